Background: an optimization exercise with open tools, aiming at small area and a short achievable clock period. Do not read the settings as production practice. RTL that was checked went through simulation tests only; none was proved equivalent to the original. Runs are listed by start time; runs that overlapped did not see each other's results, and the first one shown may already differ from the original design. The series may have gaps, and a smaller design here may also do less where the tests do not look. For runs 3 to 6, 9, 10, 13, 16 and 28 to 31, only the layout was checked, not whether the RTL still works. Power figures rest on the tool's default switching activity, not on a simulated workload.

--- flow/run.sh ---
#!/bin/bash
# synth_recipe.tcl (not shown) runs the flow's synth.tcl, then flattens the netlist and writes it again
# the make line also repeats each setting of config.mk as NAME=value (left out here)
make -C /OpenROAD-flow-scripts/flow DESIGN_CONFIG=/design/flow/config.mk WORK_HOME=/design/flow/orfs CLKGATE_MAP_FILE= SYNTH_SCRIPT=/design/flow/synth_recipe.tcl finish
--- flow/config.mk ---
export PLATFORM = sky130hd
export DESIGN_NAME = fp16_multiplier
export DESIGN_NICKNAME = fp16_multiplier
export VERILOG_FILES = /design/flow/design.v
export SDC_FILE = /design/flow/constraint.sdc
export NUM_CORES = 4
export LEC_CHECK = 0
export CAP_MARGIN = 20
export CORE_MARGIN = 2
export CORE_UTILIZATION = 40
export SLEW_MARGIN = 20
--- flow/constraint.sdc ---
create_clock -name core_clock -period 5.0 [get_ports {clk}]
set_input_delay 1.0000 -clock core_clock [delete_from_list [all_inputs] [get_ports {clk}]]
set_output_delay 1.0000 -clock core_clock [all_outputs]
set_load 0.01 [all_outputs]
--- flow/design.v ---
`timescale 1ns / 1ps
module fp16_multiplier(
  input wire clk,
  input wire [15:0] a,
  input wire [15:0] b,
  output wire [15:0] out
);
  function automatic [21:0] umul22b_11b_x_11b (input reg [10:0] lhs, input reg [10:0] rhs);
    begin
      umul22b_11b_x_11b = lhs * rhs;
    end
  endfunction
  reg [15:0] p0_a;
  reg [15:0] p0_b;
  always @ (posedge clk) begin
    p0_a <= a;
    p0_b <= b;
  end
  wire [4:0] p1_exp_a_comb;
  wire [4:0] p1_exp_b_comb;
  wire p1_eq_869_comb;
  wire p1_eq_870_comb;
  wire [9:0] p1_frac_a_raw_comb;
  wire [9:0] p1_frac_b_raw_comb;
  wire p1_leading_a_comb;
  wire p1_leading_b_comb;
  wire p1_eq_894_comb;
  wire p1_eq_895_comb;
  wire p1_eq_896_comb;
  wire p1_eq_897_comb;
  wire p1_is_zero_a_comb;
  wire p1_is_zero_b_comb;
  wire p1_is_inf_a_chk_comb;
  wire p1_is_inf_b_chk_comb;
  wire [21:0] p1_frac_mult_comb;
  wire p1_is_zero_result_comb;
  wire p1_sign_a_comb;
  wire p1_sign_b_comb;
  wire p1_is_nan_comb;
  wire p1_is_nan__1_comb;
  wire p1_leading_bit_comb;
  wire p1_bit_slice_879_comb;
  wire p1_bit_slice_880_comb;
  wire [7:0] p1_bit_slice_881_comb;
  wire [10:0] p1_bit_slice_882_comb;
  wire [10:0] p1_bit_slice_883_comb;
  wire p1_bit_slice_884_comb;
  wire [5:0] p1_add_889_comb;
  wire p1_not_903_comb;
  wire p1_sign_result_comb;
  wire p1_is_nan_result_comb;
  assign p1_exp_a_comb = p0_a[14:10];
  assign p1_exp_b_comb = p0_b[14:10];
  assign p1_eq_869_comb = p1_exp_a_comb == 5'h00;
  assign p1_eq_870_comb = p1_exp_b_comb == 5'h00;
  assign p1_frac_a_raw_comb = p0_a[9:0];
  assign p1_frac_b_raw_comb = p0_b[9:0];
  assign p1_leading_a_comb = ~p1_eq_869_comb;
  assign p1_leading_b_comb = ~p1_eq_870_comb;
  assign p1_eq_894_comb = p1_frac_a_raw_comb == 10'h000;
  assign p1_eq_895_comb = p1_frac_b_raw_comb == 10'h000;
  assign p1_eq_896_comb = p1_exp_a_comb == 5'h1f;
  assign p1_eq_897_comb = p1_exp_b_comb == 5'h1f;
  assign p1_is_zero_a_comb = p1_eq_869_comb & p1_eq_894_comb;
  assign p1_is_zero_b_comb = p1_eq_870_comb & p1_eq_895_comb;
  assign p1_is_inf_a_chk_comb = p1_eq_896_comb & p1_eq_894_comb;
  assign p1_is_inf_b_chk_comb = p1_eq_897_comb & p1_eq_895_comb;
  assign p1_frac_mult_comb = umul22b_11b_x_11b({p1_leading_a_comb, p1_frac_a_raw_comb}, {p1_leading_b_comb, p1_frac_b_raw_comb});
  assign p1_is_zero_result_comb = p1_is_zero_a_comb | p1_is_zero_b_comb;
  assign p1_sign_a_comb = p0_a[15];
  assign p1_sign_b_comb = p0_b[15];
  assign p1_is_nan_comb = ~(~p1_eq_896_comb | p1_eq_894_comb);
  assign p1_is_nan__1_comb = ~(~p1_eq_897_comb | p1_eq_895_comb);
  assign p1_leading_bit_comb = p1_frac_mult_comb[21];
  assign p1_bit_slice_879_comb = p1_frac_mult_comb[8];
  assign p1_bit_slice_880_comb = p1_frac_mult_comb[9];
  assign p1_bit_slice_881_comb = p1_frac_mult_comb[7:0];
  assign p1_bit_slice_882_comb = p1_frac_mult_comb[20:10];
  assign p1_bit_slice_883_comb = p1_frac_mult_comb[21:11];
  assign p1_bit_slice_884_comb = p1_frac_mult_comb[10];
  assign p1_add_889_comb = {1'h0, p1_exp_a_comb} + {1'h0, p1_exp_b_comb};
  assign p1_not_903_comb = ~p1_is_zero_result_comb;
  assign p1_sign_result_comb = p1_sign_a_comb ^ p1_sign_b_comb;
  assign p1_is_nan_result_comb = p1_is_nan_comb | p1_is_nan__1_comb | p1_is_inf_a_chk_comb & p1_eq_870_comb & p1_eq_895_comb | p1_eq_869_comb & p1_eq_894_comb & p1_is_inf_b_chk_comb;
  reg p1_leading_bit;
  reg p1_bit_slice_879;
  reg p1_bit_slice_880;
  reg [7:0] p1_bit_slice_881;
  reg [10:0] p1_bit_slice_882;
  reg [10:0] p1_bit_slice_883;
  reg p1_bit_slice_884;
  reg [5:0] p1_add_889;
  reg p1_is_inf_a_chk;
  reg p1_is_inf_b_chk;
  reg p1_not_903;
  reg p1_sign_result;
  reg p1_is_nan_result;
  always @ (posedge clk) begin
    p1_leading_bit <= p1_leading_bit_comb;
    p1_bit_slice_879 <= p1_bit_slice_879_comb;
    p1_bit_slice_880 <= p1_bit_slice_880_comb;
    p1_bit_slice_881 <= p1_bit_slice_881_comb;
    p1_bit_slice_882 <= p1_bit_slice_882_comb;
    p1_bit_slice_883 <= p1_bit_slice_883_comb;
    p1_bit_slice_884 <= p1_bit_slice_884_comb;
    p1_add_889 <= p1_add_889_comb;
    p1_is_inf_a_chk <= p1_is_inf_a_chk_comb;
    p1_is_inf_b_chk <= p1_is_inf_b_chk_comb;
    p1_not_903 <= p1_not_903_comb;
    p1_sign_result <= p1_sign_result_comb;
    p1_is_nan_result <= p1_is_nan_result_comb;
  end
  wire p2_round_bit_comb;
  wire p2_sticky_bit_comb;
  wire [10:0] p2_frac_adjusted_comb;
  wire p2_guard_bit_comb;
  wire p2_round_condition_comb;
  wire [11:0] p2_frac_adjusted_12_comb;
  wire [11:0] p2_one_12__1_comb;
  wire [11:0] p2_frac_no_of_12_comb;
  assign p2_round_bit_comb = p1_leading_bit ? p1_bit_slice_880 : p1_bit_slice_879;
  assign p2_sticky_bit_comb = p1_bit_slice_881 != 8'h00;
  assign p2_frac_adjusted_comb = p1_leading_bit ? p1_bit_slice_883 : p1_bit_slice_882;
  assign p2_guard_bit_comb = p1_leading_bit ? p1_bit_slice_884 : p1_bit_slice_880;
  assign p2_round_condition_comb = p2_guard_bit_comb & (p2_round_bit_comb | p2_sticky_bit_comb) | p2_guard_bit_comb & ~p2_round_bit_comb & ~p2_sticky_bit_comb & p2_frac_adjusted_comb[0];
  assign p2_frac_adjusted_12_comb = {1'h0, p2_frac_adjusted_comb};
  assign p2_one_12__1_comb = {11'h000, p2_round_condition_comb};
  assign p2_frac_no_of_12_comb = p2_frac_adjusted_12_comb + p2_one_12__1_comb;
  reg p2_leading_bit;
  reg [11:0] p2_frac_no_of_12;
  reg [5:0] p2_add_889;
  reg p2_is_inf_a_chk;
  reg p2_is_inf_b_chk;
  reg p2_not_903;
  reg p2_sign_result;
  reg p2_is_nan_result;
  always @ (posedge clk) begin
    p2_leading_bit <= p1_leading_bit;
    p2_frac_no_of_12 <= p2_frac_no_of_12_comb;
    p2_add_889 <= p1_add_889;
    p2_is_inf_a_chk <= p1_is_inf_a_chk;
    p2_is_inf_b_chk <= p1_is_inf_b_chk;
    p2_not_903 <= p1_not_903;
    p2_sign_result <= p1_sign_result;
    p2_is_nan_result <= p1_is_nan_result;
  end
  wire p3_cond_of_comb;
  wire [6:0] p3_concat_981_comb;
  wire [1:0] p3_add_986_comb;
  wire [6:0] p3_add_988_comb;
  wire [5:0] p3_add_989_comb;
  wire [10:0] p3_frac_no_of_11_comb;
  wire [10:0] p3_frac_of_shifted_11_comb;
  wire [6:0] p3_add_995_comb;
  wire [7:0] p3_add_996_comb;
  wire [10:0] p3_frac_final_11_comb;
  assign p3_cond_of_comb = p2_frac_no_of_12[11];
  assign p3_concat_981_comb = {1'h0, p2_add_889};
  assign p3_add_986_comb = {1'h0, p2_leading_bit} + {1'h0, p3_cond_of_comb};
  assign p3_add_988_comb = p3_concat_981_comb + {6'h00, p2_leading_bit};
  assign p3_add_989_comb = {5'h00, p3_cond_of_comb} + 6'h31;
  assign p3_frac_no_of_11_comb = p2_frac_no_of_12[10:0];
  assign p3_frac_of_shifted_11_comb = p2_frac_no_of_12[11:1];
  assign p3_add_995_comb = p3_concat_981_comb + {5'h00, p3_add_986_comb};
  assign p3_add_996_comb = {1'h0, p3_add_988_comb} + {{2{p3_add_989_comb[5]}}, p3_add_989_comb};
  assign p3_frac_final_11_comb = p3_cond_of_comb ? p3_frac_of_shifted_11_comb : p3_frac_no_of_11_comb;
  reg [6:0] p3_add_995;
  reg [7:0] p3_add_996;
  reg [10:0] p3_frac_final_11;
  reg p3_is_inf_a_chk;
  reg p3_is_inf_b_chk;
  reg p3_not_903;
  reg p3_sign_result;
  reg p3_is_nan_result;
  always @ (posedge clk) begin
    p3_add_995 <= p3_add_995_comb;
    p3_add_996 <= p3_add_996_comb;
    p3_frac_final_11 <= p3_frac_final_11_comb;
    p3_is_inf_a_chk <= p2_is_inf_a_chk;
    p3_is_inf_b_chk <= p2_is_inf_b_chk;
    p3_not_903 <= p2_not_903;
    p3_sign_result <= p2_sign_result;
    p3_is_nan_result <= p2_is_nan_result;
  end
  wire [4:0] p4_exp_out_5_comb;
  wire [31:0] p4_frac_final_32_comb;
  wire [8:0] p4_shift_9_comb;
  wire [31:0] p4_frac_subnormal_32_comb;
  wire p4_sign_comb;
  wire [9:0] p4_frac_out_10_comb;
  wire [9:0] p4_frac_subnormal_comb;
  wire p4_is_subnormal_comb;
  wire p4_is_inf_result_comb;
  wire [14:0] p4_sel_1039_comb;
  assign p4_exp_out_5_comb = p3_add_996[4:0];
  assign p4_frac_final_32_comb = {21'h00_0000, p3_frac_final_11};
  assign p4_shift_9_comb = 9'h010 - {2'h0, p3_add_995};
  assign p4_frac_subnormal_32_comb = p4_shift_9_comb >= 9'h020 ? 32'h0000_0000 : p4_frac_final_32_comb >> p4_shift_9_comb;
  assign p4_sign_comb = p3_add_996[7];
  assign p4_frac_out_10_comb = p3_frac_final_11[9:0];
  assign p4_frac_subnormal_comb = p4_frac_subnormal_32_comb[9:0];
  assign p4_is_subnormal_comb = p4_sign_comb | ~((|p3_add_996[7:1]) | p3_add_996[0]);
  assign p4_is_inf_result_comb = p3_is_inf_a_chk | p3_is_inf_b_chk | ~(p4_sign_comb | ~((|p3_add_996[7:5]) | (&p4_exp_out_5_comb)));
  assign p4_sel_1039_comb = p4_is_subnormal_comb ? {5'h00, p4_frac_subnormal_comb} : {p4_exp_out_5_comb, p4_frac_out_10_comb};
  reg p4_is_inf_result;
  reg [14:0] p4_sel_1039;
  reg p4_not_903;
  reg p4_sign_result;
  reg p4_is_nan_result;
  always @ (posedge clk) begin
    p4_is_inf_result <= p4_is_inf_result_comb;
    p4_sel_1039 <= p4_sel_1039_comb;
    p4_not_903 <= p3_not_903;
    p4_sign_result <= p3_sign_result;
    p4_is_nan_result <= p3_is_nan_result;
  end
  wire [15:0] p5_result_comb;
  assign p5_result_comb = p4_is_nan_result ? 16'h7e00 : {p4_sign_result, (p4_is_inf_result ? 15'h7c00 : p4_sel_1039) & {15{p4_not_903}}};
  reg [15:0] p5_result;
  always @ (posedge clk) begin
    p5_result <= p5_result_comb;
  end
  assign out = p5_result;
endmodule
==> impl_metrics.yaml, run 1 <==
run_status:
  status: "no timing/DRC/antenna violations"
synthesis:
  proportion_of_synthesized_chip_area_in_sequential_cells_pct: 33.7
  yosys.area.top_type: "dfxtp_1"
  postSynthCellCount: 933
  synth_async_sr_flop_share_pct: 0
  post-synth-top-count-cell: "dfxtp_1"
  synth_warnings: 1
  postSynthRegisterBits: 155
  synth_edf_count: 0
  synthFlopType: "dfxtp_1"
  ys_top_cells_by_count: "dfxtp_1, inv_1, fa_1"
  syn_avg_cell_area_um2: 9.86
  netlist_top_cells_area: "dfxtp_1, fa_1, ha_1"
  count_of_cell_types_in_the_netlist: 61
  synth_top_area_share_pct: 33.7
  syn_area_um2: 9200
drt:
  post_drt_via_cell_ratio: 4.78
  drt_first_pass_iters: 4
  drt_iter0_drc: 230
  via_total_after_detailed_routing: 6292
  wirelength_um: 17200
  drcViolationCount: 0
  detail-route-antenna-nets: 0
  post_dr_wirelength_cell_um: 13.1
clock_tree:
  ctsHoldBuffers: 0
  cts.path.max_buffers: 2
  cts-buffers-inserted: 17
  insertion_delay_ns: 0.41
  clk_transition_reported_paths_ns: 0.06
  htree_levels: 4
  tritoncts: "done"
  root_cell_of_the_clock_tree: "clkbuf_16"
  cts_sinks: 155
die:
  vertical_die_dimension_um: 156
  io_pins: 49
  floorplan.die_area_um2: 24200
  floorplan.rows: 55
  fp.coreArea_um2: 22600
  initial_utilization_pct: 40.7
  die_width_um: 156
timing:
  final-max-slew-violation-count: 0
  rsz0062_at_grt: "yes"
  finalCritPeriodShare_pct: 98.3
  timing.slew.headroom_pct: 42.1
  final_hold_viol_count: 0
  layout_min_cycle_time_ns: 4.92
  worstMarginPinSlew_ns: 0.864
  final_setup_vio_count: 0
  finalSetupTns_ns: 0
  setup_slack_ns: 0.0843
  skew_ns: 0.0112
  fmax_mhz: 203
global_routing:
  grt_max_degree: 24
  grt_pass1_vias: 6432
  initial_antenna_violation_count: 0
  track_usage_pct: 15.0
  grt-ovfl-total: 0
  grt_pass1_wl_um: 29600
placed_design:
  hpwl_detailed_um: 13500
  dpl_cell_area_um2: 10300
  placement.io_buffers: 48
  place.detailed.instances: 1279
  place_worst_setup_slack_ns: -0.207
  routabilityCongestion: 0.889
cells_and_area:
  filler_cell_count_in_the_final_layout: 2114
  num-nets-final: 1205
  antennaDiodeCount: 0
  flow.area_growth_from_synthesis_pct: 20.5
  final_cells: 1315
  drive_above_1_share_pct: 14.8
  design_area_um2: 11100
min_path:
  hold-path-cell-count: 0
  min_path_type: "reg2reg"
worst_setup_path:
  critical_path_arrival_ns: 5.20
  critical_path_type: "reg2reg"
  critPathRequiredTime_ns: 5.29
  setup.worst_path.start_class: "flop"
  crit_path_end_kind: "flop"
  critical_path.max_fanout: 5
  timing.reg2reg.worst_path_depth: 17
power_and_ir_drop:
  post-layout-total-power_uw: 7470
  power_leakage_uw: 0.00498
  power_density_nw_per_um2: 674
  peakVddDrop_v: 0.000347
run:
  maxCapViolations: 0
state kept, by name, indices dropped and copies added (netlist names), 6 cells and up:
register / flops
p0_a: 16
p0_b: 16
p5_result: 16
p4_sel_1039: 15
p2_frac_no_of_12: 12
p3_frac_final_11: 11
p1_bit_slice_883: 10
p1_bit_slice_881: 8
p3_add_996: 8
p3_add_995: 7
p1_add_889: 6
p2_add_889: 6
layout make-up:
class | count | area (µm²) | area share, %
Clock buffer | 18 | 429 | 3.87
Tap cell | 285 | 357 | 3.22
Timing Repair Buffer | 102 | 890 | 8.03
Sequential cell | 155 | 3110 | 28.0
Multi-Input combinational cell | 614 | 5690 | 51.3
Inverter | 128 | 480 | 4.34
Clock inverter | 13 | 134 | 1.21
metrics by stage:
step	utilization, %	hold slack [ns]
after floorplan	-	0.310
after global placement	45.5	0.311
after detailed placement	45.5	0.312
after CTS	48.4	0.327
after global routing	49.1	0.329
final	49.1	0.323
worst max-delay path, stage by stage (launching register included):
cell and delay (ns):
dfxtp_2 0.33, nor3_2 0.18, nand2_2 0.16, nand2_2 0.11, fa_1 0.43, fa_1 0.50, inv_2 0.04, fa_1 0.49
fa_1 0.50, inv_2 0.04, fa_1 0.54, inv_2 0.05, ha_4 0.21, a2111o_1 0.44, o211ai_1 0.23, a22oi_2 0.14
a2111oi_4 0.31, a211oi_2 0.07
cells in the final DEF (no fill, tap or decap), types with 7 or more instances in the layout:
cell type,count
dfxtp_1,152
inv_1,120
fa_1,82
nand2_1,79
and2_1,77
ha_1,61
buf_4,53
clkdlybuf4s50_1,48
nor2_1,39
xnor2_1,27
o21ai_0,24
mux2i_1,21
nand3_1,20
a21oi_1,17
clkbuf_16,17
nor2b_1,15
mux2_2,14
xor2_1,12
nand2b_1,11
ha_4,9
inv_2,8
o21a_1,7
a21o_1,7
nor4_1,7
power breakdown:
part           leakage (µW)  internal (µW)  total (µW)  switching, µW
logic               0.00341           2220        4310           2080
registers           0.00130           1650        1940            288
clock network      0.000272            697        1220            527
repair_timing:
action                     CTS  global route
gates resized for setup     15            29
setup buffers                3             3
pin swaps                   14            40
setup endpoints to repair    6             8
routing by layer:
metal / routed length (µm) / global-route usage (%) / vias up / share of wire, %
met1: 7650 / 18.8 / 3043 / 45
li1: - / - / 3143 / -
met5: 0 / 0 / - / 0
met4: 97 / 3.06 / 0 / 0.56
met2: 8860 / 27.1 / 96 / 52
met3: 559 / 2.97 / 10 / 3.3
cells by family after synthesis:
kind of cell | Yosys count | synth area share (%)
buffers and inverters | 164 | 6.86
AND/OR/NAND/NOR | 283 | 15.9
XOR/XNOR | 40 | 3.89
adder cells (fa/ha/maj) | 154 | 27.8
multiplexers | 38 | 4.74
flip-flops | 155 | 33.7
AO/OA/AOI/OAI | 99 | 7.05
worst paths after layout:
check / slack [ns] / start / to
worst max-delay path: 0.08 / p0_b[14] / p1_bit_slice_883[8]
worst min-delay path: 0.32 / p1_sign_result / p2_sign_result
worst max register to register: 0.08 / p0_b[14] / p1_bit_slice_883[8]
worst min register to register: 0.32 / p1_sign_result / p2_sign_result
==> run 2, diff against run 1 <==
==> flow/design.v (replaced) <==
`timescale 1ns / 1ps
module fp16_multiplier(
  input wire clk,
  input wire [15:0] a,
  input wire [15:0] b,
  output wire [15:0] out
);
  reg r0_s;
  reg [14:0] r0_a, r0_b;
  always @(posedge clk) begin
    r0_s <= a[15] ^ b[15];
    r0_a <= a[14:0];
    r0_b <= b[14:0];
  end
  wire [4:0] ea = r0_a[14:10], eb = r0_b[14:10];
  wire [9:0] fa = r0_a[9:0], fb = r0_b[9:0];
  wire ea0 = ea == 5'd0, eb0 = eb == 5'd0, ea31 = &ea, eb31 = &eb;
  wire fa0 = fa == 10'd0, fb0 = fb == 10'd0;
  wire za = ea0 & fa0, zb = eb0 & fb0;
  wire ia = ea31 & fa0, ib = eb31 & fb0;
  wire s1_nan = (ea31 & ~fa0) | (eb31 & ~fb0) | (ia & zb) | (za & ib);
  wire [5:0] esum = {1'b0, ea} + {1'b0, eb};
  wire [5:0] s1_esum = (za | zb) ? 6'd0 : (ia | ib) ? 6'd63 : esum;
  wire [10:0] ma = {~ea0, fa}, mb = {~eb0, fb};
  wire [8:0] tza, tzb;   
  assign tza[0] = 1'b1; assign tzb[0] = 1'b1;
  genvar gk;
  generate for (gk = 1; gk <= 8; gk = gk + 1) begin : g_tz
    assign tza[gk] = tza[gk-1] & ~ma[gk-1];
    assign tzb[gk] = tzb[gk-1] & ~mb[gk-1];
  end endgenerate
  wire s1_sticky = ~|(tza & {tzb[0], tzb[1], tzb[2], tzb[3], tzb[4], tzb[5], tzb[6], tzb[7], tzb[8]});
  wire pp0_0 = ma[0] & mb[0];
  wire pp0_1 = ma[0] & mb[1];
  wire pp0_2 = ma[0] & mb[2];
  wire pp0_3 = ma[0] & mb[3];
  wire pp0_4 = ma[0] & mb[4];
  wire pp0_5 = ma[0] & mb[5];
  wire pp0_6 = ma[0] & mb[6];
  wire pp0_7 = ma[0] & mb[7];
  wire pp0_8 = ma[0] & mb[8];
  wire pp0_9 = ma[0] & mb[9];
  wire pp0_10 = ma[0] & mb[10];
  wire pp1_0 = ma[1] & mb[0];
  wire pp1_1 = ma[1] & mb[1];
  wire pp1_2 = ma[1] & mb[2];
  wire pp1_3 = ma[1] & mb[3];
  wire pp1_4 = ma[1] & mb[4];
  wire pp1_5 = ma[1] & mb[5];
  wire pp1_6 = ma[1] & mb[6];
  wire pp1_7 = ma[1] & mb[7];
  wire pp1_8 = ma[1] & mb[8];
  wire pp1_9 = ma[1] & mb[9];
  wire pp1_10 = ma[1] & mb[10];
  wire pp2_0 = ma[2] & mb[0];
  wire pp2_1 = ma[2] & mb[1];
  wire pp2_2 = ma[2] & mb[2];
  wire pp2_3 = ma[2] & mb[3];
  wire pp2_4 = ma[2] & mb[4];
  wire pp2_5 = ma[2] & mb[5];
  wire pp2_6 = ma[2] & mb[6];
  wire pp2_7 = ma[2] & mb[7];
  wire pp2_8 = ma[2] & mb[8];
  wire pp2_9 = ma[2] & mb[9];
  wire pp2_10 = ma[2] & mb[10];
  wire pp3_0 = ma[3] & mb[0];
  wire pp3_1 = ma[3] & mb[1];
  wire pp3_2 = ma[3] & mb[2];
  wire pp3_3 = ma[3] & mb[3];
  wire pp3_4 = ma[3] & mb[4];
  wire pp3_5 = ma[3] & mb[5];
  wire pp3_6 = ma[3] & mb[6];
  wire pp3_7 = ma[3] & mb[7];
  wire pp3_8 = ma[3] & mb[8];
  wire pp3_9 = ma[3] & mb[9];
  wire pp3_10 = ma[3] & mb[10];
  wire pp4_0 = ma[4] & mb[0];
  wire pp4_1 = ma[4] & mb[1];
  wire pp4_2 = ma[4] & mb[2];
  wire pp4_3 = ma[4] & mb[3];
  wire pp4_4 = ma[4] & mb[4];
  wire pp4_5 = ma[4] & mb[5];
  wire pp4_6 = ma[4] & mb[6];
  wire pp4_7 = ma[4] & mb[7];
  wire pp4_8 = ma[4] & mb[8];
  wire pp4_9 = ma[4] & mb[9];
  wire pp4_10 = ma[4] & mb[10];
  wire pp5_0 = ma[5] & mb[0];
  wire pp5_1 = ma[5] & mb[1];
  wire pp5_2 = ma[5] & mb[2];
  wire pp5_3 = ma[5] & mb[3];
  wire pp5_4 = ma[5] & mb[4];
  wire pp5_5 = ma[5] & mb[5];
  wire pp5_6 = ma[5] & mb[6];
  wire pp5_7 = ma[5] & mb[7];
  wire pp5_8 = ma[5] & mb[8];
  wire pp5_9 = ma[5] & mb[9];
  wire pp5_10 = ma[5] & mb[10];
  wire pp6_0 = ma[6] & mb[0];
  wire pp6_1 = ma[6] & mb[1];
  wire pp6_2 = ma[6] & mb[2];
  wire pp6_3 = ma[6] & mb[3];
  wire pp6_4 = ma[6] & mb[4];
  wire pp6_5 = ma[6] & mb[5];
  wire pp6_6 = ma[6] & mb[6];
  wire pp6_7 = ma[6] & mb[7];
  wire pp6_8 = ma[6] & mb[8];
  wire pp6_9 = ma[6] & mb[9];
  wire pp6_10 = ma[6] & mb[10];
  wire pp7_0 = ma[7] & mb[0];
  wire pp7_1 = ma[7] & mb[1];
  wire pp7_2 = ma[7] & mb[2];
  wire pp7_3 = ma[7] & mb[3];
  wire pp7_4 = ma[7] & mb[4];
  wire pp7_5 = ma[7] & mb[5];
  wire pp7_6 = ma[7] & mb[6];
  wire pp7_7 = ma[7] & mb[7];
  wire pp7_8 = ma[7] & mb[8];
  wire pp7_9 = ma[7] & mb[9];
  wire pp7_10 = ma[7] & mb[10];
  wire pp8_0 = ma[8] & mb[0];
  wire pp8_1 = ma[8] & mb[1];
  wire pp8_2 = ma[8] & mb[2];
  wire pp8_3 = ma[8] & mb[3];
  wire pp8_4 = ma[8] & mb[4];
  wire pp8_5 = ma[8] & mb[5];
  wire pp8_6 = ma[8] & mb[6];
  wire pp8_7 = ma[8] & mb[7];
  wire pp8_8 = ma[8] & mb[8];
  wire pp8_9 = ma[8] & mb[9];
  wire pp8_10 = ma[8] & mb[10];
  wire pp9_0 = ma[9] & mb[0];
  wire pp9_1 = ma[9] & mb[1];
  wire pp9_2 = ma[9] & mb[2];
  wire pp9_3 = ma[9] & mb[3];
  wire pp9_4 = ma[9] & mb[4];
  wire pp9_5 = ma[9] & mb[5];
  wire pp9_6 = ma[9] & mb[6];
  wire pp9_7 = ma[9] & mb[7];
  wire pp9_8 = ma[9] & mb[8];
  wire pp9_9 = ma[9] & mb[9];
  wire pp9_10 = ma[9] & mb[10];
  wire pp10_0 = ma[10] & mb[0];
  wire pp10_1 = ma[10] & mb[1];
  wire pp10_2 = ma[10] & mb[2];
  wire pp10_3 = ma[10] & mb[3];
  wire pp10_4 = ma[10] & mb[4];
  wire pp10_5 = ma[10] & mb[5];
  wire pp10_6 = ma[10] & mb[6];
  wire pp10_7 = ma[10] & mb[7];
  wire pp10_8 = ma[10] & mb[8];
  wire pp10_9 = ma[10] & mb[9];
  wire pp10_10 = ma[10] & mb[10];
  wire fs0 = pp0_9 ^ pp1_8;
  wire fc0 = pp0_9 & pp1_8;
  wire fs1 = pp0_10 ^ pp1_9 ^ pp2_8;
  wire fc1 = (pp0_10 & pp1_9) | (pp2_8 & (pp0_10 ^ pp1_9));
  wire fs2 = pp3_7 ^ pp4_6;
  wire fc2 = pp3_7 & pp4_6;
  wire fs3 = pp1_10 ^ pp2_9 ^ pp3_8;
  wire fc3 = (pp1_10 & pp2_9) | (pp3_8 & (pp1_10 ^ pp2_9));
  wire fs4 = pp4_7 ^ pp5_6;
  wire fc4 = pp4_7 & pp5_6;
  wire fs5 = pp2_10 ^ pp3_9 ^ pp4_8;
  wire fc5 = (pp2_10 & pp3_9) | (pp4_8 & (pp2_10 ^ pp3_9));
  wire fs6 = pp0_6 ^ pp1_5;
  wire fc6 = pp0_6 & pp1_5;
  wire fs7 = pp0_7 ^ pp1_6 ^ pp2_5;
  wire fc7 = (pp0_7 & pp1_6) | (pp2_5 & (pp0_7 ^ pp1_6));
  wire fs8 = pp3_4 ^ pp4_3;
  wire fc8 = pp3_4 & pp4_3;
  wire fs9 = pp0_8 ^ pp1_7 ^ pp2_6;
  wire fc9 = (pp0_8 & pp1_7) | (pp2_6 & (pp0_8 ^ pp1_7));
  wire fs10 = pp3_5 ^ pp4_4 ^ pp5_3;
  wire fc10 = (pp3_5 & pp4_4) | (pp5_3 & (pp3_5 ^ pp4_4));
  wire fs11 = pp6_2 ^ pp7_1;
  wire fc11 = pp6_2 & pp7_1;
  wire fs12 = pp2_7 ^ pp3_6 ^ pp4_5;
  wire fc12 = (pp2_7 & pp3_6) | (pp4_5 & (pp2_7 ^ pp3_6));
  wire fs13 = pp5_4 ^ pp6_3 ^ pp7_2;
  wire fc13 = (pp5_4 & pp6_3) | (pp7_2 & (pp5_4 ^ pp6_3));
  wire fs14 = pp8_1 ^ pp9_0 ^ fs0;
  wire fc14 = (pp8_1 & pp9_0) | (fs0 & (pp8_1 ^ pp9_0));
  wire fs15 = pp5_5 ^ pp6_4 ^ pp7_3;
  wire fc15 = (pp5_5 & pp6_4) | (pp7_3 & (pp5_5 ^ pp6_4));
  wire fs16 = pp8_2 ^ pp9_1 ^ pp10_0;
  wire fc16 = (pp8_2 & pp9_1) | (pp10_0 & (pp8_2 ^ pp9_1));
  wire fs17 = fc0 ^ fs2 ^ fs1;
  wire fc17 = (fc0 & fs2) | (fs1 & (fc0 ^ fs2));
  wire fs18 = pp6_5 ^ pp7_4 ^ pp8_3;
  wire fc18 = (pp6_5 & pp7_4) | (pp8_3 & (pp6_5 ^ pp7_4));
  wire fs19 = pp9_2 ^ pp10_1 ^ fc2;
  wire fc19 = (pp9_2 & pp10_1) | (fc2 & (pp9_2 ^ pp10_1));
  wire fs20 = fs4 ^ fc1 ^ fs3;
  wire fc20 = (fs4 & fc1) | (fs3 & (fs4 ^ fc1));
  wire fs21 = pp5_7 ^ pp6_6 ^ pp7_5;
  wire fc21 = (pp5_7 & pp6_6) | (pp7_5 & (pp5_7 ^ pp6_6));
  wire fs22 = pp8_4 ^ pp9_3 ^ pp10_2;
  wire fc22 = (pp8_4 & pp9_3) | (pp10_2 & (pp8_4 ^ pp9_3));
  wire fs23 = fc4 ^ fc3 ^ fs5;
  wire fc23 = (fc4 & fc3) | (fs5 & (fc4 ^ fc3));
  wire fs24 = pp3_10 ^ pp4_9 ^ pp5_8;
  wire fc24 = (pp3_10 & pp4_9) | (pp5_8 & (pp3_10 ^ pp4_9));
  wire fs25 = pp6_7 ^ pp7_6 ^ pp8_5;
  wire fc25 = (pp6_7 & pp7_6) | (pp8_5 & (pp6_7 ^ pp7_6));
  wire fs26 = pp9_4 ^ pp10_3 ^ fc5;
  wire fc26 = (pp9_4 & pp10_3) | (fc5 & (pp9_4 ^ pp10_3));
  wire fs27 = pp4_10 ^ pp5_9 ^ pp6_8;
  wire fc27 = (pp4_10 & pp5_9) | (pp6_8 & (pp4_10 ^ pp5_9));
  wire fs28 = pp7_7 ^ pp8_6 ^ pp9_5;
  wire fc28 = (pp7_7 & pp8_6) | (pp9_5 & (pp7_7 ^ pp8_6));
  wire fs29 = pp5_10 ^ pp6_9 ^ pp7_8;
  wire fc29 = (pp5_10 & pp6_9) | (pp7_8 & (pp5_10 ^ pp6_9));
  wire fs30 = pp0_4 ^ pp1_3;
  wire fc30 = pp0_4 & pp1_3;
  wire fs31 = pp0_5 ^ pp1_4 ^ pp2_3;
  wire fc31 = (pp0_5 & pp1_4) | (pp2_3 & (pp0_5 ^ pp1_4));
  wire fs32 = pp3_2 ^ pp4_1;
  wire fc32 = pp3_2 & pp4_1;
  wire fs33 = pp2_4 ^ pp3_3 ^ pp4_2;
  wire fc33 = (pp2_4 & pp3_3) | (pp4_2 & (pp2_4 ^ pp3_3));
  wire fs34 = pp5_1 ^ pp6_0 ^ fs6;
  wire fc34 = (pp5_1 & pp6_0) | (fs6 & (pp5_1 ^ pp6_0));
  wire fs35 = pp5_2 ^ pp6_1 ^ pp7_0;
  wire fc35 = (pp5_2 & pp6_1) | (pp7_0 & (pp5_2 ^ pp6_1));
  wire fs36 = fc6 ^ fs8 ^ fs7;
  wire fc36 = (fc6 & fs8) | (fs7 & (fc6 ^ fs8));
  wire fs37 = pp8_0 ^ fc8 ^ fs11;
  wire fc37 = (pp8_0 & fc8) | (fs11 & (pp8_0 ^ fc8));
  wire fs38 = fc7 ^ fs9 ^ fs10;
  wire fc38 = (fc7 & fs9) | (fs10 & (fc7 ^ fs9));
  wire fs39 = fc11 ^ fc9 ^ fc10;
  wire fc39 = (fc11 & fc9) | (fc10 & (fc11 ^ fc9));
  wire fs40 = fs12 ^ fs13 ^ fs14;
  wire fc40 = (fs12 & fs13) | (fs14 & (fs12 ^ fs13));
  wire fs41 = fc12 ^ fc13 ^ fs15;
  wire fc41 = (fc12 & fc13) | (fs15 & (fc12 ^ fc13));
  wire fs42 = fs16 ^ fc14 ^ fs17;
  wire fc42 = (fs16 & fc14) | (fs17 & (fs16 ^ fc14));
  wire fs43 = fc15 ^ fc16 ^ fs18;
  wire fc43 = (fc15 & fc16) | (fs18 & (fc15 ^ fc16));
  wire fs44 = fs19 ^ fc17 ^ fs20;
  wire fc44 = (fs19 & fc17) | (fs20 & (fs19 ^ fc17));
  wire fs45 = fc18 ^ fs21 ^ fs22;
  wire fc45 = (fc18 & fs21) | (fs22 & (fc18 ^ fs21));
  wire fs46 = fc19 ^ fc20 ^ fs23;
  wire fc46 = (fc19 & fc20) | (fs23 & (fc19 ^ fc20));
  wire fs47 = fc21 ^ fc22 ^ fs24;
  wire fc47 = (fc21 & fc22) | (fs24 & (fc21 ^ fc22));
  wire fs48 = fs25 ^ fs26 ^ fc23;
  wire fc48 = (fs25 & fs26) | (fc23 & (fs25 ^ fs26));
  wire fs49 = pp10_4 ^ fc24 ^ fc25;
  wire fc49 = (pp10_4 & fc24) | (fc25 & (pp10_4 ^ fc24));
  wire fs50 = fs27 ^ fs28 ^ fc26;
  wire fc50 = (fs27 & fs28) | (fc26 & (fs27 ^ fs28));
  wire fs51 = pp8_7 ^ pp9_6 ^ pp10_5;
  wire fc51 = (pp8_7 & pp9_6) | (pp10_5 & (pp8_7 ^ pp9_6));
  wire fs52 = fc27 ^ fc28 ^ fs29;
  wire fc52 = (fc27 & fc28) | (fs29 & (fc27 ^ fc28));
  wire fs53 = pp6_10 ^ pp7_9 ^ pp8_8;
  wire fc53 = (pp6_10 & pp7_9) | (pp8_8 & (pp6_10 ^ pp7_9));
  wire fs54 = pp9_7 ^ pp10_6 ^ fc29;
  wire fc54 = (pp9_7 & pp10_6) | (fc29 & (pp9_7 ^ pp10_6));
  wire fs55 = pp7_10 ^ pp8_9 ^ pp9_8;
  wire fc55 = (pp7_10 & pp8_9) | (pp9_8 & (pp7_10 ^ pp8_9));
  wire fs56 = pp0_3 ^ pp1_2;
  wire fc56 = pp0_3 & pp1_2;
  wire fs57 = pp2_2 ^ pp3_1 ^ pp4_0;
  wire fc57 = (pp2_2 & pp3_1) | (pp4_0 & (pp2_2 ^ pp3_1));
  wire fs58 = pp5_0 ^ fc30 ^ fs32;
  wire fc58 = (pp5_0 & fc30) | (fs32 & (pp5_0 ^ fc30));
  wire fs59 = fc32 ^ fc31 ^ fs33;
  wire fc59 = (fc32 & fc31) | (fs33 & (fc32 ^ fc31));
  wire fs60 = fc33 ^ fs35 ^ fc34;
  wire fc60 = (fc33 & fs35) | (fc34 & (fc33 ^ fs35));
  wire fs61 = fc35 ^ fs37 ^ fc36;
  wire fc61 = (fc35 & fs37) | (fc36 & (fc35 ^ fs37));
  wire fs62 = fc37 ^ fs39 ^ fc38;
  wire fc62 = (fc37 & fs39) | (fc38 & (fc37 ^ fs39));
  wire fs63 = fc39 ^ fs41 ^ fc40;
  wire fc63 = (fc39 & fs41) | (fc40 & (fc39 ^ fs41));
  wire fs64 = fc41 ^ fs43 ^ fc42;
  wire fc64 = (fc41 & fs43) | (fc42 & (fc41 ^ fs43));
  wire fs65 = fc43 ^ fs45 ^ fc44;
  wire fc65 = (fc43 & fs45) | (fc44 & (fc43 ^ fs45));
  wire fs66 = fc45 ^ fs47 ^ fs48;
  wire fc66 = (fc45 & fs47) | (fs48 & (fc45 ^ fs47));
  wire fs67 = fs49 ^ fc47 ^ fs50;
  wire fc67 = (fs49 & fc47) | (fs50 & (fs49 ^ fc47));
  wire fs68 = fs51 ^ fc49 ^ fs52;
  wire fc68 = (fs51 & fc49) | (fs52 & (fs51 ^ fc49));
  wire fs69 = fc51 ^ fs53 ^ fs54;
  wire fc69 = (fc51 & fs53) | (fs54 & (fc51 ^ fs53));
  wire fs70 = pp10_7 ^ fc53 ^ fs55;
  wire fc70 = (pp10_7 & fc53) | (fs55 & (pp10_7 ^ fc53));
  wire fs71 = pp8_10 ^ pp9_9 ^ pp10_8;
  wire fc71 = (pp8_10 & pp9_9) | (pp10_8 & (pp8_10 ^ pp9_9));
  wire fs72 = pp0_2 ^ pp1_1;
  wire fc72 = pp0_2 & pp1_1;
  wire fs73 = pp2_1 ^ pp3_0 ^ fs56;
  wire fc73 = (pp2_1 & pp3_0) | (fs56 & (pp2_1 ^ pp3_0));
  wire fs74 = fc56 ^ fs30 ^ fs57;
  wire fc74 = (fc56 & fs30) | (fs57 & (fc56 ^ fs30));
  wire fs75 = fc57 ^ fs31 ^ fs58;
  wire fc75 = (fc57 & fs31) | (fs58 & (fc57 ^ fs31));
  wire fs76 = fc58 ^ fs34 ^ fs59;
  wire fc76 = (fc58 & fs34) | (fs59 & (fc58 ^ fs34));
  wire fs77 = fc59 ^ fs36 ^ fs60;
  wire fc77 = (fc59 & fs36) | (fs60 & (fc59 ^ fs36));
  wire fs78 = fs38 ^ fc60 ^ fs61;
  wire fc78 = (fs38 & fc60) | (fs61 & (fs38 ^ fc60));
  wire fs79 = fs40 ^ fc61 ^ fs62;
  wire fc79 = (fs40 & fc61) | (fs62 & (fs40 ^ fc61));
  wire fs80 = fc62 ^ fs42 ^ fs63;
  wire fc80 = (fc62 & fs42) | (fs63 & (fc62 ^ fs42));
  wire fs81 = fs44 ^ fc63 ^ fs64;
  wire fc81 = (fs44 & fc63) | (fs64 & (fs44 ^ fc63));
  wire fs82 = fs46 ^ fc64 ^ fs65;
  wire fc82 = (fs46 & fc64) | (fs65 & (fs46 ^ fc64));
  wire fs83 = fc46 ^ fc65 ^ fs66;
  wire fc83 = (fc46 & fc65) | (fs66 & (fc46 ^ fc65));
  wire fs84 = fc48 ^ fc66 ^ fs67;
  wire fc84 = (fc48 & fc66) | (fs67 & (fc48 ^ fc66));
  wire fs85 = fc50 ^ fs68 ^ fc67;
  wire fc85 = (fc50 & fs68) | (fc67 & (fc50 ^ fs68));
  wire fs86 = fc52 ^ fs69 ^ fc68;
  wire fc86 = (fc52 & fs69) | (fc68 & (fc52 ^ fs69));
  wire fs87 = fc54 ^ fs70 ^ fc69;
  wire fc87 = (fc54 & fs70) | (fc69 & (fc54 ^ fs70));
  wire fs88 = fc55 ^ fs71 ^ fc70;
  wire fc88 = (fc55 & fs71) | (fc70 & (fc55 ^ fs71));
  wire fs89 = pp9_10 ^ pp10_9 ^ fc71;
  wire fc89 = (pp9_10 & pp10_9) | (fc71 & (pp9_10 ^ pp10_9));
  wire [7:0] lx = {fs77, fs76, fs75, fs74, fs73, pp2_0, pp0_1, pp0_0};
  wire [7:0] ly = {fc76, fc75, fc74, fc73, fc72, fs72, pp1_0, 1'b0};
  wire [8:0] lsum = {1'b0, lx} + {1'b0, ly};
  wire s1_cin = lsum[8];
  wire [21:8] s1_hx = {1'b0, pp10_10, fs89, fs88, fs87, fs86, fs85, fs84, fs83, fs82, fs81, fs80, fs79, fs78};
  wire [21:8] s1_hy = {1'b0, fc89, fc88, fc87, fc86, fc85, fc84, fc83, fc82, fc81, fc80, fc79, fc78, fc77};
  reg [21:8] r1_hx, r1_hy;
  reg r1_cin, r1_sticky, r1_nan, r1_s;
  reg [5:0] r1_esum;
  always @(posedge clk) begin
    r1_hx <= s1_hx; r1_hy <= s1_hy; r1_cin <= s1_cin; r1_sticky <= s1_sticky;
    r1_nan <= s1_nan; r1_s <= r0_s; r1_esum <= s1_esum;
  end
  wire [21:8] p = r1_hx + r1_hy + {13'd0, r1_cin};
  wire lead = p[21];
  wire [10:0] kept = lead ? p[21:11] : p[20:10];
  wire guard = lead ? p[10] : p[9];
  wire rnd = lead ? p[9] : p[8];
  wire s2_ru = guard & (rnd | r1_sticky | kept[0]);
  reg [10:0] r2_kept;
  reg r2_ru, r2_lead, r2_nan, r2_s;
  reg [5:0] r2_esum;
  always @(posedge clk) begin
    r2_kept <= kept; r2_ru <= s2_ru; r2_lead <= lead;
    r2_nan <= r1_nan; r2_s <= r1_s; r2_esum <= r1_esum;
  end
  wire [11:0] sum = {1'b0, r2_kept} + {11'd0, r2_ru};
  wire of = sum[11];
  wire [10:0] s3_frac = {sum[10] | of, sum[9:0]};
  wire [6:0] s3_e = {1'b0, r2_esum} + {6'd0, r2_lead} + {6'd0, of};
  reg [10:0] r3_frac;
  reg [6:0] r3_e;
  reg r3_nan, r3_s;
  always @(posedge clk) begin
    r3_frac <= s3_frac; r3_e <= s3_e; r3_nan <= r2_nan; r3_s <= r2_s;
  end
  wire sub = r3_e[6:4] == 3'd0;
  wire ovf = r3_e >= 7'd46;
  wire [4:0] ex = (r3_e[4:0] + 5'd1) ^ 5'b10000;
  wire [9:0] subf = r3_frac[10:1] >> (~r3_e[3:0]);
  wire [14:0] low = ovf ? 15'h7c00 : sub ? {5'd0, subf} : {ex, r3_frac[9:0]};
  wire [15:0] s4_out = r3_nan ? 16'h7e00 : {r3_s, low};
  reg [15:0] r4_out, r5_out;
  always @(posedge clk) begin
    r4_out <= s4_out;
    r5_out <= r4_out;
  end
  assign out = r5_out;
endmodule
==> run 2 against run 1 <==
Compared with the run above: utilization down 1.2 points; worst hold slack worse by 0.0028 ns; clock power about the same; register-to-register slack gained 1.2 ns; clock-buffer cell count fell by 1; sequential cell count down 15; fmax is 34% higher; synthesized area down 16%; cell area is 19% lower; critical path depth down 5; critical endpoint is now r1_hx[5].
==> impl_metrics.yaml, run 2 <==
clock_tree:
  insertion_delay_ns: 0.42
  tritoncts: "done"
  cts-buffers-inserted: 17
  htree_levels: 4
  clk_transition_reported_paths_ns: 0.07
  cts-resized-gates: 0
  ctsHoldBuffers: 0
  cts.path.max_buffers: 2
  cts_sinks: 140
  root_cell_of_the_clock_tree: "clkbuf_16"
  post_cts_setup_buffers: 0
synthesis:
  proportion_of_synthesized_chip_area_in_sequential_cells_pct: 36.2
  synth_top_area_share_pct: 36.2
  postSynthRegisterBits: 140
  synthFlopType: "dfxtp_1"
  ys_top_cells_by_count: "dfxtp_1, inv_1, nand2_1"
  post-synth-top-count-cell: "dfxtp_1"
  netlist_top_cells_area: "dfxtp_1, fa_1, ha_1"
  synth_edf_count: 0
  yosys.area.top_type: "dfxtp_1"
  count_of_cell_types_in_the_netlist: 58
  synth_warnings: 1
  postSynthCellCount: 778
  syn_area_um2: 7740
  synth_async_sr_flop_share_pct: 0
  syn_avg_cell_area_um2: 9.94
cells_and_area:
  num-nets-final: 967
  layout.cells.most_common_list: "dfxtp_1, inv_1, nand2_1, fa_1, and2_1"
  design_area_um2: 9010
  antennaDiodeCount: 0
  biggestRegsByFlops: "r4_out: 16 flops, r5_out: 16 flops"
  seqCellArea_um2: 2800
  flow.area_growth_from_synthesis_pct: 16.5
  filler_cell_count_in_the_final_layout: 1762
  mostFrequentLayoutCell: "dfxtp_1"
  drive_above_1_share_pct: 6.55
  multiInputGateArea_um2: 4390
global_routing:
  grt_max_degree: 21
  grt_pass1_vias: 5128
  grt_pass1_wl_um: 24200
  grt-ovfl-total: 0
  initial_antenna_violation_count: 0
  track_usage_pct: 15.0
worst_setup_path:
  crit_slowest_cell: "fa_1"
  regToRegStartpoint: "r0_b[10]"
  critical_path_arrival_ns: 3.97
  critPathRequiredTime_ns: 5.29
  critical_path.max_fanout: 13
  cp_slowest_stage_delay_ns: 0.42
  critical_path_type: "reg2reg"
  number_of_buffers_and_inverters_on_the_critical_path: 4
  crit_path_end_kind: "flop"
  crit_path_frequent_cell: "fa_1"
  r2r-end: "r1_hx[5]"
  cp_cell_sequence: "nor3_1 -> nand2_1 -> and2_1 -> fa_1 -> inv_1 -> fa_1 -> inv_1 -> fa_1 -> inv_1 -> fa_1 -> inv_1 -> fa_1"
  timing.reg2reg.worst_path_depth: 12
  setup.worst_path.start_class: "flop"
  reg2reg_setup_slack_ns: 1.32
  timing.critical_path.max_delay_family: "adder cells"
drt:
  post_dr_wirelength_cell_um: 13.0
  drcViolationCount: 0
  wirelength_um: 14100
  drt_iter0_drc: 207
  via_total_after_detailed_routing: 5037
  post_drt_via_cell_ratio: 4.64
  detail-route-antenna-nets: 0
  drt_first_pass_iters: 4
run:
  maxCapViolations: 0
power_and_ir_drop:
  power_density_nw_per_um2: 529
  power_leakage_uw: 0.00402
  clock_power_share_pct: 26.2
  net-switching-power_uw: 1660
  peakVddDrop_v: 0.000279
  comb_power_share_pct: 37.4
  seqPwrFrac_pct: 36.4
  switching_share_pct: 34.9
  power.internal_uw: 3100
die:
  initial_utilization_pct: 41.1
  floorplan.die_area_um2: 20500
  io_pins: 49
  fp.coreArea_um2: 18800
  floorplan.rows: 50
  die_width_um: 143
  vertical_die_dimension_um: 143
timing:
  finalCritPeriodShare_pct: 73.5
  final_setup_vio_count: 0
  worstMarginPinSlew_ns: 0.821
  final-max-slew-violation-count: 0
  final_hold_viol_count: 0
  fmax_mhz: 272
  timing.slew.headroom_pct: 44.8
  layout_min_cycle_time_ns: 3.68
  rsz0062_at_grt: "no"
  finalSetupTns_ns: 0
  skew_ns: 0.0139
min_path:
  min_path_type: "reg2reg"
  hold-path-cell-count: 0
  hp-start: "r4_out[0]"
  worst_hold_path.endpoint: "r5_out[0]"
placed_design:
  placement.io_buffers: 48
  dpl_cell_area_um2: 8410
  routabilityCongestion: 0.823
  hpwl_detailed_um: 10500
run_status:
  status: "no timing/DRC/antenna violations"
run 2: final cells by class:
type                    count  area share [%]
clock inverters            15            1.94
inverters                 111            4.62
flip-flops and latches    140            31.1
repair buffers             48            5.33
multi-input cells         494            48.7
well taps                 260            3.61
clock buffers              17            4.72
run 2: cells by family (layout without fill, tap and decap cells):
| logic type | Yosys count | after routing | synth area share, % |
|---|---|---|---|
| flops | 140 | 140 | 36.2 |
| simple gates | 237 | 237 | 14.9 |
| compound gates | 86 | 86 | 7.73 |
| mux | 21 | 21 | 3.06 |
| buf+inv | 144 | 191 | 7.05 |
| fa+ha+maj | 122 | 122 | 27.9 |
| xor+xnor | 28 | 28 | 3.17 |
run 2: metrics by stage:
| stage | setup WS (ns) | instances | power (µW) | util (%) | hold WS [ns] |
|---|---|---|---|---|---|
| detailed placement | 1.36 | 1053 | 3540 | 44.7 | 0.312 |
| CTS | 1.29 | 1085 | 4820 | 47.9 | 0.323 |
| finish | 1.32 | 1085 | 4770 | 47.9 | 0.321 |
| floorplan | 1.60 | 778 | 3070 | - | 0.310 |
| global route | 1.07 | 1085 | 5170 | 47.9 | 0.330 |
| global placement | 1.38 | 1053 | 3520 | 44.7 | 0.310 |
run 2: worst max-delay path by stage:
stage | endpoint | slack (ns) | cells after the start | startpoint
final | r1_hx[5] | 1.32 | 12 | r0_b[10]
after detailed placement | r1_hx[5] | 1.36 | 12 | r0_b[11]
after CTS | r1_hx[5] | 1.29 | 12 | r0_b[10]
after global routing | r1_hx[5] | 1.07 | 12 | r0_b[11]
after floorplan | r1_hx[5] | 1.60 | 13 | r0_b[10]
after global placement | r1_hx[5] | 1.38 | 12 | r0_b[11]
run 2: power groups by stage:
stage	sequential [µW]	clock (µW)	combinational, µW
after floorplan	1680	0	1390
after global placement	1760	0	1760
after detailed placement	1760	0	1780
after CTS	1740	1280	1800
after global routing	1780	1330	2050
final	1740	1250	1780
run 2: routing by layer:
| metal | GRT usage, % | routed length, µm | vias to the layer above |
|---|---|---|---|
| li1 | - | - | 2518 |
| met1 | 19.7 | 6720 | 2396 |
| met2 | 24.8 | 6630 | 102 |
| met3 | 3.12 | 487 | 21 |
| met4 | 5.32 | 221 | 0 |
| met5 | 0 | 0 | - |
run 2: worst reg2reg max path: stages (launching register included):
cell and delay [ns]:
dfxtp_1 0.32, nor3_1 0.20, nand2_1 0.35, and2_1 0.33
fa_1 0.42, inv_1 0.08, fa_1 0.42, inv_1 0.09
fa_1 0.41, inv_1 0.08, fa_1 0.40, inv_1 0.08
fa_1 0.39
==> run 3, diff against run 2 <==
--- a/flow/design.v
+++ b/flow/design.v
@@ -5,23 +5,25 @@
   input wire [15:0] b,
   output wire [15:0] out
 );
-  reg r0_s;
-  reg [14:0] r0_a, r0_b;
-  always @(posedge clk) begin
-    r0_s <= a[15] ^ b[15];
-    r0_a <= a[14:0];
-    r0_b <= b[14:0];
-  end
-  wire [4:0] ea = r0_a[14:10], eb = r0_b[14:10];
-  wire [9:0] fa = r0_a[9:0], fb = r0_b[9:0];
+  wire [4:0] ea = a[14:10], eb = b[14:10];
+  wire [9:0] fa = a[9:0], fb = b[9:0];
   wire ea0 = ea == 5'd0, eb0 = eb == 5'd0, ea31 = &ea, eb31 = &eb;
   wire fa0 = fa == 10'd0, fb0 = fb == 10'd0;
   wire za = ea0 & fa0, zb = eb0 & fb0;
   wire ia = ea31 & fa0, ib = eb31 & fb0;
-  wire s1_nan = (ea31 & ~fa0) | (eb31 & ~fb0) | (ia & zb) | (za & ib);
+  wire s0_nan = (ea31 & ~fa0) | (eb31 & ~fb0) | (ia & zb) | (za & ib);
   wire [5:0] esum = {1'b0, ea} + {1'b0, eb};
-  wire [5:0] s1_esum = (za | zb) ? 6'd0 : (ia | ib) ? 6'd63 : esum;
-  wire [10:0] ma = {~ea0, fa}, mb = {~eb0, fb};
+  wire [5:0] s0_esum = (za | zb) ? 6'd0 : (ia | ib) ? 6'd63 : esum;
+  reg r0_s, r0_nan;
+  reg [5:0] r0_esum;
+  reg [10:0] ma, mb;
+  always @(posedge clk) begin
+    r0_s <= a[15] ^ b[15];
+    r0_nan <= s0_nan;
+    r0_esum <= s0_esum;
+    ma <= {~ea0, fa};
+    mb <= {~eb0, fb};
+  end
   wire [8:0] tza, tzb;   
   assign tza[0] = 1'b1; assign tzb[0] = 1'b1;
   genvar gk;
@@ -342,36 +344,37 @@
   reg [5:0] r1_esum;
   always @(posedge clk) begin
     r1_hx <= s1_hx; r1_hy <= s1_hy; r1_cin <= s1_cin; r1_sticky <= s1_sticky;
-    r1_nan <= s1_nan; r1_s <= r0_s; r1_esum <= s1_esum;
+    r1_nan <= r0_nan; r1_s <= r0_s; r1_esum <= r0_esum;
   end
-  wire [21:8] p = r1_hx + r1_hy + {13'd0, r1_cin};
-  wire lead = p[21];
-  wire [10:0] kept = lead ? p[21:11] : p[20:10];
-  wire guard = lead ? p[10] : p[9];
-  wire rnd = lead ? p[9] : p[8];
-  wire s2_ru = guard & (rnd | r1_sticky | kept[0]);
-  reg [10:0] r2_kept;
-  reg r2_ru, r2_lead, r2_nan, r2_s;
+  wire [22:8] psum = {1'b0, r1_hx, 1'b1} + {1'b0, r1_hy, r1_cin};
+  wire [21:8] s2_p = psum[22:9];
+  reg [21:8] r2_p;
+  reg r2_sticky, r2_nan, r2_s;
   reg [5:0] r2_esum;
   always @(posedge clk) begin
-    r2_kept <= kept; r2_ru <= s2_ru; r2_lead <= lead;
+    r2_p <= s2_p; r2_sticky <= r1_sticky;
     r2_nan <= r1_nan; r2_s <= r1_s; r2_esum <= r1_esum;
   end
-  wire [11:0] sum = {1'b0, r2_kept} + {11'd0, r2_ru};
-  wire of = sum[11];
-  wire [10:0] s3_frac = {sum[10] | of, sum[9:0]};
-  wire [6:0] s3_e = {1'b0, r2_esum} + {6'd0, r2_lead} + {6'd0, of};
-  reg [10:0] r3_frac;
+  wire lead = r2_p[21];
+  wire [10:0] kept = lead ? r2_p[21:11] : r2_p[20:10];
+  wire guard = lead ? r2_p[10] : r2_p[9];
+  wire rnd = lead ? r2_p[9] : r2_p[8];
+  wire ru = guard & (rnd | r2_sticky | kept[0]);
+  wire [11:0] s3_sum = {1'b0, kept} + {11'd0, ru};
+  wire [6:0] s3_e = {1'b0, r2_esum} + {6'd0, lead};
+  reg [11:0] r3_sum;
   reg [6:0] r3_e;
   reg r3_nan, r3_s;
   always @(posedge clk) begin
-    r3_frac <= s3_frac; r3_e <= s3_e; r3_nan <= r2_nan; r3_s <= r2_s;
+    r3_sum <= s3_sum; r3_e <= s3_e; r3_nan <= r2_nan; r3_s <= r2_s;
   end
-  wire sub = r3_e[6:4] == 3'd0;
-  wire ovf = r3_e >= 7'd46;
-  wire [4:0] ex = (r3_e[4:0] + 5'd1) ^ 5'b10000;
-  wire [9:0] subf = r3_frac[10:1] >> (~r3_e[3:0]);
-  wire [14:0] low = ovf ? 15'h7c00 : sub ? {5'd0, subf} : {ex, r3_frac[9:0]};
+  wire of = r3_sum[11];
+  wire [7:0] e = {1'b0, r3_e} + {7'd0, of};
+  wire sub = e[7:4] == 4'd0;
+  wire ovf = e >= 8'd46;
+  wire [4:0] ex = (e[4:0] + 5'd1) ^ 5'b10000;
+  wire [9:0] subf = r3_sum[11:1] >> (~r3_e[3:0]);
+  wire [14:0] low = ovf ? 15'h7c00 : sub ? {5'd0, subf} : {ex, r3_sum[9:0]};
   wire [15:0] s4_out = r3_nan ? 16'h7e00 : {r3_s, low};
   reg [15:0] r4_out, r5_out;
   always @(posedge clk) begin
==> flow/flow/run.sh (new file) <==
#!/bin/bash
# The standard layout, except that synthesis leaves full and half adders to ABC
# (ADDER_MAP_FILE empty: no extract_fa, no fa/ha cells); everything else is standard.sh.
set -euo pipefail
ADDER_MAP_FILE= bash standard.sh synth > synth.log 2>&1
bash standard.sh > layout.log 2>&1
==> flow/standard.sh (new file) <==
#!/bin/bash
# synth_recipe.tcl (not shown) runs the flow's synth.tcl, then flattens the netlist and writes it again
# the make line also repeats each setting of config.mk as NAME=value (left out here)
make -C /OpenROAD-flow-scripts/flow DESIGN_CONFIG=/design/flow/config.mk WORK_HOME=/design/flow/orfs CLKGATE_MAP_FILE= SYNTH_SCRIPT=/design/flow/synth_recipe.tcl "${@:-finish}"
--- a/flow/config.mk
+++ b/flow/config.mk
@@ -8,4 +8,5 @@
 export CAP_MARGIN = 20
 export CORE_MARGIN = 2
 export CORE_UTILIZATION = 40
+export SETUP_SLACK_MARGIN = 2.5
 export SLEW_MARGIN = 20
removed: flow/run.sh
==> run 3 against run 2 <==
Compared with the run above: clock power about the same; worst hold slack gained 0.0042 ns; sequential share of layout area is 0.99 points lower; register-to-register slack better by 1.2 ns; clock-buffer cell count is the same; first-iteration DRC count grew 27%; utilization shrank 0.32 points; synthesized cell count up 25%; global-route usage is 0.73 points higher.
==> impl_metrics.yaml, run 3 <==
min_path:
  worst_hold_path.endpoint: "r5_out[4]"
  hold-path-cell-count: 0
  hp-start: "r4_out[4]"
  min_path_type: "reg2reg"
worst_setup_path:
  critical_path_arrival_ns: 2.73
  reg2reg_setup_slack_ns: 2.57
  regToRegStartpoint: "mb[6]"
  critical_path.max_fanout: 18
  crit_path_end_kind: "flop"
  critPathRequiredTime_ns: 5.30
  r2r-end: "r1_hy[2]"
  critical_path_type: "reg2reg"
  timing.reg2reg.worst_path_depth: 6
  setup.worst_path.start_class: "flop"
  critical_path.startpoint: "mb[6]"
placed_design:
  routabilityCongestion: 0.867
  place.detailed.instances: 1240
  placement.io_buffers: 48
  hpwl_detailed_um: 11900
power_and_ir_drop:
  switching_share_pct: 36.2
  clock_power_share_pct: 25.6
  power.internal_uw: 3190
  power_density_nw_per_um2: 518
  net-switching-power_uw: 1810
  seqPwrFrac_pct: 37.3
  peakVddDrop_v: 0.000296
  comb_power_share_pct: 37.1
  power_leakage_uw: 0.00369
drt:
  drcViolationCount: 0
  post_drt_via_cell_ratio: 4.98
  wirelength_um: 17100
  drt_iter0_drc: 263
  detail-route-antenna-nets: 0
  drt_first_pass_iters: 5
  post_dr_wirelength_cell_um: 13.3
  via_total_after_detailed_routing: 6392
global_routing:
  grt-ovfl-total: 0
  grt_pass1_wl_um: 28200
  grt_max_degree: 31
  grt_pass1_vias: 5964
  track_usage_pct: 15.8
  initial_antenna_violation_count: 0
timing:
  fmax_mhz: 411
  finalSetupTns_ns: 0
  skew_ns: 0.0170
  final_hold_viol_count: 0
  layout_min_cycle_time_ns: 2.43
  final_setup_vio_count: 0
  rsz0062_at_grt: "yes"
  finalCritPeriodShare_pct: 48.7
  final-max-slew-violation-count: 0
  timing.slew.headroom_pct: 52.5
  worstMarginPinSlew_ns: 0.711
clock_tree:
  clk_transition_reported_paths_ns: 0.07
  insertion_delay_ns: 0.43
  htree_levels: 4
  ctsHoldBuffers: 0
  root_cell_of_the_clock_tree: "clkbuf_16"
  tritoncts: "done"
  cts_sinks: 142
  cts-buffers-inserted: 17
  cts.path.max_buffers: 2
synthesis:
  synth_edf_count: 0
  postSynthRegisterBits: 142
  post-synth-top-count-cell: "nand2_1"
  synth_async_sr_flop_share_pct: 0
  count_of_cell_types_in_the_netlist: 66
  synth_warnings: 1
  proportion_of_synthesized_chip_area_in_sequential_cells_pct: 34.3
  syn_avg_cell_area_um2: 8.53
  synthFlopType: "dfxtp_1"
  postSynthCellCount: 972
  yosys.area.top_type: "dfxtp_1"
  synth_top_area_share_pct: 34.3
  ys_top_cells_by_count: "nand2_1, dfxtp_1, xnor2_1"
  netlist_top_cells_area: "dfxtp_1, xnor2_1, nand2_1"
  syn_area_um2: 8290
cells_and_area:
  antennaDiodeCount: 0
  drive_above_1_share_pct: 10.7
  mostFrequentLayoutCell: "nand2_1"
  final_cells: 1284
  num-nets-final: 1034
  flow.area_growth_from_synthesis_pct: 16.5
  biggestRegsByFlops: "r4_out: 16 flops, r5_out: 16 flops, r2_p: 14 flops"
  final_core_utilization_pct: 47.5
  layout.cells.most_common_list: "nand2_1, xnor2_1, dfxtp_1, nor2_1, xor2_1"
die:
  floorplan.die_area_um2: 21900
  vertical_die_dimension_um: 148
  fp.coreArea_um2: 20300
  die_width_um: 148
  floorplan.rows: 52
  io_pins: 49
  initial_utilization_pct: 40.8
run:
  maxCapViolations: 0
run_status:
  status: "no timing/DRC/antenna violations"
[run 3: power groups by stage]
stage	Sequential (µW)	Clock, µW	Combinational (µW)
global placement	1890	0	1830
global route	1930	1360	2070
floorplan	1760	0	1560
finish	1870	1280	1850
detailed placement	1900	0	1840
CTS	1870	1320	1850
[run 3: worst max-delay path by stage]
stage / depth (start not counted) / endpoint / slack (ns)
2_1_floorplan: 7 / r0_esum[5] / 2.56
3_3_place_gp: 8 / r0_esum[5] / 2.02
3_5_place_dp: 8 / r0_esum[5] / 1.98
4_1_cts: 8 / r1_cin / 2.49
5_1_grt: 8 / r1_cin / 2.42
6_report: 6 / r1_hy[2] / 2.57
[run 3: logic make-up (layout without fill, tap and decap cells)]
kind of cell	after synthesis	in the layout	share of synthesized area (%)
AO/OA/AOI/OAI	164	164	12.9
buffers and inverters	63	105	3.73
flip-flops	142	142	34.3
XOR/XNOR	199	199	22.1
multiplexers	21	21	2.58
AND/OR/NAND/NOR	325	325	17.3
adder cells (fa/ha/maj)	58	58	7.13
[run 3: stage by stage]
step / hold WS [ns] / power (µW) / area, µm² / setup WS, ns
2_1_floorplan: 0.310 / 3320 / 8290 / 2.56
3_3_place_gp: 0.310 / 3710 / 8850 / 2.02
3_5_place_dp: 0.312 / 3740 / 8850 / 1.98
4_1_cts: 0.328 / 5040 / 9520 / 2.49
5_1_grt: 0.328 / 5360 / 9650 / 2.42
6_report: 0.325 / 5000 / 9650 / 2.57
[run 3: layout make-up]
| cell class | instances | area [µm²] |
|---|---|---|
| multi-input combinational | 767 | 5170 |
| clock inverter | 15 | 191 |
| inverter | 12 | 45.0 |
| fill | 1988 | 10600 |
| tap | 270 | 338 |
| timing repair buffer | 61 | 581 |
| clock buffer | 17 | 425 |
| sequential | 142 | 2910 |
[run 3: worst max-delay path: stages (launching register included)]
cell,delay [ns]
dfxtp_2,0.56
nand2_1,0.21
maj3_1,0.44
maj3_1,0.40
xor2_1,0.18
xnor2_1,0.16
maj3_1,0.34
[run 3: per-layer routing]
metal	track usage, %	up-vias	share of wire [%]
li1	-	3366	-
met1	19.9	2878	46
met2	27.0	121	48
met3	2.81	27	3.1
met4	5.81	0	2.1
met5	0	-	0
[run 3: repair_timing]
action,in CTS,in global routing
setup buffers,0,12
gates resized for setup,37,12
pin swaps,1,1
setup endpoints to repair,16,21
==> run 4, diff against run 3 <==
==> flow/run.sh (new file) <==
#!/bin/bash
# synth_recipe.tcl (not shown) runs the flow's synth.tcl, then flattens the netlist and writes it again
# the make line also repeats each setting of config.mk as NAME=value (left out here)
make -C /OpenROAD-flow-scripts/flow DESIGN_CONFIG=/design/flow/config.mk WORK_HOME=/design/flow/orfs CLKGATE_MAP_FILE= SYNTH_SCRIPT=/design/flow/synth_recipe.tcl finish
removed: flow/flow/run.sh
removed: flow/standard.sh
==> run 4 against run 3 <==
Compared with the run above: still clean on timing, DRC and antenna; clock-buffer cell count is the same; worst hold slack lost 0.0075 ns; routed wire length shrank 5.8%; sequential cell count is the same; cell area grew 3.3%; setup slack lost 0.53 ns; fmax shrank 18%.
==> impl_metrics.yaml, run 4 <==
run_status:
  status: "no timing/DRC/antenna violations"
die:
  vertical_die_dimension_um: 147
  floorplan.rows: 52
  fp.coreArea_um2: 20200
  initial_utilization_pct: 40.5
  io_pins: 49
  die_width_um: 147
  floorplan.die_area_um2: 21600
global_routing:
  grt_pass1_vias: 5895
  grt_pass1_wl_um: 27700
  track_usage_pct: 16.0
  grt-ovfl-total: 0
  initial_antenna_violation_count: 0
  grt_max_degree: 24
drt:
  post_drt_via_cell_ratio: 4.87
  wirelength_um: 16100
  detail-route-antenna-nets: 0
  drcViolationCount: 0
  drt_iter0_drc: 244
  drt_first_pass_iters: 7
  via_total_after_detailed_routing: 5700
  post_dr_wirelength_cell_um: 13.8
power_and_ir_drop:
  switching_share_pct: 35.8
  clock_power_share_pct: 24.9
  power_leakage_uw: 0.00434
  comb_power_share_pct: 39.5
  power_density_nw_per_um2: 508
  peakVddDrop_v: 0.000284
  seqPwrFrac_pct: 35.6
  power.internal_uw: 3250
  net-switching-power_uw: 1820
synthesis:
  postSynthCellCount: 829
  synth_top_area_share_pct: 34.8
  synthFlopType: "dfxtp_1"
  synth-compound-area-share_pct: 8.55
  synth_simple_gate_area_share_pct: 15.6
  synth_async_sr_flop_share_pct: 0
  count_of_cell_types_in_the_netlist: 59
  synth_edf_count: 0
  synth_top_family_by_area: "adder cells"
  proportion_of_synthesized_chip_area_in_sequential_cells_pct: 34.8
  netlist_top_cells_area: "dfxtp_1, fa_1, ha_1"
  multiplexer_share_of_the_synthesized_area_pct: 4.75
  synthXorXnorAreaFrac_pct: 3.22
  ys_top_cells_by_count: "dfxtp_1, nand2_1, inv_1"
  synthAdderAreaFrac_pct: 26.5
  postSynthRegisterBits: 142
  yosys.area.top_type: "dfxtp_1"
  syn_area_um2: 8170
  synth_warnings: 1
  post-synth-top-count-cell: "dfxtp_1"
  syn_avg_cell_area_um2: 9.86
cells_and_area:
  biggestRegsByFlops: "r4_out: 16 flops, r5_out: 16 flops, r2_p: 14 flops"
  drive_above_1_share_pct: 20.0
  layout.cells.most_common_list: "dfxtp_1, nand2_1, inv_1, fa_1, clkdlybuf4s50_1"
  filler_cell_count_in_the_final_layout: 1892
  mostFrequentLayoutCell: "dfxtp_1"
  antennaDiodeCount: 0
  flow.area_growth_from_synthesis_pct: 22.0
  num-nets-final: 1045
  final_core_utilization_pct: 49.4
worst_setup_path:
  cp_slowest_stage_delay_ns: 0.48
  crit_slowest_cell: "fa_1"
  crit_path_end_kind: "flop"
  critPathRequiredTime_ns: 5.30
  critical_path_arrival_ns: 3.26
  cp_cell_sequence: "nand2_4 -> fa_2 -> fa_1 -> inv_1 -> fa_1 -> inv_1 -> fa_1 -> inv_1 -> fa_1"
  setup.worst_path.start_class: "flop"
  critical_path_type: "reg2reg"
  critical_path.max_fanout: 5
  crit_path_frequent_cell: "fa_1"
timing:
  finalCritPeriodShare_pct: 59.3
  final-max-slew-violation-count: 0
  skew_ns: 0.00816
  worstMarginPinSlew_ns: 0.512
  layout_min_cycle_time_ns: 2.96
  finalSetupTns_ns: 0
  timing.slew.headroom_pct: 65.5
  final_hold_viol_count: 0
  rsz0062_at_grt: "yes"
  fmax_mhz: 337
  holdWs_ns: 0.317
  final_setup_vio_count: 0
clock_tree:
  cts.path.max_buffers: 2
  cts-buffers-inserted: 17
  insertion_delay_ns: 0.42
  htree_levels: 4
  tritoncts: "done"
  cts_sinks: 142
  ctsHoldBuffers: 0
  clk_transition_reported_paths_ns: 0.07
  root_cell_of_the_clock_tree: "clkbuf_16"
placed_design:
  placement.io_buffers: 48
  hpwl_detailed_um: 11600
  routabilityCongestion: 0.861
run:
  maxCapViolations: 0
min_path:
  min_path_type: "reg2reg"
-- run 4: cell types whose count changed after synthesis, sizes merged, moves of 39 or more --
cell and delta:
ha +42, fa +82, and2 +39, xor2 -43
nand2 -64, xnor2 -121, maj3 -58, inv +83
-- run 4: stage by stage --
step / power (µW) / std cells / instance area [µm²] / setup slack (ns)
floorplan: 3260 / 829 / 8420 / 2.02
global placement: 3720 / 1108 / 8890 / 1.84
detailed placement: 3750 / 1108 / 8890 / 1.82
CTS: 5070 / 1157 / 9760 / 2.03
global route: 5490 / 1171 / 9970 / 1.96
finish: 5070 / 1171 / 9970 / 2.04
-- run 4: cells by family after synthesis --
logic type      after synthesis
simple gates                260
flops                       142
buf+inv                     135
fa+ha+maj                   124
compound gates              106
mux                          32
xor+xnor                     30
-- run 4: path summary, 6_finish.rpt --
path	start	endpoint	slack (ns)	cells after the start
worst max-delay path	mb[8]	r1_hx[5]	2.04	9
worst min-delay path	r4_out[3]	r5_out[3]	0.32	0
worst max register to register	mb[8]	r1_hx[5]	2.04	9
worst min register to register	r4_out[3]	r5_out[3]	0.32	0
-- run 4: metal layers --
metal  up-vias  routed length (µm)  GRT usage [%]
li1       2820                   -              -
met2       115                8190           27.8
met5         -                   0              0
met4         0                 206           5.24
met3        19                 648           4.44
met1      2746                7060           19.4
-- run 4: cell type report --
type / count / area (µm²) / area share, %
Sequential cell: 142 / 2920 / 29.3
Tap cell: 270 / 338 / 3.39
Multi-Input combinational cell: 553 / 4990 / 50.1
Clock buffer: 17 / 425 / 4.27
Clock inverter: 15 / 175 / 1.76
Inverter: 95 / 357 / 3.58
Timing Repair Buffer: 79 / 754 / 7.57
-- run 4: repair_timing --
item                                   CTS  global route
setup endpoints to repair               41            41
endpoints found under the hold margin    0             0
cloned                                   1             0
setup buffers                           16            14
gates resized for setup                 58            40
pin swaps                               16            16
-- run 4: power by group through the flow --
stage / combinational, µW / clock, µW / sequential, µW
2_1_floorplan: 1530 / 0 / 1730
3_3_place_gp: 1870 / 0 / 1850
3_5_place_dp: 1910 / 0 / 1850
4_1_cts: 1960 / 1300 / 1810
5_1_grt: 2290 / 1350 / 1850
6_report: 2000 / 1260 / 1800
-- run 4: critical path, delay by kind of cell, from the launching register on --
family	cells	cell delay [ns]
buf+inv	3	0.15
simple gates	1	0.06
flops	1	0.41
fa+ha+maj	5	2.22
==> run 5, diff against run 4 <==
==> flow/flow/run.sh (new file) <==
#!/bin/bash
# The standard layout (standard.sh), with two changes:
# - synthesis leaves full and half adders to ABC (ADDER_MAP_FILE empty: no extract_fa,
#   no fa/ha cells);
# - the port buffers are buf_2 cells instead of the delay buffers buffer_ports picks.
set -euo pipefail
ADDER_MAP_FILE= bash standard.sh synth > synth.log 2>&1
BUFFER_PORTS_ARGS="-buffer_cell sky130_fd_sc_hd__buf_2" bash standard.sh > layout.log 2>&1
==> flow/standard.sh (new file) <==
#!/bin/bash
# synth_recipe.tcl (not shown) runs the flow's synth.tcl, then flattens the netlist and writes it again
# the make line also repeats each setting of config.mk as NAME=value (left out here)
make -C /OpenROAD-flow-scripts/flow DESIGN_CONFIG=/design/flow/config.mk WORK_HOME=/design/flow/orfs CLKGATE_MAP_FILE= SYNTH_SCRIPT=/design/flow/synth_recipe.tcl "${@:-finish}"
--- a/flow/config.mk
+++ b/flow/config.mk
@@ -8,5 +8,5 @@
 export CAP_MARGIN = 20
 export CORE_MARGIN = 2
 export CORE_UTILIZATION = 40
-export SETUP_SLACK_MARGIN = 2.5
+export SETUP_SLACK_MARGIN = 3.0
 export SLEW_MARGIN = 20
removed: flow/run.sh
==> run 5 against run 4 <==
Compared with the run above: register-to-register slack better by 0.58 ns; clock-buffer cell count is the same; utilization increased by 8.1 points; via count increased by 30%; die area increased by 1.4%; worst hold slack gained 0.0036 ns; setup slack improved by 0.58 ns; routed wire length increased by 38%; synthesized area is 1.4% higher.
==> impl_metrics.yaml, run 5 <==
run_status:
  status: "no timing/DRC/antenna violations"
die:
  io_pins: 49
  floorplan.die_area_um2: 21900
  fp.coreArea_um2: 20300
  vertical_die_dimension_um: 148
  initial_utilization_pct: 40.8
  die_width_um: 148
  floorplan.rows: 52
worst_setup_path:
  critical_path.max_fanout: 6
  cp_cell_sequence: "nor2_2 -> o21ai_1 -> maj3_2 -> maj3_1 -> a211o_4 -> maj3_2 -> maj3_2"
  setup.worst_path.start_class: "flop"
  timing.critical_path.max_delay_family: "adder cells"
  cp_slowest_stage_delay_ns: 0.39
  critPathRequiredTime_ns: 5.31
  reg2reg_setup_slack_ns: 2.61
  crit_slowest_cell: "maj3_1"
  crit_path_end_kind: "flop"
  crit_path_frequent_cell: "maj3_2"
  number_of_buffers_and_inverters_on_the_critical_path: 0
  critical_path_type: "reg2reg"
  critical_path_arrival_ns: 2.70
clock_tree:
  clk_transition_reported_paths_ns: 0.07
  htree_levels: 4
  cts.path.max_buffers: 2
  cts-buffers-inserted: 17
  cts_sinks: 142
  ctsHoldBuffers: 0
  root_cell_of_the_clock_tree: "clkbuf_16"
  tritoncts: "done"
  insertion_delay_ns: 0.45
cells_and_area:
  flow.area_growth_from_synthesis_pct: 40.8
  final_core_utilization_pct: 57.5
  drive_above_1_share_pct: 39.8
  biggestRegsByFlops: "r4_out: 16 flops, r5_out: 16 flops, r2_p: 14 flops"
  antennaDiodeCount: 0
  mostFrequentLayoutCell: "nand2_1"
  layout.cells.most_common_list: "nand2_1, dfxtp_1, buf_4, xnor2_1, nor2_1"
  num-nets-final: 1167
drt:
  post_drt_via_cell_ratio: 5.22
  post_dr_wirelength_cell_um: 15.7
  wirelength_um: 22200
  via_total_after_detailed_routing: 7397
  drt_iter0_drc: 371
  drt_first_pass_iters: 5
  detail-route-antenna-nets: 0
  drcViolationCount: 0
timing:
  rsz0062_at_grt: "yes"
  layout_min_cycle_time_ns: 2.39
  worstMarginPinSlew_ns: 0.450
  final-max-slew-violation-count: 0
  finalCritPeriodShare_pct: 47.7
  skew_ns: 0.0250
  final_hold_viol_count: 0
  final_setup_vio_count: 0
  fmax_mhz: 419
  timing.slew.headroom_pct: 69.8
  finalSetupTns_ns: 0
  setup_slack_ns: 2.61
power_and_ir_drop:
  power_density_nw_per_um2: 476
  net-switching-power_uw: 2010
  seqPwrFrac_pct: 33.4
  switching_share_pct: 36.2
  comb_power_share_pct: 43.1
  power_leakage_uw: 0.00486
  clock_power_share_pct: 23.5
  power.internal_uw: 3540
  peakVddDrop_v: 0.000309
synthesis:
  netlist_top_cells_area: "dfxtp_1, xnor2_1, nand2_1"
  synth_async_sr_flop_share_pct: 0
  count_of_cell_types_in_the_netlist: 66
  synth_edf_count: 0
  proportion_of_synthesized_chip_area_in_sequential_cells_pct: 34.3
  postSynthRegisterBits: 142
  synth_warnings: 1
  yosys.area.top_type: "dfxtp_1"
  postSynthCellCount: 972
  post-synth-top-count-cell: "nand2_1"
  ys_top_cells_by_count: "nand2_1, dfxtp_1, xnor2_1"
  synthFlopType: "dfxtp_1"
  syn_avg_cell_area_um2: 8.53
  syn_area_um2: 8290
  synth_top_area_share_pct: 34.3
global_routing:
  grt_max_degree: 31
  initial_antenna_violation_count: 0
  grt-ovfl-total: 0
  track_usage_pct: 18.1
  grt_pass1_wl_um: 31800
  grt_pass1_vias: 6721
run:
  maxCapViolations: 0
placed_design:
  placement.io_buffers: 48
  routabilityCongestion: 0.801
  place_worst_setup_slack_ns: 2.01
  hpwl_detailed_um: 11600
min_path:
  min_path_type: "reg2reg"
[run 5: final cells by class]
type / count / area (µm²)
Timing Repair Buffer: 194 / 1680
Clock buffer: 17 / 425
Clock inverter: 15 / 186
Inverter: 12 / 45.0
Sequential cell: 142 / 2940
Fill cell: 1717 / 8630
Multi-Input combinational cell: 767 / 6050
Tap cell: 270 / 338
[run 5: path summary, 6_finish.rpt]
path	startpoint	end	cells after the start
setup / recovery	r1_hx[8]	r2_p[21]	7
hold reg to reg	r1_esum[3]	r2_esum[3]	0
hold / removal	r1_esum[3]	r2_esum[3]	0
setup reg to reg	r1_hx[8]	r2_p[21]	7
[run 5: cells by family (layout without fill, tap and decap cells)]
group	Yosys count	in the layout	share of synthesized area [%]
flip-flops	142	142	34.3
AND/OR/NAND/NOR	325	325	17.3
adder cells (fa/ha/maj)	58	58	7.13
buffers and inverters	63	238	3.73
multiplexers	21	21	2.58
AO/OA/AOI/OAI	164	164	12.9
XOR/XNOR	199	199	22.1
[run 5: what timing repair did]
| action | CTS | global route |
|---|---|---|
| setup buffers | 101 | 43 |
| gates cloned | 0 | 1 |
| pin swaps | 73 | 82 |
| gates resized for setup | 145 | 135 |
| endpoints found under the setup margin | 46 | 47 |
[run 5: metal layers]
layer	GRT usage, %	vias up	part of all wire (%)
met4	9.05	0	4.0
li1	-	3624	-
met2	30.7	247	50
met5	0	-	0
met3	3.83	72	5.1
met1	21.8	3454	40
[run 5: power groups by stage]
stage | Clock, µW | Combinational [µW] | Sequential, µW
final | 1300 | 2390 | 1850
after CTS | 1320 | 2110 | 1840
after global placement | 0 | 1780 | 1880
after floorplan | 0 | 1590 | 1760
after detailed placement | 0 | 1790 | 1900
after global routing | 1380 | 2620 | 1900
[run 5: per-stage QoR]
step / total power (µW) / area, µm² / hold WS (ns) / instances
finish: 5550 / 11700 / 0.321 / 1417
detailed placement: 3690 / 8710 / 0.312 / 1240
CTS: 5270 / 10700 / 0.319 / 1373
floorplan: 3350 / 8460 / 0.310 / 972
global route: 5900 / 11700 / 0.331 / 1417
global placement: 3660 / 8710 / 0.310 / 1240
==> run 6, diff against run 5 <==
--- a/flow/config.mk
+++ b/flow/config.mk
@@ -8,5 +8,5 @@
 export CAP_MARGIN = 20
 export CORE_MARGIN = 2
 export CORE_UTILIZATION = 40
-export SETUP_SLACK_MARGIN = 3.0
+export SETUP_SLACK_MARGIN = 2.5
 export SLEW_MARGIN = 20
==> run 6 against run 5 <==
Compared with the run above: cell area decreased by 19%; clock skew is 0.010 ns lower; register-to-register slack got worse by 0.04 ns; clock power about the same; clock-buffer cell count unchanged; sequential power about the same; total power decreased by 11%; non-clock buffer count shrank 127; critical endpoint unchanged; largest cell class unchanged; highest routed layer unchanged.
==> impl_metrics.yaml, run 6 <==
run_status:
  status: "no timing/DRC/antenna violations"
timing:
  final_setup_vio_count: 0
  final-max-slew-violation-count: 0
  skew_ns: 0.0150
  rsz0062_at_grt: "yes"
  timing.slew.headroom_pct: 50.9
  finalSetupTns_ns: 0
  worstMarginPinSlew_ns: 0.736
  final_hold_viol_count: 0
  fmax_mhz: 412
  finalCritPeriodShare_pct: 48.6
  layout_min_cycle_time_ns: 2.43
global_routing:
  initial_antenna_violation_count: 0
  grt-ovfl-total: 0
  grt_pass1_vias: 5713
  grt_pass1_wl_um: 27000
  grt_max_degree: 31
  track_usage_pct: 15.1
cells_and_area:
  filler_cell_count_in_the_final_layout: 1977
  drive_above_1_share_pct: 15.5
  multiInputGateArea_um2: 5140
  num-nets-final: 1040
  antennaDiodeCount: 0
  biggestRegsByFlops: "r4_out: 16 flops, r5_out: 16 flops, r2_p: 14 flops"
  layout.cells.most_common_list: "nand2_1, xnor2_1, dfxtp_1, nor2_1, xor2_1"
  flow.area_growth_from_synthesis_pct: 14.0
  design_area_um2: 9450
  seqCellArea_um2: 2910
  mostFrequentLayoutCell: "nand2_1"
synthesis:
  syn_area_um2: 8290
  synthFlopType: "dfxtp_1"
  post-synth-top-count-cell: "nand2_1"
  yosys.area.top_type: "dfxtp_1"
  ys_top_cells_by_count: "nand2_1, dfxtp_1, xnor2_1"
  synth_edf_count: 0
  synth_top_area_share_pct: 34.3
  proportion_of_synthesized_chip_area_in_sequential_cells_pct: 34.3
  postSynthRegisterBits: 142
  netlist_top_cells_area: "dfxtp_1, xnor2_1, nand2_1"
  synth_async_sr_flop_share_pct: 0
  count_of_cell_types_in_the_netlist: 66
  synth_warnings: 1
  syn_avg_cell_area_um2: 8.53
  postSynthCellCount: 972
die:
  vertical_die_dimension_um: 148
  floorplan.die_area_um2: 21900
  initial_utilization_pct: 40.8
  io_pins: 49
  die_width_um: 148
  floorplan.rows: 52
  fp.coreArea_um2: 20300
clock_tree:
  htree_levels: 4
  cts.path.max_buffers: 2
  cts-buffers-inserted: 17
  ctsHoldBuffers: 0
  cts_sinks: 142
  clk_transition_reported_paths_ns: 0.07
  insertion_delay_ns: 0.43
  root_cell_of_the_clock_tree: "clkbuf_16"
  tritoncts: "done"
worst_setup_path:
  cp_slowest_stage_delay_ns: 0.35
  r2r-end: "r2_p[21]"
  setup.worst_path.start_class: "flop"
  critPathRequiredTime_ns: 5.31
  regToRegStartpoint: "r1_cin"
  critical_path.max_fanout: 3
  crit_path_frequent_cell: "maj3_2"
  cp_cell_sequence: "maj3_2 -> a211o_2 -> a31oi_4 -> a21oi_2 -> a211o_2 -> maj3_2 -> maj3_2"
  critical_path_type: "reg2reg"
  crit_slowest_cell: "dfxtp_1"
  crit_path_end_kind: "flop"
  timing.reg2reg.worst_path_depth: 7
  critical_path_arrival_ns: 2.74
  reg2reg_setup_slack_ns: 2.57
drt:
  via_total_after_detailed_routing: 6429
  wirelength_um: 16300
  post_dr_wirelength_cell_um: 12.7
  drcViolationCount: 0
  post_drt_via_cell_ratio: 4.98
  drt_iter0_drc: 311
  detail-route-antenna-nets: 0
  drt_first_pass_iters: 5
min_path:
  worst_hold_path.endpoint: "r1_s"
  min_path_type: "reg2reg"
  hp-start: "r0_s"
  hold-path-cell-count: 0
power_and_ir_drop:
  net-switching-power_uw: 1790
  clock_power_share_pct: 25.8
  post-layout-total-power_uw: 4910
  comb_power_share_pct: 36.4
  peakVddDrop_v: 0.000284
  seqPwrFrac_pct: 37.8
  power_density_nw_per_um2: 520
  switching_share_pct: 36.3
  power_leakage_uw: 0.00371
  power.internal_uw: 3130
placed_design:
  routabilityCongestion: 0.838
  placement.io_buffers: 48
  hpwl_detailed_um: 11500
  dpl_cell_area_um2: 8610
run:
  maxCapViolations: 0
-- run 6: cell counts after synthesis --
No cell type changed its count.
-- run 6: layout make-up --
| cell class | count | share of cell area (%) |
|---|---|---|
| multi-input combinational | 767 | 54.4 |
| sequential | 142 | 30.8 |
| clock buffer | 17 | 4.50 |
| timing repair buffer | 67 | 4.18 |
| tap | 270 | 3.57 |
| clock inverter | 15 | 2.05 |
| inverter | 12 | 0.477 |
-- run 6: cell families (layout without fill, tap and decap cells) --
group,count (synthesis),count (layout),synth area share (%)
flip-flops,142,142,34.3
multiplexers,21,21,2.58
XOR/XNOR,199,199,22.1
AO/OA/AOI/OAI,164,164,12.9
AND/OR/NAND/NOR,325,325,17.3
buffers and inverters,63,111,3.73
adder cells (fa/ha/maj),58,58,7.13
-- run 6: repair_timing --
action                     in CTS  in global routing
setup endpoints to repair      16                 15
setup buffers                   0                 18
gates resized for setup        28                 15
pin swaps                       0                  1
-- run 6: power by group through the flow --
| stage | Clock (µW) | Combinational (µW) | Sequential, µW |
|---|---|---|---|
| after global routing | 1350 | 2010 | 1910 |
| after detailed placement | 0 | 1770 | 1900 |
| after floorplan | 0 | 1560 | 1760 |
| after global placement | 0 | 1750 | 1890 |
| final | 1270 | 1790 | 1860 |
| after CTS | 1310 | 1770 | 1870 |
-- run 6: worst max-delay path: cells and delay by family, from the launching register on --
family                     cells  cell delay (ns)
DFF                            1             0.35
adders and majority gates      3             1.01
AOI/OAI and AO/OA              4             0.95
-- run 6: routing by layer --
layer  vias to the layer above  global-route usage (%)  routed length, µm
met5                         -                       0                  0
met4                         0                    4.33                130
met3                        10                    2.99                708
met2                       125                    26.0               7890
met1                      2918                    19.3               7610
li1                       3376                       -                  -
-- run 6: stage by stage --
step	cells	setup slack (ns)	hold WS (ns)	util (%)
detailed placement	1240	2.02	0.312	42.4
CTS	1272	2.49	0.319	45.7
global route	1290	2.42	0.325	46.6
floorplan	972	2.56	0.310	-
finish	1290	2.57	0.317	46.6
global placement	1240	2.08	0.310	42.4
-- run 6: worst max path at each step --
stage | start | endpoint | slack (ns) | cells past startpoint
final | r1_cin | r2_p[21] | 2.57 | 7
after floorplan | a[11] | r0_esum[5] | 2.56 | 7
after CTS | ma[0] | r1_cin | 2.49 | 8
after detailed placement | ma[0] | r1_cin | 2.02 | 8
after global placement | ma[0] | r1_cin | 2.08 | 8
after global routing | mb[2] | r1_cin | 2.42 | 8
==> run 7, diff against run 6 <==
==> flow/design.v (replaced) <==
`timescale 1ns / 1ps
module fp16_multiplier(
  input wire clk,
  input wire [15:0] a,
  input wire [15:0] b,
  output wire [15:0] out
);
  wire [4:0] ea = a[14:10], eb = b[14:10];
  wire [9:0] fa = a[9:0], fb = b[9:0];
  wire ea0 = ea == 5'd0, eb0 = eb == 5'd0, ea31 = &ea, eb31 = &eb;
  wire fa0 = fa == 10'd0, fb0 = fb == 10'd0;
  wire za = ea0 & fa0, zb = eb0 & fb0;
  wire ia = ea31 & fa0, ib = eb31 & fb0;
  wire s0_nan = (ea31 & ~fa0) | (eb31 & ~fb0) | (ia & zb) | (za & ib);
  wire [5:0] esum = {1'b0, ea} + {1'b0, eb};
  wire [5:0] s0_esum = (za | zb) ? 6'd0 : (ia | ib) ? 6'd63 : esum;
  wire [8:0] tza, tzb;   
  assign tza[0] = 1'b1; assign tzb[0] = 1'b1;
  genvar gk;
  generate for (gk = 1; gk <= 8; gk = gk + 1) begin : g_tz
    assign tza[gk] = tza[gk-1] & ~fa[gk-1];
    assign tzb[gk] = tzb[gk-1] & ~fb[gk-1];
  end endgenerate
  wire s0_sticky = ~|(tza & {tzb[0], tzb[1], tzb[2], tzb[3], tzb[4], tzb[5], tzb[6], tzb[7], tzb[8]});
  wire [12:0] mbx = {1'b0, ~eb0, fb, 1'b0};   
  wire [5:0] s0_bo, s0_bt, s0_bn;
  generate for (gk = 0; gk < 6; gk = gk + 1) begin : g_booth
    wire y2 = mbx[2*gk+2], y1 = mbx[2*gk+1], y0 = mbx[2*gk];
    assign s0_bo[gk] = y1 ^ y0;
    assign s0_bt[gk] = (y2 & ~y1 & ~y0) | (~y2 & y1 & y0);
    assign s0_bn[gk] = y2 & ~(y1 & y0);
  end endgenerate
  reg r0_s, r0_nan, r0_sticky;
  reg [5:0] r0_esum;
  reg [10:0] ma;
  reg [5:0] bo, bt;
  reg [4:0] bn;
  always @(posedge clk) begin
    r0_s <= a[15] ^ b[15];
    r0_nan <= s0_nan;
    r0_esum <= s0_esum;
    r0_sticky <= s0_sticky;
    ma <= {~ea0, fa};
    bo <= s0_bo;
    bt <= s0_bt;
    bn <= s0_bn[4:0];
  end
  wire t0_0 = ((bo[0] & ma[0])) ^ bn[0];
  wire t0_1 = ((bo[0] & ma[1]) | (bt[0] & ma[0])) ^ bn[0];
  wire t0_2 = ((bo[0] & ma[2]) | (bt[0] & ma[1])) ^ bn[0];
  wire t0_3 = ((bo[0] & ma[3]) | (bt[0] & ma[2])) ^ bn[0];
  wire t0_4 = ((bo[0] & ma[4]) | (bt[0] & ma[3])) ^ bn[0];
  wire t0_5 = ((bo[0] & ma[5]) | (bt[0] & ma[4])) ^ bn[0];
  wire t0_6 = ((bo[0] & ma[6]) | (bt[0] & ma[5])) ^ bn[0];
  wire t0_7 = ((bo[0] & ma[7]) | (bt[0] & ma[6])) ^ bn[0];
  wire t0_8 = ((bo[0] & ma[8]) | (bt[0] & ma[7])) ^ bn[0];
  wire t0_9 = ((bo[0] & ma[9]) | (bt[0] & ma[8])) ^ bn[0];
  wire t0_10 = ((bo[0] & ma[10]) | (bt[0] & ma[9])) ^ bn[0];
  wire t0_11 = ((bt[0] & ma[10])) ^ bn[0];
  wire t1_0 = ((bo[1] & ma[0])) ^ bn[1];
  wire t1_1 = ((bo[1] & ma[1]) | (bt[1] & ma[0])) ^ bn[1];
  wire t1_2 = ((bo[1] & ma[2]) | (bt[1] & ma[1])) ^ bn[1];
  wire t1_3 = ((bo[1] & ma[3]) | (bt[1] & ma[2])) ^ bn[1];
  wire t1_4 = ((bo[1] & ma[4]) | (bt[1] & ma[3])) ^ bn[1];
  wire t1_5 = ((bo[1] & ma[5]) | (bt[1] & ma[4])) ^ bn[1];
  wire t1_6 = ((bo[1] & ma[6]) | (bt[1] & ma[5])) ^ bn[1];
  wire t1_7 = ((bo[1] & ma[7]) | (bt[1] & ma[6])) ^ bn[1];
  wire t1_8 = ((bo[1] & ma[8]) | (bt[1] & ma[7])) ^ bn[1];
  wire t1_9 = ((bo[1] & ma[9]) | (bt[1] & ma[8])) ^ bn[1];
  wire t1_10 = ((bo[1] & ma[10]) | (bt[1] & ma[9])) ^ bn[1];
  wire t1_11 = ((bt[1] & ma[10])) ^ bn[1];
  wire t2_0 = ((bo[2] & ma[0])) ^ bn[2];
  wire t2_1 = ((bo[2] & ma[1]) | (bt[2] & ma[0])) ^ bn[2];
  wire t2_2 = ((bo[2] & ma[2]) | (bt[2] & ma[1])) ^ bn[2];
  wire t2_3 = ((bo[2] & ma[3]) | (bt[2] & ma[2])) ^ bn[2];
  wire t2_4 = ((bo[2] & ma[4]) | (bt[2] & ma[3])) ^ bn[2];
  wire t2_5 = ((bo[2] & ma[5]) | (bt[2] & ma[4])) ^ bn[2];
  wire t2_6 = ((bo[2] & ma[6]) | (bt[2] & ma[5])) ^ bn[2];
  wire t2_7 = ((bo[2] & ma[7]) | (bt[2] & ma[6])) ^ bn[2];
  wire t2_8 = ((bo[2] & ma[8]) | (bt[2] & ma[7])) ^ bn[2];
  wire t2_9 = ((bo[2] & ma[9]) | (bt[2] & ma[8])) ^ bn[2];
  wire t2_10 = ((bo[2] & ma[10]) | (bt[2] & ma[9])) ^ bn[2];
  wire t2_11 = ((bt[2] & ma[10])) ^ bn[2];
  wire t3_0 = ((bo[3] & ma[0])) ^ bn[3];
  wire t3_1 = ((bo[3] & ma[1]) | (bt[3] & ma[0])) ^ bn[3];
  wire t3_2 = ((bo[3] & ma[2]) | (bt[3] & ma[1])) ^ bn[3];
  wire t3_3 = ((bo[3] & ma[3]) | (bt[3] & ma[2])) ^ bn[3];
  wire t3_4 = ((bo[3] & ma[4]) | (bt[3] & ma[3])) ^ bn[3];
  wire t3_5 = ((bo[3] & ma[5]) | (bt[3] & ma[4])) ^ bn[3];
  wire t3_6 = ((bo[3] & ma[6]) | (bt[3] & ma[5])) ^ bn[3];
  wire t3_7 = ((bo[3] & ma[7]) | (bt[3] & ma[6])) ^ bn[3];
  wire t3_8 = ((bo[3] & ma[8]) | (bt[3] & ma[7])) ^ bn[3];
  wire t3_9 = ((bo[3] & ma[9]) | (bt[3] & ma[8])) ^ bn[3];
  wire t3_10 = ((bo[3] & ma[10]) | (bt[3] & ma[9])) ^ bn[3];
  wire t3_11 = ((bt[3] & ma[10])) ^ bn[3];
  wire t4_0 = ((bo[4] & ma[0])) ^ bn[4];
  wire t4_1 = ((bo[4] & ma[1]) | (bt[4] & ma[0])) ^ bn[4];
  wire t4_2 = ((bo[4] & ma[2]) | (bt[4] & ma[1])) ^ bn[4];
  wire t4_3 = ((bo[4] & ma[3]) | (bt[4] & ma[2])) ^ bn[4];
  wire t4_4 = ((bo[4] & ma[4]) | (bt[4] & ma[3])) ^ bn[4];
  wire t4_5 = ((bo[4] & ma[5]) | (bt[4] & ma[4])) ^ bn[4];
  wire t4_6 = ((bo[4] & ma[6]) | (bt[4] & ma[5])) ^ bn[4];
  wire t4_7 = ((bo[4] & ma[7]) | (bt[4] & ma[6])) ^ bn[4];
  wire t4_8 = ((bo[4] & ma[8]) | (bt[4] & ma[7])) ^ bn[4];
  wire t4_9 = ((bo[4] & ma[9]) | (bt[4] & ma[8])) ^ bn[4];
  wire t4_10 = ((bo[4] & ma[10]) | (bt[4] & ma[9])) ^ bn[4];
  wire t4_11 = ((bt[4] & ma[10])) ^ bn[4];
  wire t5_0 = (bo[5] & ma[0]);
  wire t5_1 = (bo[5] & ma[1]) | (bt[5] & ma[0]);
  wire t5_2 = (bo[5] & ma[2]) | (bt[5] & ma[1]);
  wire t5_3 = (bo[5] & ma[3]) | (bt[5] & ma[2]);
  wire t5_4 = (bo[5] & ma[4]) | (bt[5] & ma[3]);
  wire t5_5 = (bo[5] & ma[5]) | (bt[5] & ma[4]);
  wire t5_6 = (bo[5] & ma[6]) | (bt[5] & ma[5]);
  wire t5_7 = (bo[5] & ma[7]) | (bt[5] & ma[6]);
  wire t5_8 = (bo[5] & ma[8]) | (bt[5] & ma[7]);
  wire t5_9 = (bo[5] & ma[9]) | (bt[5] & ma[8]);
  wire t5_10 = (bo[5] & ma[10]) | (bt[5] & ma[9]);
  wire t5_11 = (bt[5] & ma[10]);
  wire fs0 = t0_6 ^ t1_4;
  wire fc0 = t0_6 & t1_4;
  wire fs1 = t0_7 ^ t1_5;
  wire fc1 = t0_7 & t1_5;
  wire fs2 = t0_8 ^ t1_6 ^ t2_4;
  wire fc2 = (t0_8 & t1_6) | (t2_4 & (t0_8 ^ t1_6));
  wire fs3 = t3_2 ^ t4_0;
  wire fc3 = t3_2 & t4_0;
  wire fs4 = t0_9 ^ t1_7 ^ t2_5;
  wire fc4 = (t0_9 & t1_7) | (t2_5 & (t0_9 ^ t1_7));
  wire fs5 = t3_3 ^ t4_1;
  wire fc5 = t3_3 & t4_1;
  wire fs6 = t0_10 ^ t1_8 ^ t2_6;
  wire fc6 = (t0_10 & t1_8) | (t2_6 & (t0_10 ^ t1_8));
  wire fs7 = t3_4 ^ t4_2 ^ t5_0;
  wire fc7 = (t3_4 & t4_2) | (t5_0 & (t3_4 ^ t4_2));
  wire fs8 = t0_11 ^ t1_9 ^ t2_7;
  wire fc8 = (t0_11 & t1_9) | (t2_7 & (t0_11 ^ t1_9));
  wire fs9 = t3_5 ^ t4_3 ^ t5_1;
  wire fc9 = (t3_5 & t4_3) | (t5_1 & (t3_5 ^ t4_3));
  wire fs10 = t1_10 ^ t2_8 ^ t3_6;
  wire fc10 = (t1_10 & t2_8) | (t3_6 & (t1_10 ^ t2_8));
  wire fs11 = t4_4 ^ t5_2 ^ bn[0];
  wire fc11 = (t4_4 & t5_2) | (bn[0] & (t4_4 ^ t5_2));
  wire fs12 = t1_11 ^ t2_9 ^ t3_7;
  wire fc12 = (t1_11 & t2_9) | (t3_7 & (t1_11 ^ t2_9));
  wire fs13 = t4_5 ^ t5_3 ^ bn[0];
  wire fc13 = (t4_5 & t5_3) | (bn[0] & (t4_5 ^ t5_3));
  wire fs14 = t2_10 ^ t3_8 ^ t4_6;
  wire fc14 = (t2_10 & t3_8) | (t4_6 & (t2_10 ^ t3_8));
  wire fs15 = t5_4 ^ ~bn[1] ^ ~bn[0];
  wire fc15 = (t5_4 & ~bn[1]) | (~bn[0] & (t5_4 ^ ~bn[1]));
  wire fs16 = t2_11 ^ t3_9 ^ t4_7;
  wire fc16 = (t2_11 & t3_9) | (t4_7 & (t2_11 ^ t3_9));
  wire fs17 = t5_5 ^ 1'b1;
  wire fc17 = t5_5 & 1'b1;
  wire fs18 = t3_10 ^ t4_8 ^ t5_6;
  wire fc18 = (t3_10 & t4_8) | (t5_6 & (t3_10 ^ t4_8));
  wire fs19 = t3_11 ^ t4_9;
  wire fc19 = t3_11 & t4_9;
  wire fs20 = t0_4 ^ t1_2;
  wire fc20 = t0_4 & t1_2;
  wire fs21 = t0_5 ^ t1_3;
  wire fc21 = t0_5 & t1_3;
  wire fs22 = t2_2 ^ t3_0 ^ bn[3];
  wire fc22 = (t2_2 & t3_0) | (bn[3] & (t2_2 ^ t3_0));
  wire fs23 = t2_3 ^ t3_1 ^ fs1;
  wire fc23 = (t2_3 & t3_1) | (fs1 & (t2_3 ^ t3_1));
  wire fs24 = bn[4] ^ fs3 ^ fc1;
  wire fc24 = (bn[4] & fs3) | (fc1 & (bn[4] ^ fs3));
  wire fs25 = fs5 ^ fc3 ^ fs4;
  wire fc25 = (fs5 & fc3) | (fs4 & (fs5 ^ fc3));
  wire fs26 = fc5 ^ fs6 ^ fs7;
  wire fc26 = (fc5 & fs6) | (fs7 & (fc5 ^ fs6));
  wire fs27 = fs8 ^ fs9 ^ fc6;
  wire fc27 = (fs8 & fs9) | (fc6 & (fs8 ^ fs9));
  wire fs28 = fs10 ^ fs11 ^ fc8;
  wire fc28 = (fs10 & fs11) | (fc8 & (fs10 ^ fs11));
  wire fs29 = fs12 ^ fs13 ^ fc10;
  wire fc29 = (fs12 & fs13) | (fc10 & (fs12 ^ fs13));
  wire fs30 = fs14 ^ fs15 ^ fc12;
  wire fc30 = (fs14 & fs15) | (fc12 & (fs14 ^ fs15));
  wire fs31 = fs17 ^ fs16 ^ fc14;
  wire fc31 = (fs17 & fs16) | (fc14 & (fs17 ^ fs16));
  wire fs32 = ~bn[2] ^ fc17 ^ fs18;
  wire fc32 = (~bn[2] & fc17) | (fs18 & (~bn[2] ^ fc17));
  wire fs33 = t5_7 ^ 1'b1 ^ fs19;
  wire fc33 = (t5_7 & 1'b1) | (fs19 & (t5_7 ^ 1'b1));
  wire fs34 = t4_10 ^ t5_8 ^ ~bn[3];
  wire fc34 = (t4_10 & t5_8) | (~bn[3] & (t4_10 ^ t5_8));
  wire fs35 = t4_11 ^ t5_9;
  wire fc35 = t4_11 & t5_9;
  wire fs36 = t0_2 ^ t1_0;
  wire fc36 = t0_2 & t1_0;
  wire fs37 = t0_3 ^ t1_1;
  wire fc37 = t0_3 & t1_1;
  wire fs38 = t2_0 ^ bn[2] ^ fs20;
  wire fc38 = (t2_0 & bn[2]) | (fs20 & (t2_0 ^ bn[2]));
  wire fs39 = t2_1 ^ fs21 ^ fc20;
  wire fc39 = (t2_1 & fs21) | (fc20 & (t2_1 ^ fs21));
  wire fs40 = fs0 ^ fc21 ^ fs22;
  wire fc40 = (fs0 & fc21) | (fs22 & (fs0 ^ fc21));
  wire fs41 = fc0 ^ fc22 ^ fs23;
  wire fc41 = (fc0 & fc22) | (fs23 & (fc0 ^ fc22));
  wire fs42 = fs2 ^ fs24 ^ fc23;
  wire fc42 = (fs2 & fs24) | (fc23 & (fs2 ^ fs24));
  wire fs43 = fc2 ^ fc24 ^ fs25;
  wire fc43 = (fc2 & fc24) | (fs25 & (fc2 ^ fc24));
  wire fs44 = fc4 ^ fs26 ^ fc25;
  wire fc44 = (fc4 & fs26) | (fc25 & (fc4 ^ fs26));
  wire fs45 = fc7 ^ fs27 ^ fc26;
  wire fc45 = (fc7 & fs27) | (fc26 & (fc7 ^ fs27));
  wire fs46 = fc9 ^ fs28 ^ fc27;
  wire fc46 = (fc9 & fs28) | (fc27 & (fc9 ^ fs28));
  wire fs47 = fc11 ^ fs29 ^ fc28;
  wire fc47 = (fc11 & fs29) | (fc28 & (fc11 ^ fs29));
  wire fs48 = fc13 ^ fs30 ^ fc29;
  wire fc48 = (fc13 & fs30) | (fc29 & (fc13 ^ fs30));
  wire fs49 = fc15 ^ fs31 ^ fc30;
  wire fc49 = (fc15 & fs31) | (fc30 & (fc15 ^ fs31));
  wire fs50 = fc16 ^ fs32 ^ fc31;
  wire fc50 = (fc16 & fs32) | (fc31 & (fc16 ^ fs32));
  wire fs51 = fc18 ^ fs33 ^ fc32;
  wire fc51 = (fc18 & fs33) | (fc32 & (fc18 ^ fs33));
  wire fs52 = fc19 ^ fs34 ^ fc33;
  wire fc52 = (fc19 & fs34) | (fc33 & (fc19 ^ fs34));
  wire fs53 = 1'b1 ^ fs35 ^ fc34;
  wire fc53 = (1'b1 & fs35) | (fc34 & (1'b1 ^ fs35));
  wire fs54 = t5_10 ^ ~bn[4] ^ fc35;
  wire fc54 = (t5_10 & ~bn[4]) | (fc35 & (t5_10 ^ ~bn[4]));
  wire fs55 = t5_11 ^ 1'b1;
  wire fc55 = t5_11 & 1'b1;
  wire [7:0] lx = {fs41, fs40, fs39, fs38, fs37, bn[1], t0_1, t0_0};
  wire [7:0] ly = {fc40, fc39, fc38, fc37, fc36, fs36, 1'b0, bn[0]};
  wire [8:0] lsum = {1'b0, lx} + {1'b0, ly};
  wire s1_cin = lsum[8];
  wire [21:8] s1_hx = {fs55, fs54, fs53, fs52, fs51, fs50, fs49, fs48, fs47, fs46, fs45, fs44, fs43, fs42};
  wire [21:8] s1_hy = {fc54, fc53, fc52, fc51, fc50, fc49, fc48, fc47, fc46, fc45, fc44, fc43, fc42, fc41};
  reg [21:8] r1_hx, r1_hy;
  reg r1_cin, r1_sticky, r1_nan, r1_s;
  reg [5:0] r1_esum;
  always @(posedge clk) begin
    r1_hx <= s1_hx; r1_hy <= s1_hy; r1_cin <= s1_cin; r1_sticky <= r0_sticky;
    r1_nan <= r0_nan; r1_s <= r0_s; r1_esum <= r0_esum;
  end
  wire [14:0] psum = {r1_hx, 1'b1} + {r1_hy, r1_cin};
  wire [21:8] s2_p = psum[14:1];
  reg [21:8] r2_p;
  reg r2_sticky, r2_nan, r2_s;
  reg [5:0] r2_esum;
  always @(posedge clk) begin
    r2_p <= s2_p; r2_sticky <= r1_sticky;
    r2_nan <= r1_nan; r2_s <= r1_s; r2_esum <= r1_esum;
  end
  wire lead = r2_p[21];
  wire [10:0] kept = lead ? r2_p[21:11] : r2_p[20:10];
  wire guard = lead ? r2_p[10] : r2_p[9];
  wire rnd = lead ? r2_p[9] : r2_p[8];
  wire ru = guard & (rnd | r2_sticky | kept[0]);
  wire [11:0] s3_sum = {1'b0, kept} + {11'd0, ru};
  wire [6:0] s3_e = {1'b0, r2_esum} + {6'd0, lead};
  reg [11:0] r3_sum;
  reg [6:0] r3_e;
  reg r3_nan, r3_s;
  always @(posedge clk) begin
    r3_sum <= s3_sum; r3_e <= s3_e; r3_nan <= r2_nan; r3_s <= r2_s;
  end
  wire of = r3_sum[11];
  wire [7:0] e = {1'b0, r3_e} + {7'd0, of};
  wire sub = e[7:4] == 4'd0;
  wire ovf = e >= 8'd46;
  wire [4:0] ex = (e[4:0] + 5'd1) ^ 5'b10000;
  wire [9:0] subf = r3_sum[11:1] >> (~r3_e[3:0]);
  wire [14:0] low = ovf ? 15'h7c00 : sub ? {5'd0, subf} : {ex, r3_sum[9:0]};
  wire [15:0] s4_out = r3_nan ? 16'h7e00 : {r3_s, low};
  reg [15:0] r4_out, r5_out;
  always @(posedge clk) begin
    r4_out <= s4_out;
    r5_out <= r4_out;
  end
  assign out = r5_out;
endmodule
--- a/flow/config.mk
+++ b/flow/config.mk
@@ -8,5 +8,5 @@
 export CAP_MARGIN = 20
 export CORE_MARGIN = 2
 export CORE_UTILIZATION = 40
-export SETUP_SLACK_MARGIN = 2.5
+export SETUP_SLACK_MARGIN = 2.8
 export SLEW_MARGIN = 20
==> run 7 against run 6 <==
Compared with the run above: via count down 7.9%; critical path depth up 2; worst hold slack better by 0.0051 ns; setup slack better by 0.17 ns; fmax up 7.4%; routed wire length down 3.8%; sequential power up 9%; clock-buffer cell count up 1; first-iteration DRC count up 15%; die area down 3.7%; clock skew down 0.0049 ns; clock power up 3%; critical path type unchanged; critical endpoint is now r1_cin; highest routed layer unchanged.
==> impl_metrics.yaml, run 7 <==
drt:
  drt_first_pass_iters: 5
  wirelength_um: 15700
  post_drt_via_cell_ratio: 5.01
  detail-route-antenna-nets: 0
  via_total_after_detailed_routing: 5922
  drt_iter0_drc: 359
  post_dr_wirelength_cell_um: 13.3
  drcViolationCount: 0
worst_setup_path:
  crit_path_end_kind: "flop"
  critical_path_type: "reg2reg"
  critPathRequiredTime_ns: 5.30
  critical_path_arrival_ns: 2.56
  reg2reg_setup_slack_ns: 2.74
  setup.worst_path.start_class: "flop"
  critical_path.max_fanout: 4
synthesis:
  yosys.area.top_type: "dfxtp_1"
  post-synth-top-count-cell: "xnor2_1"
  syn_avg_cell_area_um2: 9.28
  synth_edf_count: 0
  synth_warnings: 1
  syn_area_um2: 7970
  synthFlopType: "dfxtp_1"
  ys_top_cells_by_count: "xnor2_1, dfxtp_1, nand2_1"
  count_of_cell_types_in_the_netlist: 66
  postSynthRegisterBits: 151
  postSynthCellCount: 859
  proportion_of_synthesized_chip_area_in_sequential_cells_pct: 37.9
  netlist_top_cells_area: "dfxtp_1, xnor2_1, a22oi_1"
  synth_async_sr_flop_share_pct: 0
  synth_top_area_share_pct: 37.9
clock_tree:
  insertion_delay_ns: 0.42
  cts_sinks: 151
  root_cell_of_the_clock_tree: "clkbuf_16"
  clk_transition_reported_paths_ns: 0.07
  tritoncts: "done"
  htree_levels: 4
  ctsHoldBuffers: 0
  cts.path.max_buffers: 2
  cts-buffers-inserted: 17
power_and_ir_drop:
  post-layout-total-power_uw: 5670
  power_density_nw_per_um2: 604
  peakVddDrop_v: 0.000307
  power_leakage_uw: 0.00357
die:
  vertical_die_dimension_um: 145
  floorplan.die_area_um2: 21100
  die_width_um: 145
  fp.coreArea_um2: 19500
  initial_utilization_pct: 40.8
  floorplan.rows: 51
  io_pins: 49
cells_and_area:
  antennaDiodeCount: 0
  flow.area_growth_from_synthesis_pct: 17.8
  final_core_utilization_pct: 48.1
  drive_above_1_share_pct: 22.6
  design_area_um2: 9390
  biggestRegsByFlops: "r4_out: 16 flops, r5_out: 16 flops"
  num-nets-final: 937
  layout.cells.most_common_list: "xnor2_1, dfxtp_1, nand2_1, nor2_1, a22oi_1"
  mostFrequentLayoutCell: "xnor2_1"
timing:
  fmax_mhz: 442
  final_hold_viol_count: 0
  setup_slack_ns: 2.74
  timing.slew.headroom_pct: 55.7
  skew_ns: 0.0101
  finalCritPeriodShare_pct: 45.2
  rsz0062_at_grt: "yes"
  final-max-slew-violation-count: 0
  finalSetupTns_ns: 0
  final_setup_vio_count: 0
  layout_min_cycle_time_ns: 2.26
  worstMarginPinSlew_ns: 0.664
placed_design:
  hpwl_detailed_um: 11100
  place_worst_setup_slack_ns: 2.36
  dpl_cell_area_um2: 8270
  routabilityCongestion: 0.825
  placement.io_buffers: 48
global_routing:
  grt-ovfl-total: 0
  initial_antenna_violation_count: 0
  grt_pass1_wl_um: 26200
  grt_pass1_vias: 5487
  grt_max_degree: 22
  track_usage_pct: 15.1
run_status:
  status: "no timing/DRC/antenna violations"
run:
  maxCapViolations: 0
min_path:
  min_path_type: "reg2reg"
==> run 7: changes by cell type in the layout (fill, tap and decap cells not counted), moves of 7 or more <==
| cell | delta |
|---|---|
| nand2_1 | -93 |
| xor2_1 | -20 |
| a22oi_1 | +43 |
| o21ai_0 | -7 |
| nand4_1 | -8 |
| a22oi_2 | +8 |
| a211oi_1 | -9 |
| maj3_1 | -25 |
| xnor2_1 | +9 |
| nor2_1 | -14 |
| xnor2_2 | +9 |
| buf_4 | +8 |
==> run 7: cell families after synthesis <==
kind of cell / synth area share [%]
AOI/OAI and AO/OA: 16.7
xor gates and xnor gates: 22.8
adders and majority gates: 3.93
buffers and inverters: 4.29
DFF: 37.9
muxes: 2.73
and+or+nand+nor: 11.7
==> run 7: layout make-up <==
type / count / area (µm²)
Fill cell: 1893 / 10100
Multi-Input combinational cell: 651 / 4860
Sequential cell: 151 / 3110
Timing Repair Buffer: 74 / 435
Clock buffer: 18 / 429
Tap cell: 265 / 332
Clock inverter: 14 / 184
Inverter: 9 / 33.8
==> run 7: what timing repair did <==
| action | CTS | global route |
|---|---|---|
| buffers inserted | 20 | 5 |
| gates resized for setup | 45 | 49 |
| endpoints found under the setup margin | 21 | 20 |
| pin swaps | 16 | 14 |
==> run 7: worst paths after layout <==
check	startpoint	end	cells after the start
worst max-delay path	ma[3]	r1_cin	9
worst min-delay path	r4_out[1]	r5_out[1]	0
worst max register to register	ma[3]	r1_cin	9
worst min register to register	r4_out[1]	r5_out[1]	0
==> run 7: where the power goes <==
part / internal [µW] / total (µW) / switching (µW)
combinational: 1240 / 2330 / 1090
sequential: 1640 / 2030 / 389
clock: 761 / 1310 / 547
total: 3640 / 5670 / 2030
==> run 7: critical path, stage by stage (launching register included) <==
cell	delay [ns]
dfxtp_4	0.36
buf_4	0.15
a22oi_2	0.18
xnor2_2	0.17
and2_1	0.20
xor3_1	0.47
a31oi_4	0.19
o21a_1	0.17
o22a_1	0.16
o221ai_2	0.09
==> run 7: layer usage <==
layer,track usage (%),routed length (µm)
met2,25.5,7510
met1,19.1,7300
met3,3.27,747
met5,0,0
met4,5.39,167
==> run 7: through the flow <==
stage | hold slack (ns) | instances
after floorplan | 0.310 | 859
after global placement | 0.311 | 1125
after detailed placement | 0.312 | 1125
after CTS | 0.323 | 1177
after global routing | 0.330 | 1182
final | 0.322 | 1182
==> run 8, diff against run 7 <==
--- a/flow/config.mk
+++ b/flow/config.mk
@@ -8,5 +8,5 @@
 export CAP_MARGIN = 20
 export CORE_MARGIN = 2
 export CORE_UTILIZATION = 40
-export SETUP_SLACK_MARGIN = 2.8
+export SETUP_SLACK_MARGIN = 2.5
 export SLEW_MARGIN = 20
==> run 8 against run 7 <==
Compared with the run above: critical path depth fell by 4; sequential power barely moved; sequential share of layout area rose by 1.2 points; non-clock buffer count fell by 22; register-to-register slack got worse by 0.14 ns; setup slack got worse by 0.14 ns; clock-buffer cell count did not move; clock skew rose by 0.0029 ns; cell area fell by 4.9%; via count fell by 3.3%; largest power group unchanged; largest cell class unchanged; sequential cell count did not move; fmax fell by 5.8%.
==> impl_metrics.yaml, run 8 <==
run_status:
  status: "no timing/DRC/antenna violations"
clock_tree:
  cts.path.max_buffers: 2
  clk_transition_reported_paths_ns: 0.07
  cts_sinks: 151
  tritoncts: "done"
  htree_levels: 4
  root_cell_of_the_clock_tree: "clkbuf_16"
  insertion_delay_ns: 0.43
  cts-buffers-inserted: 17
min_path:
  min_path_type: "reg2reg"
global_routing:
  track_usage_pct: 14.7
  grt_pass1_vias: 5517
  grt_max_degree: 23
  initial_antenna_violation_count: 0
  grt-ovfl-total: 0
  grt_pass1_wl_um: 25700
die:
  io_pins: 49
  floorplan.die_area_um2: 21100
  die_width_um: 145
  floorplan.rows: 51
  initial_utilization_pct: 40.8
  fp.coreArea_um2: 19500
  vertical_die_dimension_um: 145
cells_and_area:
  filler_cell_count_in_the_final_layout: 1925
  layout.cells.most_common_list: "xnor2_1, dfxtp_1, nand2_1, nor2_1, a22oi_1"
  multiInputGateArea_um2: 4630
  seqCellArea_um2: 3070
  final_cells: 1160
  flow.area_growth_from_synthesis_pct: 12.0
  biggestRegsByFlops: "r4_out: 16 flops, r5_out: 16 flops"
  drive_above_1_share_pct: 15.5
  antennaDiodeCount: 0
  mostFrequentLayoutCell: "xnor2_1"
  num-nets-final: 915
timing:
  worstMarginPinSlew_ns: 0.665
  timing.slew.headroom_pct: 55.4
  finalSetupTns_ns: 0
  final_hold_viol_count: 0
  skew_ns: 0.0129
  final_setup_vio_count: 0
  fmax_mhz: 417
  rsz0062_at_grt: "yes"
  final-max-slew-violation-count: 0
  layout_min_cycle_time_ns: 2.40
  finalCritPeriodShare_pct: 48.0
power_and_ir_drop:
  power.internal_uw: 3420
  power_leakage_uw: 0.00335
  clock_power_share_pct: 23.2
  switching_share_pct: 36.2
  peakVddDrop_v: 0.000306
  power_density_nw_per_um2: 599
  comb_power_share_pct: 39.1
  seqPwrFrac_pct: 37.6
  net-switching-power_uw: 1930
worst_setup_path:
  critPathRequiredTime_ns: 5.30
  crit_slowest_cell: "dfxtp_1"
  number_of_buffers_and_inverters_on_the_critical_path: 0
  crit_path_frequent_cell: "maj3_1"
  critical_path_arrival_ns: 2.70
  crit_path_end_kind: "flop"
  critical_path.max_fanout: 11
  critical_path_type: "reg2reg"
  cp_cell_sequence: "a22oi_1 -> xnor2_1 -> xnor3_1 -> maj3_1 -> maj3_1"
  timing.critical_path.max_delay_family: "adder cells"
  cp_slowest_stage_delay_ns: 0.60
  setup.worst_path.start_class: "flop"
synthesis:
  yosys.area.top_type: "dfxtp_1"
  ys_top_cells_by_count: "xnor2_1, dfxtp_1, nand2_1"
  synthFlopType: "dfxtp_1"
  syn_area_um2: 7970
  post-synth-top-count-cell: "xnor2_1"
  postSynthCellCount: 859
  synth_edf_count: 0
  synth_async_sr_flop_share_pct: 0
  postSynthRegisterBits: 151
  count_of_cell_types_in_the_netlist: 66
  proportion_of_synthesized_chip_area_in_sequential_cells_pct: 37.9
  netlist_top_cells_area: "dfxtp_1, xnor2_1, a22oi_1"
  synth_warnings: 1
  syn_avg_cell_area_um2: 9.28
  synth_top_area_share_pct: 37.9
drt:
  detail-route-antenna-nets: 0
  via_total_after_detailed_routing: 5724
  drt_first_pass_iters: 5
  post_dr_wirelength_cell_um: 12.9
  post_drt_via_cell_ratio: 4.93
  drt_iter0_drc: 207
  wirelength_um: 15000
  drcViolationCount: 0
placed_design:
  place.detailed.instances: 1125
  placement.io_buffers: 48
  routabilityCongestion: 0.807
  hpwl_detailed_um: 10900
run:
  maxCapViolations: 0
==> run 8: cell type report <==
type	count	area share [%]
Sequential cell	151	34.4
Timing Repair Buffer	52	3.03
Multi-Input combinational cell	651	51.9
Tap cell	265	3.72
Clock inverter	14	1.67
Inverter	9	0.379
Clock buffer	18	4.92
==> run 8: worst paths after layout <==
kind / end / cells past startpoint / start / slack [ns]
max: r1_hy[15] / 5 / bo[4] / 2.60
min: r1_esum[4] / 0 / r0_esum[4] / 0.32
max reg2reg: r1_hy[15] / 5 / bo[4] / 2.60
min reg2reg: r1_esum[4] / 0 / r0_esum[4] / 0.32
==> run 8: layer usage <==
layer / GRT usage [%] / share of wire [%]
met5: 0 / 0
met3: 3.52 / 3.8
met4: 5.59 / 1.9
met1: 18.6 / 48
met2: 24.4 / 47
==> run 8: logic make-up after synthesis <==
group | count (synthesis) | share of synthesized area, %
simple gates | 204 | 11.7
buf+inv | 57 | 4.29
xor+xnor | 198 | 22.8
mux | 21 | 2.73
fa+ha+maj | 31 | 3.93
compound gates | 197 | 16.7
flops | 151 | 37.9
==> run 8: stage by stage <==
stage	power [µW]	hold WS (ns)	instance area, µm²	setup slack [ns]	util [%]
6_report	5350	0.317	8920	2.60	45.7
3_3_place_gp	4120	0.310	8240	2.33	42.2
2_1_floorplan	3770	0.310	7970	2.51	-
5_1_grt	5780	0.330	8920	2.49	45.7
3_5_place_dp	4140	0.312	8240	2.28	42.2
4_1_cts	5400	0.323	8840	2.43	45.3
==> run 8: what timing repair did <==
| item | CTS | global route |
|---|---|---|
| endpoints found under the hold margin | 0 | 0 |
| pin swaps | 0 | 2 |
| setup endpoints to repair | 6 | 9 |
| setup buffers | 0 | 3 |
| resized for setup | 5 | 29 |
| hold buffers | 0 | 0 |
==> run 8: power by group through the flow <==
stage | Clock, µW | Combinational [µW] | Sequential [µW]
floorplan | 0 | 1870 | 1900
global placement | 0 | 2080 | 2030
detailed placement | 0 | 2100 | 2040
CTS | 1280 | 2110 | 2010
global route | 1330 | 2370 | 2080
finish | 1240 | 2090 | 2010
==> run 9, diff against run 8 <==
--- a/flow/design.v
+++ b/flow/design.v
@@ -229,21 +229,21 @@
   wire fc54 = (t5_10 & ~bn[4]) | (fc35 & (t5_10 ^ ~bn[4]));
   wire fs55 = t5_11 ^ 1'b1;
   wire fc55 = t5_11 & 1'b1;
-  wire [7:0] lx = {fs41, fs40, fs39, fs38, fs37, bn[1], t0_1, t0_0};
-  wire [7:0] ly = {fc40, fc39, fc38, fc37, fc36, fs36, 1'b0, bn[0]};
-  wire [8:0] lsum = {1'b0, lx} + {1'b0, ly};
-  wire s1_cin = lsum[8];
-  wire [21:8] s1_hx = {fs55, fs54, fs53, fs52, fs51, fs50, fs49, fs48, fs47, fs46, fs45, fs44, fs43, fs42};
-  wire [21:8] s1_hy = {fc54, fc53, fc52, fc51, fc50, fc49, fc48, fc47, fc46, fc45, fc44, fc43, fc42, fc41};
-  reg [21:8] r1_hx, r1_hy;
+  wire [5:0] lx = {fs39, fs38, fs37, bn[1], t0_1, t0_0};
+  wire [5:0] ly = {fc38, fc37, fc36, fs36, 1'b0, bn[0]};
+  wire [6:0] lsum = {1'b0, lx} + {1'b0, ly};
+  wire s1_cin = lsum[6];
+  wire [21:6] s1_hx = {fs55, fs54, fs53, fs52, fs51, fs50, fs49, fs48, fs47, fs46, fs45, fs44, fs43, fs42, fs41, fs40};
+  wire [21:6] s1_hy = {fc54, fc53, fc52, fc51, fc50, fc49, fc48, fc47, fc46, fc45, fc44, fc43, fc42, fc41, fc40, fc39};
+  reg [21:6] r1_hx, r1_hy;
   reg r1_cin, r1_sticky, r1_nan, r1_s;
   reg [5:0] r1_esum;
   always @(posedge clk) begin
     r1_hx <= s1_hx; r1_hy <= s1_hy; r1_cin <= s1_cin; r1_sticky <= r0_sticky;
     r1_nan <= r0_nan; r1_s <= r0_s; r1_esum <= r0_esum;
   end
-  wire [14:0] psum = {r1_hx, 1'b1} + {r1_hy, r1_cin};
-  wire [21:8] s2_p = psum[14:1];
+  wire [16:0] psum = {r1_hx, 1'b1} + {r1_hy, r1_cin};
+  wire [21:8] s2_p = psum[16:3];
   reg [21:8] r2_p;
   reg r2_sticky, r2_nan, r2_s;
   reg [5:0] r2_esum;
--- a/flow/config.mk
+++ b/flow/config.mk
@@ -8,5 +8,5 @@
 export CAP_MARGIN = 20
 export CORE_MARGIN = 2
 export CORE_UTILIZATION = 40
-export SETUP_SLACK_MARGIN = 2.5
+export SETUP_SLACK_MARGIN = 2.8
 export SLEW_MARGIN = 20
==> run 9 against run 8 <==
Compared with the run above: die area is 0.40% higher; highest routed layer unchanged; cell area is 7.3% higher; register-to-register slack better by 0.07 ns; non-clock buffer count is 29 higher; critical path depth is 2 higher; sequential power is 2% higher; synthesized cell count is 0.47% higher.
==> impl_metrics.yaml, run 9 <==
drt:
  via_total_after_detailed_routing: 6014
  drt_iter0_drc: 300
  detail-route-antenna-nets: 0
  wirelength_um: 16300
  post_drt_via_cell_ratio: 5.05
  post_dr_wirelength_cell_um: 13.7
  drt_first_pass_iters: 5
  drcViolationCount: 0
global_routing:
  track_usage_pct: 15.8
  groute.layer.met3.usage_pct: 3.64
  grt_pass1_wl_um: 27500
  grt-ovfl-total: 0
  grt_max_degree: 26
  use_met1_pct: 20.3
  initial_antenna_violation_count: 0
  gr-usage-met2_pct: 25.9
  grt_pass1_vias: 5571
  grt.busiest_layer: "met2"
cells_and_area:
  multiInputGateArea_um2: 4840
  num-nets-final: 945
  drive_above_1_share_pct: 21.3
  filler_cell_count_in_the_final_layout: 1834
  antennaDiodeCount: 0
  final_core_utilization_pct: 49.0
  mostFrequentLayoutCell: "xnor2_1"
  seqCellArea_um2: 3200
  flow.area_growth_from_synthesis_pct: 19.7
  final_cells: 1190
  layout.cells.most_common_list: "xnor2_1, dfxtp_1, nor2_1, nand2_1, a22oi_1"
die:
  fp.coreArea_um2: 19500
  io_pins: 49
  vertical_die_dimension_um: 145
  floorplan.die_area_um2: 21200
  floorplan.rows: 51
  die_width_um: 145
  initial_utilization_pct: 41.0
run:
  maxCapViolations: 0
timing:
  finalCritPeriodShare_pct: 46.7
  final_hold_viol_count: 0
  final-max-slew-violation-count: 0
  fmax_mhz: 429
  rsz0062_at_grt: "yes"
  timing.slew.headroom_pct: 56.6
  final_setup_vio_count: 0
  layout_min_cycle_time_ns: 2.33
  skew_ns: 0.00930
  worstMarginPinSlew_ns: 0.651
  finalSetupTns_ns: 0
power_and_ir_drop:
  power_leakage_uw: 0.00371
  post-layout-total-power_uw: 5750
  peakVddDrop_v: 0.000303
  power_density_nw_per_um2: 600
clock_tree:
  cts.path.max_buffers: 2
  root_cell_of_the_clock_tree: "clkbuf_16"
  htree_levels: 4
  clk_transition_reported_paths_ns: 0.07
  ctsHoldBuffers: 0
  insertion_delay_ns: 0.43
  cts-buffers-inserted: 17
  tritoncts: "done"
  cts_sinks: 155
synthesis:
  synth_edf_count: 0
  synthAdderAreaFrac_pct: 4.71
  multiplexer_share_of_the_synthesized_area_pct: 3.16
  synth-compound-area-share_pct: 16.6
  synth_top_area_share_pct: 38.8
  count_of_cell_types_in_the_netlist: 59
  syn_avg_cell_area_um2: 9.27
  synthXorXnorAreaFrac_pct: 22.8
  synth_async_sr_flop_share_pct: 0
  synth_warnings: 1
  post-synth-top-count-cell: "dfxtp_1"
  synth_top_family_by_area: "XOR/XNOR gates"
  proportion_of_synthesized_chip_area_in_sequential_cells_pct: 38.8
  postSynthCellCount: 863
  netlist_top_cells_area: "dfxtp_1, xnor2_1, a22oi_1"
  yosys.area.top_type: "dfxtp_1"
  ys_top_cells_by_count: "dfxtp_1, xnor2_1, nor2_1"
  synth_simple_gate_area_share_pct: 10.9
  syn_area_um2: 8000
  postSynthRegisterBits: 155
  synthFlopType: "dfxtp_1"
placed_design:
  placement.io_buffers: 48
  hpwl_detailed_um: 11400
  routabilityCongestion: 0.811
  place.detailed.instances: 1126
worst_setup_path:
  critical_path_arrival_ns: 2.64
  crit_path_end_kind: "flop"
  critPathRequiredTime_ns: 5.30
  setup.worst_path.start_class: "flop"
  critical_path_type: "reg2reg"
  critical_path.max_fanout: 2
  timing.reg2reg.worst_path_depth: 7
run_status:
  status: "no timing/DRC/antenna violations"
min_path:
  hold-path-cell-count: 0
  min_path_type: "reg2reg"
## run 9: cell types whose count changed after synthesis, sizes merged, moves of 6 or more
cell,before,now
buf,26,9
clkbuf,22,42
maj3,31,37
nand2,71,59
nor2,58,64
nor3,15,9
xor2,40,33
## run 9: metrics by stage
stage | instance area [µm²] | setup WS, ns | hold WS [ns]
2_1_floorplan | 8040 | 2.26 | 0.310
3_3_place_gp | 8400 | 2.23 | 0.310
3_5_place_dp | 8400 | 2.20 | 0.312
4_1_cts | 9250 | 2.67 | 0.326
5_1_grt | 9580 | 2.61 | 0.328
6_report | 9580 | 2.67 | 0.326
## run 9: final cells by class
type	instances	share of cell area, %
Multi-Input combinational cell	646	50.5
Sequential cell	155	33.4
Timing Repair Buffer	81	5.55
Clock buffer	18	4.48
Tap cell	265	3.46
Clock inverter	14	2.13
Inverter	11	0.470
## run 9: what timing repair did
| action | in CTS | in global routing |
|---|---|---|
| hold endpoints to repair | 0 | 0 |
| gates resized for setup | 68 | 31 |
| buffers inserted | 6 | 26 |
| endpoints found under the setup margin | 39 | 29 |
| pin swaps | 13 | 15 |
## run 9: worst max-delay path: stages, from the launching register on
cell	delay, ns
dfxtp_1	0.30
maj3_2	0.33
a21o_1	0.20
maj3_2	0.32
maj3_2	0.31
maj3_2	0.32
maj3_2	0.30
xnor2_1	0.12
## run 9: worst paths after layout
kind             start         to  slack [ns]
max             r1_cin   r2_p[12]        2.67
min          r4_out[2]  r5_out[2]        0.33
max reg2reg     r1_cin   r2_p[12]        2.67
min reg2reg  r4_out[2]  r5_out[2]        0.33
## run 9: cell families (layout without fill, tap and decap cells)
group | count (synthesis) | count (layout)
AO/OA/AOI/OAI | 200 | 200
XOR/XNOR | 195 | 195
AND/OR/NAND/NOR | 190 | 190
flip-flops | 155 | 155
buffers and inverters | 62 | 124
adder cells (fa/ha/maj) | 37 | 37
multiplexers | 24 | 24
## run 9: per-layer routing
layer,vias to the layer above,share of wire [%]
met4,0,2.1
met1,2728,47
met2,144,47
met5,-,0
met3,30,4.3
li1,3112,-
## run 9: report_power, final
| part | leakage (µW) | internal (µW) | switching [µW] |
|---|---|---|---|
| Combinational | 0.00209 | 1250 | 1080 |
| Clock | 0.000301 | 807 | 553 |
| Sequential | 0.00131 | 1680 | 378 |
| Total | 0.00371 | 3740 | 2010 |
==> run 10, diff against run 9 <==
--- a/flow/design.v
+++ b/flow/design.v
@@ -229,21 +229,21 @@
   wire fc54 = (t5_10 & ~bn[4]) | (fc35 & (t5_10 ^ ~bn[4]));
   wire fs55 = t5_11 ^ 1'b1;
   wire fc55 = t5_11 & 1'b1;
-  wire [5:0] lx = {fs39, fs38, fs37, bn[1], t0_1, t0_0};
-  wire [5:0] ly = {fc38, fc37, fc36, fs36, 1'b0, bn[0]};
-  wire [6:0] lsum = {1'b0, lx} + {1'b0, ly};
-  wire s1_cin = lsum[6];
-  wire [21:6] s1_hx = {fs55, fs54, fs53, fs52, fs51, fs50, fs49, fs48, fs47, fs46, fs45, fs44, fs43, fs42, fs41, fs40};
-  wire [21:6] s1_hy = {fc54, fc53, fc52, fc51, fc50, fc49, fc48, fc47, fc46, fc45, fc44, fc43, fc42, fc41, fc40, fc39};
-  reg [21:6] r1_hx, r1_hy;
+  wire [3:0] lx = {fs37, bn[1], t0_1, t0_0};
+  wire [3:0] ly = {fc36, fs36, 1'b0, bn[0]};
+  wire [4:0] lsum = {1'b0, lx} + {1'b0, ly};
+  wire s1_cin = lsum[4];
+  wire [21:4] s1_hx = {fs55, fs54, fs53, fs52, fs51, fs50, fs49, fs48, fs47, fs46, fs45, fs44, fs43, fs42, fs41, fs40, fs39, fs38};
+  wire [21:4] s1_hy = {fc54, fc53, fc52, fc51, fc50, fc49, fc48, fc47, fc46, fc45, fc44, fc43, fc42, fc41, fc40, fc39, fc38, fc37};
+  reg [21:4] r1_hx, r1_hy;
   reg r1_cin, r1_sticky, r1_nan, r1_s;
   reg [5:0] r1_esum;
   always @(posedge clk) begin
     r1_hx <= s1_hx; r1_hy <= s1_hy; r1_cin <= s1_cin; r1_sticky <= r0_sticky;
     r1_nan <= r0_nan; r1_s <= r0_s; r1_esum <= r0_esum;
   end
-  wire [16:0] psum = {r1_hx, 1'b1} + {r1_hy, r1_cin};
-  wire [21:8] s2_p = psum[16:3];
+  wire [18:0] psum = {r1_hx, 1'b1} + {r1_hy, r1_cin};
+  wire [21:8] s2_p = psum[18:5];
   reg [21:8] r2_p;
   reg r2_sticky, r2_nan, r2_s;
   reg [5:0] r2_esum;
==> run 10 against run 9 <==
Compared with the run above: fmax increased by 3.0%; clock-buffer cell count decreased by 1; synthesized area increased by 1.7%; total power about the same; non-clock buffer count decreased by 5; still clean on timing, DRC and antenna; synthesized cell count decreased by 0.93%; via count decreased by 0.93%; first-iteration DRC count decreased by 16%; global-route usage decreased by 0.77 points.
==> impl_metrics.yaml, run 10 <==
worst_setup_path:
  critical_path.max_fanout: 6
  critical_path_arrival_ns: 2.58
  crit_path_end_kind: "flop"
  setup.worst_path.start_class: "input pin"
  critical_path_type: "in2reg"
  critPathRequiredTime_ns: 5.32
timing:
  final_setup_vio_count: 0
  layout_min_cycle_time_ns: 2.27
  skew_ns: 0.00953
  worstMarginPinSlew_ns: 0.565
  finalCritPeriodShare_pct: 45.3
  finalSetupTns_ns: 0
  timing.slew.headroom_pct: 62.3
  final-max-slew-violation-count: 0
  final_hold_viol_count: 0
  rsz0062_at_grt: "yes"
  fmax_mhz: 441
synthesis:
  synthFlopType: "dfxtp_1"
  syn_area_um2: 8140
  ys_top_cells_by_count: "dfxtp_1, xnor2_1, a22oi_1"
  synth_async_sr_flop_share_pct: 0
  count_of_cell_types_in_the_netlist: 68
  postSynthCellCount: 855
  postSynthRegisterBits: 159
  synth_top_area_share_pct: 39.1
  proportion_of_synthesized_chip_area_in_sequential_cells_pct: 39.1
  yosys.area.top_type: "dfxtp_1"
  syn_avg_cell_area_um2: 9.52
  post-synth-top-count-cell: "dfxtp_1"
  synth_edf_count: 0
  netlist_top_cells_area: "dfxtp_1, xnor2_1, a22oi_1"
  synth_warnings: 1
die:
  fp.coreArea_um2: 20100
  floorplan.rows: 52
  floorplan.die_area_um2: 21500
  io_pins: 49
  initial_utilization_pct: 40.5
  vertical_die_dimension_um: 147
  die_width_um: 147
placed_design:
  placement.io_buffers: 48
  hpwl_detailed_um: 11400
  dpl_cell_area_um2: 8520
  routabilityCongestion: 0.804
power_and_ir_drop:
  comb_power_share_pct: 40.2
  power_leakage_uw: 0.00368
  clock_power_share_pct: 22.3
  peakVddDrop_v: 0.000325
  power.internal_uw: 3680
  switching_share_pct: 36.0
  post-layout-total-power_uw: 5750
  power_density_nw_per_um2: 597
  net-switching-power_uw: 2070
  seqPwrFrac_pct: 37.5
drt:
  drcViolationCount: 0
  wirelength_um: 15800
  drt_first_pass_iters: 4
  post_dr_wirelength_cell_um: 13.4
  drt_iter0_drc: 253
  via_total_after_detailed_routing: 5958
  post_drt_via_cell_ratio: 5.04
  detail-route-antenna-nets: 0
global_routing:
  track_usage_pct: 15.0
  grt_pass1_vias: 5549
  grt-ovfl-total: 0
  grt_pass1_wl_um: 26400
  initial_antenna_violation_count: 0
  grt_max_degree: 24
clock_tree:
  insertion_delay_ns: 0.43
  clk_transition_reported_paths_ns: 0.07
  tritoncts: "done"
  htree_levels: 4
  root_cell_of_the_clock_tree: "clkbuf_16"
  cts_sinks: 159
  cts.path.max_buffers: 2
  cts-buffers-inserted: 17
run:
  maxCapViolations: 0
cells_and_area:
  design_area_um2: 9630
  num-nets-final: 932
  drive_above_1_share_pct: 22.0
  final_core_utilization_pct: 47.9
  filler_cell_count_in_the_final_layout: 1904
  multiInputGateArea_um2: 4880
  layout.cells.most_common_list: "xnor2_1, dfxtp_1, nand2_1, a22oi_1, nor2_1"
  antennaDiodeCount: 0
  biggestRegsByFlops: "r1_hx: 18 flops, r1_hy: 18 flops"
  mostFrequentLayoutCell: "xnor2_1"
  flow.area_growth_from_synthesis_pct: 18.3
  seqCellArea_um2: 3280
min_path:
  min_path_type: "reg2reg"
run_status:
  status: "no timing/DRC/antenna violations"
[run 10: final cells by class]
type | count | share of cell area (%)
multi-input combinational | 638 | 50.6
sequential | 159 | 34.1
timing repair buffer | 76 | 5.08
clock buffer | 17 | 4.42
tap | 270 | 3.51
clock inverter | 15 | 2.01
inverter | 7 | 0.273
[run 10: through the flow]
step	setup WS (ns)	std cells	hold slack, ns
after detailed placement	2.20	1123	0.312
final	2.73	1182	0.324
after global placement	2.22	1123	0.310
after global routing	2.71	1182	0.327
after CTS	2.63	1163	0.325
after floorplan	2.28	855	0.310
[run 10: kinds of logic (layout without fill, tap and decap cells)]
kind of cell	after synthesis	after routing	synth area share, %
adder cells (fa/ha/maj)	37	37	4.63
buffers and inverters	58	115	3.00
AND/OR/NAND/NOR	177	177	10.2
AO/OA/AOI/OAI	194	194	16.6
multiplexers	26	26	3.44
flip-flops	159	159	39.1
XOR/XNOR	204	204	23.1
[run 10: critical path, stage by stage]
cell and delay (ns):
buf_8 0.10, or4_4 0.53, or4b_4 0.57, nor3_4 0.14, or2_4 0.20, a21oi_2 0.04
[run 10: repair_timing]
action | in CTS | in global routing
setup buffers | 8 | 19
hold endpoints to repair | 0 | 0
setup endpoints to repair | 37 | 37
pin swaps | 15 | 27
gates resized for setup | 49 | 51
gates cloned | 0 | 0
hold buffers | 0 | 0
[run 10: layer usage]
metal / GRT usage [%] / vias to the layer above / wire length (µm)
met2: 26.2 / 107 / 7890
met1: 17.8 / 2752 / 7010
met3: 3.84 / 21 / 603
li1: - / 3078 / -
met4: 5.53 / 0 / 284
met5: 0 / - / 0
[run 10: worst paths after layout]
| path | from | endpoint | slack (ns) | cells after the start |
|---|---|---|---|---|
| hold / removal | r1_esum[3] | r2_esum[3] | 0.32 | 0 |
| setup reg to reg | bo[4] | r1_hy[11] | 2.78 | 6 |
| hold reg to reg | r1_esum[3] | r2_esum[3] | 0.32 | 0 |
| setup / recovery | b[7] | r0_esum[2] | 2.73 | 6 |
[run 10: power groups by stage]
stage | combinational [µW] | sequential [µW] | clock (µW)
floorplan | 1870 | 2010 | 0
global placement | 2110 | 2160 | 0
detailed placement | 2130 | 2170 | 0
CTS | 2220 | 2150 | 1310
global route | 2580 | 2230 | 1380
finish | 2310 | 2160 | 1280
==> run 11, diff against run 10 <==
--- a/flow/design.v
+++ b/flow/design.v
@@ -229,21 +229,21 @@
   wire fc54 = (t5_10 & ~bn[4]) | (fc35 & (t5_10 ^ ~bn[4]));
   wire fs55 = t5_11 ^ 1'b1;
   wire fc55 = t5_11 & 1'b1;
-  wire [3:0] lx = {fs37, bn[1], t0_1, t0_0};
-  wire [3:0] ly = {fc36, fs36, 1'b0, bn[0]};
-  wire [4:0] lsum = {1'b0, lx} + {1'b0, ly};
-  wire s1_cin = lsum[4];
-  wire [21:4] s1_hx = {fs55, fs54, fs53, fs52, fs51, fs50, fs49, fs48, fs47, fs46, fs45, fs44, fs43, fs42, fs41, fs40, fs39, fs38};
-  wire [21:4] s1_hy = {fc54, fc53, fc52, fc51, fc50, fc49, fc48, fc47, fc46, fc45, fc44, fc43, fc42, fc41, fc40, fc39, fc38, fc37};
-  reg [21:4] r1_hx, r1_hy;
+  wire [7:0] lx = {fs41, fs40, fs39, fs38, fs37, bn[1], t0_1, t0_0};
+  wire [7:0] ly = {fc40, fc39, fc38, fc37, fc36, fs36, 1'b0, bn[0]};
+  wire [8:0] lsum = {1'b0, lx} + {1'b0, ly};
+  wire s1_cin = lsum[8];
+  wire [21:8] s1_hx = {fs55, fs54, fs53, fs52, fs51, fs50, fs49, fs48, fs47, fs46, fs45, fs44, fs43, fs42};
+  wire [21:8] s1_hy = {fc54, fc53, fc52, fc51, fc50, fc49, fc48, fc47, fc46, fc45, fc44, fc43, fc42, fc41};
+  reg [21:8] r1_hx, r1_hy;
   reg r1_cin, r1_sticky, r1_nan, r1_s;
   reg [5:0] r1_esum;
   always @(posedge clk) begin
     r1_hx <= s1_hx; r1_hy <= s1_hy; r1_cin <= s1_cin; r1_sticky <= r0_sticky;
     r1_nan <= r0_nan; r1_s <= r0_s; r1_esum <= r0_esum;
   end
-  wire [18:0] psum = {r1_hx, 1'b1} + {r1_hy, r1_cin};
-  wire [21:8] s2_p = psum[18:5];
+  wire [14:0] psum = {r1_hx, 1'b1} + {r1_hy, r1_cin};
+  wire [21:8] s2_p = psum[14:1];
   reg [21:8] r2_p;
   reg r2_sticky, r2_nan, r2_s;
   reg [5:0] r2_esum;
==> flow/flow/run.sh (replaced) <==
#!/bin/bash
# The standard layout (standard.sh), with these changes:
# - synthesis leaves full and half adders to ABC (ADDER_MAP_FILE empty: no extract_fa,
#   no fa/ha cells);
# - the port buffers are buf_1 cells instead of the delay buffers buffer_ports picks;
# - clock tree synthesis inserts no dummy loads.
set -euo pipefail
ADDER_MAP_FILE= bash standard.sh synth > synth.log 2>&1
export BUFFER_PORTS_ARGS="-buffer_cell sky130_fd_sc_hd__buf_1"
export CTS_ARGS="-sink_clustering_enable -repair_clock_nets -dont_use_dummy_load -buf_list sky130_fd_sc_hd__clkbuf_8 -sink_clustering_size 20"
bash standard.sh > layout.log 2>&1
--- a/flow/config.mk
+++ b/flow/config.mk
@@ -8,5 +8,7 @@
 export CAP_MARGIN = 20
 export CORE_MARGIN = 2
 export CORE_UTILIZATION = 40
+export CTS_BUF_LIST = sky130_fd_sc_hd__clkbuf_8
+export CTS_CLUSTER_SIZE = 20
 export SETUP_SLACK_MARGIN = 2.8
 export SLEW_MARGIN = 20
==> run 11 against run 10 <==
Compared with the run above: cell area shrank 6.8%; worst hold slack worse by 0.016 ns; sequential share of layout area is 0.61 points higher; critical endpoint is now r1_cin.
==> impl_metrics.yaml, run 11 <==
clock_tree:
  cts_sinks: 151
  tritoncts: "done"
  htree_levels: 4
  root_cell_of_the_clock_tree: "clkbuf_8"
  cts-buffers-inserted: 17
  clk_transition_reported_paths_ns: 0.08
  ctsHoldBuffers: 0
  insertion_delay_ns: 0.45
  cts.path.max_buffers: 2
global_routing:
  grt_pass1_wl_um: 26600
  grt-ovfl-total: 0
  grt_pass1_vias: 5470
  initial_antenna_violation_count: 0
  track_usage_pct: 15.4
  grt_max_degree: 22
power_and_ir_drop:
  comb_power_share_pct: 46.2
  clock_power_share_pct: 13.4
  power_density_nw_per_um2: 557
  switching_share_pct: 37.1
  power_leakage_uw: 0.00327
  power.internal_uw: 3140
  seqPwrFrac_pct: 40.4
  post-layout-total-power_uw: 5000
  peakVddDrop_v: 0.000229
  net-switching-power_uw: 1860
cells_and_area:
  final_core_utilization_pct: 46.0
  flow.area_growth_from_synthesis_pct: 12.6
  antennaDiodeCount: 0
  num-nets-final: 935
  design_area_um2: 8980
  biggestRegsByFlops: "r4_out: 16 flops, r5_out: 16 flops"
  mostFrequentLayoutCell: "xnor2_1"
  drive_above_1_share_pct: 16.4
  layout.cells.most_common_list: "xnor2_1, dfxtp_1, nand2_1, nor2_1, a22oi_1"
  filler_cell_count_in_the_final_layout: 1911
timing:
  layout_min_cycle_time_ns: 2.32
  final_hold_viol_count: 0
  finalCritPeriodShare_pct: 46.4
  finalSetupTns_ns: 0
  skew_ns: 0.0241
  fmax_mhz: 431
  final-max-slew-violation-count: 0
  final_setup_vio_count: 0
  holdWs_ns: 0.308
  rsz0062_at_grt: "yes"
  timing.slew.headroom_pct: 54.1
  worstMarginPinSlew_ns: 0.687
placed_design:
  placement.io_buffers: 48
  dpl_cell_area_um2: 8210
  routabilityCongestion: 0.823
  hpwl_detailed_um: 11300
min_path:
  hold-path-cell-count: 0
  min_path_type: "reg2reg"
  worst_hold_path.endpoint: "r5_out[1]"
  hp-start: "r4_out[1]"
worst_setup_path:
  critical_path_arrival_ns: 2.66
  critical_path.max_fanout: 4
  reg2reg_setup_slack_ns: 2.68
  regToRegStartpoint: "ma[3]"
  timing.reg2reg.worst_path_depth: 8
  critPathRequiredTime_ns: 5.34
  critical_path_type: "reg2reg"
  setup.worst_path.start_class: "flop"
  r2r-end: "r1_cin"
  crit_path_end_kind: "flop"
die:
  floorplan.die_area_um2: 21100
  floorplan.rows: 51
  io_pins: 49
  vertical_die_dimension_um: 145
  initial_utilization_pct: 40.8
  fp.coreArea_um2: 19500
  die_width_um: 145
drt:
  drcViolationCount: 0
  via_total_after_detailed_routing: 5918
  post_drt_via_cell_ratio: 5.08
  drt_first_pass_iters: 6
  drt_iter0_drc: 352
  wirelength_um: 15800
  detail-route-antenna-nets: 0
  post_dr_wirelength_cell_um: 13.6
synthesis:
  netlist_top_cells_area: "dfxtp_1, xnor2_1, a22oi_1"
  synth_warnings: 1
  synthFlopType: "dfxtp_1"
  synth-compound-area-share_pct: 16.7
  syn_avg_cell_area_um2: 9.28
  proportion_of_synthesized_chip_area_in_sequential_cells_pct: 37.9
  synth_async_sr_flop_share_pct: 0
  synthXorXnorAreaFrac_pct: 22.8
  synth_edf_count: 0
  postSynthCellCount: 859
  synth_top_family_by_area: "XOR/XNOR gates"
  multiplexer_share_of_the_synthesized_area_pct: 2.73
  syn_area_um2: 7970
  synth_top_area_share_pct: 37.9
  synthAdderAreaFrac_pct: 3.93
  synth_simple_gate_area_share_pct: 11.7
  yosys.area.top_type: "dfxtp_1"
  post-synth-top-count-cell: "xnor2_1"
  ys_top_cells_by_count: "xnor2_1, dfxtp_1, nand2_1"
  count_of_cell_types_in_the_netlist: 66
  postSynthRegisterBits: 151
run:
  maxCapViolations: 0
run_status:
  status: "no timing/DRC/antenna violations"
==> run 11: cell types whose count changed in the layout (fill, tap and decap cells not counted), moves of 10 or more <==
| cell | delta |
|---|---|
| a21oi_1 | +12 |
| a22oi_2 | +10 |
| buf_1 | +48 |
| buf_2 | -45 |
| clkbuf_16 | -17 |
| clkbuf_8 | +17 |
| dfxtp_2 | -15 |
| nand2_1 | +14 |
| xnor2_2 | +10 |
| xor2_1 | -10 |
==> run 11: kinds of logic (layout without fill, tap and decap cells) <==
| logic type | count (synthesis) | count (layout) |
|---|---|---|
| AND/OR/NAND/NOR | 204 | 204 |
| flip-flops | 151 | 151 |
| AO/OA/AOI/OAI | 197 | 197 |
| buffers and inverters | 57 | 98 |
| XOR/XNOR | 198 | 198 |
| adder cells (fa/ha/maj) | 31 | 31 |
| multiplexers | 21 | 21 |
==> run 11: cell type report <==
type                    instances  area [µm²]  share of cell area (%)
well taps                     265         332                    3.69
repair buffers                 72         364                    4.06
flip-flops and latches        151        3110                    34.7
inverters                       9        33.8                   0.376
multi-input cells             651        4900                    54.6
clock buffers                  17         234                    2.61
==> run 11: worst max path at each step <==
stage / startpoint / end / slack (ns) / depth (start not counted)
global placement: bn[0] / r1_cin / 2.43 / 8
CTS: ma[3] / r1_cin / 2.71 / 8
floorplan: b[11] / r0_esum[5] / 2.73 / 7
global route: bo[0] / r1_cin / 2.53 / 8
detailed placement: bn[0] / r1_cin / 2.37 / 8
finish: ma[3] / r1_cin / 2.68 / 8
==> run 11: worst max-delay path, cell delays in order (launching register included) <==
cell	delay [ns]
dfxtp_4	0.37
or4_4	0.53
a21oi_2	0.16
o2111ai_2	0.15
a2bb2oi_2	0.23
a31oi_2	0.13
o31a_1	0.26
o22a_1	0.22
o221ai_2	0.17
==> run 11: routing by layer <==
layer	vias up	global-route usage (%)	wire (µm)
li1	3046	-	-
met4	0	6.47	285
met1	2711	19.5	7420
met3	22	3.30	674
met2	139	25.6	7460
met5	-	0	0
==> run 11: power by group through the flow <==
stage | sequential [µW] | clock (µW) | combinational (µW)
global placement | 2050 | 0 | 2070
global route | 2090 | 746 | 2580
detailed placement | 2060 | 0 | 2110
CTS | 2030 | 698 | 2230
finish | 2020 | 668 | 2310
floorplan | 1900 | 0 | 1870
==> run 11: metrics by stage <==
| stage | instances | setup WS, ns |
|---|---|---|
| global placement | 1125 | 2.43 |
| CTS | 1158 | 2.71 |
| finish | 1165 | 2.68 |
| floorplan | 859 | 2.73 |
| global route | 1165 | 2.53 |
| detailed placement | 1125 | 2.37 |
==> run 11: repair_timing <==
action	in CTS	in global routing
gates resized for setup	46	57
setup buffers	16	7
endpoints found under the hold margin	0	0
setup endpoints to repair	21	23
pin swaps	17	21
==> run 12, diff against run 11 <==
--- a/flow/config.mk
+++ b/flow/config.mk
@@ -7,7 +7,7 @@
 export LEC_CHECK = 0
 export CAP_MARGIN = 20
 export CORE_MARGIN = 2
-export CORE_UTILIZATION = 40
+export CORE_UTILIZATION = 70
 export CTS_BUF_LIST = sky130_fd_sc_hd__clkbuf_8
 export CTS_CLUSTER_SIZE = 20
 export SETUP_SLACK_MARGIN = 2.8
==> run 12 against run 11 <==
Compared with the run above: non-clock buffer count increased by 11; clock-buffer cell count unchanged; via count increased by 8.3%; synthesized cell count unchanged.
==> impl_metrics.yaml, run 12 <==
timing:
  worstMarginPinSlew_ns: 0.672
  finalCritPeriodShare_pct: 46.7
  final_setup_vio_count: 0
  finalSetupTns_ns: 0
  timing.slew.headroom_pct: 55.2
  layout_min_cycle_time_ns: 2.33
  rsz0062_at_grt: "yes"
  skew_ns: 0.0417
  fmax_mhz: 429
  final_hold_viol_count: 0
  final-max-slew-violation-count: 0
min_path:
  hold-path-cell-count: 0
  min_path_type: "reg2reg"
placed_design:
  placement.io_buffers: 48
  place.detailed.instances: 1000
  hpwl_detailed_um: 12400
  routabilityCongestion: 0.904
synthesis:
  synth_top_area_share_pct: 37.9
  post-synth-top-count-cell: "xnor2_1"
  proportion_of_synthesized_chip_area_in_sequential_cells_pct: 37.9
  synth_warnings: 1
  syn_avg_cell_area_um2: 9.28
  synth_async_sr_flop_share_pct: 0
  yosys.area.top_type: "dfxtp_1"
  synthFlopType: "dfxtp_1"
  ys_top_cells_by_count: "xnor2_1, dfxtp_1, nand2_1"
  postSynthRegisterBits: 151
  syn_area_um2: 7970
  count_of_cell_types_in_the_netlist: 66
  synth_edf_count: 0
  netlist_top_cells_area: "dfxtp_1, xnor2_1, a22oi_1"
  postSynthCellCount: 859
cells_and_area:
  drive_above_1_share_pct: 18.4
  layout.cells.most_common_list: "xnor2_1, dfxtp_1, nand2_1, nor2_1, a22oi_1"
  antennaDiodeCount: 0
  final_cells: 1051
  flow.area_growth_from_synthesis_pct: 12.0
  filler_cell_count_in_the_final_layout: 674
  mostFrequentLayoutCell: "xnor2_1"
  biggestRegsByFlops: "r4_out: 16 flops, r5_out: 16 flops"
  num-nets-final: 946
power_and_ir_drop:
  power_density_nw_per_um2: 602
  seqPwrFrac_pct: 38.6
  peakVddDrop_v: 0.000519
  power.internal_uw: 3270
  net-switching-power_uw: 2100
  power_leakage_uw: 0.00333
  clock_power_share_pct: 12.5
  comb_power_share_pct: 48.9
  switching_share_pct: 39.1
drt:
  drt_first_pass_iters: 7
  via_total_after_detailed_routing: 6411
  drt_iter0_drc: 641
  wirelength_um: 18800
  post_drt_via_cell_ratio: 6.10
  detail-route-antenna-nets: 0
  post_dr_wirelength_cell_um: 17.9
  drcViolationCount: 0
global_routing:
  grt_pass1_wl_um: 29400
  grt-ovfl-total: 0
  initial_antenna_violation_count: 0
  groute.layer.met3.usage_pct: 7.16
  grt_max_degree: 23
  use_met1_pct: 38.4
  track_usage_pct: 29.4
  grt_pass1_vias: 6088
  gr-usage-met2_pct: 49.0
  grt.busiest_layer: "met2"
die:
  floorplan.rows: 38
  vertical_die_dimension_um: 111
  initial_utilization_pct: 72.6
  floorplan.die_area_um2: 12300
  fp.coreArea_um2: 11000
  die_width_um: 111
  io_pins: 49
clock_tree:
  clk_transition_reported_paths_ns: 0.10
  cts-buffers-inserted: 17
  insertion_delay_ns: 0.46
  root_cell_of_the_clock_tree: "clkbuf_8"
  ctsHoldBuffers: 0
  cts_sinks: 151
  tritoncts: "done"
  cts.path.max_buffers: 2
  htree_levels: 4
worst_setup_path:
  setup.worst_path.start_class: "flop"
  critPathRequiredTime_ns: 5.29
  crit_path_end_kind: "flop"
  critical_path_arrival_ns: 2.63
  critical_path_type: "reg2reg"
  timing.reg2reg.worst_path_depth: 10
  critical_path.max_fanout: 3
run:
  maxCapViolations: 0
run_status:
  status: "no timing/DRC/antenna violations"
## run 12: final timing paths
check                                 from    endpoint  slack [ns]
worst min-delay path            r4_out[14]  r5_out[14]        0.30
worst max register to register      r1_cin    r2_p[13]        2.67
worst max-delay path                r1_cin    r2_p[13]        2.67
worst min register to register  r4_out[14]  r5_out[14]        0.30
## run 12: layout make-up
| type | instances | area, µm² | area share (%) |
|---|---|---|---|
| Clock buffer | 17 | 234 | 2.62 |
| Tap cell | 140 | 175 | 1.96 |
| Multi-Input combinational cell | 651 | 4890 | 54.8 |
| Inverter | 9 | 37.5 | 0.420 |
| Timing Repair Buffer | 83 | 460 | 5.16 |
| Sequential cell | 151 | 3130 | 35.0 |
## run 12: cell families after synthesis
logic type | Yosys count | share of synthesized area (%)
AND/OR/NAND/NOR | 204 | 11.7
XOR/XNOR | 198 | 22.8
AO/OA/AOI/OAI | 197 | 16.7
flip-flops | 151 | 37.9
buffers and inverters | 57 | 4.29
adder cells (fa/ha/maj) | 31 | 3.93
multiplexers | 21 | 2.73
## run 12: timing repair
action	4_1_cts	5_1_grt
gates resized for setup	52	61
setup endpoints to repair	22	25
buffers inserted	17	17
cloned	0	0
pin swaps	17	21
## run 12: routing by layer
| metal | wire length [µm] | share of wire [%] | vias to the layer above |
|---|---|---|---|
| li1 | - | - | 3074 |
| met1 | 7990 | 42 | 3021 |
| met2 | 9090 | 48 | 278 |
| met3 | 1360 | 7.2 | 38 |
| met4 | 400 | 2.1 | 0 |
| met5 | 0 | 0 | - |
## run 12: worst max-delay path: stages, from the launching register on
cell and delay [ns]:
dfxtp_4 0.35, maj3_2 0.32, a21oi_2 0.18, maj3_2 0.31, buf_12 0.13, o21ai_4 0.06
maj3_2 0.35, buf_4 0.14, buf_4 0.12, buf_4 0.12, xnor2_1 0.13
## run 12: per-stage QoR
step | utilization [%] | power (µW) | setup WS [ns] | hold WS, ns | cell area (µm²)
floorplan | - | 3770 | 2.73 | 0.310 | 8000
global placement | 73.3 | 4090 | 2.45 | 0.310 | 8050
detailed placement | 73.3 | 4200 | 2.37 | 0.312 | 8050
CTS | 77.7 | 5050 | 2.75 | 0.302 | 8540
global route | 81.3 | 5710 | 2.61 | 0.305 | 8930
finish | 81.3 | 5380 | 2.67 | 0.298 | 8930
## run 12: power by group through the flow
stage,clock [µW],sequential (µW),combinational [µW]
2_1_floorplan,0,1900,1870
3_3_place_gp,0,2030,2060
3_5_place_dp,0,2060,2140
4_1_cts,676,2040,2330
5_1_grt,734,2120,2850
6_report,670,2080,2630
==> run 13, diff against run 12 <==
--- a/flow/design.v
+++ b/flow/design.v
@@ -229,21 +229,21 @@
   wire fc54 = (t5_10 & ~bn[4]) | (fc35 & (t5_10 ^ ~bn[4]));
   wire fs55 = t5_11 ^ 1'b1;
   wire fc55 = t5_11 & 1'b1;
-  wire [7:0] lx = {fs41, fs40, fs39, fs38, fs37, bn[1], t0_1, t0_0};
-  wire [7:0] ly = {fc40, fc39, fc38, fc37, fc36, fs36, 1'b0, bn[0]};
-  wire [8:0] lsum = {1'b0, lx} + {1'b0, ly};
-  wire s1_cin = lsum[8];
-  wire [21:8] s1_hx = {fs55, fs54, fs53, fs52, fs51, fs50, fs49, fs48, fs47, fs46, fs45, fs44, fs43, fs42};
-  wire [21:8] s1_hy = {fc54, fc53, fc52, fc51, fc50, fc49, fc48, fc47, fc46, fc45, fc44, fc43, fc42, fc41};
-  reg [21:8] r1_hx, r1_hy;
+  wire [3:0] lx = {fs37, bn[1], t0_1, t0_0};
+  wire [3:0] ly = {fc36, fs36, 1'b0, bn[0]};
+  wire [4:0] lsum = {1'b0, lx} + {1'b0, ly};
+  wire s1_cin = lsum[4];
+  wire [21:4] s1_hx = {fs55, fs54, fs53, fs52, fs51, fs50, fs49, fs48, fs47, fs46, fs45, fs44, fs43, fs42, fs41, fs40, fs39, fs38};
+  wire [21:4] s1_hy = {fc54, fc53, fc52, fc51, fc50, fc49, fc48, fc47, fc46, fc45, fc44, fc43, fc42, fc41, fc40, fc39, fc38, fc37};
+  reg [21:4] r1_hx, r1_hy;
   reg r1_cin, r1_sticky, r1_nan, r1_s;
   reg [5:0] r1_esum;
   always @(posedge clk) begin
     r1_hx <= s1_hx; r1_hy <= s1_hy; r1_cin <= s1_cin; r1_sticky <= r0_sticky;
     r1_nan <= r0_nan; r1_s <= r0_s; r1_esum <= r0_esum;
   end
-  wire [14:0] psum = {r1_hx, 1'b1} + {r1_hy, r1_cin};
-  wire [21:8] s2_p = psum[14:1];
+  wire [18:0] psum = {r1_hx, 1'b1} + {r1_hy, r1_cin};
+  wire [21:8] s2_p = psum[18:5];
   reg [21:8] r2_p;
   reg r2_sticky, r2_nan, r2_s;
   reg [5:0] r2_esum;
--- a/flow/config.mk
+++ b/flow/config.mk
@@ -7,7 +7,7 @@
 export LEC_CHECK = 0
 export CAP_MARGIN = 20
 export CORE_MARGIN = 2
-export CORE_UTILIZATION = 70
+export CORE_UTILIZATION = 60
 export CTS_BUF_LIST = sky130_fd_sc_hd__clkbuf_8
 export CTS_CLUSTER_SIZE = 20
 export SETUP_SLACK_MARGIN = 2.8
==> run 13 against run 12 <==
Compared with the run above: fmax increased by 2.9%; clock power about the same; setup slack improved by 0.066 ns; sequential power increased by 6%; still clean; die area increased by 18%; worst hold slack improved by 0.030 ns; highest routed layer unchanged; cell area increased by 2.2%; first-iteration DRC count decreased by 18%; utilization decreased by 12 points; via count decreased by 4.5%; sequential cell count increased by 8; total power decreased by 1.9%.
==> impl_metrics.yaml, run 13 <==
run_status:
  status: "no timing/DRC/antenna violations"
timing:
  finalCritPeriodShare_pct: 45.3
  timing.slew.headroom_pct: 57.9
  finalSetupTns_ns: 0
  worstMarginPinSlew_ns: 0.632
  fmax_mhz: 441
  rsz0062_at_grt: "yes"
  skew_ns: 0.0265
  final-max-slew-violation-count: 0
  final_setup_vio_count: 0
  setup_slack_ns: 2.73
  holdWs_ns: 0.328
  final_hold_viol_count: 0
  layout_min_cycle_time_ns: 2.27
cells_and_area:
  antennaDiodeCount: 0
  final_cells: 1067
  layout.cells.most_common_list: "xnor2_1, dfxtp_1, nand2_1, a22oi_1, nor2_1"
  design_area_um2: 9120
  mostFrequentLayoutCell: "xnor2_1"
  num-nets-final: 926
  flow.area_growth_from_synthesis_pct: 12.1
  drive_above_1_share_pct: 16.7
  biggestRegsByFlops: "r1_hx: 18 flops, r1_hy: 18 flops"
run:
  maxCapViolations: 0
drt:
  via_total_after_detailed_routing: 6125
  drt_iter0_drc: 525
  post_drt_via_cell_ratio: 5.74
  wirelength_um: 16900
  drt_first_pass_iters: 7
  detail-route-antenna-nets: 0
  drcViolationCount: 0
  post_dr_wirelength_cell_um: 15.8
synthesis:
  postSynthRegisterBits: 159
  postSynthCellCount: 855
  yosys.area.top_type: "dfxtp_1"
  proportion_of_synthesized_chip_area_in_sequential_cells_pct: 39.1
  netlist_top_cells_area: "dfxtp_1, xnor2_1, a22oi_1"
  syn_area_um2: 8140
  synth_async_sr_flop_share_pct: 0
  post-synth-top-count-cell: "dfxtp_1"
  syn_avg_cell_area_um2: 9.52
  synth_warnings: 1
  synth_edf_count: 0
  ys_top_cells_by_count: "dfxtp_1, xnor2_1, a22oi_1"
  synth_top_area_share_pct: 39.1
  synthFlopType: "dfxtp_1"
  count_of_cell_types_in_the_netlist: 68
min_path:
  min_path_type: "reg2reg"
  hp-start: "r4_out[10]"
global_routing:
  track_usage_pct: 23.9
  grt_pass1_vias: 5827
  grt-ovfl-total: 0
  grt_max_degree: 24
  initial_antenna_violation_count: 1
  grt_pass1_wl_um: 27800
worst_setup_path:
  crit_path_frequent_cell: "buf_4"
  worst_setup_path_endpoint: "r2_p[21]"
  crit_slowest_cell: "dfxtp_4"
  cp_cell_sequence: "a21oi_2 -> o32ai_4 -> buf_4 -> a221oi_2 -> buf_4 -> o211ai_1 -> a31o_2 -> maj3_2 -> xnor2_2"
  setup.worst_path.start_class: "flop"
  cp_slowest_stage_delay_ns: 0.37
  critical_path.max_fanout: 4
  regToRegStartpoint: "r1_hx[5]"
  critical_path_arrival_ns: 2.60
  critical_path_type: "reg2reg"
  crit_path_end_kind: "flop"
  reg2reg_setup_slack_ns: 2.73
  critical_path.startpoint: "r1_hx[5]"
  r2r-end: "r2_p[21]"
  timing.reg2reg.worst_path_depth: 9
  critPathRequiredTime_ns: 5.34
die:
  floorplan.rows: 42
  initial_utilization_pct: 61.5
  fp.coreArea_um2: 13200
  floorplan.die_area_um2: 14500
  vertical_die_dimension_um: 120
  die_width_um: 120
  io_pins: 49
power_and_ir_drop:
  clock_power_share_pct: 12.7
  net-switching-power_uw: 1950
  seqPwrFrac_pct: 41.7
  power_leakage_uw: 0.00338
  power.internal_uw: 3320
  comb_power_share_pct: 45.6
  peakVddDrop_v: 0.000239
  power_density_nw_per_um2: 578
  switching_share_pct: 37.0
placed_design:
  routabilityCongestion: 0.886
  place_worst_setup_slack_ns: 2.17
  dpl_cell_area_um2: 8350
  placement.io_buffers: 48
  place.detailed.instances: 1029
  hpwl_detailed_um: 12100
clock_tree:
  cts-buffers-inserted: 17
  ctsHoldBuffers: 0
  cts.path.max_buffers: 2
  htree_levels: 4
  root_cell_of_the_clock_tree: "clkbuf_8"
  insertion_delay_ns: 0.44
  clk_transition_reported_paths_ns: 0.08
  tritoncts: "done"
  cts_sinks: 159
[run 13: changes by cell type in the layout (fill, tap and decap cells not counted), sizes merged, moves of 4 or more]
cell	change
buf	-15
nand2	-15
a21oi	-8
dfxtp	+8
xor2	+8
maj3	+6
nor3	-6
o21ai	-5
mux2i	+4
nor2	-4
[run 13: worst max-delay path, delay by kind of cell, from the launching register on]
family                     cells  cell delay, ns
DFF                            1            0.37
AOI/OAI and AO/OA              5            1.03
adders and majority gates      1            0.32
xor gates and xnor gates       1            0.13
buffers and inverters          2            0.32
[run 13: through the flow]
step / total power (µW) / utilization [%]
after global placement: 4250 / 63.0
after global routing: 5660 / 68.9
after CTS: 5100 / 66.3
after floorplan: 3880 / -
after detailed placement: 4320 / 63.0
final: 5270 / 68.9
[run 13: per-layer routing]
layer	wire length, µm	vias to the layer above	global-route usage [%]
met4	195	0	9.08
met3	1000	19	4.81
li1	-	3054	-
met1	7810	2874	31.8
met2	7850	178	38.3
met5	0	-	0
[run 13: worst min path at each step]
| stage | endpoint | slack, ns | cells after the start |
|---|---|---|---|
| finish | r5_out[10] | 0.33 | 0 |
| global route | r5_out[6] | 0.33 | 0 |
| CTS | r5_out[6] | 0.33 | 0 |
| detailed placement | r1_esum[3] | 0.31 | 0 |
| global placement | r5_out[14] | 0.31 | 0 |
| floorplan | r1_esum[0] | 0.31 | 0 |
[run 13: power by group through the flow]
stage / Clock, µW / Sequential (µW) / Combinational (µW)
floorplan: 0 / 2010 / 1870
CTS: 698 / 2160 / 2240
finish: 669 / 2200 / 2400
global route: 748 / 2260 / 2650
detailed placement: 0 / 2170 / 2150
global placement: 0 / 2160 / 2100
[run 13: cell families (layout without fill, tap and decap cells)]
family	Yosys count	in the layout	share of synthesized area [%]
adders and majority gates	37	37	4.63
muxes	26	26	3.44
DFF	159	159	39.1
and+or+nand+nor	177	177	10.2
buffers and inverters	58	94	3.00
xor gates and xnor gates	204	204	23.1
AOI/OAI and AO/OA	194	194	16.6
[run 13: area by class of cell]
cell class	count	area [µm²]
multi-input cells	638	4960
fillers	1057	4120
flip-flops and latches	159	3290
repair buffers	70	382
clock buffers	17	234
well taps	176	220
inverters	7	30.0
[run 13: repair_timing]
item | 4_1_cts | 5_1_grt
buffers inserted | 9 | 12
setup endpoints to repair | 46 | 39
hold endpoints to repair | 0 | 0
resized for setup | 52 | 74
pin swaps | 16 | 30
==> run 14, diff against run 13 <==
--- a/flow/design.v
+++ b/flow/design.v
@@ -229,21 +229,21 @@
   wire fc54 = (t5_10 & ~bn[4]) | (fc35 & (t5_10 ^ ~bn[4]));
   wire fs55 = t5_11 ^ 1'b1;
   wire fc55 = t5_11 & 1'b1;
-  wire [3:0] lx = {fs37, bn[1], t0_1, t0_0};
-  wire [3:0] ly = {fc36, fs36, 1'b0, bn[0]};
-  wire [4:0] lsum = {1'b0, lx} + {1'b0, ly};
-  wire s1_cin = lsum[4];
-  wire [21:4] s1_hx = {fs55, fs54, fs53, fs52, fs51, fs50, fs49, fs48, fs47, fs46, fs45, fs44, fs43, fs42, fs41, fs40, fs39, fs38};
-  wire [21:4] s1_hy = {fc54, fc53, fc52, fc51, fc50, fc49, fc48, fc47, fc46, fc45, fc44, fc43, fc42, fc41, fc40, fc39, fc38, fc37};
-  reg [21:4] r1_hx, r1_hy;
+  wire [7:0] lx = {fs41, fs40, fs39, fs38, fs37, bn[1], t0_1, t0_0};
+  wire [7:0] ly = {fc40, fc39, fc38, fc37, fc36, fs36, 1'b0, bn[0]};
+  wire [8:0] lsum = {1'b0, lx} + {1'b0, ly};
+  wire s1_cin = lsum[8];
+  wire [21:8] s1_hx = {fs55, fs54, fs53, fs52, fs51, fs50, fs49, fs48, fs47, fs46, fs45, fs44, fs43, fs42};
+  wire [21:8] s1_hy = {fc54, fc53, fc52, fc51, fc50, fc49, fc48, fc47, fc46, fc45, fc44, fc43, fc42, fc41};
+  reg [21:8] r1_hx, r1_hy;
   reg r1_cin, r1_sticky, r1_nan, r1_s;
   reg [5:0] r1_esum;
   always @(posedge clk) begin
     r1_hx <= s1_hx; r1_hy <= s1_hy; r1_cin <= s1_cin; r1_sticky <= r0_sticky;
     r1_nan <= r0_nan; r1_s <= r0_s; r1_esum <= r0_esum;
   end
-  wire [18:0] psum = {r1_hx, 1'b1} + {r1_hy, r1_cin};
-  wire [21:8] s2_p = psum[18:5];
+  wire [14:0] psum = {r1_hx, 1'b1} + {r1_hy, r1_cin};
+  wire [21:8] s2_p = psum[14:1];
   reg [21:8] r2_p;
   reg r2_sticky, r2_nan, r2_s;
   reg [5:0] r2_esum;
==> run 14 against run 13 <==
Compared with the run above: still clean; sequential cell count down 8; total power down 4.5%; clock-buffer cell count unchanged; combinational power down 3%; via count about the same; clock power down 2%; sequential share of layout area down 0.46 points; setup slack worse by 0.032 ns; critical path type unchanged; largest cell class unchanged; largest power group unchanged.
==> impl_metrics.yaml, run 14 <==
run_status:
  status: "no timing/DRC/antenna violations"
clock_tree:
  cts_sinks: 151
  htree_levels: 4
  cts-buffers-inserted: 17
  root_cell_of_the_clock_tree: "clkbuf_8"
  insertion_delay_ns: 0.46
  clk_transition_reported_paths_ns: 0.06
  tritoncts: "done"
  cts.path.max_buffers: 2
die:
  fp.coreArea_um2: 13100
  floorplan.die_area_um2: 14200
  floorplan.rows: 42
  die_width_um: 119
  initial_utilization_pct: 60.9
  vertical_die_dimension_um: 119
  io_pins: 49
synthesis:
  syn_area_um2: 7970
  yosys.area.top_type: "dfxtp_1"
  postSynthCellCount: 859
  netlist_top_cells_area: "dfxtp_1, xnor2_1, a22oi_1"
  proportion_of_synthesized_chip_area_in_sequential_cells_pct: 37.9
  postSynthRegisterBits: 151
  synth_warnings: 1
  count_of_cell_types_in_the_netlist: 66
  synth_top_area_share_pct: 37.9
  synth_async_sr_flop_share_pct: 0
  synth_simple_gate_area_share_pct: 11.7
  synth-compound-area-share_pct: 16.7
  syn_avg_cell_area_um2: 9.28
  synth_top_family_by_area: "XOR/XNOR gates"
  synth_edf_count: 0
  synthXorXnorAreaFrac_pct: 22.8
  post-synth-top-count-cell: "xnor2_1"
  multiplexer_share_of_the_synthesized_area_pct: 2.73
  synthFlopType: "dfxtp_1"
  ys_top_cells_by_count: "xnor2_1, dfxtp_1, nand2_1"
  synthAdderAreaFrac_pct: 3.93
power_and_ir_drop:
  power.internal_uw: 3130
  net-switching-power_uw: 1910
  comb_power_share_pct: 46.2
  peakVddDrop_v: 0.000210
  power_density_nw_per_um2: 575
  power_leakage_uw: 0.00321
  switching_share_pct: 37.9
  clock_power_share_pct: 13.0
  seqPwrFrac_pct: 40.8
drt:
  drt_iter0_drc: 423
  drt_first_pass_iters: 5
  drcViolationCount: 0
  post_drt_via_cell_ratio: 5.72
  post_dr_wirelength_cell_um: 15.7
  detail-route-antenna-nets: 0
  wirelength_um: 16800
  via_total_after_detailed_routing: 6123
timing:
  final-max-slew-violation-count: 0
  skew_ns: 0.0332
  final_hold_viol_count: 0
  worstMarginPinSlew_ns: 0.666
  finalCritPeriodShare_pct: 46.0
  rsz0062_at_grt: "yes"
  holdWs_ns: 0.326
  setup_slack_ns: 2.70
  final_setup_vio_count: 0
  timing.slew.headroom_pct: 55.5
  layout_min_cycle_time_ns: 2.30
  finalSetupTns_ns: 0
  fmax_mhz: 435
min_path:
  min_path_type: "reg2reg"
worst_setup_path:
  critical_path.max_fanout: 9
  critPathRequiredTime_ns: 5.35
  setup.worst_path.start_class: "flop"
  critical_path_type: "reg2reg"
  crit_slowest_cell: "or4_1"
  cp_slowest_stage_delay_ns: 0.54
  crit_path_end_kind: "flop"
  cp_cell_sequence: "or4_1 -> a21oi_2 -> o2111ai_2 -> a2bb2oi_2 -> a31oi_2 -> o31a_1 -> o22a_1 -> o221ai_2"
  critical_path_arrival_ns: 2.65
global_routing:
  grt-ovfl-total: 0
  grt_max_degree: 22
  track_usage_pct: 23.8
  initial_antenna_violation_count: 0
  grt_pass1_wl_um: 27000
  grt_pass1_vias: 5469
run:
  maxCapViolations: 0
cells_and_area:
  mostFrequentLayoutCell: "xnor2_1"
  drive_above_1_share_pct: 15.2
  flow.area_growth_from_synthesis_pct: 9.83
  biggestRegsByFlops: "r4_out: 16 flops, r5_out: 16 flops"
  num-nets-final: 929
  design_area_um2: 8750
  layout.cells.most_common_list: "xnor2_1, dfxtp_1, nand2_1, nor2_1, a22oi_1"
  antennaDiodeCount: 0
  filler_cell_count_in_the_final_layout: 1106
placed_design:
  place_worst_setup_slack_ns: 2.31
  routabilityCongestion: 0.867
  dpl_cell_area_um2: 8100
  hpwl_detailed_um: 12300
  placement.io_buffers: 48
## run 14: power groups by stage
stage / clock network, µW / logic (µW) / registers [µW]
4_1_cts: 673 / 2200 / 2050
2_1_floorplan: 0 / 1870 / 1900
3_3_place_gp: 0 / 2090 / 2050
6_report: 654 / 2330 / 2050
5_1_grt: 719 / 2580 / 2110
3_5_place_dp: 0 / 2140 / 2070
## run 14: cells by family after synthesis
group,after synthesis
adders and majority gates,31
xor gates and xnor gates,198
AOI/OAI and AO/OA,197
muxes,21
DFF,151
and+or+nand+nor,204
buffers and inverters,57
## run 14: layer usage
metal  global-route usage [%]  routed length (µm)  share of wire (%)
met1                     32.8                7910                 47
met2                     38.1                7780                 46
met3                     4.45                 828                4.9
met4                     7.29                 248                1.5
met5                        0                   0                  0
## run 14: critical path: cells and delay by family (launching register included)
kind            cells  cell delay [ns]
compound gates      7             1.31
simple gates        1             0.54
flops               1             0.38
## run 14: final cells by class
class | instances | area [µm²] | share of cell area (%)
multi-input cells | 651 | 4830 | 55.2
flip-flops and latches | 151 | 3120 | 35.6
well taps | 176 | 220 | 2.52
clock buffers | 17 | 234 | 2.67
inverters | 9 | 33.8 | 0.386
repair buffers | 66 | 315 | 3.60
## run 14: stage by stage
step                      utilization (%)  std cells  total power, µW
after global placement               61.9       1036             4140
final                                66.9       1070             5040
after floorplan                         -        859             3770
after global routing                 66.9       1070             5410
after CTS                            64.7       1059             4920
after detailed placement             61.9       1036             4210
## run 14: path summary, 6_finish.rpt
check	cells after the start	from	endpoint	slack, ns
setup / recovery	8	ma[2]	r1_cin	2.70
hold / removal	0	r1_sticky	r2_sticky	0.33
setup reg to reg	8	ma[2]	r1_cin	2.70
hold reg to reg	0	r1_sticky	r2_sticky	0.33
## run 14: timing repair
action / CTS / global route
cloned: 0 / 0
endpoints found under the setup margin: 24 / 24
pin swaps: 7 / 21
hold buffers: 0 / 0
hold endpoints to repair: 0 / 0
resized for setup: 45 / 47
buffers inserted: 6 / 11
==> run 15, diff against run 14 <==
==> flow/design.v (replaced) <==
`timescale 1ns / 1ps
module fp16_multiplier(
  input wire clk,
  input wire [15:0] a,
  input wire [15:0] b,
  output wire [15:0] out
);
  wire s0_s, s0_nan, s0_sticky;
  wire [5:0] s0_esum;
  wire [10:0] s0_ma;
  wire [12:0] s0_m3;
  wire [3:0] s0_d1, s0_d2, s0_d3, s0_d4;
  wire [2:0] s0_dn;
  fp16m_stage0 u_s0(.a(a), .b(b), .s(s0_s), .nan(s0_nan), .sticky(s0_sticky), .esum(s0_esum),
    .ma(s0_ma), .m3(s0_m3), .d1(s0_d1), .d2(s0_d2), .d3(s0_d3), .d4(s0_d4), .dn(s0_dn));
  reg r0_s, r0_nan, r0_sticky;
  reg [5:0] r0_esum;
  reg [10:0] ma;
  reg [12:0] m3;
  reg [3:0] d1, d2, d3, d4;
  reg [2:0] dn;
  always @(posedge clk) begin
    r0_s <= s0_s; r0_nan <= s0_nan; r0_esum <= s0_esum; r0_sticky <= s0_sticky;
    ma <= s0_ma; m3 <= s0_m3; d1 <= s0_d1; d2 <= s0_d2; d3 <= s0_d3; d4 <= s0_d4; dn <= s0_dn;
  end
  wire [21:8] s1_hx, s1_hy;
  wire [8:8] s1_pl;   
  fp16m_stage1 u_s1(.ma(ma), .m3(m3), .d1(d1), .d2(d2), .d3(d3), .d4(d4), .dn(dn),
    .hx(s1_hx), .hy(s1_hy), .pl(s1_pl));
  reg [21:8] r1_hx, r1_hy;
  reg [8:8] r1_pl;
  reg r1_sticky, r1_nan, r1_s;
  reg [5:0] r1_esum;
  always @(posedge clk) begin
    r1_hx <= s1_hx; r1_hy <= s1_hy; r1_pl <= s1_pl;
    r1_sticky <= r0_sticky; r1_nan <= r0_nan; r1_s <= r0_s; r1_esum <= r0_esum;
  end
  wire [21:8] s2_p;
  fp16m_stage2 u_s2(.hx(r1_hx), .hy(r1_hy), .pl(r1_pl), .p(s2_p));
  reg [21:8] r2_p;
  reg r2_sticky, r2_nan, r2_s;
  reg [5:0] r2_esum;
  always @(posedge clk) begin
    r2_p <= s2_p;
    r2_sticky <= r1_sticky; r2_nan <= r1_nan; r2_s <= r1_s; r2_esum <= r1_esum;
  end
  wire lead = r2_p[21];
  wire [10:0] kept = lead ? r2_p[21:11] : r2_p[20:10];
  wire guard = lead ? r2_p[10] : r2_p[9];
  wire rnd = lead ? r2_p[9] : r2_p[8];
  wire ru = guard & (rnd | r2_sticky | kept[0]);
  reg [11:0] r3_sum;   
  reg [6:0] r3_e;
  reg r3_nan, r3_s;
  always @(posedge clk) begin
    r3_sum <= {1'b0, kept} + {11'd0, ru};
    r3_e <= {1'b0, r2_esum} + {6'd0, lead};
    r3_nan <= r2_nan; r3_s <= r2_s;
  end
  wire of = r3_sum[11];
  wire [7:0] e = {1'b0, r3_e} + {7'd0, of};
  wire sub = e[7:4] == 4'd0;
  wire ovf = e >= 8'd46;
  wire [4:0] ex = (e[4:0] + 5'd1) ^ 5'b10000;
  wire [9:0] subf = r3_sum[11:1] >> (~r3_e[3:0]);
  wire [14:0] low = ovf ? 15'h7c00 : sub ? {5'd0, subf} : {ex, r3_sum[9:0]};
  reg [15:0] r4_out, r5_out;
  always @(posedge clk) begin
    r4_out <= r3_nan ? 16'h7e00 : {r3_s, low};
    r5_out <= r4_out;
  end
  assign out = r5_out;
endmodule
module fp16m_stage1(
  input wire [10:0] ma,
  input wire [12:0] m3,
  input wire [3:0] d1, d2, d3, d4,
  input wire [2:0] dn,
  output wire [21:8] hx, hy,
  output wire [8:8] pl
);
  wire t0_0 = ((d1[0] & ma[0]) | (d3[0] & m3[0])) ^ dn[0];
  wire t0_1 = ((d1[0] & ma[1]) | (d2[0] & ma[0]) | (d3[0] & m3[1])) ^ dn[0];
  wire t0_2 = ((d1[0] & ma[2]) | (d2[0] & ma[1]) | (d3[0] & m3[2]) | (d4[0] & ma[0])) ^ dn[0];
  wire t0_3 = ((d1[0] & ma[3]) | (d2[0] & ma[2]) | (d3[0] & m3[3]) | (d4[0] & ma[1])) ^ dn[0];
  wire t0_4 = ((d1[0] & ma[4]) | (d2[0] & ma[3]) | (d3[0] & m3[4]) | (d4[0] & ma[2])) ^ dn[0];
  wire t0_5 = ((d1[0] & ma[5]) | (d2[0] & ma[4]) | (d3[0] & m3[5]) | (d4[0] & ma[3])) ^ dn[0];
  wire t0_6 = ((d1[0] & ma[6]) | (d2[0] & ma[5]) | (d3[0] & m3[6]) | (d4[0] & ma[4])) ^ dn[0];
  wire t0_7 = ((d1[0] & ma[7]) | (d2[0] & ma[6]) | (d3[0] & m3[7]) | (d4[0] & ma[5])) ^ dn[0];
  wire t0_8 = ((d1[0] & ma[8]) | (d2[0] & ma[7]) | (d3[0] & m3[8]) | (d4[0] & ma[6])) ^ dn[0];
  wire t0_9 = ((d1[0] & ma[9]) | (d2[0] & ma[8]) | (d3[0] & m3[9]) | (d4[0] & ma[7])) ^ dn[0];
  wire t0_10 = ((d1[0] & ma[10]) | (d2[0] & ma[9]) | (d3[0] & m3[10]) | (d4[0] & ma[8])) ^ dn[0];
  wire t0_11 = ((d2[0] & ma[10]) | (d3[0] & m3[11]) | (d4[0] & ma[9])) ^ dn[0];
  wire t0_12 = ((d3[0] & m3[12]) | (d4[0] & ma[10])) ^ dn[0];
  wire t1_0 = ((d1[1] & ma[0]) | (d3[1] & m3[0])) ^ dn[1];
  wire t1_1 = ((d1[1] & ma[1]) | (d2[1] & ma[0]) | (d3[1] & m3[1])) ^ dn[1];
  wire t1_2 = ((d1[1] & ma[2]) | (d2[1] & ma[1]) | (d3[1] & m3[2]) | (d4[1] & ma[0])) ^ dn[1];
  wire t1_3 = ((d1[1] & ma[3]) | (d2[1] & ma[2]) | (d3[1] & m3[3]) | (d4[1] & ma[1])) ^ dn[1];
  wire t1_4 = ((d1[1] & ma[4]) | (d2[1] & ma[3]) | (d3[1] & m3[4]) | (d4[1] & ma[2])) ^ dn[1];
  wire t1_5 = ((d1[1] & ma[5]) | (d2[1] & ma[4]) | (d3[1] & m3[5]) | (d4[1] & ma[3])) ^ dn[1];
  wire t1_6 = ((d1[1] & ma[6]) | (d2[1] & ma[5]) | (d3[1] & m3[6]) | (d4[1] & ma[4])) ^ dn[1];
  wire t1_7 = ((d1[1] & ma[7]) | (d2[1] & ma[6]) | (d3[1] & m3[7]) | (d4[1] & ma[5])) ^ dn[1];
  wire t1_8 = ((d1[1] & ma[8]) | (d2[1] & ma[7]) | (d3[1] & m3[8]) | (d4[1] & ma[6])) ^ dn[1];
  wire t1_9 = ((d1[1] & ma[9]) | (d2[1] & ma[8]) | (d3[1] & m3[9]) | (d4[1] & ma[7])) ^ dn[1];
  wire t1_10 = ((d1[1] & ma[10]) | (d2[1] & ma[9]) | (d3[1] & m3[10]) | (d4[1] & ma[8])) ^ dn[1];
  wire t1_11 = ((d2[1] & ma[10]) | (d3[1] & m3[11]) | (d4[1] & ma[9])) ^ dn[1];
  wire t1_12 = ((d3[1] & m3[12]) | (d4[1] & ma[10])) ^ dn[1];
  wire t2_0 = ((d1[2] & ma[0]) | (d3[2] & m3[0])) ^ dn[2];
  wire t2_1 = ((d1[2] & ma[1]) | (d2[2] & ma[0]) | (d3[2] & m3[1])) ^ dn[2];
  wire t2_2 = ((d1[2] & ma[2]) | (d2[2] & ma[1]) | (d3[2] & m3[2]) | (d4[2] & ma[0])) ^ dn[2];
  wire t2_3 = ((d1[2] & ma[3]) | (d2[2] & ma[2]) | (d3[2] & m3[3]) | (d4[2] & ma[1])) ^ dn[2];
  wire t2_4 = ((d1[2] & ma[4]) | (d2[2] & ma[3]) | (d3[2] & m3[4]) | (d4[2] & ma[2])) ^ dn[2];
  wire t2_5 = ((d1[2] & ma[5]) | (d2[2] & ma[4]) | (d3[2] & m3[5]) | (d4[2] & ma[3])) ^ dn[2];
  wire t2_6 = ((d1[2] & ma[6]) | (d2[2] & ma[5]) | (d3[2] & m3[6]) | (d4[2] & ma[4])) ^ dn[2];
  wire t2_7 = ((d1[2] & ma[7]) | (d2[2] & ma[6]) | (d3[2] & m3[7]) | (d4[2] & ma[5])) ^ dn[2];
  wire t2_8 = ((d1[2] & ma[8]) | (d2[2] & ma[7]) | (d3[2] & m3[8]) | (d4[2] & ma[6])) ^ dn[2];
  wire t2_9 = ((d1[2] & ma[9]) | (d2[2] & ma[8]) | (d3[2] & m3[9]) | (d4[2] & ma[7])) ^ dn[2];
  wire t2_10 = ((d1[2] & ma[10]) | (d2[2] & ma[9]) | (d3[2] & m3[10]) | (d4[2] & ma[8])) ^ dn[2];
  wire t2_11 = ((d2[2] & ma[10]) | (d3[2] & m3[11]) | (d4[2] & ma[9])) ^ dn[2];
  wire t2_12 = ((d3[2] & m3[12]) | (d4[2] & ma[10])) ^ dn[2];
  wire t3_0 = (d1[3] & ma[0]) | (d3[3] & m3[0]);
  wire t3_1 = (d1[3] & ma[1]) | (d2[3] & ma[0]) | (d3[3] & m3[1]);
  wire t3_2 = (d1[3] & ma[2]) | (d2[3] & ma[1]) | (d3[3] & m3[2]) | (d4[3] & ma[0]);
  wire t3_3 = (d1[3] & ma[3]) | (d2[3] & ma[2]) | (d3[3] & m3[3]) | (d4[3] & ma[1]);
  wire t3_4 = (d1[3] & ma[4]) | (d2[3] & ma[3]) | (d3[3] & m3[4]) | (d4[3] & ma[2]);
  wire t3_5 = (d1[3] & ma[5]) | (d2[3] & ma[4]) | (d3[3] & m3[5]) | (d4[3] & ma[3]);
  wire t3_6 = (d1[3] & ma[6]) | (d2[3] & ma[5]) | (d3[3] & m3[6]) | (d4[3] & ma[4]);
  wire t3_7 = (d1[3] & ma[7]) | (d2[3] & ma[6]) | (d3[3] & m3[7]) | (d4[3] & ma[5]);
  wire t3_8 = (d1[3] & ma[8]) | (d2[3] & ma[7]) | (d3[3] & m3[8]) | (d4[3] & ma[6]);
  wire t3_9 = (d1[3] & ma[9]) | (d2[3] & ma[8]) | (d3[3] & m3[9]) | (d4[3] & ma[7]);
  wire t3_10 = (d1[3] & ma[10]) | (d2[3] & ma[9]) | (d3[3] & m3[10]) | (d4[3] & ma[8]);
  wire t3_11 = (d2[3] & ma[10]) | (d3[3] & m3[11]) | (d4[3] & ma[9]);
  wire t3_12 = (d3[3] & m3[12]) | (d4[3] & ma[10]);
  wire fs0 = t0_6 ^ t1_3;
  wire fc0 = t0_6 & t1_3;
  wire fs1 = t0_7 ^ t1_4;
  wire fc1 = t0_7 & t1_4;
  wire fs2 = t0_8 ^ t1_5;
  wire fc2 = t0_8 & t1_5;
  wire fs3 = t0_9 ^ t1_6 ^ t2_3;
  wire fc3 = (t0_9 & t1_6) | (t2_3 & (t0_9 ^ t1_6));
  wire fs4 = t0_10 ^ t1_7 ^ t2_4;
  wire fc4 = (t0_10 & t1_7) | (t2_4 & (t0_10 ^ t1_7));
  wire fs5 = t0_11 ^ t1_8 ^ t2_5;
  wire fc5 = (t0_11 & t1_8) | (t2_5 & (t0_11 ^ t1_8));
  wire fs6 = t0_12 ^ t1_9 ^ t2_6;
  wire fc6 = (t0_12 & t1_9) | (t2_6 & (t0_12 ^ t1_9));
  wire fs7 = t1_10 ^ t2_7 ^ t3_4;
  wire fc7 = (t1_10 & t2_7) | (t3_4 & (t1_10 ^ t2_7));
  wire fs8 = t1_11 ^ t2_8 ^ t3_5;
  wire fc8 = (t1_11 & t2_8) | (t3_5 & (t1_11 ^ t2_8));
  wire fs9 = t1_12 ^ t2_9 ^ t3_6;
  wire fc9 = (t1_12 & t2_9) | (t3_6 & (t1_12 ^ t2_9));
  wire fs10 = t2_10 ^ t3_7 ^ ~dn[1];
  wire fc10 = (t2_10 & t3_7) | (~dn[1] & (t2_10 ^ t3_7));
  wire fs11 = t2_11 ^ t3_8;
  wire fc11 = t2_11 & t3_8;
  wire fs12 = t2_12 ^ t3_9;
  wire fc12 = t2_12 & t3_9;
  wire fs13 = t0_3 ^ t1_0;
  wire fc13 = t0_3 & t1_0;
  wire fs14 = t0_4 ^ t1_1;
  wire fc14 = t0_4 & t1_1;
  wire fs15 = t0_5 ^ t1_2;
  wire fc15 = t0_5 & t1_2;
  wire fs16 = t2_0 ^ dn[2] ^ fs0;
  wire fc16 = (t2_0 & dn[2]) | (fs0 & (t2_0 ^ dn[2]));
  wire fs17 = t2_1 ^ fs1 ^ fc0;
  wire fc17 = (t2_1 & fs1) | (fc0 & (t2_1 ^ fs1));
  wire fs18 = t2_2 ^ fs2 ^ fc1;
  wire fc18 = (t2_2 & fs2) | (fc1 & (t2_2 ^ fs2));
  wire fs19 = t3_0 ^ fc2 ^ fs3;
  wire fc19 = (t3_0 & fc2) | (fs3 & (t3_0 ^ fc2));
  wire fs20 = t3_1 ^ fs4 ^ fc3;
  wire fc20 = (t3_1 & fs4) | (fc3 & (t3_1 ^ fs4));
  wire fs21 = t3_2 ^ fs5 ^ fc4;
  wire fc21 = (t3_2 & fs5) | (fc4 & (t3_2 ^ fs5));
  wire fs22 = t3_3 ^ fs6 ^ fc5;
  wire fc22 = (t3_3 & fs6) | (fc5 & (t3_3 ^ fs6));
  wire fs23 = dn[0] ^ fs7 ^ fc6;
  wire fc23 = (dn[0] & fs7) | (fc6 & (dn[0] ^ fs7));
  wire fs24 = dn[0] ^ fs8 ^ fc7;
  wire fc24 = (dn[0] & fs8) | (fc7 & (dn[0] ^ fs8));
  wire fs25 = dn[0] ^ fs9 ^ fc8;
  wire fc25 = (dn[0] & fs9) | (fc8 & (dn[0] ^ fs9));
  wire fs26 = ~dn[0] ^ fs10 ^ fc9;
  wire fc26 = (~dn[0] & fs10) | (fc9 & (~dn[0] ^ fs10));
  wire fs27 = 1'b1 ^ fs11 ^ fc10;
  wire fc27 = (1'b1 & fs11) | (fc10 & (1'b1 ^ fs11));
  wire fs28 = 1'b1 ^ fs12 ^ fc11;
  wire fc28 = (1'b1 & fs12) | (fc11 & (1'b1 ^ fs12));
  wire fs29 = t3_10 ^ ~dn[2] ^ fc12;
  wire fc29 = (t3_10 & ~dn[2]) | (fc12 & (t3_10 ^ ~dn[2]));
  wire fs30 = t3_11 ^ 1'b1;
  wire fc30 = t3_11 & 1'b1;
  wire fs31 = t3_12 ^ 1'b1;
  wire fc31 = t3_12 & 1'b1;
  wire [7:0] lx = {fs17, fs16, fs15, fs14, dn[1], t0_2, t0_1, t0_0};
  wire [7:0] ly = {fc16, fc15, fc14, fc13, fs13, 1'b0, 1'b0, dn[0]};
  wire [8:0] lsum = {1'b0, lx} + {1'b0, ly};
  assign pl = lsum[8:8];
  assign hx = {fs31, fs30, fs29, fs28, fs27, fs26, fs25, fs24, fs23, fs22, fs21, fs20, fs19, fs18};
  assign hy = {fc30, fc29, fc28, fc27, fc26, fc25, fc24, fc23, fc22, fc21, fc20, fc19, fc18, fc17};
endmodule
module fp16m_stage2(
  input wire [21:8] hx, hy,
  input wire [8:8] pl,
  output wire [21:8] p
);
  wire [14:0] psum = {hx, 1'b1} + {hy, pl[8]};
  assign p = psum[14:1];
endmodule
module fp16m_stage0(
  input wire [15:0] a, b,
  output wire s, nan, sticky,
  output wire [5:0] esum,
  output wire [10:0] ma,
  output wire [12:0] m3,
  output wire [3:0] d1, d2, d3, d4,
  output wire [2:0] dn
);
  wire [4:0] ea = a[14:10], eb = b[14:10];
  wire [9:0] fa = a[9:0], fb = b[9:0];
  wire ea0 = ea == 5'd0, eb0 = eb == 5'd0, ea31 = &ea, eb31 = &eb;
  wire fa0 = fa == 10'd0, fb0 = fb == 10'd0;
  wire za = ea0 & fa0, zb = eb0 & fb0;
  wire ia = ea31 & fa0, ib = eb31 & fb0;
  assign s = a[15] ^ b[15];
  assign nan = (ea31 & ~fa0) | (eb31 & ~fb0) | (ia & zb) | (za & ib);
  wire [5:0] sum = {1'b0, ea} + {1'b0, eb};
  assign esum = (za | zb) ? 6'd0 : (ia | ib) ? 6'd63 : sum;
  wire [8:0] tza, tzb;   
  assign tza[0] = 1'b1; assign tzb[0] = 1'b1;
  genvar gk;
  generate for (gk = 1; gk <= 8; gk = gk + 1) begin : g_tz
    assign tza[gk] = tza[gk-1] & ~fa[gk-1];
    assign tzb[gk] = tzb[gk-1] & ~fb[gk-1];
  end endgenerate
  assign sticky = ~|(tza & {tzb[0], tzb[1], tzb[2], tzb[3], tzb[4], tzb[5], tzb[6], tzb[7], tzb[8]});
  assign ma = {~ea0, fa};
  assign m3 = {2'b00, ma} + {1'b0, ma, 1'b0};
  wire [12:0] mbx = {1'b0, 1'b0, ~eb0, fb, 1'b0};   
  wire [3:0] dnx;
  generate for (gk = 0; gk < 4; gk = gk + 1) begin : g_booth
    wire y3 = mbx[3*gk+3], y2 = mbx[3*gk+2], y1 = mbx[3*gk+1], y0 = mbx[3*gk];
    wire [2:0] v = {1'b0, y2, 1'b0} + {2'b00, y1} + {2'b00, y0};   
    wire [2:0] m = y3 ? 3'd4 - v : v;
    assign d1[gk] = m == 3'd1;
    assign d2[gk] = m == 3'd2;
    assign d3[gk] = m == 3'd3;
    assign d4[gk] = m == 3'd4;
    assign dnx[gk] = y3 & (m != 3'd0);
  end endgenerate
  assign dn = dnx[2:0];   
endmodule
==> run 15 against run 14 <==
Compared with the run above: still clean; synthesized cell count decreased by 2.9%; worst hold slack lost 0.019 ns; fmax increased by 3.5%; sequential power increased by 7%; final cell count down 2.7%; synthesized area fell by 0.25%; combinational power fell by 18%; critical endpoint is now r1_pl; highest routed layer unchanged.
==> impl_metrics.yaml, run 15 <==
synthesis:
  synthAdderAreaFrac_pct: 3.53
  synth_async_sr_flop_share_pct: 0
  multiplexer_share_of_the_synthesized_area_pct: 2.94
  synthXorXnorAreaFrac_pct: 16.7
  synth_warnings: 1
  count_of_cell_types_in_the_netlist: 70
  ys_top_cells_by_count: "dfxtp_1, xnor2_1, nand2_1, nor2_1, a21oi_1"
  syn_avg_cell_area_um2: 9.53
  postSynthCellCount: 834
  post-synth-top-count-cell: "dfxtp_1"
  synth-compound-area-share_pct: 19.5
  postSynthRegisterBits: 165
  netlist_top_cells_area: "dfxtp_1, xnor2_1, maj3_1"
  syn_area_um2: 7950
  synthFlopType: "dfxtp_1"
  synth_edf_count: 0
  synth_top_area_share_pct: 41.6
  yosys.area.top_type: "dfxtp_1"
  synth_top_family_by_area: "compound AO/OA/AOI/OAI gates"
  proportion_of_synthesized_chip_area_in_sequential_cells_pct: 41.6
  synth_simple_gate_area_share_pct: 11.0
drt:
  drt_iter0_drc: 674
  post_dr_wirelength_cell_um: 15.8
  drcViolationCount: 0
  detail-route-antenna-nets: 0
  wirelength_um: 16500
  drt_first_pass_iters: 8
  post_drt_via_cell_ratio: 5.78
  via_total_after_detailed_routing: 6022
worst_setup_path:
  critical_path_arrival_ns: 2.54
  crit_path_end_kind: "flop"
  critical_path.max_fanout: 11
  critPathRequiredTime_ns: 5.32
  setup.worst_path.start_class: "flop"
  critical_path_type: "reg2reg"
clock_tree:
  ctsHoldBuffers: 0
  htree_levels: 4
  cts.path.max_buffers: 2
  clk_transition_reported_paths_ns: 0.10
  cts-buffers-inserted: 17
  tritoncts: "done"
  root_cell_of_the_clock_tree: "clkbuf_8"
  cts_sinks: 165
  insertion_delay_ns: 0.46
placed_design:
  hpwl_detailed_um: 12100
  place.detailed.instances: 1002
  routabilityCongestion: 0.916
  placement.io_buffers: 48
power_and_ir_drop:
  power_leakage_uw: 0.00328
  peakVddDrop_v: 0.000217
  net-switching-power_uw: 1730
  post-layout-total-power_uw: 4780
  clock_power_share_pct: 14.3
  switching_share_pct: 36.1
  seqPwrFrac_pct: 45.9
  power.internal_uw: 3050
  power_density_nw_per_um2: 547
  comb_power_share_pct: 39.9
die:
  vertical_die_dimension_um: 119
  io_pins: 49
  fp.coreArea_um2: 13100
  initial_utilization_pct: 60.7
  floorplan.rows: 42
  floorplan.die_area_um2: 14200
  die_width_um: 119
timing:
  layout_min_cycle_time_ns: 2.22
  finalCritPeriodShare_pct: 44.4
  final_hold_viol_count: 0
  holdWs_ns: 0.306
  final-max-slew-violation-count: 0
  rsz0062_at_grt: "yes"
  final_setup_vio_count: 0
  timing.slew.headroom_pct: 45.8
  finalSetupTns_ns: 0
  skew_ns: 0.0449
  worstMarginPinSlew_ns: 0.811
  fmax_mhz: 450
cells_and_area:
  biggestRegsByFlops: "r4_out: 16 flops, r5_out: 16 flops"
  layout.cells.most_common_list: "dfxtp_1, xnor2_1, nor2_1, nand2_1, buf_1"
  drive_above_1_share_pct: 14.8
  flow.area_growth_from_synthesis_pct: 9.93
  final_cells: 1041
  antennaDiodeCount: 0
  filler_cell_count_in_the_final_layout: 1058
  num-nets-final: 900
  mostFrequentLayoutCell: "dfxtp_1"
min_path:
  min_path_type: "reg2reg"
global_routing:
  grt_pass1_wl_um: 26000
  initial_antenna_violation_count: 0
  grt_pass1_vias: 5438
  grt_max_degree: 27
  grt-ovfl-total: 0
  track_usage_pct: 22.7
run:
  maxCapViolations: 0
run_status:
  status: "no timing/DRC/antenna violations"
[run 15: changes by cell type after synthesis, sizes merged, moves of 17 or more]
cell and delta:
a22oi -28, a22o +21, xnor2 -29, nand2 -17
a221oi +23
[run 15: power groups by stage]
stage	Clock (µW)	Combinational (µW)	Sequential, µW
final	682	1910	2190
after global routing	749	2110	2250
after CTS	701	1820	2160
after detailed placement	0	1760	2180
after global placement	0	1720	2160
after floorplan	0	1560	2010
[run 15: cell type report]
cell class	count	area, µm²	area share [%]
timing repair buffer	71	398	4.55
tap	176	220	2.52
multi-input combinational	594	4450	50.9
sequential	165	3370	38.6
clock buffer	17	234	2.68
inverter	18	67.6	0.773
[run 15: path summary, 6_finish.rpt]
| check | start | endpoint | slack, ns | cells after the start |
|---|---|---|---|---|
| setup / recovery | d1[1] | r1_pl | 2.78 | 8 |
| hold / removal | r1_esum[3] | r2_esum[3] | 0.31 | 0 |
| setup reg to reg | d1[1] | r1_pl | 2.78 | 8 |
| hold reg to reg | r1_esum[3] | r2_esum[3] | 0.31 | 0 |
[run 15: kinds of logic (layout without fill, tap and decap cells)]
kind of cell             count (synthesis)  after routing
flip-flops                             165            165
adder cells (fa/ha/maj)                 28             28
AO/OA/AOI/OAI                          210            210
AND/OR/NAND/NOR                        184            184
buffers and inverters                   75            106
multiplexers                            23             23
XOR/XNOR                               149            149
[run 15: per-stage QoR]
| step | setup slack, ns | utilization, % | area [µm²] |
|---|---|---|---|
| CTS | 2.75 | 64.1 | 8390 |
| floorplan | 2.42 | - | 8000 |
| global placement | 2.15 | 61.6 | 8060 |
| detailed placement | 2.07 | 61.6 | 8060 |
| global route | 2.69 | 66.8 | 8740 |
| finish | 2.78 | 66.8 | 8740 |
[run 15: timing repair]
item	4_1_cts	5_1_grt
setup buffers	3	19
pin swaps	3	21
setup endpoints to repair	9	27
hold endpoints to repair	0	0
gates resized for setup	27	73
[run 15: routing by layer]
| layer | part of all wire [%] | wire, µm | global-route usage, % |
|---|---|---|---|
| met5 | 0 | 0 | 0 |
| met4 | 1.8 | 291 | 7.89 |
| met3 | 5.5 | 914 | 4.84 |
| met2 | 47 | 7690 | 36.8 |
| met1 | 46 | 7590 | 30.1 |
[run 15: critical path, stage by stage (launching register included)]
cell	delay, ns
dfxtp_2	0.40
a22o_1	0.26
a221oi_2	0.28
xnor2_1	0.24
xnor2_2	0.17
xnor3_1	0.36
o21ai_0	0.10
o221ai_1	0.14
o211a_1	0.15
==> run 16, diff against run 15 <==
--- a/flow/design.v
+++ b/flow/design.v
@@ -23,12 +23,12 @@
     r0_s <= s0_s; r0_nan <= s0_nan; r0_esum <= s0_esum; r0_sticky <= s0_sticky;
     ma <= s0_ma; m3 <= s0_m3; d1 <= s0_d1; d2 <= s0_d2; d3 <= s0_d3; d4 <= s0_d4; dn <= s0_dn;
   end
-  wire [21:8] s1_hx, s1_hy;
-  wire [8:8] s1_pl;   
+  wire [21:10] s1_hx, s1_hy;
+  wire [10:8] s1_pl;   
   fp16m_stage1 u_s1(.ma(ma), .m3(m3), .d1(d1), .d2(d2), .d3(d3), .d4(d4), .dn(dn),
     .hx(s1_hx), .hy(s1_hy), .pl(s1_pl));
-  reg [21:8] r1_hx, r1_hy;
-  reg [8:8] r1_pl;
+  reg [21:10] r1_hx, r1_hy;
+  reg [10:8] r1_pl;
   reg r1_sticky, r1_nan, r1_s;
   reg [5:0] r1_esum;
   always @(posedge clk) begin
@@ -76,8 +76,8 @@
   input wire [12:0] m3,
   input wire [3:0] d1, d2, d3, d4,
   input wire [2:0] dn,
-  output wire [21:8] hx, hy,
-  output wire [8:8] pl
+  output wire [21:10] hx, hy,
+  output wire [10:8] pl
 );
   wire t0_0 = ((d1[0] & ma[0]) | (d3[0] & m3[0])) ^ dn[0];
   wire t0_1 = ((d1[0] & ma[1]) | (d2[0] & ma[0]) | (d3[0] & m3[1])) ^ dn[0];
@@ -195,20 +195,20 @@
   wire fc30 = t3_11 & 1'b1;
   wire fs31 = t3_12 ^ 1'b1;
   wire fc31 = t3_12 & 1'b1;
-  wire [7:0] lx = {fs17, fs16, fs15, fs14, dn[1], t0_2, t0_1, t0_0};
-  wire [7:0] ly = {fc16, fc15, fc14, fc13, fs13, 1'b0, 1'b0, dn[0]};
-  wire [8:0] lsum = {1'b0, lx} + {1'b0, ly};
-  assign pl = lsum[8:8];
-  assign hx = {fs31, fs30, fs29, fs28, fs27, fs26, fs25, fs24, fs23, fs22, fs21, fs20, fs19, fs18};
-  assign hy = {fc30, fc29, fc28, fc27, fc26, fc25, fc24, fc23, fc22, fc21, fc20, fc19, fc18, fc17};
+  wire [9:0] lx = {fs19, fs18, fs17, fs16, fs15, fs14, dn[1], t0_2, t0_1, t0_0};
+  wire [9:0] ly = {fc18, fc17, fc16, fc15, fc14, fc13, fs13, 1'b0, 1'b0, dn[0]};
+  wire [10:0] lsum = {1'b0, lx} + {1'b0, ly};
+  assign pl = lsum[10:8];
+  assign hx = {fs31, fs30, fs29, fs28, fs27, fs26, fs25, fs24, fs23, fs22, fs21, fs20};
+  assign hy = {fc30, fc29, fc28, fc27, fc26, fc25, fc24, fc23, fc22, fc21, fc20, fc19};
 endmodule
 module fp16m_stage2(
-  input wire [21:8] hx, hy,
-  input wire [8:8] pl,
+  input wire [21:10] hx, hy,
+  input wire [10:8] pl,
   output wire [21:8] p
 );
-  wire [14:0] psum = {hx, 1'b1} + {hy, pl[8]};
-  assign p = psum[14:1];
+  wire [12:0] psum = {hx, 1'b1} + {hy, pl[10]};
+  assign p = {psum[12:1], pl[9:8]};
 endmodule
 module fp16m_stage0(
   input wire [15:0] a, b,
--- a/flow/config.mk
+++ b/flow/config.mk
@@ -10,5 +10,6 @@
 export CORE_UTILIZATION = 60
 export CTS_BUF_LIST = sky130_fd_sc_hd__clkbuf_8
 export CTS_CLUSTER_SIZE = 20
-export SETUP_SLACK_MARGIN = 2.8
+export SETUP_SLACK_MARGIN = 3.0
 export SLEW_MARGIN = 20
+export SYNTH_HIERARCHICAL = 1
==> run 16 against run 15 <==
Compared with the run above: still clean on timing, DRC and antenna; first-iteration DRC count increased by 7.7%; fmax decreased by 18%; routed wire length increased by 15%; sequential share of layout area decreased by 3.3 points; synthesized cell count increased by 8.2%; sequential power about the same; utilization increased by 1.4 points; die area increased by 8.5%; clock skew decreased by 0.015 ns; highest routed layer unchanged.
==> impl_metrics.yaml, run 16 <==
worst_setup_path:
  regToRegStartpoint: "d1[2]"
  crit_slowest_cell: "xor3_1"
  r2r-end: "r1_pl[10]"
  timing.critical_path.max_delay_family: "compound AO/OA/AOI/OAI gates"
  critical_path.max_fanout: 11
  number_of_buffers_and_inverters_on_the_critical_path: 0
  timing.reg2reg.worst_path_depth: 8
  reg2reg_setup_slack_ns: 2.30
  critical_path_arrival_ns: 3.02
  critical_path_type: "reg2reg"
  setup.worst_path.start_class: "flop"
  cp_cell_sequence: "a222oi_1 -> xnor2_1 -> xor3_1 -> a21oi_2 -> a21oi_1 -> a22o_1 -> o31a_1 -> maj3_2"
  crit_path_end_kind: "flop"
  cp_slowest_stage_delay_ns: 0.50
  critPathRequiredTime_ns: 5.32
global_routing:
  grt.busiest_layer: "met2"
  gr-usage-met2_pct: 40.0
  groute.layer.met3.usage_pct: 6.59
  grt-ovfl-total: 0
  grt_max_degree: 29
  initial_antenna_violation_count: 0
  use_met1_pct: 35.1
  grt_pass1_wl_um: 30700
  grt_pass1_vias: 6015
  track_usage_pct: 25.7
synthesis:
  syn_area_um2: 8650
  synthFlopType: "dfxtp_1"
  yosys.area.top_type: "dfxtp_1"
  ys_top_cells_by_count: "dfxtp_1, xnor2_1, nand2_1"
  synth_warnings: 7
  synth_top_area_share_pct: 38.0
  netlist_top_cells_area: "dfxtp_1, xnor2_1, buf_4"
  count_of_cell_types_in_the_netlist: 78
  syn_avg_cell_area_um2: 9.59
  proportion_of_synthesized_chip_area_in_sequential_cells_pct: 38.0
  postSynthCellCount: 902
  synth_async_sr_flop_share_pct: 0
  postSynthRegisterBits: 164
  post-synth-top-count-cell: "dfxtp_1"
  synth_edf_count: 0
die:
  vertical_die_dimension_um: 124
  die_width_um: 124
  initial_utilization_pct: 61.8
  floorplan.die_area_um2: 15400
  io_pins: 49
  floorplan.rows: 43
  fp.coreArea_um2: 14000
drt:
  post_drt_via_cell_ratio: 5.97
  drcViolationCount: 0
  wirelength_um: 19000
  via_total_after_detailed_routing: 6567
  detail-route-antenna-nets: 0
  post_dr_wirelength_cell_um: 17.3
  drt_first_pass_iters: 6
  drt_iter0_drc: 726
timing:
  final-max-slew-violation-count: 0
  layout_min_cycle_time_ns: 2.70
  timing.slew.headroom_pct: 59.3
  rsz0062_at_grt: "yes"
  final_setup_vio_count: 0
  final_hold_viol_count: 0
  worstMarginPinSlew_ns: 0.610
  fmax_mhz: 371
  finalSetupTns_ns: 0
  skew_ns: 0.0297
  finalCritPeriodShare_pct: 54.0
cells_and_area:
  num-nets-final: 955
  mostFrequentLayoutCell: "dfxtp_1"
  layout.cells.most_common_list: "dfxtp_1, xnor2_1, nand2_1, buf_4"
  filler_cell_count_in_the_final_layout: 1142
  biggestRegsByFlops: "r4_out: 16 flops, r5_out: 16 flops, r2_p: 14 flops"
  flow.area_growth_from_synthesis_pct: 10.3
  design_area_um2: 9540
  drive_above_1_share_pct: 21.7
  antennaDiodeCount: 0
clock_tree:
  insertion_delay_ns: 0.47
  clk_transition_reported_paths_ns: 0.10
  cts_sinks: 164
  htree_levels: 4
  cts.path.max_buffers: 2
  ctsHoldBuffers: 0
  tritoncts: "done"
  root_cell_of_the_clock_tree: "clkbuf_8"
  cts-buffers-inserted: 17
placed_design:
  placement.io_buffers: 48
  hpwl_detailed_um: 13500
  dpl_cell_area_um2: 8640
  routabilityCongestion: 0.862
min_path:
  hp-start: "r0_esum[3]"
  worst_hold_path.endpoint: "r1_esum[3]"
  min_path_type: "reg2reg"
  hold-path-cell-count: 0
power_and_ir_drop:
  power_leakage_uw: 0.00362
  peakVddDrop_v: 0.000223
  power_density_nw_per_um2: 531
run_status:
  status: "no timing/DRC/antenna violations"
run:
  maxCapViolations: 0
[run 16: cell types whose count changed after synthesis, sizes merged, moves of 8 or more]
| cell | change |
|---|---|
| buf | +36 |
| nor2 | -16 |
| a31oi | +8 |
| nand2b | -8 |
| a21oi | +10 |
[run 16: logic make-up (layout without fill, tap and decap cells)]
| logic type | Yosys count | count (layout) | share of synthesized area (%) |
|---|---|---|---|
| adder cells (fa/ha/maj) | 25 | 25 | 2.92 |
| multiplexers | 36 | 36 | 4.85 |
| AND/OR/NAND/NOR | 186 | 186 | 11.5 |
| AO/OA/AOI/OAI | 227 | 227 | 19.6 |
| flip-flops | 164 | 164 | 38.0 |
| XOR/XNOR | 151 | 151 | 16.0 |
| buffers and inverters | 113 | 131 | 7.23 |
[run 16: layer usage]
layer / share of wire [%] / up-vias
met2: 46 / 220
li1: - / 3232
met4: 1.6 / 0
met3: 7.0 / 31
met1: 46 / 3084
met5: 0 / -
[run 16: Yosys stat by module, one instance, submodules excluded]
module | flip-flops and latches | cells inside
fp16_multiplier | 164 | 345
fp16m_stage1 | 0 | 314
fp16m_stage0 | 0 | 163
fp16m_stage2 | 0 | 80
[run 16: worst reg2reg max path, stage by stage (launching register included)]
cell and delay (ns):
dfxtp_4 0.41, a222oi_1 0.45, xnor2_1 0.22, xor3_1 0.50, a21oi_2 0.14, a21oi_1 0.06
a22o_1 0.24, o31a_1 0.26, maj3_2 0.31
[run 16: worst max-delay path by stage]
stage	start	to	slack [ns]	cells after the start
after global placement	dn[0]	r1_pl[10]	2.03	8
after floorplan	d3[0]	r1_pl[10]	2.40	10
after CTS	ma[1]	r1_pl[10]	2.35	9
after detailed placement	dn[0]	r1_pl[10]	1.97	8
final	d1[2]	r1_pl[10]	2.30	8
after global routing	ma[0]	r1_pl[10]	2.21	8
[run 16: timing repair]
| item | 4_1_cts | 5_1_grt |
|---|---|---|
| resized for setup | 65 | 45 |
| pin swaps | 24 | 16 |
| setup buffers | 33 | 12 |
| endpoints found under the setup margin | 33 | 31 |
[run 16: through the flow]
stage          utilization, %  setup slack, ns  instances  power, µW  hold WS [ns]
2_1_floorplan               -             2.40        902       3980         0.310
3_3_place_gp             61.7             2.03       1038       4180         0.310
3_5_place_dp             61.7             1.97       1038       4240         0.312
4_1_cts                  66.5             2.35       1088       5020         0.307
5_1_grt                  68.2             2.21       1100       5440         0.306
6_report                 68.2             2.30       1100       5070         0.307
[run 16: layout make-up]
type	instances	area (µm²)	area share, %
repair buffers	94	577	6.05
well taps	180	225	2.36
clock buffers	17	234	2.45
inverters	20	75.1	0.787
flip-flops and latches	164	3370	35.3
multi-input cells	625	5060	53.1
[run 16: where the power goes]
part           internal (µW)  total (µW)  switching, µW
registers               1730        2210            478
clock network            299         688            389
logic                   1120        2170           1050
total                   3150        5070           1910
==> run 17, diff against run 16 <==
--- a/flow/design.v
+++ b/flow/design.v
@@ -23,12 +23,12 @@
     r0_s <= s0_s; r0_nan <= s0_nan; r0_esum <= s0_esum; r0_sticky <= s0_sticky;
     ma <= s0_ma; m3 <= s0_m3; d1 <= s0_d1; d2 <= s0_d2; d3 <= s0_d3; d4 <= s0_d4; dn <= s0_dn;
   end
-  wire [21:10] s1_hx, s1_hy;
-  wire [10:8] s1_pl;   
+  wire [21:8] s1_hx, s1_hy;
+  wire [8:8] s1_pl;   
   fp16m_stage1 u_s1(.ma(ma), .m3(m3), .d1(d1), .d2(d2), .d3(d3), .d4(d4), .dn(dn),
     .hx(s1_hx), .hy(s1_hy), .pl(s1_pl));
-  reg [21:10] r1_hx, r1_hy;
-  reg [10:8] r1_pl;
+  reg [21:8] r1_hx, r1_hy;
+  reg [8:8] r1_pl;
   reg r1_sticky, r1_nan, r1_s;
   reg [5:0] r1_esum;
   always @(posedge clk) begin
@@ -76,8 +76,8 @@
   input wire [12:0] m3,
   input wire [3:0] d1, d2, d3, d4,
   input wire [2:0] dn,
-  output wire [21:10] hx, hy,
-  output wire [10:8] pl
+  output wire [21:8] hx, hy,
+  output wire [8:8] pl
 );
   wire t0_0 = ((d1[0] & ma[0]) | (d3[0] & m3[0])) ^ dn[0];
   wire t0_1 = ((d1[0] & ma[1]) | (d2[0] & ma[0]) | (d3[0] & m3[1])) ^ dn[0];
@@ -195,20 +195,20 @@
   wire fc30 = t3_11 & 1'b1;
   wire fs31 = t3_12 ^ 1'b1;
   wire fc31 = t3_12 & 1'b1;
-  wire [9:0] lx = {fs19, fs18, fs17, fs16, fs15, fs14, dn[1], t0_2, t0_1, t0_0};
-  wire [9:0] ly = {fc18, fc17, fc16, fc15, fc14, fc13, fs13, 1'b0, 1'b0, dn[0]};
-  wire [10:0] lsum = {1'b0, lx} + {1'b0, ly};
-  assign pl = lsum[10:8];
-  assign hx = {fs31, fs30, fs29, fs28, fs27, fs26, fs25, fs24, fs23, fs22, fs21, fs20};
-  assign hy = {fc30, fc29, fc28, fc27, fc26, fc25, fc24, fc23, fc22, fc21, fc20, fc19};
+  wire [7:0] lx = {fs17, fs16, fs15, fs14, dn[1], t0_2, t0_1, t0_0};
+  wire [7:0] ly = {fc16, fc15, fc14, fc13, fs13, 1'b0, 1'b0, dn[0]};
+  wire [8:0] lsum = {1'b0, lx} + {1'b0, ly};
+  assign pl = lsum[8:8];
+  assign hx = {fs31, fs30, fs29, fs28, fs27, fs26, fs25, fs24, fs23, fs22, fs21, fs20, fs19, fs18};
+  assign hy = {fc30, fc29, fc28, fc27, fc26, fc25, fc24, fc23, fc22, fc21, fc20, fc19, fc18, fc17};
 endmodule
 module fp16m_stage2(
-  input wire [21:10] hx, hy,
-  input wire [10:8] pl,
+  input wire [21:8] hx, hy,
+  input wire [8:8] pl,
   output wire [21:8] p
 );
-  wire [12:0] psum = {hx, 1'b1} + {hy, pl[10]};
-  assign p = {psum[12:1], pl[9:8]};
+  wire [14:0] psum = {hx, 1'b1} + {hy, pl[8]};
+  assign p = psum[14:1];
 endmodule
 module fp16m_stage0(
   input wire [15:0] a, b,
--- a/flow/config.mk
+++ b/flow/config.mk
@@ -10,6 +10,6 @@
 export CORE_UTILIZATION = 60
 export CTS_BUF_LIST = sky130_fd_sc_hd__clkbuf_8
 export CTS_CLUSTER_SIZE = 20
-export SETUP_SLACK_MARGIN = 3.0
+export SETUP_SLACK_MARGIN = 3.2
 export SLEW_MARGIN = 20
 export SYNTH_HIERARCHICAL = 1
==> run 17 against run 16 <==
Compared with the run above: largest cell class unchanged; synthesized area grew 2.2%; sequential share of layout area fell by 0.92 points; total power increased by 7.5%; highest routed layer unchanged; critical path type unchanged; global-route usage shrank 1.4 points; via count up 2.4%.
==> impl_metrics.yaml, run 17 <==
worst_setup_path:
  cp_cell_sequence: "maj3_2 -> o21a_1 -> maj3_2 -> a211o_4 -> a221oi_4 -> xnor2_1"
  critPathRequiredTime_ns: 5.36
  crit_path_frequent_cell: "maj3_2"
  setup.worst_path.start_class: "flop"
  crit_path_end_kind: "flop"
  critical_path_type: "reg2reg"
  cp_slowest_stage_delay_ns: 0.37
  crit_slowest_cell: "a211o_4"
  critical_path.max_fanout: 2
  critical_path_arrival_ns: 2.36
run:
  maxCapViolations: 0
cells_and_area:
  final_core_utilization_pct: 68.7
  biggestRegsByFlops: "r4_out: 16 flops, r5_out: 16 flops"
  num-nets-final: 969
  drive_above_1_share_pct: 28.9
  antennaDiodeCount: 0
  layout.cells.most_common_list: "dfxtp_1, xnor2_1, nand2_1, buf_4, nor2_1"
  flow.area_growth_from_synthesis_pct: 12.5
  filler_cell_count_in_the_final_layout: 1147
  mostFrequentLayoutCell: "dfxtp_1"
clock_tree:
  cts.path.max_buffers: 2
  clk_transition_reported_paths_ns: 0.08
  cts_sinks: 166
  insertion_delay_ns: 0.46
  root_cell_of_the_clock_tree: "clkbuf_8"
  tritoncts: "done"
  htree_levels: 4
  cts-buffers-inserted: 17
synthesis:
  synth_warnings: 7
  postSynthRegisterBits: 166
  yosys.area.top_type: "dfxtp_1"
  syn_avg_cell_area_um2: 9.69
  synthFlopType: "dfxtp_1"
  syn_area_um2: 8840
  proportion_of_synthesized_chip_area_in_sequential_cells_pct: 37.6
  ys_top_cells_by_count: "dfxtp_1, xnor2_1, nand2_1"
  post-synth-top-count-cell: "dfxtp_1"
  synth_top_area_share_pct: 37.6
  postSynthCellCount: 912
  synth_async_sr_flop_share_pct: 0
  count_of_cell_types_in_the_netlist: 76
  synth_edf_count: 0
  netlist_top_cells_area: "dfxtp_1, xnor2_1, buf_4"
die:
  die_width_um: 125
  vertical_die_dimension_um: 125
  floorplan.die_area_um2: 15700
  fp.coreArea_um2: 14500
  floorplan.rows: 44
  initial_utilization_pct: 61.0
  io_pins: 49
drt:
  highest_layer_used_for_signal_routing: "met4"
  detail-route-antenna-nets: 0
  wirelength_um: 19300
  wl_met2_um: 9120
  met3_length_um: 804
  post_dr_wirelength_cell_um: 17.3
  post_drt_via_cell_ratio: 6.01
  drt_first_pass_iters: 5
  drcViolationCount: 0
  drt_iter0_drc: 531
  via_total_after_detailed_routing: 6722
  wl_met1_um: 8960
run_status:
  status: "no timing/DRC/antenna violations"
timing:
  final_hold_viol_count: 0
  layout_min_cycle_time_ns: 2.01
  timing.slew.headroom_pct: 64.3
  holdWs_ns: 0.322
  skew_ns: 0.0239
  setup_slack_ns: 2.99
  final-max-slew-violation-count: 0
  worstMarginPinSlew_ns: 0.535
  fmax_mhz: 498
  rsz0062_at_grt: "yes"
  finalSetupTns_ns: 0
  finalCritPeriodShare_pct: 40.2
  final_setup_vio_count: 0
global_routing:
  track_usage_pct: 24.3
  grt_max_degree: 29
  grt-ovfl-total: 0
  grt_pass1_vias: 6291
  grt_pass1_wl_um: 31200
  initial_antenna_violation_count: 0
power_and_ir_drop:
  peakVddDrop_v: 0.000223
  power_leakage_uw: 0.00379
  post-layout-total-power_uw: 5450
  power_density_nw_per_um2: 548
placed_design:
  place_worst_setup_slack_ns: 2.43
  hpwl_detailed_um: 13300
  placement.io_buffers: 48
  routabilityCongestion: 0.880
min_path:
  min_path_type: "reg2reg"
## run 17: changes by cell type in the layout (fill, tap and decap cells not counted), moves of 6 or more
cell | before | now
buf_1 | 37 | 13
buf_2 | 6 | 19
buf_4 | 43 | 50
xnor2_2 | 5 | 14
maj3_2 | 10 | 20
maj3_1 | 15 | 5
xor2_1 | 28 | 22
buf_6 | 4 | 11
## run 17: metrics by stage
stage	instance area, µm²	cells
final	9940	1118
after global routing	9940	1118
after CTS	9490	1093
after detailed placement	8680	1045
after global placement	8680	1045
after floorplan	8970	912
## run 17: modules after synthesis, one instance, submodules excluded
module	copies in the design	cells	area, µm²	flops+latches
fp16_multiplier	1	347	4660	166
fp16m_stage0	1	163	1030	0
fp16m_stage1	1	295	2400	0
fp16m_stage2	1	107	743	0
## run 17: critical path: cells and delay by family (launching register included)
| family | cells | cell delay [ns] |
|---|---|---|
| adders and majority gates | 2 | 0.66 |
| AOI/OAI and AO/OA | 3 | 0.80 |
| DFF | 1 | 0.34 |
| xor gates and xnor gates | 1 | 0.14 |
## run 17: timing repair
action,4_1_cts,5_1_grt
gates resized for setup,119,66
setup endpoints to repair,66,62
hold buffers,0,0
pin swaps,39,35
buffers inserted,31,25
## run 17: worst paths after layout
| path | startpoint | endpoint | slack, ns | cells past startpoint |
|---|---|---|---|---|
| worst min-delay path | r4_out[13] | r5_out[13] | 0.32 | 0 |
| worst max register to register | r1_pl | r2_p[21] | 2.99 | 6 |
| worst max-delay path | r1_pl | r2_p[21] | 2.99 | 6 |
| worst min register to register | r4_out[13] | r5_out[13] | 0.32 | 0 |
## run 17: cell families after synthesis
family | synth area share (%)
xor gates and xnor gates | 15.2
DFF | 37.6
muxes | 4.74
buffers and inverters | 7.79
AOI/OAI and AO/OA | 20.0
and+or+nand+nor | 11.5
adders and majority gates | 3.09
## run 17: area by class of cell
cell class	instances	area, µm²	area share, %
Clock buffer	17	234	2.35
Inverter	16	60.1	0.604
Multi-Input combinational cell	630	5200	52.3
Sequential cell	166	3420	34.4
Tap cell	184	230	2.32
Timing Repair Buffer	105	798	8.03
## run 17: per-layer routing
metal | track usage [%] | vias up
li1 | - | 3276
met1 | 32.7 | 3205
met2 | 38.7 | 201
met3 | 4.92 | 40
met4 | 9.48 | 0
met5 | 0 | -
## run 17: power by group
part / internal (µW) / switching [µW]
Sequential: 1760 / 495
Clock: 300 / 391
Combinational: 1310 / 1190
Total: 3370 / 2070
==> run 18, diff against run 17 <==
--- a/flow/config.mk
+++ b/flow/config.mk
@@ -10,6 +10,6 @@
 export CORE_UTILIZATION = 60
 export CTS_BUF_LIST = sky130_fd_sc_hd__clkbuf_8
 export CTS_CLUSTER_SIZE = 20
-export SETUP_SLACK_MARGIN = 3.2
+export SETUP_SLACK_MARGIN = 3.0
 export SLEW_MARGIN = 20
 export SYNTH_HIERARCHICAL = 1
==> run 18 against run 17 <==
Compared with the run above: total power is 6.4% lower; final cell count is 3.6% lower; utilization is 4.9 points lower; combinational power is 14% lower; sequential share of layout area is 2.2 points higher; highest routed layer unchanged.
==> impl_metrics.yaml, run 18 <==
cells_and_area:
  num-nets-final: 929
  layout.cells.most_common_list: "dfxtp_1, xnor2_1, nand2_1, nor2_1, buf_1"
  antennaDiodeCount: 0
  biggestRegsByFlops: "r4_out: 16 flops, r5_out: 16 flops"
  drive_above_1_share_pct: 18.8
  mostFrequentLayoutCell: "dfxtp_1"
  design_area_um2: 9230
  flow.area_growth_from_synthesis_pct: 4.43
run_status:
  status: "no timing/DRC/antenna violations"
drt:
  via_total_after_detailed_routing: 6426
  wirelength_um: 18100
  drcViolationCount: 0
  detail-route-antenna-nets: 0
  post_drt_via_cell_ratio: 5.96
  drt_first_pass_iters: 5
  post_dr_wirelength_cell_um: 16.8
  drt_iter0_drc: 715
synthesis:
  syn_area_um2: 8840
  synth_edf_count: 0
  netlist_top_cells_area: "dfxtp_1, xnor2_1, buf_4"
  ys_top_cells_by_count: "dfxtp_1, xnor2_1, nand2_1"
  count_of_cell_types_in_the_netlist: 76
  proportion_of_synthesized_chip_area_in_sequential_cells_pct: 37.6
  synth_top_area_share_pct: 37.6
  yosys.area.top_type: "dfxtp_1"
  syn_avg_cell_area_um2: 9.69
  synth_async_sr_flop_share_pct: 0
  postSynthRegisterBits: 166
  post-synth-top-count-cell: "dfxtp_1"
  synth_warnings: 7
  synthFlopType: "dfxtp_1"
  postSynthCellCount: 912
power_and_ir_drop:
  power_density_nw_per_um2: 552
  peakVddDrop_v: 0.000201
  power_leakage_uw: 0.00338
placed_design:
  placement.io_buffers: 48
  dpl_cell_area_um2: 8640
  hpwl_detailed_um: 13100
  routabilityCongestion: 0.854
worst_setup_path:
  critical_path_type: "reg2reg"
  reg2reg_setup_slack_ns: 2.92
  setup.worst_path.start_class: "flop"
  critPathRequiredTime_ns: 5.35
  critical_path_arrival_ns: 2.43
  critical_path.max_fanout: 8
  crit_path_end_kind: "flop"
global_routing:
  grt-ovfl-total: 0
  grt_max_degree: 29
  grt_pass1_wl_um: 29600
  initial_antenna_violation_count: 0
  grt_pass1_vias: 6006
  track_usage_pct: 22.9
clock_tree:
  ctsHoldBuffers: 0
  clk_transition_reported_paths_ns: 0.09
  cts_sinks: 166
  tritoncts: "done"
  cts.path.max_buffers: 2
  htree_levels: 4
  insertion_delay_ns: 0.44
  cts-buffers-inserted: 17
  root_cell_of_the_clock_tree: "clkbuf_8"
die:
  vertical_die_dimension_um: 125
  initial_utilization_pct: 61.0
  floorplan.rows: 44
  io_pins: 49
  die_width_um: 125
  fp.coreArea_um2: 14500
  floorplan.die_area_um2: 15700
timing:
  skew_ns: 0.0353
  layout_min_cycle_time_ns: 2.08
  finalSetupTns_ns: 0
  timing.slew.headroom_pct: 63.9
  final-max-slew-violation-count: 0
  final_hold_viol_count: 0
  worstMarginPinSlew_ns: 0.536
  rsz0062_at_grt: "yes"
  fmax_mhz: 481
  final_setup_vio_count: 0
  finalCritPeriodShare_pct: 41.6
min_path:
  min_path_type: "reg2reg"
run:
  maxCapViolations: 0
[run 18: cell counts after synthesis]
No cell type changed its count.
[run 18: per-layer routing]
layer,global-route usage (%),routed length (µm)
met4,7.12,249
met3,5.05,1090
met5,0,0
met2,36.5,8420
met1,31.1,8350
[run 18: metrics by stage]
stage	total power, µW	util (%)	worst slack [ns]	hold slack, ns	instances
6_report	5090	63.7	2.92	0.310	1078
5_1_grt	5470	63.7	2.84	0.314	1078
4_1_cts	5090	62.0	2.88	0.315	1066
3_5_place_dp	4340	59.7	2.40	0.312	1045
3_3_place_gp	4290	59.7	2.48	0.310	1045
2_1_floorplan	4090	-	2.67	0.310	912
[run 18: cell type report]
class                      instances  area, µm²
fill                            1214       5250
multi-input combinational        630       4970
sequential                       166       3380
timing repair buffer              65        355
clock buffer                      17        234
tap                              184        230
inverter                          16       60.1
[run 18: worst paths after layout]
kind	cells past startpoint	from	end
min reg2reg	0	r4_out[2]	r5_out[2]
min	0	r4_out[2]	r5_out[2]
max reg2reg	7	d3[1]	r1_pl
max	7	d3[1]	r1_pl
[run 18: modules after synthesis, one instance, submodules excluded]
module	flops+latches	cell area, µm²	copies in the design
fp16m_stage1	0	2400	1
fp16_multiplier	166	4660	1
fp16m_stage2	0	743	1
fp16m_stage0	0	1030	1
[run 18: power breakdown]
part | switching (µW) | internal, µW
Combinational | 1050 | 1100
Sequential | 492 | 1760
Clock | 391 | 300
[run 18: cells by family after synthesis]
| kind of cell | Yosys count | share of synthesized area [%] |
|---|---|---|
| compound gates | 230 | 20.0 |
| simple gates | 187 | 11.5 |
| flops | 166 | 37.6 |
| xor+xnor | 152 | 15.2 |
| buf+inv | 116 | 7.79 |
| mux | 36 | 4.74 |
| fa+ha+maj | 25 | 3.09 |
[run 18: repair_timing]
| action | in CTS | in global routing |
|---|---|---|
| gates resized for setup | 26 | 65 |
| pin swaps | 8 | 13 |
| endpoints found under the setup margin | 23 | 33 |
| cloned | 0 | 0 |
| buffers inserted | 4 | 12 |
[run 18: critical path, cell delays in order (launching register included)]
cell and delay [ns]:
dfxtp_4 0.39, a22o_1 0.25, or3_1 0.38, and4b_4 0.24, xor2_2 0.16, xnor2_2 0.22, nand4_1 0.14, a211oi_2 0.21
==> run 19, diff against run 18 <==
--- a/flow/flow/run.sh
+++ b/flow/flow/run.sh
@@ -7,5 +7,5 @@
 set -euo pipefail
 ADDER_MAP_FILE= bash standard.sh synth > synth.log 2>&1
 export BUFFER_PORTS_ARGS="-buffer_cell sky130_fd_sc_hd__buf_1"
-export CTS_ARGS="-sink_clustering_enable -repair_clock_nets -dont_use_dummy_load -buf_list sky130_fd_sc_hd__clkbuf_8 -sink_clustering_size 20"
+export CTS_ARGS="-sink_clustering_enable -repair_clock_nets -dont_use_dummy_load -buf_list sky130_fd_sc_hd__clkbuf_8 -sink_clustering_size 50 -sink_clustering_max_diameter 150"
 bash standard.sh > layout.log 2>&1
--- a/flow/config.mk
+++ b/flow/config.mk
@@ -9,7 +9,8 @@
 export CORE_MARGIN = 2
 export CORE_UTILIZATION = 60
 export CTS_BUF_LIST = sky130_fd_sc_hd__clkbuf_8
-export CTS_CLUSTER_SIZE = 20
+export CTS_CLUSTER_DIAMETER = 150
+export CTS_CLUSTER_SIZE = 50
 export SETUP_SLACK_MARGIN = 3.0
 export SLEW_MARGIN = 20
 export SYNTH_HIERARCHICAL = 1
==> run 19 against run 18 <==
Compared with the run above: still clean on timing, DRC and antenna; first-iteration DRC count is the same; setup slack did not move; synthesized cell count unchanged; total power is the same; via count did not move; sequential cell count stayed put.
==> impl_metrics.yaml, run 19 <==
placed_design:
  hpwl_detailed_um: 13100
  placement.io_buffers: 48
  routabilityCongestion: 0.854
  dpl_cell_area_um2: 8640
min_path:
  worst_hold_path.endpoint: "r5_out[2]"
  min_path_type: "reg2reg"
  hold-path-cell-count: 0
  hp-start: "r4_out[2]"
synthesis:
  ys_top_cells_by_count: "dfxtp_1, xnor2_1, nand2_1"
  synthFlopType: "dfxtp_1"
  netlist_top_cells_area: "dfxtp_1, xnor2_1, buf_4"
  postSynthCellCount: 912
  synth_edf_count: 0
  yosys.area.top_type: "dfxtp_1"
  count_of_cell_types_in_the_netlist: 76
  postSynthRegisterBits: 166
  synth_async_sr_flop_share_pct: 0
  synth_warnings: 7
  proportion_of_synthesized_chip_area_in_sequential_cells_pct: 37.6
  synth_top_area_share_pct: 37.6
  post-synth-top-count-cell: "dfxtp_1"
  syn_area_um2: 8840
  syn_avg_cell_area_um2: 9.69
clock_tree:
  cts-buffers-inserted: 17
  clk_transition_reported_paths_ns: 0.09
  ctsHoldBuffers: 0
  insertion_delay_ns: 0.44
  cts_sinks: 166
  cts.path.max_buffers: 2
  root_cell_of_the_clock_tree: "clkbuf_8"
  tritoncts: "done"
  htree_levels: 4
timing:
  worstMarginPinSlew_ns: 0.536
  finalSetupTns_ns: 0
  rsz0062_at_grt: "yes"
  layout_min_cycle_time_ns: 2.08
  final-max-slew-violation-count: 0
  finalCritPeriodShare_pct: 41.6
  final_hold_viol_count: 0
  final_setup_vio_count: 0
  skew_ns: 0.0353
  timing.slew.headroom_pct: 63.9
  fmax_mhz: 481
power_and_ir_drop:
  peakVddDrop_v: 0.000201
  post-layout-total-power_uw: 5090
  power_leakage_uw: 0.00338
  power_density_nw_per_um2: 552
global_routing:
  grt_pass1_wl_um: 29600
  grt_pass1_vias: 6006
  grt-ovfl-total: 0
  grt_max_degree: 29
  initial_antenna_violation_count: 0
  track_usage_pct: 22.9
cells_and_area:
  filler_cell_count_in_the_final_layout: 1214
  antennaDiodeCount: 0
  seqCellArea_um2: 3380
  mostFrequentLayoutCell: "dfxtp_1"
  drive_above_1_share_pct: 18.8
  design_area_um2: 9230
  num-nets-final: 929
  layout.cells.most_common_list: "dfxtp_1, xnor2_1, nand2_1, nor2_1, buf_1"
  biggestRegsByFlops: "r4_out: 16 flops, r5_out: 16 flops"
  flow.area_growth_from_synthesis_pct: 4.43
  multiInputGateArea_um2: 4970
worst_setup_path:
  setup.worst_path.start_class: "flop"
  regToRegStartpoint: "d3[1]"
  cp_cell_sequence: "a22o_1 -> or3_1 -> and4b_4 -> xor2_2 -> xnor2_2 -> nand4_1 -> a211oi_2"
  critPathRequiredTime_ns: 5.35
  critical_path_arrival_ns: 2.43
  timing.reg2reg.worst_path_depth: 7
  cp_slowest_stage_delay_ns: 0.39
  r2r-end: "r1_pl"
  crit_slowest_cell: "dfxtp_4"
  reg2reg_setup_slack_ns: 2.92
  crit_path_end_kind: "flop"
  timing.critical_path.max_delay_family: "simple AND/OR/NAND/NOR gates"
  critical_path.max_fanout: 8
  number_of_buffers_and_inverters_on_the_critical_path: 0
  critical_path_type: "reg2reg"
drt:
  drt_first_pass_iters: 5
  post_dr_wirelength_cell_um: 16.8
  drcViolationCount: 0
  via_total_after_detailed_routing: 6426
  drt_iter0_drc: 715
  post_drt_via_cell_ratio: 5.96
  wirelength_um: 18100
  detail-route-antenna-nets: 0
die:
  floorplan.die_area_um2: 15700
  io_pins: 49
  die_width_um: 125
  fp.coreArea_um2: 14500
  initial_utilization_pct: 61.0
  vertical_die_dimension_um: 125
  floorplan.rows: 44
run:
  maxCapViolations: 0
run_status:
  status: "no timing/DRC/antenna violations"
## run 19: routing by layer
metal  part of all wire, %  vias up  GRT usage [%]  wire length (µm)
li1                      -     3191              -                 -
met1                    46     2970           31.1              8350
met2                    47      236           36.5              8420
met3                   6.0       29           5.05              1090
met4                   1.4        0           7.12               249
met5                     0        -              0                 0
## run 19: where the power goes
part | switching [µW] | internal [µW]
Combinational | 1050 | 1100
Sequential | 492 | 1760
Clock | 391 | 300
Total | 1930 | 3160
## run 19: timing repair
action	4_1_cts	5_1_grt
endpoints found under the setup margin	23	33
pin swaps	8	13
resized for setup	26	65
buffers inserted	4	12
cloned	0	0
## run 19: area by class of cell
| type | count | area share, % |
|---|---|---|
| well taps | 184 | 2.49 |
| flip-flops and latches | 166 | 36.6 |
| inverters | 16 | 0.651 |
| clock buffers | 17 | 2.54 |
| multi-input cells | 630 | 53.9 |
| repair buffers | 65 | 3.85 |
## run 19: worst max-delay path by stage
stage,from,end,slack (ns),cells past startpoint
floorplan,a[4],r0_nan,2.67,5
global placement,a[5],r0_nan,2.48,6
detailed placement,a[5],r0_nan,2.40,6
CTS,ma[2],r1_pl,2.88,7
global route,d3[1],r1_pl,2.84,7
finish,d3[1],r1_pl,2.92,7
## run 19: per-module statistics from Yosys (local to each module, per instance)
| module | cells | cell area, µm² | copies in the design | flops+latches |
|---|---|---|---|---|
| fp16m_stage1 | 295 | 2400 | 1 | 0 |
| fp16m_stage2 | 107 | 743 | 1 | 0 |
| fp16_multiplier | 347 | 4660 | 1 | 166 |
| fp16m_stage0 | 163 | 1030 | 1 | 0 |
## run 19: through the flow
step	hold slack [ns]	setup slack (ns)	util (%)	instances
CTS	0.315	2.88	62.0	1066
global placement	0.310	2.48	59.7	1045
global route	0.314	2.84	63.7	1078
floorplan	0.310	2.67	-	912
detailed placement	0.312	2.40	59.7	1045
finish	0.310	2.92	63.7	1078
## run 19: kinds of logic (layout without fill, tap and decap cells)
group / Yosys count / in the layout / share of synthesized area (%)
flip-flops: 166 / 166 / 37.6
AND/OR/NAND/NOR: 187 / 187 / 11.5
adder cells (fa/ha/maj): 25 / 25 / 3.09
multiplexers: 36 / 36 / 4.74
XOR/XNOR: 152 / 152 / 15.2
buffers and inverters: 116 / 98 / 7.79
AO/OA/AOI/OAI: 230 / 230 / 20.0
==> run 20, diff against run 19 <==
--- a/flow/flow/run.sh
+++ b/flow/flow/run.sh
@@ -7,5 +7,5 @@
 set -euo pipefail
 ADDER_MAP_FILE= bash standard.sh synth > synth.log 2>&1
 export BUFFER_PORTS_ARGS="-buffer_cell sky130_fd_sc_hd__buf_1"
-export CTS_ARGS="-sink_clustering_enable -repair_clock_nets -dont_use_dummy_load -buf_list sky130_fd_sc_hd__clkbuf_8 -sink_clustering_size 50 -sink_clustering_max_diameter 150"
+export CTS_ARGS="-sink_clustering_enable -repair_clock_nets -dont_use_dummy_load -buf_list sky130_fd_sc_hd__clkbuf_8 -sink_clustering_size 20"
 bash standard.sh > layout.log 2>&1
--- a/flow/config.mk
+++ b/flow/config.mk
@@ -9,8 +9,7 @@
 export CORE_MARGIN = 2
 export CORE_UTILIZATION = 60
 export CTS_BUF_LIST = sky130_fd_sc_hd__clkbuf_8
-export CTS_CLUSTER_DIAMETER = 150
-export CTS_CLUSTER_SIZE = 50
-export SETUP_SLACK_MARGIN = 3.0
+export CTS_CLUSTER_SIZE = 20
+export SETUP_SLACK_MARGIN = 2.9
 export SLEW_MARGIN = 20
 export SYNTH_HIERARCHICAL = 1
==> run 20 against run 19 <==
Compared with the run above: final cell count decreased by 1.1%; synthesized area unchanged; die area unchanged; worst hold slack got worse by 0.0036 ns; clock-buffer cell count unchanged.
==> impl_metrics.yaml, run 20 <==
run_status:
  status: "no timing/DRC/antenna violations"
cells_and_area:
  layout.cells.most_common_list: "dfxtp_1, xnor2_1, nand2_1, buf_1"
  mostFrequentLayoutCell: "dfxtp_1"
  final_cells: 1066
  flow.area_growth_from_synthesis_pct: 1.95
  num-nets-final: 917
  drive_above_1_share_pct: 14.7
  final_core_utilization_pct: 62.2
  biggestRegsByFlops: "r4_out: 16 flops, r5_out: 16 flops"
  antennaDiodeCount: 0
timing:
  skew_ns: 0.0329
  layout_min_cycle_time_ns: 2.07
  rsz0062_at_grt: "yes"
  finalCritPeriodShare_pct: 41.3
  setup_slack_ns: 2.93
  final_setup_vio_count: 0
  finalSetupTns_ns: 0
  worstMarginPinSlew_ns: 0.842
  fmax_mhz: 484
  final_hold_viol_count: 0
  final-max-slew-violation-count: 0
  timing.slew.headroom_pct: 43.8
global_routing:
  initial_antenna_violation_count: 0
  grt_max_degree: 29
  grt_pass1_wl_um: 30300
  grt-ovfl-total: 0
  track_usage_pct: 23.5
  grt_pass1_vias: 6172
synthesis:
  synth_top_area_share_pct: 37.6
  yosys.area.top_type: "dfxtp_1"
  synth_async_sr_flop_share_pct: 0
  multiplexer_share_of_the_synthesized_area_pct: 4.74
  postSynthRegisterBits: 166
  ys_top_cells_by_count: "dfxtp_1, xnor2_1, nand2_1"
  post-synth-top-count-cell: "dfxtp_1"
  syn_avg_cell_area_um2: 9.69
  synth-compound-area-share_pct: 20.0
  netlist_top_cells_area: "dfxtp_1, xnor2_1, buf_4"
  synth_simple_gate_area_share_pct: 11.5
  synthAdderAreaFrac_pct: 3.09
  count_of_cell_types_in_the_netlist: 76
  synth_warnings: 7
  syn_area_um2: 8840
  synth_top_family_by_area: "compound AO/OA/AOI/OAI gates"
  synthXorXnorAreaFrac_pct: 15.2
  proportion_of_synthesized_chip_area_in_sequential_cells_pct: 37.6
  postSynthCellCount: 912
  synthFlopType: "dfxtp_1"
  synth_edf_count: 0
die:
  floorplan.die_area_um2: 15700
  die_width_um: 125
  floorplan.rows: 44
  initial_utilization_pct: 61.0
  fp.coreArea_um2: 14500
  io_pins: 49
  vertical_die_dimension_um: 125
worst_setup_path:
  cp_slowest_stage_delay_ns: 0.43
  critPathRequiredTime_ns: 5.35
  timing.reg2reg.worst_path_depth: 7
  cp_cell_sequence: "a22o_1 -> or3_1 -> and4b_4 -> xor2_2 -> xnor2_2 -> nand4_1 -> a211oi_2"
  crit_path_end_kind: "flop"
  critical_path_type: "reg2reg"
  r2r-end: "r1_pl"
  crit_slowest_cell: "dfxtp_2"
  critical_path_arrival_ns: 2.42
  setup.worst_path.start_class: "flop"
  timing.critical_path.max_delay_family: "simple AND/OR/NAND/NOR gates"
  critical_path.max_fanout: 11
  regToRegStartpoint: "d2[1]"
  number_of_buffers_and_inverters_on_the_critical_path: 0
  reg2reg_setup_slack_ns: 2.93
drt:
  drt_iter0_drc: 596
  drt_first_pass_iters: 7
  wirelength_um: 18500
  post_drt_via_cell_ratio: 6.04
  via_total_after_detailed_routing: 6438
  drcViolationCount: 0
  post_dr_wirelength_cell_um: 17.3
  detail-route-antenna-nets: 0
power_and_ir_drop:
  peakVddDrop_v: 0.000216
  switching_share_pct: 38.3
  power_density_nw_per_um2: 563
  comb_power_share_pct: 42.1
  clock_power_share_pct: 13.5
  power_leakage_uw: 0.00327
  power.internal_uw: 3130
  net-switching-power_uw: 1940
  seqPwrFrac_pct: 44.4
clock_tree:
  cts-buffers-inserted: 17
  ctsHoldBuffers: 0
  insertion_delay_ns: 0.45
  htree_levels: 4
  cts_sinks: 166
  root_cell_of_the_clock_tree: "clkbuf_8"
  tritoncts: "done"
  cts.path.max_buffers: 2
  clk_transition_reported_paths_ns: 0.09
min_path:
  min_path_type: "reg2reg"
  hold-path-cell-count: 0
  hp-start: "r4_out[4]"
  worst_hold_path.endpoint: "r5_out[4]"
placed_design:
  place_worst_setup_slack_ns: 2.44
  placement.io_buffers: 48
  hpwl_detailed_um: 13300
  place.detailed.instances: 1045
  routabilityCongestion: 0.871
run:
  maxCapViolations: 0
run 20: logic make-up (layout without fill, tap and decap cells):
kind of cell             Yosys count  count (layout)
adder cells (fa/ha/maj)           25              25
AND/OR/NAND/NOR                  187             187
flip-flops                       166             166
XOR/XNOR                         152             152
multiplexers                      36              36
AO/OA/AOI/OAI                    230             230
buffers and inverters            116              86
run 20: per-layer routing:
metal / vias to the layer above / GRT usage, % / routed length [µm]
met4: 0 / 10.2 / 433
met1: 2996 / 31.5 / 8570
met2: 236 / 37.0 / 8390
met5: - / 0 / 0
met3: 41 / 4.66 / 1070
li1: 3165 / - / -
run 20: worst max path at each step:
stage,from,depth (start not counted),slack [ns],end
after detailed placement,a[5],6,2.44,r0_esum[4]
after floorplan,a[4],5,2.67,r0_nan
after global placement,a[5],6,2.47,r0_nan
final,d2[1],7,2.93,r1_pl
after CTS,d1[1],7,2.86,r1_pl
after global routing,d4[1],7,2.80,r1_pl
run 20: worst reg2reg max path, delay by kind of cell, from the launching register on:
kind                      cells  cell delay [ns]
and+or+nand+nor               3             0.74
AOI/OAI and AO/OA             2             0.44
xor gates and xnor gates      2             0.38
DFF                           1             0.43
run 20: what timing repair did:
item                       4_1_cts  5_1_grt
buffers inserted                 1        3
setup endpoints to repair        6       23
pin swaps                        2        7
gates resized for setup          8       37
run 20: area by class of cell:
type / count / area [µm²]
Sequential cell: 166 / 3360
Inverter: 16 / 60.1
Tap cell: 184 / 230
Timing Repair Buffer: 53 / 224
Multi-Input combinational cell: 630 / 4900
Fill cell: 1222 / 5470
Clock buffer: 17 / 234
run 20: power groups by stage:
stage               combinational (µW)  sequential, µW  clock (µW)
floorplan                         2060            2030           0
global placement                  2040            2250           0
detailed placement                2070            2260           0
CTS                               2110            2240         703
global route                      2360            2310         758
finish                            2140            2250         683
run 20: per-module statistics from Yosys, one instance, submodules excluded:
| module | times used | area [µm²] | flip-flops and latches | cells |
|---|---|---|---|---|
| fp16m_stage0 | 1 | 1030 | 0 | 163 |
| fp16m_stage2 | 1 | 743 | 0 | 107 |
| fp16m_stage1 | 1 | 2400 | 0 | 295 |
| fp16_multiplier | 1 | 4660 | 166 | 347 |
run 20: metrics by stage:
step | instance area (µm²) | total power (µW) | hold slack (ns)
after CTS | 8910 | 5060 | 0.314
final | 9010 | 5070 | 0.306
after global placement | 8640 | 4290 | 0.310
after floorplan | 8860 | 4090 | 0.310
after detailed placement | 8640 | 4340 | 0.312
after global routing | 9010 | 5430 | 0.325
==> run 21, diff against run 20 <==
--- a/flow/config.mk
+++ b/flow/config.mk
@@ -7,9 +7,9 @@
 export LEC_CHECK = 0
 export CAP_MARGIN = 20
 export CORE_MARGIN = 2
-export CORE_UTILIZATION = 60
+export CORE_UTILIZATION = 50
 export CTS_BUF_LIST = sky130_fd_sc_hd__clkbuf_8
 export CTS_CLUSTER_SIZE = 20
-export SETUP_SLACK_MARGIN = 2.9
+export SETUP_SLACK_MARGIN = 3.0
 export SLEW_MARGIN = 20
 export SYNTH_HIERARCHICAL = 1
==> run 21 against run 20 <==
Compared with the run above: sequential cell count did not move; worst hold slack improved by 0.021 ns; global-route usage fell by 3.5 points; sequential share of layout area fell by 0.80 points; synthesized area did not move; combinational power barely moved; register-to-register slack improved by 0.07 ns; setup slack improved by 0.055 ns; sequential power barely moved; via count fell by 1.9%; clock-buffer cell count did not move; fmax rose by 2.7%; critical endpoint is now r0_nan; largest cell class unchanged; highest routed layer unchanged.
==> impl_metrics.yaml, run 21 <==
run_status:
  status: "no timing/DRC/antenna violations"
power_and_ir_drop:
  power_leakage_uw: 0.00334
  peakVddDrop_v: 0.000226
  post-layout-total-power_uw: 5100
  power_density_nw_per_um2: 553
clock_tree:
  clk_transition_reported_paths_ns: 0.08
  cts.path.max_buffers: 2
  cts_sinks: 166
  cts-buffers-inserted: 17
  htree_levels: 4
  insertion_delay_ns: 0.47
  tritoncts: "done"
  root_cell_of_the_clock_tree: "clkbuf_8"
synthesis:
  postSynthRegisterBits: 166
  synth_edf_count: 0
  count_of_cell_types_in_the_netlist: 76
  postSynthCellCount: 912
  yosys.area.top_type: "dfxtp_1"
  synth_async_sr_flop_share_pct: 0
  synthFlopType: "dfxtp_1"
  synth_warnings: 7
  syn_area_um2: 8840
  ys_top_cells_by_count: "dfxtp_1, xnor2_1, nand2_1"
  post-synth-top-count-cell: "dfxtp_1"
  synth_top_area_share_pct: 37.6
  proportion_of_synthesized_chip_area_in_sequential_cells_pct: 37.6
  netlist_top_cells_area: "dfxtp_1, xnor2_1, buf_4"
  syn_avg_cell_area_um2: 9.69
placed_design:
  routabilityCongestion: 0.884
  hpwl_detailed_um: 13600
  placement.io_buffers: 48
global_routing:
  grt_pass1_wl_um: 29900
  initial_antenna_violation_count: 0
  grt_pass1_vias: 5954
  grt-ovfl-total: 0
  track_usage_pct: 20.0
  grt_max_degree: 26
cells_and_area:
  mostFrequentLayoutCell: "dfxtp_1"
  drive_above_1_share_pct: 18.6
  biggestRegsByFlops: "r4_out: 16 flops, r5_out: 16 flops"
  layout.cells.most_common_list: "dfxtp_1, xnor2_1, nand2_1, nor2_1, buf_1"
  flow.area_growth_from_synthesis_pct: 4.23
  antennaDiodeCount: 0
  num-nets-final: 921
  filler_cell_count_in_the_final_layout: 1601
worst_setup_path:
  regToRegStartpoint: "d3[1]"
  critical_path_arrival_ns: 2.36
  crit_slowest_cell: "or4_4"
  critical_path.max_fanout: 10
  critical_path_type: "in2reg"
  critical_path.startpoint: "a[2]"
  critPathRequiredTime_ns: 5.35
  number_of_buffers_and_inverters_on_the_critical_path: 1
  cp_slowest_stage_delay_ns: 0.59
  crit_path_end_kind: "flop"
  timing.critical_path.max_delay_family: "simple AND/OR/NAND/NOR gates"
  setup.worst_path.start_class: "input pin"
  timing.reg2reg.worst_path_depth: 7
  r2r-end: "r1_pl"
  reg2reg_setup_slack_ns: 3.00
  cp_cell_sequence: "buf_2 -> or4_4 -> nor3_4 -> nand2_1 -> a31o_2"
timing:
  finalCritPeriodShare_pct: 40.2
  skew_ns: 0.0398
  timing.slew.headroom_pct: 49.3
  rsz0062_at_grt: "yes"
  final-max-slew-violation-count: 0
  worstMarginPinSlew_ns: 0.759
  final_hold_viol_count: 0
  finalSetupTns_ns: 0
  fmax_mhz: 497
  final_setup_vio_count: 0
  layout_min_cycle_time_ns: 2.01
die:
  vertical_die_dimension_um: 137
  initial_utilization_pct: 51.1
  floorplan.rows: 48
  io_pins: 49
  fp.coreArea_um2: 17300
  die_width_um: 137
  floorplan.die_area_um2: 18800
min_path:
  min_path_type: "reg2reg"
  hp-start: "r4_out[2]"
  worst_hold_path.endpoint: "r5_out[2]"
  hold-path-cell-count: 0
drt:
  post_dr_wirelength_cell_um: 16.5
  post_drt_via_cell_ratio: 5.69
  drt_first_pass_iters: 5
  wirelength_um: 18400
  via_total_after_detailed_routing: 6317
  detail-route-antenna-nets: 0
  drcViolationCount: 0
  drt_iter0_drc: 490
run:
  maxCapViolations: 0
run 21: cell counts after synthesis:
Identical to the previous run, type by type.
run 21: worst register-to-register path: stages (launching register included):
cell	delay (ns)
dfxtp_2	0.41
a22o_1	0.28
or3_1	0.36
and4b_4	0.23
xor2_2	0.15
xnor2_2	0.19
nand4_1	0.13
a211oi_2	0.19
run 21: through the flow:
step                setup WS [ns]  hold slack [ns]  util [%]  std cells  area [µm²]
detailed placement           2.41            0.312      50.3       1086        8700
floorplan                    2.67            0.310         -        912        8870
finish                       2.99            0.327      53.3       1111        9210
CTS                          2.90            0.331      52.0       1106        8990
global placement             2.48            0.310      50.3       1086        8700
global route                 2.91            0.332      53.3       1111        9210
run 21: what timing repair did:
| item | in CTS | in global routing |
|---|---|---|
| hold buffers | 0 | 0 |
| gates resized for setup | 19 | 64 |
| endpoints found under the setup margin | 22 | 33 |
| setup buffers | 3 | 5 |
| pin swaps | 6 | 13 |
run 21: worst max path at each step:
stage,end,depth (start not counted)
final,r0_nan,5
after global routing,r1_pl,7
after CTS,r1_pl,7
after detailed placement,r0_esum[4],6
after global placement,r0_esum[5],6
after floorplan,r0_nan,5
run 21: area by class of cell:
cell class | count | area, µm² | share of cell area (%)
well taps | 225 | 282 | 3.06
multi-input cells | 630 | 4990 | 54.2
repair buffers | 57 | 277 | 3.00
clock buffers | 17 | 234 | 2.54
flip-flops and latches | 166 | 3370 | 36.5
inverters | 16 | 60.1 | 0.652
run 21: per-module statistics from Yosys (local to each module, per instance):
module,cells,times used
fp16_multiplier,347,1
fp16m_stage0,163,1
fp16m_stage1,295,1
fp16m_stage2,107,1
run 21: per-layer routing:
metal  GRT usage, %  wire (µm)  up-vias  part of all wire [%]
met4           6.30        212        0                   1.2
met5              0          0        -                     0
met2           31.9       8620      164                    47
met3           4.48        768       21                   4.2
li1               -          -     3174                     -
met1           26.8       8750     2958                    48
run 21: logic make-up after synthesis:
group	after synthesis	share of synthesized area, %
fa+ha+maj	25	3.09
xor+xnor	152	15.2
buf+inv	116	7.79
compound gates	230	20.0
flops	166	37.6
mux	36	4.74
simple gates	187	11.5
run 21: power by group:
part           switching [µW]  internal (µW)  leakage (µW)
Clock                     388            300      0.000122
Combinational            1060           1100       0.00182
Sequential                498           1760       0.00140
==> run 22, diff against run 21 <==
--- a/flow/config.mk
+++ b/flow/config.mk
@@ -10,6 +10,6 @@
 export CORE_UTILIZATION = 50
 export CTS_BUF_LIST = sky130_fd_sc_hd__clkbuf_8
 export CTS_CLUSTER_SIZE = 20
-export SETUP_SLACK_MARGIN = 3.0
+export SETUP_SLACK_MARGIN = 2.9
 export SLEW_MARGIN = 20
 export SYNTH_HIERARCHICAL = 1
==> run 22 against run 21 <==
Compared with the run above: still clean; clock-buffer cell count is the same; final cell count is the same; total power shrank 1.0%; worst hold slack lost 0.0038 ns; utilization shrank 0.56 points; fmax shrank 2.4%; clock power shrank 2%; global-route usage shrank 0.12 points; first-iteration DRC count shrank 11%; sequential cell count is the same; largest cell class unchanged; highest routed layer unchanged.
==> impl_metrics.yaml, run 22 <==
run_status:
  status: "no timing/DRC/antenna violations"
timing:
  final-max-slew-violation-count: 0
  final_hold_viol_count: 0
  final_setup_vio_count: 0
  layout_min_cycle_time_ns: 2.06
  timing.slew.headroom_pct: 48.8
  skew_ns: 0.0267
  fmax_mhz: 485
  finalSetupTns_ns: 0
  worstMarginPinSlew_ns: 0.767
  finalCritPeriodShare_pct: 41.2
  rsz0062_at_grt: "yes"
synthesis:
  syn_area_um2: 8840
  synth_top_area_share_pct: 37.6
  synth_async_sr_flop_share_pct: 0
  ys_top_cells_by_count: "dfxtp_1, xnor2_1, nand2_1"
  synth_edf_count: 0
  count_of_cell_types_in_the_netlist: 76
  postSynthRegisterBits: 166
  yosys.area.top_type: "dfxtp_1"
  syn_avg_cell_area_um2: 9.69
  proportion_of_synthesized_chip_area_in_sequential_cells_pct: 37.6
  synth_warnings: 7
  post-synth-top-count-cell: "dfxtp_1"
  synthFlopType: "dfxtp_1"
  postSynthCellCount: 912
  netlist_top_cells_area: "dfxtp_1, xnor2_1, buf_4"
global_routing:
  track_usage_pct: 19.8
  grt_max_degree: 26
  initial_antenna_violation_count: 0
  grt-ovfl-total: 0
  grt_pass1_vias: 6008
  grt_pass1_wl_um: 29700
cells_and_area:
  seqCellArea_um2: 3370
  multiInputGateArea_um2: 4910
  layout.cells.most_common_list: "dfxtp_1, xnor2_1, nand2_1, buf_1, nor2_1"
  num-nets-final: 921
  flow.area_growth_from_synthesis_pct: 3.14
  drive_above_1_share_pct: 15.6
  design_area_um2: 9110
  antennaDiodeCount: 0
  mostFrequentLayoutCell: "dfxtp_1"
  filler_cell_count_in_the_final_layout: 1599
  biggestRegsByFlops: "r4_out: 16 flops, r5_out: 16 flops"
  final_cells: 1111
clock_tree:
  cts-buffers-inserted: 17
  insertion_delay_ns: 0.45
  clk_transition_reported_paths_ns: 0.10
  cts_sinks: 166
  cts.path.max_buffers: 2
  root_cell_of_the_clock_tree: "clkbuf_8"
  ctsHoldBuffers: 0
  tritoncts: "done"
  htree_levels: 4
worst_setup_path:
  crit_path_end_kind: "flop"
  critical_path_type: "reg2reg"
  critical_path_arrival_ns: 2.40
  cp_slowest_stage_delay_ns: 0.41
  critPathRequiredTime_ns: 5.33
  crit_slowest_cell: "dfxtp_2"
  critical_path.max_fanout: 12
  number_of_buffers_and_inverters_on_the_critical_path: 0
  regToRegStartpoint: "ma[5]"
  timing.critical_path.max_delay_family: "compound AO/OA/AOI/OAI gates"
  r2r-end: "r1_pl"
  reg2reg_setup_slack_ns: 2.94
  cp.depth: 7
  critical_path.startpoint: "ma[5]"
  setup.worst_path.start_class: "flop"
  cp_cell_sequence: "a22o_1 -> a221oi_1 -> xnor2_1 -> nand2_1 -> o31ai_1 -> a21oi_1 -> a211oi_2"
  timing.reg2reg.worst_path_depth: 7
  worst_setup_path_endpoint: "r1_pl"
power_and_ir_drop:
  clock_power_share_pct: 13.3
  net-switching-power_uw: 1910
  comb_power_share_pct: 42.0
  seqPwrFrac_pct: 44.6
  power_leakage_uw: 0.00330
  power.internal_uw: 3140
  peakVddDrop_v: 0.000241
  switching_share_pct: 37.8
  power_density_nw_per_um2: 554
placed_design:
  hpwl_detailed_um: 13500
  placement.io_buffers: 48
  dpl_cell_area_um2: 8690
  routabilityCongestion: 0.883
  place.detailed.instances: 1086
min_path:
  min_path_type: "reg2reg"
  hp-start: "r0_nan"
drt:
  drcViolationCount: 0
  drt_iter0_drc: 436
  wirelength_um: 18100
  post_dr_wirelength_cell_um: 16.3
  drt_first_pass_iters: 6
  detail-route-antenna-nets: 0
  via_total_after_detailed_routing: 6356
  post_drt_via_cell_ratio: 5.72
die:
  initial_utilization_pct: 51.1
  floorplan.rows: 48
  floorplan.die_area_um2: 18800
  vertical_die_dimension_um: 137
  die_width_um: 137
  fp.coreArea_um2: 17300
  io_pins: 49
run:
  maxCapViolations: 0
-- run 22: cell counts after synthesis --
Identical to the previous run, type by type.
-- run 22: how the worst min path moves through the flow --
stage	to	slack, ns	cells after the start
2_1_floorplan	r1_esum[0]	0.31	0
3_3_place_gp	r5_out[2]	0.31	0
3_5_place_dp	r2_esum[0]	0.31	0
4_1_cts	r5_out[4]	0.33	0
5_1_grt	r1_nan	0.33	0
6_report	r1_nan	0.32	0
-- run 22: cell families (layout without fill, tap and decap cells) --
logic type	after synthesis	in the layout	synth area share, %
and+or+nand+nor	187	187	11.5
adders and majority gates	25	25	3.09
xor gates and xnor gates	152	152	15.2
DFF	166	166	37.6
buffers and inverters	116	90	7.79
muxes	36	36	4.74
AOI/OAI and AO/OA	230	230	20.0
-- run 22: cell type report --
type | instances | area share [%]
multi-input cells | 630 | 53.9
repair buffers | 57 | 2.80
clock buffers | 17 | 2.57
inverters | 16 | 0.659
well taps | 225 | 3.09
flip-flops and latches | 166 | 37.0
-- run 22: stage by stage --
step,util (%),worst slack [ns],power [µW],hold WS (ns)
global placement,50.2,2.46,4290,0.310
CTS,51.7,2.81,5030,0.331
global route,52.7,2.83,5430,0.333
finish,52.7,2.94,5050,0.323
detailed placement,50.2,2.41,4340,0.312
floorplan,-,2.67,4090,0.310
-- run 22: modules after synthesis (local to each module, per instance) --
| module | flops+latches | copies in the design | cell area, µm² |
|---|---|---|---|
| fp16_multiplier | 166 | 1 | 4660 |
| fp16m_stage2 | 0 | 1 | 743 |
| fp16m_stage0 | 0 | 1 | 1030 |
| fp16m_stage1 | 0 | 1 | 2400 |
-- run 22: per-layer routing --
metal / global-route usage [%] / routed length, µm / vias to the layer above
li1: - / - / 3178
met1: 25.8 / 8370 / 2957
met2: 32.4 / 8430 / 188
met3: 3.56 / 861 / 33
met4: 8.25 / 408 / 0
met5: 0 / 0 / -
-- run 22: power by group through the flow --
stage | logic [µW] | clock network [µW] | registers [µW]
after floorplan | 2060 | 0 | 2030
after global placement | 2040 | 0 | 2250
after detailed placement | 2070 | 0 | 2270
after CTS | 2080 | 707 | 2250
after global routing | 2350 | 760 | 2320
final | 2120 | 674 | 2250
-- run 22: what timing repair did --
item | 4_1_cts | 5_1_grt
setup buffers | 0 | 8
gates resized for setup | 7 | 45
pin swaps | 2 | 12
endpoints found under the hold margin | 0 | 0
setup endpoints to repair | 10 | 16
cloned | 0 | 0
==> run 23, diff against run 22 <==
--- a/flow/config.mk
+++ b/flow/config.mk
@@ -7,9 +7,9 @@
 export LEC_CHECK = 0
 export CAP_MARGIN = 20
 export CORE_MARGIN = 2
-export CORE_UTILIZATION = 50
+export CORE_UTILIZATION = 45
 export CTS_BUF_LIST = sky130_fd_sc_hd__clkbuf_8
 export CTS_CLUSTER_SIZE = 20
-export SETUP_SLACK_MARGIN = 2.9
+export SETUP_SLACK_MARGIN = 3.0
 export SLEW_MARGIN = 20
 export SYNTH_HIERARCHICAL = 1
==> run 23 against run 22 <==
Compared with the run above: routed wire length down 4.4%; setup slack better by 0.0074 ns; largest cell class unchanged; critical path depth unchanged; critical endpoint unchanged; global-route usage down 2.8 points; worst hold slack worse by 0.017 ns; critical path type unchanged; synthesized cell count unchanged.
==> impl_metrics.yaml, run 23 <==
cells_and_area:
  layout.cells.most_common_list: "dfxtp_1, xnor2_1, nand2_1, nor2_1, buf_1"
  final_core_utilization_pct: 48.4
  flow.area_growth_from_synthesis_pct: 5.99
  drive_above_1_share_pct: 19.5
  filler_cell_count_in_the_final_layout: 1893
  antennaDiodeCount: 0
  num-nets-final: 934
  mostFrequentLayoutCell: "dfxtp_1"
  biggestRegsByFlops: "r4_out: 16 flops, r5_out: 16 flops"
timing:
  worstMarginPinSlew_ns: 0.569
  finalCritPeriodShare_pct: 41.1
  timing.slew.headroom_pct: 62.0
  final-max-slew-violation-count: 0
  final_setup_vio_count: 0
  layout_min_cycle_time_ns: 2.05
  rsz0062_at_grt: "yes"
  skew_ns: 0.0299
  finalSetupTns_ns: 0
  final_hold_viol_count: 0
  fmax_mhz: 487
power_and_ir_drop:
  clock_power_share_pct: 13.6
  post-layout-total-power_uw: 5040
  power.internal_uw: 3160
  power_density_nw_per_um2: 539
  switching_share_pct: 37.3
  power_leakage_uw: 0.00340
  net-switching-power_uw: 1880
  seqPwrFrac_pct: 44.3
  comb_power_share_pct: 42.0
  peakVddDrop_v: 0.000215
die:
  floorplan.die_area_um2: 20800
  initial_utilization_pct: 45.7
  fp.coreArea_um2: 19300
  die_width_um: 144
  floorplan.rows: 51
  io_pins: 49
  vertical_die_dimension_um: 144
clock_tree:
  root_cell_of_the_clock_tree: "clkbuf_8"
  cts-buffers-inserted: 17
  insertion_delay_ns: 0.45
  cts_sinks: 166
  ctsHoldBuffers: 0
  clk_transition_reported_paths_ns: 0.08
  htree_levels: 4
  cts.path.max_buffers: 2
  tritoncts: "done"
global_routing:
  grt_pass1_wl_um: 28600
  grt.busiest_layer: "met2"
  track_usage_pct: 17.0
  grt-ovfl-total: 0
  grt_max_degree: 26
  groute.layer.met3.usage_pct: 3.25
  gr-usage-met2_pct: 28.0
  grt_pass1_vias: 5721
  use_met1_pct: 22.6
  initial_antenna_violation_count: 0
drt:
  post_drt_via_cell_ratio: 5.42
  drt_first_pass_iters: 6
  via_total_after_detailed_routing: 6314
  wirelength_um: 17300
  post_dr_wirelength_cell_um: 14.8
  detail-route-antenna-nets: 0
  drcViolationCount: 0
  drt_iter0_drc: 425
worst_setup_path:
  critical_path_type: "reg2reg"
  critPathRequiredTime_ns: 5.34
  crit_path_end_kind: "flop"
  critical_path_arrival_ns: 2.40
  critical_path.max_fanout: 10
  timing.reg2reg.worst_path_depth: 7
  setup.worst_path.start_class: "flop"
synthesis:
  post-synth-top-count-cell: "dfxtp_1"
  synthFlopType: "dfxtp_1"
  syn_avg_cell_area_um2: 9.69
  netlist_top_cells_area: "dfxtp_1, xnor2_1, buf_4"
  proportion_of_synthesized_chip_area_in_sequential_cells_pct: 37.6
  synth_top_area_share_pct: 37.6
  postSynthRegisterBits: 166
  syn_area_um2: 8840
  ys_top_cells_by_count: "dfxtp_1, xnor2_1, nand2_1"
  synth_async_sr_flop_share_pct: 0
  yosys.area.top_type: "dfxtp_1"
  synth_warnings: 7
  count_of_cell_types_in_the_netlist: 76
  postSynthCellCount: 912
  synth_edf_count: 0
placed_design:
  placement.io_buffers: 48
  routabilityCongestion: 0.867
  hpwl_detailed_um: 12700
min_path:
  hold-path-cell-count: 0
  min_path_type: "reg2reg"
run:
  maxCapViolations: 0
run_status:
  status: "no timing/DRC/antenna violations"
[run 23: logic make-up after synthesis]
group	after synthesis	synth area share, %
AOI/OAI and AO/OA	230	20.0
adders and majority gates	25	3.09
DFF	166	37.6
muxes	36	4.74
xor gates and xnor gates	152	15.2
buffers and inverters	116	7.79
and+or+nand+nor	187	11.5
[run 23: worst paths after layout]
path         startpoint         end  slack (ns)
max               d1[1]       r1_pl        2.95
min          r1_esum[0]  r2_esum[0]        0.31
max reg2reg       d1[1]       r1_pl        2.95
min reg2reg  r1_esum[0]  r2_esum[0]        0.31
[run 23: power by group through the flow]
stage / sequential, µW / combinational (µW) / clock, µW
after global routing: 2300 / 2370 / 766
after detailed placement: 2260 / 2040 / 0
after CTS: 2230 / 2080 / 718
after global placement: 2250 / 2020 / 0
final: 2240 / 2120 / 688
after floorplan: 2030 / 2060 / 0
[run 23: through the flow]
| step | area [µm²] | hold WS, ns | setup WS, ns | instances |
|---|---|---|---|---|
| after floorplan | 8870 | 0.310 | 2.67 | 912 |
| after global placement | 8750 | 0.310 | 2.45 | 1127 |
| after detailed placement | 8750 | 0.312 | 2.41 | 1127 |
| after CTS | 9070 | 0.308 | 2.86 | 1147 |
| after global routing | 9370 | 0.313 | 2.82 | 1164 |
| final | 9370 | 0.307 | 2.95 | 1164 |
[run 23: timing repair]
item	4_1_cts	5_1_grt
gates resized for setup	20	62
pin swaps	7	12
endpoints found under the setup margin	17	34
buffers inserted	3	17
[run 23: cell type report]
| cell class | count | area (µm²) | share of cell area [%] |
|---|---|---|---|
| Multi-Input combinational cell | 630 | 4990 | 53.2 |
| Clock buffer | 17 | 234 | 2.50 |
| Inverter | 16 | 63.8 | 0.681 |
| Timing Repair Buffer | 70 | 375 | 4.01 |
| Tap cell | 265 | 332 | 3.54 |
| Sequential cell | 166 | 3380 | 36.0 |
[run 23: per-module statistics from Yosys (local to each module, per instance)]
| module | cell area (µm²) | cells |
|---|---|---|
| fp16m_stage2 | 743 | 107 |
| fp16m_stage1 | 2400 | 295 |
| fp16m_stage0 | 1030 | 163 |
| fp16_multiplier | 4660 | 347 |
[run 23: layer usage]
metal,vias up,share of wire [%]
li1,3202,-
met1,2951,47
met2,134,48
met3,27,3.4
met4,0,1.7
met5,-,0
[run 23: critical path, cell delays in order (launching register included)]
cell and delay (ns):
dfxtp_4 0.38, a22o_1 0.24, or3_4 0.33, and4b_4 0.23, xor2_2 0.15, xnor2_2 0.22, nand4_1 0.13, a211oi_2 0.27
==> run 24, diff against run 23 <==
--- a/flow/design.v
+++ b/flow/design.v
@@ -5,44 +5,44 @@
   input wire [15:0] b,
   output wire [15:0] out
 );
-  wire s0_s, s0_nan, s0_sticky;
+  wire s0_s, s0_sticky;
   wire [5:0] s0_esum;
   wire [10:0] s0_ma;
-  wire [12:0] s0_m3;
+  wire [12:1] s0_m3;
   wire [3:0] s0_d1, s0_d2, s0_d3, s0_d4;
   wire [2:0] s0_dn;
-  fp16m_stage0 u_s0(.a(a), .b(b), .s(s0_s), .nan(s0_nan), .sticky(s0_sticky), .esum(s0_esum),
+  fp16m_stage0 u_s0(.a(a), .b(b), .s(s0_s), .sticky(s0_sticky), .esum(s0_esum),
     .ma(s0_ma), .m3(s0_m3), .d1(s0_d1), .d2(s0_d2), .d3(s0_d3), .d4(s0_d4), .dn(s0_dn));
-  reg r0_s, r0_nan, r0_sticky;
+  reg r0_s, r0_sticky;
   reg [5:0] r0_esum;
   reg [10:0] ma;
-  reg [12:0] m3;
+  reg [12:1] m3;   
   reg [3:0] d1, d2, d3, d4;
   reg [2:0] dn;
   always @(posedge clk) begin
-    r0_s <= s0_s; r0_nan <= s0_nan; r0_esum <= s0_esum; r0_sticky <= s0_sticky;
+    r0_s <= s0_s; r0_esum <= s0_esum; r0_sticky <= s0_sticky;
     ma <= s0_ma; m3 <= s0_m3; d1 <= s0_d1; d2 <= s0_d2; d3 <= s0_d3; d4 <= s0_d4; dn <= s0_dn;
   end
   wire [21:8] s1_hx, s1_hy;
   wire [8:8] s1_pl;   
-  fp16m_stage1 u_s1(.ma(ma), .m3(m3), .d1(d1), .d2(d2), .d3(d3), .d4(d4), .dn(dn),
+  fp16m_stage1 u_s1(.ma(ma), .m3({m3, ma[0]}), .d1(d1), .d2(d2), .d3(d3), .d4(d4), .dn(dn),
     .hx(s1_hx), .hy(s1_hy), .pl(s1_pl));
   reg [21:8] r1_hx, r1_hy;
   reg [8:8] r1_pl;
-  reg r1_sticky, r1_nan, r1_s;
+  reg r1_sticky, r1_s;
   reg [5:0] r1_esum;
   always @(posedge clk) begin
     r1_hx <= s1_hx; r1_hy <= s1_hy; r1_pl <= s1_pl;
-    r1_sticky <= r0_sticky; r1_nan <= r0_nan; r1_s <= r0_s; r1_esum <= r0_esum;
+    r1_sticky <= r0_sticky; r1_s <= r0_s; r1_esum <= r0_esum;
   end
   wire [21:8] s2_p;
   fp16m_stage2 u_s2(.hx(r1_hx), .hy(r1_hy), .pl(r1_pl), .p(s2_p));
   reg [21:8] r2_p;
-  reg r2_sticky, r2_nan, r2_s;
+  reg r2_sticky, r2_s;
   reg [5:0] r2_esum;
   always @(posedge clk) begin
     r2_p <= s2_p;
-    r2_sticky <= r1_sticky; r2_nan <= r1_nan; r2_s <= r1_s; r2_esum <= r1_esum;
+    r2_sticky <= r1_sticky; r2_s <= r1_s; r2_esum <= r1_esum;
   end
   wire lead = r2_p[21];
   wire [10:0] kept = lead ? r2_p[21:11] : r2_p[20:10];
@@ -50,17 +50,17 @@
   wire rnd = lead ? r2_p[9] : r2_p[8];
   wire ru = guard & (rnd | r2_sticky | kept[0]);
   reg [11:0] r3_sum;   
-  reg [6:0] r3_e;
+  reg [5:0] r3_e;
   reg r3_nan, r3_s;
   always @(posedge clk) begin
     r3_sum <= {1'b0, kept} + {11'd0, ru};
-    r3_e <= {1'b0, r2_esum} + {6'd0, lead};
-    r3_nan <= r2_nan; r3_s <= r2_s;
+    r3_e <= r2_esum + {5'd0, lead};   
+    r3_nan <= &r2_esum; r3_s <= r2_s;
   end
   wire of = r3_sum[11];
-  wire [7:0] e = {1'b0, r3_e} + {7'd0, of};
-  wire sub = e[7:4] == 4'd0;
-  wire ovf = e >= 8'd46;
+  wire [6:0] e = {1'b0, r3_e} + {6'd0, of};
+  wire sub = e[6:4] == 3'd0;
+  wire ovf = e >= 7'd46;
   wire [4:0] ex = (e[4:0] + 5'd1) ^ 5'b10000;
   wire [9:0] subf = r3_sum[11:1] >> (~r3_e[3:0]);
   wire [14:0] low = ovf ? 15'h7c00 : sub ? {5'd0, subf} : {ex, r3_sum[9:0]};
@@ -212,10 +212,10 @@
 endmodule
 module fp16m_stage0(
   input wire [15:0] a, b,
-  output wire s, nan, sticky,
+  output wire s, sticky,
   output wire [5:0] esum,
   output wire [10:0] ma,
-  output wire [12:0] m3,
+  output wire [12:1] m3,
   output wire [3:0] d1, d2, d3, d4,
   output wire [2:0] dn
 );
@@ -226,9 +226,9 @@
   wire za = ea0 & fa0, zb = eb0 & fb0;
   wire ia = ea31 & fa0, ib = eb31 & fb0;
   assign s = a[15] ^ b[15];
-  assign nan = (ea31 & ~fa0) | (eb31 & ~fb0) | (ia & zb) | (za & ib);
+  wire nan = (ea31 & ~fa0) | (eb31 & ~fb0) | (ia & zb) | (za & ib);
   wire [5:0] sum = {1'b0, ea} + {1'b0, eb};
-  assign esum = (za | zb) ? 6'd0 : (ia | ib) ? 6'd63 : sum;
+  assign esum = nan ? 6'd63 : (za | zb) ? 6'd0 : (ia | ib) ? 6'd46 : sum;
   wire [8:0] tza, tzb;   
   assign tza[0] = 1'b1; assign tzb[0] = 1'b1;
   genvar gk;
@@ -238,7 +238,8 @@
   end endgenerate
   assign sticky = ~|(tza & {tzb[0], tzb[1], tzb[2], tzb[3], tzb[4], tzb[5], tzb[6], tzb[7], tzb[8]});
   assign ma = {~ea0, fa};
-  assign m3 = {2'b00, ma} + {1'b0, ma, 1'b0};
+  wire [12:0] m3x = {2'b00, ma} + {1'b0, ma, 1'b0};
+  assign m3 = m3x[12:1];
   wire [12:0] mbx = {1'b0, 1'b0, ~eb0, fb, 1'b0};   
   wire [3:0] dnx;
   generate for (gk = 0; gk < 4; gk = gk + 1) begin : g_booth
--- a/flow/config.mk
+++ b/flow/config.mk
@@ -7,9 +7,9 @@
 export LEC_CHECK = 0
 export CAP_MARGIN = 20
 export CORE_MARGIN = 2
-export CORE_UTILIZATION = 45
+export CORE_UTILIZATION = 60
 export CTS_BUF_LIST = sky130_fd_sc_hd__clkbuf_8
 export CTS_CLUSTER_SIZE = 20
-export SETUP_SLACK_MARGIN = 3.0
+export SETUP_SLACK_MARGIN = 2.9
 export SLEW_MARGIN = 20
 export SYNTH_HIERARCHICAL = 1
==> run 24 against run 23 <==
Compared with the run above: fmax fell by 0.48%; cell area fell by 6.2%; sequential cell count is 5 lower; synthesized cell count is 0.44% higher.
==> impl_metrics.yaml, run 24 <==
run_status:
  status: "no timing/DRC/antenna violations"
clock_tree:
  tritoncts: "done"
  cts.path.max_buffers: 2
  cts_sinks: 161
  insertion_delay_ns: 0.46
  htree_levels: 4
  clk_transition_reported_paths_ns: 0.10
  cts-buffers-inserted: 17
  ctsHoldBuffers: 0
  root_cell_of_the_clock_tree: "clkbuf_8"
drt:
  detail-route-antenna-nets: 0
  post_dr_wirelength_cell_um: 16.5
  drt_first_pass_iters: 5
  via_total_after_detailed_routing: 6300
  wirelength_um: 17600
  post_drt_via_cell_ratio: 5.90
  drt_iter0_drc: 510
  drcViolationCount: 0
worst_setup_path:
  critical_path_arrival_ns: 2.38
  critPathRequiredTime_ns: 5.31
  setup.worst_path.start_class: "flop"
  crit_path_end_kind: "flop"
  critical_path_type: "reg2reg"
  cp_slowest_stage_delay_ns: 0.64
  cp_cell_sequence: "a222oi_1 -> xnor2_1 -> maj3_2 -> maj3_1"
  critical_path.max_fanout: 10
  crit_slowest_cell: "a222oi_1"
cells_and_area:
  num-nets-final: 923
  biggestRegsByFlops: "r4_out: 16 flops, r5_out: 16 flops"
  multiInputGateArea_um2: 4820
  antennaDiodeCount: 0
  drive_above_1_share_pct: 13.9
  design_area_um2: 8790
  layout.cells.most_common_list: "dfxtp_1, xnor2_1, nand2_1, nor2_1, buf_1"
  flow.area_growth_from_synthesis_pct: 1.36
  final_core_utilization_pct: 62.8
  seqCellArea_um2: 3250
  filler_cell_count_in_the_final_layout: 1220
  mostFrequentLayoutCell: "dfxtp_1"
die:
  floorplan.die_area_um2: 15400
  fp.coreArea_um2: 14000
  initial_utilization_pct: 62.0
  vertical_die_dimension_um: 124
  floorplan.rows: 43
  io_pins: 49
  die_width_um: 124
run:
  maxCapViolations: 0
synthesis:
  post-synth-top-count-cell: "dfxtp_1"
  proportion_of_synthesized_chip_area_in_sequential_cells_pct: 37.2
  synthFlopType: "dfxtp_1"
  postSynthRegisterBits: 161
  syn_avg_cell_area_um2: 9.46
  ys_top_cells_by_count: "dfxtp_1, xnor2_1, nand2_1"
  synth_async_sr_flop_share_pct: 0
  postSynthCellCount: 916
  syn_area_um2: 8670
  yosys.area.top_type: "dfxtp_1"
  synth_edf_count: 0
  synth_warnings: 7
  netlist_top_cells_area: "dfxtp_1, xnor2_1, buf_4"
  synth_top_area_share_pct: 37.2
  count_of_cell_types_in_the_netlist: 81
placed_design:
  dpl_cell_area_um2: 8470
  hpwl_detailed_um: 13500
  routabilityCongestion: 0.892
  placement.io_buffers: 48
  place_worst_setup_slack_ns: 2.55
timing:
  rsz0062_at_grt: "yes"
  fmax_mhz: 485
  skew_ns: 0.0301
  worstMarginPinSlew_ns: 0.778
  finalSetupTns_ns: 0
  finalCritPeriodShare_pct: 41.3
  layout_min_cycle_time_ns: 2.06
  timing.slew.headroom_pct: 48.1
  final_hold_viol_count: 0
  final_setup_vio_count: 0
  setup_slack_ns: 2.94
  final-max-slew-violation-count: 0
power_and_ir_drop:
  power_leakage_uw: 0.00319
  power_density_nw_per_um2: 558
  peakVddDrop_v: 0.000215
global_routing:
  groute.layer.met3.usage_pct: 4.62
  grt_pass1_vias: 5869
  grt_max_degree: 21
  initial_antenna_violation_count: 1
  use_met1_pct: 30.1
  grt-ovfl-total: 0
  gr-usage-met2_pct: 40.0
  track_usage_pct: 23.8
  grt.busiest_layer: "met2"
  grt_pass1_wl_um: 28600
min_path:
  min_path_type: "reg2reg"
==> run 24: cell families after synthesis <==
family,count (synthesis),share of synthesized area (%)
buf+inv,110,7.66
xor+xnor,158,16.1
flops,161,37.2
fa+ha+maj,23,2.92
compound gates,231,20.9
simple gates,208,12.2
mux,25,3.00
==> run 24: layout make-up <==
cell class | instances | area share [%]
clock buffers | 17 | 2.66
inverters | 15 | 0.655
multi-input cells | 645 | 54.9
flip-flops and latches | 161 | 37.0
well taps | 180 | 2.56
repair buffers | 50 | 2.24
==> run 24: what timing repair did <==
action / CTS / global route
gates resized for setup: 4 / 28
buffers inserted: 0 / 2
setup endpoints to repair: 10 / 16
pin swaps: 1 / 5
==> run 24: final timing paths <==
kind | startpoint | to | slack [ns] | depth (start not counted)
min | r1_esum[0] | r2_esum[0] | 0.31 | 0
max reg2reg | d2[0] | r1_hy[13] | 2.94 | 4
max | d2[0] | r1_hy[13] | 2.94 | 4
min reg2reg | r1_esum[0] | r2_esum[0] | 0.31 | 0
==> run 24: Yosys stat by module (local to each module, per instance) <==
module | flip-flops and latches | cell area, µm² | cells | copies in the design
fp16m_stage1 | 0 | 2400 | 295 | 1
fp16m_stage0 | 0 | 1140 | 176 | 1
fp16m_stage2 | 0 | 743 | 107 | 1
fp16_multiplier | 161 | 4390 | 338 | 1
==> run 24: per-stage QoR <==
| step | cells | hold WS [ns] | total power (µW) |
|---|---|---|---|
| 3_3_place_gp | 1049 | 0.310 | 4150 |
| 6_report | 1068 | 0.313 | 4910 |
| 5_1_grt | 1068 | 0.318 | 5270 |
| 2_1_floorplan | 916 | 0.310 | 3960 |
| 3_5_place_dp | 1049 | 0.312 | 4210 |
| 4_1_cts | 1066 | 0.316 | 4900 |
==> run 24: layer usage <==
layer | part of all wire (%) | vias up | routed length [µm]
li1 | - | 3160 | -
met1 | 46 | 2915 | 8100
met2 | 47 | 194 | 8360
met3 | 5.0 | 31 | 876
met4 | 1.7 | 0 | 308
met5 | 0 | - | 0
==> run 24: critical path, delay by kind of cell, from the launching register on <==
| kind | cells | cell delay, ns |
|---|---|---|
| fa+ha+maj | 2 | 0.70 |
| xor+xnor | 1 | 0.20 |
| compound gates | 1 | 0.64 |
| flops | 1 | 0.42 |
==> run 24: where the power goes <==
group / leakage [µW] / total [µW] / switching (µW) / internal, µW
Combinational: 0.00172 / 2020 / 1000 / 1020
Sequential: 0.00135 / 2220 / 499 / 1720
Clock: 0.000122 / 669 / 370 / 299
Total: 0.00319 / 4910 / 1870 / 3040
==> run 25, diff against run 24 <==
--- a/flow/config.mk
+++ b/flow/config.mk
@@ -7,9 +7,9 @@
 export LEC_CHECK = 0
 export CAP_MARGIN = 20
 export CORE_MARGIN = 2
-export CORE_UTILIZATION = 60
+export CORE_UTILIZATION = 50
 export CTS_BUF_LIST = sky130_fd_sc_hd__clkbuf_8
 export CTS_CLUSTER_SIZE = 20
-export SETUP_SLACK_MARGIN = 2.9
+export SETUP_SLACK_MARGIN = 3.0
 export SLEW_MARGIN = 20
 export SYNTH_HIERARCHICAL = 1
==> run 25 against run 24 <==
Compared with the run above: worst hold slack gained 0.0040 ns; largest cell class unchanged; still clean on timing, DRC and antenna; clock power about the same; largest power group unchanged; sequential cell count did not move; final cell count up 4.5%; critical endpoint is now r2_p[21]; sequential power about the same.
==> impl_metrics.yaml, run 25 <==
power_and_ir_drop:
  power_density_nw_per_um2: 556
  peakVddDrop_v: 0.000254
  power_leakage_uw: 0.00324
timing:
  finalSetupTns_ns: 0
  finalCritPeriodShare_pct: 40.7
  layout_min_cycle_time_ns: 2.04
  final_hold_viol_count: 0
  fmax_mhz: 491
  skew_ns: 0.0265
  final-max-slew-violation-count: 0
  timing.slew.headroom_pct: 63.5
  worstMarginPinSlew_ns: 0.547
  setup_slack_ns: 2.96
  rsz0062_at_grt: "yes"
  final_setup_vio_count: 0
die:
  initial_utilization_pct: 50.6
  fp.coreArea_um2: 17100
  vertical_die_dimension_um: 136
  floorplan.rows: 48
  floorplan.die_area_um2: 18400
  die_width_um: 136
  io_pins: 49
synthesis:
  post-synth-top-count-cell: "dfxtp_1"
  synth_top_area_share_pct: 37.2
  count_of_cell_types_in_the_netlist: 81
  netlist_top_cells_area: "dfxtp_1, xnor2_1, buf_4"
  synth_async_sr_flop_share_pct: 0
  yosys.area.top_type: "dfxtp_1"
  postSynthCellCount: 916
  postSynthRegisterBits: 161
  synth_warnings: 7
  syn_area_um2: 8670
  proportion_of_synthesized_chip_area_in_sequential_cells_pct: 37.2
  ys_top_cells_by_count: "dfxtp_1, xnor2_1, nand2_1"
  synth_edf_count: 0
  synthFlopType: "dfxtp_1"
  syn_avg_cell_area_um2: 9.46
run_status:
  status: "no timing/DRC/antenna violations"
cells_and_area:
  seqCellArea_um2: 3260
  filler_cell_count_in_the_final_layout: 1580
  biggestRegsByFlops: "r4_out: 16 flops, r5_out: 16 flops"
  drive_above_1_share_pct: 16.2
  design_area_um2: 8930
  final_cells: 1116
  antennaDiodeCount: 0
  layout.cells.most_common_list: "dfxtp_1, xnor2_1, nand2_1, nor2_1, buf_1"
  num-nets-final: 926
  multiInputGateArea_um2: 4870
  flow.area_growth_from_synthesis_pct: 3.02
  mostFrequentLayoutCell: "dfxtp_1"
  final_core_utilization_pct: 52.2
worst_setup_path:
  critical_path.startpoint: "r1_pl"
  timing.reg2reg.worst_path_depth: 6
  critical_path.max_fanout: 3
  critPathRequiredTime_ns: 5.34
  crit_slowest_cell: "a211o_4"
  reg2reg_setup_slack_ns: 2.96
  setup.worst_path.start_class: "flop"
  r2r-end: "r2_p[21]"
  crit_path_frequent_cell: "maj3_2"
  cp_cell_sequence: "maj3_2 -> o21a_1 -> maj3_2 -> a211o_4 -> a221oi_2 -> xnor2_1"
  cp_slowest_stage_delay_ns: 0.35
  critical_path_arrival_ns: 2.37
  critical_path_type: "reg2reg"
  regToRegStartpoint: "r1_pl"
  crit_path_end_kind: "flop"
drt:
  post_drt_via_cell_ratio: 5.66
  detail-route-antenna-nets: 0
  wl_met1_um: 8460
  met3_length_um: 840
  post_dr_wirelength_cell_um: 16.2
  wl_met2_um: 8540
  drt_iter0_drc: 670
  drt_first_pass_iters: 8
  wirelength_um: 18100
  via_total_after_detailed_routing: 6313
  highest_layer_used_for_signal_routing: "met4"
  drcViolationCount: 0
clock_tree:
  cts_sinks: 161
  cts-buffers-inserted: 17
  cts.path.max_buffers: 2
  insertion_delay_ns: 0.44
  root_cell_of_the_clock_tree: "clkbuf_8"
  ctsHoldBuffers: 0
  tritoncts: "done"
  htree_levels: 4
  clk_transition_reported_paths_ns: 0.08
global_routing:
  initial_antenna_violation_count: 0
  grt_max_degree: 19
  grt-ovfl-total: 0
  grt_pass1_wl_um: 30100
  track_usage_pct: 20.4
  grt_pass1_vias: 6003
placed_design:
  place.detailed.instances: 1095
  place_worst_setup_slack_ns: 2.52
  routabilityCongestion: 0.926
  dpl_cell_area_um2: 8530
  hpwl_detailed_um: 13800
  placement.io_buffers: 48
min_path:
  hold-path-cell-count: 0
  min_path_type: "reg2reg"
  worst_hold_path.endpoint: "r5_out[8]"
  hp-start: "r4_out[8]"
run:
  maxCapViolations: 0
## run 25: timing repair
item | CTS | global route
endpoints found under the setup margin | 8 | 27
buffers inserted | 3 | 1
gates resized for setup | 9 | 42
pin swaps | 5 | 4
## run 25: worst max path at each step
| stage | end | slack (ns) | depth (start not counted) |
|---|---|---|---|
| 4_1_cts | r1_pl | 2.87 | 7 |
| 3_3_place_gp | r0_esum[0] | 2.56 | 6 |
| 2_1_floorplan | m3[11] | 2.93 | 6 |
| 3_5_place_dp | r0_esum[0] | 2.52 | 6 |
| 5_1_grt | r1_pl | 2.84 | 7 |
| 6_report | r2_p[21] | 2.96 | 6 |
## run 25: metal layers
layer  vias to the layer above  track usage [%]
met3                        28             4.34
met1                      2921             27.0
met5                         -                0
li1                       3167                -
met2                       197             33.4
met4                         0             6.13
## run 25: layout make-up
cell class	instances	share of cell area [%]
clock buffer	17	2.62
inverter	15	0.645
multi-input combinational	645	54.5
sequential	161	36.5
tap	225	3.15
timing repair buffer	53	2.49
## run 25: critical path, delay by kind of cell (launching register included)
kind	cells	cell delay, ns
XOR/XNOR	1	0.17
adder cells (fa/ha/maj)	2	0.67
flip-flops	1	0.32
AO/OA/AOI/OAI	3	0.79
## run 25: cell families after synthesis
family,count (synthesis),share of synthesized area (%)
AO/OA/AOI/OAI,231,20.9
XOR/XNOR,158,16.1
adder cells (fa/ha/maj),23,2.92
buffers and inverters,110,7.66
flip-flops,161,37.2
multiplexers,25,3.00
AND/OR/NAND/NOR,208,12.2
## run 25: where the power goes
| group | internal (µW) | switching, µW |
|---|---|---|
| sequential | 1720 | 477 |
| clock | 300 | 370 |
| combinational | 1050 | 1040 |
## run 25: metrics by stage
step	power, µW	hold slack (ns)
global placement	4170	0.310
global route	5340	0.332
detailed placement	4220	0.312
CTS	4930	0.323
finish	4960	0.317
floorplan	3960	0.310
## run 25: Yosys stat by module, one instance, submodules excluded
module           times used  cells  flops+latches
fp16m_stage1              1    295              0
fp16m_stage2              1    107              0
fp16m_stage0              1    176              0
fp16_multiplier           1    338            161
==> run 26, diff against run 25 <==
--- a/flow/config.mk
+++ b/flow/config.mk
@@ -7,7 +7,7 @@
 export LEC_CHECK = 0
 export CAP_MARGIN = 20
 export CORE_MARGIN = 2
-export CORE_UTILIZATION = 50
+export CORE_UTILIZATION = 55
 export CTS_BUF_LIST = sky130_fd_sc_hd__clkbuf_8
 export CTS_CLUSTER_SIZE = 20
 export SETUP_SLACK_MARGIN = 3.0
==> run 26 against run 25 <==
Compared with the run above: still clean; combinational power about the same; final cell count shrank 0.72%; clock power barely moved; worst hold slack lost 0.014 ns; cell area about the same; utilization is 6.1 points higher; routed wire length fell by 1.1%; total power shrank 0.13%; register-to-register slack is essentially flat; die area down 8.8%; critical path type unchanged.
==> impl_metrics.yaml, run 26 <==
run_status:
  status: "no timing/DRC/antenna violations"
cells_and_area:
  multiInputGateArea_um2: 4840
  drive_above_1_share_pct: 15.6
  biggestRegsByFlops: "r4_out: 16 flops, r5_out: 16 flops"
  flow.area_growth_from_synthesis_pct: 3.03
  layout.cells.most_common_list: "dfxtp_1, xnor2_1, nand2_1, nor2_1, buf_1"
  seqCellArea_um2: 3270
  antennaDiodeCount: 0
  filler_cell_count_in_the_final_layout: 1399
  num-nets-final: 932
  mostFrequentLayoutCell: "dfxtp_1"
synthesis:
  syn_avg_cell_area_um2: 9.46
  synth_warnings: 7
  synthFlopType: "dfxtp_1"
  synth_edf_count: 0
  post-synth-top-count-cell: "dfxtp_1"
  synthXorXnorAreaFrac_pct: 16.1
  yosys.area.top_type: "dfxtp_1"
  postSynthRegisterBits: 161
  synth_simple_gate_area_share_pct: 12.2
  multiplexer_share_of_the_synthesized_area_pct: 3.00
  netlist_top_cells_area: "dfxtp_1, xnor2_1, buf_4"
  count_of_cell_types_in_the_netlist: 81
  synth-compound-area-share_pct: 20.9
  synth_top_area_share_pct: 37.2
  postSynthCellCount: 916
  synthAdderAreaFrac_pct: 2.92
  synth_async_sr_flop_share_pct: 0
  syn_area_um2: 8670
  synth_top_family_by_area: "compound AO/OA/AOI/OAI gates"
  ys_top_cells_by_count: "dfxtp_1, xnor2_1, nand2_1"
  proportion_of_synthesized_chip_area_in_sequential_cells_pct: 37.2
timing:
  finalSetupTns_ns: 0
  timing.slew.headroom_pct: 45.8
  finalCritPeriodShare_pct: 40.8
  layout_min_cycle_time_ns: 2.04
  rsz0062_at_grt: "yes"
  final_setup_vio_count: 0
  worstMarginPinSlew_ns: 0.812
  fmax_mhz: 491
  final_hold_viol_count: 0
  skew_ns: 0.0389
  final-max-slew-violation-count: 0
  setup_slack_ns: 2.96
drt:
  drt_first_pass_iters: 5
  detail-route-antenna-nets: 0
  via_total_after_detailed_routing: 6351
  drcViolationCount: 0
  drt_iter0_drc: 504
  wirelength_um: 17900
  post_drt_via_cell_ratio: 5.73
  post_dr_wirelength_cell_um: 16.2
clock_tree:
  ctsHoldBuffers: 0
  cts.path.max_buffers: 2
  cts_sinks: 161
  tritoncts: "done"
  root_cell_of_the_clock_tree: "clkbuf_8"
  insertion_delay_ns: 0.46
  cts-buffers-inserted: 17
  htree_levels: 4
  clk_transition_reported_paths_ns: 0.11
die:
  vertical_die_dimension_um: 130
  fp.coreArea_um2: 15300
  floorplan.rows: 45
  floorplan.die_area_um2: 16800
  io_pins: 49
  die_width_um: 130
  initial_utilization_pct: 56.6
worst_setup_path:
  critical_path_arrival_ns: 2.35
  critPathRequiredTime_ns: 5.31
  critical_path.startpoint: "r1_pl"
  critical_path_type: "reg2reg"
  critical_path.max_fanout: 3
  setup.worst_path.start_class: "flop"
  regToRegStartpoint: "r1_pl"
  crit_path_end_kind: "flop"
  timing.reg2reg.worst_path_depth: 6
global_routing:
  initial_antenna_violation_count: 0
  grt_pass1_vias: 5873
  grt-ovfl-total: 0
  grt_pass1_wl_um: 28900
  track_usage_pct: 21.9
  grt_max_degree: 21
min_path:
  hp-start: "r0_esum[1]"
  hold-path-cell-count: 0
  min_path_type: "reg2reg"
placed_design:
  routabilityCongestion: 0.864
  placement.io_buffers: 48
  hpwl_detailed_um: 13600
  place_worst_setup_slack_ns: 2.57
power_and_ir_drop:
  peakVddDrop_v: 0.000210
  power_density_nw_per_um2: 555
  power_leakage_uw: 0.00325
run:
  maxCapViolations: 0
[run 26: cell counts after synthesis]
No cell type changed its count.
[run 26: routing by layer]
layer | share of wire [%] | wire length [µm] | vias to the layer above | track usage [%]
met5 | 0 | 0 | - | 0
met4 | 2.1 | 367 | 0 | 8.35
met3 | 5.0 | 903 | 25 | 3.92
met2 | 47 | 8380 | 203 | 36.4
met1 | 46 | 8250 | 2948 | 28.4
li1 | - | - | 3175 | -
[run 26: kinds of logic after synthesis]
logic type,Yosys count
compound gates,231
xor+xnor,158
fa+ha+maj,23
buf+inv,110
flops,161
mux,25
simple gates,208
[run 26: what timing repair did]
item	in CTS	in global routing
gates resized for setup	26	18
pin swaps	8	2
gates cloned	0	0
endpoints found under the setup margin	14	19
setup buffers	4	6
[run 26: modules after synthesis, one instance, submodules excluded]
module,times used,area [µm²]
fp16_multiplier,1,4390
fp16m_stage0,1,1140
fp16m_stage1,1,2400
fp16m_stage2,1,743
[run 26: worst max-delay path, cell delays in order, from the launching register on]
cell and delay (ns):
dfxtp_2 0.34, maj3_2 0.32, o21a_1 0.20, maj3_2 0.34
a211o_4 0.37, a221oi_4 0.24, xnor2_1 0.10
[run 26: per-stage QoR]
stage               cells  instance area [µm²]  total power [µW]  util (%)  hold slack, ns
floorplan             916                 8670              3960         -           0.310
global placement     1081                 8510              4170      55.6           0.310
detailed placement   1081                 8510              4210      55.6           0.312
CTS                  1102                 8840              4940      57.7           0.306
global route         1108                 8930              5320      58.3           0.311
finish               1108                 8930              4960      58.3           0.304
[run 26: final timing paths]
check | end | slack, ns
worst max-delay path | r2_p[21] | 2.96
worst min-delay path | r1_esum[1] | 0.30
worst max register to register | r2_p[21] | 2.96
worst min register to register | r1_esum[1] | 0.30
[run 26: final cells by class]
type                    instances  share of cell area (%)
clock buffers                  17                    2.62
repair buffers                 59                    2.97
inverters                      15                   0.644
well taps                     211                    2.96
multi-input cells             645                    54.2
flip-flops and latches        161                    36.6
[run 26: power by group]
part           switching [µW]  internal, µW
Combinational            1040          1060
Clock                     373           299
Sequential                465          1720
==> run 27, diff against run 26 <==
--- a/flow/config.mk
+++ b/flow/config.mk
@@ -7,9 +7,10 @@
 export LEC_CHECK = 0
 export CAP_MARGIN = 20
 export CORE_MARGIN = 2
-export CORE_UTILIZATION = 55
+export CORE_UTILIZATION = 50
 export CTS_BUF_LIST = sky130_fd_sc_hd__clkbuf_8
 export CTS_CLUSTER_SIZE = 20
 export SETUP_SLACK_MARGIN = 3.0
 export SLEW_MARGIN = 20
 export SYNTH_HIERARCHICAL = 1
+export SYNTH_MINIMUM_KEEP_SIZE = 500
==> run 27 against run 26 <==
Compared with the run above: still clean; global-route usage decreased by 2.4 points; total power down 1.7%; non-clock buffer count increased by 15; final cell count hardly changed; routed wire length shrank 1.3%; cell area rose by 1.6%; worst hold slack improved by 0.012 ns; via count fell by 1.9%; first-iteration DRC count rose by 33%; die area grew 8.4%; clock-buffer cell count unchanged; critical endpoint is now r1_pl.
==> impl_metrics.yaml, run 27 <==
die:
  vertical_die_dimension_um: 135
  floorplan.rows: 47
  io_pins: 49
  die_width_um: 135
  initial_utilization_pct: 51.5
  fp.coreArea_um2: 16600
  floorplan.die_area_um2: 18200
clock_tree:
  cts-buffers-inserted: 17
  cts.path.max_buffers: 2
  cts_sinks: 161
  root_cell_of_the_clock_tree: "clkbuf_8"
  insertion_delay_ns: 0.44
  htree_levels: 4
  clk_transition_reported_paths_ns: 0.10
  tritoncts: "done"
drt:
  via_total_after_detailed_routing: 6229
  post_drt_via_cell_ratio: 5.63
  wirelength_um: 17700
  post_dr_wirelength_cell_um: 16.0
  drt_iter0_drc: 669
  detail-route-antenna-nets: 0
  drcViolationCount: 0
  drt_first_pass_iters: 9
cells_and_area:
  layout.cells.most_common_list: "dfxtp_1, xnor2_1, nand2_1, nor2_1, buf_1"
  drive_above_1_share_pct: 20.3
  final_core_utilization_pct: 54.5
  flow.area_growth_from_synthesis_pct: 5.90
  antennaDiodeCount: 0
  mostFrequentLayoutCell: "dfxtp_1"
  biggestRegsByFlops: "r4_out: 16 flops, r5_out: 16 flops"
  num-nets-final: 922
worst_setup_path:
  critical_path_arrival_ns: 2.36
  critical_path_type: "reg2reg"
  regToRegStartpoint: "d1[1]"
  cp_slowest_stage_delay_ns: 0.37
  crit_path_end_kind: "flop"
  timing.critical_path.max_delay_family: "simple AND/OR/NAND/NOR gates"
  r2r-end: "r1_pl"
  critPathRequiredTime_ns: 5.33
  critical_path.max_fanout: 6
  cp_cell_sequence: "a22o_1 -> or3_4 -> and4b_4 -> xor2_2 -> xnor2_2 -> nand4_1 -> a211oi_2"
  reg2reg_setup_slack_ns: 2.97
  crit_slowest_cell: "dfxtp_4"
  timing.reg2reg.worst_path_depth: 7
  number_of_buffers_and_inverters_on_the_critical_path: 0
  setup.worst_path.start_class: "flop"
synthesis:
  syn_avg_cell_area_um2: 9.59
  synth_top_area_share_pct: 37.6
  synth_warnings: 7
  ys_top_cells_by_count: "dfxtp_1, xnor2_1, nand2_1"
  count_of_cell_types_in_the_netlist: 75
  netlist_top_cells_area: "dfxtp_1, xnor2_1, buf_4"
  post-synth-top-count-cell: "dfxtp_1"
  proportion_of_synthesized_chip_area_in_sequential_cells_pct: 37.6
  postSynthCellCount: 893
  syn_area_um2: 8570
  postSynthRegisterBits: 161
  synthFlopType: "dfxtp_1"
  yosys.area.top_type: "dfxtp_1"
  synth_async_sr_flop_share_pct: 0
  synth_edf_count: 0
min_path:
  hold-path-cell-count: 0
  worst_hold_path.endpoint: "r2_esum[2]"
  min_path_type: "reg2reg"
  hp-start: "r1_esum[2]"
timing:
  final-max-slew-violation-count: 0
  final_hold_viol_count: 0
  rsz0062_at_grt: "yes"
  skew_ns: 0.0386
  finalSetupTns_ns: 0
  layout_min_cycle_time_ns: 2.03
  fmax_mhz: 493
  final_setup_vio_count: 0
  worstMarginPinSlew_ns: 0.665
  finalCritPeriodShare_pct: 40.6
  holdWs_ns: 0.315
  timing.slew.headroom_pct: 55.6
power_and_ir_drop:
  power_leakage_uw: 0.00330
  peakVddDrop_v: 0.000269
  power_density_nw_per_um2: 537
run:
  maxCapViolations: 0
global_routing:
  grt_max_degree: 30
  initial_antenna_violation_count: 0
  grt-ovfl-total: 0
  grt_pass1_wl_um: 28500
  grt_pass1_vias: 5772
  track_usage_pct: 19.5
placed_design:
  hpwl_detailed_um: 12900
  placement.io_buffers: 48
  routabilityCongestion: 0.901
run_status:
  status: "no timing/DRC/antenna violations"
==> run 27: changes by cell type after synthesis, moves of 5 or more <==
| cell | previous run | this run |
|---|---|---|
| a21oi_1 | 34 | 39 |
| a31oi_1 | 8 | 2 |
| mux2i_1 | 19 | 12 |
| nand2_1 | 69 | 59 |
| nand3_1 | 24 | 18 |
| nor2_1 | 49 | 54 |
| o21ai_0 | 35 | 30 |
| o22ai_1 | 7 | 1 |
==> run 27: worst max-delay path by stage <==
stage          startpoint         end  slack [ns]  cells after the start
2_1_floorplan        a[1]      m3[11]        2.93                      6
3_3_place_gp         a[2]  r0_esum[4]        2.60                      6
3_5_place_dp         a[1]      m3[10]        2.55                      6
4_1_cts             d3[1]       r1_pl        2.81                      7
5_1_grt             ma[6]       r1_pl        2.82                      7
6_report            d1[1]       r1_pl        2.97                      7
==> run 27: logic make-up after synthesis <==
group	Yosys count	synth area share (%)
AND/OR/NAND/NOR	195	11.6
adder cells (fa/ha/maj)	28	3.55
buffers and inverters	113	7.67
flip-flops	161	37.6
XOR/XNOR	158	16.3
AO/OA/AOI/OAI	213	19.6
multiplexers	25	3.64
==> run 27: report_power, final <==
part	internal, µW	switching (µW)	leakage (µW)
logic	1070	981	0.00182
clock network	299	366	0.000122
registers	1720	433	0.00136
==> run 27: worst reg2reg max path, cell delays in order, from the launching register on <==
cell	delay, ns
dfxtp_4	0.37
a22o_1	0.24
or3_4	0.37
and4b_4	0.23
xor2_2	0.15
xnor2_2	0.21
nand4_1	0.14
a211oi_2	0.23
==> run 27: layer usage <==
layer  share of wire [%]  routed length (µm)  vias to the layer above  GRT usage (%)
li1                    -                   -                     3097              -
met4                 1.7                 303                        0           7.43
met1                  46                8150                     2875           26.0
met3                 5.2                 921                       35           4.20
met2                  47                8300                      222           30.8
met5                   0                   0                        -              0
==> run 27: through the flow <==
stage	std cells	setup WS [ns]	power [µW]	instance area, µm²
floorplan	893	2.93	3900	8570
global placement	1065	2.60	4070	8430
detailed placement	1065	2.55	4110	8430
CTS	1082	2.81	4800	8680
global route	1107	2.82	5240	9070
finish	1107	2.97	4870	9070
==> run 27: repair_timing <==
item / 4_1_cts / 5_1_grt
resized for setup: 4 / 68
buffers inserted: 0 / 25
pin swaps: 0 / 20
endpoints found under the setup margin: 14 / 44
hold buffers: 0 / 0
==> run 27: per-module statistics from Yosys (local to each module, per instance) <==
module,times used,cell area (µm²),cells inside,flip-flops and latches
fp16_multiplier,1,5030,422,161
fp16m_stage0,1,1140,176,0
fp16m_stage1,1,2400,295,0
==> run 27: area by class of cell <==
cell class / count / area, µm²
Fill cell: 1499 / 7570
Sequential cell: 161 / 3280
Clock buffer: 17 / 234
Tap cell: 220 / 275
Multi-Input combinational cell: 619 / 4820
Timing Repair Buffer: 74 / 399
Inverter: 16 / 61.3
==> run 28, diff against run 27 <==
--- a/flow/design.v
+++ b/flow/design.v
@@ -23,20 +23,22 @@
     r0_s <= s0_s; r0_esum <= s0_esum; r0_sticky <= s0_sticky;
     ma <= s0_ma; m3 <= s0_m3; d1 <= s0_d1; d2 <= s0_d2; d3 <= s0_d3; d4 <= s0_d4; dn <= s0_dn;
   end
-  wire [21:8] s1_hx, s1_hy;
+  wire [21:8] s1_hp;
+  wire [20:8] s1_hg;
   wire [8:8] s1_pl;   
   fp16m_stage1 u_s1(.ma(ma), .m3({m3, ma[0]}), .d1(d1), .d2(d2), .d3(d3), .d4(d4), .dn(dn),
-    .hx(s1_hx), .hy(s1_hy), .pl(s1_pl));
-  reg [21:8] r1_hx, r1_hy;
+    .hp(s1_hp), .hg(s1_hg), .pl(s1_pl));
+  reg [21:8] r1_hp;
+  reg [20:8] r1_hg;
   reg [8:8] r1_pl;
   reg r1_sticky, r1_s;
   reg [5:0] r1_esum;
   always @(posedge clk) begin
-    r1_hx <= s1_hx; r1_hy <= s1_hy; r1_pl <= s1_pl;
+    r1_hp <= s1_hp; r1_hg <= s1_hg; r1_pl <= s1_pl;
     r1_sticky <= r0_sticky; r1_s <= r0_s; r1_esum <= r0_esum;
   end
   wire [21:8] s2_p;
-  fp16m_stage2 u_s2(.hx(r1_hx), .hy(r1_hy), .pl(r1_pl), .p(s2_p));
+  fp16m_stage2 u_s2(.hp(r1_hp), .hg(r1_hg), .pl(r1_pl), .p(s2_p));
   reg [21:8] r2_p;
   reg r2_sticky, r2_s;
   reg [5:0] r2_esum;
@@ -76,7 +78,8 @@
   input wire [12:0] m3,
   input wire [3:0] d1, d2, d3, d4,
   input wire [2:0] dn,
-  output wire [21:8] hx, hy,
+  output wire [21:8] hp,
+  output wire [20:8] hg,
   output wire [8:8] pl
 );
   wire t0_0 = ((d1[0] & ma[0]) | (d3[0] & m3[0])) ^ dn[0];
@@ -199,16 +202,88 @@
   wire [7:0] ly = {fc16, fc15, fc14, fc13, fs13, 1'b0, 1'b0, dn[0]};
   wire [8:0] lsum = {1'b0, lx} + {1'b0, ly};
   assign pl = lsum[8:8];
-  assign hx = {fs31, fs30, fs29, fs28, fs27, fs26, fs25, fs24, fs23, fs22, fs21, fs20, fs19, fs18};
-  assign hy = {fc30, fc29, fc28, fc27, fc26, fc25, fc24, fc23, fc22, fc21, fc20, fc19, fc18, fc17};
+  wire [21:8] hx = {fs31, fs30, fs29, fs28, fs27, fs26, fs25, fs24, fs23, fs22, fs21, fs20, fs19, fs18};
+  wire [21:8] hy = {fc30, fc29, fc28, fc27, fc26, fc25, fc24, fc23, fc22, fc21, fc20, fc19, fc18, fc17};
+  assign hp = hx ^ hy;
+  assign hg = hx[20:8] & hy[20:8];
 endmodule
 module fp16m_stage2(
-  input wire [21:8] hx, hy,
+  input wire [21:8] hp,
+  input wire [20:8] hg,
   input wire [8:8] pl,
   output wire [21:8] p
 );
-  wire [14:0] psum = {hx, 1'b1} + {hy, pl[8]};
-  assign p = psum[14:1];
+  wire g0_8 = hg[8] | (hp[8] & pl[8]);
+  wire g0_9 = hg[9] | (hp[9] & hg[8]);
+  wire p0_9 = hp[9] & hp[8];
+  wire g0_10 = hg[10] | (hp[10] & hg[9]);
+  wire p0_10 = hp[10] & hp[9];
+  wire g0_11 = hg[11] | (hp[11] & hg[10]);
+  wire p0_11 = hp[11] & hp[10];
+  wire g0_12 = hg[12] | (hp[12] & hg[11]);
+  wire p0_12 = hp[12] & hp[11];
+  wire g0_13 = hg[13] | (hp[13] & hg[12]);
+  wire p0_13 = hp[13] & hp[12];
+  wire g0_14 = hg[14] | (hp[14] & hg[13]);
+  wire p0_14 = hp[14] & hp[13];
+  wire g0_15 = hg[15] | (hp[15] & hg[14]);
+  wire p0_15 = hp[15] & hp[14];
+  wire g0_16 = hg[16] | (hp[16] & hg[15]);
+  wire p0_16 = hp[16] & hp[15];
+  wire g0_17 = hg[17] | (hp[17] & hg[16]);
+  wire p0_17 = hp[17] & hp[16];
+  wire g0_18 = hg[18] | (hp[18] & hg[17]);
+  wire p0_18 = hp[18] & hp[17];
+  wire g0_19 = hg[19] | (hp[19] & hg[18]);
+  wire p0_19 = hp[19] & hp[18];
+  wire g0_20 = hg[20] | (hp[20] & hg[19]);
+  wire p0_20 = hp[20] & hp[19];
+  wire g1_9 = g0_9 | (p0_9 & pl[8]);
+  wire g1_10 = g0_10 | (p0_10 & g0_8);
+  wire g1_11 = g0_11 | (p0_11 & g0_9);
+  wire p1_11 = p0_11 & p0_9;
+  wire g1_12 = g0_12 | (p0_12 & g0_10);
+  wire p1_12 = p0_12 & p0_10;
+  wire g1_13 = g0_13 | (p0_13 & g0_11);
+  wire p1_13 = p0_13 & p0_11;
+  wire g1_14 = g0_14 | (p0_14 & g0_12);
+  wire p1_14 = p0_14 & p0_12;
+  wire g1_15 = g0_15 | (p0_15 & g0_13);
+  wire p1_15 = p0_15 & p0_13;
+  wire g1_16 = g0_16 | (p0_16 & g0_14);
+  wire p1_16 = p0_16 & p0_14;
+  wire g1_17 = g0_17 | (p0_17 & g0_15);
+  wire p1_17 = p0_17 & p0_15;
+  wire g1_18 = g0_18 | (p0_18 & g0_16);
+  wire p1_18 = p0_18 & p0_16;
+  wire g1_19 = g0_19 | (p0_19 & g0_17);
+  wire p1_19 = p0_19 & p0_17;
+  wire g1_20 = g0_20 | (p0_20 & g0_18);
+  wire p1_20 = p0_20 & p0_18;
+  wire g2_11 = g1_11 | (p1_11 & pl[8]);
+  wire g2_12 = g1_12 | (p1_12 & g0_8);
+  wire g2_13 = g1_13 | (p1_13 & g1_9);
+  wire g2_14 = g1_14 | (p1_14 & g1_10);
+  wire g2_15 = g1_15 | (p1_15 & g1_11);
+  wire p2_15 = p1_15 & p1_11;
+  wire g2_16 = g1_16 | (p1_16 & g1_12);
+  wire p2_16 = p1_16 & p1_12;
+  wire g2_17 = g1_17 | (p1_17 & g1_13);
+  wire p2_17 = p1_17 & p1_13;
+  wire g2_18 = g1_18 | (p1_18 & g1_14);
+  wire p2_18 = p1_18 & p1_14;
+  wire g2_19 = g1_19 | (p1_19 & g1_15);
+  wire p2_19 = p1_19 & p1_15;
+  wire g2_20 = g1_20 | (p1_20 & g1_16);
+  wire p2_20 = p1_20 & p1_16;
+  wire g3_15 = g2_15 | (p2_15 & pl[8]);
+  wire g3_16 = g2_16 | (p2_16 & g0_8);
+  wire g3_17 = g2_17 | (p2_17 & g1_9);
+  wire g3_18 = g2_18 | (p2_18 & g1_10);
+  wire g3_19 = g2_19 | (p2_19 & g2_11);
+  wire g3_20 = g2_20 | (p2_20 & g2_12);
+  wire [21:8] hs = {hp[21] ^ g3_20, hp[20] ^ g3_19, hp[19] ^ g3_18, hp[18] ^ g3_17, hp[17] ^ g3_16, hp[16] ^ g3_15, hp[15] ^ g2_14, hp[14] ^ g2_13, hp[13] ^ g2_12, hp[12] ^ g2_11, hp[11] ^ g1_10, hp[10] ^ g1_9, hp[9] ^ g0_8, hp[8] ^ pl[8]};
+  assign p = hs;
 endmodule
 module fp16m_stage0(
   input wire [15:0] a, b,
--- a/flow/config.mk
+++ b/flow/config.mk
@@ -7,10 +7,9 @@
 export LEC_CHECK = 0
 export CAP_MARGIN = 20
 export CORE_MARGIN = 2
-export CORE_UTILIZATION = 50
+export CORE_UTILIZATION = 60
 export CTS_BUF_LIST = sky130_fd_sc_hd__clkbuf_8
 export CTS_CLUSTER_SIZE = 20
-export SETUP_SLACK_MARGIN = 3.0
+export SETUP_SLACK_MARGIN = 2.9
 export SLEW_MARGIN = 20
 export SYNTH_HIERARCHICAL = 1
-export SYNTH_MINIMUM_KEEP_SIZE = 500
==> run 28 against run 27 <==
Compared with the run above: still clean; sequential share of layout area decreased by 1.4 points; sequential cell count decreased by 1; combinational power about the same; cell area increased by 4.0%; final cell count about the same; register-to-register slack got worse by 0.31 ns.
==> impl_metrics.yaml, run 28 <==
run_status:
  status: "no timing/DRC/antenna violations"
synthesis:
  proportion_of_synthesized_chip_area_in_sequential_cells_pct: 38.2
  postSynthRegisterBits: 160
  yosys.area.top_type: "dfxtp_1"
  synth_warnings: 7
  netlist_top_cells_area: "dfxtp_1, xnor2_1, xor2_1"
  postSynthCellCount: 884
  synth_edf_count: 0
  synth_async_sr_flop_share_pct: 0
  synth_top_area_share_pct: 38.2
  ys_top_cells_by_count: "dfxtp_1, xnor2_1, nand2_1"
  post-synth-top-count-cell: "dfxtp_1"
  count_of_cell_types_in_the_netlist: 85
  synthFlopType: "dfxtp_1"
  syn_avg_cell_area_um2: 9.49
  syn_area_um2: 8390
timing:
  layout_min_cycle_time_ns: 2.34
  final_setup_vio_count: 0
  timing.slew.headroom_pct: 39.5
  skew_ns: 0.0254
  worstMarginPinSlew_ns: 0.908
  final-max-slew-violation-count: 0
  rsz0062_at_grt: "yes"
  final_hold_viol_count: 0
  holdWs_ns: 0.310
  fmax_mhz: 427
  finalSetupTns_ns: 0
  finalCritPeriodShare_pct: 46.8
clock_tree:
  htree_levels: 4
  cts_sinks: 160
  root_cell_of_the_clock_tree: "clkbuf_8"
  insertion_delay_ns: 0.45
  cts.path.max_buffers: 2
  cts-buffers-inserted: 17
  tritoncts: "done"
  clk_transition_reported_paths_ns: 0.08
placed_design:
  hpwl_detailed_um: 12900
  routabilityCongestion: 0.988
  placement.io_buffers: 48
cells_and_area:
  mostFrequentLayoutCell: "dfxtp_1"
  biggestRegsByFlops: "r4_out: 16 flops, r5_out: 16 flops"
  layout.cells.most_common_list: "dfxtp_1, xnor2_1, nand2_1, nor2_1, buf_1"
  flow.area_growth_from_synthesis_pct: 12.5
  antennaDiodeCount: 0
  seqCellArea_um2: 3280
  num-nets-final: 963
  drive_above_1_share_pct: 21.9
  filler_cell_count_in_the_final_layout: 1121
  multiInputGateArea_um2: 5090
drt:
  via_total_after_detailed_routing: 6678
  detail-route-antenna-nets: 0
  drcViolationCount: 0
  post_dr_wirelength_cell_um: 16.9
  wirelength_um: 18700
  drt_iter0_drc: 794
  post_drt_via_cell_ratio: 6.03
  drt_first_pass_iters: 8
die:
  fp.coreArea_um2: 13800
  io_pins: 49
  floorplan.rows: 43
  vertical_die_dimension_um: 122
  die_width_um: 122
  floorplan.die_area_um2: 14900
  initial_utilization_pct: 60.9
global_routing:
  grt_pass1_wl_um: 28700
  grt_max_degree: 19
  grt-ovfl-total: 0
  grt_pass1_vias: 5955
  initial_antenna_violation_count: 0
  track_usage_pct: 24.4
power_and_ir_drop:
  peakVddDrop_v: 0.000220
  power_leakage_uw: 0.00359
  power_density_nw_per_um2: 514
worst_setup_path:
  critical_path_type: "reg2reg"
  critical_path.max_fanout: 6
  setup.worst_path.start_class: "flop"
  critical_path_arrival_ns: 2.65
  crit_path_end_kind: "flop"
  critPathRequiredTime_ns: 5.31
run:
  maxCapViolations: 0
min_path:
  min_path_type: "reg2reg"
run 28: report_power, final:
part	switching, µW	internal (µW)	leakage [µW]	total (µW)
Combinational	1000	1050	0.00211	2050
Clock	380	299	0.000122	680
Sequential	415	1700	0.00135	2120
Total	1800	3050	0.00359	4840
run 28: worst paths after layout:
check	start	end	slack (ns)	cells past startpoint
worst max-delay path	d2[1]	r1_hp[14]	2.66	9
worst min-delay path	r4_out[11]	r5_out[11]	0.31	0
worst max register to register	d2[1]	r1_hp[14]	2.66	9
worst min register to register	r4_out[11]	r5_out[11]	0.31	0
run 28: routing by layer:
metal	global-route usage (%)	vias up	part of all wire, %
met3	6.32	44	7.1
met4	9.20	0	2.3
li1	-	3219	-
met5	0	-	0
met2	40.1	292	48
met1	30.9	3123	43
run 28: critical path: stages, from the launching register on:
cell and delay, ns:
dfxtp_4 0.35, buf_12 0.13, buf_2 0.16, a22o_1 0.23, a221oi_2 0.27, xnor2_1 0.25
maj3_2 0.30, inv_2 0.04, maj3_2 0.32, xor2_1 0.16
run 28: Yosys stat by module (local to each module, per instance):
module	cell area, µm²	flops+latches
fp16m_stage0	1140	0
fp16_multiplier	4370	160
fp16m_stage1	2490	0
fp16m_stage2	385	0
run 28: cell families after synthesis:
group / synth area share, %
compound gates: 21.3
simple gates: 13.4
flops: 38.2
xor+xnor: 16.4
buf+inv: 5.31
mux: 3.10
fa+ha+maj: 2.34
run 28: through the flow:
stage / util (%) / cells / total power, µW / area [µm²] / setup slack, ns
finish: 68.5 / 1108 / 4840 / 9430 / 2.66
global route: 68.5 / 1108 / 5190 / 9430 / 2.61
CTS: 65.4 / 1087 / 4730 / 9000 / 2.74
detailed placement: 61.3 / 1052 / 3940 / 8450 / 2.41
global placement: 61.3 / 1052 / 3890 / 8450 / 2.52
floorplan: - / 884 / 3580 / 8400 / 2.84
run 28: final cells by class:
class	count	area share, %
inverter	21	0.849
sequential	160	34.7
timing repair buffer	88	5.58
tap	180	2.39
multi-input combinational	642	54.0
clock buffer	17	2.48
run 28: timing repair:
action | 4_1_cts | 5_1_grt
endpoints found under the hold margin | 0 | 0
hold buffers | 0 | 0
buffers inserted | 17 | 21
gates resized for setup | 59 | 50
pin swaps | 30 | 35
gates cloned | 1 | 0
setup endpoints to repair | 23 | 23
==> run 29, diff against run 28 <==
--- a/flow/config.mk
+++ b/flow/config.mk
@@ -7,9 +7,9 @@
 export LEC_CHECK = 0
 export CAP_MARGIN = 20
 export CORE_MARGIN = 2
-export CORE_UTILIZATION = 60
+export CORE_UTILIZATION = 50
 export CTS_BUF_LIST = sky130_fd_sc_hd__clkbuf_8
 export CTS_CLUSTER_SIZE = 20
-export SETUP_SLACK_MARGIN = 2.9
+export SETUP_SLACK_MARGIN = 3.0
 export SLEW_MARGIN = 20
 export SYNTH_HIERARCHICAL = 1
==> run 29 against run 28 <==
Compared with the run above: global-route usage is 3.3 points lower; fmax rose by 4.8%; synthesized area stayed put; non-clock buffer count up 7; via count down 2.1%; critical endpoint is now r1_pl.
==> impl_metrics.yaml, run 29 <==
power_and_ir_drop:
  peakVddDrop_v: 0.000220
  power_leakage_uw: 0.00363
  post-layout-total-power_uw: 4860
  power_density_nw_per_um2: 509
timing:
  final_setup_vio_count: 0
  skew_ns: 0.0260
  layout_min_cycle_time_ns: 2.24
  final-max-slew-violation-count: 0
  finalCritPeriodShare_pct: 44.7
  final_hold_viol_count: 0
  timing.slew.headroom_pct: 38.4
  finalSetupTns_ns: 0
  fmax_mhz: 447
  rsz0062_at_grt: "yes"
  worstMarginPinSlew_ns: 0.924
worst_setup_path:
  critPathRequiredTime_ns: 5.31
  critical_path_type: "reg2reg"
  worst_setup_path_endpoint: "r1_pl"
  critical_path_arrival_ns: 2.55
  timing.reg2reg.worst_path_depth: 7
  regToRegStartpoint: "d2[0]"
  critical_path.max_fanout: 12
  critical_path.startpoint: "d2[0]"
  setup.worst_path.start_class: "flop"
  r2r-end: "r1_pl"
  crit_path_end_kind: "flop"
  reg2reg_setup_slack_ns: 2.76
clock_tree:
  cts.path.max_buffers: 2
  tritoncts: "done"
  insertion_delay_ns: 0.45
  cts-buffers-inserted: 17
  htree_levels: 4
  clk_transition_reported_paths_ns: 0.08
  root_cell_of_the_clock_tree: "clkbuf_8"
  cts_sinks: 160
run:
  maxCapViolations: 0
synthesis:
  synthFlopType: "dfxtp_1"
  proportion_of_synthesized_chip_area_in_sequential_cells_pct: 38.2
  netlist_top_cells_area: "dfxtp_1, xnor2_1, xor2_1"
  synth_top_area_share_pct: 38.2
  syn_area_um2: 8390
  synth_edf_count: 0
  yosys.area.top_type: "dfxtp_1"
  ys_top_cells_by_count: "dfxtp_1, xnor2_1, nand2_1"
  synth_warnings: 7
  count_of_cell_types_in_the_netlist: 85
  syn_avg_cell_area_um2: 9.49
  postSynthRegisterBits: 160
  post-synth-top-count-cell: "dfxtp_1"
  synth_async_sr_flop_share_pct: 0
  postSynthCellCount: 884
die:
  fp.coreArea_um2: 16500
  die_width_um: 134
  initial_utilization_pct: 50.9
  vertical_die_dimension_um: 134
  floorplan.die_area_um2: 17800
  io_pins: 49
  floorplan.rows: 47
cells_and_area:
  filler_cell_count_in_the_final_layout: 1451
  mostFrequentLayoutCell: "dfxtp_1"
  num-nets-final: 970
  antennaDiodeCount: 0
  drive_above_1_share_pct: 23.3
  biggestRegsByFlops: "r4_out: 16 flops, r5_out: 16 flops"
  flow.area_growth_from_synthesis_pct: 13.8
  layout.cells.most_common_list: "dfxtp_1, xnor2_1, nand2_1, nor2_1, buf_1"
global_routing:
  grt-ovfl-total: 0
  grt_pass1_wl_um: 30000
  track_usage_pct: 21.1
  initial_antenna_violation_count: 0
  grt_pass1_vias: 6098
  grt_max_degree: 19
run_status:
  status: "no timing/DRC/antenna violations"
drt:
  wirelength_um: 18800
  drt_iter0_drc: 500
  via_total_after_detailed_routing: 6539
  post_dr_wirelength_cell_um: 16.2
  post_drt_via_cell_ratio: 5.66
  detail-route-antenna-nets: 0
  drcViolationCount: 0
  drt_first_pass_iters: 6
placed_design:
  routabilityCongestion: 0.905
  hpwl_detailed_um: 13600
  placement.io_buffers: 48
min_path:
  hp-start: "r4_out[0]"
  min_path_type: "reg2reg"
==> run 29: final cells by class <==
cell class,instances,area [µm²],area share (%)
sequential,160,3290,34.5
tap,220,275,2.88
timing repair buffer,95,554,5.81
clock buffer,17,234,2.45
multi-input combinational,642,5110,53.6
inverter,21,80.1,0.839
==> run 29: how the worst min path moves through the flow <==
stage                  to  slack (ns)  cells past startpoint
2_1_floorplan  r1_esum[0]        0.31                      0
3_5_place_dp   r2_esum[1]        0.31                      0
6_report        r5_out[0]        0.31                      0
4_1_cts         r5_out[0]        0.32                      0
3_3_place_gp         r3_s        0.31                      0
5_1_grt         r5_out[0]        0.33                      0
==> run 29: stage by stage <==
| step | utilization [%] | setup WS [ns] | cell area [µm²] | hold slack, ns | instances |
|---|---|---|---|---|---|
| finish | 58.0 | 2.76 | 9550 | 0.314 | 1155 |
| global route | 58.0 | 2.71 | 9550 | 0.331 | 1155 |
| CTS | 56.6 | 2.79 | 9310 | 0.315 | 1146 |
| detailed placement | 51.9 | 2.38 | 8540 | 0.312 | 1092 |
| global placement | 51.9 | 2.45 | 8540 | 0.310 | 1092 |
| floorplan | - | 2.84 | 8470 | 0.310 | 884 |
==> run 29: worst max-delay path, cell delays in order, from the launching register on <==
cell	delay, ns
dfxtp_2	0.42
a22oi_2	0.31
and3_4	0.27
nor2_1	0.08
o41ai_2	0.33
a32oi_1	0.10
maj3_2	0.31
a221o_1	0.30
==> run 29: modules after synthesis (local to each module, per instance) <==
module,area [µm²],copies in the design,cells inside
fp16m_stage1,2490,1,314
fp16m_stage2,385,1,57
fp16m_stage0,1140,1,176
fp16_multiplier,4370,1,337
==> run 29: kinds of logic (layout without fill, tap and decap cells) <==
family	count (synthesis)	count (layout)	share of synthesized area [%]
flip-flops	160	160	38.2
buffers and inverters	82	133	5.31
adder cells (fa/ha/maj)	19	19	2.34
AND/OR/NAND/NOR	222	222	13.4
AO/OA/AOI/OAI	225	225	21.3
XOR/XNOR	151	151	16.4
multiplexers	25	25	3.10
==> run 29: routing by layer <==
| metal | global-route usage, % | up-vias | share of wire (%) |
|---|---|---|---|
| li1 | - | 3244 | - |
| met1 | 28.2 | 3060 | 46 |
| met2 | 34.3 | 195 | 47 |
| met3 | 4.68 | 40 | 5.4 |
| met4 | 6.68 | 0 | 2.0 |
| met5 | 0 | - | 0 |
==> run 29: what timing repair did <==
item,in CTS,in global routing
pin swaps,43,32
setup endpoints to repair,23,32
hold buffers,0,0
gates resized for setup,73,35
setup buffers,37,9
==> run 29: report_power, final <==
part | leakage, µW | switching [µW] | internal, µW
combinational | 0.00216 | 1000 | 1060
sequential | 0.00135 | 421 | 1700
clock | 0.000122 | 378 | 300
total | 0.00363 | 1800 | 3060
==> run 30, diff against run 29 <==
--- a/flow/design.v
+++ b/flow/design.v
@@ -200,13 +200,19 @@
   wire fc31 = t3_12 & 1'b1;
   wire [7:0] lx = {fs17, fs16, fs15, fs14, dn[1], t0_2, t0_1, t0_0};
   wire [7:0] ly = {fc16, fc15, fc14, fc13, fs13, 1'b0, 1'b0, dn[0]};
-  wire [8:0] lsum = {1'b0, lx} + {1'b0, ly};
-  assign pl = lsum[8:8];
+  fp16m_lowadd u_low(.lx(lx), .ly(ly), .pl(pl));
   wire [21:8] hx = {fs31, fs30, fs29, fs28, fs27, fs26, fs25, fs24, fs23, fs22, fs21, fs20, fs19, fs18};
   wire [21:8] hy = {fc30, fc29, fc28, fc27, fc26, fc25, fc24, fc23, fc22, fc21, fc20, fc19, fc18, fc17};
   assign hp = hx ^ hy;
   assign hg = hx[20:8] & hy[20:8];
 endmodule
+module fp16m_lowadd(
+  input wire [7:0] lx, ly,
+  output wire [8:8] pl
+);
+  wire [8:0] lsum = {1'b0, lx} + {1'b0, ly};
+  assign pl = lsum[8:8];
+endmodule
 module fp16m_stage2(
   input wire [21:8] hp,
   input wire [20:8] hg,
--- a/flow/config.mk
+++ b/flow/config.mk
@@ -7,9 +7,9 @@
 export LEC_CHECK = 0
 export CAP_MARGIN = 20
 export CORE_MARGIN = 2
-export CORE_UTILIZATION = 50
+export CORE_UTILIZATION = 60
 export CTS_BUF_LIST = sky130_fd_sc_hd__clkbuf_8
 export CTS_CLUSTER_SIZE = 20
-export SETUP_SLACK_MARGIN = 3.0
+export SETUP_SLACK_MARGIN = 2.9
 export SLEW_MARGIN = 20
 export SYNTH_HIERARCHICAL = 1
==> run 30 against run 29 <==
Compared with the run above: still clean on timing, DRC and antenna; combinational power decreased by 8%; global-route usage increased by 2.9 points; clock-buffer cell count unchanged; synthesized cell count increased by 1.2%; synthesized area decreased by 0.88%; clock skew decreased by 0.00099 ns; cell area decreased by 3.6%; via count decreased by 0.75%; total power decreased by 3.4%; final cell count decreased by 4.0%; routed wire length decreased by 3.4%; non-clock buffer count decreased by 17; critical path type unchanged; highest routed layer unchanged.
==> impl_metrics.yaml, run 30 <==
run_status:
  status: "no timing/DRC/antenna violations"
clock_tree:
  tritoncts: "done"
  insertion_delay_ns: 0.44
  clk_transition_reported_paths_ns: 0.09
  cts-buffers-inserted: 17
  root_cell_of_the_clock_tree: "clkbuf_8"
  cts.path.max_buffers: 2
  htree_levels: 4
  cts_sinks: 160
  ctsHoldBuffers: 0
power_and_ir_drop:
  post-layout-total-power_uw: 4690
  power_leakage_uw: 0.00348
  power_density_nw_per_um2: 510
  peakVddDrop_v: 0.000212
die:
  fp.coreArea_um2: 13700
  floorplan.die_area_um2: 14800
  initial_utilization_pct: 60.6
  vertical_die_dimension_um: 122
  die_width_um: 122
  io_pins: 49
  floorplan.rows: 43
worst_setup_path:
  cp_slowest_stage_delay_ns: 0.41
  critical_path.max_fanout: 13
  crit_path_end_kind: "flop"
  critical_path_type: "reg2reg"
  cp_cell_sequence: "a22o_1 -> a221oi_2 -> xnor2_1 -> maj3_1 -> maj3_2 -> xor2_1"
  number_of_buffers_and_inverters_on_the_critical_path: 0
  timing.critical_path.max_delay_family: "adder cells"
  crit_slowest_cell: "dfxtp_4"
  critical_path_arrival_ns: 2.38
  critPathRequiredTime_ns: 5.32
  setup.worst_path.start_class: "flop"
timing:
  worstMarginPinSlew_ns: 0.624
  final-max-slew-violation-count: 0
  finalSetupTns_ns: 0
  fmax_mhz: 485
  timing.slew.headroom_pct: 58.4
  skew_ns: 0.0250
  final_setup_vio_count: 0
  final_hold_viol_count: 0
  rsz0062_at_grt: "yes"
  layout_min_cycle_time_ns: 2.06
  setup_slack_ns: 2.94
  finalCritPeriodShare_pct: 41.3
cells_and_area:
  antennaDiodeCount: 0
  final_core_utilization_pct: 67.1
  flow.area_growth_from_synthesis_pct: 10.7
  num-nets-final: 964
  layout.cells.most_common_list: "dfxtp_1, xnor2_1, nand2_1, nor2_1, xor2_1"
  filler_cell_count_in_the_final_layout: 1113
  biggestRegsByFlops: "r4_out: 16 flops, r5_out: 16 flops"
  mostFrequentLayoutCell: "dfxtp_1"
  drive_above_1_share_pct: 18.0
  design_area_um2: 9200
global_routing:
  grt_pass1_wl_um: 28200
  grt-ovfl-total: 0
  grt_pass1_vias: 5776
  grt_max_degree: 27
  track_usage_pct: 24.0
  initial_antenna_violation_count: 0
synthesis:
  synth_async_sr_flop_share_pct: 0
  proportion_of_synthesized_chip_area_in_sequential_cells_pct: 38.5
  synth_warnings: 7
  postSynthCellCount: 895
  count_of_cell_types_in_the_netlist: 75
  synth_edf_count: 0
  synthFlopType: "dfxtp_1"
  ys_top_cells_by_count: "dfxtp_1, xnor2_1, nand2_1"
  post-synth-top-count-cell: "dfxtp_1"
  syn_area_um2: 8310
  synth_top_area_share_pct: 38.5
  yosys.area.top_type: "dfxtp_1"
  syn_avg_cell_area_um2: 9.29
  postSynthRegisterBits: 160
  netlist_top_cells_area: "dfxtp_1, xnor2_1, xor2_1"
drt:
  drt_first_pass_iters: 7
  via_total_after_detailed_routing: 6490
  post_dr_wirelength_cell_um: 16.3
  detail-route-antenna-nets: 0
  drt_iter0_drc: 971
  wirelength_um: 18100
  drcViolationCount: 0
  post_drt_via_cell_ratio: 5.85
placed_design:
  placement.io_buffers: 48
  hpwl_detailed_um: 13000
  place_worst_setup_slack_ns: 2.54
  dpl_cell_area_um2: 8400
  routabilityCongestion: 0.953
min_path:
  min_path_type: "reg2reg"
run:
  maxCapViolations: 0
## run 30: per-stage QoR
step                hold slack [ns]  std cells
detailed placement            0.312       1064
finish                        0.319       1109
CTS                           0.323       1083
floorplan                     0.310        897
global route                  0.325       1109
global placement              0.310       1064
## run 30: per-layer routing
metal | wire length (µm) | up-vias | global-route usage [%] | part of all wire (%)
met2 | 8470 | 254 | 38.7 | 47
li1 | - | 3208 | - | -
met4 | 519 | 0 | 10.4 | 2.9
met5 | 0 | - | 0 | 0
met3 | 1110 | 59 | 4.82 | 6.1
met1 | 8020 | 2969 | 31.5 | 44
## run 30: final cells by class
cell class                      count  area [µm²]  share of cell area [%]
Tap cell                          180         225                    2.45
Sequential cell                   160        3290                    35.7
Multi-Input combinational cell    659        4980                    54.1
Clock buffer                       17         234                    2.54
Inverter                           15        57.6                   0.626
Timing Repair Buffer               78         419                    4.56
## run 30: per-module statistics from Yosys, one instance, submodules excluded
module | copies in the design | flip-flops and latches | cells inside | cell area, µm²
fp16_multiplier | 1 | 160 | 337 | 4370
fp16m_lowadd | 1 | 0 | 15 | 92.6
fp16m_stage2 | 1 | 0 | 57 | 385
fp16m_stage1 | 1 | 0 | 310 | 2330
fp16m_stage0 | 1 | 0 | 176 | 1140
## run 30: cell families after synthesis
| kind of cell | synth area share [%] |
|---|---|
| flip-flops | 38.5 |
| AND/OR/NAND/NOR | 13.5 |
| AO/OA/AOI/OAI | 20.1 |
| other | 0.0451 |
| buffers and inverters | 4.77 |
| XOR/XNOR | 18.0 |
| multiplexers | 3.27 |
| adder cells (fa/ha/maj) | 1.87 |
## run 30: path summary, 6_finish.rpt
check	startpoint	to	slack (ns)	cells after the start
worst max-delay path	d3[1]	r1_hp[14]	2.94	6
worst min-delay path	r0_esum[2]	r1_esum[2]	0.32	0
worst max register to register	d3[1]	r1_hp[14]	2.94	6
worst min register to register	r0_esum[2]	r1_esum[2]	0.32	0
## run 30: power breakdown
| part | total, µW | leakage, µW | internal (µW) | switching (µW) |
|---|---|---|---|---|
| clock network | 670 | 0.000122 | 299 | 370 |
| logic | 1890 | 0.00200 | 935 | 954 |
| registers | 2130 | 0.00135 | 1710 | 425 |
| total | 4690 | 0.00348 | 2940 | 1750 |
## run 30: what timing repair did
item | 4_1_cts | 5_1_grt
setup endpoints to repair | 22 | 18
resized for setup | 23 | 75
buffers inserted | 2 | 26
pin swaps | 4 | 34
==> run 31, diff against run 30 <==
--- a/flow/config.mk
+++ b/flow/config.mk
@@ -7,9 +7,9 @@
 export LEC_CHECK = 0
 export CAP_MARGIN = 20
 export CORE_MARGIN = 2
-export CORE_UTILIZATION = 60
+export CORE_UTILIZATION = 50
 export CTS_BUF_LIST = sky130_fd_sc_hd__clkbuf_8
 export CTS_CLUSTER_SIZE = 20
-export SETUP_SLACK_MARGIN = 2.9
+export SETUP_SLACK_MARGIN = 3.0
 export SLEW_MARGIN = 20
 export SYNTH_HIERARCHICAL = 1
==> run 31 against run 30 <==
Compared with the run above: critical endpoint is now r1_pl; combinational power is 2% higher; first-iteration DRC count is 26% lower; global-route usage is 3.3 points lower; final cell count is 3.8% higher; synthesized area stayed put; setup slack worse by 0.042 ns; critical path depth is 3 higher; clock skew is 0.018 ns higher; largest power group unchanged; total power is 0.67% higher.
==> impl_metrics.yaml, run 31 <==
drt:
  post_drt_via_cell_ratio: 5.55
  drt_first_pass_iters: 6
  wl_met2_um: 8320
  highest_layer_used_for_signal_routing: "met4"
  wl_met1_um: 8330
  post_dr_wirelength_cell_um: 15.6
  drt_iter0_drc: 714
  via_total_after_detailed_routing: 6383
  wirelength_um: 17900
  met3_length_um: 889
  drcViolationCount: 0
  detail-route-antenna-nets: 0
cells_and_area:
  mostFrequentLayoutCell: "dfxtp_1"
  antennaDiodeCount: 0
  drive_above_1_share_pct: 18.2
  multiInputGateArea_um2: 4910
  seqCellArea_um2: 3280
  filler_cell_count_in_the_final_layout: 1511
  design_area_um2: 9210
  flow.area_growth_from_synthesis_pct: 10.8
  num-nets-final: 966
  biggestRegsByFlops: "r4_out: 16 flops, r5_out: 16 flops"
  layout.cells.most_common_list: "dfxtp_1, xnor2_1, nand2_1, nor2_1, xor2_1"
clock_tree:
  root_cell_of_the_clock_tree: "clkbuf_8"
  cts-buffers-inserted: 17
  cts_sinks: 160
  clk_transition_reported_paths_ns: 0.07
  htree_levels: 4
  cts.path.max_buffers: 2
  tritoncts: "done"
  insertion_delay_ns: 0.47
die:
  die_width_um: 133
  floorplan.die_area_um2: 17700
  fp.coreArea_um2: 16400
  io_pins: 49
  vertical_die_dimension_um: 133
  floorplan.rows: 47
  initial_utilization_pct: 50.7
power_and_ir_drop:
  peakVddDrop_v: 0.000214
  power_density_nw_per_um2: 513
  power_leakage_uw: 0.00351
  post-layout-total-power_uw: 4720
synthesis:
  multiplexer_share_of_the_synthesized_area_pct: 3.27
  synthAdderAreaFrac_pct: 1.87
  synth_top_family_by_area: "compound AO/OA/AOI/OAI gates"
  synth_top_area_share_pct: 38.5
  post-synth-top-count-cell: "dfxtp_1"
  synth_async_sr_flop_share_pct: 0
  syn_avg_cell_area_um2: 9.29
  synth_simple_gate_area_share_pct: 13.5
  synth-compound-area-share_pct: 20.1
  synthFlopType: "dfxtp_1"
  syn_area_um2: 8310
  synth_edf_count: 0
  postSynthCellCount: 895
  yosys.area.top_type: "dfxtp_1"
  count_of_cell_types_in_the_netlist: 75
  netlist_top_cells_area: "dfxtp_1, xnor2_1, xor2_1"
  proportion_of_synthesized_chip_area_in_sequential_cells_pct: 38.5
  synth_warnings: 7
  ys_top_cells_by_count: "dfxtp_1, xnor2_1, nand2_1"
  synthXorXnorAreaFrac_pct: 18.0
  postSynthRegisterBits: 160
worst_setup_path:
  critical_path_arrival_ns: 2.46
  cp_cell_sequence: "a22oi_1 -> nand2_1 -> xor2_1 -> xnor2_1 -> xnor2_1 -> xnor2_1 -> buf_4 -> a211o_1 -> o22ai_1"
  crit_path_end_kind: "flop"
  critPathRequiredTime_ns: 5.36
  critical_path_type: "reg2reg"
  setup.worst_path.start_class: "flop"
  number_of_buffers_and_inverters_on_the_critical_path: 1
  cp_slowest_stage_delay_ns: 0.41
  timing.critical_path.max_delay_family: "XOR/XNOR gates"
  crit_slowest_cell: "dfxtp_2"
  critical_path.max_fanout: 12
  crit_path_frequent_cell: "xnor2_1"
global_routing:
  grt_pass1_wl_um: 29500
  grt_max_degree: 27
  track_usage_pct: 20.8
  initial_antenna_violation_count: 0
  grt_pass1_vias: 5963
  grt-ovfl-total: 0
timing:
  finalCritPeriodShare_pct: 42.1
  final_setup_vio_count: 0
  worstMarginPinSlew_ns: 0.614
  final_hold_viol_count: 0
  final-max-slew-violation-count: 0
  fmax_mhz: 475
  rsz0062_at_grt: "yes"
  finalSetupTns_ns: 0
  holdWs_ns: 0.320
  layout_min_cycle_time_ns: 2.10
  skew_ns: 0.0426
  timing.slew.headroom_pct: 59.1
run_status:
  status: "no timing/DRC/antenna violations"
min_path:
  min_path_type: "reg2reg"
run:
  maxCapViolations: 0
placed_design:
  placement.io_buffers: 48
  routabilityCongestion: 0.923
  hpwl_detailed_um: 13100
  dpl_cell_area_um2: 8450
## run 31: cell types whose count changed in the layout (fill, tap and decap cells not counted), moves of 4 or more
cell | previous run | this run
nand2_2 | 6 | 1
a221oi_4 | 5 | 1
nand2_1 | 73 | 78
a22oi_2 | 9 | 0
a22oi_1 | 38 | 47
## run 31: through the flow
step	utilization, %	worst slack (ns)	std cells
after floorplan	-	2.93	897
after global placement	51.5	2.59	1104
after detailed placement	51.5	2.51	1104
after CTS	55.1	2.98	1146
after global routing	56.1	2.78	1151
final	56.1	2.90	1151
## run 31: final cells by class
| class | count | area share [%] |
|---|---|---|
| clock buffer | 17 | 2.54 |
| inverter | 15 | 0.625 |
| tap | 220 | 2.99 |
| multi-input combinational | 659 | 53.4 |
| sequential | 160 | 35.7 |
| timing repair buffer | 80 | 4.80 |
## run 31: where the power goes
part / switching [µW] / leakage [µW] / total, µW / internal, µW
logic: 958 / 0.00203 / 1930 / 969
registers: 412 / 0.00135 / 2120 / 1710
clock network: 376 / 0.000122 / 675 / 299
## run 31: cell families after synthesis
group	Yosys count
simple gates	226
other cells	1
compound gates	220
buf+inv	78
flops	160
xor+xnor	169
fa+ha+maj	15
mux	26
## run 31: per-module statistics from Yosys (local to each module, per instance)
module,times used,area [µm²],cells inside
fp16_multiplier,1,4370,337
fp16m_stage1,1,2330,310
fp16m_stage0,1,1140,176
fp16m_stage2,1,385,57
fp16m_lowadd,1,92.6,15
## run 31: final timing paths
kind             start         to  slack, ns  cells after the start
min reg2reg  r4_out[2]  r5_out[2]       0.32                      0
max reg2reg      ma[5]      r1_pl       2.90                      9
max              ma[5]      r1_pl       2.90                      9
min          r4_out[2]  r5_out[2]       0.32                      0
## run 31: layer usage
metal	up-vias	GRT usage [%]
li1	3211	-
met1	2929	26.9
met2	209	34.2
met3	34	4.37
met4	0	7.59
met5	-	0
## run 31: what timing repair did
item / in CTS / in global routing
setup buffers: 25 / 5
endpoints found under the setup margin: 22 / 35
pin swaps: 20 / 32
hold buffers: 0 / 0
resized for setup: 61 / 37
==> run 32, diff against run 31 <==
==> flow/design.v: back to that of run 24 <==
--- a/flow/config.mk
+++ b/flow/config.mk
@@ -10,6 +10,6 @@
 export CORE_UTILIZATION = 50
 export CTS_BUF_LIST = sky130_fd_sc_hd__clkbuf_8
 export CTS_CLUSTER_SIZE = 20
-export SETUP_SLACK_MARGIN = 3.0
+export SETUP_SLACK_MARGIN = 3.1
 export SLEW_MARGIN = 20
 export SYNTH_HIERARCHICAL = 1
==> run 32 against run 31 <==
Compared with the run above: cell area up 1.6%; clock-buffer cell count is the same; sequential power is 4% higher; sequential share of layout area decreased by 0.34 points; die area grew 4.1%; synthesized cell count increased by 2.3%; synthesized area increased by 4.3%; total power is 8.0% higher; final cell count decreased by 1.1%; critical endpoint is now r2_p[21]; largest cell class unchanged; largest power group is now combinational cells.
==> impl_metrics.yaml, run 32 <==
synthesis:
  proportion_of_synthesized_chip_area_in_sequential_cells_pct: 37.2
  synth_async_sr_flop_share_pct: 0
  synth_edf_count: 0
  post-synth-top-count-cell: "dfxtp_1"
  synth_top_area_share_pct: 37.2
  synthFlopType: "dfxtp_1"
  syn_area_um2: 8670
  yosys.area.top_type: "dfxtp_1"
  count_of_cell_types_in_the_netlist: 81
  postSynthCellCount: 916
  syn_avg_cell_area_um2: 9.46
  synth_warnings: 7
  ys_top_cells_by_count: "dfxtp_1, xnor2_1, nand2_1"
  netlist_top_cells_area: "dfxtp_1, xnor2_1, buf_4"
  postSynthRegisterBits: 161
clock_tree:
  insertion_delay_ns: 0.44
  clk_transition_reported_paths_ns: 0.08
  ctsHoldBuffers: 0
  tritoncts: "done"
  cts.path.max_buffers: 2
  htree_levels: 4
  cts_sinks: 161
  cts-buffers-inserted: 17
  root_cell_of_the_clock_tree: "clkbuf_8"
drt:
  post_drt_via_cell_ratio: 5.61
  drt_iter0_drc: 790
  wirelength_um: 18400
  drcViolationCount: 0
  drt_first_pass_iters: 5
  post_dr_wirelength_cell_um: 16.1
  detail-route-antenna-nets: 0
  via_total_after_detailed_routing: 6387
timing:
  final_hold_viol_count: 0
  worstMarginPinSlew_ns: 0.521
  final_setup_vio_count: 0
  skew_ns: 0.0311
  rsz0062_at_grt: "yes"
  layout_min_cycle_time_ns: 2.03
  finalSetupTns_ns: 0
  final-max-slew-violation-count: 0
  timing.slew.headroom_pct: 65.0
  fmax_mhz: 492
  finalCritPeriodShare_pct: 40.7
worst_setup_path:
  setup.worst_path.start_class: "flop"
  critical_path_arrival_ns: 2.36
  critPathRequiredTime_ns: 5.33
  critical_path_type: "reg2reg"
  critical_path.startpoint: "r1_pl"
  worst_setup_path_endpoint: "r2_p[21]"
  critical_path.max_fanout: 3
  crit_path_end_kind: "flop"
  timing.reg2reg.worst_path_depth: 6
  r2r-end: "r2_p[21]"
  regToRegStartpoint: "r1_pl"
  reg2reg_setup_slack_ns: 2.97
cells_and_area:
  mostFrequentLayoutCell: "dfxtp_1"
  flow.area_growth_from_synthesis_pct: 7.92
  antennaDiodeCount: 0
  biggestRegsByFlops: "r4_out: 16 flops, r5_out: 16 flops"
  final_cells: 1138
  seqCellArea_um2: 3310
  filler_cell_count_in_the_final_layout: 1537
  design_area_um2: 9360
  num-nets-final: 948
  drive_above_1_share_pct: 22.9
  multiInputGateArea_um2: 5010
  layout.cells.most_common_list: "dfxtp_1, xnor2_1, nand2_1, nor2_1, a21oi_1"
placed_design:
  placement.io_buffers: 48
  place.detailed.instances: 1095
  dpl_cell_area_um2: 8540
  hpwl_detailed_um: 13700
  routabilityCongestion: 0.908
die:
  initial_utilization_pct: 50.6
  die_width_um: 136
  io_pins: 49
  vertical_die_dimension_um: 136
  fp.coreArea_um2: 17100
  floorplan.die_area_um2: 18400
  floorplan.rows: 48
power_and_ir_drop:
  net-switching-power_uw: 1920
  peakVddDrop_v: 0.000264
  power_leakage_uw: 0.00349
  clock_power_share_pct: 13.1
  post-layout-total-power_uw: 5100
  comb_power_share_pct: 43.7
  switching_share_pct: 37.7
  seqPwrFrac_pct: 43.2
  power_density_nw_per_um2: 545
  power.internal_uw: 3180
min_path:
  hp-start: "r4_out[8]"
  hold-path-cell-count: 0
  min_path_type: "reg2reg"
run_status:
  status: "no timing/DRC/antenna violations"
global_routing:
  grt_max_degree: 20
  grt_pass1_vias: 5948
  grt-ovfl-total: 0
  initial_antenna_violation_count: 0
  grt_pass1_wl_um: 29800
  track_usage_pct: 20.2
run:
  maxCapViolations: 0
[run 32: cell types whose count changed after synthesis, moves of 9 or more]
cell,previous run,this run
buf_4,13,44
xor2_1,55,28
a22oi_1,47,29
xnor2_1,112,128
maj3_2,4,18
a221oi_2,6,17
nand2_1,79,69
a22o_1,21,30
[run 32: per-stage QoR]
| step | worst slack (ns) | hold WS, ns | util (%) |
|---|---|---|---|
| finish | 2.97 | 0.319 | 54.7 |
| global route | 2.88 | 0.332 | 54.7 |
| CTS | 2.95 | 0.325 | 52.1 |
| detailed placement | 2.47 | 0.312 | 49.9 |
| global placement | 2.56 | 0.310 | 49.9 |
| floorplan | 2.93 | 0.310 | - |
[run 32: layer usage]
| metal | global-route usage [%] | vias up | part of all wire, % |
|---|---|---|---|
| met5 | 0 | - | 0 |
| met4 | 6.66 | 0 | 1.3 |
| met3 | 4.12 | 30 | 4.2 |
| met2 | 33.3 | 181 | 48 |
| met1 | 26.5 | 2974 | 46 |
| li1 | - | 3202 | - |
[run 32: modules after synthesis, one instance, submodules excluded]
module,cell area (µm²),flops+latches,cells
fp16m_stage1,2400,0,295
fp16_multiplier,4390,161,338
fp16m_stage2,743,0,107
fp16m_stage0,1140,0,176
[run 32: logic make-up (layout without fill, tap and decap cells)]
group / Yosys count / after routing / synth area share, %
xor gates and xnor gates: 158 / 158 / 16.1
buffers and inverters: 110 / 107 / 7.66
AOI/OAI and AO/OA: 231 / 231 / 20.9
DFF: 161 / 161 / 37.2
and+or+nand+nor: 208 / 208 / 12.2
muxes: 25 / 25 / 3.00
adders and majority gates: 23 / 23 / 2.92
[run 32: how the worst min path moves through the flow]
stage / slack (ns) / end
2_1_floorplan: 0.31 / r1_esum[0]
3_3_place_gp: 0.31 / r5_out[8]
3_5_place_dp: 0.31 / r2_esum[1]
4_1_cts: 0.32 / r5_out[8]
5_1_grt: 0.33 / r5_out[0]
6_report: 0.32 / r5_out[8]
[run 32: timing repair]
item,4_1_cts,5_1_grt
buffers inserted,7,19
pin swaps,5,22
hold endpoints to repair,0,0
setup endpoints to repair,48,55
gates cloned,0,0
resized for setup,52,81
[run 32: cell type report]
type                       count  area share, %
clock buffer                  17           2.50
timing repair buffer          75           4.94
sequential                   161           35.3
multi-input combinational    645           53.6
inverter                      15          0.615
tap                          225           3.01
[run 32: power by group through the flow]
stage | Combinational [µW] | Clock [µW] | Sequential [µW]
3_3_place_gp | 1980 | 0 | 2190
6_report | 2230 | 667 | 2200
3_5_place_dp | 2010 | 0 | 2210
2_1_floorplan | 1980 | 0 | 1990
5_1_grt | 2460 | 753 | 2270
4_1_cts | 2090 | 704 | 2190
[run 32: critical path: stages, from the launching register on]
cell and delay, ns:
dfxtp_2 0.32, maj3_2 0.33, o21a_1 0.20, maj3_2 0.34, a211o_4 0.35, a221oi_4 0.23, xnor2_1 0.16
==> run 33, diff against run 32 <==
--- a/flow/config.mk
+++ b/flow/config.mk
@@ -10,6 +10,7 @@
 export CORE_UTILIZATION = 50
 export CTS_BUF_LIST = sky130_fd_sc_hd__clkbuf_8
 export CTS_CLUSTER_SIZE = 20
-export SETUP_SLACK_MARGIN = 3.1
+export GPL_ROUTABILITY_DRIVEN = 0
+export SETUP_SLACK_MARGIN = 3.0
 export SLEW_MARGIN = 20
 export SYNTH_HIERARCHICAL = 1
==> run 33 against run 32 <==
Compared with the run above: clock-buffer cell count did not move; sequential cell count did not move; fmax rose by 2.3%; worst hold slack improved by 0.0024 ns; non-clock buffer count fell by 11; synthesized cell count did not move; setup slack improved by 0.045 ns; critical path type unchanged; largest cell class unchanged; utilization fell by 1.3 points; sequential share of layout area rose by 0.64 points.
==> impl_metrics.yaml, run 33 <==
run_status:
  status: "no timing/DRC/antenna violations"
min_path:
  min_path_type: "reg2reg"
  worst_hold_path.endpoint: "r5_out[8]"
  hold-path-cell-count: 0
  hp-start: "r4_out[8]"
global_routing:
  grt_pass1_vias: 5881
  track_usage_pct: 19.1
  initial_antenna_violation_count: 0
  grt-ovfl-total: 0
  grt_max_degree: 21
  grt_pass1_wl_um: 28400
synthesis:
  synth_warnings: 7
  synth_async_sr_flop_share_pct: 0
  postSynthRegisterBits: 161
  post-synth-top-count-cell: "dfxtp_1"
  netlist_top_cells_area: "dfxtp_1, xnor2_1, buf_4"
  syn_area_um2: 8670
  count_of_cell_types_in_the_netlist: 81
  yosys.area.top_type: "dfxtp_1"
  synth_top_area_share_pct: 37.2
  synth_edf_count: 0
  syn_avg_cell_area_um2: 9.46
  ys_top_cells_by_count: "dfxtp_1, xnor2_1, nand2_1"
  synthFlopType: "dfxtp_1"
  proportion_of_synthesized_chip_area_in_sequential_cells_pct: 37.2
  postSynthCellCount: 916
die:
  initial_utilization_pct: 50.6
  die_width_um: 136
  floorplan.rows: 48
  io_pins: 49
  floorplan.die_area_um2: 18400
  fp.coreArea_um2: 17100
  vertical_die_dimension_um: 136
power_and_ir_drop:
  power_leakage_uw: 0.00332
  net-switching-power_uw: 1880
  power.internal_uw: 3080
  clock_power_share_pct: 13.6
  post-layout-total-power_uw: 4950
  power_density_nw_per_um2: 542
  peakVddDrop_v: 0.000243
  seqPwrFrac_pct: 44.6
  switching_share_pct: 37.9
  comb_power_share_pct: 41.8
clock_tree:
  cts-buffers-inserted: 17
  root_cell_of_the_clock_tree: "clkbuf_8"
  clk_transition_reported_paths_ns: 0.08
  tritoncts: "done"
  ctsHoldBuffers: 0
  cts.path.max_buffers: 2
  cts_sinks: 161
  insertion_delay_ns: 0.44
  htree_levels: 4
worst_setup_path:
  setup.worst_path.start_class: "flop"
  reg2reg_setup_slack_ns: 3.01
  cp_slowest_stage_delay_ns: 0.36
  r2r-end: "r2_p[21]"
  critical_path_arrival_ns: 2.34
  critical_path_type: "reg2reg"
  crit_slowest_cell: "a211o_4"
  cp_cell_sequence: "maj3_2 -> o21a_1 -> maj3_2 -> a211o_4 -> a221oi_4 -> xnor2_1"
  timing.reg2reg.worst_path_depth: 6
  regToRegStartpoint: "r1_pl"
  crit_path_end_kind: "flop"
  crit_path_frequent_cell: "maj3_2"
  critPathRequiredTime_ns: 5.35
  critical_path.max_fanout: 3
cells_and_area:
  mostFrequentLayoutCell: "dfxtp_1"
  antennaDiodeCount: 0
  biggestRegsByFlops: "r4_out: 16 flops, r5_out: 16 flops"
  num-nets-final: 937
  layout.cells.most_common_list: "dfxtp_1, xnor2_1, nand2_1, nor2_1, buf_1"
  flow.area_growth_from_synthesis_pct: 5.33
  drive_above_1_share_pct: 17.5
drt:
  wl_met1_um: 8200
  wirelength_um: 17500
  drt_iter0_drc: 746
  post_drt_via_cell_ratio: 5.60
  met3_length_um: 839
  drcViolationCount: 0
  post_dr_wirelength_cell_um: 15.5
  detail-route-antenna-nets: 0
  drt_first_pass_iters: 6
  wl_met2_um: 8030
  highest_layer_used_for_signal_routing: "met4"
  via_total_after_detailed_routing: 6309
run:
  maxCapViolations: 0
timing:
  final_setup_vio_count: 0
  finalCritPeriodShare_pct: 39.8
  holdWs_ns: 0.322
  final-max-slew-violation-count: 0
  timing.slew.headroom_pct: 60.6
  layout_min_cycle_time_ns: 1.99
  final_hold_viol_count: 0
  finalSetupTns_ns: 0
  worstMarginPinSlew_ns: 0.590
  rsz0062_at_grt: "yes"
  skew_ns: 0.0287
  fmax_mhz: 503
placed_design:
  placement.io_buffers: 48
  hpwl_detailed_um: 13100
==> run 33: per-layer routing <==
metal  GRT usage, %  vias to the layer above
li1               -                     3192
met1           25.0                     2858
met2           31.1                      220
met3           3.85                       39
met4           7.41                        0
met5              0                        -
==> run 33: worst max-delay path: cells and delay by family, from the launching register on <==
family,cells,cell delay [ns]
adder cells (fa/ha/maj),2,0.66
flip-flops,1,0.32
XOR/XNOR,1,0.14
AO/OA/AOI/OAI,3,0.80
==> run 33: final cells by class <==
class	instances	area [µm²]
repair buffers	64	332
flip-flops and latches	161	3280
multi-input cells	645	4940
well taps	225	282
fillers	1605	7990
clock buffers	17	234
inverters	15	57.6
==> run 33: repair_timing <==
action,in CTS,in global routing
setup endpoints to repair,15,35
hold endpoints to repair,0,0
pin swaps,4,23
setup buffers,3,13
gates cloned,0,0
resized for setup,6,70
==> run 33: Yosys stat by module, one instance, submodules excluded <==
module / cells inside / flops+latches / area [µm²] / copies in the design
fp16m_stage2: 107 / 0 / 743 / 1
fp16m_stage0: 176 / 0 / 1140 / 1
fp16_multiplier: 338 / 161 / 4390 / 1
fp16m_stage1: 295 / 0 / 2400 / 1
==> run 33: worst max-delay path by stage <==
stage	endpoint	cells after the start	startpoint	slack [ns]
2_1_floorplan	m3[11]	6	a[1]	2.93
5_1_grt	r1_pl	7	d3[0]	2.87
3_5_place_dp	r0_esum[4]	6	a[2]	2.54
3_3_place_gp	r0_esum[4]	6	a[2]	2.62
6_report	r2_p[21]	6	r1_pl	3.01
4_1_cts	r1_pl	7	ma[5]	2.85
==> run 33: power groups by stage <==
stage / Sequential [µW] / Combinational [µW] / Clock, µW
6_report: 2210 / 2070 / 672
5_1_grt: 2270 / 2310 / 750
3_3_place_gp: 2200 / 1940 / 0
3_5_place_dp: 2220 / 1970 / 0
4_1_cts: 2200 / 2010 / 698
2_1_floorplan: 1990 / 1980 / 0
==> run 33: cell families (layout without fill, tap and decap cells) <==
| logic type | after synthesis | in the layout | synth area share [%] |
|---|---|---|---|
| buffers and inverters | 110 | 96 | 7.66 |
| DFF | 161 | 161 | 37.2 |
| and+or+nand+nor | 208 | 208 | 12.2 |
| adders and majority gates | 23 | 23 | 2.92 |
| AOI/OAI and AO/OA | 231 | 231 | 20.9 |
| muxes | 25 | 25 | 3.00 |
| xor gates and xnor gates | 158 | 158 | 16.1 |
==> run 33: metrics by stage <==
| step | instances | worst slack [ns] | util [%] | area, µm² |
|---|---|---|---|---|
| 2_1_floorplan | 916 | 2.93 | - | 8670 |
| 3_3_place_gp | 1094 | 2.62 | 49.8 | 8520 |
| 3_5_place_dp | 1094 | 2.54 | 49.8 | 8520 |
| 4_1_cts | 1114 | 2.85 | 51.4 | 8800 |
| 5_1_grt | 1127 | 2.87 | 53.3 | 9130 |
| 6_report | 1127 | 3.01 | 53.3 | 9130 |
==> run 34, diff against run 33 <==
--- a/flow/flow/run.sh
+++ b/flow/flow/run.sh
@@ -7,5 +7,5 @@
 set -euo pipefail
 ADDER_MAP_FILE= bash standard.sh synth > synth.log 2>&1
 export BUFFER_PORTS_ARGS="-buffer_cell sky130_fd_sc_hd__buf_1"
-export CTS_ARGS="-sink_clustering_enable -repair_clock_nets -dont_use_dummy_load -buf_list sky130_fd_sc_hd__clkbuf_8 -sink_clustering_size 20"
+export CTS_ARGS="-sink_clustering_enable -repair_clock_nets -dont_use_dummy_load -buf_list {sky130_fd_sc_hd__clkbuf_4 sky130_fd_sc_hd__clkbuf_8} -sink_clustering_size 20"
 bash standard.sh > layout.log 2>&1
--- a/flow/config.mk
+++ b/flow/config.mk
@@ -8,9 +8,8 @@
 export CAP_MARGIN = 20
 export CORE_MARGIN = 2
 export CORE_UTILIZATION = 50
-export CTS_BUF_LIST = sky130_fd_sc_hd__clkbuf_8
+export CTS_BUF_LIST = sky130_fd_sc_hd__clkbuf_4 sky130_fd_sc_hd__clkbuf_8
 export CTS_CLUSTER_SIZE = 20
-export GPL_ROUTABILITY_DRIVEN = 0
 export SETUP_SLACK_MARGIN = 3.0
 export SLEW_MARGIN = 20
 export SYNTH_HIERARCHICAL = 1
==> run 34 against run 33 <==
Compared with the run above: critical endpoint unchanged; die area unchanged; largest cell class unchanged; worst hold slack got worse by 0.0045 ns; utilization is 1.2 points lower; clock skew decreased by 0.0022 ns; synthesized area stayed put; synthesized cell count stayed put; via count barely moved; highest routed layer unchanged; global-route usage is 1.3 points higher; critical path type unchanged.
==> impl_metrics.yaml, run 34 <==
run_status:
  status: "no timing/DRC/antenna violations"
synthesis:
  synth_top_area_share_pct: 37.2
  synthFlopType: "dfxtp_1"
  netlist_top_cells_area: "dfxtp_1, xnor2_1, buf_4"
  synth_edf_count: 0
  syn_area_um2: 8670
  synth_warnings: 7
  post-synth-top-count-cell: "dfxtp_1"
  count_of_cell_types_in_the_netlist: 81
  syn_avg_cell_area_um2: 9.46
  proportion_of_synthesized_chip_area_in_sequential_cells_pct: 37.2
  postSynthRegisterBits: 161
  postSynthCellCount: 916
  synth_async_sr_flop_share_pct: 0
  yosys.area.top_type: "dfxtp_1"
  ys_top_cells_by_count: "dfxtp_1, xnor2_1, nand2_1"
drt:
  detail-route-antenna-nets: 0
  drt_iter0_drc: 670
  post_drt_via_cell_ratio: 5.66
  via_total_after_detailed_routing: 6313
  post_dr_wirelength_cell_um: 16.2
  wirelength_um: 18100
  drcViolationCount: 0
  drt_first_pass_iters: 8
placed_design:
  dpl_cell_area_um2: 8530
  placement.io_buffers: 48
  hpwl_detailed_um: 13800
  routabilityCongestion: 0.926
cells_and_area:
  flow.area_growth_from_synthesis_pct: 3.02
  drive_above_1_share_pct: 16.2
  seqCellArea_um2: 3260
  num-nets-final: 926
  mostFrequentLayoutCell: "dfxtp_1"
  biggestRegsByFlops: "r4_out: 16 flops, r5_out: 16 flops"
  multiInputGateArea_um2: 4870
  antennaDiodeCount: 0
  filler_cell_count_in_the_final_layout: 1580
  design_area_um2: 8930
  layout.cells.most_common_list: "dfxtp_1, xnor2_1, nand2_1, nor2_1, buf_1"
  final_core_utilization_pct: 52.2
timing:
  final_setup_vio_count: 0
  final_hold_viol_count: 0
  layout_min_cycle_time_ns: 2.04
  rsz0062_at_grt: "yes"
  skew_ns: 0.0265
  finalCritPeriodShare_pct: 40.7
  timing.slew.headroom_pct: 63.5
  finalSetupTns_ns: 0
  fmax_mhz: 491
  final-max-slew-violation-count: 0
  worstMarginPinSlew_ns: 0.547
power_and_ir_drop:
  power_density_nw_per_um2: 556
  switching_share_pct: 38.1
  clock_power_share_pct: 13.5
  comb_power_share_pct: 42.2
  seqPwrFrac_pct: 44.3
  post-layout-total-power_uw: 4960
  power_leakage_uw: 0.00324
  peakVddDrop_v: 0.000254
  net-switching-power_uw: 1890
  power.internal_uw: 3070
die:
  vertical_die_dimension_um: 136
  floorplan.rows: 48
  initial_utilization_pct: 50.6
  floorplan.die_area_um2: 18400
  fp.coreArea_um2: 17100
  die_width_um: 136
  io_pins: 49
clock_tree:
  clk_transition_reported_paths_ns: 0.08
  tritoncts: "done"
  insertion_delay_ns: 0.44
  cts-buffers-inserted: 17
  cts_sinks: 161
  ctsHoldBuffers: 0
  cts.path.max_buffers: 2
  root_cell_of_the_clock_tree: "clkbuf_8"
  htree_levels: 4
worst_setup_path:
  crit_path_frequent_cell: "maj3_2"
  number_of_buffers_and_inverters_on_the_critical_path: 0
  crit_slowest_cell: "a211o_4"
  cp_slowest_stage_delay_ns: 0.35
  critPathRequiredTime_ns: 5.34
  critical_path_type: "reg2reg"
  crit_path_end_kind: "flop"
  cp_cell_sequence: "maj3_2 -> o21a_1 -> maj3_2 -> a211o_4 -> a221oi_2 -> xnor2_1"
  critical_path.max_fanout: 3
  critical_path_arrival_ns: 2.37
  timing.critical_path.max_delay_family: "compound AO/OA/AOI/OAI gates"
  setup.worst_path.start_class: "flop"
global_routing:
  grt_pass1_vias: 6003
  grt_pass1_wl_um: 30100
  grt-ovfl-total: 0
  track_usage_pct: 20.4
  initial_antenna_violation_count: 0
  grt_max_degree: 19
run:
  maxCapViolations: 0
min_path:
  min_path_type: "reg2reg"
-- run 34: cell counts after synthesis --
Identical to the previous run, type by type.
-- run 34: logic make-up after synthesis --
logic type	synth area share (%)
and+or+nand+nor	12.2
muxes	3.00
DFF	37.2
buffers and inverters	7.66
adders and majority gates	2.92
AOI/OAI and AO/OA	20.9
xor gates and xnor gates	16.1
-- run 34: modules after synthesis (local to each module, per instance) --
module           cells  area [µm²]
fp16m_stage1       295        2400
fp16m_stage2       107         743
fp16_multiplier    338        4390
fp16m_stage0       176        1140
-- run 34: power groups by stage --
stage	Clock, µW	Combinational [µW]	Sequential, µW
after floorplan	0	1980	1990
after CTS	699	2050	2180
final	669	2090	2200
after global placement	0	1980	2190
after global routing	751	2330	2260
after detailed placement	0	2010	2200
-- run 34: final cells by class --
class,instances,area share [%]
repair buffers,53,2.49
multi-input cells,645,54.5
flip-flops and latches,161,36.5
clock buffers,17,2.62
inverters,15,0.645
well taps,225,3.15
-- run 34: timing repair --
item                                    CTS  global route
resized for setup                         9            42
buffers inserted                          3             1
endpoints found under the setup margin    8            27
pin swaps                                 5             4
-- run 34: layer usage --
metal | wire length, µm | track usage (%) | vias up
li1 | - | - | 3167
met1 | 8460 | 27.0 | 2921
met2 | 8540 | 33.4 | 197
met3 | 840 | 4.34 | 28
met4 | 261 | 6.13 | 0
met5 | 0 | 0 | -
-- run 34: metrics by stage --
step / setup WS, ns / std cells / hold slack [ns]
3_3_place_gp: 2.56 / 1095 / 0.310
2_1_floorplan: 2.93 / 916 / 0.310
5_1_grt: 2.84 / 1116 / 0.332
6_report: 2.96 / 1116 / 0.317
3_5_place_dp: 2.52 / 1095 / 0.312
4_1_cts: 2.87 / 1115 / 0.323
-- run 34: final timing paths --
path,startpoint,to,slack [ns],cells past startpoint
worst max-delay path,r1_pl,r2_p[21],2.96,6
worst min-delay path,r4_out[8],r5_out[8],0.32,0
worst max register to register,r1_pl,r2_p[21],2.96,6
worst min register to register,r4_out[8],r5_out[8],0.32,0
==> run 35, diff against run 34 <==
--- a/flow/flow/run.sh
+++ b/flow/flow/run.sh
@@ -7,5 +7,5 @@
 set -euo pipefail
 ADDER_MAP_FILE= bash standard.sh synth > synth.log 2>&1
 export BUFFER_PORTS_ARGS="-buffer_cell sky130_fd_sc_hd__buf_1"
-export CTS_ARGS="-sink_clustering_enable -repair_clock_nets -dont_use_dummy_load -buf_list {sky130_fd_sc_hd__clkbuf_4 sky130_fd_sc_hd__clkbuf_8} -sink_clustering_size 20"
+export CTS_ARGS="-sink_clustering_enable -repair_clock_nets -dont_use_dummy_load -buf_list sky130_fd_sc_hd__clkbuf_8 -sink_clustering_size 20"
 bash standard.sh > layout.log 2>&1
==> flow/config.mk (replaced) <==
export PLATFORM = sky130hd
export DESIGN_NAME = fp16_multiplier
export DESIGN_NICKNAME = fp16_multiplier
export VERILOG_FILES = /design/flow/design.v
export SDC_FILE = /design/flow/constraint.sdc
export NUM_CORES = 4
export LEC_CHECK = 0
export ABC_AREA = 1
export CAP_MARGIN = 20
export CORE_MARGIN = 2
export CORE_UTILIZATION = 50
export CTS_BUF_LIST = sky130_fd_sc_hd__clkbuf_8
export CTS_CLUSTER_SIZE = 20
export SETUP_SLACK_MARGIN = 3.0
export SLEW_MARGIN = 20
==> run 35 against run 34 <==
Compared with the run above: global-route usage rose by 2.9 points; register-to-register slack improved by 0.16 ns; synthesized cell count rose by 39%; clock skew rose by 0.0018 ns; critical path depth rose by 3; worst hold slack got worse by 0.0096 ns; via count rose by 24%; die area fell by 1.6%; non-clock buffer count rose by 13; combinational power fell by 4%; sequential power fell by 11%; largest cell class unchanged; largest power group is now combinational cells.
==> impl_metrics.yaml, run 35 <==
synthesis:
  synth_edf_count: 0
  postSynthCellCount: 1274
  synth_top_area_share_pct: 37.8
  synth_warnings: 1
  count_of_cell_types_in_the_netlist: 47
  netlist_top_cells_area: "dfxtp_1, nand2_1, inv_1"
  post-synth-top-count-cell: "nand2_1"
  syn_avg_cell_area_um2: 6.69
  synth_async_sr_flop_share_pct: 0
  syn_area_um2: 8530
  postSynthRegisterBits: 161
  synthFlopType: "dfxtp_1"
  ys_top_cells_by_count: "nand2_1, inv_1, dfxtp_1"
  proportion_of_synthesized_chip_area_in_sequential_cells_pct: 37.8
  yosys.area.top_type: "dfxtp_1"
timing:
  fmax_mhz: 510
  finalCritPeriodShare_pct: 39.2
  skew_ns: 0.0283
  final_hold_viol_count: 0
  layout_min_cycle_time_ns: 1.96
  worstMarginPinSlew_ns: 0.421
  timing.slew.headroom_pct: 71.1
  final-max-slew-violation-count: 0
  final_setup_vio_count: 0
  finalSetupTns_ns: 0
  rsz0062_at_grt: "yes"
drt:
  post_dr_wirelength_cell_um: 13.4
  detail-route-antenna-nets: 0
  wirelength_um: 20800
  post_drt_via_cell_ratio: 5.04
  via_total_after_detailed_routing: 7839
  drt_first_pass_iters: 6
  drcViolationCount: 0
  drt_iter0_drc: 448
cells_and_area:
  mostFrequentLayoutCell: "nand2_1"
  layout.cells.most_common_list: "nand2_1, inv_1, dfxtp_1, nor2_1, nand3_1"
  num-nets-final: 1370
  biggestRegsByFlops: "r4_out: 16 flops, r5_out: 16 flops"
  drive_above_1_share_pct: 10.9
  flow.area_growth_from_synthesis_pct: 11.5
  final_core_utilization_pct: 57.1
  filler_cell_count_in_the_final_layout: 1666
  antennaDiodeCount: 0
die:
  floorplan.rows: 47
  die_width_um: 135
  floorplan.die_area_um2: 18100
  io_pins: 49
  initial_utilization_pct: 51.2
  fp.coreArea_um2: 16600
  vertical_die_dimension_um: 135
clock_tree:
  cts_sinks: 161
  clk_transition_reported_paths_ns: 0.09
  root_cell_of_the_clock_tree: "clkbuf_8"
  cts-buffers-inserted: 17
  tritoncts: "done"
  insertion_delay_ns: 0.44
  cts.path.max_buffers: 2
  htree_levels: 4
placed_design:
  routabilityCongestion: 0.948
  placement.io_buffers: 48
  hpwl_detailed_um: 15900
worst_setup_path:
  number_of_buffers_and_inverters_on_the_critical_path: 2
  setup.worst_path.start_class: "input pin"
  timing.critical_path.max_delay_family: "simple AND/OR/NAND/NOR gates"
  timing.reg2reg.worst_path_depth: 6
  cp.depth: 9
  cp_slowest_stage_delay_ns: 0.28
  critical_path_type: "in2reg"
  crit_slowest_cell: "nor4_1"
  crit_path_end_kind: "flop"
  critPathRequiredTime_ns: 5.35
  critical_path.max_fanout: 7
  cp_cell_sequence: "buf_2 -> nor2_1 -> nor2_2 -> inv_1 -> or2_4 -> nor4_1 -> nand3_1 -> nand2_1 -> xnor2_1"
  critical_path_arrival_ns: 2.32
power_and_ir_drop:
  power_density_nw_per_um2: 488
  post-layout-total-power_uw: 4640
  peakVddDrop_v: 0.000257
  power_leakage_uw: 0.00479
global_routing:
  grt_max_degree: 18
  groute.layer.met3.usage_pct: 4.50
  track_usage_pct: 23.3
  grt.busiest_layer: "met2"
  grt_pass1_wl_um: 33600
  use_met1_pct: 32.3
  grt_pass1_vias: 6965
  initial_antenna_violation_count: 0
  grt-ovfl-total: 0
  gr-usage-met2_pct: 37.4
min_path:
  min_path_type: "reg2reg"
  hold-path-cell-count: 0
run_status:
  status: "no timing/DRC/antenna violations"
run:
  maxCapViolations: 0
## run 35: cell count changes after synthesis, moves of 25 or more
cell	delta
o22ai_1	+49
nand3_1	+45
buf_4	-43
xor2_1	+37
o21ai_0	+28
a22o_1	-27
xnor2_1	-118
a22oi_1	-25
nor2_1	+91
nand2_1	+308
inv_1	+157
## run 35: area by class of cell
class	instances	area, µm²	area share [%]
Multi-Input combinational cell	904	4660	49.0
Timing Repair inverter	1	5.00	0.0526
Clock buffer	17	234	2.46
Inverter	186	751	7.89
Sequential cell	161	3260	34.3
Tap cell	220	275	2.89
Timing Repair Buffer	66	329	3.46
## run 35: what timing repair did
item / in CTS / in global routing
gates cloned: 0 / 1
endpoints found under the setup margin: 51 / 49
pin swaps: 1 / 12
resized for setup: 16 / 72
buffers inserted: 4 / 14
hold buffers: 0 / 0
## run 35: worst paths after layout
kind | start | endpoint | slack [ns]
setup / recovery | a[4] | m3[10] | 3.04
hold / removal | r4_out[1] | r5_out[1] | 0.31
setup reg to reg | ma[5] | r1_hx[8] | 3.12
hold reg to reg | r4_out[1] | r5_out[1] | 0.31
## run 35: power breakdown
group / internal (µW) / switching [µW]
clock network: 300 / 388
registers: 1710 / 249
logic: 722 / 1270
total: 2730 / 1910
## run 35: logic make-up (layout without fill, tap and decap cells)
family | count (synthesis) | count (layout) | synth area share (%)
AO/OA/AOI/OAI | 196 | 196 | 13.6
XOR/XNOR | 76 | 76 | 7.97
multiplexers | 7 | 7 | 0.822
buffers and inverters | 209 | 270 | 9.60
flip-flops | 161 | 161 | 37.8
AND/OR/NAND/NOR | 625 | 625 | 30.2
## run 35: through the flow
step	setup WS [ns]	area [µm²]	instances	hold WS, ns
after floorplan	2.83	8590	1274	0.310
after global placement	2.50	8930	1519	0.310
after detailed placement	2.34	8930	1519	0.312
after CTS	3.00	9240	1540	0.306
after global routing	2.94	9510	1555	0.303
final	3.04	9510	1555	0.308
## run 35: worst register-to-register path, stage by stage (launching register included)
cell	delay [ns]
dfxtp_1	0.46
inv_1	0.21
o22ai_1	0.20
nor2_1	0.08
xor2_1	0.17
xnor2_1	0.32
xnor3_1	0.31
## run 35: per-layer routing
| metal | part of all wire, % | wire length [µm] |
|---|---|---|
| met1 | 49 | 10200 |
| met2 | 45 | 9260 |
| met3 | 5.2 | 1090 |
| met4 | 1.3 | 263 |
| met5 | 0 | 0 |
==> run 36, diff against run 35 <==
--- a/flow/config.mk
+++ b/flow/config.mk
@@ -11,5 +11,5 @@
 export CORE_UTILIZATION = 50
 export CTS_BUF_LIST = sky130_fd_sc_hd__clkbuf_8
 export CTS_CLUSTER_SIZE = 20
-export SETUP_SLACK_MARGIN = 3.0
+export SETUP_SLACK_MARGIN = 3.1
 export SLEW_MARGIN = 20
==> run 36 against run 35 <==
Compared with the run above: critical path depth decreased by 8; first-iteration DRC count decreased by 1.3%; synthesized cell count unchanged; die area unchanged; still clean on timing, DRC and antenna; cell area increased by 4.7%; routed wire length increased by 0.90%; critical endpoint is now out[14]; non-clock buffer count increased by 19; clock-buffer cell count unchanged; utilization increased by 2.7 points; combinational power increased by 6%.
==> impl_metrics.yaml, run 36 <==
timing:
  rsz0062_at_grt: "yes"
  setup_slack_ns: 3.11
  final_hold_viol_count: 0
  fmax_mhz: 529
  final_setup_vio_count: 0
  worstMarginPinSlew_ns: 0.427
  finalSetupTns_ns: 0
  timing.slew.headroom_pct: 70.7
  finalCritPeriodShare_pct: 37.8
  holdWs_ns: 0.305
  layout_min_cycle_time_ns: 1.89
  skew_ns: 0.0309
  final-max-slew-violation-count: 0
worst_setup_path:
  r2r-end: "r1_hx[14]"
  timing.reg2reg.worst_path_depth: 11
  reg2reg_setup_slack_ns: 3.15
  worst_setup_path_endpoint: "out[14]"
  crit_path_end_kind: "output port"
  regToRegStartpoint: "ma[9]"
  cp_slowest_stage_delay_ns: 0.33
  critPathRequiredTime_ns: 4.00
  cp_cell_sequence: "buf_6"
  number_of_buffers_and_inverters_on_the_critical_path: 1
  critical_path_type: "reg2out"
  crit_slowest_cell: "dfxtp_2"
  timing.critical_path.max_delay_family: "flip-flops"
  cp.depth: 1
  critical_path.startpoint: "r5_out[14]"
  critical_path.max_fanout: 1
  setup.worst_path.start_class: "flop"
  critical_path_arrival_ns: 0.89
synthesis:
  syn_area_um2: 8530
  synth_top_area_share_pct: 37.8
  postSynthCellCount: 1274
  count_of_cell_types_in_the_netlist: 47
  syn_avg_cell_area_um2: 6.69
  synth_edf_count: 0
  synth_async_sr_flop_share_pct: 0
  yosys.area.top_type: "dfxtp_1"
  ys_top_cells_by_count: "nand2_1, inv_1, dfxtp_1"
  proportion_of_synthesized_chip_area_in_sequential_cells_pct: 37.8
  synthFlopType: "dfxtp_1"
  postSynthRegisterBits: 161
  synth-compound-area-share_pct: 13.6
  post-synth-top-count-cell: "nand2_1"
  synth_top_family_by_area: "simple AND/OR/NAND/NOR gates"
  synthXorXnorAreaFrac_pct: 7.97
  netlist_top_cells_area: "dfxtp_1, nand2_1, inv_1"
  synth_simple_gate_area_share_pct: 30.2
  multiplexer_share_of_the_synthesized_area_pct: 0.822
  synthAdderAreaFrac_pct: 0
  synth_warnings: 1
clock_tree:
  cts.path.max_buffers: 2
  insertion_delay_ns: 0.46
  cts-buffers-inserted: 17
  cts_sinks: 161
  clk_transition_reported_paths_ns: 0.09
  tritoncts: "done"
  root_cell_of_the_clock_tree: "clkbuf_8"
  htree_levels: 4
  ctsHoldBuffers: 0
die:
  io_pins: 49
  floorplan.die_area_um2: 18100
  floorplan.rows: 47
  die_width_um: 135
  initial_utilization_pct: 51.2
  fp.coreArea_um2: 16600
  vertical_die_dimension_um: 135
global_routing:
  grt_max_degree: 19
  grt_pass1_vias: 6985
  initial_antenna_violation_count: 0
  grt-ovfl-total: 0
  grt_pass1_wl_um: 33600
  track_usage_pct: 23.3
cells_and_area:
  flow.area_growth_from_synthesis_pct: 16.8
  biggestRegsByFlops: "r4_out: 16 flops, r5_out: 16 flops"
  layout.cells.most_common_list: "nand2_1, inv_1, dfxtp_1, nor2_1, xor2_1"
  antennaDiodeCount: 0
  mostFrequentLayoutCell: "nand2_1"
  filler_cell_count_in_the_final_layout: 1594
  design_area_um2: 9960
  num-nets-final: 1389
  drive_above_1_share_pct: 16.5
  final_core_utilization_pct: 59.8
run_status:
  status: "no timing/DRC/antenna violations"
drt:
  detail-route-antenna-nets: 0
  drt_iter0_drc: 442
  wirelength_um: 21000
  drt_first_pass_iters: 5
  post_drt_via_cell_ratio: 5.03
  post_dr_wirelength_cell_um: 13.3
  via_total_after_detailed_routing: 7913
  drcViolationCount: 0
min_path:
  min_path_type: "reg2reg"
power_and_ir_drop:
  power_leakage_uw: 0.00501
  power_density_nw_per_um2: 480
  peakVddDrop_v: 0.000271
placed_design:
  routabilityCongestion: 0.941
  place_worst_setup_slack_ns: 2.41
  dpl_cell_area_um2: 8960
  hpwl_detailed_um: 15700
  placement.io_buffers: 48
run:
  maxCapViolations: 0
==> run 36: worst min-delay path by stage <==
| stage | startpoint | endpoint | cells past startpoint |
|---|---|---|---|
| after global routing | r4_out[8] | r5_out[8] | 0 |
| after floorplan | r0_esum[0] | r1_esum[0] | 0 |
| after CTS | r4_out[8] | r5_out[8] | 0 |
| after global placement | r1_s | r2_s | 0 |
| after detailed placement | r1_esum[2] | r2_esum[2] | 0 |
| final | r4_out[8] | r5_out[8] | 0 |
==> run 36: power breakdown <==
group	leakage, µW	switching, µW	total [µW]	internal (µW)
clock	0.000122	385	684	300
combinational	0.00353	1320	2130	809
sequential	0.00136	248	1960	1710
==> run 36: final cells by class <==
| class | count | area, µm² | area share, % |
|---|---|---|---|
| Sequential cell | 161 | 3280 | 32.9 |
| Tap cell | 220 | 275 | 2.76 |
| Timing Repair inverter | 1 | 5.00 | 0.0503 |
| Multi-Input combinational cell | 904 | 4820 | 48.5 |
| Timing Repair Buffer | 85 | 589 | 5.92 |
| Clock buffer | 17 | 234 | 2.35 |
| Inverter | 186 | 752 | 7.55 |
==> run 36: stage by stage <==
stage	std cells	total power, µW
after floorplan	1274	3440
after global routing	1574	5200
after global placement	1519	3880
final	1574	4780
after detailed placement	1519	3900
after CTS	1548	4630
==> run 36: layer usage <==
layer	up-vias	global-route usage, %	wire, µm
met4	0	6.55	377
met1	3439	31.7	9970
met3	33	5.26	1180
met5	-	0	0
met2	235	37.2	9430
li1	4206	-	-
==> run 36: cell families (layout without fill, tap and decap cells) <==
kind of cell,Yosys count,count (layout)
compound gates,196,196
xor+xnor,76,76
buf+inv,209,289
flops,161,161
mux,7,7
simple gates,625,625
==> run 36: what timing repair did <==
item                                    4_1_cts  5_1_grt
gates resized for setup                      59      118
pin swaps                                     9       22
endpoints found under the setup margin       68       76
gates cloned                                  0        1
setup buffers                                12       25
==> run 37, diff against run 36 <==
--- a/flow/config.mk
+++ b/flow/config.mk
@@ -5,11 +5,12 @@
 export SDC_FILE = /design/flow/constraint.sdc
 export NUM_CORES = 4
 export LEC_CHECK = 0
-export ABC_AREA = 1
 export CAP_MARGIN = 20
 export CORE_MARGIN = 2
 export CORE_UTILIZATION = 50
 export CTS_BUF_LIST = sky130_fd_sc_hd__clkbuf_8
 export CTS_CLUSTER_SIZE = 20
-export SETUP_SLACK_MARGIN = 3.1
+export SETUP_SLACK_MARGIN = 3.0
 export SLEW_MARGIN = 20
+export SYNTH_HIERARCHICAL = 1
+export TNS_END_PERCENT = 25
==> run 37 against run 36 <==
Compared with the run above: clock power down 1%; sequential cell count is the same; fmax shrank 7.3%; clock-buffer cell count unchanged; setup slack got worse by 0.15 ns; still clean; utilization down 8.0 points; sequential share of layout area rose by 3.7 points; combinational power shrank 4%; largest power group is now sequential cells; non-clock buffer count fell by 33; critical endpoint is now r1_pl; clock skew decreased by 0.0054 ns; global-route usage decreased by 3.7 points.
==> impl_metrics.yaml, run 37 <==
cells_and_area:
  flow.area_growth_from_synthesis_pct: 2.32
  layout.cells.most_common_list: "dfxtp_1, xnor2_1, nand2_1, nor2_1, buf_1"
  filler_cell_count_in_the_final_layout: 1585
  design_area_um2: 8870
  biggestRegsByFlops: "r4_out: 16 flops, r5_out: 16 flops"
  drive_above_1_share_pct: 14.3
  num-nets-final: 925
  antennaDiodeCount: 0
  mostFrequentLayoutCell: "dfxtp_1"
global_routing:
  grt_max_degree: 19
  track_usage_pct: 19.6
  grt-ovfl-total: 0
  grt_pass1_vias: 5763
  initial_antenna_violation_count: 0
  grt_pass1_wl_um: 28800
drt:
  drt_first_pass_iters: 8
  post_drt_via_cell_ratio: 5.64
  post_dr_wirelength_cell_um: 16.0
  via_total_after_detailed_routing: 6288
  detail-route-antenna-nets: 0
  wirelength_um: 17800
  drt_iter0_drc: 681
  drcViolationCount: 0
die:
  floorplan.die_area_um2: 18400
  fp.coreArea_um2: 17100
  io_pins: 49
  die_width_um: 136
  vertical_die_dimension_um: 136
  floorplan.rows: 48
  initial_utilization_pct: 50.6
placed_design:
  dpl_cell_area_um2: 8530
  placement.io_buffers: 48
  routabilityCongestion: 0.898
  hpwl_detailed_um: 13600
synthesis:
  netlist_top_cells_area: "dfxtp_1, xnor2_1, buf_4"
  synth_top_area_share_pct: 37.2
  ys_top_cells_by_count: "dfxtp_1, xnor2_1, nand2_1"
  syn_avg_cell_area_um2: 9.46
  synthFlopType: "dfxtp_1"
  post-synth-top-count-cell: "dfxtp_1"
  postSynthCellCount: 916
  syn_area_um2: 8670
  synth_async_sr_flop_share_pct: 0
  yosys.area.top_type: "dfxtp_1"
  proportion_of_synthesized_chip_area_in_sequential_cells_pct: 37.2
  synth_edf_count: 0
  postSynthRegisterBits: 161
  synth_warnings: 7
  count_of_cell_types_in_the_netlist: 81
power_and_ir_drop:
  seqPwrFrac_pct: 44.6
  switching_share_pct: 38.0
  clock_power_share_pct: 13.7
  power_leakage_uw: 0.00321
  peakVddDrop_v: 0.000258
  power.internal_uw: 3040
  power_density_nw_per_um2: 554
  comb_power_share_pct: 41.7
  net-switching-power_uw: 1870
worst_setup_path:
  regToRegStartpoint: "d2[2]"
  critical_path.max_fanout: 11
  worst_setup_path_endpoint: "r1_pl"
  crit_path_end_kind: "flop"
  critPathRequiredTime_ns: 5.34
  critical_path.startpoint: "d2[2]"
  critical_path_arrival_ns: 2.38
  r2r-end: "r1_pl"
  reg2reg_setup_slack_ns: 2.96
  timing.reg2reg.worst_path_depth: 6
  critical_path_type: "reg2reg"
  setup.worst_path.start_class: "flop"
clock_tree:
  htree_levels: 4
  cts_sinks: 161
  ctsHoldBuffers: 0
  tritoncts: "done"
  clk_transition_reported_paths_ns: 0.08
  insertion_delay_ns: 0.44
  cts-buffers-inserted: 17
  root_cell_of_the_clock_tree: "clkbuf_8"
  cts.path.max_buffers: 2
timing:
  fmax_mhz: 490
  finalSetupTns_ns: 0
  finalCritPeriodShare_pct: 40.8
  rsz0062_at_grt: "yes"
  final-max-slew-violation-count: 0
  final_hold_viol_count: 0
  layout_min_cycle_time_ns: 2.04
  skew_ns: 0.0255
  final_setup_vio_count: 0
  worstMarginPinSlew_ns: 0.629
  timing.slew.headroom_pct: 58.0
run_status:
  status: "no timing/DRC/antenna violations"
min_path:
  hold-path-cell-count: 0
  min_path_type: "reg2reg"
run:
  maxCapViolations: 0
==> run 37: kinds of logic after synthesis <==
kind of cell / count (synthesis) / synth area share [%]
flops: 161 / 37.2
simple gates: 208 / 12.2
compound gates: 231 / 20.9
buf+inv: 110 / 7.66
fa+ha+maj: 23 / 2.92
mux: 25 / 3.00
xor+xnor: 158 / 16.1
==> run 37: power groups by stage <==
stage | Sequential [µW] | Combinational (µW) | Clock [µW]
after global routing | 2250 | 2280 | 755
after global placement | 2190 | 1990 | 0
after detailed placement | 2200 | 2020 | 0
after CTS | 2180 | 2050 | 706
after floorplan | 1990 | 1980 | 0
final | 2190 | 2050 | 674
==> run 37: Yosys stat by module (local to each module, per instance) <==
module / cells inside / times used / flip-flops and latches / area, µm²
fp16_multiplier: 338 / 1 / 161 / 4390
fp16m_stage1: 295 / 1 / 0 / 2400
fp16m_stage2: 107 / 1 / 0 / 743
fp16m_stage0: 176 / 1 / 0 / 1140
==> run 37: layer usage <==
| layer | global-route usage (%) | wire length (µm) | up-vias |
|---|---|---|---|
| li1 | - | - | 3157 |
| met1 | 26.6 | 8420 | 2912 |
| met2 | 31.4 | 8290 | 189 |
| met3 | 3.14 | 710 | 30 |
| met4 | 7.58 | 374 | 0 |
| met5 | 0 | 0 | - |
==> run 37: critical path, stage by stage, from the launching register on <==
cell	delay, ns
dfxtp_1	0.70
a222oi_1	0.22
xnor2_1	0.35
xor2_2	0.21
xnor2_2	0.15
nand4_1	0.13
a211oi_2	0.19
==> run 37: stage by stage <==
step	std cells	setup slack [ns]	hold WS (ns)	total power (µW)	util, %
2_1_floorplan	916	2.93	0.310	3960	-
3_3_place_gp	1095	2.56	0.310	4180	49.8
3_5_place_dp	1095	2.51	0.312	4220	49.8
4_1_cts	1113	2.91	0.319	4930	51.4
5_1_grt	1115	2.85	0.329	5290	51.8
6_report	1115	2.96	0.322	4910	51.8
==> run 37: worst min-delay path by stage <==
stage	slack, ns	end	startpoint
6_report	0.32	r5_out[7]	r4_out[7]
2_1_floorplan	0.31	r1_esum[0]	r0_esum[0]
3_5_place_dp	0.31	r2_esum[2]	r1_esum[2]
5_1_grt	0.33	r5_out[7]	r4_out[7]
4_1_cts	0.32	r5_out[7]	r4_out[7]
3_3_place_gp	0.31	r5_out[8]	r4_out[8]
==> run 37: repair_timing <==
action | 4_1_cts | 5_1_grt
cloned | 0 | 0
setup endpoints to repair | 8 | 38
resized for setup | 9 | 27
setup buffers | 1 | 2
pin swaps | 1 | 6
==> run 37: cell type report <==
type	instances	area, µm²	area share (%)
Clock buffer	17	234	2.64
Inverter	15	57.6	0.649
Multi-Input combinational cell	645	4830	54.5
Sequential cell	161	3250	36.6
Tap cell	225	282	3.17
Timing Repair Buffer	52	213	2.40
==> run 38, diff against run 37 <==
--- a/flow/config.mk
+++ b/flow/config.mk
@@ -13,4 +13,4 @@
 export SETUP_SLACK_MARGIN = 3.0
 export SLEW_MARGIN = 20
 export SYNTH_HIERARCHICAL = 1
-export TNS_END_PERCENT = 25
+export TNS_END_PERCENT = 5
==> run 38 against run 37 <==
Compared with the run above: synthesized cell count stayed put; via count is 0.32% lower; total power is 0.39% higher; routed wire length is 0.45% higher; critical path depth stayed put; setup slack worse by 0.025 ns; final cell count stayed put; sequential power hardly changed; fmax is 1.2% lower; largest power group unchanged; utilization is 0.059 points lower.
==> impl_metrics.yaml, run 38 <==
worst_setup_path:
  crit_path_end_kind: "flop"
  critical_path_type: "reg2reg"
  setup.worst_path.start_class: "flop"
  critPathRequiredTime_ns: 5.35
  critical_path_arrival_ns: 2.41
  critical_path.max_fanout: 3
placed_design:
  place.detailed.instances: 1095
  routabilityCongestion: 0.903
  placement.io_buffers: 48
  hpwl_detailed_um: 13700
synthesis:
  synth_top_area_share_pct: 37.2
  netlist_top_cells_area: "dfxtp_1, xnor2_1, buf_4"
  synthFlopType: "dfxtp_1"
  synth_async_sr_flop_share_pct: 0
  synthXorXnorAreaFrac_pct: 16.1
  synth-compound-area-share_pct: 20.9
  synth_warnings: 7
  synth_edf_count: 0
  multiplexer_share_of_the_synthesized_area_pct: 3.00
  yosys.area.top_type: "dfxtp_1"
  syn_area_um2: 8670
  syn_avg_cell_area_um2: 9.46
  post-synth-top-count-cell: "dfxtp_1"
  postSynthCellCount: 916
  count_of_cell_types_in_the_netlist: 81
  synthAdderAreaFrac_pct: 2.92
  synth_simple_gate_area_share_pct: 12.2
  ys_top_cells_by_count: "dfxtp_1, xnor2_1, nand2_1"
  synth_top_family_by_area: "compound AO/OA/AOI/OAI gates"
  postSynthRegisterBits: 161
  proportion_of_synthesized_chip_area_in_sequential_cells_pct: 37.2
run:
  maxCapViolations: 0
timing:
  final-max-slew-violation-count: 0
  skew_ns: 0.0379
  fmax_mhz: 484
  holdWs_ns: 0.323
  worstMarginPinSlew_ns: 0.772
  timing.slew.headroom_pct: 48.5
  final_setup_vio_count: 0
  finalCritPeriodShare_pct: 41.3
  rsz0062_at_grt: "yes"
  final_hold_viol_count: 0
  layout_min_cycle_time_ns: 2.06
  finalSetupTns_ns: 0
power_and_ir_drop:
  post-layout-total-power_uw: 4930
  power_density_nw_per_um2: 557
  power_leakage_uw: 0.00321
  peakVddDrop_v: 0.000244
die:
  fp.coreArea_um2: 17100
  floorplan.rows: 48
  io_pins: 49
  initial_utilization_pct: 50.6
  die_width_um: 136
  floorplan.die_area_um2: 18400
  vertical_die_dimension_um: 136
drt:
  detail-route-antenna-nets: 0
  wirelength_um: 17900
  post_dr_wirelength_cell_um: 16.0
  drt_iter0_drc: 507
  drt_first_pass_iters: 5
  drcViolationCount: 0
  via_total_after_detailed_routing: 6268
  post_drt_via_cell_ratio: 5.62
clock_tree:
  cts.path.max_buffers: 2
  clk_transition_reported_paths_ns: 0.09
  cts-buffers-inserted: 17
  tritoncts: "done"
  root_cell_of_the_clock_tree: "clkbuf_8"
  cts_sinks: 161
  insertion_delay_ns: 0.44
  ctsHoldBuffers: 0
  htree_levels: 4
global_routing:
  grt-ovfl-total: 0
  track_usage_pct: 20.1
  initial_antenna_violation_count: 0
  grt_max_degree: 19
  grt_pass1_vias: 5986
  grt_pass1_wl_um: 29600
run_status:
  status: "no timing/DRC/antenna violations"
cells_and_area:
  final_cells: 1115
  flow.area_growth_from_synthesis_pct: 2.21
  biggestRegsByFlops: "r4_out: 16 flops, r5_out: 16 flops"
  filler_cell_count_in_the_final_layout: 1612
  drive_above_1_share_pct: 13.8
  num-nets-final: 925
  layout.cells.most_common_list: "dfxtp_1, xnor2_1, nand2_1, nor2_1, buf_1"
  antennaDiodeCount: 0
  mostFrequentLayoutCell: "dfxtp_1"
min_path:
  min_path_type: "reg2reg"
## run 38: cell counts after synthesis
No cell type changed its count.
## run 38: worst max-delay path, cell delays in order (launching register included)
cell,delay (ns)
dfxtp_2,0.33
maj3_2,0.34
o21a_1,0.20
maj3_2,0.34
a211o_4,0.36
a221oi_2,0.26
xnor2_1,0.16
## run 38: repair_timing
action / in CTS / in global routing
pin swaps: 3 / 6
gates resized for setup: 8 / 22
hold endpoints to repair: 0 / 0
buffers inserted: 1 / 2
endpoints found under the setup margin: 8 / 33
## run 38: cell families (layout without fill, tap and decap cells)
| family | Yosys count | after routing |
|---|---|---|
| AOI/OAI and AO/OA | 231 | 231 |
| xor gates and xnor gates | 158 | 158 |
| adders and majority gates | 23 | 23 |
| buffers and inverters | 110 | 84 |
| DFF | 161 | 161 |
| muxes | 25 | 25 |
| and+or+nand+nor | 208 | 208 |
## run 38: worst paths after layout
| kind | depth (start not counted) | slack [ns] | to | from |
|---|---|---|---|---|
| worst min-delay path | 0 | 0.32 | r1_esum[0] | r0_esum[0] |
| worst min register to register | 0 | 0.32 | r1_esum[0] | r0_esum[0] |
| worst max register to register | 6 | 2.94 | r2_p[21] | r1_hx[8] |
| worst max-delay path | 6 | 2.94 | r2_p[21] | r1_hx[8] |
## run 38: layout make-up
| type | count | area (µm²) | area share [%] |
|---|---|---|---|
| well taps | 225 | 282 | 3.18 |
| clock buffers | 17 | 234 | 2.64 |
| repair buffers | 52 | 210 | 2.37 |
| flip-flops and latches | 161 | 3250 | 36.7 |
| inverters | 15 | 57.6 | 0.650 |
| multi-input cells | 645 | 4830 | 54.5 |
## run 38: Yosys stat by module, one instance, submodules excluded
module / cells inside / copies in the design / flops+latches
fp16_multiplier: 338 / 1 / 161
fp16m_stage1: 295 / 1 / 0
fp16m_stage2: 107 / 1 / 0
fp16m_stage0: 176 / 1 / 0
## run 38: power breakdown
| group | leakage [µW] | switching [µW] | total (µW) | internal [µW] |
|---|---|---|---|---|
| clock network | 0.000122 | 382 | 682 | 300 |
| registers | 0.00136 | 476 | 2200 | 1720 |
| logic | 0.00173 | 1020 | 2050 | 1030 |
| total | 0.00321 | 1880 | 4930 | 3050 |
## run 38: stage by stage
| stage | utilization [%] | area (µm²) | worst slack [ns] |
|---|---|---|---|
| finish | 51.8 | 8860 | 2.94 |
| global route | 51.8 | 8860 | 2.86 |
| CTS | 51.4 | 8790 | 2.92 |
| detailed placement | 49.8 | 8530 | 2.52 |
| global placement | 49.8 | 8530 | 2.62 |
| floorplan | - | 8670 | 2.93 |
## run 38: metal layers
| metal | track usage (%) | up-vias | share of wire, % |
|---|---|---|---|
| li1 | - | 3151 | - |
| met1 | 26.4 | 2895 | 47 |
| met2 | 32.6 | 194 | 47 |
| met3 | 4.04 | 28 | 4.9 |
| met4 | 7.93 | 0 | 1.8 |
| met5 | 0 | - | 0 |
==> run 39, diff against run 38 <==
--- a/flow/config.mk
+++ b/flow/config.mk
@@ -7,10 +7,10 @@
 export LEC_CHECK = 0
 export CAP_MARGIN = 20
 export CORE_MARGIN = 2
-export CORE_UTILIZATION = 50
+export CORE_UTILIZATION = 60
 export CTS_BUF_LIST = sky130_fd_sc_hd__clkbuf_8
 export CTS_CLUSTER_SIZE = 20
+export PLACE_DENSITY = 0.75
 export SETUP_SLACK_MARGIN = 3.0
 export SLEW_MARGIN = 20
 export SYNTH_HIERARCHICAL = 1
-export TNS_END_PERCENT = 5
==> run 39 against run 38 <==
Compared with the run above: global-route usage up 2.3 points; setup slack better by 0.049 ns; routed wire length down 7.0%; sequential cell count unchanged; synthesized cell count unchanged; via count up 1.0%; fmax up 2.4%.
==> impl_metrics.yaml, run 39 <==
run_status:
  status: "no timing/DRC/antenna violations"
timing:
  final_setup_vio_count: 0
  finalCritPeriodShare_pct: 40.3
  skew_ns: 0.0240
  layout_min_cycle_time_ns: 2.02
  final_hold_viol_count: 0
  rsz0062_at_grt: "yes"
  worstMarginPinSlew_ns: 0.669
  final-max-slew-violation-count: 0
  fmax_mhz: 496
  timing.slew.headroom_pct: 55.3
  finalSetupTns_ns: 0
  setup_slack_ns: 2.98
run:
  maxCapViolations: 0
worst_setup_path:
  setup.worst_path.start_class: "flop"
  critical_path.max_fanout: 10
  crit_slowest_cell: "dfxtp_1"
  critical_path_type: "reg2reg"
  critical_path_arrival_ns: 2.37
  number_of_buffers_and_inverters_on_the_critical_path: 1
  critPathRequiredTime_ns: 5.35
  cp_cell_sequence: "a22o_1 -> a221oi_1 -> xnor2_1 -> buf_4 -> nand2_1 -> o31ai_2 -> a21oi_1 -> a211oi_2"
  crit_path_end_kind: "flop"
  reg2reg_setup_slack_ns: 2.98
  cp_slowest_stage_delay_ns: 0.43
  timing.critical_path.max_delay_family: "compound AO/OA/AOI/OAI gates"
global_routing:
  grt_pass1_wl_um: 27200
  grt_pass1_vias: 5703
  grt_max_degree: 19
  track_usage_pct: 22.4
  grt-ovfl-total: 0
  initial_antenna_violation_count: 0
synthesis:
  synth_warnings: 7
  ys_top_cells_by_count: "dfxtp_1, xnor2_1, nand2_1"
  yosys.area.top_type: "dfxtp_1"
  synth_top_area_share_pct: 37.2
  syn_avg_cell_area_um2: 9.46
  post-synth-top-count-cell: "dfxtp_1"
  postSynthRegisterBits: 161
  netlist_top_cells_area: "dfxtp_1, xnor2_1, buf_4"
  synth_edf_count: 0
  syn_area_um2: 8670
  proportion_of_synthesized_chip_area_in_sequential_cells_pct: 37.2
  synthFlopType: "dfxtp_1"
  postSynthCellCount: 916
  count_of_cell_types_in_the_netlist: 81
  synth_async_sr_flop_share_pct: 0
drt:
  wirelength_um: 16600
  drt_iter0_drc: 512
  wl_met1_um: 7490
  drcViolationCount: 0
  wl_met2_um: 7800
  detail-route-antenna-nets: 0
  highest_layer_used_for_signal_routing: "met4"
  drt_first_pass_iters: 5
  via_total_after_detailed_routing: 6332
  post_drt_via_cell_ratio: 5.88
  post_dr_wirelength_cell_um: 15.4
  met3_length_um: 935
clock_tree:
  cts_sinks: 161
  cts.path.max_buffers: 2
  htree_levels: 4
  cts-buffers-inserted: 17
  ctsHoldBuffers: 0
  clk_transition_reported_paths_ns: 0.06
  root_cell_of_the_clock_tree: "clkbuf_8"
  insertion_delay_ns: 0.44
  tritoncts: "done"
die:
  initial_utilization_pct: 62.0
  floorplan.die_area_um2: 15400
  die_width_um: 124
  io_pins: 49
  vertical_die_dimension_um: 124
  fp.coreArea_um2: 14000
  floorplan.rows: 43
min_path:
  min_path_type: "reg2reg"
placed_design:
  routabilityCongestion: 0.892
  place.detailed.instances: 1050
  place_worst_setup_slack_ns: 2.57
  placement.io_buffers: 48
  hpwl_detailed_um: 12300
cells_and_area:
  mostFrequentLayoutCell: "dfxtp_1"
  num-nets-final: 932
  filler_cell_count_in_the_final_layout: 1177
  flow.area_growth_from_synthesis_pct: 3.10
  final_cells: 1077
  biggestRegsByFlops: "r4_out: 16 flops, r5_out: 16 flops"
  layout.cells.most_common_list: "dfxtp_1, xnor2_1, nand2_1, nor2_1, buf_1"
  antennaDiodeCount: 0
  drive_above_1_share_pct: 16.2
power_and_ir_drop:
  power_leakage_uw: 0.00326
  power_density_nw_per_um2: 547
  post-layout-total-power_uw: 4890
  peakVddDrop_v: 0.000277
## run 39: cell counts after synthesis
Identical to the previous run, type by type.
## run 39: logic make-up (layout without fill, tap and decap cells)
group | Yosys count | after routing | share of synthesized area, %
DFF | 161 | 161 | 37.2
buffers and inverters | 110 | 91 | 7.66
xor gates and xnor gates | 158 | 158 | 16.1
and+or+nand+nor | 208 | 208 | 12.2
muxes | 25 | 25 | 3.00
AOI/OAI and AO/OA | 231 | 231 | 20.9
adders and majority gates | 23 | 23 | 2.92
## run 39: layout make-up
cell class	count	area [µm²]	area share, %
multi-input combinational	645	4880	54.6
sequential	161	3270	36.6
timing repair buffer	59	264	2.95
clock buffer	17	234	2.62
tap	180	225	2.52
inverter	15	57.6	0.644
## run 39: worst paths after layout
check	start	endpoint	depth (start not counted)
worst max-delay path	d2[0]	r1_pl	8
worst min-delay path	r1_sticky	r2_sticky	0
worst max register to register	d2[0]	r1_pl	8
worst min register to register	r1_sticky	r2_sticky	0
## run 39: Yosys stat by module, one instance, submodules excluded
module / area [µm²] / times used
fp16m_stage2: 743 / 1
fp16_multiplier: 4390 / 1
fp16m_stage0: 1140 / 1
fp16m_stage1: 2400 / 1
## run 39: routing by layer
layer	track usage [%]	vias up
met5	0	-
met4	9.97	0
met3	4.40	28
met2	36.4	207
met1	28.9	2930
li1	-	3167
## run 39: repair_timing
item | 4_1_cts | 5_1_grt
pin swaps | 4 | 13
gates resized for setup | 13 | 41
buffers inserted | 2 | 8
endpoints found under the setup margin | 5 | 36
## run 39: per-stage QoR
stage,util (%),area (µm²),hold slack [ns]
4_1_cts,62.6,8750,0.324
2_1_floorplan,-,8670,0.310
5_1_grt,63.9,8940,0.329
3_3_place_gp,60.6,8470,0.310
3_5_place_dp,60.6,8470,0.312
6_report,63.9,8940,0.324
## run 39: power breakdown
group / internal (µW) / switching, µW / total (µW)
logic: 1040 / 987 / 2030
registers: 1720 / 476 / 2190
clock network: 299 / 370 / 668
==> run 40, diff against run 39 <==
--- a/flow/config.mk
+++ b/flow/config.mk
@@ -7,10 +7,10 @@
 export LEC_CHECK = 0
 export CAP_MARGIN = 20
 export CORE_MARGIN = 2
-export CORE_UTILIZATION = 60
+export CORE_UTILIZATION = 50
 export CTS_BUF_LIST = sky130_fd_sc_hd__clkbuf_8
 export CTS_CLUSTER_SIZE = 20
-export PLACE_DENSITY = 0.75
+export PLACE_DENSITY = 0.8
 export SETUP_SLACK_MARGIN = 3.0
 export SLEW_MARGIN = 20
 export SYNTH_HIERARCHICAL = 1
==> run 40 against run 39 <==
Compared with the run above: still clean; combinational power about the same; die area is 19% higher; sequential power about the same; total power about the same; critical path type unchanged.
==> impl_metrics.yaml, run 40 <==
run_status:
  status: "no timing/DRC/antenna violations"
cells_and_area:
  antennaDiodeCount: 0
  layout.cells.most_common_list: "dfxtp_1, xnor2_1, nand2_1, nor2_1, buf_1"
  flow.area_growth_from_synthesis_pct: 4.98
  mostFrequentLayoutCell: "dfxtp_1"
  num-nets-final: 940
  biggestRegsByFlops: "r4_out: 16 flops, r5_out: 16 flops"
  design_area_um2: 9100
  drive_above_1_share_pct: 17.3
  filler_cell_count_in_the_final_layout: 1517
worst_setup_path:
  crit_slowest_cell: "dfxtp_2"
  cp_slowest_stage_delay_ns: 0.44
  timing.reg2reg.worst_path_depth: 7
  r2r-end: "r1_pl"
  critical_path_type: "reg2reg"
  number_of_buffers_and_inverters_on_the_critical_path: 0
  cp_cell_sequence: "a22o_1 -> a221oi_2 -> xnor2_1 -> nand2_1 -> o31ai_2 -> a21oi_1 -> a211oi_2"
  timing.critical_path.max_delay_family: "compound AO/OA/AOI/OAI gates"
  critical_path.max_fanout: 12
  crit_path_end_kind: "flop"
  critPathRequiredTime_ns: 5.36
  reg2reg_setup_slack_ns: 2.94
  critical_path_arrival_ns: 2.42
  regToRegStartpoint: "ma[5]"
  setup.worst_path.start_class: "flop"
power_and_ir_drop:
  seqPwrFrac_pct: 44.6
  switching_share_pct: 37.3
  power_leakage_uw: 0.00332
  clock_power_share_pct: 13.9
  net-switching-power_uw: 1830
  power.internal_uw: 3070
  comb_power_share_pct: 41.5
  power_density_nw_per_um2: 538
  peakVddDrop_v: 0.000277
die:
  floorplan.die_area_um2: 18400
  initial_utilization_pct: 50.6
  fp.coreArea_um2: 17100
  floorplan.rows: 48
  vertical_die_dimension_um: 136
  io_pins: 49
  die_width_um: 136
min_path:
  hp-start: "r4_out[11]"
  min_path_type: "reg2reg"
  hold-path-cell-count: 0
  worst_hold_path.endpoint: "r5_out[11]"
drt:
  wirelength_um: 16700
  via_total_after_detailed_routing: 6420
  post_dr_wirelength_cell_um: 14.8
  drt_first_pass_iters: 6
  detail-route-antenna-nets: 0
  post_drt_via_cell_ratio: 5.68
  drcViolationCount: 0
  drt_iter0_drc: 538
clock_tree:
  root_cell_of_the_clock_tree: "clkbuf_8"
  cts.path.max_buffers: 2
  insertion_delay_ns: 0.44
  cts_sinks: 161
  htree_levels: 4
  tritoncts: "done"
  cts-buffers-inserted: 17
  clk_transition_reported_paths_ns: 0.09
timing:
  final_setup_vio_count: 0
  skew_ns: 0.0345
  finalCritPeriodShare_pct: 41.2
  final_hold_viol_count: 0
  rsz0062_at_grt: "yes"
  finalSetupTns_ns: 0
  timing.slew.headroom_pct: 65.1
  final-max-slew-violation-count: 0
  layout_min_cycle_time_ns: 2.06
  worstMarginPinSlew_ns: 0.522
  fmax_mhz: 485
synthesis:
  syn_avg_cell_area_um2: 9.46
  postSynthRegisterBits: 161
  synthXorXnorAreaFrac_pct: 16.1
  yosys.area.top_type: "dfxtp_1"
  synth_top_family_by_area: "compound AO/OA/AOI/OAI gates"
  synth_edf_count: 0
  synth_warnings: 7
  synth_top_area_share_pct: 37.2
  count_of_cell_types_in_the_netlist: 81
  synthAdderAreaFrac_pct: 2.92
  synth_async_sr_flop_share_pct: 0
  netlist_top_cells_area: "dfxtp_1, xnor2_1, buf_4"
  postSynthCellCount: 916
  proportion_of_synthesized_chip_area_in_sequential_cells_pct: 37.2
  synth_simple_gate_area_share_pct: 12.2
  synthFlopType: "dfxtp_1"
  post-synth-top-count-cell: "dfxtp_1"
  syn_area_um2: 8670
  ys_top_cells_by_count: "dfxtp_1, xnor2_1, nand2_1"
  synth-compound-area-share_pct: 20.9
  multiplexer_share_of_the_synthesized_area_pct: 3.00
global_routing:
  initial_antenna_violation_count: 1
  grt_pass1_wl_um: 26700
  grt_max_degree: 19
  grt-ovfl-total: 0
  track_usage_pct: 17.8
  grt_pass1_vias: 5783
run:
  maxCapViolations: 0
placed_design:
  placement.io_buffers: 48
  hpwl_detailed_um: 12200
  routabilityCongestion: 0.883
  dpl_cell_area_um2: 8530
==> run 40: cell counts after synthesis <==
Identical to the previous run, type by type.
==> run 40: cells by family (layout without fill, tap and decap cells) <==
| group | Yosys count | in the layout |
|---|---|---|
| AO/OA/AOI/OAI | 231 | 231 |
| buffers and inverters | 110 | 99 |
| multiplexers | 25 | 25 |
| flip-flops | 161 | 161 |
| AND/OR/NAND/NOR | 208 | 208 |
| adder cells (fa/ha/maj) | 23 | 23 |
| XOR/XNOR | 158 | 158 |
==> run 40: final cells by class <==
type | instances | area [µm²] | area share [%]
multi-input combinational | 645 | 4920 | 54.0
sequential | 161 | 3280 | 36.0
timing repair buffer | 67 | 329 | 3.62
tap | 225 | 282 | 3.09
clock buffer | 17 | 234 | 2.57
inverter | 15 | 57.6 | 0.632
==> run 40: per-stage QoR <==
step	instances	setup WS (ns)	utilization [%]	power [µW]	hold WS (ns)
2_1_floorplan	916	2.93	-	3960	0.310
3_3_place_gp	1095	2.61	49.8	4080	0.310
3_5_place_dp	1095	2.54	49.8	4150	0.312
4_1_cts	1114	2.94	51.5	4850	0.326
5_1_grt	1130	2.84	53.2	5240	0.331
6_report	1130	2.94	53.2	4890	0.322
==> run 40: worst max-delay path by stage <==
stage          cells after the start  startpoint    endpoint
4_1_cts                            7       ma[3]       r1_pl
3_3_place_gp                       6        a[2]  r0_esum[0]
3_5_place_dp                       6        a[2]  r0_esum[4]
2_1_floorplan                      6        a[1]      m3[11]
6_report                           7       ma[5]       r1_pl
5_1_grt                            7       ma[5]       r1_pl
==> run 40: power by group through the flow <==
stage / Sequential [µW] / Combinational, µW / Clock, µW
3_5_place_dp: 2200 / 1940 / 0
6_report: 2180 / 2030 / 680
2_1_floorplan: 1990 / 1980 / 0
5_1_grt: 2240 / 2250 / 752
3_3_place_gp: 2190 / 1890 / 0
4_1_cts: 2180 / 1970 / 700
==> run 40: worst register-to-register path, cell delays in order (launching register included) <==
cell      delay (ns)
dfxtp_2         0.44
a22o_1          0.31
a221oi_2        0.30
xnor2_1         0.25
nand2_1         0.14
o31ai_2         0.26
a21oi_1         0.10
a211oi_2        0.18
==> run 40: Yosys stat by module, one instance, submodules excluded <==
module	copies in the design	cell area (µm²)
fp16_multiplier	1	4390
fp16m_stage0	1	1140
fp16m_stage1	1	2400
fp16m_stage2	1	743
==> run 40: timing repair <==
action                     4_1_cts  5_1_grt
hold endpoints to repair         0        0
setup endpoints to repair        5       35
setup buffers                    2       16
pin swaps                        3       17
hold buffers                     0        0
gates resized for setup         12       51
gates cloned                     0        0
==> run 40: metal layers <==
metal  vias to the layer above  part of all wire, %  track usage (%)  routed length [µm]
li1                       3195                    -                -                   -
met1                      2940                   42             21.5                7050
met2                       240                   49             30.8                8270
met3                        43                  5.9             4.45                 980
met4                         2                  2.4             5.96                 402
met5                         -                0.078                0                  13

[afterwards: timing with drivers on the ports]
Ports are ideal in the flow. The routed layouts listed here were re-timed in OpenROAD.
Step 1: set_driving_cell puts a clkbuf_16 on clk and a buf_2 on each other input, an assumption about the parent block.
Step 2 adds t to the input delays and takes it off the output delays; t is the mean of the earliest and latest rising clock arrival at the registers after step 1. Input paths then give back, and output paths get back, about the clock's delay inside the block.
a / b / c = ideal ports / drivers / drivers and shift; a / b = the first two.
| run | t (ns) | slack for setup (ns) | hold slack, ns | pins driven straight from the clock port |
|---|---|---|---|---|
| run 1 | 0.452 | 0.084 / 0.084 / 0.084 | 0.323 / 0.323 / 0.323 | 1 |
| run 2 | 0.454 | 1.323 / 1.323 / 1.323 | 0.321 / 0.321 / 0.321 | 1 |
| run 3 | 0.471 | 2.567 / 2.567 / 2.167 | 0.325 / 0.325 / 0.325 | 1 |
| run 4 | 0.461 | 2.037 / 2.037 / 2.037 | 0.317 / 0.317 / 0.317 | 1 |
| run 5 | 0.483 | 2.615 / 2.615 / 2.539 | 0.321 / 0.321 / 0.321 | 1 |
| run 6 | 0.462 | 2.572 / 2.572 / 2.347 | 0.317 / 0.317 / 0.317 | 1 |
| run 7 | 0.457 | 2.740 / 2.740 / 2.538 | 0.322 / 0.322 / 0.322 | 1 |
| run 8 | 0.467 | 2.601 / 2.601 / 2.271 | 0.317 / 0.317 / 0.317 | 1 |
| run 9 | 0.468 | 2.667 / 2.667 / 2.309 | 0.326 / 0.326 / 0.326 | 1 |
| run 10 | 0.473 | 2.734 / 2.740 / 2.267 | 0.324 / 0.324 / 0.324 | 1 |
| run 11 | 0.471 | 2.682 / 2.682 / 2.507 | 0.308 / 0.308 / 0.308 | 1 |
| run 12 | 0.483 | 2.666 / 2.666 / 2.474 | 0.298 / 0.298 / 0.298 | 1 |
| run 13 | 0.455 | 2.733 / 2.733 / 2.318 | 0.328 / 0.328 / 0.328 | 1 |
| run 14 | 0.476 | 2.701 / 2.701 / 2.504 | 0.326 / 0.326 / 0.326 | 1 |
| run 15 | 0.469 | 2.778 / 2.778 / 2.457 | 0.306 / 0.306 / 0.306 | 1 |
| run 16 | 0.483 | 2.302 / 2.302 / 2.302 | 0.307 / 0.307 / 0.307 | 1 |
| run 17 | 0.473 | 2.992 / 2.992 / 2.575 | 0.322 / 0.322 / 0.322 | 1 |
| run 18 | 0.461 | 2.920 / 2.920 / 2.503 | 0.310 / 0.310 / 0.310 | 1 |
| run 19 | 0.461 | 2.920 / 2.920 / 2.503 | 0.310 / 0.310 / 0.310 | 1 |
| run 20 | 0.470 | 2.933 / 2.933 / 2.531 | 0.306 / 0.306 / 0.306 | 1 |
| run 21 | 0.477 | 2.988 / 2.996 / 2.519 | 0.327 / 0.327 / 0.327 | 1 |
| run 22 | 0.463 | 2.939 / 2.939 / 2.499 | 0.323 / 0.323 / 0.323 | 1 |
| run 23 | 0.473 | 2.946 / 2.946 / 2.483 | 0.307 / 0.307 / 0.307 | 1 |
| run 24 | 0.473 | 2.936 / 2.936 / 2.597 | 0.313 / 0.313 / 0.313 | 1 |
| run 25 | 0.455 | 2.965 / 2.965 / 2.609 | 0.317 / 0.317 / 0.317 | 1 |
| run 26 | 0.474 | 2.962 / 2.962 / 2.633 | 0.304 / 0.304 / 0.304 | 1 |
| run 27 | 0.456 | 2.971 / 2.971 / 2.578 | 0.315 / 0.315 / 0.315 | 1 |
| run 28 | 0.475 | 2.659 / 2.659 / 2.578 | 0.310 / 0.310 / 0.310 | 1 |
| run 29 | 0.471 | 2.765 / 2.765 / 2.576 | 0.314 / 0.314 / 0.314 | 1 |
| run 30 | 0.471 | 2.937 / 2.937 / 2.549 | 0.319 / 0.319 / 0.319 | 1 |
| run 31 | 0.487 | 2.895 / 2.895 / 2.617 | 0.320 / 0.320 / 0.320 | 1 |
| run 32 | 0.463 | 2.966 / 2.966 / 2.651 | 0.319 / 0.319 / 0.319 | 1 |
| run 33 | 0.469 | 3.010 / 3.010 / 2.601 | 0.322 / 0.322 / 0.322 | 1 |
| run 34 | 0.455 | 2.965 / 2.965 / 2.609 | 0.317 / 0.317 / 0.317 | 1 |
| run 35 | 0.466 | 3.040 / 3.052 / 2.594 | 0.308 / 0.308 / 0.308 | 1 |
| run 36 | 0.477 | 3.109 / 3.070 / 2.634 | 0.305 / 0.305 / 0.305 | 1 |
| run 37 | 0.463 | 2.961 / 2.961 / 2.586 | 0.322 / 0.322 / 0.322 | 1 |
| run 38 | 0.463 | 2.935 / 2.935 / 2.530 | 0.323 / 0.323 / 0.323 | 1 |
| run 39 | 0.469 | 2.984 / 2.984 / 2.625 | 0.324 / 0.324 / 0.324 | 1 |
| run 40 | 0.462 | 2.939 / 2.939 / 2.570 | 0.322 / 0.322 / 0.322 | 1 |
After both steps setup and hold are still met in every run listed. For run 36, which loses most, drivers alone change the setup slack by -0.039 ns; drivers and shift together by -0.475 ns.
